From an optimization exercise on the open Yosys and OpenROAD flow, aimed at small area and a short achievable clock period; shortcuts taken in it are not production practice. RTL that was checked went through simulation tests only; none was proved equivalent to the original. Runs are listed by start time; runs that overlapped did not see each other's results, and the first one shown may already differ from the original design. Not every run is shown, and edits may drop behaviour that the tests do not exercise. For runs 2 to 11, 14, 15, 20 and 23 to 26, only the layout was checked, not whether the RTL still works.

==> flow/design.v <==
`timescale 1ns / 1ps
module lowp5(signal_in,
                                signal_out,  
										  time_constant,
                                clock_in,
                                reset,
										  enable);
parameter N=3;
input enable;
input   signed  [27:0]  signal_in;
integer i;
input   signed  [4:0]  time_constant;
input   clock_in;
input   reset;           
reg signed  [27:0]  signal_out_1 [0:N-1];
reg signed  [27:0]  signal_in_1 [0:N-1];
output signed  [27:0]  signal_out;
assign signal_out=signal_out_1[0];
wire signed [31:0] a1=1073741824;
wire signed [31:0] a2=2148224448;
wire signed [31:0] a3=1073001490;
wire signed [31:0] b1=104;
wire signed [31:0] b2=208;
wire signed [31:0] b3=104;
wire    signed  [59:0]  multiply_out;
assign  multiply_out = (b1*signal_in+b2*signal_in_1[0]+b3*signal_in_1[1])-(a2*signal_out_1[0]+a3*signal_out_1[1]);
always @ (posedge clock_in)
begin
    if(reset)  
    begin
		  for (i = 0; i < N ; i = i + 1) begin
				signal_out_1[i] <= signal_in;
				signal_in_1[i] <= signal_in;
		  end
    end
    else if(enable)
    begin
	 signal_in_1[0]<=signal_in;
	 signal_out_1[0]<={multiply_out[59], multiply_out[56:30]};
		  for (i = 1; i < N ; i = i + 1) begin
				signal_out_1[i] <= signal_out_1[i-1];
				signal_in_1[i]  <= signal_in_1[i-1];
		  end
    end
end
endmodule
==> flow/run.sh <==
#!/bin/bash
# synth_recipe.tcl (not shown) runs the flow's synth.tcl, then flattens the netlist and writes it again
# the make line also repeats each setting of config.mk as NAME=value (left out here)
make -C /OpenROAD-flow-scripts/flow DESIGN_CONFIG=/design/flow/config.mk WORK_HOME=/design/flow/orfs CLKGATE_MAP_FILE= SYNTH_SCRIPT=/design/flow/synth_recipe.tcl finish
==> flow/config.mk <==
export PLATFORM = sky130hd
export DESIGN_NAME = lowp5
export DESIGN_NICKNAME = lowp5
export VERILOG_FILES = /design/flow/design.v
export SDC_FILE = /design/flow/constraint.sdc
export NUM_CORES = 4
export LEC_CHECK = 0
export CAP_MARGIN = 20
export CORE_MARGIN = 2
export CORE_UTILIZATION = 40
export SLEW_MARGIN = 20
==> flow/constraint.sdc <==
create_clock -name core_clock -period 15.0 [get_ports {clock_in}]
set_input_delay 3.0000 -clock core_clock [delete_from_list [all_inputs] [get_ports {clock_in}]]
set_output_delay 3.0000 -clock core_clock [all_outputs]
set_load 0.01 [all_outputs]
==> results of run 1 <==
==> state kept, by name, summed over array words and instances, names as in the netlist <==
| signal | count |
|---|---|
| signal_in_1 | 56 |
| signal_out_1 | 56 |
==> cells by family after synthesis <==
| kind of cell | count (synthesis) | share of synthesized area, % |
|---|---|---|
| flops | 112 | 7.74 |
| compound gates | 674 | 9.90 |
| simple gates | 464 | 5.21 |
| buf+inv | 1417 | 12.2 |
| xor+xnor | 224 | 4.53 |
| mux | 13 | 0.325 |
| fa+ha+maj | 1642 | 60.1 |
==> placed cells by master, fill, tap and decap left out, types with 7 or more instances in the layout <==
cell                n
and2_1             13
o21a_1             26
and3_1             26
a311oi_1            8
a21o_1            102
edfxtp_1          112
o2111ai_1           7
nand3_1            43
clkbuf_16           9
o31ai_1             7
mux2_2              9
and4_1              9
buf_4              11
xnor2_1           157
o211ai_1           10
o21ai_1            10
nand2b_1           31
nand4_1            21
ha_1              901
clkdlybuf4s50_1    57
inv_1            1393
xor2_1             66
fa_1              741
o21ai_0           188
a31oi_1            16
nand2_1           138
o21bai_1           21
a211o_1            13
a211oi_1           17
a21oi_1           176
nor2_1            109
nor2b_1            26
nor3_1             20
or3_1               8
a21boi_0            9
==> layer usage <==
layer	up-vias	track usage, %	share of wire (%)	wire, um
li1	14500	-	-	-
met1	14900	28.4	47	51200
met2	545	34.1	47	51600
met3	95	1.41	3.6	3970
met4	0	4.96	2.5	2690
met5	-	0	0	0
==> area by class of cell <==
| cell class | count | area [um2] |
|---|---|---|
| fillers | 10500 | 61200 |
| diodes | 1 | 2.50 |
| clock inverters | 7 | 104 |
| clock buffers | 9 | 225 |
| flip-flops and latches | 112 | 3360 |
| well taps | 1403 | 1760 |
| multi-input cells | 3017 | 34800 |
| inverters | 1393 | 5230 |
| repair buffers | 68 | 653 |
==> Yosys cell counts, drive strengths merged, types with 20 or more instances <==
cell type | n | area (um2)
nand2b | 31 | 194
xor2 | 66 | 578
inv | 1393 | 5230
nor2b | 26 | 163
nand3 | 43 | 215
o21bai | 21 | 158
fa | 741 | 14800
xnor2 | 158 | 1390
nand4 | 21 | 131
edfxtp | 112 | 3360
o21a | 26 | 195
ha | 901 | 11300
and3 | 27 | 170
o21ai | 200 | 1000
a21o | 104 | 783
clkbuf | 22 | 82.6
nand2 | 138 | 518
a21oi | 177 | 890
nor3 | 20 | 100
nor2 | 109 | 409
==> critical path: cells and delay by family <==
family	cells	cell delay [ps]
buffers and inverters	4	760
adder cells (fa/ha/maj)	8	3140
AO/OA/AOI/OAI	22	5610
AND/OR/NAND/NOR	1	140
XOR/XNOR	1	290
==> final timing paths <==
| path | from | end | slack [ps] | cells after the start |
|---|---|---|---|---|
| max | signal_in[3] | signal_out_1[0][27] | 2160 | 36 |
| min | signal_in_1[0][2] | signal_in_1[1][2] | 750 | 2 |
| max reg2reg | signal_out_1[1][2] | signal_out_1[0][26] | 2780 | 38 |
| min reg2reg | signal_in_1[0][2] | signal_in_1[1][2] | 750 | 2 |
==> per-stage QoR <==
| stage | hold slack, ps | worst slack (ps) | instances | utilization, % |
|---|---|---|---|---|
| finish | 745 | 2160 | 6010 | 43.0 |
| global route | 768 | 1620 | 6009 | 43.0 |
| global placement | 719 | 1970 | 5993 | 42.7 |
| CTS | 751 | 2290 | 6009 | 43.0 |
| detailed placement | 730 | 1900 | 5993 | 42.7 |
| floorplan | 631 | 3940 | 4546 | - |
==> notes.md, run 1 <==
* Status: no timing/DRC/antenna violations
* DIE HEIGHT at 334 um
* Mapped Cells at 4546
* # rows at 120
* Sequential area share after synthesis at 7.74%
* Async S/R FF share, synth at 0%
* Pin count of the biggest net entering global routing at 85
* Critical Path RT at 15120 ps
* Worst-Margin Slew at 1080 ps
* Die area at 111000 um2
* CP max-delay cell: clkdlybuf4s50_1
* First-pass GRT wire length at 175 mm
* Tcrit/Tclk final at 85.6%
* Final instance area at 46100 um2
* Fmax at 77.9 MHz
* Final nets at 6279
* Share of cells above drive strength 1 at 1.35%
* Post-Route WL at 109 mm
* Cts hold-fix bufs at 0
* Cts repair resizes at 0
* Total global-route track usage at 20.3%
* Yosys cell types at 81
* Slew Limit Headroom at 26.0%
* DP Area at 45800 um2
* Setup crit end kind: register
* Slew Viols, Final at 0
* Via/cell ratio at 4.99
* Routed len/inst at 18.2 um
* Routability congestion estimate at 0.899
* Starting DRT DRC Count at 1602
* CTS Buf Count at 9
* Crit path max fanout at 5
* # setup viols final at 0
* TritonCTS Sinks at 112
* Initial antenna violation count at 4
* CTS tree: built
* Pre-antenna DRT Iters at 8
* Synth warn at 3
* HPWL Detailed at 98.4 mm
* Mapped Avg Cell Area at 9.56 um2
* Clock latency (worst-skew pair) at 390 ps
* Antenna Nets Post-Route at 0
* Main synth FF type: edfxtp_1
* H-tree depth at 3
* Fin. Hold Viols at 0
* Max stage delay on crit path at 590 ps
* Hold WC Path Type: reg2reg
* Most used cell, CP: o21ai_0
* Total core area at 107000 um2
* Routed vias at 30000
* Total of max-cap violations at 0
* Post-synth EDFFs at 112
* Clock skew at 11.9 ps
* Synthesized flop and latch total at 112
* Post-CTS setup buffer count at 0
* Worst-path clk slew at 90 ps
* RSZ-0062 raised after global routing: false
* Residual DRC at 0
* Crit path time final at 12840 ps
* Die width at 334 um
* CP Class: in2reg
* Startpoint types: input pin
* Crit path DAT at 12960 ps
* Vias in the first global route at 31800
* Netlist Area Pre-Place at 43500 um2
* Longest Clk Path Bufs at 2
* I/O Pins at 64
* GR Overflow Total at 0
* Port bufs at 58
* CTS root buf: clkbuf_16
* Synth-to-Final Area Change at 6.11%
* Starting Density at 40.5%
* Setup TNS at 0 ps
Power of run 1 is not shown: default switching activity piles up to over one toggle a cycle in this logic, so the estimate is an artifact.
==> run 2: changes to the inputs <==
==> flow/design.v (replaced) <==
module lowp5(signal_in, signal_out, time_constant, clock_in, reset, enable);
input enable;
input signed [27:0] signal_in;
input signed [4:0] time_constant;
input clock_in;
input reset;
output signed [27:0] signal_out;
reg [27:0] x1, x2, y1, y2;
assign signal_out = y1;
wire [27:0] x = signal_in;
wire [27:0] xn = ~x, x1n = ~x1, x2n = ~x2, y1n = ~y1, y2n = ~y2;
wire s1, c2; bq_ha us1 (.a(y2n[2]), .b(x2[0]), .s(s1), .co(c2));
wire s3, c4; bq_fa us3 (.a(y2n[0]), .b(x2[1]), .c(x1[0]), .s(s3), .co(c4));
wire s5, c6; bq_fa us5 (.a(~y2n[3]), .b(c2), .c(s3), .s(s5), .co(c6));
wire s7, c8; bq_fa us7 (.a(y2n[4]), .b(y2n[1]), .c(x2[2]), .s(s7), .co(c8));
wire s9, c10; bq_fa us9 (.a(x2n[0]), .b(x1[1]), .c(y2n[3]), .s(s9), .co(c10));
wire s11, c12; bq_fa us11 (.a(c4), .b(s7), .c(s9), .s(s11), .co(c12));
wire s13, c14; bq_fa us13 (.a(c6), .b(s11), .c(x[2]), .s(s13), .co(c14));
wire s15, c16; bq_fa us15 (.a(y1[0]), .b(y2n[5]), .c(y2n[2]), .s(s15), .co(c16));
wire s17, c18; bq_fa us17 (.a(x2[3]), .b(x2n[1]), .c(x1[2]), .s(s17), .co(c18));
wire s19, c20; bq_fa us19 (.a(x1n[0]), .b(c8), .c(c10), .s(s19), .co(c20));
wire s21, c22; bq_fa us21 (.a(s15), .b(s17), .c(c12), .s(s21), .co(c22));
wire s23, c24; bq_fa us23 (.a(s19), .b(s21), .c(x[3]), .s(s23), .co(c24));
wire s25, c26; bq_ha us25 (.a(xn[1]), .b(c14), .s(s25), .co(c26));
wire s27, c28; bq_fa us27 (.a(y2n[6]), .b(y2n[3]), .c(x2[4]), .s(s27), .co(c28));
wire s29, c30; bq_fa us29 (.a(x2n[2]), .b(x2[0]), .c(x1[3]), .s(s29), .co(c30));
wire s31, c32; bq_fa us31 (.a(x1n[1]), .b(~y1[1]), .c(c16), .s(s31), .co(c32));
wire s33, c34; bq_fa us33 (.a(c18), .b(s27), .c(s29), .s(s33), .co(c34));
wire s35, c36; bq_fa us35 (.a(c20), .b(s31), .c(s33), .s(s35), .co(c36));
wire s37, c38; bq_fa us37 (.a(c22), .b(s35), .c(x[4]), .s(s37), .co(c38));
wire s39, c40; bq_fa us39 (.a(xn[2]), .b(x[0]), .c(c24), .s(s39), .co(c40));
wire s41, c42; bq_ha us41 (.a(s37), .b(c26), .s(s41), .co(c42));
wire s43, c44; bq_fa us43 (.a(y1[2]), .b(y2n[7]), .c(y2n[4]), .s(s43), .co(c44));
wire s45, c46; bq_fa us45 (.a(x2[5]), .b(x2n[3]), .c(x2[1]), .s(s45), .co(c46));
wire s47, c48; bq_fa us47 (.a(x1[4]), .b(x1n[2]), .c(x1[0]), .s(s47), .co(c48));
wire s49, c50; bq_fa us49 (.a(y1[1]), .b(c28), .c(c30), .s(s49), .co(c50));
wire s51, c52; bq_fa us51 (.a(s43), .b(s45), .c(s47), .s(s51), .co(c52));
wire s53, c54; bq_fa us53 (.a(c32), .b(c34), .c(s49), .s(s53), .co(c54));
wire s55, c56; bq_fa us55 (.a(s51), .b(c36), .c(s53), .s(s55), .co(c56));
wire s57, c58; bq_fa us57 (.a(s55), .b(x[5]), .c(xn[3]), .s(s57), .co(c58));
wire s59, c60; bq_fa us59 (.a(x[1]), .b(c38), .c(s57), .s(s59), .co(c60));
wire s61, c62; bq_ha us61 (.a(c40), .b(c42), .s(s61), .co(c62));
wire s63, c64; bq_fa us63 (.a(y1[3]), .b(y1[0]), .c(y2n[8]), .s(s63), .co(c64));
wire s65, c66; bq_fa us65 (.a(y2n[5]), .b(x2[6]), .c(x2n[4]), .s(s65), .co(c66));
wire s67, c68; bq_fa us67 (.a(x2[2]), .b(x1[5]), .c(x1n[3]), .s(s67), .co(c68));
wire s69, c70; bq_fa us69 (.a(x1[1]), .b(c44), .c(c46), .s(s69), .co(c70));
wire s71, c72; bq_fa us71 (.a(c48), .b(s63), .c(s65), .s(s71), .co(c72));
wire s73, c74; bq_fa us73 (.a(s67), .b(c50), .c(c52), .s(s73), .co(c74));
wire s75, c76; bq_fa us75 (.a(s69), .b(s71), .c(c54), .s(s75), .co(c76));
wire s77, c78; bq_fa us77 (.a(s73), .b(c56), .c(s75), .s(s77), .co(c78));
wire s79, c80; bq_fa us79 (.a(s77), .b(x[6]), .c(xn[4]), .s(s79), .co(c80));
wire s81, c82; bq_fa us81 (.a(x[2]), .b(c58), .c(s79), .s(s81), .co(c82));
wire s83, c84; bq_ha us83 (.a(c60), .b(s81), .s(s83), .co(c84));
wire s85, c86; bq_fa us85 (.a(y1[1]), .b(y2n[9]), .c(y2n[6]), .s(s85), .co(c86));
wire s87, c88; bq_fa us87 (.a(y2n[0]), .b(x2[7]), .c(x2n[5]), .s(s87), .co(c88));
wire s89, c90; bq_fa us89 (.a(x2[3]), .b(x1[6]), .c(x1n[4]), .s(s89), .co(c90));
wire s91, c92; bq_fa us91 (.a(x1[2]), .b(~y1[4]), .c(c64), .s(s91), .co(c92));
wire s93, c94; bq_fa us93 (.a(c66), .b(c68), .c(s85), .s(s93), .co(c94));
wire s95, c96; bq_fa us95 (.a(s87), .b(s89), .c(c70), .s(s95), .co(c96));
wire s97, c98; bq_fa us97 (.a(c72), .b(s91), .c(s93), .s(s97), .co(c98));
wire s99, c100; bq_fa us99 (.a(c74), .b(s95), .c(s97), .s(s99), .co(c100));
wire s101, c102; bq_fa us101 (.a(c76), .b(s99), .c(c78), .s(s101), .co(c102));
wire s103, c104; bq_fa us103 (.a(s101), .b(x[7]), .c(xn[5]), .s(s103), .co(c104));
wire s105, c106; bq_fa us105 (.a(x[3]), .b(c80), .c(s103), .s(s105), .co(c106));
wire s107, c108; bq_ha us107 (.a(c82), .b(s105), .s(s107), .co(c108));
wire s109, c110; bq_fa us109 (.a(y1[5]), .b(y1[2]), .c(y2n[10]), .s(s109), .co(c110));
wire s111, c112; bq_fa us111 (.a(y2n[7]), .b(y2n[1]), .c(x2[8]), .s(s111), .co(c112));
wire s113, c114; bq_fa us113 (.a(x2n[6]), .b(x2[4]), .c(x1[7]), .s(s113), .co(c114));
wire s115, c116; bq_fa us115 (.a(x1n[5]), .b(x1[3]), .c(y1[4]), .s(s115), .co(c116));
wire s117, c118; bq_fa us117 (.a(c86), .b(c88), .c(c90), .s(s117), .co(c118));
wire s119, c120; bq_fa us119 (.a(s109), .b(s111), .c(s113), .s(s119), .co(c120));
wire s121, c122; bq_fa us121 (.a(s115), .b(c92), .c(c94), .s(s121), .co(c122));
wire s123, c124; bq_fa us123 (.a(s117), .b(s119), .c(c96), .s(s123), .co(c124));
wire s125, c126; bq_fa us125 (.a(c98), .b(s121), .c(s123), .s(s125), .co(c126));
wire s127, c128; bq_fa us127 (.a(c100), .b(s125), .c(c102), .s(s127), .co(c128));
wire s129, c130; bq_fa us129 (.a(s127), .b(x[8]), .c(xn[6]), .s(s129), .co(c130));
wire s131, c132; bq_fa us131 (.a(x[4]), .b(c104), .c(s129), .s(s131), .co(c132));
wire s133, c134; bq_ha us133 (.a(c106), .b(s131), .s(s133), .co(c134));
wire s135, c136; bq_fa us135 (.a(y1[3]), .b(y1n[0]), .c(y2n[11]), .s(s135), .co(c136));
wire s137, c138; bq_fa us137 (.a(y2n[8]), .b(y2n[2]), .c(y2[0]), .s(s137), .co(c138));
wire s139, c140; bq_fa us139 (.a(x2[9]), .b(x2n[7]), .c(x2[5]), .s(s139), .co(c140));
wire s141, c142; bq_fa us141 (.a(x1[8]), .b(x1n[6]), .c(x1[4]), .s(s141), .co(c142));
wire s143, c144; bq_fa us143 (.a(~y1[6]), .b(c110), .c(c112), .s(s143), .co(c144));
wire s145, c146; bq_fa us145 (.a(c114), .b(c116), .c(s135), .s(s145), .co(c146));
wire s147, c148; bq_fa us147 (.a(s137), .b(s139), .c(s141), .s(s147), .co(c148));
wire s149, c150; bq_fa us149 (.a(c118), .b(c120), .c(s143), .s(s149), .co(c150));
wire s151, c152; bq_fa us151 (.a(s145), .b(s147), .c(c122), .s(s151), .co(c152));
wire s153, c154; bq_fa us153 (.a(s149), .b(c124), .c(s151), .s(s153), .co(c154));
wire s155, c156; bq_fa us155 (.a(c126), .b(s153), .c(c128), .s(s155), .co(c156));
wire s157, c158; bq_fa us157 (.a(x[9]), .b(xn[7]), .c(x[5]), .s(s157), .co(c158));
wire s159, c160; bq_fa us159 (.a(s155), .b(c130), .c(s157), .s(s159), .co(c160));
wire s161, c162; bq_ha us161 (.a(c132), .b(s159), .s(s161), .co(c162));
wire s163, c164; bq_fa us163 (.a(y1[7]), .b(y1[4]), .c(y1n[1]), .s(s163), .co(c164));
wire s165, c166; bq_fa us165 (.a(y2n[12]), .b(y2n[9]), .c(y2n[3]), .s(s165), .co(c166));
wire s167, c168; bq_fa us167 (.a(y2[1]), .b(x2[10]), .c(x2n[8]), .s(s167), .co(c168));
wire s169, c170; bq_fa us169 (.a(x2[6]), .b(x1[9]), .c(x1n[7]), .s(s169), .co(c170));
wire s171, c172; bq_fa us171 (.a(x1[5]), .b(y1[6]), .c(c136), .s(s171), .co(c172));
wire s173, c174; bq_fa us173 (.a(c138), .b(c140), .c(c142), .s(s173), .co(c174));
wire s175, c176; bq_fa us175 (.a(s163), .b(s165), .c(s167), .s(s175), .co(c176));
wire s177, c178; bq_fa us177 (.a(s169), .b(c144), .c(c146), .s(s177), .co(c178));
wire s179, c180; bq_fa us179 (.a(c148), .b(s171), .c(s173), .s(s179), .co(c180));
wire s181, c182; bq_fa us181 (.a(s175), .b(c150), .c(s177), .s(s181), .co(c182));
wire s183, c184; bq_fa us183 (.a(s179), .b(c152), .c(s181), .s(s183), .co(c184));
wire s185, c186; bq_fa us185 (.a(c154), .b(s183), .c(x[10]), .s(s185), .co(c186));
wire s187, c188; bq_fa us187 (.a(xn[8]), .b(x[6]), .c(c156), .s(s187), .co(c188));
wire s189, c190; bq_fa us189 (.a(c158), .b(s185), .c(s187), .s(s189), .co(c190));
wire s191, c192; bq_ha us191 (.a(c160), .b(s189), .s(s191), .co(c192));
wire s193, c194; bq_fa us193 (.a(y1[5]), .b(y1n[2]), .c(y1n[0]), .s(s193), .co(c194));
wire s195, c196; bq_fa us195 (.a(y2n[13]), .b(y2n[10]), .c(y2n[4]), .s(s195), .co(c196));
wire s197, c198; bq_fa us197 (.a(y2[2]), .b(y2[0]), .c(x2[11]), .s(s197), .co(c198));
wire s199, c200; bq_fa us199 (.a(x2n[9]), .b(x2[7]), .c(x1[10]), .s(s199), .co(c200));
wire s201, c202; bq_fa us201 (.a(x1n[8]), .b(x1[6]), .c(~y1[8]), .s(s201), .co(c202));
wire s203, c204; bq_fa us203 (.a(c164), .b(c166), .c(c168), .s(s203), .co(c204));
wire s205, c206; bq_fa us205 (.a(c170), .b(s193), .c(s195), .s(s205), .co(c206));
wire s207, c208; bq_fa us207 (.a(s197), .b(s199), .c(s201), .s(s207), .co(c208));
wire s209, c210; bq_fa us209 (.a(c172), .b(c174), .c(c176), .s(s209), .co(c210));
wire s211, c212; bq_fa us211 (.a(s203), .b(s205), .c(s207), .s(s211), .co(c212));
wire s213, c214; bq_fa us213 (.a(c178), .b(c180), .c(s209), .s(s213), .co(c214));
wire s215, c216; bq_fa us215 (.a(s211), .b(c182), .c(s213), .s(s215), .co(c216));
wire s217, c218; bq_fa us217 (.a(c184), .b(s215), .c(x[11]), .s(s217), .co(c218));
wire s219, c220; bq_fa us219 (.a(xn[9]), .b(x[7]), .c(c186), .s(s219), .co(c220));
wire s221, c222; bq_fa us221 (.a(s217), .b(c188), .c(s219), .s(s221), .co(c222));
wire s223, c224; bq_ha us223 (.a(c190), .b(c192), .s(s223), .co(c224));
wire s225, c226; bq_fa us225 (.a(y1[9]), .b(y1[6]), .c(y1n[3]), .s(s225), .co(c226));
wire s227, c228; bq_fa us227 (.a(y1n[1]), .b(y2n[14]), .c(y2n[11]), .s(s227), .co(c228));
wire s229, c230; bq_fa us229 (.a(y2n[5]), .b(y2[3]), .c(y2[1]), .s(s229), .co(c230));
wire s231, c232; bq_fa us231 (.a(x2[12]), .b(x2n[10]), .c(x2[8]), .s(s231), .co(c232));
wire s233, c234; bq_fa us233 (.a(x1[11]), .b(x1n[9]), .c(x1[7]), .s(s233), .co(c234));
wire s235, c236; bq_fa us235 (.a(y1[8]), .b(c194), .c(c196), .s(s235), .co(c236));
wire s237, c238; bq_fa us237 (.a(c198), .b(c200), .c(c202), .s(s237), .co(c238));
wire s239, c240; bq_fa us239 (.a(s225), .b(s227), .c(s229), .s(s239), .co(c240));
wire s241, c242; bq_fa us241 (.a(s231), .b(s233), .c(c204), .s(s241), .co(c242));
wire s243, c244; bq_fa us243 (.a(c206), .b(c208), .c(s235), .s(s243), .co(c244));
wire s245, c246; bq_fa us245 (.a(s237), .b(s239), .c(c210), .s(s245), .co(c246));
wire s247, c248; bq_fa us247 (.a(s241), .b(c212), .c(s243), .s(s247), .co(c248));
wire s249, c250; bq_fa us249 (.a(c214), .b(s245), .c(s247), .s(s249), .co(c250));
wire s251, c252; bq_fa us251 (.a(c216), .b(s249), .c(x[12]), .s(s251), .co(c252));
wire s253, c254; bq_fa us253 (.a(xn[10]), .b(x[8]), .c(c218), .s(s253), .co(c254));
wire s255, c256; bq_fa us255 (.a(s251), .b(c220), .c(s253), .s(s255), .co(c256));
wire s257, c258; bq_ha us257 (.a(c222), .b(s255), .s(s257), .co(c258));
wire s259, c260; bq_fa us259 (.a(y1[7]), .b(y1n[4]), .c(y1n[2]), .s(s259), .co(c260));
wire s261, c262; bq_fa us261 (.a(y1[0]), .b(y2n[15]), .c(y2n[12]), .s(s261), .co(c262));
wire s263, c264; bq_fa us263 (.a(y2n[6]), .b(y2[4]), .c(y2[2]), .s(s263), .co(c264));
wire s265, c266; bq_fa us265 (.a(y2n[0]), .b(x2[13]), .c(x2n[11]), .s(s265), .co(c266));
wire s267, c268; bq_fa us267 (.a(x2[9]), .b(x1[12]), .c(x1n[10]), .s(s267), .co(c268));
wire s269, c270; bq_fa us269 (.a(x1[8]), .b(~y1[10]), .c(c226), .s(s269), .co(c270));
wire s271, c272; bq_fa us271 (.a(c228), .b(c230), .c(c232), .s(s271), .co(c272));
wire s273, c274; bq_fa us273 (.a(c234), .b(s259), .c(s261), .s(s273), .co(c274));
wire s275, c276; bq_fa us275 (.a(s263), .b(s265), .c(s267), .s(s275), .co(c276));
wire s277, c278; bq_fa us277 (.a(c236), .b(c238), .c(c240), .s(s277), .co(c278));
wire s279, c280; bq_fa us279 (.a(s269), .b(s271), .c(s273), .s(s279), .co(c280));
wire s281, c282; bq_fa us281 (.a(s275), .b(c242), .c(c244), .s(s281), .co(c282));
wire s283, c284; bq_fa us283 (.a(s277), .b(s279), .c(c246), .s(s283), .co(c284));
wire s285, c286; bq_fa us285 (.a(c248), .b(s281), .c(s283), .s(s285), .co(c286));
wire s287, c288; bq_fa us287 (.a(c250), .b(s285), .c(x[13]), .s(s287), .co(c288));
wire s289, c290; bq_fa us289 (.a(xn[11]), .b(x[9]), .c(c252), .s(s289), .co(c290));
wire s291, c292; bq_fa us291 (.a(s287), .b(c254), .c(s289), .s(s291), .co(c292));
wire s293, c294; bq_ha us293 (.a(c256), .b(s291), .s(s293), .co(c294));
wire s295, c296; bq_fa us295 (.a(y1[11]), .b(y1[8]), .c(y1n[5]), .s(s295), .co(c296));
wire s297, c298; bq_fa us297 (.a(y1n[3]), .b(y1[1]), .c(y2n[16]), .s(s297), .co(c298));
wire s299, c300; bq_fa us299 (.a(y2n[13]), .b(y2n[7]), .c(y2[5]), .s(s299), .co(c300));
wire s301, c302; bq_fa us301 (.a(y2[3]), .b(y2n[1]), .c(x2[14]), .s(s301), .co(c302));
wire s303, c304; bq_fa us303 (.a(x2n[12]), .b(x2[10]), .c(x1[13]), .s(s303), .co(c304));
wire s305, c306; bq_fa us305 (.a(x1n[11]), .b(x1[9]), .c(y1[10]), .s(s305), .co(c306));
wire s307, c308; bq_fa us307 (.a(c260), .b(c262), .c(c264), .s(s307), .co(c308));
wire s309, c310; bq_fa us309 (.a(c266), .b(c268), .c(s295), .s(s309), .co(c310));
wire s311, c312; bq_fa us311 (.a(s297), .b(s299), .c(s301), .s(s311), .co(c312));
wire s313, c314; bq_fa us313 (.a(s303), .b(s305), .c(c270), .s(s313), .co(c314));
wire s315, c316; bq_fa us315 (.a(c272), .b(c274), .c(c276), .s(s315), .co(c316));
wire s317, c318; bq_fa us317 (.a(s307), .b(s309), .c(s311), .s(s317), .co(c318));
wire s319, c320; bq_fa us319 (.a(c278), .b(s313), .c(c280), .s(s319), .co(c320));
wire s321, c322; bq_fa us321 (.a(s315), .b(s317), .c(c282), .s(s321), .co(c322));
wire s323, c324; bq_fa us323 (.a(s319), .b(c284), .c(s321), .s(s323), .co(c324));
wire s325, c326; bq_fa us325 (.a(c286), .b(s323), .c(x[14]), .s(s325), .co(c326));
wire s327, c328; bq_fa us327 (.a(xn[12]), .b(x[10]), .c(c288), .s(s327), .co(c328));
wire s329, c330; bq_fa us329 (.a(s325), .b(c290), .c(s327), .s(s329), .co(c330));
wire s331, c332; bq_ha us331 (.a(c292), .b(s329), .s(s331), .co(c332));
wire s333, c334; bq_fa us333 (.a(y1[9]), .b(y1n[6]), .c(y1n[4]), .s(s333), .co(c334));
wire s335, c336; bq_fa us335 (.a(y1[2]), .b(y1[0]), .c(y2n[17]), .s(s335), .co(c336));
wire s337, c338; bq_fa us337 (.a(y2n[14]), .b(y2n[8]), .c(y2[6]), .s(s337), .co(c338));
wire s339, c340; bq_fa us339 (.a(y2[4]), .b(y2n[2]), .c(y2n[0]), .s(s339), .co(c340));
wire s341, c342; bq_fa us341 (.a(x2[15]), .b(x2n[13]), .c(x2[11]), .s(s341), .co(c342));
wire s343, c344; bq_fa us343 (.a(x1[14]), .b(x1n[12]), .c(x1[10]), .s(s343), .co(c344));
wire s345, c346; bq_fa us345 (.a(~y1[12]), .b(c296), .c(c298), .s(s345), .co(c346));
wire s347, c348; bq_fa us347 (.a(c300), .b(c302), .c(c304), .s(s347), .co(c348));
wire s349, c350; bq_fa us349 (.a(c306), .b(s333), .c(s335), .s(s349), .co(c350));
wire s351, c352; bq_fa us351 (.a(s337), .b(s339), .c(s341), .s(s351), .co(c352));
wire s353, c354; bq_fa us353 (.a(s343), .b(c308), .c(c310), .s(s353), .co(c354));
wire s355, c356; bq_fa us355 (.a(c312), .b(s345), .c(s347), .s(s355), .co(c356));
wire s357, c358; bq_fa us357 (.a(s349), .b(s351), .c(c314), .s(s357), .co(c358));
wire s359, c360; bq_fa us359 (.a(c316), .b(c318), .c(s353), .s(s359), .co(c360));
wire s361, c362; bq_fa us361 (.a(s355), .b(s357), .c(c320), .s(s361), .co(c362));
wire s363, c364; bq_fa us363 (.a(s359), .b(c322), .c(s361), .s(s363), .co(c364));
wire s365, c366; bq_fa us365 (.a(c324), .b(s363), .c(x[15]), .s(s365), .co(c366));
wire s367, c368; bq_fa us367 (.a(xn[13]), .b(x[11]), .c(c326), .s(s367), .co(c368));
wire s369, c370; bq_fa us369 (.a(s365), .b(c328), .c(s367), .s(s369), .co(c370));
wire s371, c372; bq_ha us371 (.a(c330), .b(s369), .s(s371), .co(c372));
wire s373, c374; bq_fa us373 (.a(y1[13]), .b(y1[10]), .c(y1n[7]), .s(s373), .co(c374));
wire s375, c376; bq_fa us375 (.a(y1n[5]), .b(y1[3]), .c(y1[1]), .s(s375), .co(c376));
wire s377, c378; bq_fa us377 (.a(y2n[18]), .b(y2n[15]), .c(y2n[9]), .s(s377), .co(c378));
wire s379, c380; bq_fa us379 (.a(y2[7]), .b(y2[5]), .c(y2n[3]), .s(s379), .co(c380));
wire s381, c382; bq_fa us381 (.a(y2n[1]), .b(x2[16]), .c(x2n[14]), .s(s381), .co(c382));
wire s383, c384; bq_fa us383 (.a(x2[12]), .b(x1[15]), .c(x1n[13]), .s(s383), .co(c384));
wire s385, c386; bq_fa us385 (.a(x1[11]), .b(y1[12]), .c(c334), .s(s385), .co(c386));
wire s387, c388; bq_fa us387 (.a(c336), .b(c338), .c(c340), .s(s387), .co(c388));
wire s389, c390; bq_fa us389 (.a(c342), .b(c344), .c(s373), .s(s389), .co(c390));
wire s391, c392; bq_fa us391 (.a(s375), .b(s377), .c(s379), .s(s391), .co(c392));
wire s393, c394; bq_fa us393 (.a(s381), .b(s383), .c(c346), .s(s393), .co(c394));
wire s395, c396; bq_fa us395 (.a(c348), .b(c350), .c(c352), .s(s395), .co(c396));
wire s397, c398; bq_fa us397 (.a(s385), .b(s387), .c(s389), .s(s397), .co(c398));
wire s399, c400; bq_fa us399 (.a(s391), .b(c354), .c(c356), .s(s399), .co(c400));
wire s401, c402; bq_fa us401 (.a(s393), .b(s395), .c(s397), .s(s401), .co(c402));
wire s403, c404; bq_fa us403 (.a(c358), .b(c360), .c(s399), .s(s403), .co(c404));
wire s405, c406; bq_fa us405 (.a(s401), .b(c362), .c(s403), .s(s405), .co(c406));
wire s407, c408; bq_fa us407 (.a(c364), .b(s405), .c(x[16]), .s(s407), .co(c408));
wire s409, c410; bq_fa us409 (.a(xn[14]), .b(x[12]), .c(c366), .s(s409), .co(c410));
wire s411, c412; bq_fa us411 (.a(s407), .b(c368), .c(s409), .s(s411), .co(c412));
wire s413, c414; bq_ha us413 (.a(c370), .b(s411), .s(s413), .co(c414));
wire s415, c416; bq_fa us415 (.a(y1[11]), .b(y1n[8]), .c(y1n[6]), .s(s415), .co(c416));
wire s417, c418; bq_fa us417 (.a(y1[4]), .b(y1[2]), .c(y1n[0]), .s(s417), .co(c418));
wire s419, c420; bq_fa us419 (.a(y2n[19]), .b(y2n[16]), .c(y2n[10]), .s(s419), .co(c420));
wire s421, c422; bq_fa us421 (.a(y2[8]), .b(y2[6]), .c(y2n[4]), .s(s421), .co(c422));
wire s423, c424; bq_fa us423 (.a(y2n[2]), .b(y2[0]), .c(x2[17]), .s(s423), .co(c424));
wire s425, c426; bq_fa us425 (.a(x2n[15]), .b(x2[13]), .c(x1[16]), .s(s425), .co(c426));
wire s427, c428; bq_fa us427 (.a(x1n[14]), .b(x1[12]), .c(~y1[14]), .s(s427), .co(c428));
wire s429, c430; bq_fa us429 (.a(c374), .b(c376), .c(c378), .s(s429), .co(c430));
wire s431, c432; bq_fa us431 (.a(c380), .b(c382), .c(c384), .s(s431), .co(c432));
wire s433, c434; bq_fa us433 (.a(s415), .b(s417), .c(s419), .s(s433), .co(c434));
wire s435, c436; bq_fa us435 (.a(s421), .b(s423), .c(s425), .s(s435), .co(c436));
wire s437, c438; bq_fa us437 (.a(s427), .b(c386), .c(c388), .s(s437), .co(c438));
wire s439, c440; bq_fa us439 (.a(c390), .b(c392), .c(s429), .s(s439), .co(c440));
wire s441, c442; bq_fa us441 (.a(s431), .b(s433), .c(s435), .s(s441), .co(c442));
wire s443, c444; bq_fa us443 (.a(c394), .b(c396), .c(s437), .s(s443), .co(c444));
wire s445, c446; bq_fa us445 (.a(c398), .b(s439), .c(s441), .s(s445), .co(c446));
wire s447, c448; bq_fa us447 (.a(c400), .b(s443), .c(c402), .s(s447), .co(c448));
wire s449, c450; bq_fa us449 (.a(s445), .b(c404), .c(s447), .s(s449), .co(c450));
wire s451, c452; bq_fa us451 (.a(c406), .b(s449), .c(x[17]), .s(s451), .co(c452));
wire s453, c454; bq_fa us453 (.a(xn[15]), .b(x[13]), .c(c408), .s(s453), .co(c454));
wire s455, c456; bq_fa us455 (.a(s451), .b(c410), .c(s453), .s(s455), .co(c456));
wire s457, c458; bq_ha us457 (.a(c412), .b(s455), .s(s457), .co(c458));
wire s459, c460; bq_fa us459 (.a(y1[15]), .b(y1[12]), .c(y1n[9]), .s(s459), .co(c460));
wire s461, c462; bq_fa us461 (.a(y1n[7]), .b(y1[5]), .c(y1[3]), .s(s461), .co(c462));
wire s463, c464; bq_fa us463 (.a(y1n[1]), .b(y2n[20]), .c(y2n[17]), .s(s463), .co(c464));
wire s465, c466; bq_fa us465 (.a(y2n[11]), .b(y2[9]), .c(y2[7]), .s(s465), .co(c466));
wire s467, c468; bq_fa us467 (.a(y2n[5]), .b(y2n[3]), .c(y2[1]), .s(s467), .co(c468));
wire s469, c470; bq_fa us469 (.a(x2[18]), .b(x2n[16]), .c(x2[14]), .s(s469), .co(c470));
wire s471, c472; bq_fa us471 (.a(x1[17]), .b(x1n[15]), .c(x1[13]), .s(s471), .co(c472));
wire s473, c474; bq_fa us473 (.a(y1[14]), .b(c416), .c(c418), .s(s473), .co(c474));
wire s475, c476; bq_fa us475 (.a(c420), .b(c422), .c(c424), .s(s475), .co(c476));
wire s477, c478; bq_fa us477 (.a(c426), .b(c428), .c(s459), .s(s477), .co(c478));
wire s479, c480; bq_fa us479 (.a(s461), .b(s463), .c(s465), .s(s479), .co(c480));
wire s481, c482; bq_fa us481 (.a(s467), .b(s469), .c(s471), .s(s481), .co(c482));
wire s483, c484; bq_fa us483 (.a(c430), .b(c432), .c(c434), .s(s483), .co(c484));
wire s485, c486; bq_fa us485 (.a(c436), .b(s473), .c(s475), .s(s485), .co(c486));
wire s487, c488; bq_fa us487 (.a(s477), .b(s479), .c(s481), .s(s487), .co(c488));
wire s489, c490; bq_fa us489 (.a(c438), .b(c440), .c(c442), .s(s489), .co(c490));
wire s491, c492; bq_fa us491 (.a(s483), .b(s485), .c(s487), .s(s491), .co(c492));
wire s493, c494; bq_fa us493 (.a(c444), .b(c446), .c(s489), .s(s493), .co(c494));
wire s495, c496; bq_fa us495 (.a(s491), .b(c448), .c(s493), .s(s495), .co(c496));
wire s497, c498; bq_fa us497 (.a(c450), .b(s495), .c(x[18]), .s(s497), .co(c498));
wire s499, c500; bq_fa us499 (.a(xn[16]), .b(x[14]), .c(c452), .s(s499), .co(c500));
wire s501, c502; bq_fa us501 (.a(s497), .b(c454), .c(s499), .s(s501), .co(c502));
wire s503, c504; bq_ha us503 (.a(c456), .b(s501), .s(s503), .co(c504));
wire s505, c506; bq_fa us505 (.a(y1[16]), .b(y1[13]), .c(y1n[10]), .s(s505), .co(c506));
wire s507, c508; bq_fa us507 (.a(y1n[8]), .b(y1[6]), .c(y1[4]), .s(s507), .co(c508));
wire s509, c510; bq_fa us509 (.a(y1n[2]), .b(y2n[21]), .c(y2n[18]), .s(s509), .co(c510));
wire s511, c512; bq_fa us511 (.a(y2n[12]), .b(y2[10]), .c(y2[8]), .s(s511), .co(c512));
wire s513, c514; bq_fa us513 (.a(y2n[6]), .b(y2n[4]), .c(y2[2]), .s(s513), .co(c514));
wire s515, c516; bq_fa us515 (.a(x2[19]), .b(x2n[17]), .c(x2[15]), .s(s515), .co(c516));
wire s517, c518; bq_fa us517 (.a(x1[18]), .b(x1n[16]), .c(x1[14]), .s(s517), .co(c518));
wire s519, c520; bq_fa us519 (.a(c460), .b(c462), .c(c464), .s(s519), .co(c520));
wire s521, c522; bq_fa us521 (.a(c466), .b(c468), .c(c470), .s(s521), .co(c522));
wire s523, c524; bq_fa us523 (.a(c472), .b(s505), .c(s507), .s(s523), .co(c524));
wire s525, c526; bq_fa us525 (.a(s509), .b(s511), .c(s513), .s(s525), .co(c526));
wire s527, c528; bq_fa us527 (.a(s515), .b(s517), .c(c474), .s(s527), .co(c528));
wire s529, c530; bq_fa us529 (.a(c476), .b(c478), .c(c480), .s(s529), .co(c530));
wire s531, c532; bq_fa us531 (.a(c482), .b(s519), .c(s521), .s(s531), .co(c532));
wire s533, c534; bq_fa us533 (.a(s523), .b(s525), .c(c484), .s(s533), .co(c534));
wire s535, c536; bq_fa us535 (.a(c486), .b(s527), .c(c488), .s(s535), .co(c536));
wire s537, c538; bq_fa us537 (.a(s529), .b(s531), .c(c490), .s(s537), .co(c538));
wire s539, c540; bq_fa us539 (.a(s533), .b(c492), .c(s535), .s(s539), .co(c540));
wire s541, c542; bq_fa us541 (.a(c494), .b(s537), .c(s539), .s(s541), .co(c542));
wire s543, c544; bq_fa us543 (.a(c496), .b(s541), .c(x[19]), .s(s543), .co(c544));
wire s545, c546; bq_fa us545 (.a(xn[17]), .b(x[15]), .c(c498), .s(s545), .co(c546));
wire s547, c548; bq_fa us547 (.a(s543), .b(c500), .c(s545), .s(s547), .co(c548));
wire s549, c550; bq_ha us549 (.a(c502), .b(s547), .s(s549), .co(c550));
wire s551, c552; bq_fa us551 (.a(y1[17]), .b(y1[14]), .c(y1n[11]), .s(s551), .co(c552));
wire s553, c554; bq_fa us553 (.a(y1n[9]), .b(y1[7]), .c(y1[5]), .s(s553), .co(c554));
wire s555, c556; bq_fa us555 (.a(y1n[3]), .b(y2n[22]), .c(y2n[19]), .s(s555), .co(c556));
wire s557, c558; bq_fa us557 (.a(y2n[13]), .b(y2[11]), .c(y2[9]), .s(s557), .co(c558));
wire s559, c560; bq_fa us559 (.a(y2n[7]), .b(y2n[5]), .c(y2[3]), .s(s559), .co(c560));
wire s561, c562; bq_fa us561 (.a(x2[20]), .b(x2n[18]), .c(x2[16]), .s(s561), .co(c562));
wire s563, c564; bq_fa us563 (.a(x1[19]), .b(x1n[17]), .c(x1[15]), .s(s563), .co(c564));
wire s565, c566; bq_fa us565 (.a(c506), .b(c508), .c(c510), .s(s565), .co(c566));
wire s567, c568; bq_fa us567 (.a(c512), .b(c514), .c(c516), .s(s567), .co(c568));
wire s569, c570; bq_fa us569 (.a(c518), .b(s551), .c(s553), .s(s569), .co(c570));
wire s571, c572; bq_fa us571 (.a(s555), .b(s557), .c(s559), .s(s571), .co(c572));
wire s573, c574; bq_fa us573 (.a(s561), .b(s563), .c(c520), .s(s573), .co(c574));
wire s575, c576; bq_fa us575 (.a(c522), .b(c524), .c(c526), .s(s575), .co(c576));
wire s577, c578; bq_fa us577 (.a(s565), .b(s567), .c(s569), .s(s577), .co(c578));
wire s579, c580; bq_fa us579 (.a(s571), .b(c528), .c(c530), .s(s579), .co(c580));
wire s581, c582; bq_fa us581 (.a(c532), .b(s573), .c(s575), .s(s581), .co(c582));
wire s583, c584; bq_fa us583 (.a(s577), .b(c534), .c(c536), .s(s583), .co(c584));
wire s585, c586; bq_fa us585 (.a(s579), .b(s581), .c(c538), .s(s585), .co(c586));
wire s587, c588; bq_fa us587 (.a(c540), .b(s583), .c(s585), .s(s587), .co(c588));
wire s589, c590; bq_fa us589 (.a(c542), .b(s587), .c(x[20]), .s(s589), .co(c590));
wire s591, c592; bq_fa us591 (.a(xn[18]), .b(x[16]), .c(c544), .s(s591), .co(c592));
wire s593, c594; bq_fa us593 (.a(s589), .b(c546), .c(s591), .s(s593), .co(c594));
wire s595, c596; bq_ha us595 (.a(c548), .b(s593), .s(s595), .co(c596));
wire s597, c598; bq_fa us597 (.a(y1[18]), .b(y1[15]), .c(y1n[12]), .s(s597), .co(c598));
wire s599, c600; bq_fa us599 (.a(y1n[10]), .b(y1[8]), .c(y1[6]), .s(s599), .co(c600));
wire s601, c602; bq_fa us601 (.a(y1n[4]), .b(y2n[23]), .c(y2n[20]), .s(s601), .co(c602));
wire s603, c604; bq_fa us603 (.a(y2n[14]), .b(y2[12]), .c(y2[10]), .s(s603), .co(c604));
wire s605, c606; bq_fa us605 (.a(y2n[8]), .b(y2n[6]), .c(y2[4]), .s(s605), .co(c606));
wire s607, c608; bq_fa us607 (.a(x2[21]), .b(x2n[19]), .c(x2[17]), .s(s607), .co(c608));
wire s609, c610; bq_fa us609 (.a(x1[20]), .b(x1n[18]), .c(x1[16]), .s(s609), .co(c610));
wire s611, c612; bq_fa us611 (.a(c552), .b(c554), .c(c556), .s(s611), .co(c612));
wire s613, c614; bq_fa us613 (.a(c558), .b(c560), .c(c562), .s(s613), .co(c614));
wire s615, c616; bq_fa us615 (.a(c564), .b(s597), .c(s599), .s(s615), .co(c616));
wire s617, c618; bq_fa us617 (.a(s601), .b(s603), .c(s605), .s(s617), .co(c618));
wire s619, c620; bq_fa us619 (.a(s607), .b(s609), .c(c566), .s(s619), .co(c620));
wire s621, c622; bq_fa us621 (.a(c568), .b(c570), .c(c572), .s(s621), .co(c622));
wire s623, c624; bq_fa us623 (.a(s611), .b(s613), .c(s615), .s(s623), .co(c624));
wire s625, c626; bq_fa us625 (.a(s617), .b(c574), .c(c576), .s(s625), .co(c626));
wire s627, c628; bq_fa us627 (.a(s619), .b(c578), .c(s621), .s(s627), .co(c628));
wire s629, c630; bq_fa us629 (.a(s623), .b(c580), .c(c582), .s(s629), .co(c630));
wire s631, c632; bq_fa us631 (.a(s625), .b(s627), .c(c584), .s(s631), .co(c632));
wire s633, c634; bq_fa us633 (.a(s629), .b(c586), .c(s631), .s(s633), .co(c634));
wire s635, c636; bq_fa us635 (.a(c588), .b(s633), .c(x[21]), .s(s635), .co(c636));
wire s637, c638; bq_fa us637 (.a(xn[19]), .b(x[17]), .c(c590), .s(s637), .co(c638));
wire s639, c640; bq_fa us639 (.a(s635), .b(c592), .c(s637), .s(s639), .co(c640));
wire s641, c642; bq_ha us641 (.a(c594), .b(s639), .s(s641), .co(c642));
wire s643, c644; bq_fa us643 (.a(y1[19]), .b(y1[16]), .c(y1n[13]), .s(s643), .co(c644));
wire s645, c646; bq_fa us645 (.a(y1n[11]), .b(y1[9]), .c(y1[7]), .s(s645), .co(c646));
wire s647, c648; bq_fa us647 (.a(y1n[5]), .b(y2n[24]), .c(y2n[21]), .s(s647), .co(c648));
wire s649, c650; bq_fa us649 (.a(y2n[15]), .b(y2[13]), .c(y2[11]), .s(s649), .co(c650));
wire s651, c652; bq_fa us651 (.a(y2n[9]), .b(y2n[7]), .c(y2[5]), .s(s651), .co(c652));
wire s653, c654; bq_fa us653 (.a(x2[22]), .b(x2n[20]), .c(x2[18]), .s(s653), .co(c654));
wire s655, c656; bq_fa us655 (.a(x1[21]), .b(x1n[19]), .c(x1[17]), .s(s655), .co(c656));
wire s657, c658; bq_fa us657 (.a(c598), .b(c600), .c(c602), .s(s657), .co(c658));
wire s659, c660; bq_fa us659 (.a(c604), .b(c606), .c(c608), .s(s659), .co(c660));
wire s661, c662; bq_fa us661 (.a(c610), .b(s643), .c(s645), .s(s661), .co(c662));
wire s663, c664; bq_fa us663 (.a(s647), .b(s649), .c(s651), .s(s663), .co(c664));
wire s665, c666; bq_fa us665 (.a(s653), .b(s655), .c(c612), .s(s665), .co(c666));
wire s667, c668; bq_fa us667 (.a(c614), .b(c616), .c(c618), .s(s667), .co(c668));
wire s669, c670; bq_fa us669 (.a(s657), .b(s659), .c(s661), .s(s669), .co(c670));
wire s671, c672; bq_fa us671 (.a(s663), .b(c620), .c(c622), .s(s671), .co(c672));
wire s673, c674; bq_fa us673 (.a(s665), .b(c624), .c(s667), .s(s673), .co(c674));
wire s675, c676; bq_fa us675 (.a(s669), .b(c626), .c(c628), .s(s675), .co(c676));
wire s677, c678; bq_fa us677 (.a(s671), .b(s673), .c(c630), .s(s677), .co(c678));
wire s679, c680; bq_fa us679 (.a(s675), .b(c632), .c(s677), .s(s679), .co(c680));
wire s681, c682; bq_fa us681 (.a(c634), .b(s679), .c(x[22]), .s(s681), .co(c682));
wire s683, c684; bq_fa us683 (.a(xn[20]), .b(x[18]), .c(c636), .s(s683), .co(c684));
wire s685, c686; bq_fa us685 (.a(s681), .b(c638), .c(s683), .s(s685), .co(c686));
wire s687, c688; bq_ha us687 (.a(c640), .b(s685), .s(s687), .co(c688));
wire s689, c690; bq_fa us689 (.a(y1[20]), .b(y1[17]), .c(y1n[14]), .s(s689), .co(c690));
wire s691, c692; bq_fa us691 (.a(y1n[12]), .b(y1[10]), .c(y1[8]), .s(s691), .co(c692));
wire s693, c694; bq_fa us693 (.a(y1n[6]), .b(y2n[25]), .c(y2n[22]), .s(s693), .co(c694));
wire s695, c696; bq_fa us695 (.a(y2n[16]), .b(y2[14]), .c(y2[12]), .s(s695), .co(c696));
wire s697, c698; bq_fa us697 (.a(y2n[10]), .b(y2n[8]), .c(y2[6]), .s(s697), .co(c698));
wire s699, c700; bq_fa us699 (.a(x2[23]), .b(x2n[21]), .c(x2[19]), .s(s699), .co(c700));
wire s701, c702; bq_fa us701 (.a(x1[22]), .b(x1n[20]), .c(x1[18]), .s(s701), .co(c702));
wire s703, c704; bq_fa us703 (.a(c644), .b(c646), .c(c648), .s(s703), .co(c704));
wire s705, c706; bq_fa us705 (.a(c650), .b(c652), .c(c654), .s(s705), .co(c706));
wire s707, c708; bq_fa us707 (.a(c656), .b(s689), .c(s691), .s(s707), .co(c708));
wire s709, c710; bq_fa us709 (.a(s693), .b(s695), .c(s697), .s(s709), .co(c710));
wire s711, c712; bq_fa us711 (.a(s699), .b(s701), .c(c658), .s(s711), .co(c712));
wire s713, c714; bq_fa us713 (.a(c660), .b(c662), .c(c664), .s(s713), .co(c714));
wire s715, c716; bq_fa us715 (.a(s703), .b(s705), .c(s707), .s(s715), .co(c716));
wire s717, c718; bq_fa us717 (.a(s709), .b(c666), .c(c668), .s(s717), .co(c718));
wire s719, c720; bq_fa us719 (.a(s711), .b(c670), .c(s713), .s(s719), .co(c720));
wire s721, c722; bq_fa us721 (.a(s715), .b(c672), .c(c674), .s(s721), .co(c722));
wire s723, c724; bq_fa us723 (.a(s717), .b(s719), .c(c676), .s(s723), .co(c724));
wire s725, c726; bq_fa us725 (.a(s721), .b(c678), .c(s723), .s(s725), .co(c726));
wire s727, c728; bq_fa us727 (.a(c680), .b(s725), .c(x[23]), .s(s727), .co(c728));
wire s729, c730; bq_fa us729 (.a(xn[21]), .b(x[19]), .c(c682), .s(s729), .co(c730));
wire s731, c732; bq_fa us731 (.a(s727), .b(c684), .c(s729), .s(s731), .co(c732));
wire s733, c734; bq_ha us733 (.a(c686), .b(s731), .s(s733), .co(c734));
wire s735, c736; bq_fa us735 (.a(y1[21]), .b(y1[18]), .c(y1n[15]), .s(s735), .co(c736));
wire s737, c738; bq_fa us737 (.a(y1n[13]), .b(y1[11]), .c(y1[9]), .s(s737), .co(c738));
wire s739, c740; bq_fa us739 (.a(y1n[7]), .b(y2n[26]), .c(y2n[23]), .s(s739), .co(c740));
wire s741, c742; bq_fa us741 (.a(y2n[17]), .b(y2[15]), .c(y2[13]), .s(s741), .co(c742));
wire s743, c744; bq_fa us743 (.a(y2n[11]), .b(y2n[9]), .c(y2[7]), .s(s743), .co(c744));
wire s745, c746; bq_fa us745 (.a(x2[24]), .b(x2n[22]), .c(x2[20]), .s(s745), .co(c746));
wire s747, c748; bq_fa us747 (.a(x1[23]), .b(x1n[21]), .c(x1[19]), .s(s747), .co(c748));
wire s749, c750; bq_fa us749 (.a(c690), .b(c692), .c(c694), .s(s749), .co(c750));
wire s751, c752; bq_fa us751 (.a(c696), .b(c698), .c(c700), .s(s751), .co(c752));
wire s753, c754; bq_fa us753 (.a(c702), .b(s735), .c(s737), .s(s753), .co(c754));
wire s755, c756; bq_fa us755 (.a(s739), .b(s741), .c(s743), .s(s755), .co(c756));
wire s757, c758; bq_fa us757 (.a(s745), .b(s747), .c(c704), .s(s757), .co(c758));
wire s759, c760; bq_fa us759 (.a(c706), .b(c708), .c(c710), .s(s759), .co(c760));
wire s761, c762; bq_fa us761 (.a(s749), .b(s751), .c(s753), .s(s761), .co(c762));
wire s763, c764; bq_fa us763 (.a(s755), .b(c712), .c(c714), .s(s763), .co(c764));
wire s765, c766; bq_fa us765 (.a(s757), .b(c716), .c(s759), .s(s765), .co(c766));
wire s767, c768; bq_fa us767 (.a(s761), .b(c718), .c(c720), .s(s767), .co(c768));
wire s769, c770; bq_fa us769 (.a(s763), .b(s765), .c(c722), .s(s769), .co(c770));
wire s771, c772; bq_fa us771 (.a(s767), .b(c724), .c(s769), .s(s771), .co(c772));
wire s773, c774; bq_fa us773 (.a(c726), .b(s771), .c(x[24]), .s(s773), .co(c774));
wire s775, c776; bq_fa us775 (.a(xn[22]), .b(x[20]), .c(c728), .s(s775), .co(c776));
wire s777, c778; bq_fa us777 (.a(s773), .b(c730), .c(s775), .s(s777), .co(c778));
wire s779, c780; bq_ha us779 (.a(c732), .b(s777), .s(s779), .co(c780));
wire s781, c782; bq_fa us781 (.a(y1[19]), .b(y1n[16]), .c(y1n[14]), .s(s781), .co(c782));
wire s783, c784; bq_fa us783 (.a(y1[12]), .b(y1[10]), .c(y1n[8]), .s(s783), .co(c784));
wire s785, c786; bq_fa us785 (.a(y2[27]), .b(y2n[24]), .c(y2n[18]), .s(s785), .co(c786));
wire s787, c788; bq_fa us787 (.a(y2[16]), .b(y2[14]), .c(y2n[12]), .s(s787), .co(c788));
wire s789, c790; bq_fa us789 (.a(y2n[10]), .b(y2[8]), .c(x2[25]), .s(s789), .co(c790));
wire s791, c792; bq_fa us791 (.a(x2n[23]), .b(x2[21]), .c(x1[24]), .s(s791), .co(c792));
wire s793, c794; bq_fa us793 (.a(x1n[22]), .b(x1[20]), .c(~y1[22]), .s(s793), .co(c794));
wire s795, c796; bq_fa us795 (.a(c736), .b(c738), .c(c740), .s(s795), .co(c796));
wire s797, c798; bq_fa us797 (.a(c742), .b(c744), .c(c746), .s(s797), .co(c798));
wire s799, c800; bq_fa us799 (.a(c748), .b(s781), .c(s783), .s(s799), .co(c800));
wire s801, c802; bq_fa us801 (.a(s785), .b(s787), .c(s789), .s(s801), .co(c802));
wire s803, c804; bq_fa us803 (.a(s791), .b(s793), .c(c750), .s(s803), .co(c804));
wire s805, c806; bq_fa us805 (.a(c752), .b(c754), .c(c756), .s(s805), .co(c806));
wire s807, c808; bq_fa us807 (.a(s795), .b(s797), .c(s799), .s(s807), .co(c808));
wire s809, c810; bq_fa us809 (.a(s801), .b(c758), .c(c760), .s(s809), .co(c810));
wire s811, c812; bq_fa us811 (.a(s803), .b(c762), .c(s805), .s(s811), .co(c812));
wire s813, c814; bq_fa us813 (.a(s807), .b(c764), .c(c766), .s(s813), .co(c814));
wire s815, c816; bq_fa us815 (.a(s809), .b(s811), .c(c768), .s(s815), .co(c816));
wire s817, c818; bq_fa us817 (.a(s813), .b(c770), .c(s815), .s(s817), .co(c818));
wire s819, c820; bq_fa us819 (.a(c772), .b(s817), .c(x[25]), .s(s819), .co(c820));
wire s821, c822; bq_fa us821 (.a(xn[23]), .b(x[21]), .c(c774), .s(s821), .co(c822));
wire s823, c824; bq_fa us823 (.a(s819), .b(c776), .c(s821), .s(s823), .co(c824));
wire s825, c826; bq_ha us825 (.a(c778), .b(s823), .s(s825), .co(c826));
wire s827, c828; bq_fa us827 (.a(y1[20]), .b(y1n[17]), .c(y1n[15]), .s(s827), .co(c828));
wire s829, c830; bq_fa us829 (.a(y1[13]), .b(y1[11]), .c(y1n[9]), .s(s829), .co(c830));
wire s831, c832; bq_fa us831 (.a(y2n[25]), .b(y2n[19]), .c(y2[17]), .s(s831), .co(c832));
wire s833, c834; bq_fa us833 (.a(y2[15]), .b(y2n[13]), .c(y2n[11]), .s(s833), .co(c834));
wire s835, c836; bq_fa us835 (.a(y2[9]), .b(x2[26]), .c(x2n[24]), .s(s835), .co(c836));
wire s837, c838; bq_fa us837 (.a(x2[22]), .b(x1[25]), .c(x1n[23]), .s(s837), .co(c838));
wire s839, c840; bq_fa us839 (.a(x1[21]), .b(y1[22]), .c(~y1[23]), .s(s839), .co(c840));
wire s841, c842; bq_fa us841 (.a(c782), .b(c784), .c(c786), .s(s841), .co(c842));
wire s843, c844; bq_fa us843 (.a(c788), .b(c790), .c(c792), .s(s843), .co(c844));
wire s845, c846; bq_fa us845 (.a(c794), .b(s827), .c(s829), .s(s845), .co(c846));
wire s847, c848; bq_fa us847 (.a(s831), .b(s833), .c(s835), .s(s847), .co(c848));
wire s849, c850; bq_fa us849 (.a(s837), .b(s839), .c(c796), .s(s849), .co(c850));
wire s851, c852; bq_fa us851 (.a(c798), .b(c800), .c(c802), .s(s851), .co(c852));
wire s853, c854; bq_fa us853 (.a(s841), .b(s843), .c(s845), .s(s853), .co(c854));
wire s855, c856; bq_fa us855 (.a(s847), .b(c804), .c(c806), .s(s855), .co(c856));
wire s857, c858; bq_fa us857 (.a(s849), .b(c808), .c(s851), .s(s857), .co(c858));
wire s859, c860; bq_fa us859 (.a(s853), .b(c810), .c(c812), .s(s859), .co(c860));
wire s861, c862; bq_fa us861 (.a(s855), .b(s857), .c(c814), .s(s861), .co(c862));
wire s863, c864; bq_fa us863 (.a(s859), .b(c816), .c(s861), .s(s863), .co(c864));
wire s865, c866; bq_fa us865 (.a(c818), .b(s863), .c(x[26]), .s(s865), .co(c866));
wire s867, c868; bq_fa us867 (.a(xn[24]), .b(x[22]), .c(c820), .s(s867), .co(c868));
wire s869, c870; bq_fa us869 (.a(s865), .b(c822), .c(s867), .s(s869), .co(c870));
wire s871, c872; bq_ha us871 (.a(c824), .b(s869), .s(s871), .co(c872));
wire s873, c874; bq_fa us873 (.a(y1[24]), .b(y1[21]), .c(y1n[18]), .s(s873), .co(c874));
wire s875, c876; bq_fa us875 (.a(y1n[16]), .b(y1[14]), .c(y1[12]), .s(s875), .co(c876));
wire s877, c878; bq_fa us877 (.a(y1n[10]), .b(y2n[26]), .c(y2n[20]), .s(s877), .co(c878));
wire s879, c880; bq_fa us879 (.a(y2[18]), .b(y2[16]), .c(y2n[14]), .s(s879), .co(c880));
wire s881, c882; bq_fa us881 (.a(y2n[12]), .b(y2[10]), .c(y2n[0]), .s(s881), .co(c882));
wire s883, c884; bq_fa us883 (.a(x2n[27]), .b(x2n[25]), .c(x2[23]), .s(s883), .co(c884));
wire s885, c886; bq_fa us885 (.a(x1[26]), .b(x1n[24]), .c(x1[22]), .s(s885), .co(c886));
wire s887, c888; bq_fa us887 (.a(y1[23]), .b(c828), .c(c830), .s(s887), .co(c888));
wire s889, c890; bq_fa us889 (.a(c832), .b(c834), .c(c836), .s(s889), .co(c890));
wire s891, c892; bq_fa us891 (.a(c838), .b(c840), .c(s873), .s(s891), .co(c892));
wire s893, c894; bq_fa us893 (.a(s875), .b(s877), .c(s879), .s(s893), .co(c894));
wire s895, c896; bq_fa us895 (.a(s881), .b(s883), .c(s885), .s(s895), .co(c896));
wire s897, c898; bq_fa us897 (.a(c842), .b(c844), .c(c846), .s(s897), .co(c898));
wire s899, c900; bq_fa us899 (.a(c848), .b(s887), .c(s889), .s(s899), .co(c900));
wire s901, c902; bq_fa us901 (.a(s891), .b(s893), .c(s895), .s(s901), .co(c902));
wire s903, c904; bq_fa us903 (.a(c850), .b(c852), .c(c854), .s(s903), .co(c904));
wire s905, c906; bq_fa us905 (.a(s897), .b(s899), .c(s901), .s(s905), .co(c906));
wire s907, c908; bq_fa us907 (.a(c856), .b(c858), .c(s903), .s(s907), .co(c908));
wire s909, c910; bq_fa us909 (.a(s905), .b(c860), .c(s907), .s(s909), .co(c910));
wire s911, c912; bq_fa us911 (.a(c862), .b(s909), .c(c864), .s(s911), .co(c912));
wire s913, c914; bq_fa us913 (.a(xn[27]), .b(xn[25]), .c(x[23]), .s(s913), .co(c914));
wire s915, c916; bq_fa us915 (.a(s911), .b(c866), .c(s913), .s(s915), .co(c916));
wire s917, c918; bq_fa us917 (.a(c868), .b(s915), .c(c870), .s(s917), .co(c918));
wire s919, c920; bq_fa us919 (.a(y1[22]), .b(y1n[19]), .c(y1n[17]), .s(s919), .co(c920));
wire s921, c922; bq_fa us921 (.a(y1[15]), .b(y1[13]), .c(y1n[11]), .s(s921), .co(c922));
wire s923, c924; bq_fa us923 (.a(y1[0]), .b(y2[27]), .c(y2n[21]), .s(s923), .co(c924));
wire s925, c926; bq_fa us925 (.a(y2[19]), .b(y2[17]), .c(y2n[15]), .s(s925), .co(c926));
wire s927, c928; bq_fa us927 (.a(y2n[13]), .b(y2[11]), .c(y2n[1]), .s(s927), .co(c928));
wire s929, c930; bq_fa us929 (.a(x2n[26]), .b(x2[24]), .c(x1n[27]), .s(s929), .co(c930));
wire s931, c932; bq_fa us931 (.a(x1n[25]), .b(x1[23]), .c(~y1[25]), .s(s931), .co(c932));
wire s933, c934; bq_fa us933 (.a(c874), .b(c876), .c(c878), .s(s933), .co(c934));
wire s935, c936; bq_fa us935 (.a(c880), .b(c882), .c(c884), .s(s935), .co(c936));
wire s937, c938; bq_fa us937 (.a(c886), .b(s919), .c(s921), .s(s937), .co(c938));
wire s939, c940; bq_fa us939 (.a(s923), .b(s925), .c(s927), .s(s939), .co(c940));
wire s941, c942; bq_fa us941 (.a(s929), .b(s931), .c(c888), .s(s941), .co(c942));
wire s943, c944; bq_fa us943 (.a(c890), .b(c892), .c(c894), .s(s943), .co(c944));
wire s945, c946; bq_fa us945 (.a(c896), .b(s933), .c(s935), .s(s945), .co(c946));
wire s947, c948; bq_fa us947 (.a(s937), .b(s939), .c(c898), .s(s947), .co(c948));
wire s949, c950; bq_fa us949 (.a(c900), .b(s941), .c(c902), .s(s949), .co(c950));
wire s951, c952; bq_fa us951 (.a(s943), .b(s945), .c(c904), .s(s951), .co(c952));
wire s953, c954; bq_fa us953 (.a(s947), .b(c906), .c(s949), .s(s953), .co(c954));
wire s955, c956; bq_fa us955 (.a(c908), .b(s951), .c(s953), .s(s955), .co(c956));
wire s957, c958; bq_fa us957 (.a(c910), .b(s955), .c(xn[26]), .s(s957), .co(c958));
wire s959, c960; bq_fa us959 (.a(x[24]), .b(c912), .c(c914), .s(s959), .co(c960));
wire s961, c962; bq_fa us961 (.a(s957), .b(c916), .c(s959), .s(s961), .co(c962));
wire s963, c964; bq_fa us963 (.a(y1[26]), .b(y1[23]), .c(y1n[20]), .s(s963), .co(c964));
wire s965, c966; bq_fa us965 (.a(y1n[18]), .b(y1[16]), .c(y1[14]), .s(s965), .co(c966));
wire s967, c968; bq_fa us967 (.a(y1n[12]), .b(y1[1]), .c(y2n[22]), .s(s967), .co(c968));
wire s969, c970; bq_fa us969 (.a(y2[20]), .b(y2[18]), .c(y2n[16]), .s(s969), .co(c970));
wire s971, c972; bq_fa us971 (.a(y2n[14]), .b(y2[12]), .c(y2n[2]), .s(s971), .co(c972));
wire s973, c974; bq_fa us973 (.a(x2[27]), .b(x2[25]), .c(x1n[26]), .s(s973), .co(c974));
wire s975, c976; bq_fa us975 (.a(x1[24]), .b(y1[25]), .c(c920), .s(s975), .co(c976));
wire s977, c978; bq_fa us977 (.a(c922), .b(c924), .c(c926), .s(s977), .co(c978));
wire s979, c980; bq_fa us979 (.a(c928), .b(c930), .c(c932), .s(s979), .co(c980));
wire s981, c982; bq_fa us981 (.a(s963), .b(s965), .c(s967), .s(s981), .co(c982));
wire s983, c984; bq_fa us983 (.a(s969), .b(s971), .c(s973), .s(s983), .co(c984));
wire s985, c986; bq_fa us985 (.a(c934), .b(c936), .c(c938), .s(s985), .co(c986));
wire s987, c988; bq_fa us987 (.a(c940), .b(s975), .c(s977), .s(s987), .co(c988));
wire s989, c990; bq_fa us989 (.a(s979), .b(s981), .c(s983), .s(s989), .co(c990));
wire s991, c992; bq_fa us991 (.a(c942), .b(c944), .c(c946), .s(s991), .co(c992));
wire s993, c994; bq_fa us993 (.a(s985), .b(s987), .c(s989), .s(s993), .co(c994));
wire s995, c996; bq_fa us995 (.a(c948), .b(c950), .c(s991), .s(s995), .co(c996));
wire s997, c998; bq_fa us997 (.a(s993), .b(c952), .c(c954), .s(s997), .co(c998));
wire s999, c1000; bq_fa us999 (.a(s995), .b(c956), .c(s997), .s(s999), .co(c1000));
wire s1001, c1002; bq_fa us1001 (.a(s999), .b(x[27]), .c(x[25]), .s(s1001), .co(c1002));
wire s1003, c1004; bq_fa us1003 (.a(c958), .b(s1001), .c(c960), .s(s1003), .co(c1004));
wire s1005, c1006; bq_fa us1005 (.a(y1n[27]), .b(y1[24]), .c(y1n[21]), .s(s1005), .co(c1006));
wire s1007, c1008; bq_fa us1007 (.a(y1n[19]), .b(y1[17]), .c(y1[15]), .s(s1007), .co(c1008));
wire s1009, c1010; bq_fa us1009 (.a(y1n[13]), .b(y1[2]), .c(y2n[23]), .s(s1009), .co(c1010));
wire s1011, c1012; bq_fa us1011 (.a(y2[21]), .b(y2[19]), .c(y2n[17]), .s(s1011), .co(c1012));
wire s1013, c1014; bq_fa us1013 (.a(y2n[15]), .b(y2[13]), .c(y2n[3]), .s(s1013), .co(c1014));
wire s1015, c1016; bq_fa us1015 (.a(x2[26]), .b(x1[27]), .c(x1[25]), .s(s1015), .co(c1016));
wire s1017, c1018; bq_fa us1017 (.a(c964), .b(c966), .c(c968), .s(s1017), .co(c1018));
wire s1019, c1020; bq_fa us1019 (.a(c970), .b(c972), .c(c974), .s(s1019), .co(c1020));
wire s1021, c1022; bq_fa us1021 (.a(s1005), .b(s1007), .c(s1009), .s(s1021), .co(c1022));
wire s1023, c1024; bq_fa us1023 (.a(s1011), .b(s1013), .c(s1015), .s(s1023), .co(c1024));
wire s1025, c1026; bq_fa us1025 (.a(c976), .b(c978), .c(c980), .s(s1025), .co(c1026));
wire s1027, c1028; bq_fa us1027 (.a(c982), .b(c984), .c(s1017), .s(s1027), .co(c1028));
wire s1029, c1030; bq_fa us1029 (.a(s1019), .b(s1021), .c(s1023), .s(s1029), .co(c1030));
wire s1031, c1032; bq_fa us1031 (.a(c986), .b(c988), .c(s1025), .s(s1031), .co(c1032));
wire s1033, c1034; bq_fa us1033 (.a(c990), .b(s1027), .c(s1029), .s(s1033), .co(c1034));
wire s1035, c1036; bq_fa us1035 (.a(c992), .b(s1031), .c(c994), .s(s1035), .co(c1036));
wire s1037, c1038; bq_fa us1037 (.a(s1033), .b(c996), .c(s1035), .s(s1037), .co(c1038));
wire s1039, c1040; bq_fa us1039 (.a(c998), .b(s1037), .c(c1000), .s(s1039), .co(c1040));
wire s1041, c1042; bq_fa us1041 (.a(x[26]), .b(s1039), .c(c1002), .s(s1041), .co(c1042));
wire s1043, c1044; bq_fa us1043 (.a(y1[25]), .b(y1n[22]), .c(y1n[20]), .s(s1043), .co(c1044));
wire s1045, c1046; bq_fa us1045 (.a(y1[18]), .b(y1[16]), .c(y1n[14]), .s(s1045), .co(c1046));
wire s1047, c1048; bq_fa us1047 (.a(y1[3]), .b(y2n[24]), .c(y2[22]), .s(s1047), .co(c1048));
wire s1049, c1050; bq_fa us1049 (.a(y2[20]), .b(y2n[18]), .c(y2n[16]), .s(s1049), .co(c1050));
wire s1051, c1052; bq_fa us1051 (.a(y2[14]), .b(y2n[4]), .c(x2n[27]), .s(s1051), .co(c1052));
wire s1053, c1054; bq_fa us1053 (.a(x1[26]), .b(c1006), .c(c1008), .s(s1053), .co(c1054));
wire s1055, c1056; bq_fa us1055 (.a(c1010), .b(c1012), .c(c1014), .s(s1055), .co(c1056));
wire s1057, c1058; bq_fa us1057 (.a(c1016), .b(s1043), .c(s1045), .s(s1057), .co(c1058));
wire s1059, c1060; bq_fa us1059 (.a(s1047), .b(s1049), .c(s1051), .s(s1059), .co(c1060));
wire s1061, c1062; bq_fa us1061 (.a(c1018), .b(c1020), .c(c1022), .s(s1061), .co(c1062));
wire s1063, c1064; bq_fa us1063 (.a(c1024), .b(s1053), .c(s1055), .s(s1063), .co(c1064));
wire s1065, c1066; bq_fa us1065 (.a(s1057), .b(s1059), .c(c1026), .s(s1065), .co(c1066));
wire s1067, c1068; bq_fa us1067 (.a(c1028), .b(c1030), .c(s1061), .s(s1067), .co(c1068));
wire s1069, c1070; bq_fa us1069 (.a(s1063), .b(c1032), .c(s1065), .s(s1069), .co(c1070));
wire s1071, c1072; bq_fa us1071 (.a(c1034), .b(s1067), .c(s1069), .s(s1071), .co(c1072));
wire s1073, c1074; bq_fa us1073 (.a(c1036), .b(s1071), .c(c1038), .s(s1073), .co(c1074));
wire s1075, c1076; bq_fa us1075 (.a(s1073), .b(xn[27]), .c(c1040), .s(s1075), .co(c1076));
wire s1077, c1078; bq_fa us1077 (.a(y1n[23]), .b(y1n[21]), .c(y1[19]), .s(s1077), .co(c1078));
wire s1079, c1080; bq_fa us1079 (.a(y1[17]), .b(y1n[15]), .c(y1[4]), .s(s1079), .co(c1080));
wire s1081, c1082; bq_fa us1081 (.a(y2n[25]), .b(y2[23]), .c(y2[21]), .s(s1081), .co(c1082));
wire s1083, c1084; bq_fa us1083 (.a(y2n[19]), .b(y2n[17]), .c(y2[15]), .s(s1083), .co(c1084));
wire s1085, c1086; bq_fa us1085 (.a(y2n[5]), .b(x1n[27]), .c(~y1[26]), .s(s1085), .co(c1086));
wire s1087, c1088; bq_fa us1087 (.a(c1044), .b(c1046), .c(c1048), .s(s1087), .co(c1088));
wire s1089, c1090; bq_fa us1089 (.a(c1050), .b(c1052), .c(s1077), .s(s1089), .co(c1090));
wire s1091, c1092; bq_fa us1091 (.a(s1079), .b(s1081), .c(s1083), .s(s1091), .co(c1092));
wire s1093, c1094; bq_fa us1093 (.a(s1085), .b(c1054), .c(c1056), .s(s1093), .co(c1094));
wire s1095, c1096; bq_fa us1095 (.a(c1058), .b(c1060), .c(s1087), .s(s1095), .co(c1096));
wire s1097, c1098; bq_fa us1097 (.a(s1089), .b(s1091), .c(c1062), .s(s1097), .co(c1098));
wire s1099, c1100; bq_fa us1099 (.a(c1064), .b(s1093), .c(s1095), .s(s1099), .co(c1100));
wire s1101, c1102; bq_fa us1101 (.a(c1066), .b(c1068), .c(s1097), .s(s1101), .co(c1102));
wire s1103, c1104; bq_fa us1103 (.a(s1099), .b(c1070), .c(s1101), .s(s1103), .co(c1104));
wire s1105, c1106; bq_fa us1105 (.a(c1072), .b(s1103), .c(c1074), .s(s1105), .co(c1106));
wire s1107, c1108; bq_fa us1107 (.a(y1n[24]), .b(y1n[22]), .c(y1[20]), .s(s1107), .co(c1108));
wire s1109, c1110; bq_fa us1109 (.a(y1[18]), .b(y1n[16]), .c(y1[5]), .s(s1109), .co(c1110));
wire s1111, c1112; bq_fa us1111 (.a(y2n[26]), .b(y2[24]), .c(y2[22]), .s(s1111), .co(c1112));
wire s1113, c1114; bq_fa us1113 (.a(y2n[20]), .b(y2n[18]), .c(y2[16]), .s(s1113), .co(c1114));
wire s1115, c1116; bq_fa us1115 (.a(y2n[6]), .b(y1[26]), .c(~y1n[27]), .s(s1115), .co(c1116));
wire s1117, c1118; bq_fa us1117 (.a(c1078), .b(c1080), .c(c1082), .s(s1117), .co(c1118));
wire s1119, c1120; bq_fa us1119 (.a(c1084), .b(c1086), .c(s1107), .s(s1119), .co(c1120));
wire s1121, c1122; bq_fa us1121 (.a(s1109), .b(s1111), .c(s1113), .s(s1121), .co(c1122));
wire s1123, c1124; bq_fa us1123 (.a(s1115), .b(c1088), .c(c1090), .s(s1123), .co(c1124));
wire s1125, c1126; bq_fa us1125 (.a(c1092), .b(s1117), .c(s1119), .s(s1125), .co(c1126));
wire s1127, c1128; bq_fa us1127 (.a(s1121), .b(c1094), .c(c1096), .s(s1127), .co(c1128));
wire s1129, c1130; bq_fa us1129 (.a(s1123), .b(s1125), .c(c1098), .s(s1129), .co(c1130));
wire s1131, c1132; bq_fa us1131 (.a(c1100), .b(s1127), .c(c1102), .s(s1131), .co(c1132));
wire s1133, c1134; bq_fa us1133 (.a(s1129), .b(c1104), .c(s1131), .s(s1133), .co(c1134));
wire s1135, c1136; bq_fa us1135 (.a(y1n[23]), .b(y1[21]), .c(y1[19]), .s(s1135), .co(c1136));
wire s1137, c1138; bq_fa us1137 (.a(y1n[17]), .b(y1[6]), .c(y2[27]), .s(s1137), .co(c1138));
wire s1139, c1140; bq_fa us1139 (.a(y2[25]), .b(y2[23]), .c(y2n[21]), .s(s1139), .co(c1140));
wire s1141, c1142; bq_fa us1141 (.a(y2n[19]), .b(y2[17]), .c(y2n[7]), .s(s1141), .co(c1142));
wire s1143, c1144; bq_fa us1143 (.a(y1n[27]), .b(~y1n[25]), .c(c1108), .s(s1143), .co(c1144));
wire s1145, c1146; bq_fa us1145 (.a(c1110), .b(c1112), .c(c1114), .s(s1145), .co(c1146));
wire s1147, c1148; bq_fa us1147 (.a(c1116), .b(s1135), .c(s1137), .s(s1147), .co(c1148));
wire s1149, c1150; bq_fa us1149 (.a(s1139), .b(s1141), .c(c1118), .s(s1149), .co(c1150));
wire s1151, c1152; bq_fa us1151 (.a(c1120), .b(c1122), .c(s1143), .s(s1151), .co(c1152));
wire s1153, c1154; bq_fa us1153 (.a(s1145), .b(s1147), .c(c1124), .s(s1153), .co(c1154));
wire s1155, c1156; bq_fa us1155 (.a(s1149), .b(c1126), .c(s1151), .s(s1155), .co(c1156));
wire s1157, c1158; bq_fa us1157 (.a(c1128), .b(s1153), .c(s1155), .s(s1157), .co(c1158));
wire s1159, c1160; bq_fa us1159 (.a(c1130), .b(s1157), .c(c1132), .s(s1159), .co(c1160));
wire s1161, c1162; bq_fa us1161 (.a(y1n[26]), .b(y1n[24]), .c(y1[22]), .s(s1161), .co(c1162));
wire s1163, c1164; bq_fa us1163 (.a(y1[20]), .b(y1n[18]), .c(y1[7]), .s(s1163), .co(c1164));
wire s1165, c1166; bq_fa us1165 (.a(y2[26]), .b(y2[24]), .c(y2n[22]), .s(s1165), .co(c1166));
wire s1167, c1168; bq_fa us1167 (.a(y2n[20]), .b(y2[18]), .c(y2n[8]), .s(s1167), .co(c1168));
wire s1169, c1170; bq_fa us1169 (.a(y1n[25]), .b(c1136), .c(c1138), .s(s1169), .co(c1170));
wire s1171, c1172; bq_fa us1171 (.a(c1140), .b(c1142), .c(s1161), .s(s1171), .co(c1172));
wire s1173, c1174; bq_fa us1173 (.a(s1163), .b(s1165), .c(s1167), .s(s1173), .co(c1174));
wire s1175, c1176; bq_fa us1175 (.a(c1144), .b(c1146), .c(c1148), .s(s1175), .co(c1176));
wire s1177, c1178; bq_fa us1177 (.a(s1169), .b(s1171), .c(s1173), .s(s1177), .co(c1178));
wire s1179, c1180; bq_fa us1179 (.a(c1150), .b(c1152), .c(s1175), .s(s1179), .co(c1180));
wire s1181, c1182; bq_fa us1181 (.a(s1177), .b(c1154), .c(c1156), .s(s1181), .co(c1182));
wire s1183, c1184; bq_fa us1183 (.a(s1179), .b(c1158), .c(s1181), .s(s1183), .co(c1184));
wire s1185, c1186; bq_fa us1185 (.a(y1n[25]), .b(y1[23]), .c(y1[21]), .s(s1185), .co(c1186));
wire s1187, c1188; bq_fa us1187 (.a(y1n[19]), .b(y1[8]), .c(y2n[27]), .s(s1187), .co(c1188));
wire s1189, c1190; bq_fa us1189 (.a(y2[25]), .b(y2n[23]), .c(y2n[21]), .s(s1189), .co(c1190));
wire s1191, c1192; bq_fa us1191 (.a(y2[19]), .b(y2n[9]), .c(~y1[27]), .s(s1191), .co(c1192));
wire s1193, c1194; bq_fa us1193 (.a(c1162), .b(c1164), .c(c1166), .s(s1193), .co(c1194));
wire s1195, c1196; bq_fa us1195 (.a(c1168), .b(s1185), .c(s1187), .s(s1195), .co(c1196));
wire s1197, c1198; bq_fa us1197 (.a(s1189), .b(s1191), .c(c1170), .s(s1197), .co(c1198));
wire s1199, c1200; bq_fa us1199 (.a(c1172), .b(c1174), .c(s1193), .s(s1199), .co(c1200));
wire s1201, c1202; bq_fa us1201 (.a(s1195), .b(c1176), .c(s1197), .s(s1201), .co(c1202));
wire s1203, c1204; bq_fa us1203 (.a(c1178), .b(s1199), .c(c1180), .s(s1203), .co(c1204));
wire s1205, c1206; bq_fa us1205 (.a(s1201), .b(c1182), .c(s1203), .s(s1205), .co(c1206));
wire s1207, c1208; bq_fa us1207 (.a(y1n[26]), .b(y1[24]), .c(y1[22]), .s(s1207), .co(c1208));
wire s1209, c1210; bq_fa us1209 (.a(y1n[20]), .b(y1[9]), .c(y2[26]), .s(s1209), .co(c1210));
wire s1211, c1212; bq_fa us1211 (.a(y2n[24]), .b(y2n[22]), .c(y2[20]), .s(s1211), .co(c1212));
wire s1213, c1214; bq_fa us1213 (.a(y2n[10]), .b(y1[27]), .c(c1186), .s(s1213), .co(c1214));
wire s1215, c1216; bq_fa us1215 (.a(c1188), .b(c1190), .c(c1192), .s(s1215), .co(c1216));
wire s1217, c1218; bq_fa us1217 (.a(s1207), .b(s1209), .c(s1211), .s(s1217), .co(c1218));
wire s1219, c1220; bq_fa us1219 (.a(c1194), .b(c1196), .c(s1213), .s(s1219), .co(c1220));
wire s1221, c1222; bq_fa us1221 (.a(s1215), .b(s1217), .c(c1198), .s(s1221), .co(c1222));
wire s1223, c1224; bq_fa us1223 (.a(c1200), .b(s1219), .c(c1202), .s(s1223), .co(c1224));
wire s1225, c1226; bq_fa us1225 (.a(s1221), .b(c1204), .c(s1223), .s(s1225), .co(c1226));
wire s1227, c1228; bq_fa us1227 (.a(y1[25]), .b(y1[23]), .c(y1n[21]), .s(s1227), .co(c1228));
wire s1229, c1230; bq_fa us1229 (.a(y1[10]), .b(y2n[27]), .c(y2n[25]), .s(s1229), .co(c1230));
wire s1231, c1232; bq_fa us1231 (.a(y2n[23]), .b(y2[21]), .c(y2n[11]), .s(s1231), .co(c1232));
wire s1233, c1234; bq_fa us1233 (.a(~y1[27]), .b(c1208), .c(c1210), .s(s1233), .co(c1234));
wire s1235, c1236; bq_fa us1235 (.a(c1212), .b(s1227), .c(s1229), .s(s1235), .co(c1236));
wire s1237, c1238; bq_fa us1237 (.a(s1231), .b(c1214), .c(c1216), .s(s1237), .co(c1238));
wire s1239, c1240; bq_fa us1239 (.a(c1218), .b(s1233), .c(s1235), .s(s1239), .co(c1240));
wire s1241, c1242; bq_fa us1241 (.a(c1220), .b(s1237), .c(s1239), .s(s1241), .co(c1242));
wire s1243, c1244; bq_fa us1243 (.a(c1222), .b(s1241), .c(c1224), .s(s1243), .co(c1244));
wire s1245, c1246; bq_fa us1245 (.a(y1[26]), .b(y1[24]), .c(y1n[22]), .s(s1245), .co(c1246));
wire s1247, c1248; bq_fa us1247 (.a(y1[11]), .b(y2n[26]), .c(y2n[24]), .s(s1247), .co(c1248));
wire s1249, c1250; bq_fa us1249 (.a(y2[22]), .b(y2n[12]), .c(y1[27]), .s(s1249), .co(c1250));
wire s1251, c1252; bq_fa us1251 (.a(c1228), .b(c1230), .c(c1232), .s(s1251), .co(c1252));
wire s1253, c1254; bq_fa us1253 (.a(s1245), .b(s1247), .c(s1249), .s(s1253), .co(c1254));
wire s1255, c1256; bq_fa us1255 (.a(c1234), .b(c1236), .c(s1251), .s(s1255), .co(c1256));
wire s1257, c1258; bq_fa us1257 (.a(s1253), .b(c1238), .c(c1240), .s(s1257), .co(c1258));
wire s1259, c1260; bq_fa us1259 (.a(s1255), .b(c1242), .c(s1257), .s(s1259), .co(c1260));
wire s1261, c1262; bq_fa us1261 (.a(y1[25]), .b(y1n[23]), .c(y1[12]), .s(s1261), .co(c1262));
wire s1263, c1264; bq_fa us1263 (.a(y2[27]), .b(y2n[25]), .c(y2[23]), .s(s1263), .co(c1264));
wire s1265, c1266; bq_fa us1265 (.a(y2n[13]), .b(~y1n[27]), .c(c1246), .s(s1265), .co(c1266));
wire s1267, c1268; bq_fa us1267 (.a(c1248), .b(c1250), .c(s1261), .s(s1267), .co(c1268));
wire s1269, c1270; bq_fa us1269 (.a(s1263), .b(c1252), .c(c1254), .s(s1269), .co(c1270));
wire s1271, c1272; bq_fa us1271 (.a(s1265), .b(s1267), .c(c1256), .s(s1271), .co(c1272));
wire s1273, c1274; bq_fa us1273 (.a(s1269), .b(c1258), .c(s1271), .s(s1273), .co(c1274));
wire s1275, c1276; bq_fa us1275 (.a(y1[26]), .b(y1n[24]), .c(y1[13]), .s(s1275), .co(c1276));
wire s1277, c1278; bq_fa us1277 (.a(y2n[26]), .b(y2[24]), .c(y2n[14]), .s(s1277), .co(c1278));
wire s1279, c1280; bq_fa us1279 (.a(y1n[27]), .b(c1262), .c(c1264), .s(s1279), .co(c1280));
wire s1281, c1282; bq_fa us1281 (.a(s1275), .b(s1277), .c(c1266), .s(s1281), .co(c1282));
wire s1283, c1284; bq_fa us1283 (.a(c1268), .b(s1279), .c(c1270), .s(s1283), .co(c1284));
wire s1285, c1286; bq_fa us1285 (.a(s1281), .b(c1272), .c(s1283), .s(s1285), .co(c1286));
wire s1287, c1288; bq_fa us1287 (.a(y1n[25]), .b(y1[14]), .c(y2[27]), .s(s1287), .co(c1288));
wire s1289, c1290; bq_fa us1289 (.a(y2[25]), .b(y2n[15]), .c(~y1n[27]), .s(s1289), .co(c1290));
wire s1291, c1292; bq_fa us1291 (.a(c1276), .b(c1278), .c(s1287), .s(s1291), .co(c1292));
wire s1293, c1294; bq_fa us1293 (.a(s1289), .b(c1280), .c(s1291), .s(s1293), .co(c1294));
wire s1295, c1296; bq_fa us1295 (.a(c1282), .b(s1293), .c(c1284), .s(s1295), .co(c1296));
wire s1297, c1298; bq_fa us1297 (.a(y1n[26]), .b(y1[15]), .c(y2[26]), .s(s1297), .co(c1298));
wire s1299, c1300; bq_fa us1299 (.a(y2n[16]), .b(y1n[27]), .c(c1288), .s(s1299), .co(c1300));
wire s1301, c1302; bq_fa us1301 (.a(c1290), .b(s1297), .c(c1292), .s(s1301), .co(c1302));
wire s1303, c1304; bq_fa us1303 (.a(s1299), .b(c1294), .c(s1301), .s(s1303), .co(c1304));
wire s1305, c1306; bq_fa us1305 (.a(y1[16]), .b(y2n[27]), .c(y2n[17]), .s(s1305), .co(c1306));
wire s1307, c1308; bq_fa us1307 (.a(~y1[27]), .b(c1298), .c(s1305), .s(s1307), .co(c1308));
wire s1309, c1310; bq_fa us1309 (.a(c1300), .b(s1307), .c(c1302), .s(s1309), .co(c1310));
wire s1311, c1312; bq_fa us1311 (.a(y1[17]), .b(y2n[18]), .c(y1[27]), .s(s1311), .co(c1312));
wire s1313, c1314; bq_fa us1313 (.a(c1306), .b(s1311), .c(c1308), .s(s1313), .co(c1314));
wire s1315, c1316; bq_fa us1315 (.a(y2n[19]), .b(~y1[18]), .c(c1312), .s(s1315), .co(c1316));
wire s1317, c1318; bq_fa us1317 (.a(y2n[20]), .b(y1[18]), .c(~y1[19]), .s(s1317), .co(c1318));
wire s1319, c1320; bq_fa us1319 (.a(y2n[21]), .b(y1[19]), .c(~y1[20]), .s(s1319), .co(c1320));
wire s1321, c1322; bq_fa us1321 (.a(y2n[22]), .b(y1[20]), .c(~y1[21]), .s(s1321), .co(c1322));
wire s1323, c1324; bq_fa us1323 (.a(y2n[23]), .b(y1[21]), .c(~y1[22]), .s(s1323), .co(c1324));
wire s1325, c1326; bq_fa us1325 (.a(y2n[24]), .b(y1[22]), .c(~y1[23]), .s(s1325), .co(c1326));
wire s1327, c1328; bq_fa us1327 (.a(y2n[25]), .b(y1[23]), .c(~y1[24]), .s(s1327), .co(c1328));
wire s1329, c1330; bq_fa us1329 (.a(y2n[26]), .b(y1[24]), .c(~y1[25]), .s(s1329), .co(c1330));
wire s1331, c1332; bq_fa us1331 (.a(y1[26]), .b(y2[27]), .c(y1[25]), .s(s1331), .co(c1332));
wire [59:0] ra = {1'b1, y1n[27], c1330, c1328, c1326, c1324, c1322, c1320, c1318, s1317, s1315, s1313, c1304, s1303, c1286, c1274, c1260, s1259, c1226, c1206, c1184, s1183, c1134, s1133, s1105, s1075, s1041, s1003, s961, c872, c826, c780, c734, c688, c642, c596, c550, c504, c458, c414, c372, c332, c294, c258, c224, s221, c162, c134, c108, c84, c62, s59, s39, s23, xn[0], s5, s1, y2n[1], 1'b1, 1'b0};
wire [59:0] rb = {1'b0, c1332, s1331, s1329, s1327, s1325, s1323, s1321, s1319, c1316, c1314, c1310, s1309, c1296, s1295, s1285, s1273, c1244, s1243, s1225, s1205, c1160, s1159, c1106, c1076, c1042, c1004, c962, c918, s917, s871, s825, s779, s733, s687, s641, s595, s549, s503, s457, s413, s371, s331, s293, s257, s223, s191, s161, s133, s107, s83, s61, s41, s25, s13, x[1], x[0], 1'b0, y2n[0], 1'b0};
wire [59:0] m = ra + rb;
wire [27:0] ynew = {m[59], m[56:30]};
always @(posedge clock_in) begin
  if (reset) begin
    x1 <= signal_in; x2 <= signal_in; y1 <= signal_in; y2 <= signal_in;
  end else if (enable) begin
    x1 <= x; x2 <= x1; y1 <= ynew; y2 <= y1;
  end
end
endmodule
module bq_fa(input a, input b, input c, output s, output co);
assign s = a ^ b ^ c;
assign co = (a & b) | (a & c) | (b & c);
endmodule
module bq_ha(input a, input b, output s, output co);
assign s = a ^ b;
assign co = a & b;
endmodule
--- a/flow/config.mk
+++ b/flow/config.mk
@@ -9,3 +9,4 @@
 export CORE_MARGIN = 2
 export CORE_UTILIZATION = 40
 export SLEW_MARGIN = 20
+export SYNTH_HIERARCHICAL = 1
==> run 2 against run 1 <==
Compared with the run above:
- maximum frequency is 33% higher
- cell count is 64% lower
- count of clock-buffer cells in the layout is 1 higher
==> notes.md, run 2 <==
* Clock skew at 19.8 ps
* Tcrit/Tclk final at 64.5%
* # setup viols final at 0
* Worst R2R Setup Slack at 5330 ps
* Area leader, netlist: fa_1
* Critical Path RT at 15120 ps
* I/O Pins at 64
* CP Class: reg2reg
* Starting DRT DRC Count at 1047
* Mapped Avg Cell Area at 14.4 um2
* Mapped Cells at 1402
* RSZ-0062 raised after global routing: false
* Worst r2r path cells at 21
* Startpoint types: register
* Synth top area share at 63.4%
* Initial antenna violation count at 2
* HP Start: x1[0]
* GR Overflow Total at 0
* Commonest cells after routing, fill and taps aside: fa_1 (641), inv_1 (149), edfxtp_1 (112)
* Worst-Margin Slew at 961 ps
* DIE HEIGHT at 229 um
* Cts repair resizes at 0
* CTS root buf: clkbuf_16
* Die area at 52400 um2
* TritonCTS Sinks at 112
* H-tree depth at 3
* Slew Limit Headroom at 35.9%
* Crit path DAT at 9790 ps
* Status: no timing/DRC/antenna violations
* Post-CTS setup buffer count at 0
* Netlist Area Pre-Place at 20200 um2
* Slew Viols, Final at 0
* Routability congestion estimate at 0.982
* Final nets at 2216
* Worst r2r dst: y1[22]
* Cts hold-fix bufs at 0
* Fmax at 103 MHz
* Setup TNS at 0 ps
* Total of max-cap violations at 0
* Sequential area share after synthesis at 16.6%
* Routed len/inst at 30.3 um
* Fin. Hold Viols at 0
* Combinational family with the most area after synthesis: adder cells
* Hold EP: x2[0]
* Residual DRC at 0
* Post-synth EDFFs at 112
* HPWL Detailed at 54.7 mm
* Synth top area cells: fa_1 (63%), edfxtp_1 (17%), ha_1 (5.0%)
* CTS Buf Count at 9
* Crit path time final at 9670 ps
* Crit path max fanout at 8
* Share of cells above drive strength 1 at 3.01%
* Routed vias at 12200
* Cells on Worst Hold Path at 2
* Cell with the most instances after synthesis: fa_1
* Port bufs at 58
* Setup crit end kind: register
* Post-synthesis mux area share at 0%
* Die width at 229 um
* CTS tree: built
* Synth Area in Adders at 68.5%
* Most common cell after layout, fill and taps aside: fa_1
* Vias in the first global route at 14300
* Pin count of the biggest net entering global routing at 69
* Synth warn at 7
* Synth-to-Final Area Change at 8.57%
* Hold WC Path Type: reg2reg
* Yosys cell types at 71
* Async S/R FF share, synth at 0%
* Post-synthesis xor/xnor area fraction at 0.606%
* RR Startpoint: y1[12]
* Pre-antenna DRT Iters at 8
* Post-Route WL at 64.7 mm
* Antenna Nets Post-Route at 0
* Total global-route track usage at 26.2%
* Worst-path clk slew at 80 ps
* Longest Clk Path Bufs at 2
* First-pass GRT wire length at 97.0 mm
* Synthesized flop and latch total at 112
* Main synth FF type: edfxtp_1
* Via/cell ratio at 5.72
* Top cells by count, synth: fa_1 (641), inv_1 (149), edfxtp_1 (112)
* Total core area at 50100 um2
* Clock latency (worst-skew pair) at 400 ps
* Starting Density at 40.4%
* Post-Synth Simple-Gate Area at 3.82%
* # rows at 82
* Compound-Gate Fraction of Synth Area at 7.29%
[run 2: cell types whose count changed after synthesis, sizes merged, moves of 74 or more]
cell	change
inv	-1244
ha	-820
xnor2	-149
a21oi	-133
o21ai	-106
fa	-100
nand2	-83
nor2	-80
a21o	-74
[run 2: modules after synthesis, one instance, submodules excluded]
module	cell area [um2]	flops+latches
bq_fa	20.0	0
bq_ha	12.5	0
lowp5	7080	112
[run 2: routing by layer]
metal | GRT usage, % | up-vias | part of all wire, %
li1 | - | 4748 | -
met3 | 8.15 | 117 | 10
met4 | 9.19 | 2 | 3.9
met1 | 34.0 | 6721 | 38
met5 | 0 | - | 0.017
met2 | 41.9 | 640 | 48
[run 2: area by class of cell]
| type | count | area [um2] |
|---|---|---|
| Clock buffer | 10 | 229 |
| Fill cell | 4708 | 28100 |
| Sequential cell | 112 | 3360 |
| Antenna cell | 2 | 5.00 |
| Timing Repair Buffer | 67 | 646 |
| Inverter | 149 | 559 |
| Tap cell | 672 | 841 |
| Clock inverter | 6 | 97.6 |
| Multi-Input combinational cell | 1119 | 16200 |
[run 2: through the flow]
| step | hold slack, ps | setup WS (ps) | cells | area (um2) | utilization, % |
|---|---|---|---|---|---|
| after detailed placement | 767 | 5450 | 2119 | 21600 | 43.2 |
| final | 798 | 5330 | 2137 | 22000 | 43.9 |
| after floorplan | 667 | 7100 | 1402 | 20200 | - |
| after global routing | 848 | 5060 | 2135 | 22000 | 43.8 |
| after CTS | 775 | 5430 | 2135 | 22000 | 43.8 |
| after global placement | 742 | 5470 | 2119 | 21600 | 43.2 |
[run 2: critical path, stage by stage (launching register included)]
cell	delay (ps)
edfxtp_1	920
inv_1	570
fa_1	700
fa_1	470
fa_1	420
fa_1	420
fa_1	400
fa_1	510
fa_1	460
fa_1	420
fa_1	420
fa_1	420
fa_1	480
ha_1	510
and4_2	380
nand4_1	180
a21oi_2	290
o21ai_2	190
o31ai_2	690
a41oi_1	230
xor2_1	220
o21ai_1	80
[run 2: how the worst max path moves through the flow]
stage / from / end / cells past startpoint
4_1_cts: y1[12] / y1[26] / 22
3_5_place_dp: y1[12] / y1[26] / 22
3_3_place_gp: y1[12] / y1[26] / 22
6_report: y1[12] / y1[22] / 21
5_1_grt: y1[12] / y1[22] / 21
2_1_floorplan: y1[10] / y1[26] / 22
[run 2: logic make-up after synthesis]
kind of cell	Yosys count
simple gates	155
xor+xnor	14
buf+inv	171
compound gates	228
flops	112
fa+ha+maj	722
Power of run 2 is left out for the same reason.
## Run 3: large edit since run 2, in outline
flow/design.v: 697 -> 557 lines; modules unchanged: 2
  lowp5: edited, 689 -> 549 lines, shown in part
==> module lowp5 as of run 3, first 17 of 549 lines <==
module lowp5(signal_in, signal_out, time_constant, clock_in, reset, enable);
input enable;
input signed [27:0] signal_in;
input signed [4:0] time_constant;
input clock_in;
input reset;
output signed [27:0] signal_out;
reg [27:0] x1, x2, y1, y2;
assign signal_out = y1;
wire [27:0] x = signal_in;
wire [27:0] xn = ~x, x1n = ~x1, x2n = ~x2, y1n = ~y1, y2n = ~y2;
wire [28:0] d = {y1[27], y1} - {y2[27], y2};
wire [28:0] dn = ~d;
wire s1, c2; bq_ha us1 (.a(y2n[2]), .b(x2[0]), .s(s1), .co(c2));
wire s3, c4; bq_fa us3 (.a(y2n[0]), .b(x2[1]), .c(x1[0]), .s(s3), .co(c4));
wire s5, c6; bq_fa us5 (.a(~y2n[3]), .b(c2), .c(s3), .s(s5), .co(c6));
wire s7, c8; bq_fa us7 (.a(y2n[4]), .b(y2n[1]), .c(x2[2]), .s(s7), .co(c8));
==> run 3 against run 2 <==
Compared with the run above:
- sequential cell count is the same
- critical path type unchanged
- cell count up 1.8%
- register-to-register slack got worse by 130 ps
- via count rose by 1.2%
- synthesized area shrank 4.9%
- first-iteration DRC count down 9.7%
- sequential share of layout area is 0.92 points higher
- count of clock-buffer cells in the layout down 1
- largest cell class unchanged
- routed wire length fell by 12%
- synthesized cell count rose by 8.2%
==> notes.md, run 3 <==
* Combinational family with the most area after synthesis: adder cells
* Synth-to-Final Area Change at 7.68%
* DIE HEIGHT at 223 um
* Most used cell, CP: fa_1
* Post-CTS setup buffer count at 0
* # setup viols final at 0
* Critical Path RT at 15130 ps
* Hold WC Path Type: reg2reg
* Synth warn at 7
* Netlist Area Pre-Place at 19200 um2
* Total global-route track usage at 23.8%
* Crit-path leading delay family: adder cells
* Port bufs at 58
* Share of cells above drive strength 1 at 3.20%
* Starting DRT DRC Count at 945
* Fin. Hold Viols at 0
* Initial antenna violation count at 0
* Synth Area in Adders at 59.3%
* Final nets at 2201
* Vias in the first global route at 13600
* Top cells by count, synth: fa_1 (505), inv_1 (179), edfxtp_1 (112)
* Worst-path clk slew at 80 ps
* Mapped Avg Cell Area at 12.7 um2
* Max stage delay on crit path at 620 ps
* Routability congestion estimate at 0.929
* Async S/R FF share, synth at 0%
* Cell with the most instances after synthesis: fa_1
* Final Non-Filler Cells at 2176
* Pin count of the biggest net entering global routing at 91
* Worst r2r path cells at 28
* TritonCTS Sinks at 112
* CTS Buf Count at 9
* Commonest cells after routing, fill and taps aside: fa_1 (505), inv_1 (179), edfxtp_1 (112)
* Die area at 49900 um2
* # rows at 80
* Compound-Gate Fraction of Synth Area at 10.8%
* Startpoint types: register
* Worst r2r dst: y1[20]
* Worst path buffer plus inverter count at 2
* Synth top area cells: fa_1 (53%), edfxtp_1 (17%), ha_1 (6.8%)
* Fmax at 102 MHz
* Cts repair resizes at 0
* HP Start: x1[3]
* Synthesized flop and latch total at 112
* CP max-delay cell: edfxtp_1
* Post-Route WL at 56.6 mm
* Post-synthesis mux area share at 0.111%
* Routed len/inst at 26.0 um
* Post-synthesis xor/xnor area fraction at 1.96%
* Worst R2R Setup Slack at 5200 ps
* RR Startpoint: y1[0]
* Slew Viols, Final at 0
* Synth top area share at 52.6%
* Setup TNS at 0 ps
* Mapped Cells at 1517
* Crit path max fanout at 11
* CP Class: reg2reg
* Placed cell count at 2160
* H-tree depth at 3
* Die width at 223 um
* Worst-Margin Slew at 1020 ps
* Tcrit/Tclk final at 65.3%
* Crit path DAT at 9930 ps
* Crit path time final at 9800 ps
* Hold EP: x2[3]
* GR Overflow Total at 0
* Sequential area share after synthesis at 17.5%
* Clock skew at 13.1 ps
* Status: no timing/DRC/antenna violations
* Longest Clk Path Bufs at 2
* Starting Density at 40.4%
* RSZ-0062 raised after global routing: false
* Routed vias at 12400
* Post-synth EDFFs at 112
* Cts hold-fix bufs at 0
* I/O Pins at 64
* Main synth FF type: edfxtp_1
* Slew Limit Headroom at 32.1%
* First-pass GRT wire length at 85.3 mm
* Residual DRC at 0
* Clock latency (worst-skew pair) at 370 ps
* ANT cells at 0
* HPWL Detailed at 48.4 mm
* Via/cell ratio at 5.69
* Yosys cell types at 78
* Area leader, netlist: fa_1
* Total of max-cap violations at 0
* Setup crit end kind: register
* # fillers at 4405
* Cells on Worst Hold Path at 2
* Total core area at 47600 um2
* Post-Synth Simple-Gate Area at 5.91%
* Most common cell after layout, fill and taps aside: fa_1
* Pre-antenna DRT Iters at 5
* CTS tree: built
* Antenna Nets Post-Route at 0
* CTS root buf: clkbuf_16
## run 3: changes by cell type in the layout (fill, tap and decap cells not counted), moves of 13 or more
| cell | delta |
|---|---|
| xnor2_1 | +15 |
| nor2_1 | +15 |
| nor3_1 | +17 |
| a21oi_1 | +21 |
| fa_1 | -136 |
| xor2_1 | +14 |
| ha_1 | +23 |
| nand2_1 | +13 |
| inv_1 | +30 |
## run 3: worst register-to-register path: cells and delay by family, from the launching register on
family	cells	cell delay, ps
buffers and inverters	2	220
flip-flops	1	620
AO/OA/AOI/OAI	10	2820
multiplexers	1	140
AND/OR/NAND/NOR	5	1180
adder cells (fa/ha/maj)	10	4580
## run 3: layout make-up
type | instances | area [um2] | area share (%)
clock buffer | 9 | 225 | 1.09
inverter | 179 | 672 | 3.24
clock inverter | 7 | 53.8 | 0.260
timing repair buffer | 60 | 593 | 2.86
multi-input combinational | 1194 | 15000 | 72.6
tap | 615 | 769 | 3.71
sequential | 112 | 3360 | 16.2
## run 3: worst max path at each step
stage,from,to,slack [ps],cells after the start
after global routing,y1[0],y1[20],4750,28
after global placement,y1[0],y1[20],5330,28
after detailed placement,y1[0],y1[20],5280,28
after floorplan,y1[0],y1[19],7040,28
after CTS,y1[0],y1[20],5200,28
final,y1[0],y1[20],5200,28
## run 3: per-layer routing
metal  GRT usage [%]  wire length, um  share of wire (%)
met5               0                0                  0
met4            8.30             2260                4.0
met3            4.79             3920                6.9
met2            39.2            27200                 48
met1            31.5            23200                 41
## run 3: cell families after synthesis
group | after synthesis
adder cells (fa/ha/maj) | 609
AO/OA/AOI/OAI | 314
AND/OR/NAND/NOR | 226
buffers and inverters | 211
flip-flops | 112
XOR/XNOR | 43
multiplexers | 2
## run 3: metrics by stage
step / util, % / hold slack [ps] / instance area (um2) / setup slack, ps
5_1_grt: 43.5 / 819 / 20700 / 4750
3_5_place_dp: 42.9 / 765 / 20400 / 5280
6_report: 43.5 / 781 / 20700 / 5200
4_1_cts: 43.5 / 778 / 20700 / 5200
2_1_floorplan: - / 680 / 19200 / 7040
3_3_place_gp: 42.9 / 763 / 20400 / 5330
## run 3: per-module statistics from Yosys (local to each module, per instance)
module	area, um2	times used
bq_fa	20.0	504
bq_ha	12.5	20
lowp5	8900	1
Power of run 3 is left out for the same reason.
==> run 4: changes to the inputs <==
--- a/flow/config.mk
+++ b/flow/config.mk
@@ -8,5 +8,6 @@
 export CAP_MARGIN = 20
 export CORE_MARGIN = 2
 export CORE_UTILIZATION = 40
+export SETUP_SLACK_MARGIN = 5
 export SLEW_MARGIN = 20
 export SYNTH_HIERARCHICAL = 1
==> run 4 against run 3 <==
Compared with the run above:
- largest cell class unchanged
- still clean
- hold slack better by 3.2 ps
- global-route usage stayed put
- worst setup slack better by 300 ps
- die area stayed put
- register-to-register slack better by 300 ps
- clock skew is 0.56 ps higher
- critical path type unchanged
- sequential cell count stayed put
==> notes.md, run 4 <==
* Reg area at 3360 um2
* Worst r2r path cells at 28
* RSZ-0062 raised after global routing: false
* Cells on Worst Hold Path at 2
* First-pass GRT wire length at 85.3 mm
* Crit-path leading delay family: adder cells
* Share of cells above drive strength 1 at 3.40%
* Post-synth EDFFs at 112
* Routed len/inst at 26.1 um
* Startpoint types: register
* Port bufs at 58
* Worst r2r dst: y1[20]
* Longest Clk Path Bufs at 2
* Worst R2R Setup Slack at 5500 ps
* Fin. Hold Viols at 0
* Routed vias at 12300
* Most common cell after layout, fill and taps aside: fa_1
* Post-CTS setup buffer count at 0
* Final nets at 2201
* Residual DRC at 0
* Cell with the most instances after synthesis: fa_1
* Main synth FF type: edfxtp_1
* RR Startpoint: y1[0]
* Sequential area share after synthesis at 17.5%
* DIE HEIGHT at 223 um
* Critical Path RT at 15130 ps
* Total core area at 47600 um2
* Multi-input gate area at 15100 um2
* Async S/R FF share, synth at 0%
* Final Util at 43.5%
* Clock skew at 13.7 ps
* Pre-antenna DRT Iters at 5
* # setup viols final at 0
* Most used cell, CP: fa_1
* Netlist Area Pre-Place at 19200 um2
* Total global-route track usage at 23.8%
* Synthesized flop and latch total at 112
* TritonCTS Sinks at 112
* Routability congestion estimate at 0.929
* Cts hold-fix bufs at 0
* # fillers at 4405
* Crit path time final at 9500 ps
* Die width at 223 um
* Tcrit/Tclk final at 63.4%
* Mapped Avg Cell Area at 12.7 um2
* Top cells by count, synth: fa_1 (505), inv_1 (179), edfxtp_1 (112)
* Worst path buffer plus inverter count at 3
* Initial antenna violation count at 0
* Fmax at 105 MHz
* Hold WC Path Type: reg2reg
* Max stage delay on crit path at 630 ps
* Setup TNS at 0 ps
* Hold EP: x2[3]
* Starting DRT DRC Count at 985
* Clock latency (worst-skew pair) at 380 ps
* Setup crit end kind: register
* Mapped Cells at 1517
* ANT cells at 0
* CP Class: reg2reg
* CTS root buf: clkbuf_16
* Slew Viols, Final at 0
* CTS Buf Count at 9
* CTS tree: built
* Antenna Nets Post-Route at 0
* Synth top area share at 52.6%
* Commonest cells after routing, fill and taps aside: fa_1 (505), inv_1 (179), edfxtp_1 (112)
* Synth top area cells: fa_1 (53%), edfxtp_1 (17%), ha_1 (6.8%)
* Starting Density at 40.4%
* Yosys cell types at 78
* Slew Limit Headroom at 32.4%
* Post-Route WL at 56.7 mm
* Synth warn at 7
* Pin count of the biggest net entering global routing at 91
* CP max-delay cell: edfxtp_1
* Vias in the first global route at 13600
* Crit path max fanout at 11
* H-tree depth at 3
* Via/cell ratio at 5.67
* HPWL Detailed at 48.4 mm
* Synth-to-Final Area Change at 7.78%
* Total of max-cap violations at 0
* HP Start: x1[3]
* Die area at 49900 um2
* Crit path DAT at 9630 ps
* GR Overflow Total at 0
* Status: no timing/DRC/antenna violations
* Area leader, netlist: fa_1
* I/O Pins at 64
* Worst-path clk slew at 80 ps
* Worst-Margin Slew at 1010 ps
* # rows at 80
-- run 4: area by class of cell --
type | count | area share, %
Clock buffer | 9 | 1.09
Clock inverter | 7 | 0.259
Inverter | 179 | 3.24
Multi-Input combinational cell | 1194 | 72.6
Sequential cell | 112 | 16.2
Tap cell | 615 | 3.71
Timing Repair Buffer | 60 | 2.86
-- run 4: kinds of logic (layout without fill, tap and decap cells) --
group	after synthesis	count (layout)	share of synthesized area (%)
adder cells (fa/ha/maj)	609	609	59.3
AO/OA/AOI/OAI	314	314	10.8
AND/OR/NAND/NOR	226	226	5.91
buffers and inverters	211	255	4.40
flip-flops	112	112	17.5
XOR/XNOR	43	43	1.96
multiplexers	2	2	0.111
-- run 4: timing repair --
item                                   CTS  global route
setup endpoints to repair                0             9
endpoints found under the hold margin    0             0
resized for setup                        0             4
-- run 4: tightest hold or removal path: cells and delay by family, from the launching register on --
family                 cells  cell delay, ps
AOI/OAI and AO/OA          1             140
buffers and inverters      1             100
DFF                        1             430
-- run 4: how the worst max path moves through the flow --
stage,to,startpoint,cells after the start
finish,y1[20],y1[0],28
global route,y1[21],y1[0],28
CTS,y1[20],y1[0],28
detailed placement,y1[20],y1[0],28
global placement,y1[20],y1[0],28
floorplan,y1[19],y1[0],28
-- run 4: modules after synthesis (local to each module, per instance) --
module | flops+latches | cells
lowp5 | 112 | 993
bq_ha | 0 | 1
bq_fa | 0 | 1
-- run 4: layer usage --
layer  global-route usage (%)  up-vias  part of all wire (%)
met5                        0        -                     0
met4                     8.30        0                   3.9
met3                     4.79       86                   6.7
met2                     39.2      445                    48
met1                     31.5     6576                    41
li1                         -     5221                     -
-- run 4: stage by stage --
step	worst slack (ps)	hold slack (ps)	instance area [um2]	std cells
2_1_floorplan	7040	680	19200	1517
3_3_place_gp	5330	763	20400	2160
6_report	5500	784	20700	2176
4_1_cts	5200	778	20700	2176
5_1_grt	5010	819	20700	2176
3_5_place_dp	5280	765	20400	2160
Power of run 4 is left out for the same reason.
==> run 5: changes to the inputs <==
--- a/flow/config.mk
+++ b/flow/config.mk
@@ -5,9 +5,9 @@
 export SDC_FILE = /design/flow/constraint.sdc
 export NUM_CORES = 4
 export LEC_CHECK = 0
+export ABC_CLOCK_PERIOD_IN_PS = 3000
 export CAP_MARGIN = 20
 export CORE_MARGIN = 2
 export CORE_UTILIZATION = 40
-export SETUP_SLACK_MARGIN = 5
 export SLEW_MARGIN = 20
 export SYNTH_HIERARCHICAL = 1
==> run 5 against run 4 <==
Compared with the run above:
- highest routed layer unchanged
- core utilization is essentially flat
- worst setup slack worse by 300 ps
- via count up 0.41%
- synthesized cell count unchanged
- critical path depth unchanged
- synthesized area unchanged
- maximum frequency shrank 3.0%
- routed wire length shrank 0.28%
==> notes.md, run 5 <==
* Antenna Nets Post-Route at 0
* Synth top area share at 52.6%
* Residual DRC at 0
* Slew Viols, Final at 0
* Setup ws final at 5200 ps
* Vias in the first global route at 13600
* Fin. Hold Viols at 0
* Die area at 49900 um2
* Combinational family with the most area after synthesis: adder cells
* Final nets at 2201
* Most common cell after layout, fill and taps aside: fa_1
* Post-Route WL at 56.6 mm
* Routability congestion estimate at 0.929
* Worst-path clk slew at 80 ps
* # setup viols final at 0
* Via/cell ratio at 5.69
* Status: no timing/DRC/antenna violations
* Setup TNS at 0 ps
* Sequential area share after synthesis at 17.5%
* Crit path time final at 9800 ps
* Netlist Area Pre-Place at 19200 um2
* Post-Synth Simple-Gate Area at 5.91%
* Post-synthesis mux area share at 0.111%
* ANT cells at 0
* Total core area at 47600 um2
* CTS Buf Count at 9
* CTS tree: built
* First-pass GRT wire length at 85.3 mm
* CP max-delay cell: edfxtp_1
* Clock latency (worst-skew pair) at 370 ps
* I/O Pins at 64
* Yosys cell types at 78
* Critical Path RT at 15130 ps
* Cell with the most instances after synthesis: fa_1
* Total of max-cap violations at 0
* Compound-Gate Fraction of Synth Area at 10.8%
* Synth-to-Final Area Change at 7.68%
* Hold WC Path Type: reg2reg
* GR Overflow Total at 0
* Post-synthesis xor/xnor area fraction at 1.96%
* Post-synth EDFFs at 112
* Pin count of the biggest net entering global routing at 91
* Initial antenna violation count at 0
* Cts hold-fix bufs at 0
* Synth warn at 7
* Final Util at 43.5%
* Worst-Margin Slew at 1020 ps
* HPWL Detailed at 48.4 mm
* # rows at 80
* Synth top area cells: fa_1 (53%), edfxtp_1 (17%), ha_1 (6.8%)
* Main synth FF type: edfxtp_1
* RSZ-0062 raised after global routing: false
* Most used cell, CP: fa_1
* Mapped Cells at 1517
* Mapped Avg Cell Area at 12.7 um2
* Starting DRT DRC Count at 945
* Slew Limit Headroom at 32.1%
* Cts repair resizes at 0
* Starting Density at 40.4%
* Async S/R FF share, synth at 0%
* Crit path max fanout at 11
* Area leader, netlist: fa_1
* CP Class: reg2reg
* Share of cells above drive strength 1 at 3.20%
* Longest Clk Path Bufs at 2
* Startpoint types: register
* H-tree depth at 3
* Crit path DAT at 9930 ps
* Synthesized flop and latch total at 112
* Post-CTS setup buffer count at 0
* Setup crit end kind: register
* Pre-antenna DRT Iters at 5
* DIE HEIGHT at 223 um
* Routed len/inst at 26.0 um
* Total global-route track usage at 23.8%
* Port bufs at 58
* CTS root buf: clkbuf_16
* Routed vias at 12400
* Die width at 223 um
* TritonCTS Sinks at 112
* Tcrit/Tclk final at 65.3%
* Synth Area in Adders at 59.3%
* Dpl ws at 5280 ps
* Clock skew at 13.1 ps
* Max stage delay on crit path at 620 ps
* Commonest cells after routing, fill and taps aside: fa_1 (505), inv_1 (179), edfxtp_1 (112)
* Fmax at 102 MHz
* Top cells by count, synth: fa_1 (505), inv_1 (179), edfxtp_1 (112)
-- run 5: kinds of logic (layout without fill, tap and decap cells) --
logic type | Yosys count | count (layout)
AOI/OAI and AO/OA | 314 | 314
and+or+nand+nor | 226 | 226
DFF | 112 | 112
muxes | 2 | 2
buffers and inverters | 211 | 255
xor gates and xnor gates | 43 | 43
adders and majority gates | 609 | 609
-- run 5: cell type report --
| cell class | instances | area [um2] |
|---|---|---|
| Fill cell | 4405 | 26900 |
| Multi-Input combinational cell | 1194 | 15000 |
| Sequential cell | 112 | 3360 |
| Tap cell | 615 | 769 |
| Inverter | 179 | 672 |
| Timing Repair Buffer | 60 | 593 |
| Clock buffer | 9 | 225 |
| Clock inverter | 7 | 53.8 |
-- run 5: per-layer routing --
layer	up-vias	track usage, %	part of all wire (%)
met5	-	0	0
met2	480	39.2	48
met3	90	4.79	6.9
met1	6585	31.5	41
met4	0	8.30	4.0
li1	5223	-	-
-- run 5: final timing paths --
kind                            depth (start not counted)  slack (ps)  startpoint      to
worst min register to register                          2         780       x1[3]   x2[3]
worst min-delay path                                    2         780       x1[3]   x2[3]
worst max-delay path                                   28        5200       y1[0]  y1[20]
worst max register to register                         28        5200       y1[0]  y1[20]
-- run 5: metrics by stage --
step	hold WS [ps]	area (um2)	cells
2_1_floorplan	680	19200	1517
3_3_place_gp	763	20400	2160
3_5_place_dp	765	20400	2160
4_1_cts	778	20700	2176
5_1_grt	819	20700	2176
6_report	781	20700	2176
-- run 5: critical path, delay by kind of cell (launching register included) --
family,cells,cell delay (ps)
adders and majority gates,10,4570
AOI/OAI and AO/OA,10,2820
and+or+nand+nor,5,1160
DFF,1,620
buffers and inverters,2,220
muxes,1,140
-- run 5: per-module statistics from Yosys (local to each module, per instance) --
module	flip-flops and latches	cells	cell area, um2
bq_fa	0	1	20.0
lowp5	112	993	8900
bq_ha	0	1	12.5
Power of run 5 is left out for the same reason.
==> run 6: too many edits to list; what changed since run 5 <==
flow/design.v: 557 -> 486 lines; modules unchanged: 2
  lowp5: edited, 549 -> 478 lines, not shown
--- a/flow/config.mk
+++ b/flow/config.mk
@@ -5,9 +5,9 @@
 export SDC_FILE = /design/flow/constraint.sdc
 export NUM_CORES = 4
 export LEC_CHECK = 0
-export ABC_CLOCK_PERIOD_IN_PS = 3000
 export CAP_MARGIN = 20
 export CORE_MARGIN = 2
 export CORE_UTILIZATION = 40
+export SETUP_SLACK_MARGIN = 5
 export SLEW_MARGIN = 20
 export SYNTH_HIERARCHICAL = 1
==> run 6 against run 5 <==
Compared with the run above:
- first-iteration DRC count is 0.21% higher
- critical path depth is 1 higher
- die area is 3.2% lower
- count of clock-buffer cells in the layout is 9 higher
- cell count is 2.0% higher
- clock skew is 5.8 ps higher
- synthesized cell count is 2.1% higher
- non-clock buffer count is 1 higher
- register-to-register slack better by 330 ps
- hold slack worse by 190 ps
- sequential share of layout area is 0.53 points higher
- critical endpoint is now y1[11]
==> notes.md, run 6 <==
* Final nets at 2198
* Tcrit/Tclk final at 63.2%
* Worst-Margin Slew at 870 ps
* Most flops, register: r
* Routability congestion estimate at 0.911
* Longest Clk Path Bufs at 2
* Synth top area share at 46.2%
* Combinational family with the most area after synthesis: adder cells
* Post-Synth Simple-Gate Area at 6.92%
* Pre-antenna DRT Iters at 5
* Synth warn at 7
* CTS tree: built
* Worst R2R Setup Slack at 5530 ps
* Top cells by count, synth: fa_1 (429), inv_1 (137), ha_1 (133)
* # fillers at 4391
* GR Overflow Total at 0
* Async S/R FF share, synth at 0%
* CP Class: reg2reg
* Via/cell ratio at 5.60
* Crit path launch: y1[0]
* Post-synth EDFFs at 114
* Clock skew at 18.9 ps
* Commonest cells after routing, fill and taps aside: fa_1 (429), inv_1 (137), ha_1 (133)
* Starting Density at 40.2%
* CP max-delay cell: edfxtp_1
* Initial antenna violation count at 0
* Mapped Avg Cell Area at 12.0 um2
* Worst r2r dst: y1[11]
* Post-synthesis mux area share at 0.0605%
* Startpoint types: register
* First-pass GRT wire length at 84.5 mm
* Most common cell after layout, fill and taps aside: fa_1
* Starting DRT DRC Count at 947
* Yosys cell types at 68
* RR Startpoint: y1[0]
* Mapped Cells at 1549
* Total of max-cap violations at 0
* Synth Area in Adders at 55.1%
* Vias in the first global route at 13400
* CTS root buf: clkbuf_16
* Slew Viols, Final at 0
* Synth-to-Final Area Change at 9.73%
* Clock latency (worst-skew pair) at 490 ps
* CP Capture Point: y1[11]
* Fmax at 106 MHz
* Multi-input gate area at 14600 um2
* CTS Buf Count at 17
* RSZ-0062 raised after global routing: false
* Cts hold-fix bufs at 0
* Routed len/inst at 25.2 um
* Residual DRC at 0
* HPWL Detailed at 47.4 mm
* Port bufs at 58
* Synthesized flop and latch total at 114
* Setup crit end kind: register
* Post-synthesis xor/xnor area fraction at 3.30%
* Die area at 48300 um2
* Worst-path clk slew at 60 ps
* Most used cell, CP: fa_1
* Compound-Gate Fraction of Synth Area at 12.9%
* Hold WC Path Type: reg2reg
* Antenna Nets Post-Route at 0
* H-tree depth at 4
* Max stage delay on crit path at 660 ps
* Netlist Area Pre-Place at 18600 um2
* Cell with the most instances after synthesis: fa_1
* Sequential area share after synthesis at 18.4%
* Main synth FF type: edfxtp_1
* Post-Route WL at 55.9 mm
* Post-CTS setup buffer count at 0
* TritonCTS Sinks at 114
* Crit path max fanout at 6
* Reg area at 3420 um2
* Cts repair resizes at 0
* Die width at 220 um
* Crit path DAT at 9690 ps
* Setup ws final at 5530 ps
* I/O Pins at 64
* # rows at 79
* DIE HEIGHT at 220 um
* Number of flip-flops in the largest register at 30
* Status: no timing/DRC/antenna violations
* # setup viols final at 0
* Dpl ws at 5320 ps
* Pin count of the biggest net entering global routing at 62
* Total global-route track usage at 24.7%
* Fin. Hold Viols at 0
* Crit path time final at 9470 ps
* ANT cells at 0
* Worst r2r path cells at 29
* Setup TNS at 0 ps
* Critical Path RT at 15210 ps
* Share of cells above drive strength 1 at 3.53%
* Total core area at 46300 um2
* HP Start: x1[0]
* Slew Limit Headroom at 42.0%
* Area leader, netlist: fa_1
* Routed vias at 12400
* Synth top area cells: fa_1 (46%), edfxtp_1 (18%), ha_1 (8.9%)
run 6: cell type report:
| type | count | area share (%) |
|---|---|---|
| Clock buffer | 18 | 2.10 |
| Clock inverter | 14 | 0.631 |
| Inverter | 137 | 2.52 |
| Multi-Input combinational cell | 1269 | 71.3 |
| Sequential cell | 114 | 16.8 |
| Tap cell | 607 | 3.72 |
| Timing Repair Buffer | 61 | 2.94 |
run 6: Yosys stat by module, one instance, submodules excluded:
module / cell area, um2 / times used / cells
bq_fa: 20.0 / 427 / 1
lowp5: 9790 / 1 / 1101
bq_ha: 12.5 / 21 / 1
run 6: logic make-up (layout without fill, tap and decap cells):
| group | Yosys count | in the layout |
|---|---|---|
| AOI/OAI and AO/OA | 377 | 377 |
| xor gates and xnor gates | 70 | 70 |
| adders and majority gates | 562 | 562 |
| buffers and inverters | 166 | 230 |
| DFF | 114 | 114 |
| muxes | 1 | 1 |
| and+or+nand+nor | 259 | 259 |
run 6: how the worst min path moves through the flow:
| stage | to | slack (ps) | cells past startpoint |
|---|---|---|---|
| after floorplan | r[0] | 550 | 2 |
| after global placement | r[0] | 570 | 2 |
| after detailed placement | r[0] | 580 | 2 |
| after CTS | r[0] | 590 | 2 |
| after global routing | r[0] | 630 | 2 |
| final | r[0] | 590 | 2 |
run 6: layer usage:
layer / vias to the layer above / track usage, % / wire length [um]
met5: - / 0 / 0
met4: 0 / 9.37 / 1990
met3: 78 / 5.16 / 3450
met2: 396 / 39.8 / 26500
met1: 6473 / 32.9 / 24000
li1: 5487 / - / -
run 6: worst max-delay path: cells and delay by family (launching register included):
| family | cells | cell delay, ps |
|---|---|---|
| compound gates | 14 | 3480 |
| fa+ha+maj | 8 | 3280 |
| simple gates | 2 | 390 |
| buf+inv | 3 | 570 |
| flops | 1 | 660 |
| xor+xnor | 2 | 820 |
run 6: stage by stage:
step | area (um2) | std cells | utilization, % | hold slack, ps
finish | 20400 | 2220 | 44.1 | 587
detailed placement | 19900 | 2188 | 42.9 | 580
floorplan | 18600 | 1549 | - | 549
CTS | 20400 | 2220 | 44.1 | 591
global route | 20400 | 2220 | 44.1 | 630
global placement | 19900 | 2188 | 42.9 | 573
Power of run 6 is left out for the same reason.
## Run 7: large edit since run 6, in outline
flow/design.v: 486 -> 555 lines; modules unchanged: 2
  lowp5: edited, 478 -> 547 lines, shown in part
==> module lowp5 as of run 7, first 18 of 547 lines <==
module lowp5(signal_in, signal_out, time_constant, clock_in, reset, enable);
input enable;
input signed [27:0] signal_in;
input signed [4:0] time_constant;
input clock_in;
input reset;
output signed [27:0] signal_out;
reg [27:0] x1, x2, y1, y2;
wire [27:0] x2n = ~x2;
assign signal_out = y1;
wire [27:0] x = signal_in;
wire [27:0] xn = ~x, x1n = ~x1, y1n = ~y1, y2n = ~y2;
wire [28:0] d = {y1[27], y1} - {y2[27], y2};
wire [28:0] dn = ~d;
wire s1, c2; bq_ha us1 (.a(x2[0]), .b(y2n[2]), .s(s1), .co(c2));
wire s3, c4; bq_fa us3 (.a(x1[0]), .b(~x2[1]), .c(y2n[3]), .s(s3), .co(c4));
wire s5, c6; bq_fa us5 (.a(y2n[0]), .b(c2), .c(s3), .s(s5), .co(c6));
wire s7, c8; bq_fa us7 (.a(x2[2]), .b(x2[0]), .c(x1[1]), .s(s7), .co(c8));
==> run 7 against run 6 <==
Compared with the run above:
- global-route usage down 0.086 points
- still clean
- sequential share of layout area down 0.43 points
- worst setup slack better by 440 ps
- die area up 2.0%
- via count up 0.36%
- synthesized cell count down 4.3%
- sequential cell count down 2
- core utilization about the same
==> notes.md, run 7 <==
* Post-Route WL at 58.3 mm
* Most common cell after layout, fill and taps aside: fa_1
* # setup viols final at 0
* Starting DRT DRC Count at 1071
* Antenna Nets Post-Route at 0
* Share of cells above drive strength 1 at 2.35%
* CTS root buf: clkbuf_16
* Fin. Hold Viols at 0
* Slew Limit Headroom at 31.6%
* Synth-to-Final Area Change at 8.50%
* Slew Viols, Final at 0
* Mapped Avg Cell Area at 12.8 um2
* Post-Synth Simple-Gate Area at 6.32%
* Cts hold-fix bufs at 0
* Crit path time final at 9030 ps
* # fillers at 4332
* Hold WC Path Type: reg2reg
* Final nets at 2172
* Synth Area in Adders at 59.8%
* Worst-Margin Slew at 1020 ps
* Pin count of the biggest net entering global routing at 77
* Cts repair resizes at 0
* Area leader, netlist: fa_1
* Async S/R FF share, synth at 0%
* Via/cell ratio at 5.83
* Post-synthesis mux area share at 0.224%
* Yosys cell types at 68
* DP Area at 20300 um2
* Starting Density at 40.7%
* Port bufs at 58
* H-tree depth at 3
* GR Overflow Total at 0
* Routability congestion estimate at 0.946
* Top cells by count, synth: fa_1 (502), inv_1 (134), edfxtp_1 (112)
* Routed len/inst at 27.2 um
* Main synth FF type: edfxtp_1
* Hold EP: x2[27]
* Die area at 49200 um2
* Synth top area share at 53.0%
* Netlist Area Pre-Place at 19000 um2
* Vias in the first global route at 13700
* Final instance area at 20600 um2
* Synthesized flop and latch total at 112
* Crit path DAT at 9170 ps
* Post-synthesis xor/xnor area fraction at 1.66%
* Worst R2R Setup Slack at 6040 ps
* HPWL Detailed at 49.7 mm
* Total of max-cap violations at 0
* Setup TNS at 0 ps
* Worst r2r dst: y1[27]
* CP Class: in2reg
* Clock latency (worst-skew pair) at 390 ps
* Total core area at 46700 um2
* Compound-Gate Fraction of Synth Area at 11.1%
* First-pass GRT wire length at 87.8 mm
* RR Startpoint: y1[0]
* Combinational family with the most area after synthesis: adder cells
* CTS Buf Count at 9
* Commonest cells after routing, fill and taps aside: fa_1 (502), inv_1 (134), edfxtp_1 (112)
* Post-CTS setup buffer count at 0
* CTS tree: built
* DIE HEIGHT at 222 um
* Mapped Cells at 1483
* Fmax at 111 MHz
* Longest Clk Path Bufs at 2
* Tcrit/Tclk final at 60.2%
* Cells on Worst Hold Path at 2
* Total global-route track usage at 24.6%
* RSZ-0062 raised after global routing: false
* Die width at 222 um
* Synth warn at 7
* Worst r2r path cells at 25
* Startpoint types: input pin
* Synth top area cells: fa_1 (53%), edfxtp_1 (18%), ha_1 (6.9%)
* Residual DRC at 0
* Clock skew at 11.9 ps
* Critical Path RT at 15140 ps
* Status: no timing/DRC/antenna violations
* ANT cells at 0
* Min Hold Slack at 727 ps
* Setup crit end kind: register
* TritonCTS Sinks at 112
* Worst-path clk slew at 90 ps
* Initial antenna violation count at 0
* Post-synth EDFFs at 112
* # rows at 79
* Routed vias at 12500
* Sequential area share after synthesis at 17.7%
* I/O Pins at 64
* Pre-antenna DRT Iters at 18
* HP Start: x1[27]
* Cell with the most instances after synthesis: fa_1
* Crit path max fanout at 9
[run 7: changes by cell type after synthesis, moves of 7 or more]
| cell | previous run | this run |
|---|---|---|
| a211oi_1 | 4 | 11 |
| a21o_1 | 61 | 35 |
| a21oi_1 | 87 | 76 |
| a31oi_1 | 17 | 10 |
| fa_1 | 429 | 502 |
| ha_1 | 133 | 104 |
| nor2_1 | 50 | 39 |
| nor3_1 | 10 | 17 |
| o21ai_0 | 116 | 109 |
| xnor2_1 | 40 | 24 |
| xor2_1 | 30 | 12 |
[run 7: Yosys stat by module (local to each module, per instance)]
module	cells	area, um2	copies in the design
lowp5	962	8700	1
bq_fa	1	20.0	501
bq_ha	1	12.5	20
[run 7: per-layer routing]
| layer | GRT usage, % | vias up | wire, um |
|---|---|---|---|
| met5 | 0 | - | 0 |
| met4 | 7.30 | 0 | 1770 |
| met3 | 6.73 | 86 | 4810 |
| met2 | 40.5 | 480 | 28300 |
| met1 | 31.9 | 6704 | 23400 |
| li1 | - | 5209 | - |
[run 7: worst max path at each step]
stage / cells after the start / to / slack (ps) / from
2_1_floorplan: 15 / y1[23] / 7140 / signal_in[25]
3_3_place_gp: 16 / y1[23] / 5550 / signal_in[25]
3_5_place_dp: 16 / y1[23] / 5500 / signal_in[25]
4_1_cts: 16 / y1[23] / 5910 / signal_in[25]
5_1_grt: 26 / y1[23] / 5640 / y1[0]
6_report: 16 / y1[23] / 5970 / signal_in[25]
[run 7: cells by family (layout without fill, tap and decap cells)]
logic type	count (synthesis)	after routing
simple gates	239	239
fa+ha+maj	606	606
mux	4	4
buf+inv	161	213
flops	112	112
xor+xnor	36	36
compound gates	325	325
[run 7: cell type report]
class                   count  area [um2]  share of cell area (%)
repair buffers             63         616                    2.99
well taps                 607         759                    3.69
flip-flops and latches    112        3360                    16.3
clock inverters             7         111                   0.541
clock buffers               9         225                    1.09
inverters                 134         503                    2.44
multi-input cells        1210       15000                    72.9
[run 7: critical path: stages]
cell and delay, ps:
clkdlybuf4s50_1 800, fa_1 560, fa_1 470, fa_1 410
fa_1 480, fa_1 390, fa_1 430, ha_1 450
inv_1 200, nor3_1 400, o21ai_0 140, o21ai_0 300
a31oi_4 180, a2111oi_4 530, nor2_1 80, a311o_1 330
[run 7: stage by stage]
step | setup WS, ps | utilization [%] | std cells
2_1_floorplan | 7140 | - | 1483
3_3_place_gp | 5550 | 43.4 | 2126
3_5_place_dp | 5500 | 43.4 | 2126
4_1_cts | 5910 | 44.1 | 2142
5_1_grt | 5640 | 44.1 | 2142
6_report | 5970 | 44.1 | 2142
Power of run 7 is left out for the same reason.
--- run 8: outline of the changes from run 7 ---
flow/design.v: 555 -> 909 lines; modules unchanged: 2
  lowp5: edited, 547 -> 901 lines, not shown
removed: flow/run.sh
==> flow/flow/run.sh (new file) <==
#!/bin/bash
set -euo pipefail
MARGIN=$(cat flow/margin.txt 2>/dev/null || echo 5)
bash standard.sh \
  "BUFFER_PORTS_ARGS=-buffer_cell sky130_fd_sc_hd__buf_2" \
  "SETUP_SLACK_MARGIN=$MARGIN" \
  finish > flow_make.log 2>&1
==> flow/flow/margin.txt (new file) <==
7
==> flow/standard.sh (new file) <==
#!/bin/bash
# synth_recipe.tcl (not shown) runs the flow's synth.tcl, then flattens the netlist and writes it again
# the make line also repeats each setting of config.mk as NAME=value (left out here)
make -C /OpenROAD-flow-scripts/flow DESIGN_CONFIG=/design/flow/config.mk WORK_HOME=/design/flow/orfs CLKGATE_MAP_FILE= SYNTH_SCRIPT=/design/flow/synth_recipe.tcl "${@:-finish}"
--- a/flow/config.mk
+++ b/flow/config.mk
@@ -8,6 +8,5 @@
 export CAP_MARGIN = 20
 export CORE_MARGIN = 2
 export CORE_UTILIZATION = 40
-export SETUP_SLACK_MARGIN = 5
 export SLEW_MARGIN = 20
 export SYNTH_HIERARCHICAL = 1
==> run 8 against run 7 <==
Compared with the run above:
- still clean
- clock skew rose by 5.7 ps
- sequential share of layout area increased by 0.087 points
- worst setup slack gained 1200 ps
- die area is 3.1% lower
==> notes.md, run 8 <==
* Residual DRC at 0
* Pre-antenna DRT Iters at 5
* Tcrit/Tclk final at 51.9%
* RSZ-0062 raised after global routing: false
* HPWL Detailed at 46.1 mm
* Total global-route track usage at 24.3%
* DIE HEIGHT at 218 um
* Setup crit end kind: register
* Synth top area cells: fa_1 (46%), edfxtp_1 (19%), ha_1 (8.5%)
* Routed vias at 12800
* CTS tree: built
* Sequential area share after synthesis at 18.6%
* Starting DRT DRC Count at 953
* Min Hold Slack at 597 ps
* Mapped Avg Cell Area at 12.2 um2
* Pin count of the biggest net entering global routing at 66
* CP Class: reg2reg
* Synthesized flop and latch total at 114
* Post-Route WL at 55.2 mm
* Status: no timing/DRC/antenna violations
* Routed len/inst at 24.5 um
* CTS Buf Count at 17
* Die width at 218 um
* Clock latency (worst-skew pair) at 460 ps
* Post-synth EDFFs at 114
* Crit path DAT at 7980 ps
* I/O Pins at 64
* Initial antenna violation count at 1
* Starting Density at 40.5%
* Share of cells above drive strength 1 at 13.8%
* Via/cell ratio at 5.70
* Total of max-cap violations at 0
* Crit path time final at 7790 ps
* Most common cell after layout, fill and taps aside: fa_1
* Number of flip-flops in the largest register at 30
* Fmax at 128 MHz
* Longest Clk Path Bufs at 2
* Cts hold-fix bufs at 0
* Vias in the first global route at 13600
* Total core area at 45400 um2
* Most flops, register: r
* Clock skew at 17.7 ps
* Slew Viols, Final at 0
* Netlist Area Pre-Place at 18400 um2
* Critical Path RT at 15190 ps
* GR Overflow Total at 0
* Die area at 47700 um2
* Setup TNS at 0 ps
* Hold WC Path Type: reg2reg
* H-tree depth at 4
* TritonCTS Sinks at 114
* Top cells by count, synth: fa_1 (426), ha_1 (125), edfxtp_1 (114)
* Worst-Margin Slew at 1090 ps
* Crit path max fanout at 6
* Main synth FF type: edfxtp_1
* First-pass GRT wire length at 83.4 mm
* Synth-to-Final Area Change at 13.4%
* CTS root buf: clkbuf_16
* Port bufs at 58
* # setup viols final at 0
* Fin. Hold Viols at 0
* Async S/R FF share, synth at 0%
* Final nets at 2224
* Synth top area share at 46.4%
* Mapped Cells at 1507
* Antenna Nets Post-Route at 0
* Worst-path clk slew at 60 ps
* Startpoint types: register
* Commonest cells after routing, fill and taps aside: fa_1 (426), ha_1 (122), edfxtp_1 (114)
* Slew Limit Headroom at 27.1%
* Cell with the most instances after synthesis: fa_1
* # rows at 78
* Synth warn at 7
* Routability congestion estimate at 0.962
* Area leader, netlist: fa_1
* Yosys cell types at 64
-- run 8: logic make-up (layout without fill, tap and decap cells) --
family | count (synthesis) | after routing | share of synthesized area, %
mux | 7 | 7 | 0.408
other cells | 0 | 1 | 0
flops | 114 | 114 | 18.6
xor+xnor | 65 | 65 | 3.10
buf+inv | 134 | 277 | 2.75
fa+ha+maj | 551 | 551 | 54.9
simple gates | 255 | 255 | 6.96
compound gates | 381 | 381 | 13.3
-- run 8: modules after synthesis (local to each module, per instance) --
module | times used | cell area (um2) | cells inside | flip-flops and latches
lowp5 | 1 | 9740 | 1070 | 114
bq_fa | 424 | 20.0 | 1 | 0
bq_ha | 13 | 12.5 | 1 | 0
-- run 8: cell type report --
class,count,area (um2)
Fill cell,4166,24500
Multi-Input combinational cell,1259,14800
Sequential cell,114,3420
Timing Repair Buffer,136,891
Tap cell,600,751
Clock buffer,17,425
Inverter,109,409
Clock inverter,15,144
Antenna cell,1,2.50
-- run 8: worst paths after layout --
path | start | to | slack [ps] | depth (start not counted)
setup / recovery | y1[18] | y1[26] | 7210 | 19
hold / removal | x1[0] | r[0] | 600 | 2
setup reg to reg | y1[18] | y1[26] | 7210 | 19
hold reg to reg | x1[0] | r[0] | 600 | 2
-- run 8: what timing repair did --
action | CTS | global route
gates resized for setup | 27 | 30
setup endpoints to repair | 28 | 25
setup buffers | 14 | 55
pin swaps | 3 | 9
-- run 8: routing by layer --
metal / part of all wire [%] / vias up / track usage (%) / wire length, um
li1: - / 5552 / - / -
met5: 0 / - / 0 / 0
met1: 42 / 6708 / 32.5 / 23400
met4: 3.5 / 0 / 8.78 / 1920
met3: 6.6 / 87 / 4.89 / 3620
met2: 48 / 482 / 39.1 / 26200
-- run 8: worst max-delay path, stage by stage (launching register included) --
cell and delay, ps:
edfxtp_1 480, fa_1 580, fa_1 450, fa_1 430
fa_1 440, fa_1 560, fa_1 450, fa_1 400
fa_1 530, fa_1 440, fa_1 510, ha_1 440
and2_1 350, o211ai_1 170, and3b_1 220, o21ai_2 310
o21a_2 290, o211ai_1 140, a21boi_0 250, o31ai_1 80
-- run 8: through the flow --
| step | worst slack [ps] | cell area (um2) | util (%) | instances |
|---|---|---|---|---|
| floorplan | 7760 | 18400 | - | 1507 |
| global placement | 5800 | 19400 | 42.7 | 2148 |
| detailed placement | 5710 | 19400 | 42.7 | 2148 |
| CTS | 7000 | 20300 | 44.7 | 2194 |
| global route | 7000 | 20800 | 45.9 | 2250 |
| finish | 7210 | 20800 | 45.9 | 2251 |
Power of run 8 is left out for the same reason.
--- run 9: outline of the changes from run 8 ---
flow/design.v: 909 -> 1051 lines; modules unchanged: 2
  lowp5: edited, 901 -> 1043 lines, not shown
removed: flow/flow/run.sh
removed: flow/flow/margin.txt
removed: flow/standard.sh
==> flow/run.sh (new file) <==
#!/bin/bash
# synth_recipe.tcl (not shown) runs the flow's synth.tcl, then flattens the netlist and writes it again
# the make line also repeats each setting of config.mk as NAME=value (left out here)
make -C /OpenROAD-flow-scripts/flow DESIGN_CONFIG=/design/flow/config.mk WORK_HOME=/design/flow/orfs CLKGATE_MAP_FILE= SYNTH_SCRIPT=/design/flow/synth_recipe.tcl finish
--- a/flow/config.mk
+++ b/flow/config.mk
@@ -8,5 +8,6 @@
 export CAP_MARGIN = 20
 export CORE_MARGIN = 2
 export CORE_UTILIZATION = 40
+export SETUP_SLACK_MARGIN = 5
 export SLEW_MARGIN = 20
 export SYNTH_HIERARCHICAL = 1
==> run 9 against run 8 <==
Compared with the run above:
- still clean on timing, DRC and antenna
- maximum frequency down 15%
- core utilization fell by 1.7 points
- routed wire length fell by 5.7%
- synthesized cell count down 7.4%
- critical path type unchanged
- largest cell class unchanged
- highest routed layer is now met5
==> notes.md, run 9 <==
* Synth-to-Final Area Change at 8.77%
* Fin. Hold Viols at 0
* Slew Viols, Final at 0
* Final nets at 2078
* Starting DRT DRC Count at 829
* Total of max-cap violations at 0
* Cts repair resizes at 0
* Worst r2r path cells at 25
* Crit path time final at 9220 ps
* # fillers at 4160
* Vias in the first global route at 13000
* Total core area at 45600 um2
* Crit path max fanout at 6
* # setup viols final at 0
* Routed vias at 11700
* I/O Pins at 64
* ANT cells at 0
* Hold WC Path Type: reg2reg
* Sequential area share after synthesis at 18.1%
* Share of cells above drive strength 1 at 3.37%
* Startpoint types: register
* Setup crit end kind: register
* First-pass GRT wire length at 79.6 mm
* Synth warn at 7
* # rows at 78
* Via/cell ratio at 5.68
* Main synth FF type: edfxtp_1
* Die width at 219 um
* Initial antenna violation count at 1
* Worst-Margin Slew at 1120 ps
* Crit path launch: y1[0]
* Pin count of the biggest net entering global routing at 76
* Synth top area share at 53.9%
* CTS Buf Count at 9
* Port bufs at 58
* Area leader, netlist: fa_1
* Longest Clk Path Bufs at 2
* CP Class: reg2reg
* Status: no timing/DRC/antenna violations
* DIE HEIGHT at 219 um
* Synth top area cells: fa_1 (54%), edfxtp_1 (18%), ha_1 (6.5%)
* Yosys cell types at 73
* GR Overflow Total at 0
* Crit path DAT at 9410 ps
* Crit-path leading delay family: compound AO/OA/AOI/OAI gates
* H-tree depth at 3
* Die area at 48100 um2
* Critical Path Stages at 25
* HP Start: x1[27]
* Total global-route track usage at 23.0%
* Min Hold Slack at 738 ps
* Cells on Worst Hold Path at 2
* Top cells by count, synth: fa_1 (499), edfxtp_1 (112), ha_1 (96)
* Clock skew at 21.7 ps
* Critical Path RT at 15200 ps
* Starting Density at 40.7%
* Post-Route WL at 52.1 mm
* Residual DRC at 0
* CP max-delay cell: edfxtp_1
* Commonest cells after routing, fill and taps aside: fa_1 (499), edfxtp_1 (112), ha_1 (96)
* Post-synth EDFFs at 112
* Mapped Cells at 1396
* TritonCTS Sinks at 112
* Clock latency (worst-skew pair) at 390 ps
* RR Startpoint: y1[0]
* Post-CTS setup buffer count at 0
* CTS root buf: clkbuf_16
* Max stage delay on crit path at 700 ps
* Netlist Area Pre-Place at 18500 um2
* HPWL Detailed at 44.3 mm
* Antenna Nets Post-Route at 0
* Fmax at 109 MHz
* Tcrit/Tclk final at 61.4%
* Final Non-Filler Cells at 2052
* Most common cell after layout, fill and taps aside: fa_1
* Cell with the most instances after synthesis: fa_1
* Routed len/inst at 25.4 um
* Pre-antenna DRT Iters at 5
* Async S/R FF share, synth at 0%
* Synthesized flop and latch total at 112
* RSZ-0062 raised after global routing: false
* Mapped Avg Cell Area at 13.3 um2
* Worst-path clk slew at 100 ps
* Placed cell count at 2036
* Routability congestion estimate at 0.920
* CTS tree: built
* Setup TNS at 0 ps
* Slew Limit Headroom at 24.5%
* Most used cell, CP: fa_1
* Cts hold-fix bufs at 0
* Worst path buffer plus inverter count at 1
[run 9: cell count changes in the layout (fill, tap and decap cells not counted), moves of 11 or more]
| cell | before | now |
|---|---|---|
| a21oi_1 | 83 | 62 |
| buf_2 | 57 | 0 |
| buf_4 | 77 | 11 |
| clkdlybuf4s50_1 | 0 | 57 |
| fa_1 | 426 | 499 |
| ha_1 | 122 | 96 |
| inv_1 | 109 | 94 |
| nand2_1 | 77 | 62 |
| o211ai_1 | 19 | 6 |
| o21ai_1 | 20 | 9 |
| xnor2_1 | 36 | 22 |
[run 9: worst reg2reg max path, stage by stage (launching register included)]
cell       delay [ps]
edfxtp_1          700
ha_1              280
inv_1              60
fa_1              410
a211oi_1          230
nor2_1            120
o221a_2           280
a21bo_2           230
o21ai_1           420
o21ai_0           150
a21oi_1           350
xnor2_1           460
fa_1              560
fa_1              480
fa_1              430
fa_1              510
fa_1              440
ha_1              360
a21oi_1           230
a2bb2oi_1         250
a21oi_1           140
o311ai_0          430
o211ai_1          150
a21oi_1           650
o21ai_1           330
o311ai_1          390
[run 9: worst paths after layout]
path,endpoint,slack [ps]
setup / recovery,y1[25],5780
hold / removal,x2[27],740
setup reg to reg,y1[25],5780
hold reg to reg,x2[27],740
[run 9: logic make-up after synthesis]
kind of cell | count (synthesis) | synth area share, %
AOI/OAI and AO/OA | 310 | 11.0
xor gates and xnor gates | 44 | 2.08
DFF | 112 | 18.1
buffers and inverters | 122 | 2.48
muxes | 11 | 0.621
adders and majority gates | 595 | 60.4
and+or+nand+nor | 202 | 5.33
[run 9: metrics by stage]
step	cell area (um2)	util, %	setup slack, ps
detailed placement	19800	43.5	5910
CTS	20100	44.2	5880
global placement	19800	43.5	5890
floorplan	18500	-	7720
finish	20200	44.2	5780
global route	20200	44.2	5290
[run 9: cell type report]
type	count	area, um2	share of cell area, %
timing repair buffer	68	653	3.24
sequential	112	3360	16.7
inverter	94	353	1.75
clock buffer	9	225	1.12
clock inverter	7	78.8	0.391
multi-input combinational	1162	14700	73.1
tap	600	751	3.72
[run 9: modules after synthesis (local to each module, per instance)]
module / cell area (um2) / cells inside
lowp5: 8420 / 886
bq_fa: 20.0 / 1
bq_ha: 12.5 / 1
[run 9: routing by layer]
| metal | global-route usage [%] | wire (um) | part of all wire (%) |
|---|---|---|---|
| met3 | 4.24 | 3300 | 6.3 |
| met5 | 0 | 10 | 0.019 |
| met2 | 38.1 | 25600 | 49 |
| met1 | 30.5 | 21600 | 41 |
| met4 | 7.61 | 1610 | 3.1 |
Power of run 9 is left out for the same reason.
==> run 10: changes to the inputs <==
==> flow/design.v: back to that of run 8 <==
==> flow/flow/run.sh (new file) <==
#!/bin/bash
set -euo pipefail
MARGIN=$(cat flow/margin.txt 2>/dev/null || echo 5)
bash standard.sh \
  "BUFFER_PORTS_ARGS=-buffer_cell sky130_fd_sc_hd__buf_2" \
  "SETUP_SLACK_MARGIN=$MARGIN" \
  finish > flow_make.log 2>&1
==> flow/flow/margin.txt (new file) <==
9
==> flow/standard.sh (new file) <==
#!/bin/bash
# synth_recipe.tcl (not shown) runs the flow's synth.tcl, then flattens the netlist and writes it again
# the make line also repeats each setting of config.mk as NAME=value (left out here)
make -C /OpenROAD-flow-scripts/flow DESIGN_CONFIG=/design/flow/config.mk WORK_HOME=/design/flow/orfs CLKGATE_MAP_FILE= SYNTH_SCRIPT=/design/flow/synth_recipe.tcl "${@:-finish}"
--- a/flow/config.mk
+++ b/flow/config.mk
@@ -8,6 +8,5 @@
 export CAP_MARGIN = 20
 export CORE_MARGIN = 2
 export CORE_UTILIZATION = 40
-export SETUP_SLACK_MARGIN = 5
 export SLEW_MARGIN = 20
 export SYNTH_HIERARCHICAL = 1
removed: flow/run.sh
==> run 10 against run 9 <==
Compared with the run above:
- worst setup slack better by 1800 ps
- core utilization up 5.8 points
- sequential cell count up 2
- synthesized area down 0.81%
- critical endpoint is now y1[23]
- sequential share of layout area down 1.6 points
- critical path depth down 2
- first-iteration DRC count up 23%
- cell count up 14%
- global-route usage up 2.4 points
- die area down 0.80%
==> notes.md, run 10 <==
* Die width at 218 um
* Fin. Hold Viols at 0
* Final nets at 2318
* Starting Density at 40.5%
* Routed vias at 13300
* Starting DRT DRC Count at 1022
* Fmax at 134 MHz
* CTS Buf Count at 17
* Longest Clk Path Bufs at 2
* Synth warn at 7
* Combinational family with the most area after synthesis: adder cells
* Synth top area share at 46.4%
* Residual DRC at 0
* Post-Synth Simple-Gate Area at 6.96%
* First-pass GRT wire length at 87.5 mm
* Setup crit end kind: register
* Initial antenna violation count at 0
* Compound-Gate Fraction of Synth Area at 13.3%
* Slew Viols, Final at 0
* # setup viols final at 0
* Critical Path RT at 15200 ps
* CTS root buf: clkbuf_16
* Clock latency (worst-skew pair) at 460 ps
* Main synth FF type: edfxtp_1
* Post-synth EDFFs at 114
* Worst R2R Setup Slack at 7550 ps
* RSZ-0062 raised after global routing: true
* Die area at 47700 um2
* Netlist Area Pre-Place at 18400 um2
* Final Non-Filler Cells at 2344
* Synth top area cells: fa_1 (46%), edfxtp_1 (19%), ha_1 (8.5%)
* Routability congestion estimate at 0.948
* Tcrit/Tclk final at 49.7%
* Share of cells above drive strength 1 at 28.5%
* Sequential area share after synthesis at 18.6%
* Crit path time final at 7450 ps
* CP Class: reg2reg
* Worst-Margin Slew at 1080 ps
* Startpoint types: register
* Clock skew at 13.4 ps
* CTS tree: built
* Post-synthesis mux area share at 0.408%
* Worst r2r dst: y1[23]
* Mapped Cells at 1507
* Pre-antenna DRT Iters at 5
* Commonest cells after routing, fill and taps aside: fa_1 (353), buf_4 (145), edfxtp_1 (114)
* Port bufs at 58
* Crit path max fanout at 4
* Final instance area at 22700 um2
* DIE HEIGHT at 218 um
* Worst r2r path cells at 23
* Via/cell ratio at 5.67
* Total of max-cap violations at 0
* TritonCTS Sinks at 114
* HP Start: x1[0]
* Hold EP: r[0]
* RR Startpoint: r[25]
* Async S/R FF share, synth at 0%
* Final Util at 50.0%
* Cell with the most instances after synthesis: fa_1
* Yosys cell types at 64
* Mapped Avg Cell Area at 12.2 um2
* Synthesized flop and latch total at 114
* Area leader, netlist: fa_1
* Post-synthesis xor/xnor area fraction at 3.10%
* Routed len/inst at 24.7 um
* GR Overflow Total at 0
* HPWL Detailed at 47.0 mm
* DP Area at 19700 um2
* # rows at 78
* Setup TNS at 0 ps
* Slew Limit Headroom at 27.8%
* H-tree depth at 4
* Vias in the first global route at 14300
* Placed cell count at 2147
* Synth-to-Final Area Change at 23.5%
* Hold WC Path Type: reg2reg
* Cells on Worst Hold Path at 2
* Top cells by count, synth: fa_1 (426), ha_1 (125), edfxtp_1 (114)
* Most common cell after layout, fill and taps aside: fa_1
* Synth Area in Adders at 54.9%
* Worst-path clk slew at 60 ps
* Total core area at 45400 um2
* Crit path DAT at 7660 ps
* Number of flip-flops in the largest register at 30
* Pin count of the biggest net entering global routing at 56
* ANT cells at 0
* Status: no timing/DRC/antenna violations
* I/O Pins at 64
* Post-Route WL at 57.8 mm
* Total global-route track usage at 25.3%
* Antenna Nets Post-Route at 0
* Most flops, register: r
-- run 10: cell types whose count changed in the layout (fill, tap and decap cells not counted), sizes merged, moves of 10 or more --
| cell | change |
|---|---|
| a211oi | +10 |
| a21oi | +27 |
| buf | +219 |
| clkdlybuf4s50 | -57 |
| fa | -73 |
| ha | +29 |
| inv | +12 |
| nand2 | +15 |
| o211ai | +13 |
| o21ai | +15 |
| xnor2 | +20 |
-- run 10: kinds of logic (layout without fill, tap and decap cells) --
group / Yosys count / count (layout)
fa+ha+maj: 551 / 551
compound gates: 381 / 381
simple gates: 255 / 255
buf+inv: 134 / 371
flops: 114 / 114
xor+xnor: 65 / 65
mux: 7 / 7
-- run 10: timing repair --
item,in CTS,in global routing
pin swaps,73,67
buffers inserted,121,44
gates resized for setup,173,66
hold buffers,0,0
endpoints found under the setup margin,31,33
-- run 10: layout make-up --
class | count | area [um2]
clock inverter | 14 | 133
sequential | 114 | 3420
multi-input combinational | 1259 | 15800
inverter | 109 | 409
clock buffer | 18 | 429
timing repair buffer | 230 | 1720
fill | 3970 | 22700
tap | 600 | 751
-- run 10: metal layers --
layer,vias up,track usage (%),part of all wire [%]
li1,5732,-,-
met1,6967,33.6,42
met2,487,41.3,48
met3,116,4.93,6.0
met4,0,9.25,3.9
met5,-,0,0
-- run 10: worst max path at each step --
stage / to / start / depth (start not counted)
finish: y1[23] / r[25] / 23
detailed placement: y1[20] / y2n[1] / 25
global placement: y1[26] / y1[1] / 25
floorplan: y1[27] / y1[19] / 21
CTS: y1[19] / y2n[18] / 22
global route: y1[19] / y2n[18] / 22
-- run 10: through the flow --
stage	hold slack (ps)	worst slack [ps]
final	654	7550
after global routing	689	7360
after CTS	613	7630
after detailed placement	601	6420
after global placement	578	6470
after floorplan	549	7990
-- run 10: worst max-delay path: stages, from the launching register on --
cell	delay, ps
edfxtp_1	420
buf_4	160
fa_1	500
fa_2	350
fa_1	490
fa_2	380
fa_1	550
fa_1	450
fa_2	540
fa_1	440
fa_2	580
ha_4	210
ha_4	280
nand4_1	160
nor2_1	170
o31ai_2	100
a211oi_2	320
a21oi_2	60
buf_6	140
o31ai_4	310
buf_6	170
a31oi_4	100
xor2_2	230
o21ai_1	70
-- run 10: Yosys stat by module (local to each module, per instance) --
module / area [um2] / cells / flops+latches / copies in the design
bq_fa: 20.0 / 1 / 0 / 424
bq_ha: 12.5 / 1 / 0 / 13
lowp5: 9740 / 1070 / 114 / 1
Power of run 10 is left out for the same reason.
==> run 11: changes to the inputs <==
==> flow/flow/margin.txt (replaced) <==
7
--- a/flow/config.mk
+++ b/flow/config.mk
@@ -8,5 +8,6 @@
 export CAP_MARGIN = 20
 export CORE_MARGIN = 2
 export CORE_UTILIZATION = 40
+export CTS_BUF_LIST = sky130_fd_sc_hd__clkbuf_4 sky130_fd_sc_hd__clkbuf_8
 export SLEW_MARGIN = 20
 export SYNTH_HIERARCHICAL = 1
==> run 11 against run 10 <==
Compared with the run above:
- still clean on timing, DRC and antenna
- core utilization shrank 4.6 points
- count of clock-buffer cells in the layout shrank 1
- synthesized area is the same
- hold slack lost 62 ps
- die area is the same
- highest routed layer unchanged
==> notes.md, run 11 <==
* Status: no timing/DRC/antenna violations
* Share of cells above drive strength 1 at 13.7%
* Port bufs at 58
* GR Overflow Total at 0
* Clock skew at 22.9 ps
* Via/cell ratio at 5.70
* Most flops, register: r
* Main synth FF type: edfxtp_1
* Worst-Margin Slew at 1100 ps
* Clock latency (worst-skew pair) at 510 ps
* Antenna Nets Post-Route at 0
* Routed vias at 12800
* Hold WC Path Type: reg2reg
* TritonCTS Sinks at 114
* Synthesized flop and latch total at 114
* Pin count of the biggest net entering global routing at 66
* Fin. Hold Viols at 0
* CTS tree: built
* # setup viols final at 0
* Routability congestion estimate at 0.962
* Setup TNS at 0 ps
* Crit path max fanout at 6
* CTS root buf: clkbuf_8
* Post-Route WL at 54.9 mm
* Slew Limit Headroom at 26.2%
* Residual DRC at 0
* RSZ-0062 raised after global routing: false
* Pre-antenna DRT Iters at 5
* Netlist Area Pre-Place at 18400 um2
* Cell with the most instances after synthesis: fa_1
* Final nets at 2222
* Yosys cell types at 64
* Worst-path clk slew at 90 ps
* Tcrit/Tclk final at 51.7%
* Top cells by count, synth: fa_1 (426), ha_1 (125), edfxtp_1 (114)
* CP Class: reg2reg
* Post-synth EDFFs at 114
* HPWL Detailed at 46.1 mm
* H-tree depth at 4
* Total core area at 45400 um2
* CTS Buf Count at 17
* Setup crit end kind: register
* Most common cell after layout, fill and taps aside: fa_1
* Cts hold-fix bufs at 0
* # rows at 78
* Number of flip-flops in the largest register at 30
* Initial antenna violation count at 0
* Mapped Avg Cell Area at 12.2 um2
* Fmax at 129 MHz
* Area leader, netlist: fa_1
* Routed len/inst at 24.4 um
* First-pass GRT wire length at 83.3 mm
* Async S/R FF share, synth at 0%
* Critical Path RT at 15240 ps
* Crit path DAT at 8000 ps
* DIE HEIGHT at 218 um
* Longest Clk Path Bufs at 2
* Mapped Cells at 1507
* Die area at 47700 um2
* Vias in the first global route at 13600
* Commonest cells after routing, fill and taps aside: fa_1 (426), ha_1 (122), edfxtp_1 (114)
* Synth-to-Final Area Change at 12.2%
* Die width at 218 um
* Total global-route track usage at 24.2%
* Startpoint types: register
* Starting DRT DRC Count at 919
* I/O Pins at 64
* Starting Density at 40.5%
* Synth top area share at 46.4%
* Synth top area cells: fa_1 (46%), edfxtp_1 (19%), ha_1 (8.5%)
* Sequential area share after synthesis at 18.6%
* Synth warn at 7
* Crit path time final at 7760 ps
* Total of max-cap violations at 0
* Slew Viols, Final at 0
## run 11: cell counts after synthesis
Identical to the previous run, type by type.
## run 11: worst paths after layout
check                 to  depth (start not counted)    start  slack (ps)
setup / recovery  y1[27]                         20  y2n[15]        7240
hold / removal      r[0]                          2    x1[0]         590
setup reg to reg  y1[27]                         20  y2n[15]        7240
hold reg to reg     r[0]                          2    x1[0]         590
## run 11: cell families after synthesis
family | Yosys count | synth area share (%)
flip-flops | 114 | 18.6
AND/OR/NAND/NOR | 255 | 6.96
adder cells (fa/ha/maj) | 551 | 54.9
multiplexers | 7 | 0.408
AO/OA/AOI/OAI | 381 | 13.3
buffers and inverters | 134 | 2.75
XOR/XNOR | 65 | 3.10
## run 11: Yosys stat by module (local to each module, per instance)
module | flops+latches | cell area [um2] | cells inside | times used
bq_fa | 0 | 20.0 | 1 | 424
bq_ha | 0 | 12.5 | 1 | 13
lowp5 | 114 | 9740 | 1070 | 1
## run 11: critical path, stage by stage, from the launching register on
cell,delay (ps)
edfxtp_1,600
fa_1,560
fa_1,410
fa_1,540
fa_1,460
fa_1,430
fa_1,430
fa_1,490
fa_1,540
fa_1,440
ha_1,420
nand2_1,150
nor4_2,380
nand4_1,210
nor4b_2,420
nor3_4,120
o31ai_4,220
buf_4,190
a31o_2,210
nor2b_1,180
o41ai_2,90
## run 11: per-stage QoR
stage	util (%)	instances	hold WS [ps]	setup WS, ps	area, um2
after floorplan	-	1507	549	7760	18400
after global placement	42.7	2148	569	5800	19400
after detailed placement	42.7	2148	600	5710	19400
after CTS	44.2	2194	604	7000	20100
after global routing	45.5	2248	679	6990	20600
final	45.5	2249	592	7240	20600
## run 11: area by class of cell
cell class              count  area, um2
repair buffers            134        876
clock buffers              17        234
fillers                  4193      24700
well taps                 600        751
multi-input cells        1259      14800
flip-flops and latches    114       3420
diodes                      1       2.50
clock inverters            15        144
inverters                 109        409
## run 11: repair_timing
action | in CTS | in global routing
gates resized for setup | 26 | 30
cloned | 0 | 0
endpoints found under the setup margin | 28 | 25
pin swaps | 3 | 7
setup buffers | 14 | 53
## run 11: routing by layer
metal | wire [um] | vias to the layer above | share of wire (%) | global-route usage, %
li1 | - | 5547 | - | -
met3 | 3580 | 87 | 6.5 | 4.90
met4 | 1970 | 0 | 3.6 | 9.16
met5 | 0 | - | 0 | 0
met1 | 23200 | 6703 | 42 | 32.5
met2 | 26100 | 482 | 48 | 38.7
Power of run 11 is left out for the same reason.
==> run 12: changes to the inputs <==
--- a/flow/design.v
+++ b/flow/design.v
@@ -9,7 +9,8 @@
 reg [29:0] r;
 assign signal_out = y1;
 wire [27:0] x = signal_in;
-wire [28:0] e = {~y2n[27], ~y2n} - {y1[27], y1};
+wire [27:0] xm = reset ? x : x1;
+wire [28:0] e = {e_s[27], e_s[26], e_s[25], e_s[24], e_s[23], e_s[22], e_s[21], e_s[20], e_s[19], e_s[18], e_s[17], e_s[16], e_s[15], e_s[14], e_s[13], e_s[12], e_s[11], e_s[10], e_s[9], e_s[8], e_s[7], e_s[6], e_s[5], e_s[4], e_s[3], e_s[2], e_s[1], e_s[0], ~e_p[0]};
 wire t1s, t1c;
 bq_ha ut1 (.a(y2n[2]), .b(r[0]), .s(t1s), .co(t1c));
 wire t2s, t2c;
@@ -884,12 +885,35 @@
 bq_fa ut436 (.a(y2n[26]), .b(y1[24]), .c(~y1[25]), .s(t436s), .co(t436c));
 wire t437s, t437c;
 bq_fa ut437 (.a(y1[26]), .b(y1[25]), .c(~y2n[27]), .s(t437s), .co(t437c));
-wire [59:0] ra = {1'b1, ~y1[27], t436c, t435c, t434c, t433c, t432c, t431c, t430c, t429c, t428c, t427c, t425c, t423c, t420c, t416c, t412c, t407c, t402c, t396c, t390c, t383c, t375c, t366c, t356c, t345c, t332c, t318c, t303c, t288c, t274c, t260c, t246c, t232c, t218c, t204c, t190c, t176c, t162c, t148c, t134c, t121c, t108c, t107s, t85c, t74c, t64c, t54c, t44c, t35c, t27c, t26s, t19s, t12s, x[0], x[1], x[0], y2n[1], ~y2n[0], 1'b0};
-wire [59:0] rb = {1'b0, t437c, t437s, t436s, t435s, t434s, t433s, t432s, t431s, t430s, t429s, t428s, t427s, t425s, t423s, t420s, t416s, t412s, t407s, t402s, t396s, t390s, t383s, t375s, t366s, t356s, t345s, t332s, t318s, t303s, t288s, t274s, t260s, t246s, t232s, t218s, t204s, t190s, t176s, t162s, t148s, t134s, t121s, t108s, t96s, t85s, t74s, t64s, t54s, t44s, t35s, t27s, t20s, t13s, t7s, t3s, t1s, y2n[0], 1'b0, 1'b0};
-wire [59:0] m = ra + rb;
-wire [27:0] ynew = {m[59], m[56:30]};
-wire [27:0] xm = reset ? x : x1;
-wire [29:0] rnext = {x[27], x, 1'b0} + {{2{xm[27]}}, xm};
+wire [56:0] m_pa, m_pb, m_p, m_g;
+assign m_pa = {~y1[27], t436c, t435c, t434c, t433c, t432c, t431c, t430c, t429c, t428c, t427c, t425c, t423c, t420c, t416c, t412c, t407c, t402c, t396c, t390c, t383c, t375c, t366c, t356c, t345c, t332c, t318c, t303c, t288c, t274c, t260c, t246c, t232c, t218c, t204c, t190c, t176c, t162c, t148c, t134c, t121c, t108c, t107s, t85c, t74c, t64c, t54c, t44c, t35c, t27c, t26s, t19s, t12s, x[0], x[1], x[0], y2n[1]};
+assign m_pb = {t437c, t437s, t436s, t435s, t434s, t433s, t432s, t431s, t430s, t429s, t428s, t427s, t425s, t423s, t420s, t416s, t412s, t407s, t402s, t396s, t390s, t383s, t375s, t366s, t356s, t345s, t332s, t318s, t303s, t288s, t274s, t260s, t246s, t232s, t218s, t204s, t190s, t176s, t162s, t148s, t134s, t121s, t108s, t96s, t85s, t74s, t64s, t54s, t44s, t35s, t27s, t20s, t13s, t7s, t3s, t1s, y2n[0]};
+bq_m_x um_x (.a(m_pa), .b(m_pb), .y(m_p));
+bq_m_a um_a (.a(m_pa), .b(m_pb), .y(m_g));
+wire [27:0] m_c;
+bq_m_c um_c (.i({1'b1, m_p[56], m_p[55], m_p[54], m_p[53], m_p[52], m_p[51], m_p[50], m_p[49], m_p[48], m_p[47], m_p[46], m_p[45], m_p[44], m_p[43], m_p[42], m_p[41], m_p[40], m_p[39], m_p[38], m_p[37], m_p[36], m_p[35], m_p[34], m_p[33], m_p[32], m_p[31], m_p[30], m_p[29], m_p[28], m_p[27], m_p[26], m_p[25], m_p[24], m_p[23], m_p[22], m_p[21], m_p[20], m_p[19], m_p[18], m_p[17], m_p[16], m_p[15], m_p[14], m_p[13], m_p[12], m_p[11], m_p[10], m_p[9], m_p[8], m_p[7], m_p[6], m_p[5], m_p[4], m_p[3], m_p[2], m_p[1], m_p[0], ~y2n[0], m_g[56], m_g[55], m_g[54], m_g[53], m_g[52], m_g[51], m_g[50], m_g[49], m_g[48], m_g[47], m_g[46], m_g[45], m_g[44], m_g[43], m_g[42], m_g[41], m_g[40], m_g[39], m_g[38], m_g[37], m_g[36], m_g[35], m_g[34], m_g[33], m_g[32], m_g[31], m_g[30], m_g[29], m_g[28], m_g[27], m_g[26], m_g[25], m_g[24], m_g[23], m_g[22], m_g[21], m_g[20], m_g[19], m_g[18], m_g[17], m_g[16], m_g[15], m_g[14], m_g[13], m_g[12], m_g[11], m_g[10], m_g[9], m_g[8], m_g[7], m_g[6], m_g[5], m_g[4], m_g[3], m_g[2], m_g[1], m_g[0]}), .c(m_c));
+wire [27:0] m_s;
+bq_m_s um_s (.a({1'b1, m_p[54], m_p[53], m_p[52], m_p[51], m_p[50], m_p[49], m_p[48], m_p[47], m_p[46], m_p[45], m_p[44], m_p[43], m_p[42], m_p[41], m_p[40], m_p[39], m_p[38], m_p[37], m_p[36], m_p[35], m_p[34], m_p[33], m_p[32], m_p[31], m_p[30], m_p[29], m_p[28]}), .b({m_c[27], m_c[26], m_c[25], m_c[24], m_c[23], m_c[22], m_c[21], m_c[20], m_c[19], m_c[18], m_c[17], m_c[16], m_c[15], m_c[14], m_c[13], m_c[12], m_c[11], m_c[10], m_c[9], m_c[8], m_c[7], m_c[6], m_c[5], m_c[4], m_c[3], m_c[2], m_c[1], m_c[0]}), .y(m_s));
+wire [28:0] e_pa, e_pb, e_p, e_g;
+assign e_pa = {y1[27], y1[27], y1[26], y1[25], y1[24], y1[23], y1[22], y1[21], y1[20], y1[19], y1[18], y1[17], y1[16], y1[15], y1[14], y1[13], y1[12], y1[11], y1[10], y1[9], y1[8], y1[7], y1[6], y1[5], y1[4], y1[3], y1[2], y1[1], y1[0]};
+assign e_pb = {y2n[27], y2n[27], y2n[26], y2n[25], y2n[24], y2n[23], y2n[22], y2n[21], y2n[20], y2n[19], y2n[18], y2n[17], y2n[16], y2n[15], y2n[14], y2n[13], y2n[12], y2n[11], y2n[10], y2n[9], y2n[8], y2n[7], y2n[6], y2n[5], y2n[4], y2n[3], y2n[2], y2n[1], y2n[0]};
+bq_e_x ue_x (.a(e_pa), .b(e_pb), .y(e_p));
+bq_e_a ue_a (.a(e_pa), .b(e_pb), .y(e_g));
+wire [26:0] e_c;
+bq_e_c ue_c (.i({e_p[28], e_p[27], e_p[26], e_p[25], e_p[24], e_p[23], e_p[22], e_p[21], e_p[20], e_p[19], e_p[18], e_p[17], e_p[16], e_p[15], e_p[14], e_p[13], e_p[12], e_p[11], e_p[10], e_p[9], e_p[8], e_p[7], e_p[6], e_p[5], e_p[4], e_p[3], e_p[2], e_p[1], e_p[0], e_g[28], e_g[27], e_g[26], e_g[25], e_g[24], e_g[23], e_g[22], e_g[21], e_g[20], e_g[19], e_g[18], e_g[17], e_g[16], e_g[15], e_g[14], e_g[13], e_g[12], e_g[11], e_g[10], e_g[9], e_g[8], e_g[7], e_g[6], e_g[5], e_g[4], e_g[3], e_g[2], e_g[1], e_g[0]}), .c(e_c));
+wire [27:0] e_s;
+bq_e_s ue_s (.a({e_p[28], e_p[27], e_p[26], e_p[25], e_p[24], e_p[23], e_p[22], e_p[21], e_p[20], e_p[19], e_p[18], e_p[17], e_p[16], e_p[15], e_p[14], e_p[13], e_p[12], e_p[11], e_p[10], e_p[9], e_p[8], e_p[7], e_p[6], e_p[5], e_p[4], e_p[3], e_p[2], e_p[1]}), .b({e_c[26], e_c[25], e_c[24], e_c[23], e_c[22], e_c[21], e_c[20], e_c[19], e_c[18], e_c[17], e_c[16], e_c[15], e_c[14], e_c[13], e_c[12], e_c[11], e_c[10], e_c[9], e_c[8], e_c[7], e_c[6], e_c[5], e_c[4], e_c[3], e_c[2], e_c[1], e_c[0], e_g[0]}), .y(e_s));
+wire [28:0] r_pa, r_pb, r_p, r_g;
+assign r_pa = {x[27], x[27], x[26], x[25], x[24], x[23], x[22], x[21], x[20], x[19], x[18], x[17], x[16], x[15], x[14], x[13], x[12], x[11], x[10], x[9], x[8], x[7], x[6], x[5], x[4], x[3], x[2], x[1], x[0]};
+assign r_pb = {xm[27], xm[27], xm[27], xm[26], xm[25], xm[24], xm[23], xm[22], xm[21], xm[20], xm[19], xm[18], xm[17], xm[16], xm[15], xm[14], xm[13], xm[12], xm[11], xm[10], xm[9], xm[8], xm[7], xm[6], xm[5], xm[4], xm[3], xm[2], xm[1]};
+bq_r_x ur_x (.a(r_pa), .b(r_pb), .y(r_p));
+bq_r_a ur_a (.a(r_pa), .b(r_pb), .y(r_g));
+wire [26:0] r_c;
+bq_r_c ur_c (.i({r_p[28], r_p[27], r_p[26], r_p[25], r_p[24], r_p[23], r_p[22], r_p[21], r_p[20], r_p[19], r_p[18], r_p[17], r_p[16], r_p[15], r_p[14], r_p[13], r_p[12], r_p[11], r_p[10], r_p[9], r_p[8], r_p[7], r_p[6], r_p[5], r_p[4], r_p[3], r_p[2], r_p[1], r_p[0], xm[0], r_g[28], r_g[27], r_g[26], r_g[25], r_g[24], r_g[23], r_g[22], r_g[21], r_g[20], r_g[19], r_g[18], r_g[17], r_g[16], r_g[15], r_g[14], r_g[13], r_g[12], r_g[11], r_g[10], r_g[9], r_g[8], r_g[7], r_g[6], r_g[5], r_g[4], r_g[3], r_g[2], r_g[1], r_g[0]}), .c(r_c));
+wire [27:0] r_s;
+bq_r_s ur_s (.a({r_p[28], r_p[27], r_p[26], r_p[25], r_p[24], r_p[23], r_p[22], r_p[21], r_p[20], r_p[19], r_p[18], r_p[17], r_p[16], r_p[15], r_p[14], r_p[13], r_p[12], r_p[11], r_p[10], r_p[9], r_p[8], r_p[7], r_p[6], r_p[5], r_p[4], r_p[3], r_p[2], r_p[1]}), .b({r_c[26], r_c[25], r_c[24], r_c[23], r_c[22], r_c[21], r_c[20], r_c[19], r_c[18], r_c[17], r_c[16], r_c[15], r_c[14], r_c[13], r_c[12], r_c[11], r_c[10], r_c[9], r_c[8], r_c[7], r_c[6], r_c[5], r_c[4], r_c[3], r_c[2], r_c[1], r_c[0], r_g[0]}), .y(r_s));
+wire [27:0] ynew = {m_s[27], m_s[26], m_s[25], m_s[24], m_s[23], m_s[22], m_s[21], m_s[20], m_s[19], m_s[18], m_s[17], m_s[16], m_s[15], m_s[14], m_s[13], m_s[12], m_s[11], m_s[10], m_s[9], m_s[8], m_s[7], m_s[6], m_s[5], m_s[4], m_s[3], m_s[2], m_s[1], m_s[0]};
+wire [29:0] rnext = {r_s[27], r_s[26], r_s[25], r_s[24], r_s[23], r_s[22], r_s[21], r_s[20], r_s[19], r_s[18], r_s[17], r_s[16], r_s[15], r_s[14], r_s[13], r_s[12], r_s[11], r_s[10], r_s[9], r_s[8], r_s[7], r_s[6], r_s[5], r_s[4], r_s[3], r_s[2], r_s[1], r_s[0], r_p[0], xm[0]};
 always @(posedge clock_in) begin
   if (reset | enable) r <= rnext;
   if (reset) begin
@@ -907,3 +931,901 @@
 assign s = a ^ b;
 assign co = a & b;
 endmodule
+module bq_m_x(input [56:0] a, input [56:0] b, output [56:0] y);
+assign y = a ^ b;
+endmodule
+module bq_m_a(input [56:0] a, input [56:0] b, output [56:0] y);
+assign y = a & b;
+endmodule
+module bq_m_c(input [115:0] i, output [27:0] c);
+wire w1 = i[59] & i[0];
+wire w2 = i[1] | w1;
+wire w3 = i[59] & i[58];
+wire w4 = i[61] & i[2];
+wire w5 = i[3] | w4;
+wire w6 = i[61] & i[60];
+wire w7 = i[63] & i[4];
+wire w8 = i[5] | w7;
+wire w9 = i[63] & i[62];
+wire w10 = i[62] & w5;
+wire w11 = i[4] | w10;
+wire w12 = i[62] & w6;
+wire w13 = w9 & w5;
+wire w14 = w8 | w13;
+wire w15 = w9 & w6;
+wire w16 = i[60] & w2;
+wire w17 = i[2] | w16;
+wire w18 = w6 & w2;
+wire w19 = w5 | w18;
+wire w20 = w12 & w2;
+wire w21 = w11 | w20;
+wire w22 = w15 & w2;
+wire w23 = w14 | w22;
+wire w24 = i[65] & i[6];
+wire w25 = i[7] | w24;
+wire w26 = i[65] & i[64];
+wire w27 = i[67] & i[8];
+wire w28 = i[9] | w27;
+wire w29 = i[67] & i[66];
+wire w30 = i[66] & w25;
+wire w31 = i[8] | w30;
+wire w32 = i[66] & w26;
+wire w33 = w29 & w25;
+wire w34 = w28 | w33;
+wire w35 = w29 & w26;
+wire w36 = i[69] & i[10];
+wire w37 = i[11] | w36;
+wire w38 = i[69] & i[68];
+wire w39 = i[70] & w37;
+wire w40 = i[12] | w39;
+wire w41 = i[70] & w38;
+wire w42 = i[68] & w34;
+wire w43 = i[10] | w42;
+wire w44 = i[68] & w35;
+wire w45 = w38 & w34;
+wire w46 = w37 | w45;
+wire w47 = w38 & w35;
+wire w48 = w41 & w34;
+wire w49 = w40 | w48;
+wire w50 = w41 & w35;
+wire w51 = i[64] & w23;
+wire w52 = i[6] | w51;
+wire w53 = w26 & w23;
+wire w54 = w25 | w53;
+wire w55 = w32 & w23;
+wire w56 = w31 | w55;
+wire w57 = w35 & w23;
+wire w58 = w34 | w57;
+wire w59 = w44 & w23;
+wire w60 = w43 | w59;
+wire w61 = w47 & w23;
+wire w62 = w46 | w61;
+wire w63 = w50 & w23;
+wire w64 = w49 | w63;
+wire w65 = i[72] & i[13];
+wire w66 = i[14] | w65;
+wire w67 = i[72] & i[71];
+wire w68 = i[74] & i[15];
+wire w69 = i[16] | w68;
+wire w70 = i[74] & i[73];
+wire w71 = i[73] & w66;
+wire w72 = i[15] | w71;
+wire w73 = i[73] & w67;
+wire w74 = w70 & w66;
+wire w75 = w69 | w74;
+wire w76 = w70 & w67;
+wire w77 = i[76] & i[17];
+wire w78 = i[18] | w77;
+wire w79 = i[76] & i[75];
+wire w80 = i[78] & i[19];
+wire w81 = i[20] | w80;
+wire w82 = i[78] & i[77];
+wire w83 = i[77] & w78;
+wire w84 = i[19] | w83;
+wire w85 = i[77] & w79;
+wire w86 = w82 & w78;
+wire w87 = w81 | w86;
+wire w88 = w82 & w79;
+wire w89 = i[75] & w75;
+wire w90 = i[17] | w89;
+wire w91 = i[75] & w76;
+wire w92 = w79 & w75;
+wire w93 = w78 | w92;
+wire w94 = w79 & w76;
+wire w95 = w85 & w75;
+wire w96 = w84 | w95;
+wire w97 = w85 & w76;
+wire w98 = w88 & w75;
+wire w99 = w87 | w98;
+wire w100 = w88 & w76;
+wire w101 = i[80] & i[21];
+wire w102 = i[22] | w101;
+wire w103 = i[80] & i[79];
+wire w104 = i[82] & i[23];
+wire w105 = i[24] | w104;
+wire w106 = i[82] & i[81];
+wire w107 = i[81] & w102;
+wire w108 = i[23] | w107;
+wire w109 = i[81] & w103;
+wire w110 = w106 & w102;
+wire w111 = w105 | w110;
+wire w112 = w106 & w103;
+wire w113 = i[84] & i[25];
+wire w114 = i[26] | w113;
+wire w115 = i[84] & i[83];
+wire w116 = i[85] & w114;
+wire w117 = i[27] | w116;
+wire w118 = i[85] & w115;
+wire w119 = i[83] & w111;
+wire w120 = i[25] | w119;
+wire w121 = i[83] & w112;
+wire w122 = w115 & w111;
+wire w123 = w114 | w122;
+wire w124 = w115 & w112;
+wire w125 = w118 & w111;
+wire w126 = w117 | w125;
+wire w127 = w118 & w112;
+wire w128 = i[79] & w99;
+wire w129 = i[21] | w128;
+wire w130 = i[79] & w100;
+wire w131 = w103 & w99;
+wire w132 = w102 | w131;
+wire w133 = w103 & w100;
+wire w134 = w109 & w99;
+wire w135 = w108 | w134;
+wire w136 = w109 & w100;
+wire w137 = w112 & w99;
+wire w138 = w111 | w137;
+wire w139 = w112 & w100;
+wire w140 = w121 & w99;
+wire w141 = w120 | w140;
+wire w142 = w121 & w100;
+wire w143 = w124 & w99;
+wire w144 = w123 | w143;
+wire w145 = w124 & w100;
+wire w146 = w127 & w99;
+wire w147 = w126 | w146;
+wire w148 = w127 & w100;
+wire w149 = i[71] & w64;
+wire w150 = i[13] | w149;
+wire w151 = w67 & w64;
+wire w152 = w66 | w151;
+wire w153 = w73 & w64;
+wire w154 = w72 | w153;
+wire w155 = w76 & w64;
+wire w156 = w75 | w155;
+wire w157 = w91 & w64;
+wire w158 = w90 | w157;
+wire w159 = w94 & w64;
+wire w160 = w93 | w159;
+wire w161 = w97 & w64;
+wire w162 = w96 | w161;
+wire w163 = w100 & w64;
+wire w164 = w99 | w163;
+wire w165 = w130 & w64;
+wire w166 = w129 | w165;
+wire w167 = w133 & w64;
+wire w168 = w132 | w167;
+wire w169 = w136 & w64;
+wire w170 = w135 | w169;
+wire w171 = w139 & w64;
+wire w172 = w138 | w171;
+wire w173 = w142 & w64;
+wire w174 = w141 | w173;
+wire w175 = w145 & w64;
+wire w176 = w144 | w175;
+wire w177 = w148 & w64;
+wire w178 = w147 | w177;
+wire w179 = i[87] & i[28];
+wire w180 = i[29] | w179;
+wire w181 = i[87] & i[86];
+wire w182 = i[89] & i[30];
+wire w183 = i[31] | w182;
+wire w184 = i[89] & i[88];
+wire w185 = i[88] & w180;
+wire w186 = i[30] | w185;
+wire w187 = i[88] & w181;
+wire w188 = w184 & w180;
+wire w189 = w183 | w188;
+wire w190 = w184 & w181;
+wire w191 = i[91] & i[32];
+wire w192 = i[33] | w191;
+wire w193 = i[91] & i[90];
+wire w194 = i[93] & i[34];
+wire w195 = i[35] | w194;
+wire w196 = i[93] & i[92];
+wire w197 = i[92] & w192;
+wire w198 = i[34] | w197;
+wire w199 = i[92] & w193;
+wire w200 = w196 & w192;
+wire w201 = w195 | w200;
+wire w202 = w196 & w193;
+wire w203 = i[90] & w189;
+wire w204 = i[32] | w203;
+wire w205 = i[90] & w190;
+wire w206 = w193 & w189;
+wire w207 = w192 | w206;
+wire w208 = w193 & w190;
+wire w209 = w199 & w189;
+wire w210 = w198 | w209;
+wire w211 = w199 & w190;
+wire w212 = w202 & w189;
+wire w213 = w201 | w212;
+wire w214 = w202 & w190;
+wire w215 = i[95] & i[36];
+wire w216 = i[37] | w215;
+wire w217 = i[95] & i[94];
+wire w218 = i[97] & i[38];
+wire w219 = i[39] | w218;
+wire w220 = i[97] & i[96];
+wire w221 = i[96] & w216;
+wire w222 = i[38] | w221;
+wire w223 = i[96] & w217;
+wire w224 = w220 & w216;
+wire w225 = w219 | w224;
+wire w226 = w220 & w217;
+wire w227 = i[99] & i[40];
+wire w228 = i[41] | w227;
+wire w229 = i[99] & i[98];
+wire w230 = i[100] & w228;
+wire w231 = i[42] | w230;
+wire w232 = i[100] & w229;
+wire w233 = i[98] & w225;
+wire w234 = i[40] | w233;
+wire w235 = i[98] & w226;
+wire w236 = w229 & w225;
+wire w237 = w228 | w236;
+wire w238 = w229 & w226;
+wire w239 = w232 & w225;
+wire w240 = w231 | w239;
+wire w241 = w232 & w226;
+wire w242 = i[94] & w213;
+wire w243 = i[36] | w242;
+wire w244 = i[94] & w214;
+wire w245 = w217 & w213;
+wire w246 = w216 | w245;
+wire w247 = w217 & w214;
+wire w248 = w223 & w213;
+wire w249 = w222 | w248;
+wire w250 = w223 & w214;
+wire w251 = w226 & w213;
+wire w252 = w225 | w251;
+wire w253 = w226 & w214;
+wire w254 = w235 & w213;
+wire w255 = w234 | w254;
+wire w256 = w235 & w214;
+wire w257 = w238 & w213;
+wire w258 = w237 | w257;
+wire w259 = w238 & w214;
+wire w260 = w241 & w213;
+wire w261 = w240 | w260;
+wire w262 = w241 & w214;
+wire w263 = i[102] & i[43];
+wire w264 = i[44] | w263;
+wire w265 = i[102] & i[101];
+wire w266 = i[104] & i[45];
+wire w267 = i[46] | w266;
+wire w268 = i[104] & i[103];
+wire w269 = i[103] & w264;
+wire w270 = i[45] | w269;
+wire w271 = i[103] & w265;
+wire w272 = w268 & w264;
+wire w273 = w267 | w272;
+wire w274 = w268 & w265;
+wire w275 = i[106] & i[47];
+wire w276 = i[48] | w275;
+wire w277 = i[106] & i[105];
+wire w278 = i[108] & i[49];
+wire w279 = i[50] | w278;
+wire w280 = i[108] & i[107];
+wire w281 = i[107] & w276;
+wire w282 = i[49] | w281;
+wire w283 = i[107] & w277;
+wire w284 = w280 & w276;
+wire w285 = w279 | w284;
+wire w286 = w280 & w277;
+wire w287 = i[105] & w273;
+wire w288 = i[47] | w287;
+wire w289 = i[105] & w274;
+wire w290 = w277 & w273;
+wire w291 = w276 | w290;
+wire w292 = w277 & w274;
+wire w293 = w283 & w273;
+wire w294 = w282 | w293;
+wire w295 = w283 & w274;
+wire w296 = w286 & w273;
+wire w297 = w285 | w296;
+wire w298 = w286 & w274;
+wire w299 = i[110] & i[51];
+wire w300 = i[52] | w299;
+wire w301 = i[110] & i[109];
+wire w302 = i[112] & i[53];
+wire w303 = i[54] | w302;
+wire w304 = i[112] & i[111];
+wire w305 = i[111] & w300;
+wire w306 = i[53] | w305;
+wire w307 = i[111] & w301;
+wire w308 = w304 & w300;
+wire w309 = w303 | w308;
+wire w310 = w304 & w301;
+wire w311 = i[114] & i[55];
+wire w312 = i[56] | w311;
+wire w313 = i[114] & i[113];
+wire w314 = i[115] & w312;
+wire w315 = i[115] & w313;
+wire w316 = i[113] & w309;
+wire w317 = i[55] | w316;
+wire w318 = i[113] & w310;
+wire w319 = w313 & w309;
+wire w320 = w312 | w319;
+wire w321 = w313 & w310;
+wire w322 = w315 & w309;
+wire w323 = w314 | w322;
+wire w324 = w315 & w310;
+wire w325 = i[109] & w297;
+wire w326 = i[51] | w325;
+wire w327 = i[109] & w298;
+wire w328 = w301 & w297;
+wire w329 = w300 | w328;
+wire w330 = w301 & w298;
+wire w331 = w307 & w297;
+wire w332 = w306 | w331;
+wire w333 = w307 & w298;
+wire w334 = w310 & w297;
+wire w335 = w309 | w334;
+wire w336 = w310 & w298;
+wire w337 = w318 & w297;
+wire w338 = w317 | w337;
+wire w339 = w318 & w298;
+wire w340 = w321 & w297;
+wire w341 = w320 | w340;
+wire w342 = w321 & w298;
+wire w343 = w324 & w297;
+wire w344 = w323 | w343;
+wire w345 = w324 & w298;
+wire w346 = i[101] & w261;
+wire w347 = i[43] | w346;
+wire w348 = i[101] & w262;
+wire w349 = w265 & w261;
+wire w350 = w264 | w349;
+wire w351 = w265 & w262;
+wire w352 = w271 & w261;
+wire w353 = w270 | w352;
+wire w354 = w271 & w262;
+wire w355 = w274 & w261;
+wire w356 = w273 | w355;
+wire w357 = w274 & w262;
+wire w358 = w289 & w261;
+wire w359 = w288 | w358;
+wire w360 = w289 & w262;
+wire w361 = w292 & w261;
+wire w362 = w291 | w361;
+wire w363 = w292 & w262;
+wire w364 = w295 & w261;
+wire w365 = w294 | w364;
+wire w366 = w295 & w262;
+wire w367 = w298 & w261;
+wire w368 = w297 | w367;
+wire w369 = w298 & w262;
+wire w370 = w327 & w261;
+wire w371 = w326 | w370;
+wire w372 = w327 & w262;
+wire w373 = w330 & w261;
+wire w374 = w329 | w373;
+wire w375 = w330 & w262;
+wire w376 = w333 & w261;
+wire w377 = w332 | w376;
+wire w378 = w333 & w262;
+wire w379 = w336 & w261;
+wire w380 = w335 | w379;
+wire w381 = w336 & w262;
+wire w382 = w339 & w261;
+wire w383 = w338 | w382;
+wire w384 = w339 & w262;
+wire w385 = w342 & w261;
+wire w386 = w341 | w385;
+wire w387 = w342 & w262;
+wire w388 = w345 & w261;
+wire w389 = w344 | w388;
+wire w390 = w345 & w262;
+wire w391 = i[86] & w178;
+wire w392 = i[28] | w391;
+wire w393 = w181 & w178;
+wire w394 = w180 | w393;
+wire w395 = w187 & w178;
+wire w396 = w186 | w395;
+wire w397 = w190 & w178;
+wire w398 = w189 | w397;
+wire w399 = w205 & w178;
+wire w400 = w204 | w399;
+wire w401 = w208 & w178;
+wire w402 = w207 | w401;
+wire w403 = w211 & w178;
+wire w404 = w210 | w403;
+wire w405 = w214 & w178;
+wire w406 = w213 | w405;
+wire w407 = w244 & w178;
+wire w408 = w243 | w407;
+wire w409 = w247 & w178;
+wire w410 = w246 | w409;
+wire w411 = w250 & w178;
+wire w412 = w249 | w411;
+wire w413 = w253 & w178;
+wire w414 = w252 | w413;
+wire w415 = w256 & w178;
+wire w416 = w255 | w415;
+wire w417 = w259 & w178;
+wire w418 = w258 | w417;
+wire w419 = w262 & w178;
+wire w420 = w261 | w419;
+wire w421 = w348 & w178;
+wire w422 = w347 | w421;
+wire w423 = w351 & w178;
+wire w424 = w350 | w423;
+wire w425 = w354 & w178;
+wire w426 = w353 | w425;
+wire w427 = w357 & w178;
+wire w428 = w356 | w427;
+wire w429 = w360 & w178;
+wire w430 = w359 | w429;
+wire w431 = w363 & w178;
+wire w432 = w362 | w431;
+wire w433 = w366 & w178;
+wire w434 = w365 | w433;
+wire w435 = w369 & w178;
+wire w436 = w368 | w435;
+wire w437 = w372 & w178;
+wire w438 = w371 | w437;
+wire w439 = w375 & w178;
+wire w440 = w374 | w439;
+wire w441 = w378 & w178;
+wire w442 = w377 | w441;
+wire w443 = w381 & w178;
+wire w444 = w380 | w443;
+wire w445 = w384 & w178;
+wire w446 = w383 | w445;
+wire w447 = w387 & w178;
+wire w448 = w386 | w447;
+wire w449 = w390 & w178;
+wire w450 = w389 | w449;
+assign c = {w448, w442, w440, w438, w436, w434, w432, w430, w428, w426, w424, w422, w420, w418, w416, w414, w412, w410, w408, w406, w404, w402, w400, w398, w396, w394, w392, w178};
+endmodule
+module bq_m_s(input [27:0] a, input [27:0] b, output [27:0] y);
+assign y = (a ^ b);
+endmodule
+module bq_e_x(input [28:0] a, input [28:0] b, output [28:0] y);
+assign y = a ^ b;
+endmodule
+module bq_e_a(input [28:0] a, input [28:0] b, output [28:0] y);
+assign y = a & b;
+endmodule
+module bq_e_c(input [57:0] i, output [26:0] c);
+wire w1 = i[30] & i[0];
+wire w2 = i[1] | w1;
+wire w3 = i[30] & i[29];
+wire w4 = i[32] & i[2];
+wire w5 = i[3] | w4;
+wire w6 = i[32] & i[31];
+wire w7 = i[31] & w2;
+wire w8 = i[2] | w7;
+wire w9 = i[31] & w3;
+wire w10 = w6 & w2;
+wire w11 = w5 | w10;
+wire w12 = w6 & w3;
+wire w13 = i[34] & i[4];
+wire w14 = i[5] | w13;
+wire w15 = i[34] & i[33];
+wire w16 = i[36] & i[6];
+wire w17 = i[7] | w16;
+wire w18 = i[36] & i[35];
+wire w19 = i[35] & w14;
+wire w20 = i[6] | w19;
+wire w21 = i[35] & w15;
+wire w22 = w18 & w14;
+wire w23 = w17 | w22;
+wire w24 = w18 & w15;
+wire w25 = i[33] & w11;
+wire w26 = i[4] | w25;
+wire w27 = i[33] & w12;
+wire w28 = w15 & w11;
+wire w29 = w14 | w28;
+wire w30 = w15 & w12;
+wire w31 = w21 & w11;
+wire w32 = w20 | w31;
+wire w33 = w21 & w12;
+wire w34 = w24 & w11;
+wire w35 = w23 | w34;
+wire w36 = w24 & w12;
+wire w37 = i[38] & i[8];
+wire w38 = i[9] | w37;
+wire w39 = i[38] & i[37];
+wire w40 = i[40] & i[10];
+wire w41 = i[11] | w40;
+wire w42 = i[40] & i[39];
+wire w43 = i[39] & w38;
+wire w44 = i[10] | w43;
+wire w45 = i[39] & w39;
+wire w46 = w42 & w38;
+wire w47 = w41 | w46;
+wire w48 = w42 & w39;
+wire w49 = i[42] & i[12];
+wire w50 = i[13] | w49;
+wire w51 = i[42] & i[41];
+wire w52 = i[43] & w50;
+wire w53 = i[14] | w52;
+wire w54 = i[43] & w51;
+wire w55 = i[41] & w47;
+wire w56 = i[12] | w55;
+wire w57 = i[41] & w48;
+wire w58 = w51 & w47;
+wire w59 = w50 | w58;
+wire w60 = w51 & w48;
+wire w61 = w54 & w47;
+wire w62 = w53 | w61;
+wire w63 = w54 & w48;
+wire w64 = i[37] & w35;
+wire w65 = i[8] | w64;
+wire w66 = i[37] & w36;
+wire w67 = w39 & w35;
+wire w68 = w38 | w67;
+wire w69 = w39 & w36;
+wire w70 = w45 & w35;
+wire w71 = w44 | w70;
+wire w72 = w45 & w36;
+wire w73 = w48 & w35;
+wire w74 = w47 | w73;
+wire w75 = w48 & w36;
+wire w76 = w57 & w35;
+wire w77 = w56 | w76;
+wire w78 = w57 & w36;
+wire w79 = w60 & w35;
+wire w80 = w59 | w79;
+wire w81 = w60 & w36;
+wire w82 = w63 & w35;
+wire w83 = w62 | w82;
+wire w84 = w63 & w36;
+wire w85 = i[45] & i[15];
+wire w86 = i[16] | w85;
+wire w87 = i[45] & i[44];
+wire w88 = i[47] & i[17];
+wire w89 = i[18] | w88;
+wire w90 = i[47] & i[46];
+wire w91 = i[46] & w86;
+wire w92 = i[17] | w91;
+wire w93 = i[46] & w87;
+wire w94 = w90 & w86;
+wire w95 = w89 | w94;
+wire w96 = w90 & w87;
+wire w97 = i[49] & i[19];
+wire w98 = i[20] | w97;
+wire w99 = i[49] & i[48];
+wire w100 = i[50] & w98;
+wire w101 = i[21] | w100;
+wire w102 = i[50] & w99;
+wire w103 = i[48] & w95;
+wire w104 = i[19] | w103;
+wire w105 = i[48] & w96;
+wire w106 = w99 & w95;
+wire w107 = w98 | w106;
+wire w108 = w99 & w96;
+wire w109 = w102 & w95;
+wire w110 = w101 | w109;
+wire w111 = w102 & w96;
+wire w112 = i[52] & i[22];
+wire w113 = i[23] | w112;
+wire w114 = i[52] & i[51];
+wire w115 = i[54] & i[24];
+wire w116 = i[25] | w115;
+wire w117 = i[54] & i[53];
+wire w118 = i[53] & w113;
+wire w119 = i[24] | w118;
+wire w120 = i[53] & w114;
+wire w121 = w117 & w113;
+wire w122 = w116 | w121;
+wire w123 = w117 & w114;
+wire w124 = i[56] & i[26];
+wire w125 = i[27] | w124;
+wire w126 = i[56] & i[55];
+wire w127 = i[57] & w125;
+wire w128 = i[28] | w127;
+wire w129 = i[57] & w126;
+wire w130 = i[55] & w122;
+wire w131 = i[26] | w130;
+wire w132 = i[55] & w123;
+wire w133 = w126 & w122;
+wire w134 = w125 | w133;
+wire w135 = w126 & w123;
+wire w136 = w129 & w122;
+wire w137 = w128 | w136;
+wire w138 = w129 & w123;
+wire w139 = i[51] & w110;
+wire w140 = i[22] | w139;
+wire w141 = i[51] & w111;
+wire w142 = w114 & w110;
+wire w143 = w113 | w142;
+wire w144 = w114 & w111;
+wire w145 = w120 & w110;
+wire w146 = w119 | w145;
+wire w147 = w120 & w111;
+wire w148 = w123 & w110;
+wire w149 = w122 | w148;
+wire w150 = w123 & w111;
+wire w151 = w132 & w110;
+wire w152 = w131 | w151;
+wire w153 = w132 & w111;
+wire w154 = w135 & w110;
+wire w155 = w134 | w154;
+wire w156 = w135 & w111;
+wire w157 = w138 & w110;
+wire w158 = w137 | w157;
+wire w159 = w138 & w111;
+wire w160 = i[44] & w83;
+wire w161 = i[15] | w160;
+wire w162 = i[44] & w84;
+wire w163 = w87 & w83;
+wire w164 = w86 | w163;
+wire w165 = w87 & w84;
+wire w166 = w93 & w83;
+wire w167 = w92 | w166;
+wire w168 = w93 & w84;
+wire w169 = w96 & w83;
+wire w170 = w95 | w169;
+wire w171 = w96 & w84;
+wire w172 = w105 & w83;
+wire w173 = w104 | w172;
+wire w174 = w105 & w84;
+wire w175 = w108 & w83;
+wire w176 = w107 | w175;
+wire w177 = w108 & w84;
+wire w178 = w111 & w83;
+wire w179 = w110 | w178;
+wire w180 = w111 & w84;
+wire w181 = w141 & w83;
+wire w182 = w140 | w181;
+wire w183 = w141 & w84;
+wire w184 = w144 & w83;
+wire w185 = w143 | w184;
+wire w186 = w144 & w84;
+wire w187 = w147 & w83;
+wire w188 = w146 | w187;
+wire w189 = w147 & w84;
+wire w190 = w150 & w83;
+wire w191 = w149 | w190;
+wire w192 = w150 & w84;
+wire w193 = w153 & w83;
+wire w194 = w152 | w193;
+wire w195 = w153 & w84;
+wire w196 = w156 & w83;
+wire w197 = w155 | w196;
+wire w198 = w156 & w84;
+wire w199 = w159 & w83;
+wire w200 = w158 | w199;
+wire w201 = w159 & w84;
+assign c = {w197, w194, w191, w188, w185, w182, w179, w176, w173, w170, w167, w164, w161, w83, w80, w77, w74, w71, w68, w65, w35, w32, w29, w26, w11, w8, w2};
+endmodule
+module bq_e_s(input [27:0] a, input [27:0] b, output [27:0] y);
+assign y = ~(a ^ b);
+endmodule
+module bq_r_x(input [28:0] a, input [28:0] b, output [28:0] y);
+assign y = a ^ b;
+endmodule
+module bq_r_a(input [28:0] a, input [28:0] b, output [28:0] y);
+assign y = a & b;
+endmodule
+module bq_r_c(input [58:0] i, output [26:0] c);
+wire w1 = i[30] & i[29];
+wire w2 = i[32] & i[1];
+wire w3 = i[2] | w2;
+wire w4 = i[32] & i[31];
+wire w5 = i[31] & i[0];
+wire w6 = i[1] | w5;
+wire w7 = i[31] & w1;
+wire w8 = w4 & i[0];
+wire w9 = w3 | w8;
+wire w10 = w4 & w1;
+wire w11 = i[34] & i[3];
+wire w12 = i[4] | w11;
+wire w13 = i[34] & i[33];
+wire w14 = i[36] & i[5];
+wire w15 = i[6] | w14;
+wire w16 = i[36] & i[35];
+wire w17 = i[35] & w12;
+wire w18 = i[5] | w17;
+wire w19 = i[35] & w13;
+wire w20 = w16 & w12;
+wire w21 = w15 | w20;
+wire w22 = w16 & w13;
+wire w23 = i[33] & w9;
+wire w24 = i[3] | w23;
+wire w25 = i[33] & w10;
+wire w26 = w13 & w9;
+wire w27 = w12 | w26;
+wire w28 = w13 & w10;
+wire w29 = w19 & w9;
+wire w30 = w18 | w29;
+wire w31 = w19 & w10;
+wire w32 = w22 & w9;
+wire w33 = w21 | w32;
+wire w34 = w22 & w10;
+wire w35 = i[38] & i[7];
+wire w36 = i[8] | w35;
+wire w37 = i[38] & i[37];
+wire w38 = i[40] & i[9];
+wire w39 = i[10] | w38;
+wire w40 = i[40] & i[39];
+wire w41 = i[39] & w36;
+wire w42 = i[9] | w41;
+wire w43 = i[39] & w37;
+wire w44 = w40 & w36;
+wire w45 = w39 | w44;
+wire w46 = w40 & w37;
+wire w47 = i[42] & i[11];
+wire w48 = i[12] | w47;
+wire w49 = i[42] & i[41];
+wire w50 = i[43] & w48;
+wire w51 = i[13] | w50;
+wire w52 = i[43] & w49;
+wire w53 = i[41] & w45;
+wire w54 = i[11] | w53;
+wire w55 = i[41] & w46;
+wire w56 = w49 & w45;
+wire w57 = w48 | w56;
+wire w58 = w49 & w46;
+wire w59 = w52 & w45;
+wire w60 = w51 | w59;
+wire w61 = w52 & w46;
+wire w62 = i[37] & w33;
+wire w63 = i[7] | w62;
+wire w64 = i[37] & w34;
+wire w65 = w37 & w33;
+wire w66 = w36 | w65;
+wire w67 = w37 & w34;
+wire w68 = w43 & w33;
+wire w69 = w42 | w68;
+wire w70 = w43 & w34;
+wire w71 = w46 & w33;
+wire w72 = w45 | w71;
+wire w73 = w46 & w34;
+wire w74 = w55 & w33;
+wire w75 = w54 | w74;
+wire w76 = w55 & w34;
+wire w77 = w58 & w33;
+wire w78 = w57 | w77;
+wire w79 = w58 & w34;
+wire w80 = w61 & w33;
+wire w81 = w60 | w80;
+wire w82 = w61 & w34;
+wire w83 = i[45] & i[14];
+wire w84 = i[15] | w83;
+wire w85 = i[45] & i[44];
+wire w86 = i[47] & i[16];
+wire w87 = i[17] | w86;
+wire w88 = i[47] & i[46];
+wire w89 = i[46] & w84;
+wire w90 = i[16] | w89;
+wire w91 = i[46] & w85;
+wire w92 = w88 & w84;
+wire w93 = w87 | w92;
+wire w94 = w88 & w85;
+wire w95 = i[49] & i[18];
+wire w96 = i[19] | w95;
+wire w97 = i[49] & i[48];
+wire w98 = i[51] & i[20];
+wire w99 = i[21] | w98;
+wire w100 = i[51] & i[50];
+wire w101 = i[50] & w96;
+wire w102 = i[20] | w101;
+wire w103 = i[50] & w97;
+wire w104 = w100 & w96;
+wire w105 = w99 | w104;
+wire w106 = w100 & w97;
+wire w107 = i[48] & w93;
+wire w108 = i[18] | w107;
+wire w109 = i[48] & w94;
+wire w110 = w97 & w93;
+wire w111 = w96 | w110;
+wire w112 = w97 & w94;
+wire w113 = w103 & w93;
+wire w114 = w102 | w113;
+wire w115 = w103 & w94;
+wire w116 = w106 & w93;
+wire w117 = w105 | w116;
+wire w118 = w106 & w94;
+wire w119 = i[53] & i[22];
+wire w120 = i[23] | w119;
+wire w121 = i[53] & i[52];
+wire w122 = i[55] & i[24];
+wire w123 = i[25] | w122;
+wire w124 = i[55] & i[54];
+wire w125 = i[54] & w120;
+wire w126 = i[24] | w125;
+wire w127 = i[54] & w121;
+wire w128 = w124 & w120;
+wire w129 = w123 | w128;
+wire w130 = w124 & w121;
+wire w131 = i[57] & i[26];
+wire w132 = i[27] | w131;
+wire w133 = i[57] & i[56];
+wire w134 = i[58] & w132;
+wire w135 = i[28] | w134;
+wire w136 = i[58] & w133;
+wire w137 = i[56] & w129;
+wire w138 = i[26] | w137;
+wire w139 = i[56] & w130;
+wire w140 = w133 & w129;
+wire w141 = w132 | w140;
+wire w142 = w133 & w130;
+wire w143 = w136 & w129;
+wire w144 = w135 | w143;
+wire w145 = w136 & w130;
+wire w146 = i[52] & w117;
+wire w147 = i[22] | w146;
+wire w148 = i[52] & w118;
+wire w149 = w121 & w117;
+wire w150 = w120 | w149;
+wire w151 = w121 & w118;
+wire w152 = w127 & w117;
+wire w153 = w126 | w152;
+wire w154 = w127 & w118;
+wire w155 = w130 & w117;
+wire w156 = w129 | w155;
+wire w157 = w130 & w118;
+wire w158 = w139 & w117;
+wire w159 = w138 | w158;
+wire w160 = w139 & w118;
+wire w161 = w142 & w117;
+wire w162 = w141 | w161;
+wire w163 = w142 & w118;
+wire w164 = w145 & w117;
+wire w165 = w144 | w164;
+wire w166 = w145 & w118;
+wire w167 = i[44] & w81;
+wire w168 = i[14] | w167;
+wire w169 = i[44] & w82;
+wire w170 = w85 & w81;
+wire w171 = w84 | w170;
+wire w172 = w85 & w82;
+wire w173 = w91 & w81;
+wire w174 = w90 | w173;
+wire w175 = w91 & w82;
+wire w176 = w94 & w81;
+wire w177 = w93 | w176;
+wire w178 = w94 & w82;
+wire w179 = w109 & w81;
+wire w180 = w108 | w179;
+wire w181 = w109 & w82;
+wire w182 = w112 & w81;
+wire w183 = w111 | w182;
+wire w184 = w112 & w82;
+wire w185 = w115 & w81;
+wire w186 = w114 | w185;
+wire w187 = w115 & w82;
+wire w188 = w118 & w81;
+wire w189 = w117 | w188;
+wire w190 = w118 & w82;
+wire w191 = w148 & w81;
+wire w192 = w147 | w191;
+wire w193 = w148 & w82;
+wire w194 = w151 & w81;
+wire w195 = w150 | w194;
+wire w196 = w151 & w82;
+wire w197 = w154 & w81;
+wire w198 = w153 | w197;
+wire w199 = w154 & w82;
+wire w200 = w157 & w81;
+wire w201 = w156 | w200;
+wire w202 = w157 & w82;
+wire w203 = w160 & w81;
+wire w204 = w159 | w203;
+wire w205 = w160 & w82;
+wire w206 = w163 & w81;
+wire w207 = w162 | w206;
+wire w208 = w163 & w82;
+wire w209 = w166 & w81;
+wire w210 = w165 | w209;
+wire w211 = w166 & w82;
+assign c = {w207, w204, w201, w198, w195, w192, w189, w186, w183, w180, w177, w174, w171, w168, w81, w78, w75, w72, w69, w66, w63, w33, w30, w27, w24, w9, w6};
+endmodule
+module bq_r_s(input [27:0] a, input [27:0] b, output [27:0] y);
+assign y = (a ^ b);
+endmodule
--- a/flow/config.mk
+++ b/flow/config.mk
@@ -8,6 +8,5 @@
 export CAP_MARGIN = 20
 export CORE_MARGIN = 2
 export CORE_UTILIZATION = 40
-export CTS_BUF_LIST = sky130_fd_sc_hd__clkbuf_4 sky130_fd_sc_hd__clkbuf_8
 export SLEW_MARGIN = 20
 export SYNTH_HIERARCHICAL = 1
==> run 12 against run 11 <==
Compared with the run above:
- still clean on timing, DRC and antenna
- global-route usage shrank 3.8 points
- synthesized area fell by 1.1%
- sequential cell count unchanged
- die area decreased by 1.1%
- non-clock buffer count rose by 41
- final area down 1.3%
- count of clock-buffer cells in the layout increased by 2
- largest cell class unchanged
- sequential share of layout area grew 0.22 points
- maximum frequency increased by 0.41%
==> notes.md, run 12 <==
* Worst r2r path cells at 21
* Commonest cells after routing, fill and taps aside: fa_1 (423), xor2_1 (163), buf_4 (114), edfxtp_1 (114), and2_1 (113)
* HP Start: x1[0]
* CP Cell Sequence: buf_4 -> fa_1 -> fa_1 -> fa_1 -> fa_1 -> fa_1 -> fa_1 -> fa_1 -> fa_1 -> fa_1 -> xor2_1 -> a21oi_1 -> o21ai_1 -> a221oi_2 -> a31oi_1 -> a2111o_1 -> a21bo_1 -> a21o_1 -> a31o_1 -> xor2_1 -> mux2_2
* I/O Pins at 64
* CP max-delay cell: fa_1
* Clock latency (worst-skew pair) at 460 ps
* Total core area at 45100 um2
* Total of max-cap violations at 0
* Mapped Cells at 1363
* Setup crit end kind: register
* Slew Limit Headroom at 27.4%
* Max stage delay on crit path at 530 ps
* RR Startpoint: y2n[16]
* Netlist Area Pre-Place at 18200 um2
* HPWL Detailed at 36.1 mm
* Crit path time final at 7730 ps
* Pin count of the biggest net entering global routing at 66
* Crit path max fanout at 5
* First-pass GRT wire length at 70.3 mm
* Routed len/inst at 22.0 um
* Crit path launch: y2n[16]
* ANT cells at 0
* H-tree depth at 4
* Hold WC Path Type: reg2reg
* Post-Route WL at 45.6 mm
* Routability congestion estimate at 0.874
* Residual DRC at 0
* Longest Clk Path Bufs at 2
* GR Overflow Total at 0
* Mapped Avg Cell Area at 13.3 um2
* CTS Buf Count at 17
* Status: no timing/DRC/antenna violations
* Worst R2R Setup Slack at 7270 ps
* DIE HEIGHT at 217 um
* Via/cell ratio at 5.22
* Worst-path clk slew at 60 ps
* Die area at 47200 um2
* RSZ-0062 raised after global routing: false
* Crit path DAT at 7940 ps
* Startpoint types: register
* Cts hold-fix bufs at 0
* Synth warn at 7
* Final nets at 1938
* CTS tree: built
* Die width at 217 um
* Number of flip-flops in the largest register at 30
* Antenna Nets Post-Route at 0
* Worst-Margin Slew at 1080 ps
* Total global-route track usage at 20.4%
* Initial antenna violation count at 0
* # setup viols final at 0
* Hold EP: r[0]
* Cells on Worst Hold Path at 1
* Synth-to-Final Area Change at 12.0%
* Fmax at 129 MHz
* TritonCTS Sinks at 114
* Port bufs at 58
* Critical Path RT at 15210 ps
* Fin. Hold Viols at 0
* Routed vias at 10800
* Setup TNS at 0 ps
* Worst r2r dst: y1[7]
* CP Class: reg2reg
* Tcrit/Tclk final at 51.5%
* Most common cell after layout, fill and taps aside: fa_1
* CTS root buf: clkbuf_16
* Pre-antenna DRT Iters at 5
* Starting DRT DRC Count at 590
* Slew Viols, Final at 0
* Share of cells above drive strength 1 at 21.3%
* Most used cell, CP: fa_1
* # rows at 78
* Most flops, register: r
* Clock skew at 11.3 ps
* Vias in the first global route at 11600
* Starting Density at 40.3%
## run 12: layout make-up
cell class | instances | area (um2)
Fill cell | 4134 | 24700
Clock inverter | 12 | 213
Multi-Input combinational cell | 1119 | 14200
Tap cell | 600 | 751
Clock buffer | 19 | 433
Timing Repair Buffer | 175 | 1220
Sequential cell | 114 | 3420
Inverter | 38 | 143
## run 12: routing by layer
layer	vias to the layer above	track usage, %	routed length [um]
met4	0	6.23	881
met3	42	3.49	2120
li1	4711	-	-
met2	246	33.3	22500
met5	-	0	0
met1	5847	27.9	20100
## run 12: critical path, delay by kind of cell (launching register included)
family,cells,cell delay [ps]
compound gates,8,1960
xor+xnor,2,370
fa+ha+maj,9,4180
buf+inv,1,220
flops,1,460
mux,1,280
## run 12: repair_timing
action,CTS,global route
gates cloned,0,0
setup buffers,27,81
resized for setup,8,22
pin swaps,0,4
endpoints found under the setup margin,14,21
## run 12: stage by stage
step / instances / utilization (%) / worst slack [ps] / cell area [um2] / hold slack (ps)
6_report: 2077 / 45.2 / 7270 / 20400 / 556
4_1_cts: 1996 / 43.3 / 7000 / 19500 / 554
3_5_place_dp: 1938 / 41.3 / 6600 / 18600 / 538
2_1_floorplan: 1363 / - / 7490 / 18200 / 525
5_1_grt: 2077 / 45.2 / 6960 / 20400 / 559
3_3_place_gp: 1937 / 41.2 / 6670 / 18600 / 538
## run 12: how the worst max path moves through the flow
stage	slack, ps	to	cells after the start
4_1_cts	7000	y1[27]	20
2_1_floorplan	7490	y1[27]	22
3_5_place_dp	6600	y1[27]	23
6_report	7270	y1[7]	21
3_3_place_gp	6670	y1[25]	23
5_1_grt	6960	y1[27]	22
Power of run 12 is left out for the same reason.
==> run 13: changes to the inputs <==
--- a/flow/config.mk
+++ b/flow/config.mk
@@ -7,6 +7,7 @@
 export LEC_CHECK = 0
 export CAP_MARGIN = 20
 export CORE_MARGIN = 2
-export CORE_UTILIZATION = 40
+export CORE_UTILIZATION = 60
+export CTS_BUF_LIST = sky130_fd_sc_hd__clkbuf_4 sky130_fd_sc_hd__clkbuf_8
 export SLEW_MARGIN = 20
 export SYNTH_HIERARCHICAL = 1
==> run 13 against run 12 <==
Compared with the run above:
- critical path depth increased by 1
- first-iteration DRC count grew 0.17%
- die area down 33%
- critical path type unchanged
==> notes.md, run 13 <==
* Critical Path RT at 15260 ps
* Total global-route track usage at 29.9%
* WL met1 at 18.4 mm
* Synth warn at 7
* Die area at 31700 um2
* Synth-to-Final Area Change at 7.30%
* Status: no timing/DRC/antenna violations
* CTS tree: built
* Crit-path leading delay family: adder cells
* ANT cells at 0
* DP Area at 18300 um2
* Share of cells above drive strength 1 at 19.3%
* Fmax at 128 MHz
* Starting Density at 61.2%
* TritonCTS Sinks at 114
* Mapped Cells at 1363
* Antenna Nets Post-Route at 0
* Final nets at 1898
* Netlist Area Pre-Place at 18200 um2
* Startpoint types: register
* Total core area at 29700 um2
* Routability congestion estimate at 0.881
* Setup crit end kind: register
* Crit path time final at 7780 ps
* First-pass GRT wire length at 67.1 mm
* Port bufs at 58
* Post-Route WL at 43.6 mm
* DR WL met2 at 21.4 mm
* CP max-delay cell: fa_1
* Commonest cells after routing, fill and taps aside: fa_1 (423), xor2_1 (165), edfxtp_1 (114)
* Worst-Margin Slew at 1080 ps
* Crit path max fanout at 3
* Hold EP: r[0]
* Total of max-cap violations at 0
* # setup viols final at 0
* # rows at 63
* I/O Pins at 64
* CP Cell Sequence: buf_4 -> fa_1 -> fa_1 -> fa_1 -> fa_1 -> fa_1 -> fa_1 -> fa_1 -> fa_1 -> fa_1 -> xor2_1 -> nand4_1 -> buf_4 -> nor4_4 -> a21boi_2 -> o21ai_2 -> a2bb2oi_4 -> buf_4 -> o31ai_2 -> a21o_1 -> xor2_1 -> mux2_2
* Reg area at 3420 um2
* Clock latency (worst-skew pair) at 520 ps
* HP Start: x1[0]
* Clock skew at 17.7 ps
* Most used cell, CP: fa_1
* RSZ-0062 raised after global routing: true
* Worst R2R Setup Slack at 7220 ps
* Routed vias at 10600
* Most flops, register: r
* GR Overflow Total at 0
* Residual DRC at 0
* Crit path DAT at 8040 ps
* Die width at 178 um
* Fin. Hold Viols at 0
* CTS Buf Count at 17
* Hold WC Path Type: reg2reg
* Starting DRT DRC Count at 591
* Slew Viols, Final at 0
* # fillers at 2255
* Met3 WL at 2.58 mm
* CP Class: reg2reg
* Max stage delay on crit path at 570 ps
* HPWL Detailed at 34.4 mm
* CTS root buf: clkbuf_8
* Via/cell ratio at 5.81
* Mapped Avg Cell Area at 13.3 um2
* RR Startpoint: y2n[18]
* Worst path buffer plus inverter count at 3
* DIE HEIGHT at 178 um
* Worst-path clk slew at 70 ps
* Top Metal Used: met4
* Setup TNS at 0 ps
* Final instance area at 19500 um2
* Multi-input gate area at 14200 um2
* Pre-antenna DRT Iters at 5
* Pin count of the biggest net entering global routing at 61
* Number of flip-flops in the largest register at 30
* Initial antenna violation count at 0
* Tcrit/Tclk final at 51.9%
* Most common cell after layout, fill and taps aside: fa_1
* Vias in the first global route at 11500
* Worst r2r dst: y1[22]
* Longest Clk Path Bufs at 2
* Routed len/inst at 23.8 um
* Cells on Worst Hold Path at 1
* Worst r2r path cells at 22
* Slew Limit Headroom at 27.3%
* H-tree depth at 4
run 13: worst max-delay path by stage:
| stage | start | to | cells past startpoint |
|---|---|---|---|
| after global routing | y1[8] | y1[22] | 24 |
| after global placement | y2n[9] | y1[25] | 23 |
| final | y2n[18] | y1[22] | 22 |
| after detailed placement | y2n[3] | y1[26] | 23 |
| after floorplan | y1[19] | y1[27] | 22 |
| after CTS | y2n[18] | y1[27] | 21 |
run 13: repair_timing:
item | 4_1_cts | 5_1_grt
setup endpoints to repair | 15 | 19
hold buffers | 0 | 0
hold endpoints to repair | 0 | 0
setup buffers | 32 | 41
pin swaps | 0 | 4
gates resized for setup | 13 | 15
run 13: stage by stage:
stage | utilization (%) | setup slack (ps) | hold WS, ps | cells
after global placement | 61.6 | 6690 | 531 | 1723
after CTS | 64.2 | 7030 | 555 | 1787
after detailed placement | 61.6 | 6600 | 538 | 1723
after floorplan | - | 7490 | 525 | 1363
final | 65.6 | 7220 | 551 | 1828
after global routing | 65.6 | 6960 | 569 | 1828
run 13: layout make-up:
| cell class | count | share of cell area, % |
|---|---|---|
| Clock buffer | 17 | 1.20 |
| Clock inverter | 15 | 0.949 |
| Inverter | 38 | 0.731 |
| Multi-Input combinational cell | 1119 | 72.5 |
| Sequential cell | 114 | 17.5 |
| Tap cell | 390 | 2.50 |
| Timing Repair Buffer | 135 | 4.53 |
run 13: per-layer routing:
layer,GRT usage (%),vias up
met5,0,-
met4,10.1,0
met3,7.20,73
met2,48.3,279
met1,40.2,5638
li1,-,4632
Power of run 13 is left out for the same reason.
## Run 14: large edit since run 13, in outline
flow/design.v: 1831 -> 1972 lines; modules unchanged: 8
  lowp5: edited, 925 -> 925 lines, not shown
  bq_m_a: edited, 3 -> 3 lines
  bq_m_c: edited, 453 -> 453 lines, not shown
  bq_e_a: edited, 3 -> 3 lines
  bq_e_c: edited, 204 -> 345 lines, not shown
  bq_r_a: edited, 3 -> 3 lines, not shown
  bq_r_c: edited, 214 -> 214 lines, not shown
==> module bq_m_a as of run 14 <==
module bq_m_a(input [56:0] a, input [56:0] b, output [56:0] y);
assign y = ~(a & b);
endmodule
==> module bq_e_a as of run 14 <==
module bq_e_a(input [28:0] a, input [28:0] b, output [28:0] y);
assign y = ~(a & b);
endmodule
==> run 14 against run 13 <==
Compared with the run above:
- final area up 2.4%
- count of clock-buffer cells in the layout rose by 1
- non-clock buffer count grew 23
==> notes.md, run 14 <==
* Status: no timing/DRC/antenna violations
* Total global-route track usage at 30.9%
* Worst-path clk slew at 80 ps
* Routability congestion estimate at 0.931
* Cts hold-fix bufs at 0
* Startpoint types: register
* DP Area at 18300 um2
* # rows at 63
* Netlist Area Pre-Place at 18100 um2
* Tcrit/Tclk final at 52.2%
* ANT cells at 0
* Longest Clk Path Bufs at 2
* Clock latency (worst-skew pair) at 490 ps
* Final nets at 2002
* Worst-Margin Slew at 1100 ps
* Most common cell after layout, fill and taps aside: fa_1
* Mapped Avg Cell Area at 12.6 um2
* Post-Route WL at 45.6 mm
* Synth warn at 7
* CTS Buf Count at 17
* Share of cells above drive strength 1 at 21.9%
* Die width at 178 um
* Final Non-Filler Cells at 1932
* Setup TNS at 0 ps
* Most flops, register: r
* HPWL Detailed at 34.5 mm
* Crit path max fanout at 4
* Slew Viols, Final at 0
* Clock skew at 8.72 ps
* Fin. Hold Viols at 0
* CP Class: reg2reg
* Critical Path RT at 15250 ps
* Total core area at 29700 um2
* TritonCTS Sinks at 114
* CTS root buf: clkbuf_8
* Vias in the first global route at 11800
* Fmax at 128 MHz
* Crit path time final at 7840 ps
* Pre-antenna DRT Iters at 5
* First-pass GRT wire length at 69.6 mm
* RSZ-0062 raised after global routing: true
* Starting DRT DRC Count at 742
* CTS tree: built
* Cells on Worst Hold Path at 1
* Via/cell ratio at 5.76
* I/O Pins at 64
* Mapped Cells at 1444
* Commonest cells after routing, fill and taps aside: fa_1 (417), nand2_1 (185), xor2_1 (153)
* Starting Density at 61.0%
* Number of flip-flops in the largest register at 30
* Synth-to-Final Area Change at 10.2%
* Worst r2r path cells at 27
* Initial antenna violation count at 0
* # setup viols final at 0
* Slew Limit Headroom at 25.9%
* Final instance area at 20000 um2
* # fillers at 2254
* Hold WC Path Type: reg2reg
* Port bufs at 58
* Antenna Nets Post-Route at 0
* Crit path DAT at 8080 ps
* Routed vias at 11100
* Pin count of the biggest net entering global routing at 63
* Routed len/inst at 23.6 um
* Total of max-cap violations at 0
* H-tree depth at 4
* Residual DRC at 0
* Placed cell count at 1808
* GR Overflow Total at 0
* Setup crit end kind: register
* DIE HEIGHT at 178 um
* Die area at 31600 um2
==> run 14: final cells by class <==
cell class / count / area, um2 / area share (%)
multi-input cells: 1144 / 14200 / 71.1
flip-flops and latches: 114 / 3420 / 17.1
clock buffers: 18 / 241 / 1.21
well taps: 390 / 488 / 2.44
clock inverters: 14 / 204 / 1.02
inverters: 94 / 353 / 1.77
repair buffers: 158 / 1060 / 5.29
==> run 14: path summary, 6_finish.rpt <==
check        startpoint      to  slack [ps]
min               x1[0]    r[0]         560
min reg2reg       x1[0]    r[0]         560
max               y1[2]  y1[14]        7160
max reg2reg       y1[2]  y1[14]        7160
==> run 14: timing repair <==
action,in CTS,in global routing
pin swaps,9,28
buffers inserted,40,52
setup endpoints to repair,28,23
resized for setup,34,45
==> run 14: metal layers <==
layer | track usage, % | wire (um) | vias to the layer above
met2 | 52.6 | 23100 | 327
met4 | 10.1 | 1460 | 0
met5 | 0 | 0 | -
met1 | 41.0 | 18700 | 5907
met3 | 4.52 | 2280 | 68
li1 | - | - | 4835
==> run 14: metrics by stage <==
step                worst slack [ps]  util (%)  hold WS, ps
floorplan                       7390         -          525
global placement                5770      61.5          536
detailed placement              5740      61.5          535
CTS                             6950      64.8          566
global route                    6950      67.2          573
finish                          7160      67.2          562
==> run 14: worst max-delay path, stage by stage (launching register included) <==
cell and delay, ps:
edfxtp_1 530, xor2_2 250, nand4_1 180, a21oi_4 60, nor3_4 220, o21ai_2 90
a31o_4 250, a31oi_4 240, inv_2 110, xnor2_4 250, fa_1 470, fa_1 400
fa_1 480, fa_1 450, fa_1 470, fa_1 600, xor2_2 230, nand4_2 170
nor4_4 240, buf_4 180, nand2_2 80, a41oi_4 310, o21ai_4 120, o2111ai_2 250
a31oi_2 140, o31ai_2 340, xor2_2 170, mux2_2 290
Power of run 14 is left out for the same reason.
==> run 15: changes to the inputs <==
--- a/flow/design.v
+++ b/flow/design.v
@@ -938,457 +938,814 @@
 assign y = ~(a & b);
 endmodule
 module bq_m_c(input [115:0] i, output [27:0] c);
-wire w1 = i[59] & ~i[0];
-wire w2 = ~i[1] | w1;
-wire w3 = i[59] & i[58];
-wire w4 = i[61] & ~i[2];
-wire w5 = ~i[3] | w4;
-wire w6 = i[61] & i[60];
-wire w7 = i[63] & ~i[4];
-wire w8 = ~i[5] | w7;
-wire w9 = i[63] & i[62];
-wire w10 = i[62] & w5;
-wire w11 = ~i[4] | w10;
-wire w12 = i[62] & w6;
-wire w13 = w9 & w5;
-wire w14 = w8 | w13;
-wire w15 = w9 & w6;
-wire w16 = i[60] & w2;
-wire w17 = ~i[2] | w16;
-wire w18 = w6 & w2;
-wire w19 = w5 | w18;
-wire w20 = w12 & w2;
-wire w21 = w11 | w20;
-wire w22 = w15 & w2;
-wire w23 = w14 | w22;
-wire w24 = i[65] & ~i[6];
-wire w25 = ~i[7] | w24;
-wire w26 = i[65] & i[64];
-wire w27 = i[67] & ~i[8];
-wire w28 = ~i[9] | w27;
-wire w29 = i[67] & i[66];
-wire w30 = i[66] & w25;
-wire w31 = ~i[8] | w30;
-wire w32 = i[66] & w26;
-wire w33 = w29 & w25;
-wire w34 = w28 | w33;
-wire w35 = w29 & w26;
-wire w36 = i[69] & ~i[10];
-wire w37 = ~i[11] | w36;
-wire w38 = i[69] & i[68];
-wire w39 = i[70] & w37;
-wire w40 = ~i[12] | w39;
-wire w41 = i[70] & w38;
-wire w42 = i[68] & w34;
-wire w43 = ~i[10] | w42;
-wire w44 = i[68] & w35;
-wire w45 = w38 & w34;
-wire w46 = w37 | w45;
-wire w47 = w38 & w35;
-wire w48 = w41 & w34;
-wire w49 = w40 | w48;
-wire w50 = w41 & w35;
-wire w51 = i[64] & w23;
-wire w52 = ~i[6] | w51;
-wire w53 = w26 & w23;
-wire w54 = w25 | w53;
-wire w55 = w32 & w23;
-wire w56 = w31 | w55;
-wire w57 = w35 & w23;
-wire w58 = w34 | w57;
-wire w59 = w44 & w23;
-wire w60 = w43 | w59;
-wire w61 = w47 & w23;
-wire w62 = w46 | w61;
-wire w63 = w50 & w23;
-wire w64 = w49 | w63;
-wire w65 = i[72] & ~i[13];
-wire w66 = ~i[14] | w65;
-wire w67 = i[72] & i[71];
-wire w68 = i[74] & ~i[15];
-wire w69 = ~i[16] | w68;
-wire w70 = i[74] & i[73];
-wire w71 = i[73] & w66;
-wire w72 = ~i[15] | w71;
-wire w73 = i[73] & w67;
-wire w74 = w70 & w66;
-wire w75 = w69 | w74;
-wire w76 = w70 & w67;
-wire w77 = i[76] & ~i[17];
-wire w78 = ~i[18] | w77;
-wire w79 = i[76] & i[75];
-wire w80 = i[78] & ~i[19];
-wire w81 = ~i[20] | w80;
-wire w82 = i[78] & i[77];
-wire w83 = i[77] & w78;
-wire w84 = ~i[19] | w83;
-wire w85 = i[77] & w79;
-wire w86 = w82 & w78;
-wire w87 = w81 | w86;
-wire w88 = w82 & w79;
-wire w89 = i[75] & w75;
-wire w90 = ~i[17] | w89;
-wire w91 = i[75] & w76;
-wire w92 = w79 & w75;
-wire w93 = w78 | w92;
-wire w94 = w79 & w76;
-wire w95 = w85 & w75;
-wire w96 = w84 | w95;
-wire w97 = w85 & w76;
-wire w98 = w88 & w75;
-wire w99 = w87 | w98;
-wire w100 = w88 & w76;
-wire w101 = i[80] & ~i[21];
-wire w102 = ~i[22] | w101;
-wire w103 = i[80] & i[79];
-wire w104 = i[82] & ~i[23];
-wire w105 = ~i[24] | w104;
-wire w106 = i[82] & i[81];
-wire w107 = i[81] & w102;
-wire w108 = ~i[23] | w107;
-wire w109 = i[81] & w103;
-wire w110 = w106 & w102;
-wire w111 = w105 | w110;
-wire w112 = w106 & w103;
-wire w113 = i[84] & ~i[25];
-wire w114 = ~i[26] | w113;
-wire w115 = i[84] & i[83];
-wire w116 = i[85] & w114;
-wire w117 = ~i[27] | w116;
-wire w118 = i[85] & w115;
-wire w119 = i[83] & w111;
-wire w120 = ~i[25] | w119;
-wire w121 = i[83] & w112;
-wire w122 = w115 & w111;
-wire w123 = w114 | w122;
-wire w124 = w115 & w112;
-wire w125 = w118 & w111;
-wire w126 = w117 | w125;
-wire w127 = w118 & w112;
-wire w128 = i[79] & w99;
-wire w129 = ~i[21] | w128;
-wire w130 = i[79] & w100;
-wire w131 = w103 & w99;
-wire w132 = w102 | w131;
-wire w133 = w103 & w100;
-wire w134 = w109 & w99;
-wire w135 = w108 | w134;
-wire w136 = w109 & w100;
-wire w137 = w112 & w99;
-wire w138 = w111 | w137;
-wire w139 = w112 & w100;
-wire w140 = w121 & w99;
-wire w141 = w120 | w140;
-wire w142 = w121 & w100;
-wire w143 = w124 & w99;
-wire w144 = w123 | w143;
-wire w145 = w124 & w100;
-wire w146 = w127 & w99;
-wire w147 = w126 | w146;
-wire w148 = w127 & w100;
-wire w149 = i[71] & w64;
-wire w150 = ~i[13] | w149;
-wire w151 = w67 & w64;
-wire w152 = w66 | w151;
-wire w153 = w73 & w64;
-wire w154 = w72 | w153;
-wire w155 = w76 & w64;
-wire w156 = w75 | w155;
-wire w157 = w91 & w64;
-wire w158 = w90 | w157;
-wire w159 = w94 & w64;
-wire w160 = w93 | w159;
-wire w161 = w97 & w64;
-wire w162 = w96 | w161;
-wire w163 = w100 & w64;
-wire w164 = w99 | w163;
-wire w165 = w130 & w64;
-wire w166 = w129 | w165;
-wire w167 = w133 & w64;
-wire w168 = w132 | w167;
-wire w169 = w136 & w64;
-wire w170 = w135 | w169;
-wire w171 = w139 & w64;
-wire w172 = w138 | w171;
-wire w173 = w142 & w64;
-wire w174 = w141 | w173;
-wire w175 = w145 & w64;
-wire w176 = w144 | w175;
-wire w177 = w148 & w64;
-wire w178 = w147 | w177;
-wire w179 = i[87] & ~i[28];
-wire w180 = ~i[29] | w179;
-wire w181 = i[87] & i[86];
-wire w182 = i[89] & ~i[30];
-wire w183 = ~i[31] | w182;
-wire w184 = i[89] & i[88];
-wire w185 = i[88] & w180;
-wire w186 = ~i[30] | w185;
-wire w187 = i[88] & w181;
-wire w188 = w184 & w180;
-wire w189 = w183 | w188;
-wire w190 = w184 & w181;
-wire w191 = i[91] & ~i[32];
-wire w192 = ~i[33] | w191;
-wire w193 = i[91] & i[90];
-wire w194 = i[93] & ~i[34];
-wire w195 = ~i[35] | w194;
-wire w196 = i[93] & i[92];
-wire w197 = i[92] & w192;
-wire w198 = ~i[34] | w197;
-wire w199 = i[92] & w193;
-wire w200 = w196 & w192;
-wire w201 = w195 | w200;
-wire w202 = w196 & w193;
-wire w203 = i[90] & w189;
-wire w204 = ~i[32] | w203;
-wire w205 = i[90] & w190;
-wire w206 = w193 & w189;
-wire w207 = w192 | w206;
-wire w208 = w193 & w190;
-wire w209 = w199 & w189;
-wire w210 = w198 | w209;
-wire w211 = w199 & w190;
-wire w212 = w202 & w189;
-wire w213 = w201 | w212;
-wire w214 = w202 & w190;
-wire w215 = i[95] & ~i[36];
-wire w216 = ~i[37] | w215;
-wire w217 = i[95] & i[94];
-wire w218 = i[97] & ~i[38];
-wire w219 = ~i[39] | w218;
-wire w220 = i[97] & i[96];
-wire w221 = i[96] & w216;
-wire w222 = ~i[38] | w221;
-wire w223 = i[96] & w217;
-wire w224 = w220 & w216;
-wire w225 = w219 | w224;
-wire w226 = w220 & w217;
-wire w227 = i[99] & ~i[40];
-wire w228 = ~i[41] | w227;
-wire w229 = i[99] & i[98];
-wire w230 = i[100] & w228;
-wire w231 = ~i[42] | w230;
-wire w232 = i[100] & w229;
-wire w233 = i[98] & w225;
-wire w234 = ~i[40] | w233;
-wire w235 = i[98] & w226;
-wire w236 = w229 & w225;
-wire w237 = w228 | w236;
-wire w238 = w229 & w226;
-wire w239 = w232 & w225;
-wire w240 = w231 | w239;
-wire w241 = w232 & w226;
-wire w242 = i[94] & w213;
-wire w243 = ~i[36] | w242;
-wire w244 = i[94] & w214;
-wire w245 = w217 & w213;
-wire w246 = w216 | w245;
-wire w247 = w217 & w214;
-wire w248 = w223 & w213;
-wire w249 = w222 | w248;
-wire w250 = w223 & w214;
-wire w251 = w226 & w213;
-wire w252 = w225 | w251;
-wire w253 = w226 & w214;
-wire w254 = w235 & w213;
-wire w255 = w234 | w254;
-wire w256 = w235 & w214;
-wire w257 = w238 & w213;
-wire w258 = w237 | w257;
-wire w259 = w238 & w214;
-wire w260 = w241 & w213;
-wire w261 = w240 | w260;
-wire w262 = w241 & w214;
-wire w263 = i[102] & ~i[43];
-wire w264 = ~i[44] | w263;
-wire w265 = i[102] & i[101];
-wire w266 = i[104] & ~i[45];
-wire w267 = ~i[46] | w266;
-wire w268 = i[104] & i[103];
-wire w269 = i[103] & w264;
-wire w270 = ~i[45] | w269;
-wire w271 = i[103] & w265;
-wire w272 = w268 & w264;
-wire w273 = w267 | w272;
-wire w274 = w268 & w265;
-wire w275 = i[106] & ~i[47];
-wire w276 = ~i[48] | w275;
-wire w277 = i[106] & i[105];
-wire w278 = i[108] & ~i[49];
-wire w279 = ~i[50] | w278;
-wire w280 = i[108] & i[107];
-wire w281 = i[107] & w276;
-wire w282 = ~i[49] | w281;
-wire w283 = i[107] & w277;
-wire w284 = w280 & w276;
-wire w285 = w279 | w284;
-wire w286 = w280 & w277;
-wire w287 = i[105] & w273;
-wire w288 = ~i[47] | w287;
-wire w289 = i[105] & w274;
-wire w290 = w277 & w273;
-wire w291 = w276 | w290;
-wire w292 = w277 & w274;
-wire w293 = w283 & w273;
-wire w294 = w282 | w293;
-wire w295 = w283 & w274;
-wire w296 = w286 & w273;
-wire w297 = w285 | w296;
-wire w298 = w286 & w274;
-wire w299 = i[110] & ~i[51];
-wire w300 = ~i[52] | w299;
-wire w301 = i[110] & i[109];
-wire w302 = i[112] & ~i[53];
-wire w303 = ~i[54] | w302;
-wire w304 = i[112] & i[111];
-wire w305 = i[111] & w300;
-wire w306 = ~i[53] | w305;
-wire w307 = i[111] & w301;
-wire w308 = w304 & w300;
-wire w309 = w303 | w308;
-wire w310 = w304 & w301;
-wire w311 = i[114] & ~i[55];
-wire w312 = ~i[56] | w311;
-wire w313 = i[114] & i[113];
-wire w314 = i[115] & w312;
-wire w315 = i[115] & w313;
-wire w316 = i[113] & w309;
-wire w317 = ~i[55] | w316;
-wire w318 = i[113] & w310;
-wire w319 = w313 & w309;
-wire w320 = w312 | w319;
-wire w321 = w313 & w310;
-wire w322 = w315 & w309;
-wire w323 = w314 | w322;
-wire w324 = w315 & w310;
-wire w325 = i[109] & w297;
-wire w326 = ~i[51] | w325;
-wire w327 = i[109] & w298;
-wire w328 = w301 & w297;
-wire w329 = w300 | w328;
-wire w330 = w301 & w298;
-wire w331 = w307 & w297;
-wire w332 = w306 | w331;
-wire w333 = w307 & w298;
-wire w334 = w310 & w297;
-wire w335 = w309 | w334;
-wire w336 = w310 & w298;
-wire w337 = w318 & w297;
-wire w338 = w317 | w337;
-wire w339 = w318 & w298;
-wire w340 = w321 & w297;
-wire w341 = w320 | w340;
-wire w342 = w321 & w298;
-wire w343 = w324 & w297;
-wire w344 = w323 | w343;
-wire w345 = w324 & w298;
-wire w346 = i[101] & w261;
-wire w347 = ~i[43] | w346;
-wire w348 = i[101] & w262;
-wire w349 = w265 & w261;
-wire w350 = w264 | w349;
-wire w351 = w265 & w262;
-wire w352 = w271 & w261;
-wire w353 = w270 | w352;
-wire w354 = w271 & w262;
-wire w355 = w274 & w261;
-wire w356 = w273 | w355;
-wire w357 = w274 & w262;
-wire w358 = w289 & w261;
-wire w359 = w288 | w358;
-wire w360 = w289 & w262;
-wire w361 = w292 & w261;
-wire w362 = w291 | w361;
-wire w363 = w292 & w262;
-wire w364 = w295 & w261;
-wire w365 = w294 | w364;
-wire w366 = w295 & w262;
-wire w367 = w298 & w261;
-wire w368 = w297 | w367;
-wire w369 = w298 & w262;
-wire w370 = w327 & w261;
-wire w371 = w326 | w370;
-wire w372 = w327 & w262;
-wire w373 = w330 & w261;
-wire w374 = w329 | w373;
-wire w375 = w330 & w262;
-wire w376 = w333 & w261;
-wire w377 = w332 | w376;
-wire w378 = w333 & w262;
-wire w379 = w336 & w261;
-wire w380 = w335 | w379;
-wire w381 = w336 & w262;
-wire w382 = w339 & w261;
-wire w383 = w338 | w382;
-wire w384 = w339 & w262;
-wire w385 = w342 & w261;
-wire w386 = w341 | w385;
-wire w387 = w342 & w262;
-wire w388 = w345 & w261;
-wire w389 = w344 | w388;
-wire w390 = w345 & w262;
-wire w391 = i[86] & w178;
-wire w392 = ~i[28] | w391;
-wire w393 = w181 & w178;
-wire w394 = w180 | w393;
-wire w395 = w187 & w178;
-wire w396 = w186 | w395;
-wire w397 = w190 & w178;
-wire w398 = w189 | w397;
-wire w399 = w205 & w178;
-wire w400 = w204 | w399;
-wire w401 = w208 & w178;
-wire w402 = w207 | w401;
-wire w403 = w211 & w178;
-wire w404 = w210 | w403;
-wire w405 = w214 & w178;
-wire w406 = w213 | w405;
-wire w407 = w244 & w178;
-wire w408 = w243 | w407;
-wire w409 = w247 & w178;
-wire w410 = w246 | w409;
-wire w411 = w250 & w178;
-wire w412 = w249 | w411;
-wire w413 = w253 & w178;
-wire w414 = w252 | w413;
-wire w415 = w256 & w178;
-wire w416 = w255 | w415;
-wire w417 = w259 & w178;
-wire w418 = w258 | w417;
-wire w419 = w262 & w178;
-wire w420 = w261 | w419;
-wire w421 = w348 & w178;
-wire w422 = w347 | w421;
-wire w423 = w351 & w178;
-wire w424 = w350 | w423;
-wire w425 = w354 & w178;
-wire w426 = w353 | w425;
-wire w427 = w357 & w178;
-wire w428 = w356 | w427;
-wire w429 = w360 & w178;
-wire w430 = w359 | w429;
-wire w431 = w363 & w178;
-wire w432 = w362 | w431;
-wire w433 = w366 & w178;
-wire w434 = w365 | w433;
-wire w435 = w369 & w178;
-wire w436 = w368 | w435;
-wire w437 = w372 & w178;
-wire w438 = w371 | w437;
-wire w439 = w375 & w178;
-wire w440 = w374 | w439;
-wire w441 = w378 & w178;
-wire w442 = w377 | w441;
-wire w443 = w381 & w178;
-wire w444 = w380 | w443;
-wire w445 = w384 & w178;
-wire w446 = w383 | w445;
-wire w447 = w387 & w178;
-wire w448 = w386 | w447;
-wire w449 = w390 & w178;
-wire w450 = w389 | w449;
-assign c = {w448, w442, w440, w438, w436, w434, w432, w430, w428, w426, w424, w422, w420, w418, w416, w414, w412, w410, w408, w406, w404, w402, w400, w398, w396, w394, w392, w178};
+wire w1 = i[58] & i[57];
+wire w2 = i[59] & ~i[0];
+wire w3 = ~i[1] | w2;
+wire w4 = i[59] & i[58];
+wire w5 = i[60] & ~i[1];
+wire w6 = ~i[2] | w5;
+wire w7 = i[60] & i[59];
+wire w8 = i[61] & ~i[2];
+wire w9 = ~i[3] | w8;
+wire w10 = i[61] & i[60];
+wire w11 = i[62] & ~i[3];
+wire w12 = ~i[4] | w11;
+wire w13 = i[62] & i[61];
+wire w14 = i[63] & ~i[4];
+wire w15 = ~i[5] | w14;
+wire w16 = i[63] & i[62];
+wire w17 = i[64] & ~i[5];
+wire w18 = ~i[6] | w17;
+wire w19 = i[64] & i[63];
+wire w20 = i[65] & ~i[6];
+wire w21 = ~i[7] | w20;
+wire w22 = i[65] & i[64];
+wire w23 = i[66] & ~i[7];
+wire w24 = ~i[8] | w23;
+wire w25 = i[66] & i[65];
+wire w26 = i[67] & ~i[8];
+wire w27 = ~i[9] | w26;
+wire w28 = i[67] & i[66];
+wire w29 = i[68] & ~i[9];
+wire w30 = ~i[10] | w29;
+wire w31 = i[68] & i[67];
+wire w32 = i[69] & ~i[10];
+wire w33 = ~i[11] | w32;
+wire w34 = i[69] & i[68];
+wire w35 = i[70] & ~i[11];
+wire w36 = ~i[12] | w35;
+wire w37 = i[70] & i[69];
+wire w38 = i[71] & ~i[12];
+wire w39 = ~i[13] | w38;
+wire w40 = i[71] & i[70];
+wire w41 = i[72] & ~i[13];
+wire w42 = ~i[14] | w41;
+wire w43 = i[72] & i[71];
+wire w44 = i[73] & ~i[14];
+wire w45 = ~i[15] | w44;
+wire w46 = i[73] & i[72];
+wire w47 = i[74] & ~i[15];
+wire w48 = ~i[16] | w47;
+wire w49 = i[74] & i[73];
+wire w50 = i[75] & ~i[16];
+wire w51 = ~i[17] | w50;
+wire w52 = i[75] & i[74];
+wire w53 = i[76] & ~i[17];
+wire w54 = ~i[18] | w53;
+wire w55 = i[76] & i[75];
+wire w56 = i[77] & ~i[18];
+wire w57 = ~i[19] | w56;
+wire w58 = i[77] & i[76];
+wire w59 = i[78] & ~i[19];
+wire w60 = ~i[20] | w59;
+wire w61 = i[78] & i[77];
+wire w62 = i[79] & ~i[20];
+wire w63 = ~i[21] | w62;
+wire w64 = i[79] & i[78];
+wire w65 = i[80] & ~i[21];
+wire w66 = ~i[22] | w65;
+wire w67 = i[80] & i[79];
+wire w68 = i[81] & ~i[22];
+wire w69 = ~i[23] | w68;
+wire w70 = i[81] & i[80];
+wire w71 = i[82] & ~i[23];
+wire w72 = ~i[24] | w71;
+wire w73 = i[82] & i[81];
+wire w74 = i[83] & ~i[24];
+wire w75 = ~i[25] | w74;
+wire w76 = i[83] & i[82];
+wire w77 = i[84] & ~i[25];
+wire w78 = ~i[26] | w77;
+wire w79 = i[84] & i[83];
+wire w80 = i[85] & ~i[26];
+wire w81 = ~i[27] | w80;
+wire w82 = i[85] & i[84];
+wire w83 = i[86] & ~i[27];
+wire w84 = ~i[28] | w83;
+wire w85 = i[86] & i[85];
+wire w86 = i[87] & ~i[28];
+wire w87 = ~i[29] | w86;
+wire w88 = i[87] & i[86];
+wire w89 = i[88] & ~i[29];
+wire w90 = ~i[30] | w89;
+wire w91 = i[88] & i[87];
+wire w92 = i[89] & ~i[30];
+wire w93 = ~i[31] | w92;
+wire w94 = i[89] & i[88];
+wire w95 = i[90] & ~i[31];
+wire w96 = ~i[32] | w95;
+wire w97 = i[90] & i[89];
+wire w98 = i[91] & ~i[32];
+wire w99 = ~i[33] | w98;
+wire w100 = i[91] & i[90];
+wire w101 = i[92] & ~i[33];
+wire w102 = ~i[34] | w101;
+wire w103 = i[92] & i[91];
+wire w104 = i[93] & ~i[34];
+wire w105 = ~i[35] | w104;
+wire w106 = i[93] & i[92];
+wire w107 = i[94] & ~i[35];
+wire w108 = ~i[36] | w107;
+wire w109 = i[94] & i[93];
+wire w110 = i[95] & ~i[36];
+wire w111 = ~i[37] | w110;
+wire w112 = i[95] & i[94];
+wire w113 = i[96] & ~i[37];
+wire w114 = ~i[38] | w113;
+wire w115 = i[96] & i[95];
+wire w116 = i[97] & ~i[38];
+wire w117 = ~i[39] | w116;
+wire w118 = i[97] & i[96];
+wire w119 = i[98] & ~i[39];
+wire w120 = ~i[40] | w119;
+wire w121 = i[98] & i[97];
+wire w122 = i[99] & ~i[40];
+wire w123 = ~i[41] | w122;
+wire w124 = i[99] & i[98];
+wire w125 = i[100] & ~i[41];
+wire w126 = ~i[42] | w125;
+wire w127 = i[100] & i[99];
+wire w128 = i[101] & ~i[42];
+wire w129 = ~i[43] | w128;
+wire w130 = i[101] & i[100];
+wire w131 = i[102] & ~i[43];
+wire w132 = ~i[44] | w131;
+wire w133 = i[102] & i[101];
+wire w134 = i[103] & ~i[44];
+wire w135 = ~i[45] | w134;
+wire w136 = i[103] & i[102];
+wire w137 = i[104] & ~i[45];
+wire w138 = ~i[46] | w137;
+wire w139 = i[104] & i[103];
+wire w140 = i[105] & ~i[46];
+wire w141 = ~i[47] | w140;
+wire w142 = i[105] & i[104];
+wire w143 = i[106] & ~i[47];
+wire w144 = ~i[48] | w143;
+wire w145 = i[106] & i[105];
+wire w146 = i[107] & ~i[48];
+wire w147 = ~i[49] | w146;
+wire w148 = i[107] & i[106];
+wire w149 = i[108] & ~i[49];
+wire w150 = ~i[50] | w149;
+wire w151 = i[108] & i[107];
+wire w152 = i[109] & ~i[50];
+wire w153 = ~i[51] | w152;
+wire w154 = i[109] & i[108];
+wire w155 = i[110] & ~i[51];
+wire w156 = ~i[52] | w155;
+wire w157 = i[110] & i[109];
+wire w158 = i[111] & ~i[52];
+wire w159 = ~i[53] | w158;
+wire w160 = i[111] & i[110];
+wire w161 = i[112] & ~i[53];
+wire w162 = ~i[54] | w161;
+wire w163 = i[112] & i[111];
+wire w164 = i[113] & ~i[54];
+wire w165 = ~i[55] | w164;
+wire w166 = i[113] & i[112];
+wire w167 = i[114] & ~i[55];
+wire w168 = ~i[56] | w167;
+wire w169 = i[114] & i[113];
+wire w170 = i[115] & ~i[56];
+wire w171 = i[115] & i[114];
+wire w172 = w7 & ~i[0];
+wire w173 = w6 | w172;
+wire w174 = w7 & w1;
+wire w175 = w10 & w3;
+wire w176 = w9 | w175;
+wire w177 = w10 & w4;
+wire w178 = w13 & w6;
+wire w179 = w12 | w178;
+wire w180 = w13 & w7;
+wire w181 = w16 & w9;
+wire w182 = w15 | w181;
+wire w183 = w16 & w10;
+wire w184 = w19 & w12;
+wire w185 = w18 | w184;
+wire w186 = w19 & w13;
+wire w187 = w22 & w15;
+wire w188 = w21 | w187;
+wire w189 = w22 & w16;
+wire w190 = w25 & w18;
+wire w191 = w24 | w190;
+wire w192 = w25 & w19;
+wire w193 = w28 & w21;
+wire w194 = w27 | w193;
+wire w195 = w28 & w22;
+wire w196 = w31 & w24;
+wire w197 = w30 | w196;
+wire w198 = w31 & w25;
+wire w199 = w34 & w27;
+wire w200 = w33 | w199;
+wire w201 = w34 & w28;
+wire w202 = w37 & w30;
+wire w203 = w36 | w202;
+wire w204 = w37 & w31;
+wire w205 = w40 & w33;
+wire w206 = w39 | w205;
+wire w207 = w40 & w34;
+wire w208 = w43 & w36;
+wire w209 = w42 | w208;
+wire w210 = w43 & w37;
+wire w211 = w46 & w39;
+wire w212 = w45 | w211;
+wire w213 = w46 & w40;
+wire w214 = w49 & w42;
+wire w215 = w48 | w214;
+wire w216 = w49 & w43;
+wire w217 = w52 & w45;
+wire w218 = w51 | w217;
+wire w219 = w52 & w46;
+wire w220 = w55 & w48;
+wire w221 = w54 | w220;
+wire w222 = w55 & w49;
+wire w223 = w58 & w51;
+wire w224 = w57 | w223;
+wire w225 = w58 & w52;
+wire w226 = w61 & w54;
+wire w227 = w60 | w226;
+wire w228 = w61 & w55;
+wire w229 = w64 & w57;
+wire w230 = w63 | w229;
+wire w231 = w64 & w58;
+wire w232 = w67 & w60;
+wire w233 = w66 | w232;
+wire w234 = w67 & w61;
+wire w235 = w70 & w63;
+wire w236 = w69 | w235;
+wire w237 = w70 & w64;
+wire w238 = w73 & w66;
+wire w239 = w72 | w238;
+wire w240 = w73 & w67;
+wire w241 = w76 & w69;
+wire w242 = w75 | w241;
+wire w243 = w76 & w70;
+wire w244 = w79 & w72;
+wire w245 = w78 | w244;
+wire w246 = w79 & w73;
+wire w247 = w82 & w75;
+wire w248 = w81 | w247;
+wire w249 = w82 & w76;
+wire w250 = w85 & w78;
+wire w251 = w84 | w250;
+wire w252 = w85 & w79;
+wire w253 = w88 & w81;
+wire w254 = w87 | w253;
+wire w255 = w88 & w82;
+wire w256 = w91 & w84;
+wire w257 = w90 | w256;
+wire w258 = w91 & w85;
+wire w259 = w94 & w87;
+wire w260 = w93 | w259;
+wire w261 = w94 & w88;
+wire w262 = w97 & w90;
+wire w263 = w96 | w262;
+wire w264 = w97 & w91;
+wire w265 = w100 & w93;
+wire w266 = w99 | w265;
+wire w267 = w100 & w94;
+wire w268 = w103 & w96;
+wire w269 = w102 | w268;
+wire w270 = w103 & w97;
+wire w271 = w106 & w99;
+wire w272 = w105 | w271;
+wire w273 = w106 & w100;
+wire w274 = w109 & w102;
+wire w275 = w108 | w274;
+wire w276 = w109 & w103;
+wire w277 = w112 & w105;
+wire w278 = w111 | w277;
+wire w279 = w112 & w106;
+wire w280 = w115 & w108;
+wire w281 = w114 | w280;
+wire w282 = w115 & w109;
+wire w283 = w118 & w111;
+wire w284 = w117 | w283;
+wire w285 = w118 & w112;
+wire w286 = w121 & w114;
+wire w287 = w120 | w286;
+wire w288 = w121 & w115;
+wire w289 = w124 & w117;
+wire w290 = w123 | w289;
+wire w291 = w124 & w118;
+wire w292 = w127 & w120;
+wire w293 = w126 | w292;
+wire w294 = w127 & w121;
+wire w295 = w130 & w123;
+wire w296 = w129 | w295;
+wire w297 = w130 & w124;
+wire w298 = w133 & w126;
+wire w299 = w132 | w298;
+wire w300 = w133 & w127;
+wire w301 = w136 & w129;
+wire w302 = w135 | w301;
+wire w303 = w136 & w130;
+wire w304 = w139 & w132;
+wire w305 = w138 | w304;
+wire w306 = w139 & w133;
+wire w307 = w142 & w135;
+wire w308 = w141 | w307;
+wire w309 = w142 & w136;
+wire w310 = w145 & w138;
+wire w311 = w144 | w310;
+wire w312 = w145 & w139;
+wire w313 = w148 & w141;
+wire w314 = w147 | w313;
+wire w315 = w148 & w142;
+wire w316 = w151 & w144;
+wire w317 = w150 | w316;
+wire w318 = w151 & w145;
+wire w319 = w154 & w147;
+wire w320 = w153 | w319;
+wire w321 = w154 & w148;
+wire w322 = w157 & w150;
+wire w323 = w156 | w322;
+wire w324 = w157 & w151;
+wire w325 = w160 & w153;
+wire w326 = w159 | w325;
+wire w327 = w160 & w154;
+wire w328 = w163 & w156;
+wire w329 = w162 | w328;
+wire w330 = w163 & w157;
+wire w331 = w166 & w159;
+wire w332 = w165 | w331;
+wire w333 = w166 & w160;
+wire w334 = w169 & w162;
+wire w335 = w168 | w334;
+wire w336 = w169 & w163;
+wire w337 = w171 & w165;
+wire w338 = w170 | w337;
+wire w339 = w171 & w166;
+wire w340 = w180 & ~i[0];
+wire w341 = w179 | w340;
+wire w342 = w183 & w3;
+wire w343 = w182 | w342;
+wire w344 = w186 & w173;
+wire w345 = w185 | w344;
+wire w346 = w186 & w174;
+wire w347 = w189 & w176;
+wire w348 = w188 | w347;
+wire w349 = w189 & w177;
+wire w350 = w192 & w179;
+wire w351 = w191 | w350;
+wire w352 = w192 & w180;
+wire w353 = w195 & w182;
+wire w354 = w194 | w353;
+wire w355 = w195 & w183;
+wire w356 = w198 & w185;
+wire w357 = w197 | w356;
+wire w358 = w198 & w186;
+wire w359 = w201 & w188;
+wire w360 = w200 | w359;
+wire w361 = w201 & w189;
+wire w362 = w204 & w191;
+wire w363 = w203 | w362;
+wire w364 = w204 & w192;
+wire w365 = w207 & w194;
+wire w366 = w206 | w365;
+wire w367 = w207 & w195;
+wire w368 = w210 & w197;
+wire w369 = w209 | w368;
+wire w370 = w210 & w198;
+wire w371 = w213 & w200;
+wire w372 = w212 | w371;
+wire w373 = w213 & w201;
+wire w374 = w216 & w203;
+wire w375 = w215 | w374;
+wire w376 = w216 & w204;
+wire w377 = w219 & w206;
+wire w378 = w218 | w377;
+wire w379 = w219 & w207;
+wire w380 = w222 & w209;
+wire w381 = w221 | w380;
+wire w382 = w222 & w210;
+wire w383 = w225 & w212;
+wire w384 = w224 | w383;
+wire w385 = w225 & w213;
+wire w386 = w228 & w215;
+wire w387 = w227 | w386;
+wire w388 = w228 & w216;
+wire w389 = w231 & w218;
+wire w390 = w230 | w389;
+wire w391 = w231 & w219;
+wire w392 = w234 & w221;
+wire w393 = w233 | w392;
+wire w394 = w234 & w222;
+wire w395 = w237 & w224;
+wire w396 = w236 | w395;
+wire w397 = w237 & w225;
+wire w398 = w240 & w227;
+wire w399 = w239 | w398;
+wire w400 = w240 & w228;
+wire w401 = w243 & w230;
+wire w402 = w242 | w401;
+wire w403 = w243 & w231;
+wire w404 = w246 & w233;
+wire w405 = w245 | w404;
+wire w406 = w246 & w234;
+wire w407 = w249 & w236;
+wire w408 = w248 | w407;
+wire w409 = w249 & w237;
+wire w410 = w252 & w239;
+wire w411 = w251 | w410;
+wire w412 = w252 & w240;
+wire w413 = w255 & w242;
+wire w414 = w254 | w413;
+wire w415 = w255 & w243;
+wire w416 = w258 & w245;
+wire w417 = w257 | w416;
+wire w418 = w258 & w246;
+wire w419 = w261 & w248;
+wire w420 = w260 | w419;
+wire w421 = w261 & w249;
+wire w422 = w264 & w251;
+wire w423 = w263 | w422;
+wire w424 = w264 & w252;
+wire w425 = w267 & w254;
+wire w426 = w266 | w425;
+wire w427 = w267 & w255;
+wire w428 = w270 & w257;
+wire w429 = w269 | w428;
+wire w430 = w270 & w258;
+wire w431 = w273 & w260;
+wire w432 = w272 | w431;
+wire w433 = w273 & w261;
+wire w434 = w276 & w263;
+wire w435 = w275 | w434;
+wire w436 = w276 & w264;
+wire w437 = w279 & w266;
+wire w438 = w278 | w437;
+wire w439 = w279 & w267;
+wire w440 = w282 & w269;
+wire w441 = w281 | w440;
+wire w442 = w282 & w270;
+wire w443 = w285 & w272;
+wire w444 = w284 | w443;
+wire w445 = w285 & w273;
+wire w446 = w288 & w275;
+wire w447 = w287 | w446;
+wire w448 = w288 & w276;
+wire w449 = w291 & w278;
+wire w450 = w290 | w449;
+wire w451 = w291 & w279;
+wire w452 = w294 & w281;
+wire w453 = w293 | w452;
+wire w454 = w294 & w282;
+wire w455 = w297 & w284;
+wire w456 = w296 | w455;
+wire w457 = w297 & w285;
+wire w458 = w300 & w287;
+wire w459 = w299 | w458;
+wire w460 = w300 & w288;
+wire w461 = w303 & w290;
+wire w462 = w302 | w461;
+wire w463 = w303 & w291;
+wire w464 = w306 & w293;
+wire w465 = w305 | w464;
+wire w466 = w306 & w294;
+wire w467 = w309 & w296;
+wire w468 = w308 | w467;
+wire w469 = w309 & w297;
+wire w470 = w312 & w299;
+wire w471 = w311 | w470;
+wire w472 = w312 & w300;
+wire w473 = w315 & w302;
+wire w474 = w314 | w473;
+wire w475 = w315 & w303;
+wire w476 = w318 & w305;
+wire w477 = w317 | w476;
+wire w478 = w318 & w306;
+wire w479 = w321 & w308;
+wire w480 = w320 | w479;
+wire w481 = w321 & w309;
+wire w482 = w324 & w311;
+wire w483 = w323 | w482;
+wire w484 = w324 & w312;
+wire w485 = w327 & w314;
+wire w486 = w326 | w485;
+wire w487 = w327 & w315;
+wire w488 = w330 & w317;
+wire w489 = w329 | w488;
+wire w490 = w330 & w318;
+wire w491 = w333 & w320;
+wire w492 = w332 | w491;
+wire w493 = w333 & w321;
+wire w494 = w336 & w323;
+wire w495 = w335 | w494;
+wire w496 = w336 & w324;
+wire w497 = w339 & w326;
+wire w498 = w338 | w497;
+wire w499 = w339 & w327;
+wire w500 = w352 & ~i[0];
+wire w501 = w351 | w500;
+wire w502 = w355 & w3;
+wire w503 = w354 | w502;
+wire w504 = w358 & w173;
+wire w505 = w357 | w504;
+wire w506 = w361 & w176;
+wire w507 = w360 | w506;
+wire w508 = w364 & w341;
+wire w509 = w363 | w508;
+wire w510 = w367 & w343;
+wire w511 = w366 | w510;
+wire w512 = w370 & w345;
+wire w513 = w369 | w512;
+wire w514 = w370 & w346;
+wire w515 = w373 & w348;
+wire w516 = w372 | w515;
+wire w517 = w373 & w349;
+wire w518 = w376 & w351;
+wire w519 = w375 | w518;
+wire w520 = w376 & w352;
+wire w521 = w379 & w354;
+wire w522 = w378 | w521;
+wire w523 = w379 & w355;
+wire w524 = w382 & w357;
+wire w525 = w381 | w524;
+wire w526 = w382 & w358;
+wire w527 = w385 & w360;
+wire w528 = w384 | w527;
+wire w529 = w385 & w361;
+wire w530 = w388 & w363;
+wire w531 = w387 | w530;
+wire w532 = w388 & w364;
+wire w533 = w391 & w366;
+wire w534 = w390 | w533;
+wire w535 = w391 & w367;
+wire w536 = w394 & w369;
+wire w537 = w393 | w536;
+wire w538 = w394 & w370;
+wire w539 = w397 & w372;
+wire w540 = w396 | w539;
+wire w541 = w397 & w373;
+wire w542 = w400 & w375;
+wire w543 = w399 | w542;
+wire w544 = w400 & w376;
+wire w545 = w403 & w378;
+wire w546 = w402 | w545;
+wire w547 = w403 & w379;
+wire w548 = w406 & w381;
+wire w549 = w405 | w548;
+wire w550 = w406 & w382;
+wire w551 = w409 & w384;
+wire w552 = w408 | w551;
+wire w553 = w409 & w385;
+wire w554 = w412 & w387;
+wire w555 = w411 | w554;
+wire w556 = w412 & w388;
+wire w557 = w415 & w390;
+wire w558 = w414 | w557;
+wire w559 = w415 & w391;
+wire w560 = w418 & w393;
+wire w561 = w417 | w560;
+wire w562 = w418 & w394;
+wire w563 = w421 & w396;
+wire w564 = w420 | w563;
+wire w565 = w421 & w397;
+wire w566 = w424 & w399;
+wire w567 = w423 | w566;
+wire w568 = w424 & w400;
+wire w569 = w427 & w402;
+wire w570 = w426 | w569;
+wire w571 = w427 & w403;
+wire w572 = w430 & w405;
+wire w573 = w429 | w572;
+wire w574 = w430 & w406;
+wire w575 = w433 & w408;
+wire w576 = w432 | w575;
+wire w577 = w433 & w409;
+wire w578 = w436 & w411;
+wire w579 = w435 | w578;
+wire w580 = w436 & w412;
+wire w581 = w439 & w414;
+wire w582 = w438 | w581;
+wire w583 = w439 & w415;
+wire w584 = w442 & w417;
+wire w585 = w441 | w584;
+wire w586 = w442 & w418;
+wire w587 = w445 & w420;
+wire w588 = w444 | w587;
+wire w589 = w445 & w421;
+wire w590 = w448 & w423;
+wire w591 = w447 | w590;
+wire w592 = w448 & w424;
+wire w593 = w451 & w426;
+wire w594 = w450 | w593;
+wire w595 = w451 & w427;
+wire w596 = w454 & w429;
+wire w597 = w453 | w596;
+wire w598 = w454 & w430;
+wire w599 = w457 & w432;
+wire w600 = w456 | w599;
+wire w601 = w457 & w433;
+wire w602 = w460 & w435;
+wire w603 = w459 | w602;
+wire w604 = w460 & w436;
+wire w605 = w463 & w438;
+wire w606 = w462 | w605;
+wire w607 = w463 & w439;
+wire w608 = w466 & w441;
+wire w609 = w465 | w608;
+wire w610 = w466 & w442;
+wire w611 = w469 & w444;
+wire w612 = w468 | w611;
+wire w613 = w469 & w445;
+wire w614 = w472 & w447;
+wire w615 = w471 | w614;
+wire w616 = w472 & w448;
+wire w617 = w475 & w450;
+wire w618 = w474 | w617;
+wire w619 = w475 & w451;
+wire w620 = w478 & w453;
+wire w621 = w477 | w620;
+wire w622 = w478 & w454;
+wire w623 = w481 & w456;
+wire w624 = w480 | w623;
+wire w625 = w481 & w457;
+wire w626 = w484 & w459;
+wire w627 = w483 | w626;
+wire w628 = w484 & w460;
+wire w629 = w487 & w462;
+wire w630 = w486 | w629;
+wire w631 = w487 & w463;
+wire w632 = w490 & w465;
+wire w633 = w489 | w632;
+wire w634 = w490 & w466;
+wire w635 = w493 & w468;
+wire w636 = w492 | w635;
+wire w637 = w493 & w469;
+wire w638 = w496 & w471;
+wire w639 = w495 | w638;
+wire w640 = w496 & w472;
+wire w641 = w499 & w474;
+wire w642 = w498 | w641;
+wire w643 = w499 & w475;
+wire w644 = w520 & ~i[0];
+wire w645 = w519 | w644;
+wire w646 = w523 & w3;
+wire w647 = w522 | w646;
+wire w648 = w526 & w173;
+wire w649 = w525 | w648;
+wire w650 = w529 & w176;
+wire w651 = w528 | w650;
+wire w652 = w532 & w341;
+wire w653 = w531 | w652;
+wire w654 = w535 & w343;
+wire w655 = w534 | w654;
+wire w656 = w538 & w345;
+wire w657 = w537 | w656;
+wire w658 = w541 & w348;
+wire w659 = w540 | w658;
+wire w660 = w544 & w501;
+wire w661 = w543 | w660;
+wire w662 = w547 & w503;
+wire w663 = w546 | w662;
+wire w664 = w550 & w505;
+wire w665 = w549 | w664;
+wire w666 = w553 & w507;
+wire w667 = w552 | w666;
+wire w668 = w556 & w509;
+wire w669 = w555 | w668;
+wire w670 = w559 & w511;
+wire w671 = w558 | w670;
+wire w672 = w562 & w513;
+wire w673 = w561 | w672;
+wire w674 = w562 & w514;
+wire w675 = w565 & w516;
+wire w676 = w564 | w675;
+wire w677 = w565 & w517;
+wire w678 = w568 & w519;
+wire w679 = w567 | w678;
+wire w680 = w568 & w520;
+wire w681 = w571 & w522;
+wire w682 = w570 | w681;
+wire w683 = w571 & w523;
+wire w684 = w574 & w525;
+wire w685 = w573 | w684;
+wire w686 = w574 & w526;
+wire w687 = w577 & w528;
+wire w688 = w576 | w687;
+wire w689 = w577 & w529;
+wire w690 = w580 & w531;
+wire w691 = w579 | w690;
+wire w692 = w580 & w532;
+wire w693 = w583 & w534;
+wire w694 = w582 | w693;
+wire w695 = w583 & w535;
+wire w696 = w586 & w537;
+wire w697 = w585 | w696;
+wire w698 = w586 & w538;
+wire w699 = w589 & w540;
+wire w700 = w588 | w699;
+wire w701 = w589 & w541;
+wire w702 = w592 & w543;
+wire w703 = w591 | w702;
+wire w704 = w592 & w544;
+wire w705 = w595 & w546;
+wire w706 = w594 | w705;
+wire w707 = w595 & w547;
+wire w708 = w598 & w549;
+wire w709 = w597 | w708;
+wire w710 = w598 & w550;
+wire w711 = w601 & w552;
+wire w712 = w600 | w711;
+wire w713 = w601 & w553;
+wire w714 = w604 & w555;
+wire w715 = w603 | w714;
+wire w716 = w604 & w556;
+wire w717 = w607 & w558;
+wire w718 = w606 | w717;
+wire w719 = w607 & w559;
+wire w720 = w610 & w561;
+wire w721 = w609 | w720;
+wire w722 = w610 & w562;
+wire w723 = w613 & w564;
+wire w724 = w612 | w723;
+wire w725 = w613 & w565;
+wire w726 = w616 & w567;
+wire w727 = w615 | w726;
+wire w728 = w616 & w568;
+wire w729 = w619 & w570;
+wire w730 = w618 | w729;
+wire w731 = w619 & w571;
+wire w732 = w622 & w573;
+wire w733 = w621 | w732;
+wire w734 = w622 & w574;
+wire w735 = w625 & w576;
+wire w736 = w624 | w735;
+wire w737 = w625 & w577;
+wire w738 = w628 & w579;
+wire w739 = w627 | w738;
+wire w740 = w628 & w580;
+wire w741 = w631 & w582;
+wire w742 = w630 | w741;
+wire w743 = w631 & w583;
+wire w744 = w634 & w585;
+wire w745 = w633 | w744;
+wire w746 = w634 & w586;
+wire w747 = w637 & w588;
+wire w748 = w636 | w747;
+wire w749 = w637 & w589;
+wire w750 = w640 & w591;
+wire w751 = w639 | w750;
+wire w752 = w640 & w592;
+wire w753 = w643 & w594;
+wire w754 = w642 | w753;
+wire w755 = w643 & w595;
+wire w756 = w680 & ~i[0];
+wire w757 = w679 | w756;
+wire w758 = w683 & w3;
+wire w759 = w682 | w758;
+wire w760 = w686 & w173;
+wire w761 = w685 | w760;
+wire w762 = w689 & w176;
+wire w763 = w688 | w762;
+wire w764 = w692 & w341;
+wire w765 = w691 | w764;
+wire w766 = w695 & w343;
+wire w767 = w694 | w766;
+wire w768 = w698 & w345;
+wire w769 = w697 | w768;
+wire w770 = w701 & w348;
+wire w771 = w700 | w770;
+wire w772 = w704 & w501;
+wire w773 = w703 | w772;
+wire w774 = w707 & w503;
+wire w775 = w706 | w774;
+wire w776 = w710 & w505;
+wire w777 = w709 | w776;
+wire w778 = w713 & w507;
+wire w779 = w712 | w778;
+wire w780 = w716 & w509;
+wire w781 = w715 | w780;
+wire w782 = w719 & w511;
+wire w783 = w718 | w782;
+wire w784 = w722 & w513;
+wire w785 = w721 | w784;
+wire w786 = w725 & w516;
+wire w787 = w724 | w786;
+wire w788 = w728 & w645;
+wire w789 = w727 | w788;
+wire w790 = w731 & w647;
+wire w791 = w730 | w790;
+wire w792 = w734 & w649;
+wire w793 = w733 | w792;
+wire w794 = w737 & w651;
+wire w795 = w736 | w794;
+wire w796 = w740 & w653;
+wire w797 = w739 | w796;
+wire w798 = w743 & w655;
+wire w799 = w742 | w798;
+wire w800 = w746 & w657;
+wire w801 = w745 | w800;
+wire w802 = w749 & w659;
+wire w803 = w748 | w802;
+wire w804 = w752 & w661;
+wire w805 = w751 | w804;
+wire w806 = w755 & w663;
+wire w807 = w754 | w806;
+assign c = {w805, w799, w797, w795, w793, w791, w789, w787, w785, w783, w781, w779, w777, w775, w773, w771, w769, w767, w765, w763, w761, w759, w757, w676, w673, w671, w669, w667};
 endmodule
 module bq_m_s(input [27:0] a, input [27:0] b, output [27:0] y);
 assign y = (a ^ b);
==> run 15 against run 14 <==
Compared with the run above:
- still clean
- worst setup slack worse by 25 ps
- register-to-register slack got worse by 20 ps
- maximum frequency shrank 0.31%
- critical endpoint is now y1[20]
- largest cell class unchanged
==> notes.md, run 15 <==
* Status: no timing/DRC/antenna violations
* HPWL Detailed at 40.5 mm
* Tcrit/Tclk final at 52.4%
* First-pass GRT wire length at 81.3 mm
* Routed len/inst at 25.5 um
* RSZ-0062 raised after global routing: true
* RR Startpoint: y2n[8]
* Cells on Worst Hold Path at 1
* Total global-route track usage at 34.4%
* H-tree depth at 4
* Crit path time final at 7860 ps
* Fin. Hold Viols at 0
* Clock latency (worst-skew pair) at 520 ps
* Longest Clk Path Bufs at 2
* Total of max-cap violations at 0
* Residual DRC at 0
* Netlist Area Pre-Place at 18900 um2
* Routed vias at 12700
* Commonest cells after routing, fill and taps aside: fa_1 (395), nand2_1 (203), xor2_1 (140)
* Final nets at 2159
* # setup viols final at 0
* Critical Path RT at 15260 ps
* Total core area at 30700 um2
* Slew Viols, Final at 0
* Worst-Margin Slew at 891 ps
* Setup crit end kind: register
* Most common cell after layout, fill and taps aside: fa_1
* Worst r2r dst: y1[20]
* DIE HEIGHT at 181 um
* Slew Limit Headroom at 40.6%
* # rows at 64
* I/O Pins at 64
* CP Class: reg2reg
* Startpoint types: register
* Setup TNS at 0 ps
* Port bufs at 58
* ANT cells at 0
* Hold WC Path Type: reg2reg
* Initial antenna violation count at 0
* Vias in the first global route at 13600
* Starting Density at 61.3%
* TritonCTS Sinks at 114
* Hold EP: r[0]
* Die width at 181 um
* Placed cell count at 1952
* HP Start: x1[0]
* Post-Route WL at 53.4 mm
* CTS Buf Count at 17
* Starting DRT DRC Count at 955
* Most flops, register: r
* Final Non-Filler Cells at 2095
* Cts hold-fix bufs at 0
* Clock skew at 30.7 ps
* Synth-to-Final Area Change at 12.3%
* Crit path max fanout at 4
* Mapped Avg Cell Area at 11.9 um2
* GR Overflow Total at 0
* Pin count of the biggest net entering global routing at 60
* Worst-path clk slew at 80 ps
* Number of flip-flops in the largest register at 30
* Fmax at 127 MHz
* Die area at 32900 um2
* Mapped Cells at 1579
* Worst R2R Setup Slack at 7140 ps
* Final Util at 68.9%
* Antenna Nets Post-Route at 0
* Synth warn at 7
* CTS tree: built
* Crit path DAT at 8120 ps
* Pre-antenna DRT Iters at 5
* Via/cell ratio at 6.06
* Worst r2r path cells at 22
* Routability congestion estimate at 0.929
* Share of cells above drive strength 1 at 23.6%
* CTS root buf: clkbuf_8
[run 15: cell type report]
type | count | area, um2
clock inverters | 14 | 115
repair buffers | 181 | 1270
well taps | 396 | 495
multi-input cells | 1258 | 15200
clock buffers | 18 | 241
inverters | 114 | 428
fillers | 2292 | 9570
flip-flops and latches | 114 | 3420
[run 15: critical path, stage by stage (launching register included)]
cell	delay, ps
edfxtp_1	410
buf_6	180
fa_1	510
fa_1	420
fa_1	490
fa_1	540
fa_1	440
fa_2	550
fa_1	450
fa_2	390
fa_2	580
xor2_2	180
nand4_1	190
nor4_4	330
nand4_1	180
nor3_2	210
o21ai_1	110
nand4_2	150
a31oi_4	130
o41a_1	510
o311ai_2	270
xor2_1	120
mux2_4	280
[run 15: metal layers]
layer	GRT usage [%]	vias to the layer above	wire length, um
met5	0	-	72
met4	13.9	2	2450
met3	6.41	112	3660
met2	56.8	499	26300
met1	45.6	6673	20900
li1	-	5407	-
[run 15: worst max path at each step]
| stage | from | to | depth (start not counted) |
|---|---|---|---|
| 3_5_place_dp | y1[4] | y1[18] | 27 |
| 2_1_floorplan | y1[5] | y1[18] | 29 |
| 3_3_place_gp | y2n[5] | y1[18] | 27 |
| 5_1_grt | y1[9] | y1[20] | 25 |
| 4_1_cts | y1[11] | y1[18] | 24 |
| 6_report | y2n[8] | y1[20] | 22 |
[run 15: through the flow]
stage,worst slack [ps],instance area [um2],hold slack [ps]
after global routing,6810,21200,598
after CTS,6970,20100,560
after global placement,5490,19000,528
final,7140,21200,575
after detailed placement,5470,19000,542
after floorplan,7120,18900,525
[run 15: repair_timing]
item / CTS / global route
pin swaps: 10 / 53
setup endpoints to repair: 28 / 18
cloned: 0 / 0
buffers inserted: 39 / 72
gates resized for setup: 57 / 96
Power of run 15 is left out for the same reason.
==> run 16: changes to the inputs <==
==> flow/design.v: back to that of run 12 <==
--- a/flow/config.mk
+++ b/flow/config.mk
@@ -7,7 +7,7 @@
 export LEC_CHECK = 0
 export CAP_MARGIN = 20
 export CORE_MARGIN = 2
-export CORE_UTILIZATION = 60
+export CORE_UTILIZATION = 70
 export CTS_BUF_LIST = sky130_fd_sc_hd__clkbuf_4 sky130_fd_sc_hd__clkbuf_8
 export SLEW_MARGIN = 20
 export SYNTH_HIERARCHICAL = 1
==> run 16 against run 15 <==
Compared with the run above:
- core utilization increased by 7.0 points
- final area down 9.3%
- highest routed layer is now met4
- critical path type unchanged
- worst setup slack better by 31 ps
- die area fell by 17%
==> notes.md, run 16 <==
* RSZ-0062 raised after global routing: true
* Share of cells above drive strength 1 at 17.9%
* CTS root buf: clkbuf_8
* Startpoint types: register
* Synth warn at 7
* Status: no timing/DRC/antenna violations
* I/O Pins at 64
* Most flops, register: r
* Setup TNS at 0 ps
* Final nets at 1876
* Tcrit/Tclk final at 52.2%
* Routability congestion estimate at 0.887
* Longest Clk Path Bufs at 2
* Post-Route WL at 42.8 mm
* Most common cell after layout, fill and taps aside: fa_1
* Commonest cells after routing, fill and taps aside: fa_1 (423), xor2_1 (166), edfxtp_1 (114)
* Initial antenna violation count at 0
* Hold WC Path Type: reg2reg
* Vias in the first global route at 11600
* Total global-route track usage at 34.0%
* # setup viols final at 0
* Worst path buffer plus inverter count at 0
* Critical Path Stages at 21
* Synth-to-Final Area Change at 5.68%
* Cells on Worst Hold Path at 1
* Port bufs at 58
* Die area at 27300 um2
* Pin count of the biggest net entering global routing at 62
* Slew Limit Headroom at 19.4%
* Fmax at 128 MHz
* Crit-path leading delay family: adder cells
* Fin. Hold Viols at 0
* TritonCTS Sinks at 114
* CTS tree: built
* Number of flip-flops in the largest register at 30
* Die width at 165 um
* Antenna Nets Post-Route at 0
* Residual DRC at 0
* Worst-path clk slew at 80 ps
* Worst r2r path cells at 21
* Routed vias at 10800
* Routed len/inst at 24.5 um
* Starting Density at 71.8%
* Worst-Margin Slew at 1200 ps
* # rows at 58
* CP max-delay cell: fa_2
* Mapped Avg Cell Area at 13.3 um2
* Slew Viols, Final at 0
* Crit path max fanout at 7
* Total core area at 25300 um2
* Netlist Area Pre-Place at 18200 um2
* Mapped Cells at 1363
* Clock latency (worst-skew pair) at 460 ps
* Setup crit end kind: register
* Cts hold-fix bufs at 0
* HPWL Detailed at 33.8 mm
* Most used cell, CP: fa_1
* H-tree depth at 4
* Total of max-cap violations at 0
* CTS Buf Count at 17
* Crit path DAT at 8030 ps
* Clock skew at 27.6 ps
* GR Overflow Total at 0
* Crit path time final at 7830 ps
* CP Class: reg2reg
* Pre-antenna DRT Iters at 5
* Max stage delay on crit path at 640 ps
* Critical Path RT at 15200 ps
* Via/cell ratio at 6.16
* ANT cells at 0
* First-pass GRT wire length at 65.7 mm
* Starting DRT DRC Count at 792
* DIE HEIGHT at 165 um
* CP Cell Sequence: fa_1 -> fa_1 -> fa_1 -> fa_1 -> fa_1 -> fa_1 -> fa_1 -> fa_1 -> fa_1 -> fa_2 -> xor2_4 -> a21oi_1 -> o21ai_1 -> a221oi_2 -> o21a_1 -> o21ai_2 -> a2bb2oi_4 -> o21ba_2 -> o31ai_2 -> xor2_1 -> mux2_2
==> run 16: through the flow <==
step / instances / hold WS (ps) / cell area, um2 / util, % / setup WS (ps)
3_5_place_dp: 1662 / 547 / 18200 / 71.9 / 6710
6_report: 1746 / 566 / 19200 / 75.9 / 7170
3_3_place_gp: 1662 / 531 / 18200 / 71.9 / 6790
5_1_grt: 1746 / 596 / 19200 / 75.9 / 6870
4_1_cts: 1708 / 566 / 18800 / 74.1 / 7000
2_1_floorplan: 1363 / 525 / 18200 / - / 7490
==> run 16: layout make-up <==
type | instances | area [um2]
fillers | 1710 | 6110
flip-flops and latches | 114 | 3420
clock inverters | 14 | 164
inverters | 38 | 143
well taps | 330 | 413
clock buffers | 18 | 241
multi-input cells | 1119 | 14100
repair buffers | 113 | 706
==> run 16: per-layer routing <==
metal  global-route usage, %  vias to the layer above  part of all wire [%]
li1                        -                     4593                     -
met1                    46.0                     5685                    40
met2                    55.9                      402                    50
met3                    7.09                       70                   6.8
met4                    11.1                        0                   3.0
met5                       0                        -                     0
==> run 16: final timing paths <==
| path | startpoint | endpoint | slack, ps |
|---|---|---|---|
| hold / removal | x1[0] | r[0] | 570 |
| hold reg to reg | x1[0] | r[0] | 570 |
| setup reg to reg | y2n[24] | y1[27] | 7170 |
| setup / recovery | y2n[24] | y1[27] | 7170 |
==> run 16: what timing repair did <==
| action | in CTS | in global routing |
|---|---|---|
| resized for setup | 6 | 20 |
| endpoints found under the setup margin | 12 | 20 |
| buffers inserted | 14 | 38 |
| pin swaps | 0 | 4 |
| cloned | 0 | 0 |
Power of run 16 is left out for the same reason.
==> run 17: changes to the inputs <==
==> flow/flow/margin.txt (replaced) <==
7.5
--- a/flow/config.mk
+++ b/flow/config.mk
@@ -7,7 +7,7 @@
 export LEC_CHECK = 0
 export CAP_MARGIN = 20
 export CORE_MARGIN = 2
-export CORE_UTILIZATION = 70
+export CORE_UTILIZATION = 60
 export CTS_BUF_LIST = sky130_fd_sc_hd__clkbuf_4 sky130_fd_sc_hd__clkbuf_8
 export SLEW_MARGIN = 20
 export SYNTH_HIERARCHICAL = 1
==> run 17 against run 16 <==
Compared with the run above:
- synthesized area did not move
- critical path depth up 2
- non-clock buffer count grew 112
- sequential share of layout area decreased by 1.4 points
- via count up 3.9%
- hold slack lost 12 ps
- count of clock-buffer cells in the layout grew 1
- sequential cell count stayed put
- synthesized cell count is the same
- maximum frequency rose by 4.4%
- largest cell class unchanged
==> notes.md, run 17 <==
* CTS Buf Count at 17
* Synth warn at 7
* Via/cell ratio at 5.83
* Hold WC Path Type: reg2reg
* Number of flip-flops in the largest register at 30
* Netlist Area Pre-Place at 18200 um2
* Tcrit/Tclk final at 50.0%
* Placed cell count at 1723
* Status: no timing/DRC/antenna violations
* CTS tree: built
* Die width at 178 um
* Slew Viols, Final at 0
* Final Non-Filler Cells at 1917
* Most used cell, CP: fa_2
* Initial antenna violation count at 0
* Worst-path clk slew at 100 ps
* RSZ-0062 raised after global routing: true
* Total core area at 29700 um2
* Pre-antenna DRT Iters at 6
* GR Overflow Total at 0
* Most common cell after layout, fill and taps aside: fa_1
* Routed len/inst at 24.2 um
* CP Class: reg2reg
* Slew Limit Headroom at 27.9%
* Total of max-cap violations at 0
* Total global-route track usage at 30.9%
* Met3 WL at 2.35 mm
* ANT cells at 0
* Post-Route WL at 46.3 mm
* Critical Path RT at 15270 ps
* Worst-Margin Slew at 1070 ps
* Clock latency (worst-skew pair) at 510 ps
* HPWL Detailed at 34.7 mm
* I/O Pins at 64
* Starting DRT DRC Count at 712
* # rows at 63
* Cells on Worst Hold Path at 1
* Vias in the first global route at 12100
* Starting Density at 61.2%
* Crit path time final at 7500 ps
* TritonCTS Sinks at 114
* Setup crit end kind: register
* Share of cells above drive strength 1 at 31.8%
* Most flops, register: r
* Crit path max fanout at 4
* CP Cell Sequence: buf_12 -> fa_2 -> fa_2 -> fa_1 -> fa_1 -> fa_2 -> fa_2 -> fa_1 -> fa_1 -> fa_2 -> xor2_4 -> nand4_1 -> buf_6 -> buf_4 -> nor3_2 -> nand2_1 -> nand3_2 -> o21ai_4 -> o31a_1 -> o31ai_4 -> a21o_1 -> xor2_1 -> mux2_2
* # setup viols final at 0
* Worst r2r dst: y1[14]
* Pin count of the biggest net entering global routing at 61
* Port bufs at 58
* Fin. Hold Viols at 0
* CP max-delay cell: fa_2
* HP Start: x1[0]
* First-pass GRT wire length at 69.5 mm
* Cts hold-fix bufs at 0
* Longest Clk Path Bufs at 2
* Final nets at 1988
* # fillers at 2114
* RR Startpoint: y1[14]
* WL met1 at 19.1 mm
* Routability congestion estimate at 0.877
* Setup TNS at 0 ps
* DIE HEIGHT at 178 um
* Routed vias at 11200
* Antenna Nets Post-Route at 0
* Max stage delay on crit path at 620 ps
* Worst R2R Setup Slack at 7500 ps
* Crit path DAT at 7780 ps
* Reg area at 3420 um2
* H-tree depth at 4
* Top Metal Used: met4
* Startpoint types: register
* Hold EP: r[0]
* Multi-input gate area at 14800 um2
* CTS root buf: clkbuf_8
* Clock skew at 30.2 ps
* Mapped Avg Cell Area at 13.3 um2
* Commonest cells after routing, fill and taps aside: fa_1 (340), buf_4 (154), xor2_1 (148)
* Fmax at 133 MHz
* Synth-to-Final Area Change at 14.6%
* Mapped Cells at 1363
* DR WL met2 at 23.6 mm
* Worst r2r path cells at 23
* Die area at 31700 um2
* Residual DRC at 0
[run 17: cell types whose count changed in the layout (fill, tap and decap cells not counted), sizes merged]
cell and delta:
clkinvlp +1, inv -1, bufinv -2, clkbuf +1
buf +112
[run 17: worst max-delay path by stage]
| stage | slack (ps) | depth (start not counted) | endpoint | startpoint |
|---|---|---|---|---|
| floorplan | 7560 | 22 | y1[25] | y1[19] |
| global placement | 6730 | 23 | y1[25] | y2n[9] |
| detailed placement | 6670 | 23 | y1[26] | y2n[9] |
| CTS | 7440 | 21 | y1[14] | y1[14] |
| global route | 7290 | 23 | y1[14] | y1[14] |
| finish | 7500 | 23 | y1[14] | y1[14] |
[run 17: critical path: cells and delay by family (launching register included)]
| family | cells | cell delay (ps) |
|---|---|---|
| DFF | 1 | 420 |
| xor gates and xnor gates | 2 | 300 |
| muxes | 1 | 290 |
| and+or+nand+nor | 4 | 550 |
| adders and majority gates | 9 | 4300 |
| buffers and inverters | 3 | 440 |
| AOI/OAI and AO/OA | 4 | 930 |
[run 17: per-stage QoR]
stage | instance area (um2) | utilization (%) | setup WS (ps) | hold WS (ps)
3_3_place_gp | 18300 | 61.6 | 6730 | 532
3_5_place_dp | 18300 | 61.6 | 6670 | 539
6_report | 20800 | 70.1 | 7500 | 554
5_1_grt | 20800 | 70.1 | 7290 | 567
2_1_floorplan | 18200 | - | 7560 | 525
4_1_cts | 19700 | 66.4 | 7440 | 560
[run 17: layout make-up]
type / instances / share of cell area (%)
clock buffers: 19 / 1.20
well taps: 390 / 2.34
inverters: 38 / 0.685
repair buffers: 225 / 7.85
flip-flops and latches: 114 / 16.4
multi-input cells: 1119 / 71.0
clock inverters: 12 / 0.451
[run 17: what timing repair did]
| item | CTS | global route |
|---|---|---|
| setup buffers | 96 | 67 |
| resized for setup | 55 | 126 |
| cloned | 0 | 0 |
| endpoints found under the setup margin | 25 | 23 |
| pin swaps | 35 | 69 |
[run 17: layer usage]
layer | vias to the layer above | track usage (%)
li1 | 4796 | -
met1 | 6026 | 41.1
met2 | 284 | 50.5
met4 | 0 | 12.7
met3 | 65 | 6.05
met5 | - | 0
Power of run 17 is left out for the same reason.
==> run 18: changes to the inputs <==
==> flow/flow/margin.txt (replaced) <==
7
--- a/flow/config.mk
+++ b/flow/config.mk
@@ -5,6 +5,7 @@
 export SDC_FILE = /design/flow/constraint.sdc
 export NUM_CORES = 4
 export LEC_CHECK = 0
+export ABC_AREA = 1
 export CAP_MARGIN = 20
 export CORE_MARGIN = 2
 export CORE_UTILIZATION = 60
==> run 18 against run 17 <==
Compared with the run above:
- critical path type unchanged
- routed wire length rose by 16%
- die area rose by 18%
- first-iteration DRC count rose by 47%
- sequential share of layout area fell by 0.97 points
- largest cell class unchanged
- register-to-register slack got worse by 60 ps
==> notes.md, run 18 <==
* Crit-path leading delay family: adder cells
* # rows at 69
* GR Overflow Total at 0
* CTS root buf: clkbuf_8
* Commonest cells after routing, fill and taps aside: nand2_1 (1196), inv_1 (693), fa_1 (424)
* Post-Route WL at 53.6 mm
* Synth warn at 7
* Crit path max fanout at 13
* Routed len/inst at 16.3 um
* Pin count of the biggest net entering global routing at 68
* Antenna Nets Post-Route at 0
* Starting Density at 60.9%
* Startpoint types: register
* Die area at 37500 um2
* Netlist Area Pre-Place at 21600 um2
* Mapped Cells at 2823
* Die width at 194 um
* Worst-Margin Slew at 1010 ps
* Pre-antenna DRT Iters at 7
* Hold WC Path Type: reg2reg
* Setup crit end kind: register
* # fillers at 3244
* Most flops, register: r
* CTS tree: built
* H-tree depth at 4
* Total of max-cap violations at 0
* Most used cell, CP: nand2_1
* Total core area at 35500 um2
* # setup viols final at 0
* Starting DRT DRC Count at 1050
* CTS Buf Count at 17
* Initial antenna violation count at 1
* ANT cells at 0
* First-pass GRT wire length at 87.9 mm
* Clock latency (worst-skew pair) at 470 ps
* Slew Viols, Final at 0
* Fin. Hold Viols at 0
* Clock skew at 22.0 ps
* Slew Limit Headroom at 32.9%
* I/O Pins at 64
* DIE HEIGHT at 194 um
* Vias in the first global route at 16600
* Share of cells above drive strength 1 at 7.14%
* Worst-path clk slew at 80 ps
* Total global-route track usage at 30.5%
* Worst path buffer plus inverter count at 1
* CP Class: reg2reg
* Synth-to-Final Area Change at 2.53%
* Mapped Avg Cell Area at 7.65 um2
* Tcrit/Tclk final at 50.4%
* Longest Clk Path Bufs at 2
* Fmax at 132 MHz
* Setup TNS at 0 ps
* CP max-delay cell: edfxtp_1
* Routability congestion estimate at 0.958
* Crit path time final at 7560 ps
* Max stage delay on crit path at 700 ps
* Cts hold-fix bufs at 0
* Crit path DAT at 7770 ps
* Residual DRC at 0
* Final nets at 3277
* TritonCTS Sinks at 114
* RSZ-0062 raised after global routing: false
* Most common cell after layout, fill and taps aside: nand2_1
* Critical Path RT at 15220 ps
* Port bufs at 58
* Number of flip-flops in the largest register at 30
* Routed vias at 16100
* Status: no timing/DRC/antenna violations
* HPWL Detailed at 44.0 mm
* Via/cell ratio at 4.91
[run 18: tightest hold or removal path: stages (launching register included)]
cell	delay, ps
edfxtp_1	340
nand2_1	60
nand2_1	60
[run 18: metrics by stage]
step                      hold WS (ps)  worst slack (ps)  instance area, um2  util (%)  std cells
after detailed placement           532              7170               21700      61.2       3243
after global placement             503              7240               21700      61.2       3243
after global routing               603              7040               22100      62.4       3278
final                              563              7440               22100      62.4       3278
after floorplan                    487              8240               21600         -       2824
after CTS                          554              7170               22100      62.3       3275
[run 18: cell type report]
type | instances | area (um2) | area share (%)
clock buffer | 18 | 241 | 1.09
clock inverter | 14 | 153 | 0.690
inverter | 707 | 2650 | 12.0
multi-input combinational | 1900 | 14800 | 66.6
sequential | 114 | 3420 | 15.5
tap | 461 | 577 | 2.61
timing repair buffer | 64 | 335 | 1.51
[run 18: layer usage]
| layer | part of all wire (%) | vias up | track usage [%] |
|---|---|---|---|
| met5 | 0 | - | 0 |
| li1 | - | 7924 | - |
| met3 | 4.5 | 87 | 3.67 |
| met4 | 3.3 | 0 | 10.7 |
| met1 | 42 | 7720 | 39.7 |
| met2 | 50 | 356 | 53.2 |
[run 18: path summary, 6_finish.rpt]
kind	start	slack, ps	end	cells after the start
max reg2reg	y2n[18]	7440	y1[18]	27
max	y2n[18]	7440	y1[18]	27
min reg2reg	x1[0]	560	r[0]	2
min	x1[0]	560	r[0]	2
[run 18: what timing repair did]
item	in CTS	in global routing
setup buffers	0	3
setup endpoints to repair	0	12
resized for setup	0	1
Power of run 18 is left out for the same reason.
==> run 19: changes to the inputs <==
==> flow/flow/margin.txt (replaced) <==
6.5
--- a/flow/config.mk
+++ b/flow/config.mk
@@ -5,10 +5,9 @@
 export SDC_FILE = /design/flow/constraint.sdc
 export NUM_CORES = 4
 export LEC_CHECK = 0
-export ABC_AREA = 1
 export CAP_MARGIN = 20
 export CORE_MARGIN = 2
-export CORE_UTILIZATION = 60
+export CORE_UTILIZATION = 65
 export CTS_BUF_LIST = sky130_fd_sc_hd__clkbuf_4 sky130_fd_sc_hd__clkbuf_8
 export SLEW_MARGIN = 20
 export SYNTH_HIERARCHICAL = 1
==> run 19 against run 18 <==
Compared with the run above:
- non-clock buffer count down 2
- critical path depth is 6 lower
- hold slack lost 5.8 ps
- still clean on timing, DRC and antenna
- core utilization is 5.5 points higher
- maximum frequency down 7.6%
- routed wire length decreased by 22%
==> notes.md, run 19 <==
* Status: no timing/DRC/antenna violations
* Top Metal Used: met4
* Routability congestion estimate at 0.882
* Fmax at 122 MHz
* Crit path max fanout at 7
* Setup TNS at 0 ps
* Total of max-cap violations at 0
* RSZ-0062 raised after global routing: false
* Setup crit end kind: register
* Routed vias at 10300
* DIE HEIGHT at 171 um
* ANT cells at 0
* Final nets at 1825
* Synth warn at 7
* WL met1 at 17.4 mm
* Vias in the first global route at 11300
* H-tree depth at 4
* Die area at 29300 um2
* Synth-to-Final Area Change at 3.10%
* Worst r2r path cells at 21
* Total global-route track usage at 31.4%
* Post-Route WL at 41.8 mm
* Crit path time final at 8180 ps
* Via/cell ratio at 5.90
* # setup viols final at 0
* HP Start: x1[0]
* Netlist Area Pre-Place at 18200 um2
* CTS tree: built
* Slew Viols, Final at 0
* Routed len/inst at 24.0 um
* Starting DRT DRC Count at 597
* Slew Limit Headroom at 26.9%
* Worst-path clk slew at 80 ps
* Critical Path RT at 15250 ps
* Port bufs at 58
* HPWL Detailed at 34.2 mm
* GR Overflow Total at 0
* Total core area at 27600 um2
* Crit path DAT at 8430 ps
* Tcrit/Tclk final at 54.5%
* Starting Density at 65.8%
* TritonCTS Sinks at 114
* Met3 WL at 2.53 mm
* Cts repair resizes at 0
* RR Startpoint: y2n[24]
* Most flops, register: r
* Cells on Worst Hold Path at 1
* CP Class: reg2reg
* Clock skew at 17.5 ps
* Antenna Nets Post-Route at 0
* Worst r2r dst: y1[25]
* CTS Buf Count at 17
* Number of flip-flops in the largest register at 30
* # rows at 61
* Cts hold-fix bufs at 0
* CTS root buf: clkbuf_8
* Residual DRC at 0
* Longest Clk Path Bufs at 2
* Mapped Cells at 1363
* Worst-Margin Slew at 1090 ps
* Most common cell after layout, fill and taps aside: fa_1
* Commonest cells after routing, fill and taps aside: fa_1 (424), xor2_1 (169), edfxtp_1 (114)
* Pre-antenna DRT Iters at 6
* Pin count of the biggest net entering global routing at 62
* Share of cells above drive strength 1 at 13.4%
* Startpoint types: register
* I/O Pins at 64
* Initial antenna violation count at 0
* Hold EP: r[0]
* Post-CTS setup buffer count at 0
* First-pass GRT wire length at 65.2 mm
* Fin. Hold Viols at 0
* Worst R2R Setup Slack at 6820 ps
* Mapped Avg Cell Area at 13.3 um2
* Clock latency (worst-skew pair) at 500 ps
* Die width at 171 um
* DR WL met2 at 21.2 mm
* Hold WC Path Type: reg2reg
==> run 19: final cells by class <==
type | count | area, um2
multi-input combinational | 1119 | 14000
tap | 378 | 473
inverter | 38 | 143
timing repair buffer | 62 | 323
fill | 2070 | 8880
sequential | 114 | 3420
clock buffer | 18 | 241
clock inverter | 14 | 164
==> run 19: worst max path at each step <==
stage | startpoint | to | slack (ps) | cells after the start
2_1_floorplan | y1[19] | y1[27] | 7490 | 22
3_3_place_gp | y2n[9] | y1[25] | 6720 | 23
3_5_place_dp | y2n[9] | y1[26] | 6690 | 23
4_1_cts | y2n[9] | y1[26] | 6650 | 23
5_1_grt | y1[19] | y1[25] | 6540 | 21
6_report | y2n[24] | y1[25] | 6820 | 21
==> run 19: worst max-delay path, cell delays in order (launching register included) <==
cell and delay (ps):
edfxtp_1 630, fa_1 540, fa_1 420, fa_1 530
fa_1 440, fa_1 550, fa_1 430, fa_1 400
fa_1 540, fa_1 440, fa_1 560, xor2_2 250
a21oi_1 190, o21ai_1 80, a221oi_1 460, o21a_1 190
o21ai_1 120, a2bb2oi_4 310, o21ba_2 290, o21ai_1 100
xor2_1 160, mux2_2 270
==> run 19: metal layers <==
layer	vias to the layer above	global-route usage (%)
li1	4478	-
met5	-	0
met2	247	52.3
met3	30	7.46
met4	0	7.89
met1	5525	42.3
==> run 19: stage by stage <==
step                setup slack (ps)  cells  util, %  cell area, um2  hold slack (ps)
floorplan                       7490   1363        -           18200              525
global placement                6720   1710     66.1           18300              533
detailed placement              6690   1710     66.1           18300              535
CTS                             6650   1742     67.6           18700              556
global route                    6540   1743     67.8           18700              587
finish                          6820   1743     67.8           18700              557
Power of run 19 is left out for the same reason.
==> run 20: changes to the inputs <==
--- a/flow/design.v
+++ b/flow/design.v
@@ -74,7 +74,7 @@
 wire t31s, t31c;
 bq_fa ut31 (.a(t28s), .b(t29s), .c(t23c), .s(t31s), .co(t31c));
 wire t32s, t32c;
-bq_fa ut32 (.a(t30s), .b(t31s), .c(t24c), .s(t32s), .co(t32c));
+bq_fa ut32 (.a(t30s), .b(t24c), .c(t31s), .s(t32s), .co(t32c));
 wire t33s, t33c;
 bq_fa ut33 (.a(t32s), .b(x[6]), .c(x[4]), .s(t33s), .co(t33c));
 wire t34s, t34c;
@@ -134,9 +134,9 @@
 wire t61s, t61c;
 bq_fa ut61 (.a(t50c), .b(t60s), .c(e[0]), .s(t61s), .co(t61c));
 wire t62s, t62c;
-bq_fa ut62 (.a(t51c), .b(x[9]), .c(x[7]), .s(t62s), .co(t62c));
+bq_fa ut62 (.a(x[9]), .b(x[7]), .c(x[6]), .s(t62s), .co(t62c));
 wire t63s, t63c;
-bq_fa ut63 (.a(x[6]), .b(t61s), .c(t52c), .s(t63s), .co(t63c));
+bq_fa ut63 (.a(t61s), .b(t51c), .c(t52c), .s(t63s), .co(t63c));
 wire t64s, t64c;
 bq_fa ut64 (.a(t62s), .b(t53c), .c(t63s), .s(t64s), .co(t64c));
 wire t65s, t65c;
@@ -598,9 +598,9 @@
 wire t293s, t293c;
 bq_fa ut293 (.a(t290s), .b(t291s), .c(t277c), .s(t293s), .co(t293c));
 wire t294s, t294c;
-bq_fa ut294 (.a(t278c), .b(t292s), .c(t293s), .s(t294s), .co(t294c));
+bq_fa ut294 (.a(t278c), .b(t292s), .c(t279c), .s(t294s), .co(t294c));
 wire t295s, t295c;
-bq_fa ut295 (.a(t279c), .b(t294s), .c(t280c), .s(t295s), .co(t295c));
+bq_fa ut295 (.a(t293s), .b(t280c), .c(t294s), .s(t295s), .co(t295c));
 wire t296s, t296c;
 bq_fa ut296 (.a(e[18]), .b(e[16]), .c(e[14]), .s(t296s), .co(t296c));
 wire t297s, t297c;
@@ -608,9 +608,9 @@
 wire t298s, t298c;
 bq_fa ut298 (.a(t281c), .b(t282c), .c(x[25]), .s(t298s), .co(t298c));
 wire t299s, t299c;
-bq_fa ut299 (.a(x[24]), .b(t296s), .c(t297s), .s(t299s), .co(t299c));
+bq_fa ut299 (.a(x[24]), .b(t296s), .c(~x[27]), .s(t299s), .co(t299c));
 wire t300s, t300c;
-bq_fa ut300 (.a(~x[27]), .b(t283c), .c(t284c), .s(t300s), .co(t300c));
+bq_fa ut300 (.a(t283c), .b(t297s), .c(t284c), .s(t300s), .co(t300c));
 wire t301s, t301c;
 bq_fa ut301 (.a(t298s), .b(t299s), .c(t285c), .s(t301s), .co(t301c));
 wire t302s, t302c;
@@ -642,7 +642,7 @@
 wire t315s, t315c;
 bq_fa ut315 (.a(t312s), .b(t297c), .c(t298c), .s(t315s), .co(t315c));
 wire t316s, t316c;
-bq_fa ut316 (.a(t313s), .b(t299c), .c(t314s), .s(t316s), .co(t316c));
+bq_fa ut316 (.a(t313s), .b(t314s), .c(t299c), .s(t316s), .co(t316c));
 wire t317s, t317c;
 bq_fa ut317 (.a(t300c), .b(t315s), .c(t316s), .s(t317s), .co(t317c));
 wire t318s, t318c;
@@ -668,11 +668,11 @@
 wire t328s, t328c;
 bq_fa ut328 (.a(t311c), .b(t312c), .c(x[26]), .s(t328s), .co(t328c));
 wire t329s, t329c;
-bq_fa ut329 (.a(t326s), .b(t327s), .c(~x[27]), .s(t329s), .co(t329c));
+bq_fa ut329 (.a(t326s), .b(~x[27]), .c(t313c), .s(t329s), .co(t329c));
 wire t330s, t330c;
-bq_fa ut330 (.a(t313c), .b(t314c), .c(t328s), .s(t330s), .co(t330c));
+bq_fa ut330 (.a(t327s), .b(t314c), .c(t328s), .s(t330s), .co(t330c));
 wire t331s, t331c;
-bq_fa ut331 (.a(t329s), .b(t315c), .c(t316c), .s(t331s), .co(t331c));
+bq_fa ut331 (.a(t315c), .b(t329s), .c(t316c), .s(t331s), .co(t331c));
 wire t332s, t332c;
 bq_fa ut332 (.a(t330s), .b(t317c), .c(t331s), .s(t332s), .co(t332c));
 wire t333s, t333c;
@@ -694,9 +694,9 @@
 wire t341s, t341c;
 bq_fa ut341 (.a(e[14]), .b(t325c), .c(t326c), .s(t341s), .co(t341c));
 wire t342s, t342c;
-bq_fa ut342 (.a(t339s), .b(t340s), .c(t327c), .s(t342s), .co(t342c));
+bq_fa ut342 (.a(t339s), .b(t340s), .c(~x[27]), .s(t342s), .co(t342c));
 wire t343s, t343c;
-bq_fa ut343 (.a(~x[27]), .b(t328c), .c(t341s), .s(t343s), .co(t343c));
+bq_fa ut343 (.a(t327c), .b(t328c), .c(t341s), .s(t343s), .co(t343c));
 wire t344s, t344c;
 bq_fa ut344 (.a(t342s), .b(t329c), .c(t330c), .s(t344s), .co(t344c));
 wire t345s, t345c;
@@ -740,7 +740,7 @@
 wire t364s, t364c;
 bq_fa ut364 (.a(t351c), .b(t352c), .c(t362s), .s(t364s), .co(t364c));
 wire t365s, t365c;
-bq_fa ut365 (.a(t363s), .b(t353c), .c(t364s), .s(t365s), .co(t365c));
+bq_fa ut365 (.a(t353c), .b(t363s), .c(t364s), .s(t365s), .co(t365c));
 wire t366s, t366c;
 bq_fa ut366 (.a(t354c), .b(t365s), .c(t355c), .s(t366s), .co(t366c));
 wire t367s, t367c;
@@ -752,13 +752,13 @@
 wire t370s, t370c;
 bq_fa ut370 (.a(t359c), .b(t369s), .c(t360c), .s(t370s), .co(t370c));
 wire t371s, t371c;
-bq_fa ut371 (.a(t370s), .b(e[24]), .c(e[22]), .s(t371s), .co(t371c));
+bq_fa ut371 (.a(e[24]), .b(e[22]), .c(e[20]), .s(t371s), .co(t371c));
 wire t372s, t372c;
-bq_fa ut372 (.a(e[20]), .b(e[19]), .c(e[17]), .s(t372s), .co(t372c));
+bq_fa ut372 (.a(e[19]), .b(e[17]), .c(t370s), .s(t372s), .co(t372c));
 wire t373s, t373c;
-bq_fa ut373 (.a(t361c), .b(t362c), .c(t363c), .s(t373s), .co(t373c));
+bq_fa ut373 (.a(t361c), .b(t362c), .c(t371s), .s(t373s), .co(t373c));
 wire t374s, t374c;
-bq_fa ut374 (.a(t371s), .b(t372s), .c(t364c), .s(t374s), .co(t374c));
+bq_fa ut374 (.a(t372s), .b(t363c), .c(t364c), .s(t374s), .co(t374c));
 wire t375s, t375c;
 bq_fa ut375 (.a(t373s), .b(t365c), .c(t374s), .s(t375s), .co(t375c));
 wire t376s, t376c;
@@ -935,7 +935,7 @@
 assign y = a ^ b;
 endmodule
 module bq_m_a(input [56:0] a, input [56:0] b, output [56:0] y);
-assign y = a & b;
+assign y = (a & b);
 endmodule
 module bq_m_c(input [115:0] i, output [27:0] c);
 wire w1 = i[59] & i[0];
@@ -1397,7 +1397,7 @@
 assign y = a ^ b;
 endmodule
 module bq_e_a(input [28:0] a, input [28:0] b, output [28:0] y);
-assign y = a & b;
+assign y = (a & b);
 endmodule
 module bq_e_c(input [57:0] i, output [26:0] c);
 wire w1 = i[30] & i[0];
@@ -1610,7 +1610,7 @@
 assign y = a ^ b;
 endmodule
 module bq_r_a(input [28:0] a, input [28:0] b, output [28:0] y);
-assign y = a & b;
+assign y = (a & b);
 endmodule
 module bq_r_c(input [58:0] i, output [26:0] c);
 wire w1 = i[30] & i[29];
==> flow/flow/margin.txt (replaced) <==
7
--- a/flow/config.mk
+++ b/flow/config.mk
@@ -7,7 +7,7 @@
 export LEC_CHECK = 0
 export CAP_MARGIN = 20
 export CORE_MARGIN = 2
-export CORE_UTILIZATION = 65
+export CORE_UTILIZATION = 60
 export CTS_BUF_LIST = sky130_fd_sc_hd__clkbuf_4 sky130_fd_sc_hd__clkbuf_8
 export SLEW_MARGIN = 20
 export SYNTH_HIERARCHICAL = 1
==> run 20 against run 19 <==
Compared with the run above:
- still clean on timing, DRC and antenna
- hold slack worse by 1.6 ps
- global-route usage down 1.2 points
- core utilization fell by 1.6 points
- final area grew 5.1%
==> notes.md, run 20 <==
* Initial antenna violation count at 1
* Most flops, register: r
* Netlist Area Pre-Place at 18200 um2
* Starting Density at 61.2%
* Routability congestion estimate at 0.876
* Clock skew at 18.2 ps
* Critical Path RT at 15210 ps
* Number of flip-flops in the largest register at 30
* Total of max-cap violations at 0
* Status: no timing/DRC/antenna violations
* Crit-path leading delay family: adder cells
* Cts hold-fix bufs at 0
* Worst-Margin Slew at 1030 ps
* Final Non-Filler Cells at 1857
* Final nets at 1927
* Worst path buffer plus inverter count at 0
* Pre-antenna DRT Iters at 5
* CP Class: reg2reg
* Fmax at 129 MHz
* I/O Pins at 64
* Vias in the first global route at 11900
* Die width at 178 um
* Total core area at 29700 um2
* Crit path DAT at 7980 ps
* Clock latency (worst-skew pair) at 470 ps
* Final instance area at 19700 um2
* Most common cell after layout, fill and taps aside: fa_1
* DR WL met2 at 22.4 mm
* Top Metal Used: met4
* Routed len/inst at 23.9 um
* Placed cell count at 1725
* Tcrit/Tclk final at 51.8%
* Hold WC Path Type: reg2reg
* DP Area at 18300 um2
* GR Overflow Total at 0
* RSZ-0062 raised after global routing: true
* Slew Viols, Final at 0
* Commonest cells after routing, fill and taps aside: fa_1 (423), xor2_1 (165), edfxtp_1 (114)
* Total global-route track usage at 30.2%
* CP max-delay cell: fa_1
* Mapped Cells at 1363
* CTS Buf Count at 17
* Most used cell, CP: fa_1
* Die area at 31700 um2
* Mapped Avg Cell Area at 13.3 um2
* Max stage delay on crit path at 580 ps
* Crit path time final at 7770 ps
* HPWL Detailed at 35.3 mm
* CTS tree: built
* First-pass GRT wire length at 68.4 mm
* DIE HEIGHT at 178 um
* Residual DRC at 0
* Pin count of the biggest net entering global routing at 60
* Fin. Hold Viols at 0
* # rows at 63
* Starting DRT DRC Count at 728
* WL met1 at 18.3 mm
* ANT cells at 0
* Post-Route WL at 44.3 mm
* Crit path max fanout at 6
* Share of cells above drive strength 1 at 20.7%
* Routed vias at 10800
* Synth warn at 7
* Synth-to-Final Area Change at 8.31%
* Startpoint types: register
* H-tree depth at 4
* CTS root buf: clkbuf_8
* Met3 WL at 2.55 mm
* Worst-path clk slew at 70 ps
* Setup crit end kind: register
* Via/cell ratio at 5.83
* Antenna Nets Post-Route at 0
* # setup viols final at 0
* CP Cell Sequence: fa_1 -> fa_1 -> fa_1 -> fa_1 -> fa_1 -> fa_1 -> fa_1 -> fa_1 -> fa_1 -> xor2_1 -> nand3_2 -> nor4_4 -> a21boi_2 -> o21ai_2 -> a2bb2oi_4 -> o21ba_2 -> o31ai_1 -> xor2_1 -> mux2_2
* Longest Clk Path Bufs at 2
* TritonCTS Sinks at 114
* Slew Limit Headroom at 30.8%
* Port bufs at 58
* Setup TNS at 0 ps
## run 20: final timing paths
kind / from / endpoint / slack [ps] / cells after the start
setup / recovery: y2n[20] / y1[27] / 7230 / 19
hold / removal: x1[0] / r[0] / 560 / 1
setup reg to reg: y2n[20] / y1[27] / 7230 / 19
hold reg to reg: x1[0] / r[0] / 560 / 1
## run 20: worst reg2reg max path: stages, from the launching register on
cell	delay, ps
edfxtp_1	500
fa_1	510
fa_1	470
fa_1	530
fa_1	450
fa_1	450
fa_1	460
fa_1	490
fa_1	470
fa_1	580
xor2_1	270
nand3_2	260
nor4_4	430
a21boi_2	250
o21ai_2	120
a2bb2oi_4	240
o21ba_2	320
o31ai_1	340
xor2_1	110
mux2_2	270
## run 20: through the flow
step,setup WS [ps],hold WS [ps],utilization (%)
final,7230,556,66.3
after global placement,6770,528,61.6
after floorplan,7640,525,-
after detailed placement,6660,541,61.6
after global routing,6960,566,66.3
after CTS,7000,558,63.9
## run 20: what timing repair did
| item | in CTS | in global routing |
|---|---|---|
| buffers inserted | 22 | 78 |
| endpoints found under the setup margin | 14 | 18 |
| pin swaps | 0 | 6 |
| gates resized for setup | 12 | 14 |
## run 20: cell type report
type / instances / area [um2]
multi-input combinational: 1119 / 14100
fill: 2299 / 10000
sequential: 114 / 3420
timing repair buffer: 164 / 1090
tap: 390 / 488
clock buffer: 21 / 264
clock inverter: 11 / 161
inverter: 38 / 143
## run 20: metal layers
metal  track usage [%]  vias up
li1                  -     4690
met1              40.5     5806
met2              50.9      286
met3              5.71       53
met4              8.61        0
met5                 0        -
Power of run 20 is left out for the same reason.
==> run 21: changes to the inputs <==
--- a/flow/design.v
+++ b/flow/design.v
@@ -74,7 +74,7 @@
 wire t31s, t31c;
 bq_fa ut31 (.a(t28s), .b(t29s), .c(t23c), .s(t31s), .co(t31c));
 wire t32s, t32c;
-bq_fa ut32 (.a(t30s), .b(t24c), .c(t31s), .s(t32s), .co(t32c));
+bq_fa ut32 (.a(t30s), .b(t31s), .c(t24c), .s(t32s), .co(t32c));
 wire t33s, t33c;
 bq_fa ut33 (.a(t32s), .b(x[6]), .c(x[4]), .s(t33s), .co(t33c));
 wire t34s, t34c;
@@ -134,9 +134,9 @@
 wire t61s, t61c;
 bq_fa ut61 (.a(t50c), .b(t60s), .c(e[0]), .s(t61s), .co(t61c));
 wire t62s, t62c;
-bq_fa ut62 (.a(x[9]), .b(x[7]), .c(x[6]), .s(t62s), .co(t62c));
+bq_fa ut62 (.a(t51c), .b(x[9]), .c(x[7]), .s(t62s), .co(t62c));
 wire t63s, t63c;
-bq_fa ut63 (.a(t61s), .b(t51c), .c(t52c), .s(t63s), .co(t63c));
+bq_fa ut63 (.a(x[6]), .b(t61s), .c(t52c), .s(t63s), .co(t63c));
 wire t64s, t64c;
 bq_fa ut64 (.a(t62s), .b(t53c), .c(t63s), .s(t64s), .co(t64c));
 wire t65s, t65c;
@@ -598,9 +598,9 @@
 wire t293s, t293c;
 bq_fa ut293 (.a(t290s), .b(t291s), .c(t277c), .s(t293s), .co(t293c));
 wire t294s, t294c;
-bq_fa ut294 (.a(t278c), .b(t292s), .c(t279c), .s(t294s), .co(t294c));
+bq_fa ut294 (.a(t278c), .b(t292s), .c(t293s), .s(t294s), .co(t294c));
 wire t295s, t295c;
-bq_fa ut295 (.a(t293s), .b(t280c), .c(t294s), .s(t295s), .co(t295c));
+bq_fa ut295 (.a(t279c), .b(t294s), .c(t280c), .s(t295s), .co(t295c));
 wire t296s, t296c;
 bq_fa ut296 (.a(e[18]), .b(e[16]), .c(e[14]), .s(t296s), .co(t296c));
 wire t297s, t297c;
@@ -608,9 +608,9 @@
 wire t298s, t298c;
 bq_fa ut298 (.a(t281c), .b(t282c), .c(x[25]), .s(t298s), .co(t298c));
 wire t299s, t299c;
-bq_fa ut299 (.a(x[24]), .b(t296s), .c(~x[27]), .s(t299s), .co(t299c));
+bq_fa ut299 (.a(x[24]), .b(t296s), .c(t297s), .s(t299s), .co(t299c));
 wire t300s, t300c;
-bq_fa ut300 (.a(t283c), .b(t297s), .c(t284c), .s(t300s), .co(t300c));
+bq_fa ut300 (.a(~x[27]), .b(t283c), .c(t284c), .s(t300s), .co(t300c));
 wire t301s, t301c;
 bq_fa ut301 (.a(t298s), .b(t299s), .c(t285c), .s(t301s), .co(t301c));
 wire t302s, t302c;
@@ -642,7 +642,7 @@
 wire t315s, t315c;
 bq_fa ut315 (.a(t312s), .b(t297c), .c(t298c), .s(t315s), .co(t315c));
 wire t316s, t316c;
-bq_fa ut316 (.a(t313s), .b(t314s), .c(t299c), .s(t316s), .co(t316c));
+bq_fa ut316 (.a(t313s), .b(t299c), .c(t314s), .s(t316s), .co(t316c));
 wire t317s, t317c;
 bq_fa ut317 (.a(t300c), .b(t315s), .c(t316s), .s(t317s), .co(t317c));
 wire t318s, t318c;
@@ -668,11 +668,11 @@
 wire t328s, t328c;
 bq_fa ut328 (.a(t311c), .b(t312c), .c(x[26]), .s(t328s), .co(t328c));
 wire t329s, t329c;
-bq_fa ut329 (.a(t326s), .b(~x[27]), .c(t313c), .s(t329s), .co(t329c));
+bq_fa ut329 (.a(t326s), .b(t327s), .c(~x[27]), .s(t329s), .co(t329c));
 wire t330s, t330c;
-bq_fa ut330 (.a(t327s), .b(t314c), .c(t328s), .s(t330s), .co(t330c));
+bq_fa ut330 (.a(t313c), .b(t314c), .c(t328s), .s(t330s), .co(t330c));
 wire t331s, t331c;
-bq_fa ut331 (.a(t315c), .b(t329s), .c(t316c), .s(t331s), .co(t331c));
+bq_fa ut331 (.a(t329s), .b(t315c), .c(t316c), .s(t331s), .co(t331c));
 wire t332s, t332c;
 bq_fa ut332 (.a(t330s), .b(t317c), .c(t331s), .s(t332s), .co(t332c));
 wire t333s, t333c;
@@ -694,9 +694,9 @@
 wire t341s, t341c;
 bq_fa ut341 (.a(e[14]), .b(t325c), .c(t326c), .s(t341s), .co(t341c));
 wire t342s, t342c;
-bq_fa ut342 (.a(t339s), .b(t340s), .c(~x[27]), .s(t342s), .co(t342c));
+bq_fa ut342 (.a(t339s), .b(t340s), .c(t327c), .s(t342s), .co(t342c));
 wire t343s, t343c;
-bq_fa ut343 (.a(t327c), .b(t328c), .c(t341s), .s(t343s), .co(t343c));
+bq_fa ut343 (.a(~x[27]), .b(t328c), .c(t341s), .s(t343s), .co(t343c));
 wire t344s, t344c;
 bq_fa ut344 (.a(t342s), .b(t329c), .c(t330c), .s(t344s), .co(t344c));
 wire t345s, t345c;
@@ -740,7 +740,7 @@
 wire t364s, t364c;
 bq_fa ut364 (.a(t351c), .b(t352c), .c(t362s), .s(t364s), .co(t364c));
 wire t365s, t365c;
-bq_fa ut365 (.a(t353c), .b(t363s), .c(t364s), .s(t365s), .co(t365c));
+bq_fa ut365 (.a(t363s), .b(t353c), .c(t364s), .s(t365s), .co(t365c));
 wire t366s, t366c;
 bq_fa ut366 (.a(t354c), .b(t365s), .c(t355c), .s(t366s), .co(t366c));
 wire t367s, t367c;
@@ -752,13 +752,13 @@
 wire t370s, t370c;
 bq_fa ut370 (.a(t359c), .b(t369s), .c(t360c), .s(t370s), .co(t370c));
 wire t371s, t371c;
-bq_fa ut371 (.a(e[24]), .b(e[22]), .c(e[20]), .s(t371s), .co(t371c));
+bq_fa ut371 (.a(t370s), .b(e[24]), .c(e[22]), .s(t371s), .co(t371c));
 wire t372s, t372c;
-bq_fa ut372 (.a(e[19]), .b(e[17]), .c(t370s), .s(t372s), .co(t372c));
+bq_fa ut372 (.a(e[20]), .b(e[19]), .c(e[17]), .s(t372s), .co(t372c));
 wire t373s, t373c;
-bq_fa ut373 (.a(t361c), .b(t362c), .c(t371s), .s(t373s), .co(t373c));
+bq_fa ut373 (.a(t361c), .b(t362c), .c(t363c), .s(t373s), .co(t373c));
 wire t374s, t374c;
-bq_fa ut374 (.a(t372s), .b(t363c), .c(t364c), .s(t374s), .co(t374c));
+bq_fa ut374 (.a(t371s), .b(t372s), .c(t364c), .s(t374s), .co(t374c));
 wire t375s, t375c;
 bq_fa ut375 (.a(t373s), .b(t365c), .c(t374s), .s(t375s), .co(t375c));
 wire t376s, t376c;
==> run 21 against run 20 <==
Compared with the run above:
- global-route usage fell by 0.32 points
- non-clock buffer count decreased by 29
- synthesized cell count did not move
- die area did not move
- via count is 2.0% lower
- synthesized area stayed put
- critical path type unchanged
- sequential cell count did not move
- cell count down 1.6%
- clock skew down 0.53 ps
- worst setup slack lost 10 ps
- hold slack got worse by 4.3 ps
- highest routed layer unchanged
- maximum frequency decreased by 0.13%
==> notes.md, run 21 <==
* GR Overflow Total at 0
* H-tree depth at 4
* # rows at 63
* Most common cell after layout, fill and taps aside: fa_1
* Longest Clk Path Bufs at 2
* Vias in the first global route at 11500
* First-pass GRT wire length at 67.1 mm
* Via/cell ratio at 5.81
* Max stage delay on crit path at 570 ps
* Die width at 178 um
* DP Area at 18300 um2
* Pin count of the biggest net entering global routing at 61
* Die area at 31700 um2
* Crit path max fanout at 3
* Total core area at 29700 um2
* RR Startpoint: y2n[18]
* CP Class: reg2reg
* Mapped Cells at 1363
* Synth-to-Final Area Change at 7.30%
* Fmax at 128 MHz
* Crit path launch: y2n[18]
* Starting Density at 61.2%
* Status: no timing/DRC/antenna violations
* # setup viols final at 0
* CTS Buf Count at 17
* HPWL Detailed at 34.4 mm
* Crit path time final at 7780 ps
* Share of cells above drive strength 1 at 19.3%
* Total global-route track usage at 29.9%
* # fillers at 2255
* CP max-delay cell: fa_1
* Residual DRC at 0
* Tcrit/Tclk final at 51.9%
* Worst-Margin Slew at 1080 ps
* Port bufs at 58
* Setup ws final at 7220 ps
* Dpl ws at 6600 ps
* Final nets at 1898
* Worst-path clk slew at 70 ps
* Most flops, register: r
* DIE HEIGHT at 178 um
* Pre-antenna DRT Iters at 5
* Netlist Area Pre-Place at 18200 um2
* Hold WC Path Type: reg2reg
* Total of max-cap violations at 0
* HP Start: x1[0]
* Starting DRT DRC Count at 591
* Mapped Avg Cell Area at 13.3 um2
* Number of flip-flops in the largest register at 30
* Most used cell, CP: fa_1
* Clock latency (worst-skew pair) at 520 ps
* Routability congestion estimate at 0.881
* Slew Limit Headroom at 27.3%
* RSZ-0062 raised after global routing: true
* Slew Viols, Final at 0
* Multi-input gate area at 14200 um2
* CTS root buf: clkbuf_8
* Crit path DAT at 8040 ps
* ANT cells at 0
* CP Cell Sequence: buf_4 -> fa_1 -> fa_1 -> fa_1 -> fa_1 -> fa_1 -> fa_1 -> fa_1 -> fa_1 -> fa_1 -> xor2_1 -> nand4_1 -> buf_4 -> nor4_4 -> a21boi_2 -> o21ai_2 -> a2bb2oi_4 -> buf_4 -> o31ai_2 -> a21o_1 -> xor2_1 -> mux2_2
* Initial antenna violation count at 0
* I/O Pins at 64
* Final instance area at 19500 um2
* Critical Path RT at 15260 ps
* Worst path buffer plus inverter count at 3
* Startpoint types: register
* Routed vias at 10600
* Post-Route WL at 43.6 mm
* Synth warn at 7
* Setup TNS at 0 ps
* Cts hold-fix bufs at 0
* Setup crit end kind: register
* Antenna Nets Post-Route at 0
* Routed len/inst at 23.8 um
* Reg area at 3420 um2
* Commonest cells after routing, fill and taps aside: fa_1 (423), xor2_1 (165), edfxtp_1 (114)
* Crit-path leading delay family: adder cells
* TritonCTS Sinks at 114
* Clock skew at 17.7 ps
* CTS tree: built
* Fin. Hold Viols at 0
run 21: per-layer routing:
metal  vias up  track usage (%)  wire [um]
met3        73             7.20       2580
met1      5638             40.2      18400
met4         0             10.1       1260
met2       279             48.3      21400
met5         -                0          0
li1       4632                -          -
run 21: worst paths after layout:
| kind | end | slack, ps | depth (start not counted) |
|---|---|---|---|
| setup / recovery | y1[22] | 7220 | 22 |
| hold / removal | r[0] | 550 | 1 |
| setup reg to reg | y1[22] | 7220 | 22 |
| hold reg to reg | r[0] | 550 | 1 |
run 21: cell type report:
type,count,area share (%)
repair buffers,135,4.53
flip-flops and latches,114,17.5
clock buffers,17,1.20
clock inverters,15,0.949
well taps,390,2.50
inverters,38,0.731
multi-input cells,1119,72.5
run 21: stage by stage:
step	util [%]	cells	hold slack (ps)
after floorplan	-	1363	525
after global placement	61.6	1723	531
after detailed placement	61.6	1723	538
after CTS	64.2	1787	555
after global routing	65.6	1828	569
final	65.6	1828	551
run 21: timing repair:
action | CTS | global route
gates resized for setup | 13 | 15
pin swaps | 0 | 4
endpoints found under the setup margin | 15 | 19
buffers inserted | 32 | 41
Power of run 21 is left out for the same reason.
==> run 22: changes to the inputs <==
--- a/flow/config.mk
+++ b/flow/config.mk
@@ -11,3 +11,4 @@
 export CTS_BUF_LIST = sky130_fd_sc_hd__clkbuf_4 sky130_fd_sc_hd__clkbuf_8
 export SLEW_MARGIN = 20
 export SYNTH_HIERARCHICAL = 1
+export TNS_END_PERCENT = 20
==> run 22 against run 21 <==
Compared with the run above:
- synthesized cell count unchanged
- count of clock-buffer cells in the layout unchanged
- global-route usage about the same
==> notes.md, run 22 <==
* Initial antenna violation count at 0
* Pin count of the biggest net entering global routing at 61
* Longest Clk Path Bufs at 2
* Final nets at 1896
* # fillers at 2267
* Routability congestion estimate at 0.881
* Starting DRT DRC Count at 602
* Number of flip-flops in the largest register at 30
* Mapped Cells at 1363
* Pre-antenna DRT Iters at 5
* Residual DRC at 0
* CTS root buf: clkbuf_8
* Antenna Nets Post-Route at 0
* Min Hold Slack at 551 ps
* ANT cells at 0
* Post-Route WL at 43.5 mm
* Crit path DAT at 8040 ps
* RSZ-0062 raised after global routing: true
* Setup crit end kind: register
* Clock skew at 18.4 ps
* Total of max-cap violations at 0
* Most used cell, CP: fa_1
* Worst R2R Setup Slack at 7210 ps
* Status: no timing/DRC/antenna violations
* Hold WC Path Type: reg2reg
* Commonest cells after routing, fill and taps aside: fa_1 (424), xor2_1 (165), edfxtp_1 (114)
* Total global-route track usage at 29.9%
* Crit path time final at 7790 ps
* Routed len/inst at 23.8 um
* I/O Pins at 64
* H-tree depth at 4
* Starting Density at 61.2%
* Die area at 31700 um2
* DIE HEIGHT at 178 um
* Via/cell ratio at 5.81
* Worst-Margin Slew at 1040 ps
* CP Capture Point: y1[26]
* Port bufs at 58
* Clock latency (worst-skew pair) at 510 ps
* TritonCTS Sinks at 114
* Total core area at 29700 um2
* CP Class: reg2reg
* Most common cell after layout, fill and taps aside: fa_1
* HPWL Detailed at 34.4 mm
* Worst-path clk slew at 70 ps
* RR Startpoint: y1[19]
* Setup TNS at 0 ps
* Tcrit/Tclk final at 51.9%
* CP max-delay cell: fa_1
* Share of cells above drive strength 1 at 19.1%
* Netlist Area Pre-Place at 18200 um2
* Vias in the first global route at 11500
* GR Overflow Total at 0
* Worst r2r path cells at 21
* Die width at 178 um
* First-pass GRT wire length at 67.0 mm
* Crit path launch: y1[19]
* Critical Path RT at 15250 ps
* Mapped Avg Cell Area at 13.3 um2
* CTS tree: built
* Startpoint types: register
* # setup viols final at 0
* Routed vias at 10600
* CP Cell Sequence: fa_1 -> fa_1 -> fa_1 -> fa_1 -> fa_1 -> fa_1 -> fa_1 -> fa_1 -> fa_1 -> fa_1 -> xor2_2 -> a21oi_1 -> o21ai_1 -> a221oi_2 -> o21a_1 -> o21ai_2 -> a2bb2oi_4 -> o21ba_2 -> o21ai_1 -> xor2_1 -> mux2_2
* Slew Limit Headroom at 30.4%
* Fmax at 128 MHz
* CTS Buf Count at 17
* Most flops, register: r
* Synth warn at 7
* Crit path max fanout at 6
* Slew Viols, Final at 0
* # rows at 63
* Synth-to-Final Area Change at 7.12%
* Fin. Hold Viols at 0
* Max stage delay on crit path at 560 ps
* Worst r2r dst: y1[26]
## run 22: cell types whose count changed in the layout (fill, tap and decap cells not counted)
cell,change
buf_4,-2
xor2_2,+1
fa_2,-1
fa_1,+1
o31ai_1,+1
xor2_4,-1
o31ai_2,-1
## run 22: worst min path at each step
stage | start | cells after the start | slack [ps] | to
floorplan | x1[0] | 1 | 520 | r[0]
global placement | x1[0] | 1 | 530 | r[0]
detailed placement | x1[0] | 1 | 540 | r[0]
CTS | x1[0] | 1 | 560 | r[0]
global route | x1[0] | 1 | 570 | r[0]
finish | x1[0] | 1 | 550 | r[0]
## run 22: critical path, delay by kind of cell (launching register included)
family                     cells  cell delay, ps
xor gates and xnor gates       2             370
DFF                            1             480
AOI/OAI and AO/OA              8            1610
adders and majority gates     10            4800
muxes                          1             270
## run 22: area by class of cell
class	instances	area [um2]	area share, %
inverter	38	143	0.732
clock buffer	17	234	1.20
tap	390	488	2.51
multi-input combinational	1119	14100	72.6
timing repair buffer	133	868	4.46
sequential	114	3420	17.6
clock inverter	15	185	0.951
## run 22: what timing repair did
action                                  4_1_cts  5_1_grt
endpoints found under the setup margin       15       19
buffers inserted                             29       42
gates resized for setup                      12       13
hold buffers                                  0        0
pin swaps                                     0        4
## run 22: routing by layer
layer  wire length, um  global-route usage [%]  vias up
li1                  -                       -     4623
met1             18600                    40.2     5654
met2             21300                    48.4      261
met3              2320                    7.18       69
met4              1220                    9.73        0
met5                 0                       0        -
## run 22: metrics by stage
stage               util, %  std cells  instance area (um2)  worst slack (ps)
floorplan                 -       1363                18200              7490
global placement       61.6       1723                18300              6690
detailed placement     61.6       1723                18300              6600
CTS                    64.1       1784                19000              6990
global route           65.5       1826                19500              6890
finish                 65.5       1826                19500              7210
Power of run 22 is left out for the same reason.
==> run 23: changes to the inputs <==
--- a/flow/design.v
+++ b/flow/design.v
@@ -893,7 +893,7 @@
 wire [27:0] m_c;
 bq_m_c um_c (.i({1'b1, m_p[56], m_p[55], m_p[54], m_p[53], m_p[52], m_p[51], m_p[50], m_p[49], m_p[48], m_p[47], m_p[46], m_p[45], m_p[44], m_p[43], m_p[42], m_p[41], m_p[40], m_p[39], m_p[38], m_p[37], m_p[36], m_p[35], m_p[34], m_p[33], m_p[32], m_p[31], m_p[30], m_p[29], m_p[28], m_p[27], m_p[26], m_p[25], m_p[24], m_p[23], m_p[22], m_p[21], m_p[20], m_p[19], m_p[18], m_p[17], m_p[16], m_p[15], m_p[14], m_p[13], m_p[12], m_p[11], m_p[10], m_p[9], m_p[8], m_p[7], m_p[6], m_p[5], m_p[4], m_p[3], m_p[2], m_p[1], m_p[0], ~y2n[0], m_g[56], m_g[55], m_g[54], m_g[53], m_g[52], m_g[51], m_g[50], m_g[49], m_g[48], m_g[47], m_g[46], m_g[45], m_g[44], m_g[43], m_g[42], m_g[41], m_g[40], m_g[39], m_g[38], m_g[37], m_g[36], m_g[35], m_g[34], m_g[33], m_g[32], m_g[31], m_g[30], m_g[29], m_g[28], m_g[27], m_g[26], m_g[25], m_g[24], m_g[23], m_g[22], m_g[21], m_g[20], m_g[19], m_g[18], m_g[17], m_g[16], m_g[15], m_g[14], m_g[13], m_g[12], m_g[11], m_g[10], m_g[9], m_g[8], m_g[7], m_g[6], m_g[5], m_g[4], m_g[3], m_g[2], m_g[1], m_g[0]}), .c(m_c));
 wire [27:0] m_s;
-bq_m_s um_s (.a({1'b1, m_p[54], m_p[53], m_p[52], m_p[51], m_p[50], m_p[49], m_p[48], m_p[47], m_p[46], m_p[45], m_p[44], m_p[43], m_p[42], m_p[41], m_p[40], m_p[39], m_p[38], m_p[37], m_p[36], m_p[35], m_p[34], m_p[33], m_p[32], m_p[31], m_p[30], m_p[29], m_p[28]}), .b({m_c[27], m_c[26], m_c[25], m_c[24], m_c[23], m_c[22], m_c[21], m_c[20], m_c[19], m_c[18], m_c[17], m_c[16], m_c[15], m_c[14], m_c[13], m_c[12], m_c[11], m_c[10], m_c[9], m_c[8], m_c[7], m_c[6], m_c[5], m_c[4], m_c[3], m_c[2], m_c[1], m_c[0]}), .y(m_s));
+bq_m_s um_s (.a({1'b1, m_p[54], m_p[53], m_p[52], m_p[51], m_p[50], m_p[49], m_p[48], m_p[47], m_p[46], m_p[45], m_p[44], m_p[43], m_p[42], m_p[41], m_p[40], m_p[39], m_p[38], m_p[37], m_p[36], m_p[35], m_p[34], m_p[33], m_p[32], m_p[31], m_p[30], m_p[29], m_p[28]}), .b({m_c[27], m_c[26], m_c[25], m_c[24], m_c[23], m_c[22], m_c[21], m_c[20], m_c[19], m_c[18], m_c[17], m_c[16], m_c[15], m_c[14], m_c[13], m_c[12], m_c[11], m_c[10], m_c[9], m_c[8], m_c[7], m_c[6], m_c[5], m_c[4], m_c[3], m_c[2], m_c[1], m_c[0]}), .v({signal_in[27], signal_in[26], signal_in[25], signal_in[24], signal_in[23], signal_in[22], signal_in[21], signal_in[20], signal_in[19], signal_in[18], signal_in[17], signal_in[16], signal_in[15], signal_in[14], signal_in[13], signal_in[12], signal_in[11], signal_in[10], signal_in[9], signal_in[8], signal_in[7], signal_in[6], signal_in[5], signal_in[4], signal_in[3], signal_in[2], signal_in[1], signal_in[0]}), .r(reset), .y(m_s));
 wire [28:0] e_pa, e_pb, e_p, e_g;
 assign e_pa = {y1[27], y1[27], y1[26], y1[25], y1[24], y1[23], y1[22], y1[21], y1[20], y1[19], y1[18], y1[17], y1[16], y1[15], y1[14], y1[13], y1[12], y1[11], y1[10], y1[9], y1[8], y1[7], y1[6], y1[5], y1[4], y1[3], y1[2], y1[1], y1[0]};
 assign e_pb = {y2n[27], y2n[27], y2n[26], y2n[25], y2n[24], y2n[23], y2n[22], y2n[21], y2n[20], y2n[19], y2n[18], y2n[17], y2n[16], y2n[15], y2n[14], y2n[13], y2n[12], y2n[11], y2n[10], y2n[9], y2n[8], y2n[7], y2n[6], y2n[5], y2n[4], y2n[3], y2n[2], y2n[1], y2n[0]};
@@ -912,15 +912,14 @@
 bq_r_c ur_c (.i({r_p[28], r_p[27], r_p[26], r_p[25], r_p[24], r_p[23], r_p[22], r_p[21], r_p[20], r_p[19], r_p[18], r_p[17], r_p[16], r_p[15], r_p[14], r_p[13], r_p[12], r_p[11], r_p[10], r_p[9], r_p[8], r_p[7], r_p[6], r_p[5], r_p[4], r_p[3], r_p[2], r_p[1], r_p[0], xm[0], r_g[28], r_g[27], r_g[26], r_g[25], r_g[24], r_g[23], r_g[22], r_g[21], r_g[20], r_g[19], r_g[18], r_g[17], r_g[16], r_g[15], r_g[14], r_g[13], r_g[12], r_g[11], r_g[10], r_g[9], r_g[8], r_g[7], r_g[6], r_g[5], r_g[4], r_g[3], r_g[2], r_g[1], r_g[0]}), .c(r_c));
 wire [27:0] r_s;
 bq_r_s ur_s (.a({r_p[28], r_p[27], r_p[26], r_p[25], r_p[24], r_p[23], r_p[22], r_p[21], r_p[20], r_p[19], r_p[18], r_p[17], r_p[16], r_p[15], r_p[14], r_p[13], r_p[12], r_p[11], r_p[10], r_p[9], r_p[8], r_p[7], r_p[6], r_p[5], r_p[4], r_p[3], r_p[2], r_p[1]}), .b({r_c[26], r_c[25], r_c[24], r_c[23], r_c[22], r_c[21], r_c[20], r_c[19], r_c[18], r_c[17], r_c[16], r_c[15], r_c[14], r_c[13], r_c[12], r_c[11], r_c[10], r_c[9], r_c[8], r_c[7], r_c[6], r_c[5], r_c[4], r_c[3], r_c[2], r_c[1], r_c[0], r_g[0]}), .y(r_s));
-wire [27:0] ynew = {m_s[27], m_s[26], m_s[25], m_s[24], m_s[23], m_s[22], m_s[21], m_s[20], m_s[19], m_s[18], m_s[17], m_s[16], m_s[15], m_s[14], m_s[13], m_s[12], m_s[11], m_s[10], m_s[9], m_s[8], m_s[7], m_s[6], m_s[5], m_s[4], m_s[3], m_s[2], m_s[1], m_s[0]};
+wire [27:0] y1d = {m_s[27], m_s[26], m_s[25], m_s[24], m_s[23], m_s[22], m_s[21], m_s[20], m_s[19], m_s[18], m_s[17], m_s[16], m_s[15], m_s[14], m_s[13], m_s[12], m_s[11], m_s[10], m_s[9], m_s[8], m_s[7], m_s[6], m_s[5], m_s[4], m_s[3], m_s[2], m_s[1], m_s[0]};
 wire [29:0] rnext = {r_s[27], r_s[26], r_s[25], r_s[24], r_s[23], r_s[22], r_s[21], r_s[20], r_s[19], r_s[18], r_s[17], r_s[16], r_s[15], r_s[14], r_s[13], r_s[12], r_s[11], r_s[10], r_s[9], r_s[8], r_s[7], r_s[6], r_s[5], r_s[4], r_s[3], r_s[2], r_s[1], r_s[0], r_p[0], xm[0]};
 always @(posedge clock_in) begin
-  if (reset | enable) r <= rnext;
-  if (reset) begin
-    x1 <= signal_in; y1 <= signal_in; y2n <= ~signal_in;
-  end else if (enable) begin
-    x1 <= x; y1 <= ynew; y2n <= ~y1;
+  if (reset | enable) begin
+    r <= rnext; x1 <= x; y1 <= y1d;
   end
+  if (reset) y2n <= ~signal_in;
+  else if (enable) y2n <= ~y1;
 end
 endmodule
 module bq_fa(input a, input b, input c, output s, output co);
@@ -1390,8 +1389,8 @@
 wire w450 = w389 | w449;
 assign c = {w448, w442, w440, w438, w436, w434, w432, w430, w428, w426, w424, w422, w420, w418, w416, w414, w412, w410, w408, w406, w404, w402, w400, w398, w396, w394, w392, w178};
 endmodule
-module bq_m_s(input [27:0] a, input [27:0] b, output [27:0] y);
-assign y = (a ^ b);
+module bq_m_s(input [27:0] a, input [27:0] b, input [27:0] v, input r, output [27:0] y);
+assign y = (r ? v : a) ^ (b & {28{~r}});
 endmodule
 module bq_e_x(input [28:0] a, input [28:0] b, output [28:0] y);
 assign y = a ^ b;
--- a/flow/config.mk
+++ b/flow/config.mk
@@ -7,8 +7,7 @@
 export LEC_CHECK = 0
 export CAP_MARGIN = 20
 export CORE_MARGIN = 2
-export CORE_UTILIZATION = 60
+export CORE_UTILIZATION = 70
 export CTS_BUF_LIST = sky130_fd_sc_hd__clkbuf_4 sky130_fd_sc_hd__clkbuf_8
 export SLEW_MARGIN = 20
 export SYNTH_HIERARCHICAL = 1
-export TNS_END_PERCENT = 20
==> run 23 against run 22 <==
Compared with the run above:
- the flow now stops in Yosys front end
==> notes.md, run 23 <==
* Synth warn at 0
* Run Error: ERROR: Assert `arg->is_signed == sig.as_wire()->is_signed' failed in frontends/ast/genrtlil.cc:2140.
* Status: did not finish
* Halt Stage: Yosys front end
==> run 24: changes to the inputs <==
--- a/flow/config.mk
+++ b/flow/config.mk
@@ -7,7 +7,7 @@
 export LEC_CHECK = 0
 export CAP_MARGIN = 20
 export CORE_MARGIN = 2
-export CORE_UTILIZATION = 70
+export CORE_UTILIZATION = 60
 export CTS_BUF_LIST = sky130_fd_sc_hd__clkbuf_4 sky130_fd_sc_hd__clkbuf_8
 export SLEW_MARGIN = 20
 export SYNTH_HIERARCHICAL = 1
==> run 24 against run 23 <==
Compared with the run above:
- the flow again stops in Yosys front end
==> notes.md, run 24 <==
* Synth warn at 0
* Status: did not finish
* Halt Stage: Yosys front end
* Run Error: ERROR: Assert `arg->is_signed == sig.as_wire()->is_signed' failed in frontends/ast/genrtlil.cc:2140.
==> run 25: changes to the inputs <==
--- a/flow/design.v
+++ b/flow/design.v
@@ -74,7 +74,7 @@
 wire t31s, t31c;
 bq_fa ut31 (.a(t28s), .b(t29s), .c(t23c), .s(t31s), .co(t31c));
 wire t32s, t32c;
-bq_fa ut32 (.a(t30s), .b(t31s), .c(t24c), .s(t32s), .co(t32c));
+bq_fa ut32 (.a(t30s), .b(t24c), .c(t31s), .s(t32s), .co(t32c));
 wire t33s, t33c;
 bq_fa ut33 (.a(t32s), .b(x[6]), .c(x[4]), .s(t33s), .co(t33c));
 wire t34s, t34c;
@@ -128,15 +128,15 @@
 wire t58s, t58c;
 bq_fa ut58 (.a(t46c), .b(t47c), .c(t55s), .s(t58s), .co(t58c));
 wire t59s, t59c;
-bq_fa ut59 (.a(t56s), .b(t48c), .c(t57s), .s(t59s), .co(t59c));
+bq_fa ut59 (.a(t56s), .b(e[0]), .c(t48c), .s(t59s), .co(t59c));
 wire t60s, t60c;
-bq_fa ut60 (.a(t58s), .b(t49c), .c(t59s), .s(t60s), .co(t60c));
+bq_fa ut60 (.a(t57s), .b(t58s), .c(t49c), .s(t60s), .co(t60c));
 wire t61s, t61c;
-bq_fa ut61 (.a(t50c), .b(t60s), .c(e[0]), .s(t61s), .co(t61c));
+bq_fa ut61 (.a(t59s), .b(t60s), .c(t50c), .s(t61s), .co(t61c));
 wire t62s, t62c;
-bq_fa ut62 (.a(t51c), .b(x[9]), .c(x[7]), .s(t62s), .co(t62c));
+bq_fa ut62 (.a(t61s), .b(x[9]), .c(x[7]), .s(t62s), .co(t62c));
 wire t63s, t63c;
-bq_fa ut63 (.a(x[6]), .b(t61s), .c(t52c), .s(t63s), .co(t63c));
+bq_fa ut63 (.a(x[6]), .b(t51c), .c(t52c), .s(t63s), .co(t63c));
 wire t64s, t64c;
 bq_fa ut64 (.a(t62s), .b(t53c), .c(t63s), .s(t64s), .co(t64c));
 wire t65s, t65c;
@@ -148,15 +148,15 @@
 wire t68s, t68c;
 bq_fa ut68 (.a(t56c), .b(t65s), .c(t66s), .s(t68s), .co(t68c));
 wire t69s, t69c;
-bq_fa ut69 (.a(t57c), .b(t58c), .c(t67s), .s(t69s), .co(t69c));
+bq_fa ut69 (.a(t57c), .b(e[1]), .c(t58c), .s(t69s), .co(t69c));
 wire t70s, t70c;
-bq_fa ut70 (.a(t68s), .b(t59c), .c(t69s), .s(t70s), .co(t70c));
+bq_fa ut70 (.a(t67s), .b(t68s), .c(t59c), .s(t70s), .co(t70c));
 wire t71s, t71c;
-bq_fa ut71 (.a(t60c), .b(t70s), .c(e[1]), .s(t71s), .co(t71c));
+bq_fa ut71 (.a(t69s), .b(t60c), .c(t70s), .s(t71s), .co(t71c));
 wire t72s, t72c;
-bq_fa ut72 (.a(t61c), .b(x[10]), .c(x[8]), .s(t72s), .co(t72c));
+bq_fa ut72 (.a(t61c), .b(t71s), .c(x[10]), .s(t72s), .co(t72c));
 wire t73s, t73c;
-bq_fa ut73 (.a(x[7]), .b(t71s), .c(t62c), .s(t73s), .co(t73c));
+bq_fa ut73 (.a(x[8]), .b(x[7]), .c(t62c), .s(t73s), .co(t73c));
 wire t74s, t74c;
 bq_fa ut74 (.a(t72s), .b(t63c), .c(t73s), .s(t74s), .co(t74c));
 wire t75s, t75c;
@@ -168,17 +168,17 @@
 wire t78s, t78c;
 bq_fa ut78 (.a(t66c), .b(t75s), .c(t76s), .s(t78s), .co(t78c));
 wire t79s, t79c;
-bq_fa ut79 (.a(t67c), .b(t68c), .c(t77s), .s(t79s), .co(t79c));
+bq_fa ut79 (.a(e[0]), .b(t67c), .c(t68c), .s(t79s), .co(t79c));
 wire t80s, t80c;
-bq_fa ut80 (.a(t78s), .b(t69c), .c(t79s), .s(t80s), .co(t80c));
+bq_fa ut80 (.a(t77s), .b(t78s), .c(e[2]), .s(t80s), .co(t80c));
 wire t81s, t81c;
-bq_fa ut81 (.a(t70c), .b(t80s), .c(e[2]), .s(t81s), .co(t81c));
+bq_fa ut81 (.a(t69c), .b(t79s), .c(t80s), .s(t81s), .co(t81c));
 wire t82s, t82c;
-bq_fa ut82 (.a(e[0]), .b(t71c), .c(x[11]), .s(t82s), .co(t82c));
+bq_fa ut82 (.a(t70c), .b(t81s), .c(t71c), .s(t82s), .co(t82c));
 wire t83s, t83c;
-bq_fa ut83 (.a(x[9]), .b(x[8]), .c(t81s), .s(t83s), .co(t83c));
+bq_fa ut83 (.a(x[11]), .b(x[9]), .c(x[8]), .s(t83s), .co(t83c));
 wire t84s, t84c;
-bq_fa ut84 (.a(t72c), .b(t82s), .c(t83s), .s(t84s), .co(t84c));
+bq_fa ut84 (.a(t82s), .b(t72c), .c(t83s), .s(t84s), .co(t84c));
 wire t85s, t85c;
 bq_ha ut85 (.a(t73c), .b(t84s), .s(t85s), .co(t85c));
 wire t86s, t86c;
@@ -190,17 +190,17 @@
 wire t89s, t89c;
 bq_fa ut89 (.a(t76c), .b(t86s), .c(t87s), .s(t89s), .co(t89c));
 wire t90s, t90c;
-bq_fa ut90 (.a(t77c), .b(t78c), .c(t88s), .s(t90s), .co(t90c));
+bq_fa ut90 (.a(t77c), .b(e[1]), .c(t78c), .s(t90s), .co(t90c));
 wire t91s, t91c;
-bq_fa ut91 (.a(t89s), .b(t79c), .c(t90s), .s(t91s), .co(t91c));
+bq_fa ut91 (.a(t88s), .b(t89s), .c(e[3]), .s(t91s), .co(t91c));
 wire t92s, t92c;
-bq_fa ut92 (.a(t80c), .b(t91s), .c(e[3]), .s(t92s), .co(t92c));
+bq_fa ut92 (.a(t79c), .b(t90s), .c(t80c), .s(t92s), .co(t92c));
 wire t93s, t93c;
-bq_fa ut93 (.a(e[1]), .b(t81c), .c(x[12]), .s(t93s), .co(t93c));
+bq_fa ut93 (.a(t91s), .b(t81c), .c(t92s), .s(t93s), .co(t93c));
 wire t94s, t94c;
-bq_fa ut94 (.a(x[10]), .b(x[9]), .c(t92s), .s(t94s), .co(t94c));
+bq_fa ut94 (.a(x[12]), .b(x[10]), .c(x[9]), .s(t94s), .co(t94c));
 wire t95s, t95c;
-bq_fa ut95 (.a(t82c), .b(t83c), .c(t93s), .s(t95s), .co(t95c));
+bq_fa ut95 (.a(t93s), .b(t82c), .c(t83c), .s(t95s), .co(t95c));
 wire t96s, t96c;
 bq_fa ut96 (.a(t94s), .b(t84c), .c(t95s), .s(t96s), .co(t96c));
 wire t97s, t97c;
@@ -212,21 +212,21 @@
 wire t100s, t100c;
 bq_fa ut100 (.a(t87c), .b(t97s), .c(t98s), .s(t100s), .co(t100c));
 wire t101s, t101c;
-bq_fa ut101 (.a(t88c), .b(t89c), .c(t99s), .s(t101s), .co(t101c));
+bq_fa ut101 (.a(e[0]), .b(t88c), .c(t89c), .s(t101s), .co(t101c));
 wire t102s, t102c;
-bq_fa ut102 (.a(t100s), .b(t90c), .c(t101s), .s(t102s), .co(t102c));
+bq_fa ut102 (.a(t99s), .b(t100s), .c(e[2]), .s(t102s), .co(t102c));
 wire t103s, t103c;
-bq_fa ut103 (.a(t91c), .b(t102s), .c(e[4]), .s(t103s), .co(t103c));
+bq_fa ut103 (.a(e[4]), .b(t90c), .c(t101s), .s(t103s), .co(t103c));
 wire t104s, t104c;
-bq_fa ut104 (.a(e[2]), .b(e[0]), .c(t92c), .s(t104s), .co(t104c));
+bq_fa ut104 (.a(t91c), .b(t102s), .c(t103s), .s(t104s), .co(t104c));
 wire t105s, t105c;
-bq_fa ut105 (.a(x[13]), .b(x[11]), .c(x[10]), .s(t105s), .co(t105c));
+bq_fa ut105 (.a(t92c), .b(t104s), .c(x[13]), .s(t105s), .co(t105c));
 wire t106s, t106c;
-bq_fa ut106 (.a(t103s), .b(t93c), .c(t94c), .s(t106s), .co(t106c));
+bq_fa ut106 (.a(x[11]), .b(x[10]), .c(t93c), .s(t106s), .co(t106c));
 wire t107s, t107c;
-bq_fa ut107 (.a(t104s), .b(t105s), .c(t95c), .s(t107s), .co(t107c));
+bq_fa ut107 (.a(t94c), .b(t105s), .c(t106s), .s(t107s), .co(t107c));
 wire t108s, t108c;
-bq_ha ut108 (.a(t106s), .b(t96c), .s(t108s), .co(t108c));
+bq_ha ut108 (.a(t95c), .b(t107s), .s(t108s), .co(t108c));
 wire t109s, t109c;
 bq_fa ut109 (.a(y1[11]), .b(y1[8]), .c(y2n[16]), .s(t109s), .co(t109c));
 wire t110s, t110c;
@@ -236,23 +236,23 @@
 wire t112s, t112c;
 bq_fa ut112 (.a(t98c), .b(t109s), .c(t110s), .s(t112s), .co(t112c));
 wire t113s, t113c;
-bq_fa ut113 (.a(t99c), .b(t100c), .c(t111s), .s(t113s), .co(t113c));
+bq_fa ut113 (.a(e[0]), .b(t99c), .c(e[1]), .s(t113s), .co(t113c));
 wire t114s, t114c;
-bq_fa ut114 (.a(t112s), .b(t101c), .c(t113s), .s(t114s), .co(t114c));
+bq_fa ut114 (.a(t100c), .b(t111s), .c(t112s), .s(t114s), .co(t114c));
 wire t115s, t115c;
-bq_fa ut115 (.a(t102c), .b(t114s), .c(e[5]), .s(t115s), .co(t115c));
+bq_fa ut115 (.a(e[3]), .b(e[5]), .c(t101c), .s(t115s), .co(t115c));
 wire t116s, t116c;
-bq_fa ut116 (.a(e[3]), .b(e[1]), .c(e[0]), .s(t116s), .co(t116c));
+bq_fa ut116 (.a(t113s), .b(t114s), .c(t102c), .s(t116s), .co(t116c));
 wire t117s, t117c;
-bq_fa ut117 (.a(t103c), .b(x[14]), .c(x[12]), .s(t117s), .co(t117c));
+bq_fa ut117 (.a(t103c), .b(t115s), .c(t116s), .s(t117s), .co(t117c));
 wire t118s, t118c;
-bq_fa ut118 (.a(x[11]), .b(t115s), .c(t116s), .s(t118s), .co(t118c));
+bq_fa ut118 (.a(t104c), .b(x[14]), .c(x[12]), .s(t118s), .co(t118c));
 wire t119s, t119c;
-bq_fa ut119 (.a(t104c), .b(t105c), .c(t117s), .s(t119s), .co(t119c));
+bq_fa ut119 (.a(x[11]), .b(t117s), .c(t105c), .s(t119s), .co(t119c));
 wire t120s, t120c;
 bq_fa ut120 (.a(t118s), .b(t106c), .c(t119s), .s(t120s), .co(t120c));
 wire t121s, t121c;
-bq_ha ut121 (.a(t107c), .b(t120s), .s(t121s), .co(t121c));
+bq_ha ut121 (.a(t107c), .b(t108c), .s(t121s), .co(t121c));
 wire t122s, t122c;
 bq_fa ut122 (.a(y1[12]), .b(y1[9]), .c(y2n[17]), .s(t122s), .co(t122c));
 wire t123s, t123c;
@@ -262,23 +262,23 @@
 wire t125s, t125c;
 bq_fa ut125 (.a(t110c), .b(t122s), .c(t123s), .s(t125s), .co(t125c));
 wire t126s, t126c;
-bq_fa ut126 (.a(t111c), .b(t112c), .c(t124s), .s(t126s), .co(t126c));
+bq_fa ut126 (.a(t111c), .b(e[1]), .c(t112c), .s(t126s), .co(t126c));
 wire t127s, t127c;
-bq_fa ut127 (.a(t125s), .b(t113c), .c(t126s), .s(t127s), .co(t127c));
+bq_fa ut127 (.a(t124s), .b(t125s), .c(e[2]), .s(t127s), .co(t127c));
 wire t128s, t128c;
-bq_fa ut128 (.a(t114c), .b(t127s), .c(e[6]), .s(t128s), .co(t128c));
+bq_fa ut128 (.a(t113c), .b(e[6]), .c(e[4]), .s(t128s), .co(t128c));
 wire t129s, t129c;
-bq_fa ut129 (.a(e[4]), .b(e[2]), .c(e[1]), .s(t129s), .co(t129c));
+bq_fa ut129 (.a(t114c), .b(t126s), .c(t127s), .s(t129s), .co(t129c));
 wire t130s, t130c;
-bq_fa ut130 (.a(t115c), .b(t116c), .c(x[15]), .s(t130s), .co(t130c));
+bq_fa ut130 (.a(t115c), .b(t128s), .c(t116c), .s(t130s), .co(t130c));
 wire t131s, t131c;
-bq_fa ut131 (.a(x[13]), .b(x[12]), .c(t128s), .s(t131s), .co(t131c));
+bq_fa ut131 (.a(t129s), .b(x[15]), .c(x[13]), .s(t131s), .co(t131c));
 wire t132s, t132c;
-bq_fa ut132 (.a(t129s), .b(t117c), .c(t118c), .s(t132s), .co(t132c));
+bq_fa ut132 (.a(x[12]), .b(t117c), .c(t130s), .s(t132s), .co(t132c));
 wire t133s, t133c;
-bq_fa ut133 (.a(t130s), .b(t131s), .c(t119c), .s(t133s), .co(t133c));
+bq_fa ut133 (.a(t118c), .b(t131s), .c(t132s), .s(t133s), .co(t133c));
 wire t134s, t134c;
-bq_fa ut134 (.a(t132s), .b(t120c), .c(t133s), .s(t134s), .co(t134c));
+bq_fa ut134 (.a(t119c), .b(t133s), .c(t120c), .s(t134s), .co(t134c));
 wire t135s, t135c;
 bq_fa ut135 (.a(y1[13]), .b(y1[10]), .c(y2n[18]), .s(t135s), .co(t135c));
 wire t136s, t136c;
@@ -288,23 +288,23 @@
 wire t138s, t138c;
 bq_fa ut138 (.a(t123c), .b(t135s), .c(t136s), .s(t138s), .co(t138c));
 wire t139s, t139c;
-bq_fa ut139 (.a(t124c), .b(t125c), .c(t137s), .s(t139s), .co(t139c));
+bq_fa ut139 (.a(e[0]), .b(t124c), .c(t125c), .s(t139s), .co(t139c));
 wire t140s, t140c;
-bq_fa ut140 (.a(t138s), .b(t126c), .c(t139s), .s(t140s), .co(t140c));
+bq_fa ut140 (.a(t137s), .b(t138s), .c(e[3]), .s(t140s), .co(t140c));
 wire t141s, t141c;
-bq_fa ut141 (.a(t127c), .b(t140s), .c(e[7]), .s(t141s), .co(t141c));
+bq_fa ut141 (.a(e[2]), .b(e[7]), .c(e[5]), .s(t141s), .co(t141c));
 wire t142s, t142c;
-bq_fa ut142 (.a(e[5]), .b(e[3]), .c(e[2]), .s(t142s), .co(t142c));
+bq_fa ut142 (.a(t126c), .b(t139s), .c(t127c), .s(t142s), .co(t142c));
 wire t143s, t143c;
-bq_fa ut143 (.a(e[0]), .b(t128c), .c(t129c), .s(t143s), .co(t143c));
+bq_fa ut143 (.a(t140s), .b(t128c), .c(t141s), .s(t143s), .co(t143c));
 wire t144s, t144c;
-bq_fa ut144 (.a(x[16]), .b(x[14]), .c(x[13]), .s(t144s), .co(t144c));
+bq_fa ut144 (.a(t129c), .b(t142s), .c(t143s), .s(t144s), .co(t144c));
 wire t145s, t145c;
-bq_fa ut145 (.a(t141s), .b(t142s), .c(t130c), .s(t145s), .co(t145c));
+bq_fa ut145 (.a(x[16]), .b(x[14]), .c(x[13]), .s(t145s), .co(t145c));
 wire t146s, t146c;
-bq_fa ut146 (.a(t131c), .b(t143s), .c(t144s), .s(t146s), .co(t146c));
+bq_fa ut146 (.a(t130c), .b(t144s), .c(t131c), .s(t146s), .co(t146c));
 wire t147s, t147c;
-bq_fa ut147 (.a(t132c), .b(t145s), .c(t146s), .s(t147s), .co(t147c));
+bq_fa ut147 (.a(t145s), .b(t132c), .c(t146s), .s(t147s), .co(t147c));
 wire t148s, t148c;
 bq_ha ut148 (.a(t133c), .b(t147s), .s(t148s), .co(t148c));
 wire t149s, t149c;
@@ -316,25 +316,25 @@
 wire t152s, t152c;
 bq_fa ut152 (.a(t136c), .b(t149s), .c(t150s), .s(t152s), .co(t152c));
 wire t153s, t153c;
-bq_fa ut153 (.a(t137c), .b(t138c), .c(t151s), .s(t153s), .co(t153c));
+bq_fa ut153 (.a(t137c), .b(e[1]), .c(t138c), .s(t153s), .co(t153c));
 wire t154s, t154c;
-bq_fa ut154 (.a(t152s), .b(t139c), .c(t153s), .s(t154s), .co(t154c));
+bq_fa ut154 (.a(t151s), .b(t152s), .c(e[3]), .s(t154s), .co(t154c));
 wire t155s, t155c;
-bq_fa ut155 (.a(t140c), .b(t154s), .c(e[8]), .s(t155s), .co(t155c));
+bq_fa ut155 (.a(e[6]), .b(e[4]), .c(t139c), .s(t155s), .co(t155c));
 wire t156s, t156c;
-bq_fa ut156 (.a(e[6]), .b(e[4]), .c(e[3]), .s(t156s), .co(t156c));
+bq_fa ut156 (.a(t153s), .b(t140c), .c(e[8]), .s(t156s), .co(t156c));
 wire t157s, t157c;
-bq_fa ut157 (.a(e[1]), .b(t141c), .c(t142c), .s(t157s), .co(t157c));
+bq_fa ut157 (.a(t154s), .b(t141c), .c(t155s), .s(t157s), .co(t157c));
 wire t158s, t158c;
-bq_fa ut158 (.a(x[17]), .b(x[15]), .c(x[14]), .s(t158s), .co(t158c));
+bq_fa ut158 (.a(t142c), .b(t156s), .c(t143c), .s(t158s), .co(t158c));
 wire t159s, t159c;
-bq_fa ut159 (.a(t155s), .b(t156s), .c(t143c), .s(t159s), .co(t159c));
+bq_fa ut159 (.a(t157s), .b(x[17]), .c(x[15]), .s(t159s), .co(t159c));
 wire t160s, t160c;
-bq_fa ut160 (.a(t144c), .b(t157s), .c(t158s), .s(t160s), .co(t160c));
+bq_fa ut160 (.a(x[14]), .b(t144c), .c(t158s), .s(t160s), .co(t160c));
 wire t161s, t161c;
-bq_fa ut161 (.a(t145c), .b(t159s), .c(t146c), .s(t161s), .co(t161c));
+bq_fa ut161 (.a(t145c), .b(t159s), .c(t160s), .s(t161s), .co(t161c));
 wire t162s, t162c;
-bq_fa ut162 (.a(t160s), .b(t147c), .c(t161s), .s(t162s), .co(t162c));
+bq_fa ut162 (.a(t146c), .b(t161s), .c(t147c), .s(t162s), .co(t162c));
 wire t163s, t163c;
 bq_fa ut163 (.a(y1[15]), .b(y1[12]), .c(y2n[20]), .s(t163s), .co(t163c));
 wire t164s, t164c;
@@ -346,19 +346,19 @@
 wire t167s, t167c;
 bq_fa ut167 (.a(t151c), .b(t152c), .c(t165s), .s(t167s), .co(t167c));
 wire t168s, t168c;
-bq_fa ut168 (.a(t166s), .b(t153c), .c(t167s), .s(t168s), .co(t168c));
+bq_fa ut168 (.a(t166s), .b(e[2]), .c(e[7]), .s(t168s), .co(t168c));
 wire t169s, t169c;
-bq_fa ut169 (.a(t154c), .b(t168s), .c(e[9]), .s(t169s), .co(t169c));
+bq_fa ut169 (.a(e[5]), .b(e[4]), .c(t153c), .s(t169s), .co(t169c));
 wire t170s, t170c;
-bq_fa ut170 (.a(e[7]), .b(e[5]), .c(e[4]), .s(t170s), .co(t170c));
+bq_fa ut170 (.a(t167s), .b(t154c), .c(e[9]), .s(t170s), .co(t170c));
 wire t171s, t171c;
-bq_fa ut171 (.a(e[2]), .b(t155c), .c(t156c), .s(t171s), .co(t171c));
+bq_fa ut171 (.a(t155c), .b(t168s), .c(t169s), .s(t171s), .co(t171c));
 wire t172s, t172c;
-bq_fa ut172 (.a(x[18]), .b(x[16]), .c(x[15]), .s(t172s), .co(t172c));
+bq_fa ut172 (.a(t156c), .b(t170s), .c(t157c), .s(t172s), .co(t172c));
 wire t173s, t173c;
-bq_fa ut173 (.a(t169s), .b(t170s), .c(t157c), .s(t173s), .co(t173c));
+bq_fa ut173 (.a(t171s), .b(x[18]), .c(x[16]), .s(t173s), .co(t173c));
 wire t174s, t174c;
-bq_fa ut174 (.a(t158c), .b(t171s), .c(t172s), .s(t174s), .co(t174c));
+bq_fa ut174 (.a(x[15]), .b(t158c), .c(t172s), .s(t174s), .co(t174c));
 wire t175s, t175c;
 bq_fa ut175 (.a(t159c), .b(t173s), .c(t160c), .s(t175s), .co(t175c));
 wire t176s, t176c;
@@ -374,19 +374,19 @@
 wire t181s, t181c;
 bq_fa ut181 (.a(t165c), .b(t166c), .c(t179s), .s(t181s), .co(t181c));
 wire t182s, t182c;
-bq_fa ut182 (.a(t180s), .b(t167c), .c(t181s), .s(t182s), .co(t182c));
+bq_fa ut182 (.a(t180s), .b(e[3]), .c(e[6]), .s(t182s), .co(t182c));
 wire t183s, t183c;
-bq_fa ut183 (.a(t168c), .b(t182s), .c(e[10]), .s(t183s), .co(t183c));
+bq_fa ut183 (.a(e[5]), .b(t167c), .c(t181s), .s(t183s), .co(t183c));
 wire t184s, t184c;
-bq_fa ut184 (.a(e[8]), .b(e[6]), .c(e[5]), .s(t184s), .co(t184c));
+bq_fa ut184 (.a(e[10]), .b(e[8]), .c(t168c), .s(t184s), .co(t184c));
 wire t185s, t185c;
-bq_fa ut185 (.a(e[3]), .b(t169c), .c(t170c), .s(t185s), .co(t185c));
+bq_fa ut185 (.a(t169c), .b(t182s), .c(t183s), .s(t185s), .co(t185c));
 wire t186s, t186c;
-bq_fa ut186 (.a(x[19]), .b(x[17]), .c(x[16]), .s(t186s), .co(t186c));
+bq_fa ut186 (.a(t170c), .b(t171c), .c(t184s), .s(t186s), .co(t186c));
 wire t187s, t187c;
-bq_fa ut187 (.a(t183s), .b(t184s), .c(t171c), .s(t187s), .co(t187c));
+bq_fa ut187 (.a(t185s), .b(x[19]), .c(x[17]), .s(t187s), .co(t187c));
 wire t188s, t188c;
-bq_fa ut188 (.a(t172c), .b(t185s), .c(t186s), .s(t188s), .co(t188c));
+bq_fa ut188 (.a(x[16]), .b(t172c), .c(t186s), .s(t188s), .co(t188c));
 wire t189s, t189c;
 bq_fa ut189 (.a(t173c), .b(t187s), .c(t174c), .s(t189s), .co(t189c));
 wire t190s, t190c;
@@ -402,19 +402,19 @@
 wire t195s, t195c;
 bq_fa ut195 (.a(t179c), .b(t180c), .c(t193s), .s(t195s), .co(t195c));
 wire t196s, t196c;
-bq_fa ut196 (.a(t194s), .b(t181c), .c(t195s), .s(t196s), .co(t196c));
+bq_fa ut196 (.a(t194s), .b(e[7]), .c(e[6]), .s(t196s), .co(t196c));
 wire t197s, t197c;
-bq_fa ut197 (.a(t182c), .b(t196s), .c(e[11]), .s(t197s), .co(t197c));
+bq_fa ut197 (.a(e[4]), .b(t181c), .c(t195s), .s(t197s), .co(t197c));
 wire t198s, t198c;
-bq_fa ut198 (.a(e[9]), .b(e[7]), .c(e[6]), .s(t198s), .co(t198c));
+bq_fa ut198 (.a(e[11]), .b(e[9]), .c(t182c), .s(t198s), .co(t198c));
 wire t199s, t199c;
-bq_fa ut199 (.a(e[4]), .b(t183c), .c(t184c), .s(t199s), .co(t199c));
+bq_fa ut199 (.a(t183c), .b(t196s), .c(t197s), .s(t199s), .co(t199c));
 wire t200s, t200c;
-bq_fa ut200 (.a(x[20]), .b(x[18]), .c(x[17]), .s(t200s), .co(t200c));
+bq_fa ut200 (.a(t184c), .b(t198s), .c(t185c), .s(t200s), .co(t200c));
 wire t201s, t201c;
-bq_fa ut201 (.a(t197s), .b(t198s), .c(t185c), .s(t201s), .co(t201c));
+bq_fa ut201 (.a(t199s), .b(x[20]), .c(x[18]), .s(t201s), .co(t201c));
 wire t202s, t202c;
-bq_fa ut202 (.a(t186c), .b(t199s), .c(t200s), .s(t202s), .co(t202c));
+bq_fa ut202 (.a(x[17]), .b(t186c), .c(t200s), .s(t202s), .co(t202c));
 wire t203s, t203c;
 bq_fa ut203 (.a(t187c), .b(t201s), .c(t188c), .s(t203s), .co(t203c));
 wire t204s, t204c;
@@ -430,19 +430,19 @@
 wire t209s, t209c;
 bq_fa ut209 (.a(t193c), .b(t194c), .c(t207s), .s(t209s), .co(t209c));
 wire t210s, t210c;
-bq_fa ut210 (.a(t208s), .b(t195c), .c(t209s), .s(t210s), .co(t210c));
+bq_fa ut210 (.a(t208s), .b(e[7]), .c(e[5]), .s(t210s), .co(t210c));
 wire t211s, t211c;
-bq_fa ut211 (.a(t196c), .b(t210s), .c(e[12]), .s(t211s), .co(t211c));
+bq_fa ut211 (.a(t195c), .b(t209s), .c(e[12]), .s(t211s), .co(t211c));
 wire t212s, t212c;
-bq_fa ut212 (.a(e[10]), .b(e[8]), .c(e[7]), .s(t212s), .co(t212c));
+bq_fa ut212 (.a(e[10]), .b(e[8]), .c(t196c), .s(t212s), .co(t212c));
 wire t213s, t213c;
-bq_fa ut213 (.a(e[5]), .b(t197c), .c(t198c), .s(t213s), .co(t213c));
+bq_fa ut213 (.a(t197c), .b(t210s), .c(t211s), .s(t213s), .co(t213c));
 wire t214s, t214c;
-bq_fa ut214 (.a(x[21]), .b(x[19]), .c(x[18]), .s(t214s), .co(t214c));
+bq_fa ut214 (.a(t198c), .b(t212s), .c(t199c), .s(t214s), .co(t214c));
 wire t215s, t215c;
-bq_fa ut215 (.a(t211s), .b(t212s), .c(t199c), .s(t215s), .co(t215c));
+bq_fa ut215 (.a(x[21]), .b(x[19]), .c(x[18]), .s(t215s), .co(t215c));
 wire t216s, t216c;
-bq_fa ut216 (.a(t200c), .b(t213s), .c(t214s), .s(t216s), .co(t216c));
+bq_fa ut216 (.a(t213s), .b(t200c), .c(t214s), .s(t216s), .co(t216c));
 wire t217s, t217c;
 bq_fa ut217 (.a(t201c), .b(t215s), .c(t202c), .s(t217s), .co(t217c));
 wire t218s, t218c;
@@ -458,21 +458,21 @@
 wire t223s, t223c;
 bq_fa ut223 (.a(t207c), .b(t208c), .c(t221s), .s(t223s), .co(t223c));
 wire t224s, t224c;
-bq_fa ut224 (.a(t222s), .b(t209c), .c(t223s), .s(t224s), .co(t224c));
+bq_fa ut224 (.a(t222s), .b(e[6]), .c(t209c), .s(t224s), .co(t224c));
 wire t225s, t225c;
-bq_fa ut225 (.a(t210c), .b(t224s), .c(e[13]), .s(t225s), .co(t225c));
+bq_fa ut225 (.a(t223s), .b(e[13]), .c(e[11]), .s(t225s), .co(t225c));
 wire t226s, t226c;
-bq_fa ut226 (.a(e[11]), .b(e[9]), .c(e[8]), .s(t226s), .co(t226c));
+bq_fa ut226 (.a(e[9]), .b(e[8]), .c(t210c), .s(t226s), .co(t226c));
 wire t227s, t227c;
-bq_fa ut227 (.a(e[6]), .b(t211c), .c(t212c), .s(t227s), .co(t227c));
+bq_fa ut227 (.a(t224s), .b(t211c), .c(t225s), .s(t227s), .co(t227c));
 wire t228s, t228c;
-bq_fa ut228 (.a(x[22]), .b(x[20]), .c(x[19]), .s(t228s), .co(t228c));
+bq_fa ut228 (.a(t212c), .b(t226s), .c(x[22]), .s(t228s), .co(t228c));
 wire t229s, t229c;
-bq_fa ut229 (.a(t225s), .b(t226s), .c(t213c), .s(t229s), .co(t229c));
+bq_fa ut229 (.a(x[20]), .b(x[19]), .c(t213c), .s(t229s), .co(t229c));
 wire t230s, t230c;
-bq_fa ut230 (.a(t214c), .b(t227s), .c(t228s), .s(t230s), .co(t230c));
+bq_fa ut230 (.a(t227s), .b(t214c), .c(t215c), .s(t230s), .co(t230c));
 wire t231s, t231c;
-bq_fa ut231 (.a(t215c), .b(t229s), .c(t216c), .s(t231s), .co(t231c));
+bq_fa ut231 (.a(t228s), .b(t229s), .c(t216c), .s(t231s), .co(t231c));
 wire t232s, t232c;
 bq_fa ut232 (.a(t230s), .b(t217c), .c(t231s), .s(t232s), .co(t232c));
 wire t233s, t233c;
@@ -486,19 +486,19 @@
 wire t237s, t237c;
 bq_fa ut237 (.a(t221c), .b(t222c), .c(t235s), .s(t237s), .co(t237c));
 wire t238s, t238c;
-bq_fa ut238 (.a(t236s), .b(t223c), .c(t237s), .s(t238s), .co(t238c));
+bq_fa ut238 (.a(t236s), .b(e[7]), .c(t223c), .s(t238s), .co(t238c));
 wire t239s, t239c;
-bq_fa ut239 (.a(t224c), .b(t238s), .c(e[14]), .s(t239s), .co(t239c));
+bq_fa ut239 (.a(t237s), .b(e[14]), .c(e[12]), .s(t239s), .co(t239c));
 wire t240s, t240c;
-bq_fa ut240 (.a(e[12]), .b(e[10]), .c(e[9]), .s(t240s), .co(t240c));
+bq_fa ut240 (.a(e[10]), .b(e[9]), .c(t224c), .s(t240s), .co(t240c));
 wire t241s, t241c;
-bq_fa ut241 (.a(e[7]), .b(t225c), .c(t226c), .s(t241s), .co(t241c));
+bq_fa ut241 (.a(t238s), .b(t225c), .c(t239s), .s(t241s), .co(t241c));
 wire t242s, t242c;
-bq_fa ut242 (.a(x[23]), .b(x[21]), .c(x[20]), .s(t242s), .co(t242c));
+bq_fa ut242 (.a(t226c), .b(t240s), .c(x[23]), .s(t242s), .co(t242c));
 wire t243s, t243c;
-bq_fa ut243 (.a(t239s), .b(t240s), .c(t227c), .s(t243s), .co(t243c));
+bq_fa ut243 (.a(x[21]), .b(x[20]), .c(t227c), .s(t243s), .co(t243c));
 wire t244s, t244c;
-bq_fa ut244 (.a(t228c), .b(t241s), .c(t242s), .s(t244s), .co(t244c));
+bq_fa ut244 (.a(t241s), .b(t228c), .c(t242s), .s(t244s), .co(t244c));
 wire t245s, t245c;
 bq_fa ut245 (.a(t229c), .b(t243s), .c(t230c), .s(t245s), .co(t245c));
 wire t246s, t246c;
@@ -516,17 +516,17 @@
 wire t252s, t252c;
 bq_fa ut252 (.a(t250s), .b(t237c), .c(t251s), .s(t252s), .co(t252c));
 wire t253s, t253c;
-bq_fa ut253 (.a(t238c), .b(t252s), .c(e[15]), .s(t253s), .co(t253c));
+bq_fa ut253 (.a(e[15]), .b(e[13]), .c(e[11]), .s(t253s), .co(t253c));
 wire t254s, t254c;
-bq_fa ut254 (.a(e[13]), .b(e[11]), .c(e[10]), .s(t254s), .co(t254c));
+bq_fa ut254 (.a(e[10]), .b(e[8]), .c(t238c), .s(t254s), .co(t254c));
 wire t255s, t255c;
-bq_fa ut255 (.a(e[8]), .b(t239c), .c(t240c), .s(t255s), .co(t255c));
+bq_fa ut255 (.a(t252s), .b(t239c), .c(t253s), .s(t255s), .co(t255c));
 wire t256s, t256c;
-bq_fa ut256 (.a(x[24]), .b(x[22]), .c(x[21]), .s(t256s), .co(t256c));
+bq_fa ut256 (.a(t240c), .b(t254s), .c(x[24]), .s(t256s), .co(t256c));
 wire t257s, t257c;
-bq_fa ut257 (.a(t253s), .b(t254s), .c(t241c), .s(t257s), .co(t257c));
+bq_fa ut257 (.a(x[22]), .b(x[21]), .c(t241c), .s(t257s), .co(t257c));
 wire t258s, t258c;
-bq_fa ut258 (.a(t242c), .b(t255s), .c(t256s), .s(t258s), .co(t258c));
+bq_fa ut258 (.a(t255s), .b(t242c), .c(t256s), .s(t258s), .co(t258c));
 wire t259s, t259c;
 bq_fa ut259 (.a(t243c), .b(t257s), .c(t244c), .s(t259s), .co(t259c));
 wire t260s, t260c;
@@ -544,17 +544,17 @@
 wire t266s, t266c;
 bq_fa ut266 (.a(t264s), .b(t251c), .c(t265s), .s(t266s), .co(t266c));
 wire t267s, t267c;
-bq_fa ut267 (.a(t252c), .b(t266s), .c(e[16]), .s(t267s), .co(t267c));
+bq_fa ut267 (.a(e[14]), .b(e[12]), .c(e[11]), .s(t267s), .co(t267c));
 wire t268s, t268c;
-bq_fa ut268 (.a(e[14]), .b(e[12]), .c(e[11]), .s(t268s), .co(t268c));
+bq_fa ut268 (.a(e[9]), .b(e[16]), .c(t252c), .s(t268s), .co(t268c));
 wire t269s, t269c;
-bq_fa ut269 (.a(e[9]), .b(t253c), .c(t254c), .s(t269s), .co(t269c));
+bq_fa ut269 (.a(t266s), .b(t253c), .c(t267s), .s(t269s), .co(t269c));
 wire t270s, t270c;
-bq_fa ut270 (.a(x[25]), .b(x[23]), .c(x[22]), .s(t270s), .co(t270c));
+bq_fa ut270 (.a(t254c), .b(t268s), .c(x[25]), .s(t270s), .co(t270c));
 wire t271s, t271c;
-bq_fa ut271 (.a(t267s), .b(t268s), .c(t255c), .s(t271s), .co(t271c));
+bq_fa ut271 (.a(x[23]), .b(x[22]), .c(t255c), .s(t271s), .co(t271c));
 wire t272s, t272c;
-bq_fa ut272 (.a(t256c), .b(t269s), .c(t270s), .s(t272s), .co(t272c));
+bq_fa ut272 (.a(t269s), .b(t256c), .c(t270s), .s(t272s), .co(t272c));
 wire t273s, t273c;
 bq_fa ut273 (.a(t257c), .b(t271s), .c(t258c), .s(t273s), .co(t273c));
 wire t274s, t274c;
@@ -572,17 +572,17 @@
 wire t280s, t280c;
 bq_fa ut280 (.a(t278s), .b(t265c), .c(t279s), .s(t280s), .co(t280c));
 wire t281s, t281c;
-bq_fa ut281 (.a(t266c), .b(t280s), .c(e[17]), .s(t281s), .co(t281c));
+bq_fa ut281 (.a(e[15]), .b(e[13]), .c(e[12]), .s(t281s), .co(t281c));
 wire t282s, t282c;
-bq_fa ut282 (.a(e[15]), .b(e[13]), .c(e[12]), .s(t282s), .co(t282c));
+bq_fa ut282 (.a(e[10]), .b(e[17]), .c(t266c), .s(t282s), .co(t282c));
 wire t283s, t283c;
-bq_fa ut283 (.a(e[10]), .b(t267c), .c(t268c), .s(t283s), .co(t283c));
+bq_fa ut283 (.a(t280s), .b(t267c), .c(t281s), .s(t283s), .co(t283c));
 wire t284s, t284c;
-bq_fa ut284 (.a(x[26]), .b(x[24]), .c(x[23]), .s(t284s), .co(t284c));
+bq_fa ut284 (.a(t268c), .b(t282s), .c(x[26]), .s(t284s), .co(t284c));
 wire t285s, t285c;
-bq_fa ut285 (.a(t281s), .b(t282s), .c(t269c), .s(t285s), .co(t285c));
+bq_fa ut285 (.a(x[24]), .b(x[23]), .c(t269c), .s(t285s), .co(t285c));
 wire t286s, t286c;
-bq_fa ut286 (.a(t270c), .b(t283s), .c(t284s), .s(t286s), .co(t286c));
+bq_fa ut286 (.a(t283s), .b(t270c), .c(t284s), .s(t286s), .co(t286c));
 wire t287s, t287c;
 bq_fa ut287 (.a(t271c), .b(t285s), .c(t272c), .s(t287s), .co(t287c));
 wire t288s, t288c;
@@ -598,23 +598,23 @@
 wire t293s, t293c;
 bq_fa ut293 (.a(t290s), .b(t291s), .c(t277c), .s(t293s), .co(t293c));
 wire t294s, t294c;
-bq_fa ut294 (.a(t278c), .b(t292s), .c(t293s), .s(t294s), .co(t294c));
+bq_fa ut294 (.a(t278c), .b(t292s), .c(t279c), .s(t294s), .co(t294c));
 wire t295s, t295c;
-bq_fa ut295 (.a(t279c), .b(t294s), .c(t280c), .s(t295s), .co(t295c));
+bq_fa ut295 (.a(t293s), .b(e[14]), .c(e[13]), .s(t295s), .co(t295c));
 wire t296s, t296c;
-bq_fa ut296 (.a(e[18]), .b(e[16]), .c(e[14]), .s(t296s), .co(t296c));
+bq_fa ut296 (.a(e[11]), .b(e[18]), .c(e[16]), .s(t296s), .co(t296c));
 wire t297s, t297c;
-bq_fa ut297 (.a(e[13]), .b(e[11]), .c(t295s), .s(t297s), .co(t297c));
+bq_fa ut297 (.a(t280c), .b(t294s), .c(t281c), .s(t297s), .co(t297c));
 wire t298s, t298c;
-bq_fa ut298 (.a(t281c), .b(t282c), .c(x[25]), .s(t298s), .co(t298c));
+bq_fa ut298 (.a(t295s), .b(t282c), .c(t296s), .s(t298s), .co(t298c));
 wire t299s, t299c;
-bq_fa ut299 (.a(x[24]), .b(t296s), .c(t297s), .s(t299s), .co(t299c));
+bq_fa ut299 (.a(x[25]), .b(x[24]), .c(~x[27]), .s(t299s), .co(t299c));
 wire t300s, t300c;
-bq_fa ut300 (.a(~x[27]), .b(t283c), .c(t284c), .s(t300s), .co(t300c));
+bq_fa ut300 (.a(t283c), .b(t297s), .c(t298s), .s(t300s), .co(t300c));
 wire t301s, t301c;
-bq_fa ut301 (.a(t298s), .b(t299s), .c(t285c), .s(t301s), .co(t301c));
+bq_fa ut301 (.a(t284c), .b(t285c), .c(t299s), .s(t301s), .co(t301c));
 wire t302s, t302c;
-bq_fa ut302 (.a(t286c), .b(t300s), .c(t301s), .s(t302s), .co(t302c));
+bq_fa ut302 (.a(t300s), .b(t286c), .c(t301s), .s(t302s), .co(t302c));
 wire t303s, t303c;
 bq_ha ut303 (.a(t287c), .b(t302s), .s(t303s), .co(t303c));
 wire t304s, t304c;
@@ -632,21 +632,21 @@
 wire t310s, t310c;
 bq_fa ut310 (.a(t308s), .b(t293c), .c(t309s), .s(t310s), .co(t310c));
 wire t311s, t311c;
-bq_fa ut311 (.a(t294c), .b(t310s), .c(e[19]), .s(t311s), .co(t311c));
+bq_fa ut311 (.a(e[15]), .b(e[14]), .c(e[12]), .s(t311s), .co(t311c));
 wire t312s, t312c;
-bq_fa ut312 (.a(e[17]), .b(e[15]), .c(e[14]), .s(t312s), .co(t312c));
+bq_fa ut312 (.a(t294c), .b(e[19]), .c(e[17]), .s(t312s), .co(t312c));
 wire t313s, t313c;
-bq_fa ut313 (.a(e[12]), .b(t295c), .c(t296c), .s(t313s), .co(t313c));
+bq_fa ut313 (.a(t310s), .b(t295c), .c(t311s), .s(t313s), .co(t313c));
 wire t314s, t314c;
-bq_fa ut314 (.a(x[26]), .b(x[25]), .c(t311s), .s(t314s), .co(t314c));
+bq_fa ut314 (.a(t296c), .b(t312s), .c(x[26]), .s(t314s), .co(t314c));
 wire t315s, t315c;
-bq_fa ut315 (.a(t312s), .b(t297c), .c(t298c), .s(t315s), .co(t315c));
+bq_fa ut315 (.a(x[25]), .b(t297c), .c(t313s), .s(t315s), .co(t315c));
 wire t316s, t316c;
-bq_fa ut316 (.a(t313s), .b(t299c), .c(t314s), .s(t316s), .co(t316c));
+bq_fa ut316 (.a(t298c), .b(t314s), .c(t299c), .s(t316s), .co(t316c));
 wire t317s, t317c;
-bq_fa ut317 (.a(t300c), .b(t315s), .c(t316s), .s(t317s), .co(t317c));
+bq_fa ut317 (.a(t315s), .b(t300c), .c(t301c), .s(t317s), .co(t317c));
 wire t318s, t318c;
-bq_fa ut318 (.a(t301c), .b(t317s), .c(t302c), .s(t318s), .co(t318c));
+bq_fa ut318 (.a(t316s), .b(t317s), .c(t302c), .s(t318s), .co(t318c));
 wire t319s, t319c;
 bq_fa ut319 (.a(y1[23]), .b(y1[1]), .c(y2n[22]), .s(t319s), .co(t319c));
 wire t320s, t320c;
@@ -660,21 +660,21 @@
 wire t324s, t324c;
 bq_fa ut324 (.a(t321s), .b(t322s), .c(t309c), .s(t324s), .co(t324c));
 wire t325s, t325c;
-bq_fa ut325 (.a(t323s), .b(t310c), .c(t324s), .s(t325s), .co(t325c));
+bq_fa ut325 (.a(t323s), .b(e[15]), .c(e[13]), .s(t325s), .co(t325c));
 wire t326s, t326c;
 bq_fa ut326 (.a(e[20]), .b(e[18]), .c(e[16]), .s(t326s), .co(t326c));
 wire t327s, t327c;
-bq_fa ut327 (.a(e[15]), .b(e[13]), .c(t325s), .s(t327s), .co(t327c));
+bq_fa ut327 (.a(t310c), .b(t324s), .c(t311c), .s(t327s), .co(t327c));
 wire t328s, t328c;
-bq_fa ut328 (.a(t311c), .b(t312c), .c(x[26]), .s(t328s), .co(t328c));
+bq_fa ut328 (.a(t325s), .b(t312c), .c(t326s), .s(t328s), .co(t328c));
 wire t329s, t329c;
-bq_fa ut329 (.a(t326s), .b(t327s), .c(~x[27]), .s(t329s), .co(t329c));
+bq_fa ut329 (.a(x[26]), .b(~x[27]), .c(t313c), .s(t329s), .co(t329c));
 wire t330s, t330c;
-bq_fa ut330 (.a(t313c), .b(t314c), .c(t328s), .s(t330s), .co(t330c));
+bq_fa ut330 (.a(t327s), .b(t328s), .c(t314c), .s(t330s), .co(t330c));
 wire t331s, t331c;
-bq_fa ut331 (.a(t329s), .b(t315c), .c(t316c), .s(t331s), .co(t331c));
+bq_fa ut331 (.a(t315c), .b(t329s), .c(t330s), .s(t331s), .co(t331c));
 wire t332s, t332c;
-bq_fa ut332 (.a(t330s), .b(t317c), .c(t331s), .s(t332s), .co(t332c));
+bq_fa ut332 (.a(t316c), .b(t331s), .c(t317c), .s(t332s), .co(t332c));
 wire t333s, t333c;
 bq_fa ut333 (.a(y1[24]), .b(y1[2]), .c(y2n[23]), .s(t333s), .co(t333c));
 wire t334s, t334c;
@@ -688,19 +688,19 @@
 wire t338s, t338c;
 bq_fa ut338 (.a(t336s), .b(t323c), .c(t337s), .s(t338s), .co(t338c));
 wire t339s, t339c;
-bq_fa ut339 (.a(t324c), .b(t338s), .c(e[21]), .s(t339s), .co(t339c));
+bq_fa ut339 (.a(e[14]), .b(t324c), .c(e[21]), .s(t339s), .co(t339c));
 wire t340s, t340c;
 bq_fa ut340 (.a(e[19]), .b(e[17]), .c(e[16]), .s(t340s), .co(t340c));
 wire t341s, t341c;
-bq_fa ut341 (.a(e[14]), .b(t325c), .c(t326c), .s(t341s), .co(t341c));
+bq_fa ut341 (.a(t338s), .b(t325c), .c(t326c), .s(t341s), .co(t341c));
 wire t342s, t342c;
 bq_fa ut342 (.a(t339s), .b(t340s), .c(t327c), .s(t342s), .co(t342c));
 wire t343s, t343c;
 bq_fa ut343 (.a(~x[27]), .b(t328c), .c(t341s), .s(t343s), .co(t343c));
 wire t344s, t344c;
-bq_fa ut344 (.a(t342s), .b(t329c), .c(t330c), .s(t344s), .co(t344c));
+bq_fa ut344 (.a(t329c), .b(t342s), .c(t343s), .s(t344s), .co(t344c));
 wire t345s, t345c;
-bq_fa ut345 (.a(t343s), .b(t331c), .c(t344s), .s(t345s), .co(t345c));
+bq_fa ut345 (.a(t330c), .b(t344s), .c(t331c), .s(t345s), .co(t345c));
 wire t346s, t346c;
 bq_fa ut346 (.a(y1[3]), .b(y2n[24]), .c(y2n[4]), .s(t346s), .co(t346c));
 wire t347s, t347c;
@@ -712,11 +712,11 @@
 wire t350s, t350c;
 bq_fa ut350 (.a(t348s), .b(t337c), .c(t349s), .s(t350s), .co(t350c));
 wire t351s, t351c;
-bq_fa ut351 (.a(t338c), .b(t350s), .c(e[22]), .s(t351s), .co(t351c));
+bq_fa ut351 (.a(e[15]), .b(e[22]), .c(e[20]), .s(t351s), .co(t351c));
 wire t352s, t352c;
-bq_fa ut352 (.a(e[20]), .b(e[18]), .c(e[17]), .s(t352s), .co(t352c));
+bq_fa ut352 (.a(e[18]), .b(e[17]), .c(t338c), .s(t352s), .co(t352c));
 wire t353s, t353c;
-bq_fa ut353 (.a(e[15]), .b(t339c), .c(t340c), .s(t353s), .co(t353c));
+bq_fa ut353 (.a(t350s), .b(t339c), .c(t340c), .s(t353s), .co(t353c));
 wire t354s, t354c;
 bq_fa ut354 (.a(t351s), .b(t352s), .c(t341c), .s(t354s), .co(t354c));
 wire t355s, t355c;
@@ -732,15 +732,15 @@
 wire t360s, t360c;
 bq_fa ut360 (.a(t358s), .b(t348c), .c(t359s), .s(t360s), .co(t360c));
 wire t361s, t361c;
-bq_fa ut361 (.a(t349c), .b(t360s), .c(t350c), .s(t361s), .co(t361c));
+bq_fa ut361 (.a(t349c), .b(t360s), .c(e[23]), .s(t361s), .co(t361c));
 wire t362s, t362c;
-bq_fa ut362 (.a(e[23]), .b(e[21]), .c(e[19]), .s(t362s), .co(t362c));
+bq_fa ut362 (.a(e[21]), .b(e[19]), .c(e[18]), .s(t362s), .co(t362c));
 wire t363s, t363c;
-bq_fa ut363 (.a(e[18]), .b(e[16]), .c(t361s), .s(t363s), .co(t363c));
+bq_fa ut363 (.a(e[16]), .b(t350c), .c(t351c), .s(t363s), .co(t363c));
 wire t364s, t364c;
-bq_fa ut364 (.a(t351c), .b(t352c), .c(t362s), .s(t364s), .co(t364c));
+bq_fa ut364 (.a(t352c), .b(t361s), .c(t362s), .s(t364s), .co(t364c));
 wire t365s, t365c;
-bq_fa ut365 (.a(t363s), .b(t353c), .c(t364s), .s(t365s), .co(t365c));
+bq_fa ut365 (.a(t353c), .b(t363s), .c(t364s), .s(t365s), .co(t365c));
 wire t366s, t366c;
 bq_fa ut366 (.a(t354c), .b(t365s), .c(t355c), .s(t366s), .co(t366c));
 wire t367s, t367c;
@@ -752,13 +752,13 @@
 wire t370s, t370c;
 bq_fa ut370 (.a(t359c), .b(t369s), .c(t360c), .s(t370s), .co(t370c));
 wire t371s, t371c;
-bq_fa ut371 (.a(t370s), .b(e[24]), .c(e[22]), .s(t371s), .co(t371c));
+bq_fa ut371 (.a(e[24]), .b(e[22]), .c(e[20]), .s(t371s), .co(t371c));
 wire t372s, t372c;
-bq_fa ut372 (.a(e[20]), .b(e[19]), .c(e[17]), .s(t372s), .co(t372c));
+bq_fa ut372 (.a(e[19]), .b(e[17]), .c(t370s), .s(t372s), .co(t372c));
 wire t373s, t373c;
-bq_fa ut373 (.a(t361c), .b(t362c), .c(t363c), .s(t373s), .co(t373c));
+bq_fa ut373 (.a(t361c), .b(t362c), .c(t371s), .s(t373s), .co(t373c));
 wire t374s, t374c;
-bq_fa ut374 (.a(t371s), .b(t372s), .c(t364c), .s(t374s), .co(t374c));
+bq_fa ut374 (.a(t372s), .b(t363c), .c(t364c), .s(t374s), .co(t374c));
 wire t375s, t375c;
 bq_fa ut375 (.a(t373s), .b(t365c), .c(t374s), .s(t375s), .co(t375c));
 wire t376s, t376c;
@@ -768,13 +768,13 @@
 wire t378s, t378c;
 bq_fa ut378 (.a(t368c), .b(t377s), .c(t369c), .s(t378s), .co(t378c));
 wire t379s, t379c;
-bq_fa ut379 (.a(t378s), .b(t370c), .c(e[25]), .s(t379s), .co(t379c));
+bq_fa ut379 (.a(e[25]), .b(e[23]), .c(e[21]), .s(t379s), .co(t379c));
 wire t380s, t380c;
-bq_fa ut380 (.a(e[23]), .b(e[21]), .c(e[20]), .s(t380s), .co(t380c));
+bq_fa ut380 (.a(e[20]), .b(e[18]), .c(t378s), .s(t380s), .co(t380c));
 wire t381s, t381c;
-bq_fa ut381 (.a(e[18]), .b(t371c), .c(t372c), .s(t381s), .co(t381c));
+bq_fa ut381 (.a(t370c), .b(t371c), .c(t379s), .s(t381s), .co(t381c));
 wire t382s, t382c;
-bq_fa ut382 (.a(t379s), .b(t380s), .c(t373c), .s(t382s), .co(t382c));
+bq_fa ut382 (.a(t380s), .b(t372c), .c(t373c), .s(t382s), .co(t382c));
 wire t383s, t383c;
 bq_fa ut383 (.a(t381s), .b(t374c), .c(t382s), .s(t383s), .co(t383c));
 wire t384s, t384c;
@@ -886,7 +886,7 @@
 wire t437s, t437c;
 bq_fa ut437 (.a(y1[26]), .b(y1[25]), .c(~y2n[27]), .s(t437s), .co(t437c));
 wire [56:0] m_pa, m_pb, m_p, m_g;
-assign m_pa = {~y1[27], t436c, t435c, t434c, t433c, t432c, t431c, t430c, t429c, t428c, t427c, t425c, t423c, t420c, t416c, t412c, t407c, t402c, t396c, t390c, t383c, t375c, t366c, t356c, t345c, t332c, t318c, t303c, t288c, t274c, t260c, t246c, t232c, t218c, t204c, t190c, t176c, t162c, t148c, t134c, t121c, t108c, t107s, t85c, t74c, t64c, t54c, t44c, t35c, t27c, t26s, t19s, t12s, x[0], x[1], x[0], y2n[1]};
+assign m_pa = {~y1[27], t436c, t435c, t434c, t433c, t432c, t431c, t430c, t429c, t428c, t427c, t425c, t423c, t420c, t416c, t412c, t407c, t402c, t396c, t390c, t383c, t375c, t366c, t356c, t345c, t332c, t318c, t303c, t288c, t274c, t260c, t246c, t232c, t218c, t204c, t190c, t176c, t162c, t148c, t134c, t121c, t120s, t96c, t85c, t74c, t64c, t54c, t44c, t35c, t27c, t26s, t19s, t12s, x[0], x[1], x[0], y2n[1]};
 assign m_pb = {t437c, t437s, t436s, t435s, t434s, t433s, t432s, t431s, t430s, t429s, t428s, t427s, t425s, t423s, t420s, t416s, t412s, t407s, t402s, t396s, t390s, t383s, t375s, t366s, t356s, t345s, t332s, t318s, t303s, t288s, t274s, t260s, t246s, t232s, t218s, t204s, t190s, t176s, t162s, t148s, t134s, t121s, t108s, t96s, t85s, t74s, t64s, t54s, t44s, t35s, t27s, t20s, t13s, t7s, t3s, t1s, y2n[0]};
 bq_m_x um_x (.a(m_pa), .b(m_pb), .y(m_p));
 bq_m_a um_a (.a(m_pa), .b(m_pb), .y(m_g));
==> run 25 against run 24 <==
Compared with the run above:
- the flow again stops in Yosys front end
==> notes.md, run 25 <==
* Status: did not finish
* Halt Stage: Yosys front end
* Synth warn at 0
* Run Error: ERROR: Assert `arg->is_signed == sig.as_wire()->is_signed' failed in frontends/ast/genrtlil.cc:2140.
==> run 26: too many edits to list; what changed since run 25 <==
flow/design.v: 1830 -> 1830 lines; modules unchanged: 14
  lowp5: edited, 924 -> 924 lines, not shown
==> run 26 against run 25 <==
Compared with the run above:
- now clean on timing, DRC and antenna
==> notes.md, run 26 <==
* CP Capture Point: y1[27]
* Pre-antenna DRT Iters at 5
* Most common cell after layout, fill and taps aside: fa_1
* HP Start: x1[0]
* Commonest cells after routing, fill and taps aside: fa_1 (423), xor2_1 (138), edfxtp_1 (114)
* I/O Pins at 64
* HPWL Detailed at 35.2 mm
* Longest Clk Path Bufs at 2
* Residual DRC at 0
* Post-Route WL at 43.6 mm
* Routed vias at 10800
* CP Class: reg2reg
* Fin. Hold Viols at 0
* Crit path max fanout at 7
* Fmax at 129 MHz
* TritonCTS Sinks at 114
* Share of cells above drive strength 1 at 17.4%
* Crit path DAT at 7960 ps
* Pin count of the biggest net entering global routing at 63
* Starting Density at 61.1%
* RSZ-0062 raised after global routing: false
* Antenna Nets Post-Route at 0
* Number of flip-flops in the largest register at 30
* Mapped Cells at 1393
* Clock skew at 26.5 ps
* Tcrit/Tclk final at 51.7%
* H-tree depth at 4
* DIE HEIGHT at 178 um
* CTS root buf: clkbuf_8
* Port bufs at 58
* Worst r2r dst: y1[27]
* CTS tree: built
* Crit path launch: y1[19]
* # rows at 63
* Startpoint types: register
* Vias in the first global route at 11600
* Cells on Worst Hold Path at 1
* Most flops, register: r
* Worst r2r path cells at 21
* Routability congestion estimate at 0.895
* Routed len/inst at 23.5 um
* Setup TNS at 0 ps
* Crit path time final at 7750 ps
* Worst R2R Setup Slack at 7250 ps
* ANT cells at 0
* Synth warn at 7
* Final nets at 1926
* Worst-Margin Slew at 1050 ps
* Worst-path clk slew at 80 ps
* Via/cell ratio at 5.79
* RR Startpoint: y1[19]
* Slew Viols, Final at 0
* Die width at 178 um
* Initial antenna violation count at 0
* Synth-to-Final Area Change at 6.68%
* Status: no timing/DRC/antenna violations
* Setup crit end kind: register
* Netlist Area Pre-Place at 18100 um2
* Mapped Avg Cell Area at 13.0 um2
* Starting DRT DRC Count at 551
* Hold WC Path Type: reg2reg
* Total core area at 29600 um2
* # setup viols final at 0
* Clock latency (worst-skew pair) at 490 ps
* Total global-route track usage at 29.8%
* CTS Buf Count at 17
* Slew Limit Headroom at 29.6%
* Critical Path RT at 15210 ps
* Die area at 31600 um2
* Total of max-cap violations at 0
* First-pass GRT wire length at 67.3 mm
* GR Overflow Total at 0
-- run 26: through the flow --
step	worst slack, ps	hold slack (ps)	cells	utilization (%)	area (um2)
after floorplan	7620	525	1393	-	18100
after global placement	6770	530	1754	61.5	18200
after detailed placement	6700	536	1754	61.5	18200
after CTS	6920	559	1788	62.9	18700
after global routing	6960	569	1856	65.2	19300
final	7250	557	1856	65.2	19300
-- run 26: repair_timing --
item | CTS | global route
endpoints found under the hold margin | 0 | 0
resized for setup | 3 | 18
buffers inserted | 2 | 67
pin swaps | 0 | 3
setup endpoints to repair | 9 | 20
hold buffers | 0 | 0
-- run 26: per-layer routing --
metal | global-route usage (%) | vias up | part of all wire, %
met5 | 0 | - | 0
met4 | 8.33 | 0 | 1.7
met3 | 6.21 | 50 | 4.9
met2 | 49.8 | 251 | 51
met1 | 39.9 | 5746 | 42
li1 | - | 4707 | -
-- run 26: final cells by class --
type | instances | area (um2)
multi-input cells | 1147 | 14000
fillers | 2333 | 10300
flip-flops and latches | 114 | 3420
repair buffers | 135 | 871
well taps | 390 | 488
clock buffers | 20 | 256
inverters | 38 | 143
clock inverters | 12 | 140
-- run 26: worst min-delay path by stage --
stage,end,slack [ps]
global route,r[0],570
global placement,r[0],530
floorplan,r[0],520
detailed placement,r[0],540
CTS,r[0],560
finish,r[0],560
-- run 26: critical path, cell delays in order, from the launching register on --
cell and delay, ps:
edfxtp_1 530, fa_1 490, fa_1 440, fa_1 540, fa_1 460, fa_1 550
fa_1 430, fa_1 410, fa_1 540, fa_1 450, fa_2 620, xor2_4 220
a21oi_1 100, o21ai_1 170, a221oi_2 100, o21a_1 220, o21ai_2 220, a2bb2oi_4 140
o21ba_2 340, o31ai_2 280, xnor2_1 140, o21ai_0 80
Power of run 26 is left out for the same reason.
==> run 27: changes to the inputs <==
--- a/flow/design.v
+++ b/flow/design.v
@@ -74,7 +74,7 @@
 wire t31s, t31c;
 bq_fa ut31 (.a(t28s), .b(t29s), .c(t23c), .s(t31s), .co(t31c));
 wire t32s, t32c;
-bq_fa ut32 (.a(t30s), .b(t31s), .c(t24c), .s(t32s), .co(t32c));
+bq_fa ut32 (.a(t30s), .b(t24c), .c(t31s), .s(t32s), .co(t32c));
 wire t33s, t33c;
 bq_fa ut33 (.a(t32s), .b(x[6]), .c(x[4]), .s(t33s), .co(t33c));
 wire t34s, t34c;
@@ -128,15 +128,15 @@
 wire t58s, t58c;
 bq_fa ut58 (.a(t46c), .b(t47c), .c(t55s), .s(t58s), .co(t58c));
 wire t59s, t59c;
-bq_fa ut59 (.a(t56s), .b(t48c), .c(t57s), .s(t59s), .co(t59c));
+bq_fa ut59 (.a(t56s), .b(e[0]), .c(t48c), .s(t59s), .co(t59c));
 wire t60s, t60c;
-bq_fa ut60 (.a(t58s), .b(t49c), .c(t59s), .s(t60s), .co(t60c));
+bq_fa ut60 (.a(t57s), .b(t58s), .c(t49c), .s(t60s), .co(t60c));
 wire t61s, t61c;
-bq_fa ut61 (.a(t50c), .b(t60s), .c(e[0]), .s(t61s), .co(t61c));
+bq_fa ut61 (.a(t59s), .b(t60s), .c(t50c), .s(t61s), .co(t61c));
 wire t62s, t62c;
-bq_fa ut62 (.a(t51c), .b(x[9]), .c(x[7]), .s(t62s), .co(t62c));
+bq_fa ut62 (.a(t61s), .b(x[9]), .c(x[7]), .s(t62s), .co(t62c));
 wire t63s, t63c;
-bq_fa ut63 (.a(x[6]), .b(t61s), .c(t52c), .s(t63s), .co(t63c));
+bq_fa ut63 (.a(x[6]), .b(t51c), .c(t52c), .s(t63s), .co(t63c));
 wire t64s, t64c;
 bq_fa ut64 (.a(t62s), .b(t53c), .c(t63s), .s(t64s), .co(t64c));
 wire t65s, t65c;
@@ -148,15 +148,15 @@
 wire t68s, t68c;
 bq_fa ut68 (.a(t56c), .b(t65s), .c(t66s), .s(t68s), .co(t68c));
 wire t69s, t69c;
-bq_fa ut69 (.a(t57c), .b(t58c), .c(t67s), .s(t69s), .co(t69c));
+bq_fa ut69 (.a(t57c), .b(e[1]), .c(t58c), .s(t69s), .co(t69c));
 wire t70s, t70c;
-bq_fa ut70 (.a(t68s), .b(t59c), .c(t69s), .s(t70s), .co(t70c));
+bq_fa ut70 (.a(t67s), .b(t68s), .c(t59c), .s(t70s), .co(t70c));
 wire t71s, t71c;
-bq_fa ut71 (.a(t60c), .b(t70s), .c(e[1]), .s(t71s), .co(t71c));
+bq_fa ut71 (.a(t69s), .b(t60c), .c(t70s), .s(t71s), .co(t71c));
 wire t72s, t72c;
-bq_fa ut72 (.a(t61c), .b(x[10]), .c(x[8]), .s(t72s), .co(t72c));
+bq_fa ut72 (.a(t61c), .b(t71s), .c(x[10]), .s(t72s), .co(t72c));
 wire t73s, t73c;
-bq_fa ut73 (.a(x[7]), .b(t71s), .c(t62c), .s(t73s), .co(t73c));
+bq_fa ut73 (.a(x[8]), .b(x[7]), .c(t62c), .s(t73s), .co(t73c));
 wire t74s, t74c;
 bq_fa ut74 (.a(t72s), .b(t63c), .c(t73s), .s(t74s), .co(t74c));
 wire t75s, t75c;
@@ -168,17 +168,17 @@
 wire t78s, t78c;
 bq_fa ut78 (.a(t66c), .b(t75s), .c(t76s), .s(t78s), .co(t78c));
 wire t79s, t79c;
-bq_fa ut79 (.a(t67c), .b(t68c), .c(t77s), .s(t79s), .co(t79c));
+bq_fa ut79 (.a(e[0]), .b(t67c), .c(t68c), .s(t79s), .co(t79c));
 wire t80s, t80c;
-bq_fa ut80 (.a(t78s), .b(t69c), .c(t79s), .s(t80s), .co(t80c));
+bq_fa ut80 (.a(t77s), .b(t78s), .c(e[2]), .s(t80s), .co(t80c));
 wire t81s, t81c;
-bq_fa ut81 (.a(t70c), .b(t80s), .c(e[2]), .s(t81s), .co(t81c));
+bq_fa ut81 (.a(t69c), .b(t79s), .c(t80s), .s(t81s), .co(t81c));
 wire t82s, t82c;
-bq_fa ut82 (.a(e[0]), .b(t71c), .c(x[11]), .s(t82s), .co(t82c));
+bq_fa ut82 (.a(t70c), .b(t81s), .c(t71c), .s(t82s), .co(t82c));
 wire t83s, t83c;
-bq_fa ut83 (.a(x[9]), .b(x[8]), .c(t81s), .s(t83s), .co(t83c));
+bq_fa ut83 (.a(x[11]), .b(x[9]), .c(x[8]), .s(t83s), .co(t83c));
 wire t84s, t84c;
-bq_fa ut84 (.a(t72c), .b(t82s), .c(t83s), .s(t84s), .co(t84c));
+bq_fa ut84 (.a(t82s), .b(t72c), .c(t83s), .s(t84s), .co(t84c));
 wire t85s, t85c;
 bq_ha ut85 (.a(t73c), .b(t84s), .s(t85s), .co(t85c));
 wire t86s, t86c;
@@ -190,17 +190,17 @@
 wire t89s, t89c;
 bq_fa ut89 (.a(t76c), .b(t86s), .c(t87s), .s(t89s), .co(t89c));
 wire t90s, t90c;
-bq_fa ut90 (.a(t77c), .b(t78c), .c(t88s), .s(t90s), .co(t90c));
+bq_fa ut90 (.a(t77c), .b(e[1]), .c(t78c), .s(t90s), .co(t90c));
 wire t91s, t91c;
-bq_fa ut91 (.a(t89s), .b(t79c), .c(t90s), .s(t91s), .co(t91c));
+bq_fa ut91 (.a(t88s), .b(t89s), .c(e[3]), .s(t91s), .co(t91c));
 wire t92s, t92c;
-bq_fa ut92 (.a(t80c), .b(t91s), .c(e[3]), .s(t92s), .co(t92c));
+bq_fa ut92 (.a(t79c), .b(t90s), .c(t80c), .s(t92s), .co(t92c));
 wire t93s, t93c;
-bq_fa ut93 (.a(e[1]), .b(t81c), .c(x[12]), .s(t93s), .co(t93c));
+bq_fa ut93 (.a(t91s), .b(t81c), .c(t92s), .s(t93s), .co(t93c));
 wire t94s, t94c;
-bq_fa ut94 (.a(x[10]), .b(x[9]), .c(t92s), .s(t94s), .co(t94c));
+bq_fa ut94 (.a(x[12]), .b(x[10]), .c(x[9]), .s(t94s), .co(t94c));
 wire t95s, t95c;
-bq_fa ut95 (.a(t82c), .b(t83c), .c(t93s), .s(t95s), .co(t95c));
+bq_fa ut95 (.a(t93s), .b(t82c), .c(t83c), .s(t95s), .co(t95c));
 wire t96s, t96c;
 bq_fa ut96 (.a(t94s), .b(t84c), .c(t95s), .s(t96s), .co(t96c));
 wire t97s, t97c;
@@ -212,21 +212,21 @@
 wire t100s, t100c;
 bq_fa ut100 (.a(t87c), .b(t97s), .c(t98s), .s(t100s), .co(t100c));
 wire t101s, t101c;
-bq_fa ut101 (.a(t88c), .b(t89c), .c(t99s), .s(t101s), .co(t101c));
+bq_fa ut101 (.a(e[0]), .b(t88c), .c(t89c), .s(t101s), .co(t101c));
 wire t102s, t102c;
-bq_fa ut102 (.a(t100s), .b(t90c), .c(t101s), .s(t102s), .co(t102c));
+bq_fa ut102 (.a(t99s), .b(t100s), .c(e[2]), .s(t102s), .co(t102c));
 wire t103s, t103c;
-bq_fa ut103 (.a(t91c), .b(t102s), .c(e[4]), .s(t103s), .co(t103c));
+bq_fa ut103 (.a(e[4]), .b(t90c), .c(t101s), .s(t103s), .co(t103c));
 wire t104s, t104c;
-bq_fa ut104 (.a(e[2]), .b(e[0]), .c(t92c), .s(t104s), .co(t104c));
+bq_fa ut104 (.a(t91c), .b(t102s), .c(t103s), .s(t104s), .co(t104c));
 wire t105s, t105c;
-bq_fa ut105 (.a(x[13]), .b(x[11]), .c(x[10]), .s(t105s), .co(t105c));
+bq_fa ut105 (.a(t92c), .b(t104s), .c(x[13]), .s(t105s), .co(t105c));
 wire t106s, t106c;
-bq_fa ut106 (.a(t103s), .b(t93c), .c(t94c), .s(t106s), .co(t106c));
+bq_fa ut106 (.a(x[11]), .b(x[10]), .c(t93c), .s(t106s), .co(t106c));
 wire t107s, t107c;
-bq_fa ut107 (.a(t104s), .b(t105s), .c(t95c), .s(t107s), .co(t107c));
+bq_fa ut107 (.a(t94c), .b(t105s), .c(t106s), .s(t107s), .co(t107c));
 wire t108s, t108c;
-bq_ha ut108 (.a(t106s), .b(t96c), .s(t108s), .co(t108c));
+bq_ha ut108 (.a(t95c), .b(t107s), .s(t108s), .co(t108c));
 wire t109s, t109c;
 bq_fa ut109 (.a(y1[11]), .b(y1[8]), .c(y2n[16]), .s(t109s), .co(t109c));
 wire t110s, t110c;
@@ -236,23 +236,23 @@
 wire t112s, t112c;
 bq_fa ut112 (.a(t98c), .b(t109s), .c(t110s), .s(t112s), .co(t112c));
 wire t113s, t113c;
-bq_fa ut113 (.a(t99c), .b(t100c), .c(t111s), .s(t113s), .co(t113c));
+bq_fa ut113 (.a(e[0]), .b(t99c), .c(e[1]), .s(t113s), .co(t113c));
 wire t114s, t114c;
-bq_fa ut114 (.a(t112s), .b(t101c), .c(t113s), .s(t114s), .co(t114c));
+bq_fa ut114 (.a(t100c), .b(t111s), .c(t112s), .s(t114s), .co(t114c));
 wire t115s, t115c;
-bq_fa ut115 (.a(t102c), .b(t114s), .c(e[5]), .s(t115s), .co(t115c));
+bq_fa ut115 (.a(e[3]), .b(e[5]), .c(t101c), .s(t115s), .co(t115c));
 wire t116s, t116c;
-bq_fa ut116 (.a(e[3]), .b(e[1]), .c(e[0]), .s(t116s), .co(t116c));
+bq_fa ut116 (.a(t113s), .b(t114s), .c(t102c), .s(t116s), .co(t116c));
 wire t117s, t117c;
-bq_fa ut117 (.a(t103c), .b(x[14]), .c(x[12]), .s(t117s), .co(t117c));
+bq_fa ut117 (.a(t103c), .b(t115s), .c(t116s), .s(t117s), .co(t117c));
 wire t118s, t118c;
-bq_fa ut118 (.a(x[11]), .b(t115s), .c(t116s), .s(t118s), .co(t118c));
+bq_fa ut118 (.a(t104c), .b(x[14]), .c(x[12]), .s(t118s), .co(t118c));
 wire t119s, t119c;
-bq_fa ut119 (.a(t104c), .b(t105c), .c(t117s), .s(t119s), .co(t119c));
+bq_fa ut119 (.a(x[11]), .b(t117s), .c(t105c), .s(t119s), .co(t119c));
 wire t120s, t120c;
 bq_fa ut120 (.a(t118s), .b(t106c), .c(t119s), .s(t120s), .co(t120c));
 wire t121s, t121c;
-bq_ha ut121 (.a(t107c), .b(t120s), .s(t121s), .co(t121c));
+bq_ha ut121 (.a(t107c), .b(t108c), .s(t121s), .co(t121c));
 wire t122s, t122c;
 bq_fa ut122 (.a(y1[12]), .b(y1[9]), .c(y2n[17]), .s(t122s), .co(t122c));
 wire t123s, t123c;
@@ -262,23 +262,23 @@
 wire t125s, t125c;
 bq_fa ut125 (.a(t110c), .b(t122s), .c(t123s), .s(t125s), .co(t125c));
 wire t126s, t126c;
-bq_fa ut126 (.a(t111c), .b(t112c), .c(t124s), .s(t126s), .co(t126c));
+bq_fa ut126 (.a(t111c), .b(e[1]), .c(t112c), .s(t126s), .co(t126c));
 wire t127s, t127c;
-bq_fa ut127 (.a(t125s), .b(t113c), .c(t126s), .s(t127s), .co(t127c));
+bq_fa ut127 (.a(t124s), .b(t125s), .c(e[2]), .s(t127s), .co(t127c));
 wire t128s, t128c;
-bq_fa ut128 (.a(t114c), .b(t127s), .c(e[6]), .s(t128s), .co(t128c));
+bq_fa ut128 (.a(t113c), .b(e[6]), .c(e[4]), .s(t128s), .co(t128c));
 wire t129s, t129c;
-bq_fa ut129 (.a(e[4]), .b(e[2]), .c(e[1]), .s(t129s), .co(t129c));
+bq_fa ut129 (.a(t114c), .b(t126s), .c(t127s), .s(t129s), .co(t129c));
 wire t130s, t130c;
-bq_fa ut130 (.a(t115c), .b(t116c), .c(x[15]), .s(t130s), .co(t130c));
+bq_fa ut130 (.a(t115c), .b(t128s), .c(t116c), .s(t130s), .co(t130c));
 wire t131s, t131c;
-bq_fa ut131 (.a(x[13]), .b(x[12]), .c(t128s), .s(t131s), .co(t131c));
+bq_fa ut131 (.a(t129s), .b(x[15]), .c(x[13]), .s(t131s), .co(t131c));
 wire t132s, t132c;
-bq_fa ut132 (.a(t129s), .b(t117c), .c(t118c), .s(t132s), .co(t132c));
+bq_fa ut132 (.a(x[12]), .b(t117c), .c(t130s), .s(t132s), .co(t132c));
 wire t133s, t133c;
-bq_fa ut133 (.a(t130s), .b(t131s), .c(t119c), .s(t133s), .co(t133c));
+bq_fa ut133 (.a(t118c), .b(t131s), .c(t132s), .s(t133s), .co(t133c));
 wire t134s, t134c;
-bq_fa ut134 (.a(t132s), .b(t120c), .c(t133s), .s(t134s), .co(t134c));
+bq_fa ut134 (.a(t119c), .b(t133s), .c(t120c), .s(t134s), .co(t134c));
 wire t135s, t135c;
 bq_fa ut135 (.a(y1[13]), .b(y1[10]), .c(y2n[18]), .s(t135s), .co(t135c));
 wire t136s, t136c;
@@ -288,23 +288,23 @@
 wire t138s, t138c;
 bq_fa ut138 (.a(t123c), .b(t135s), .c(t136s), .s(t138s), .co(t138c));
 wire t139s, t139c;
-bq_fa ut139 (.a(t124c), .b(t125c), .c(t137s), .s(t139s), .co(t139c));
+bq_fa ut139 (.a(e[0]), .b(t124c), .c(t125c), .s(t139s), .co(t139c));
 wire t140s, t140c;
-bq_fa ut140 (.a(t138s), .b(t126c), .c(t139s), .s(t140s), .co(t140c));
+bq_fa ut140 (.a(t137s), .b(t138s), .c(e[3]), .s(t140s), .co(t140c));
 wire t141s, t141c;
-bq_fa ut141 (.a(t127c), .b(t140s), .c(e[7]), .s(t141s), .co(t141c));
+bq_fa ut141 (.a(e[2]), .b(e[7]), .c(e[5]), .s(t141s), .co(t141c));
 wire t142s, t142c;
-bq_fa ut142 (.a(e[5]), .b(e[3]), .c(e[2]), .s(t142s), .co(t142c));
+bq_fa ut142 (.a(t126c), .b(t139s), .c(t127c), .s(t142s), .co(t142c));
 wire t143s, t143c;
-bq_fa ut143 (.a(e[0]), .b(t128c), .c(t129c), .s(t143s), .co(t143c));
+bq_fa ut143 (.a(t140s), .b(t128c), .c(t141s), .s(t143s), .co(t143c));
 wire t144s, t144c;
-bq_fa ut144 (.a(x[16]), .b(x[14]), .c(x[13]), .s(t144s), .co(t144c));
+bq_fa ut144 (.a(t129c), .b(t142s), .c(t143s), .s(t144s), .co(t144c));
 wire t145s, t145c;
-bq_fa ut145 (.a(t141s), .b(t142s), .c(t130c), .s(t145s), .co(t145c));
+bq_fa ut145 (.a(x[16]), .b(x[14]), .c(x[13]), .s(t145s), .co(t145c));
 wire t146s, t146c;
-bq_fa ut146 (.a(t131c), .b(t143s), .c(t144s), .s(t146s), .co(t146c));
+bq_fa ut146 (.a(t130c), .b(t144s), .c(t131c), .s(t146s), .co(t146c));
 wire t147s, t147c;
-bq_fa ut147 (.a(t132c), .b(t145s), .c(t146s), .s(t147s), .co(t147c));
+bq_fa ut147 (.a(t145s), .b(t132c), .c(t146s), .s(t147s), .co(t147c));
 wire t148s, t148c;
 bq_ha ut148 (.a(t133c), .b(t147s), .s(t148s), .co(t148c));
 wire t149s, t149c;
@@ -316,25 +316,25 @@
 wire t152s, t152c;
 bq_fa ut152 (.a(t136c), .b(t149s), .c(t150s), .s(t152s), .co(t152c));
 wire t153s, t153c;
-bq_fa ut153 (.a(t137c), .b(t138c), .c(t151s), .s(t153s), .co(t153c));
+bq_fa ut153 (.a(t137c), .b(e[1]), .c(t138c), .s(t153s), .co(t153c));
 wire t154s, t154c;
-bq_fa ut154 (.a(t152s), .b(t139c), .c(t153s), .s(t154s), .co(t154c));
+bq_fa ut154 (.a(t151s), .b(t152s), .c(e[3]), .s(t154s), .co(t154c));
 wire t155s, t155c;
-bq_fa ut155 (.a(t140c), .b(t154s), .c(e[8]), .s(t155s), .co(t155c));
+bq_fa ut155 (.a(e[6]), .b(e[4]), .c(t139c), .s(t155s), .co(t155c));
 wire t156s, t156c;
-bq_fa ut156 (.a(e[6]), .b(e[4]), .c(e[3]), .s(t156s), .co(t156c));
+bq_fa ut156 (.a(t153s), .b(t140c), .c(e[8]), .s(t156s), .co(t156c));
 wire t157s, t157c;
-bq_fa ut157 (.a(e[1]), .b(t141c), .c(t142c), .s(t157s), .co(t157c));
+bq_fa ut157 (.a(t154s), .b(t141c), .c(t155s), .s(t157s), .co(t157c));
 wire t158s, t158c;
-bq_fa ut158 (.a(x[17]), .b(x[15]), .c(x[14]), .s(t158s), .co(t158c));
+bq_fa ut158 (.a(t142c), .b(t156s), .c(t143c), .s(t158s), .co(t158c));
 wire t159s, t159c;
-bq_fa ut159 (.a(t155s), .b(t156s), .c(t143c), .s(t159s), .co(t159c));
+bq_fa ut159 (.a(t157s), .b(x[17]), .c(x[15]), .s(t159s), .co(t159c));
 wire t160s, t160c;
-bq_fa ut160 (.a(t144c), .b(t157s), .c(t158s), .s(t160s), .co(t160c));
+bq_fa ut160 (.a(x[14]), .b(t144c), .c(t158s), .s(t160s), .co(t160c));
 wire t161s, t161c;
-bq_fa ut161 (.a(t145c), .b(t159s), .c(t146c), .s(t161s), .co(t161c));
+bq_fa ut161 (.a(t145c), .b(t159s), .c(t160s), .s(t161s), .co(t161c));
 wire t162s, t162c;
-bq_fa ut162 (.a(t160s), .b(t147c), .c(t161s), .s(t162s), .co(t162c));
+bq_fa ut162 (.a(t146c), .b(t161s), .c(t147c), .s(t162s), .co(t162c));
 wire t163s, t163c;
 bq_fa ut163 (.a(y1[15]), .b(y1[12]), .c(y2n[20]), .s(t163s), .co(t163c));
 wire t164s, t164c;
@@ -346,19 +346,19 @@
 wire t167s, t167c;
 bq_fa ut167 (.a(t151c), .b(t152c), .c(t165s), .s(t167s), .co(t167c));
 wire t168s, t168c;
-bq_fa ut168 (.a(t166s), .b(t153c), .c(t167s), .s(t168s), .co(t168c));
+bq_fa ut168 (.a(t166s), .b(e[2]), .c(e[7]), .s(t168s), .co(t168c));
 wire t169s, t169c;
-bq_fa ut169 (.a(t154c), .b(t168s), .c(e[9]), .s(t169s), .co(t169c));
+bq_fa ut169 (.a(e[5]), .b(e[4]), .c(t153c), .s(t169s), .co(t169c));
 wire t170s, t170c;
-bq_fa ut170 (.a(e[7]), .b(e[5]), .c(e[4]), .s(t170s), .co(t170c));
+bq_fa ut170 (.a(t167s), .b(t154c), .c(e[9]), .s(t170s), .co(t170c));
 wire t171s, t171c;
-bq_fa ut171 (.a(e[2]), .b(t155c), .c(t156c), .s(t171s), .co(t171c));
+bq_fa ut171 (.a(t155c), .b(t168s), .c(t169s), .s(t171s), .co(t171c));
 wire t172s, t172c;
-bq_fa ut172 (.a(x[18]), .b(x[16]), .c(x[15]), .s(t172s), .co(t172c));
+bq_fa ut172 (.a(t156c), .b(t170s), .c(t157c), .s(t172s), .co(t172c));
 wire t173s, t173c;
-bq_fa ut173 (.a(t169s), .b(t170s), .c(t157c), .s(t173s), .co(t173c));
+bq_fa ut173 (.a(t171s), .b(x[18]), .c(x[16]), .s(t173s), .co(t173c));
 wire t174s, t174c;
-bq_fa ut174 (.a(t158c), .b(t171s), .c(t172s), .s(t174s), .co(t174c));
+bq_fa ut174 (.a(x[15]), .b(t158c), .c(t172s), .s(t174s), .co(t174c));
 wire t175s, t175c;
 bq_fa ut175 (.a(t159c), .b(t173s), .c(t160c), .s(t175s), .co(t175c));
 wire t176s, t176c;
@@ -374,19 +374,19 @@
 wire t181s, t181c;
 bq_fa ut181 (.a(t165c), .b(t166c), .c(t179s), .s(t181s), .co(t181c));
 wire t182s, t182c;
-bq_fa ut182 (.a(t180s), .b(t167c), .c(t181s), .s(t182s), .co(t182c));
+bq_fa ut182 (.a(t180s), .b(e[3]), .c(e[6]), .s(t182s), .co(t182c));
 wire t183s, t183c;
-bq_fa ut183 (.a(t168c), .b(t182s), .c(e[10]), .s(t183s), .co(t183c));
+bq_fa ut183 (.a(e[5]), .b(t167c), .c(t181s), .s(t183s), .co(t183c));
 wire t184s, t184c;
-bq_fa ut184 (.a(e[8]), .b(e[6]), .c(e[5]), .s(t184s), .co(t184c));
+bq_fa ut184 (.a(e[10]), .b(e[8]), .c(t168c), .s(t184s), .co(t184c));
 wire t185s, t185c;
-bq_fa ut185 (.a(e[3]), .b(t169c), .c(t170c), .s(t185s), .co(t185c));
+bq_fa ut185 (.a(t169c), .b(t182s), .c(t183s), .s(t185s), .co(t185c));
 wire t186s, t186c;
-bq_fa ut186 (.a(x[19]), .b(x[17]), .c(x[16]), .s(t186s), .co(t186c));
+bq_fa ut186 (.a(t170c), .b(t171c), .c(t184s), .s(t186s), .co(t186c));
 wire t187s, t187c;
-bq_fa ut187 (.a(t183s), .b(t184s), .c(t171c), .s(t187s), .co(t187c));
+bq_fa ut187 (.a(t185s), .b(x[19]), .c(x[17]), .s(t187s), .co(t187c));
 wire t188s, t188c;
-bq_fa ut188 (.a(t172c), .b(t185s), .c(t186s), .s(t188s), .co(t188c));
+bq_fa ut188 (.a(x[16]), .b(t172c), .c(t186s), .s(t188s), .co(t188c));
 wire t189s, t189c;
 bq_fa ut189 (.a(t173c), .b(t187s), .c(t174c), .s(t189s), .co(t189c));
 wire t190s, t190c;
@@ -402,19 +402,19 @@
 wire t195s, t195c;
 bq_fa ut195 (.a(t179c), .b(t180c), .c(t193s), .s(t195s), .co(t195c));
 wire t196s, t196c;
-bq_fa ut196 (.a(t194s), .b(t181c), .c(t195s), .s(t196s), .co(t196c));
+bq_fa ut196 (.a(t194s), .b(e[7]), .c(e[6]), .s(t196s), .co(t196c));
 wire t197s, t197c;
-bq_fa ut197 (.a(t182c), .b(t196s), .c(e[11]), .s(t197s), .co(t197c));
+bq_fa ut197 (.a(e[4]), .b(t181c), .c(t195s), .s(t197s), .co(t197c));
 wire t198s, t198c;
-bq_fa ut198 (.a(e[9]), .b(e[7]), .c(e[6]), .s(t198s), .co(t198c));
+bq_fa ut198 (.a(e[11]), .b(e[9]), .c(t182c), .s(t198s), .co(t198c));
 wire t199s, t199c;
-bq_fa ut199 (.a(e[4]), .b(t183c), .c(t184c), .s(t199s), .co(t199c));
+bq_fa ut199 (.a(t183c), .b(t196s), .c(t197s), .s(t199s), .co(t199c));
 wire t200s, t200c;
-bq_fa ut200 (.a(x[20]), .b(x[18]), .c(x[17]), .s(t200s), .co(t200c));
+bq_fa ut200 (.a(t184c), .b(t198s), .c(t185c), .s(t200s), .co(t200c));
 wire t201s, t201c;
-bq_fa ut201 (.a(t197s), .b(t198s), .c(t185c), .s(t201s), .co(t201c));
+bq_fa ut201 (.a(t199s), .b(x[20]), .c(x[18]), .s(t201s), .co(t201c));
 wire t202s, t202c;
-bq_fa ut202 (.a(t186c), .b(t199s), .c(t200s), .s(t202s), .co(t202c));
+bq_fa ut202 (.a(x[17]), .b(t186c), .c(t200s), .s(t202s), .co(t202c));
 wire t203s, t203c;
 bq_fa ut203 (.a(t187c), .b(t201s), .c(t188c), .s(t203s), .co(t203c));
 wire t204s, t204c;
@@ -430,19 +430,19 @@
 wire t209s, t209c;
 bq_fa ut209 (.a(t193c), .b(t194c), .c(t207s), .s(t209s), .co(t209c));
 wire t210s, t210c;
-bq_fa ut210 (.a(t208s), .b(t195c), .c(t209s), .s(t210s), .co(t210c));
+bq_fa ut210 (.a(t208s), .b(e[7]), .c(e[5]), .s(t210s), .co(t210c));
 wire t211s, t211c;
-bq_fa ut211 (.a(t196c), .b(t210s), .c(e[12]), .s(t211s), .co(t211c));
+bq_fa ut211 (.a(t195c), .b(t209s), .c(e[12]), .s(t211s), .co(t211c));
 wire t212s, t212c;
-bq_fa ut212 (.a(e[10]), .b(e[8]), .c(e[7]), .s(t212s), .co(t212c));
+bq_fa ut212 (.a(e[10]), .b(e[8]), .c(t196c), .s(t212s), .co(t212c));
 wire t213s, t213c;
-bq_fa ut213 (.a(e[5]), .b(t197c), .c(t198c), .s(t213s), .co(t213c));
+bq_fa ut213 (.a(t197c), .b(t210s), .c(t211s), .s(t213s), .co(t213c));
 wire t214s, t214c;
-bq_fa ut214 (.a(x[21]), .b(x[19]), .c(x[18]), .s(t214s), .co(t214c));
+bq_fa ut214 (.a(t198c), .b(t212s), .c(t199c), .s(t214s), .co(t214c));
 wire t215s, t215c;
-bq_fa ut215 (.a(t211s), .b(t212s), .c(t199c), .s(t215s), .co(t215c));
+bq_fa ut215 (.a(x[21]), .b(x[19]), .c(x[18]), .s(t215s), .co(t215c));
 wire t216s, t216c;
-bq_fa ut216 (.a(t200c), .b(t213s), .c(t214s), .s(t216s), .co(t216c));
+bq_fa ut216 (.a(t213s), .b(t200c), .c(t214s), .s(t216s), .co(t216c));
 wire t217s, t217c;
 bq_fa ut217 (.a(t201c), .b(t215s), .c(t202c), .s(t217s), .co(t217c));
 wire t218s, t218c;
@@ -458,21 +458,21 @@
 wire t223s, t223c;
 bq_fa ut223 (.a(t207c), .b(t208c), .c(t221s), .s(t223s), .co(t223c));
 wire t224s, t224c;
-bq_fa ut224 (.a(t222s), .b(t209c), .c(t223s), .s(t224s), .co(t224c));
+bq_fa ut224 (.a(t222s), .b(e[6]), .c(t209c), .s(t224s), .co(t224c));
 wire t225s, t225c;
-bq_fa ut225 (.a(t210c), .b(t224s), .c(e[13]), .s(t225s), .co(t225c));
+bq_fa ut225 (.a(t223s), .b(e[13]), .c(e[11]), .s(t225s), .co(t225c));
 wire t226s, t226c;
-bq_fa ut226 (.a(e[11]), .b(e[9]), .c(e[8]), .s(t226s), .co(t226c));
+bq_fa ut226 (.a(e[9]), .b(e[8]), .c(t210c), .s(t226s), .co(t226c));
 wire t227s, t227c;
-bq_fa ut227 (.a(e[6]), .b(t211c), .c(t212c), .s(t227s), .co(t227c));
+bq_fa ut227 (.a(t224s), .b(t211c), .c(t225s), .s(t227s), .co(t227c));
 wire t228s, t228c;
-bq_fa ut228 (.a(x[22]), .b(x[20]), .c(x[19]), .s(t228s), .co(t228c));
+bq_fa ut228 (.a(t212c), .b(t226s), .c(x[22]), .s(t228s), .co(t228c));
 wire t229s, t229c;
-bq_fa ut229 (.a(t225s), .b(t226s), .c(t213c), .s(t229s), .co(t229c));
+bq_fa ut229 (.a(x[20]), .b(x[19]), .c(t213c), .s(t229s), .co(t229c));
 wire t230s, t230c;
-bq_fa ut230 (.a(t214c), .b(t227s), .c(t228s), .s(t230s), .co(t230c));
+bq_fa ut230 (.a(t227s), .b(t214c), .c(t215c), .s(t230s), .co(t230c));
 wire t231s, t231c;
-bq_fa ut231 (.a(t215c), .b(t229s), .c(t216c), .s(t231s), .co(t231c));
+bq_fa ut231 (.a(t228s), .b(t229s), .c(t216c), .s(t231s), .co(t231c));
 wire t232s, t232c;
 bq_fa ut232 (.a(t230s), .b(t217c), .c(t231s), .s(t232s), .co(t232c));
 wire t233s, t233c;
@@ -486,19 +486,19 @@
 wire t237s, t237c;
 bq_fa ut237 (.a(t221c), .b(t222c), .c(t235s), .s(t237s), .co(t237c));
 wire t238s, t238c;
-bq_fa ut238 (.a(t236s), .b(t223c), .c(t237s), .s(t238s), .co(t238c));
+bq_fa ut238 (.a(t236s), .b(e[7]), .c(t223c), .s(t238s), .co(t238c));
 wire t239s, t239c;
-bq_fa ut239 (.a(t224c), .b(t238s), .c(e[14]), .s(t239s), .co(t239c));
+bq_fa ut239 (.a(t237s), .b(e[14]), .c(e[12]), .s(t239s), .co(t239c));
 wire t240s, t240c;
-bq_fa ut240 (.a(e[12]), .b(e[10]), .c(e[9]), .s(t240s), .co(t240c));
+bq_fa ut240 (.a(e[10]), .b(e[9]), .c(t224c), .s(t240s), .co(t240c));
 wire t241s, t241c;
-bq_fa ut241 (.a(e[7]), .b(t225c), .c(t226c), .s(t241s), .co(t241c));
+bq_fa ut241 (.a(t238s), .b(t225c), .c(t239s), .s(t241s), .co(t241c));
 wire t242s, t242c;
-bq_fa ut242 (.a(x[23]), .b(x[21]), .c(x[20]), .s(t242s), .co(t242c));
+bq_fa ut242 (.a(t226c), .b(t240s), .c(x[23]), .s(t242s), .co(t242c));
 wire t243s, t243c;
-bq_fa ut243 (.a(t239s), .b(t240s), .c(t227c), .s(t243s), .co(t243c));
+bq_fa ut243 (.a(x[21]), .b(x[20]), .c(t227c), .s(t243s), .co(t243c));
 wire t244s, t244c;
-bq_fa ut244 (.a(t228c), .b(t241s), .c(t242s), .s(t244s), .co(t244c));
+bq_fa ut244 (.a(t241s), .b(t228c), .c(t242s), .s(t244s), .co(t244c));
 wire t245s, t245c;
 bq_fa ut245 (.a(t229c), .b(t243s), .c(t230c), .s(t245s), .co(t245c));
 wire t246s, t246c;
@@ -516,17 +516,17 @@
 wire t252s, t252c;
 bq_fa ut252 (.a(t250s), .b(t237c), .c(t251s), .s(t252s), .co(t252c));
 wire t253s, t253c;
-bq_fa ut253 (.a(t238c), .b(t252s), .c(e[15]), .s(t253s), .co(t253c));
+bq_fa ut253 (.a(e[15]), .b(e[13]), .c(e[11]), .s(t253s), .co(t253c));
 wire t254s, t254c;
-bq_fa ut254 (.a(e[13]), .b(e[11]), .c(e[10]), .s(t254s), .co(t254c));
+bq_fa ut254 (.a(e[10]), .b(e[8]), .c(t238c), .s(t254s), .co(t254c));
 wire t255s, t255c;
-bq_fa ut255 (.a(e[8]), .b(t239c), .c(t240c), .s(t255s), .co(t255c));
+bq_fa ut255 (.a(t252s), .b(t239c), .c(t253s), .s(t255s), .co(t255c));
 wire t256s, t256c;
-bq_fa ut256 (.a(x[24]), .b(x[22]), .c(x[21]), .s(t256s), .co(t256c));
+bq_fa ut256 (.a(t240c), .b(t254s), .c(x[24]), .s(t256s), .co(t256c));
 wire t257s, t257c;
-bq_fa ut257 (.a(t253s), .b(t254s), .c(t241c), .s(t257s), .co(t257c));
+bq_fa ut257 (.a(x[22]), .b(x[21]), .c(t241c), .s(t257s), .co(t257c));
 wire t258s, t258c;
-bq_fa ut258 (.a(t242c), .b(t255s), .c(t256s), .s(t258s), .co(t258c));
+bq_fa ut258 (.a(t255s), .b(t242c), .c(t256s), .s(t258s), .co(t258c));
 wire t259s, t259c;
 bq_fa ut259 (.a(t243c), .b(t257s), .c(t244c), .s(t259s), .co(t259c));
 wire t260s, t260c;
@@ -544,17 +544,17 @@
 wire t266s, t266c;
 bq_fa ut266 (.a(t264s), .b(t251c), .c(t265s), .s(t266s), .co(t266c));
 wire t267s, t267c;
-bq_fa ut267 (.a(t252c), .b(t266s), .c(e[16]), .s(t267s), .co(t267c));
+bq_fa ut267 (.a(e[14]), .b(e[12]), .c(e[11]), .s(t267s), .co(t267c));
 wire t268s, t268c;
-bq_fa ut268 (.a(e[14]), .b(e[12]), .c(e[11]), .s(t268s), .co(t268c));
+bq_fa ut268 (.a(e[9]), .b(e[16]), .c(t252c), .s(t268s), .co(t268c));
 wire t269s, t269c;
-bq_fa ut269 (.a(e[9]), .b(t253c), .c(t254c), .s(t269s), .co(t269c));
+bq_fa ut269 (.a(t266s), .b(t253c), .c(t267s), .s(t269s), .co(t269c));
 wire t270s, t270c;
-bq_fa ut270 (.a(x[25]), .b(x[23]), .c(x[22]), .s(t270s), .co(t270c));
+bq_fa ut270 (.a(t254c), .b(t268s), .c(x[25]), .s(t270s), .co(t270c));
 wire t271s, t271c;
-bq_fa ut271 (.a(t267s), .b(t268s), .c(t255c), .s(t271s), .co(t271c));
+bq_fa ut271 (.a(x[23]), .b(x[22]), .c(t255c), .s(t271s), .co(t271c));
 wire t272s, t272c;
-bq_fa ut272 (.a(t256c), .b(t269s), .c(t270s), .s(t272s), .co(t272c));
+bq_fa ut272 (.a(t269s), .b(t256c), .c(t270s), .s(t272s), .co(t272c));
 wire t273s, t273c;
 bq_fa ut273 (.a(t257c), .b(t271s), .c(t258c), .s(t273s), .co(t273c));
 wire t274s, t274c;
@@ -572,17 +572,17 @@
 wire t280s, t280c;
 bq_fa ut280 (.a(t278s), .b(t265c), .c(t279s), .s(t280s), .co(t280c));
 wire t281s, t281c;
-bq_fa ut281 (.a(t266c), .b(t280s), .c(e[17]), .s(t281s), .co(t281c));
+bq_fa ut281 (.a(e[15]), .b(e[13]), .c(e[12]), .s(t281s), .co(t281c));
 wire t282s, t282c;
-bq_fa ut282 (.a(e[15]), .b(e[13]), .c(e[12]), .s(t282s), .co(t282c));
+bq_fa ut282 (.a(e[10]), .b(e[17]), .c(t266c), .s(t282s), .co(t282c));
 wire t283s, t283c;
-bq_fa ut283 (.a(e[10]), .b(t267c), .c(t268c), .s(t283s), .co(t283c));
+bq_fa ut283 (.a(t280s), .b(t267c), .c(t281s), .s(t283s), .co(t283c));
 wire t284s, t284c;
-bq_fa ut284 (.a(x[26]), .b(x[24]), .c(x[23]), .s(t284s), .co(t284c));
+bq_fa ut284 (.a(t268c), .b(t282s), .c(x[26]), .s(t284s), .co(t284c));
 wire t285s, t285c;
-bq_fa ut285 (.a(t281s), .b(t282s), .c(t269c), .s(t285s), .co(t285c));
+bq_fa ut285 (.a(x[24]), .b(x[23]), .c(t269c), .s(t285s), .co(t285c));
 wire t286s, t286c;
-bq_fa ut286 (.a(t270c), .b(t283s), .c(t284s), .s(t286s), .co(t286c));
+bq_fa ut286 (.a(t283s), .b(t270c), .c(t284s), .s(t286s), .co(t286c));
 wire t287s, t287c;
 bq_fa ut287 (.a(t271c), .b(t285s), .c(t272c), .s(t287s), .co(t287c));
 wire t288s, t288c;
@@ -598,23 +598,23 @@
 wire t293s, t293c;
 bq_fa ut293 (.a(t290s), .b(t291s), .c(t277c), .s(t293s), .co(t293c));
 wire t294s, t294c;
-bq_fa ut294 (.a(t278c), .b(t292s), .c(t293s), .s(t294s), .co(t294c));
+bq_fa ut294 (.a(t278c), .b(t292s), .c(t279c), .s(t294s), .co(t294c));
 wire t295s, t295c;
-bq_fa ut295 (.a(t279c), .b(t294s), .c(t280c), .s(t295s), .co(t295c));
+bq_fa ut295 (.a(t293s), .b(e[14]), .c(e[13]), .s(t295s), .co(t295c));
 wire t296s, t296c;
-bq_fa ut296 (.a(e[18]), .b(e[16]), .c(e[14]), .s(t296s), .co(t296c));
+bq_fa ut296 (.a(e[11]), .b(e[18]), .c(e[16]), .s(t296s), .co(t296c));
 wire t297s, t297c;
-bq_fa ut297 (.a(e[13]), .b(e[11]), .c(t295s), .s(t297s), .co(t297c));
+bq_fa ut297 (.a(t280c), .b(t294s), .c(t281c), .s(t297s), .co(t297c));
 wire t298s, t298c;
-bq_fa ut298 (.a(t281c), .b(t282c), .c(x[25]), .s(t298s), .co(t298c));
+bq_fa ut298 (.a(t295s), .b(t282c), .c(t296s), .s(t298s), .co(t298c));
 wire t299s, t299c;
-bq_fa ut299 (.a(x[24]), .b(t296s), .c(t297s), .s(t299s), .co(t299c));
+bq_fa ut299 (.a(x[25]), .b(x[24]), .c(~x[27]), .s(t299s), .co(t299c));
 wire t300s, t300c;
-bq_fa ut300 (.a(~x[27]), .b(t283c), .c(t284c), .s(t300s), .co(t300c));
+bq_fa ut300 (.a(t283c), .b(t297s), .c(t298s), .s(t300s), .co(t300c));
 wire t301s, t301c;
-bq_fa ut301 (.a(t298s), .b(t299s), .c(t285c), .s(t301s), .co(t301c));
+bq_fa ut301 (.a(t284c), .b(t285c), .c(t299s), .s(t301s), .co(t301c));
 wire t302s, t302c;
-bq_fa ut302 (.a(t286c), .b(t300s), .c(t301s), .s(t302s), .co(t302c));
+bq_fa ut302 (.a(t300s), .b(t286c), .c(t301s), .s(t302s), .co(t302c));
 wire t303s, t303c;
 bq_ha ut303 (.a(t287c), .b(t302s), .s(t303s), .co(t303c));
 wire t304s, t304c;
@@ -632,21 +632,21 @@
 wire t310s, t310c;
 bq_fa ut310 (.a(t308s), .b(t293c), .c(t309s), .s(t310s), .co(t310c));
 wire t311s, t311c;
-bq_fa ut311 (.a(t294c), .b(t310s), .c(e[19]), .s(t311s), .co(t311c));
+bq_fa ut311 (.a(e[15]), .b(e[14]), .c(e[12]), .s(t311s), .co(t311c));
 wire t312s, t312c;
-bq_fa ut312 (.a(e[17]), .b(e[15]), .c(e[14]), .s(t312s), .co(t312c));
+bq_fa ut312 (.a(t294c), .b(e[19]), .c(e[17]), .s(t312s), .co(t312c));
 wire t313s, t313c;
-bq_fa ut313 (.a(e[12]), .b(t295c), .c(t296c), .s(t313s), .co(t313c));
+bq_fa ut313 (.a(t310s), .b(t295c), .c(t311s), .s(t313s), .co(t313c));
 wire t314s, t314c;
-bq_fa ut314 (.a(x[26]), .b(x[25]), .c(t311s), .s(t314s), .co(t314c));
+bq_fa ut314 (.a(t296c), .b(t312s), .c(x[26]), .s(t314s), .co(t314c));
 wire t315s, t315c;
-bq_fa ut315 (.a(t312s), .b(t297c), .c(t298c), .s(t315s), .co(t315c));
+bq_fa ut315 (.a(x[25]), .b(t297c), .c(t313s), .s(t315s), .co(t315c));
 wire t316s, t316c;
-bq_fa ut316 (.a(t313s), .b(t299c), .c(t314s), .s(t316s), .co(t316c));
+bq_fa ut316 (.a(t298c), .b(t314s), .c(t299c), .s(t316s), .co(t316c));
 wire t317s, t317c;
-bq_fa ut317 (.a(t300c), .b(t315s), .c(t316s), .s(t317s), .co(t317c));
+bq_fa ut317 (.a(t315s), .b(t300c), .c(t301c), .s(t317s), .co(t317c));
 wire t318s, t318c;
-bq_fa ut318 (.a(t301c), .b(t317s), .c(t302c), .s(t318s), .co(t318c));
+bq_fa ut318 (.a(t316s), .b(t317s), .c(t302c), .s(t318s), .co(t318c));
 wire t319s, t319c;
 bq_fa ut319 (.a(y1[23]), .b(y1[1]), .c(y2n[22]), .s(t319s), .co(t319c));
 wire t320s, t320c;
@@ -660,21 +660,21 @@
 wire t324s, t324c;
 bq_fa ut324 (.a(t321s), .b(t322s), .c(t309c), .s(t324s), .co(t324c));
 wire t325s, t325c;
-bq_fa ut325 (.a(t323s), .b(t310c), .c(t324s), .s(t325s), .co(t325c));
+bq_fa ut325 (.a(t323s), .b(e[15]), .c(e[13]), .s(t325s), .co(t325c));
 wire t326s, t326c;
 bq_fa ut326 (.a(e[20]), .b(e[18]), .c(e[16]), .s(t326s), .co(t326c));
 wire t327s, t327c;
-bq_fa ut327 (.a(e[15]), .b(e[13]), .c(t325s), .s(t327s), .co(t327c));
+bq_fa ut327 (.a(t310c), .b(t324s), .c(t311c), .s(t327s), .co(t327c));
 wire t328s, t328c;
-bq_fa ut328 (.a(t311c), .b(t312c), .c(x[26]), .s(t328s), .co(t328c));
+bq_fa ut328 (.a(t325s), .b(t312c), .c(t326s), .s(t328s), .co(t328c));
 wire t329s, t329c;
-bq_fa ut329 (.a(t326s), .b(t327s), .c(~x[27]), .s(t329s), .co(t329c));
+bq_fa ut329 (.a(x[26]), .b(~x[27]), .c(t313c), .s(t329s), .co(t329c));
 wire t330s, t330c;
-bq_fa ut330 (.a(t313c), .b(t314c), .c(t328s), .s(t330s), .co(t330c));
+bq_fa ut330 (.a(t327s), .b(t328s), .c(t314c), .s(t330s), .co(t330c));
 wire t331s, t331c;
-bq_fa ut331 (.a(t329s), .b(t315c), .c(t316c), .s(t331s), .co(t331c));
+bq_fa ut331 (.a(t315c), .b(t329s), .c(t330s), .s(t331s), .co(t331c));
 wire t332s, t332c;
-bq_fa ut332 (.a(t330s), .b(t317c), .c(t331s), .s(t332s), .co(t332c));
+bq_fa ut332 (.a(t316c), .b(t331s), .c(t317c), .s(t332s), .co(t332c));
 wire t333s, t333c;
 bq_fa ut333 (.a(y1[24]), .b(y1[2]), .c(y2n[23]), .s(t333s), .co(t333c));
 wire t334s, t334c;
@@ -688,19 +688,19 @@
 wire t338s, t338c;
 bq_fa ut338 (.a(t336s), .b(t323c), .c(t337s), .s(t338s), .co(t338c));
 wire t339s, t339c;
-bq_fa ut339 (.a(t324c), .b(t338s), .c(e[21]), .s(t339s), .co(t339c));
+bq_fa ut339 (.a(e[14]), .b(t324c), .c(e[21]), .s(t339s), .co(t339c));
 wire t340s, t340c;
 bq_fa ut340 (.a(e[19]), .b(e[17]), .c(e[16]), .s(t340s), .co(t340c));
 wire t341s, t341c;
-bq_fa ut341 (.a(e[14]), .b(t325c), .c(t326c), .s(t341s), .co(t341c));
+bq_fa ut341 (.a(t338s), .b(t325c), .c(t326c), .s(t341s), .co(t341c));
 wire t342s, t342c;
 bq_fa ut342 (.a(t339s), .b(t340s), .c(t327c), .s(t342s), .co(t342c));
 wire t343s, t343c;
 bq_fa ut343 (.a(~x[27]), .b(t328c), .c(t341s), .s(t343s), .co(t343c));
 wire t344s, t344c;
-bq_fa ut344 (.a(t342s), .b(t329c), .c(t330c), .s(t344s), .co(t344c));
+bq_fa ut344 (.a(t329c), .b(t342s), .c(t343s), .s(t344s), .co(t344c));
 wire t345s, t345c;
-bq_fa ut345 (.a(t343s), .b(t331c), .c(t344s), .s(t345s), .co(t345c));
+bq_fa ut345 (.a(t330c), .b(t344s), .c(t331c), .s(t345s), .co(t345c));
 wire t346s, t346c;
 bq_fa ut346 (.a(y1[3]), .b(y2n[24]), .c(y2n[4]), .s(t346s), .co(t346c));
 wire t347s, t347c;
@@ -712,11 +712,11 @@
 wire t350s, t350c;
 bq_fa ut350 (.a(t348s), .b(t337c), .c(t349s), .s(t350s), .co(t350c));
 wire t351s, t351c;
-bq_fa ut351 (.a(t338c), .b(t350s), .c(e[22]), .s(t351s), .co(t351c));
+bq_fa ut351 (.a(e[15]), .b(e[22]), .c(e[20]), .s(t351s), .co(t351c));
 wire t352s, t352c;
-bq_fa ut352 (.a(e[20]), .b(e[18]), .c(e[17]), .s(t352s), .co(t352c));
+bq_fa ut352 (.a(e[18]), .b(e[17]), .c(t338c), .s(t352s), .co(t352c));
 wire t353s, t353c;
-bq_fa ut353 (.a(e[15]), .b(t339c), .c(t340c), .s(t353s), .co(t353c));
+bq_fa ut353 (.a(t350s), .b(t339c), .c(t340c), .s(t353s), .co(t353c));
 wire t354s, t354c;
 bq_fa ut354 (.a(t351s), .b(t352s), .c(t341c), .s(t354s), .co(t354c));
 wire t355s, t355c;
@@ -732,15 +732,15 @@
 wire t360s, t360c;
 bq_fa ut360 (.a(t358s), .b(t348c), .c(t359s), .s(t360s), .co(t360c));
 wire t361s, t361c;
-bq_fa ut361 (.a(t349c), .b(t360s), .c(t350c), .s(t361s), .co(t361c));
+bq_fa ut361 (.a(t349c), .b(t360s), .c(e[23]), .s(t361s), .co(t361c));
 wire t362s, t362c;
-bq_fa ut362 (.a(e[23]), .b(e[21]), .c(e[19]), .s(t362s), .co(t362c));
+bq_fa ut362 (.a(e[21]), .b(e[19]), .c(e[18]), .s(t362s), .co(t362c));
 wire t363s, t363c;
-bq_fa ut363 (.a(e[18]), .b(e[16]), .c(t361s), .s(t363s), .co(t363c));
+bq_fa ut363 (.a(e[16]), .b(t350c), .c(t351c), .s(t363s), .co(t363c));
 wire t364s, t364c;
-bq_fa ut364 (.a(t351c), .b(t352c), .c(t362s), .s(t364s), .co(t364c));
+bq_fa ut364 (.a(t352c), .b(t361s), .c(t362s), .s(t364s), .co(t364c));
 wire t365s, t365c;
-bq_fa ut365 (.a(t363s), .b(t353c), .c(t364s), .s(t365s), .co(t365c));
+bq_fa ut365 (.a(t353c), .b(t363s), .c(t364s), .s(t365s), .co(t365c));
 wire t366s, t366c;
 bq_fa ut366 (.a(t354c), .b(t365s), .c(t355c), .s(t366s), .co(t366c));
 wire t367s, t367c;
@@ -752,13 +752,13 @@
 wire t370s, t370c;
 bq_fa ut370 (.a(t359c), .b(t369s), .c(t360c), .s(t370s), .co(t370c));
 wire t371s, t371c;
-bq_fa ut371 (.a(t370s), .b(e[24]), .c(e[22]), .s(t371s), .co(t371c));
+bq_fa ut371 (.a(e[24]), .b(e[22]), .c(e[20]), .s(t371s), .co(t371c));
 wire t372s, t372c;
-bq_fa ut372 (.a(e[20]), .b(e[19]), .c(e[17]), .s(t372s), .co(t372c));
+bq_fa ut372 (.a(e[19]), .b(e[17]), .c(t370s), .s(t372s), .co(t372c));
 wire t373s, t373c;
-bq_fa ut373 (.a(t361c), .b(t362c), .c(t363c), .s(t373s), .co(t373c));
+bq_fa ut373 (.a(t361c), .b(t362c), .c(t371s), .s(t373s), .co(t373c));
 wire t374s, t374c;
-bq_fa ut374 (.a(t371s), .b(t372s), .c(t364c), .s(t374s), .co(t374c));
+bq_fa ut374 (.a(t372s), .b(t363c), .c(t364c), .s(t374s), .co(t374c));
 wire t375s, t375c;
 bq_fa ut375 (.a(t373s), .b(t365c), .c(t374s), .s(t375s), .co(t375c));
 wire t376s, t376c;
@@ -768,13 +768,13 @@
 wire t378s, t378c;
 bq_fa ut378 (.a(t368c), .b(t377s), .c(t369c), .s(t378s), .co(t378c));
 wire t379s, t379c;
-bq_fa ut379 (.a(t378s), .b(t370c), .c(e[25]), .s(t379s), .co(t379c));
+bq_fa ut379 (.a(e[25]), .b(e[23]), .c(e[21]), .s(t379s), .co(t379c));
 wire t380s, t380c;
-bq_fa ut380 (.a(e[23]), .b(e[21]), .c(e[20]), .s(t380s), .co(t380c));
+bq_fa ut380 (.a(e[20]), .b(e[18]), .c(t378s), .s(t380s), .co(t380c));
 wire t381s, t381c;
-bq_fa ut381 (.a(e[18]), .b(t371c), .c(t372c), .s(t381s), .co(t381c));
+bq_fa ut381 (.a(t370c), .b(t371c), .c(t379s), .s(t381s), .co(t381c));
 wire t382s, t382c;
-bq_fa ut382 (.a(t379s), .b(t380s), .c(t373c), .s(t382s), .co(t382c));
+bq_fa ut382 (.a(t380s), .b(t372c), .c(t373c), .s(t382s), .co(t382c));
 wire t383s, t383c;
 bq_fa ut383 (.a(t381s), .b(t374c), .c(t382s), .s(t383s), .co(t383c));
 wire t384s, t384c;
@@ -886,7 +886,7 @@
 wire t437s, t437c;
 bq_fa ut437 (.a(y1[26]), .b(y1[25]), .c(~y2n[27]), .s(t437s), .co(t437c));
 wire [56:0] m_pa, m_pb, m_p, m_g;
-assign m_pa = {~y1[27], t436c, t435c, t434c, t433c, t432c, t431c, t430c, t429c, t428c, t427c, t425c, t423c, t420c, t416c, t412c, t407c, t402c, t396c, t390c, t383c, t375c, t366c, t356c, t345c, t332c, t318c, t303c, t288c, t274c, t260c, t246c, t232c, t218c, t204c, t190c, t176c, t162c, t148c, t134c, t121c, t108c, t107s, t85c, t74c, t64c, t54c, t44c, t35c, t27c, t26s, t19s, t12s, x[0], x[1], x[0], y2n[1]};
+assign m_pa = {~y1[27], t436c, t435c, t434c, t433c, t432c, t431c, t430c, t429c, t428c, t427c, t425c, t423c, t420c, t416c, t412c, t407c, t402c, t396c, t390c, t383c, t375c, t366c, t356c, t345c, t332c, t318c, t303c, t288c, t274c, t260c, t246c, t232c, t218c, t204c, t190c, t176c, t162c, t148c, t134c, t121c, t120s, t96c, t85c, t74c, t64c, t54c, t44c, t35c, t27c, t26s, t19s, t12s, x[0], x[1], x[0], y2n[1]};
 assign m_pb = {t437c, t437s, t436s, t435s, t434s, t433s, t432s, t431s, t430s, t429s, t428s, t427s, t425s, t423s, t420s, t416s, t412s, t407s, t402s, t396s, t390s, t383s, t375s, t366s, t356s, t345s, t332s, t318s, t303s, t288s, t274s, t260s, t246s, t232s, t218s, t204s, t190s, t176s, t162s, t148s, t134s, t121s, t108s, t96s, t85s, t74s, t64s, t54s, t44s, t35s, t27s, t20s, t13s, t7s, t3s, t1s, y2n[0]};
 bq_m_x um_x (.a(m_pa), .b(m_pb), .y(m_p));
 bq_m_a um_a (.a(m_pa), .b(m_pb), .y(m_g));
==> run 27 against run 26 <==
Compared with the run above:
- final area is 0.38% higher
- count of clock-buffer cells in the layout is 3 lower
- die area stayed put
- first-iteration DRC count is 31% higher
- critical path depth is 3 higher
- synthesized area stayed put
- clock skew is 15 ps lower
- register-to-register slack better by 20 ps
- global-route usage is 0.67 points higher
- critical endpoint is now y1[7]
==> notes.md, run 27 <==
* Status: no timing/DRC/antenna violations
* Vias in the first global route at 11700
* # rows at 63
* Cts hold-fix bufs at 0
* Share of cells above drive strength 1 at 17.3%
* Critical Path RT at 15210 ps
* Tcrit/Tclk final at 51.5%
* CP Class: reg2reg
* Setup TNS at 0 ps
* CTS root buf: clkbuf_8
* Crit path DAT at 7940 ps
* Hold WC Path Type: reg2reg
* Mapped Cells at 1393
* Port bufs at 58
* Total of max-cap violations at 0
* Die width at 178 um
* Pre-antenna DRT Iters at 5
* Pin count of the biggest net entering global routing at 61
* TritonCTS Sinks at 114
* Longest Clk Path Bufs at 2
* Most used cell, CP: fa_1
* Total core area at 29600 um2
* Number of flip-flops in the largest register at 30
* Max stage delay on crit path at 530 ps
* Netlist Area Pre-Place at 18100 um2
* Via/cell ratio at 5.83
* Synth-to-Final Area Change at 7.08%
* DIE HEIGHT at 178 um
* Worst r2r path cells at 24
* Starting DRT DRC Count at 722
* CTS tree: built
* HP Start: x1[0]
* CP max-delay cell: edfxtp_1
* First-pass GRT wire length at 68.4 mm
* Final instance area at 19400 um2
* # fillers at 2335
* RSZ-0062 raised after global routing: false
* Post-Route WL at 44.5 mm
* Commonest cells after routing, fill and taps aside: fa_1 (424), xor2_1 (136), edfxtp_1 (114)
* Startpoint types: register
* Crit path max fanout at 5
* Crit path time final at 7730 ps
* Fin. Hold Viols at 0
* CP Cell Sequence: xor2_1 -> a21o_1 -> a22oi_4 -> nand2b_1 -> a21o_1 -> a21o_1 -> xnor2_4 -> fa_1 -> fa_1 -> fa_1 -> fa_1 -> fa_1 -> fa_1 -> xor2_2 -> a21oi_1 -> o21ai_1 -> a221oi_2 -> a31oi_1 -> a2111o_1 -> a21bo_1 -> a21o_1 -> a31o_1 -> xnor2_1 -> o21ai_0
* HPWL Detailed at 35.2 mm
* Clock latency (worst-skew pair) at 470 ps
* Die area at 31600 um2
* Crit path launch: y1[3]
* Final nets at 1927
* Mapped Avg Cell Area at 13.0 um2
* Clock skew at 11.7 ps
* # setup viols final at 0
* Starting Density at 61.1%
* Cells on Worst Hold Path at 1
* RR Startpoint: y1[3]
* GR Overflow Total at 0
* Slew Limit Headroom at 30.2%
* H-tree depth at 4
* Antenna Nets Post-Route at 0
* Final Util at 65.4%
* Most common cell after layout, fill and taps aside: fa_1
* Routed len/inst at 24.0 um
* Slew Viols, Final at 0
* Routed vias at 10800
* Total global-route track usage at 30.5%
* Fmax at 129 MHz
* Initial antenna violation count at 0
* Worst-Margin Slew at 1040 ps
* Most flops, register: r
* Routability congestion estimate at 0.901
* DP Area at 18300 um2
* CTS Buf Count at 17
* Residual DRC at 0
* Synth warn at 7
* I/O Pins at 64
* Setup crit end kind: register
* Worst-path clk slew at 80 ps
-- run 27: path summary, 6_finish.rpt --
check        slack, ps    end
max               7270  y1[7]
min                550   r[0]
min reg2reg        550   r[0]
max reg2reg       7270  y1[7]
-- run 27: area by class of cell --
| type | instances | area, um2 | share of cell area (%) |
|---|---|---|---|
| Multi-Input combinational cell | 1147 | 14000 | 72.3 |
| Sequential cell | 114 | 3420 | 17.7 |
| Timing Repair Buffer | 136 | 878 | 4.53 |
| Tap cell | 390 | 488 | 2.52 |
| Clock buffer | 17 | 234 | 1.21 |
| Clock inverter | 15 | 191 | 0.988 |
| Inverter | 38 | 143 | 0.736 |
| Antenna cell | 1 | 2.50 | 0.0129 |
-- run 27: critical path, delay by kind of cell (launching register included) --
| family | cells | cell delay, ps |
|---|---|---|
| flip-flops | 1 | 530 |
| AO/OA/AOI/OAI | 13 | 3060 |
| XOR/XNOR | 4 | 930 |
| adder cells (fa/ha/maj) | 6 | 2780 |
| AND/OR/NAND/NOR | 1 | 150 |
-- run 27: per-stage QoR --
stage | setup WS (ps) | hold WS [ps] | instances
4_1_cts | 7030 | 556 | 1800
2_1_floorplan | 7690 | 525 | 1393
6_report | 7270 | 552 | 1858
5_1_grt | 6990 | 579 | 1857
3_3_place_gp | 6500 | 531 | 1758
3_5_place_dp | 6410 | 536 | 1758
-- run 27: routing by layer --
layer | vias to the layer above | GRT usage [%] | wire length, um
met5 | - | 0 | 0
met4 | 0 | 9.80 | 1200
met3 | 63 | 6.66 | 2570
met2 | 273 | 50.4 | 22600
met1 | 5774 | 40.4 | 18100
li1 | 4716 | - | -
-- run 27: timing repair --
action / CTS / global route
buffers inserted: 10 / 57
pin swaps: 0 / 6
setup endpoints to repair: 23 / 20
gates resized for setup: 9 / 14
Power of run 27 is left out for the same reason.
==> run 28: changes to the inputs <==
--- a/flow/config.mk
+++ b/flow/config.mk
@@ -7,7 +7,7 @@
 export LEC_CHECK = 0
 export CAP_MARGIN = 20
 export CORE_MARGIN = 2
-export CORE_UTILIZATION = 60
+export CORE_UTILIZATION = 70
 export CTS_BUF_LIST = sky130_fd_sc_hd__clkbuf_4 sky130_fd_sc_hd__clkbuf_8
 export SLEW_MARGIN = 20
 export SYNTH_HIERARCHICAL = 1
==> run 28 against run 27 <==
Compared with the run above:
- still clean
- critical path depth is 1 higher
- non-clock buffer count is 9 higher
- maximum frequency is 1.7% lower
- routed wire length is 1.6% lower
- sequential share of layout area hardly changed
- worst setup slack worse by 140 ps
- synthesized cell count stayed put
- count of clock-buffer cells in the layout stayed put
- highest routed layer unchanged
==> notes.md, run 28 <==
* Synth-to-Final Area Change at 7.16%
* Final nets at 1936
* Starting Density at 71.7%
* Antenna Nets Post-Route at 0
* Clock latency (worst-skew pair) at 470 ps
* Pin count of the biggest net entering global routing at 61
* Initial antenna violation count at 0
* Share of cells above drive strength 1 at 17.8%
* H-tree depth at 4
* Cts hold-fix bufs at 0
* TritonCTS Sinks at 114
* Clock skew at 22.7 ps
* Hold WC Path Type: reg2reg
* Port bufs at 58
* Pre-antenna DRT Iters at 5
* Starting DRT DRC Count at 698
* Routability congestion estimate at 0.890
* Longest Clk Path Bufs at 2
* Total global-route track usage at 34.2%
* First-pass GRT wire length at 66.4 mm
* # rows at 58
* Commonest cells after routing, fill and taps aside: fa_1 (424), xor2_1 (135), edfxtp_1 (114)
* Residual DRC at 0
* Final Util at 76.8%
* Tcrit/Tclk final at 52.5%
* CP max-delay cell: edfxtp_1
* GR Overflow Total at 0
* Post-Route WL at 43.8 mm
* Crit path DAT at 8040 ps
* # setup viols final at 0
* CTS Buf Count at 17
* CTS tree: built
* Number of flip-flops in the largest register at 30
* Slew Viols, Final at 0
* Most flops, register: r
* Routed len/inst at 24.3 um
* Startpoint types: register
* Worst-path clk slew at 70 ps
* I/O Pins at 64
* Slew Limit Headroom at 25.4%
* Die width at 165 um
* Placed cell count at 1695
* Die area at 27200 um2
* DIE HEIGHT at 165 um
* CP Class: reg2reg
* Crit path max fanout at 6
* Synth warn at 7
* Netlist Area Pre-Place at 18100 um2
* Setup crit end kind: register
* Most used cell, CP: fa_1
* RSZ-0062 raised after global routing: false
* ANT cells at 0
* Worst-Margin Slew at 1110 ps
* Total of max-cap violations at 0
* Mapped Cells at 1393
* Fin. Hold Viols at 0
* Crit path time final at 7870 ps
* Via/cell ratio at 6.18
* Setup TNS at 0 ps
* Fmax at 127 MHz
* Max stage delay on crit path at 560 ps
* Vias in the first global route at 11900
* Routed vias at 11200
* CTS root buf: clkbuf_8
* # fillers at 1623
* Total core area at 25300 um2
* Critical Path RT at 15170 ps
* Final Non-Filler Cells at 1806
* Status: no timing/DRC/antenna violations
* Mapped Avg Cell Area at 13.0 um2
* HPWL Detailed at 34.2 mm
* Most common cell after layout, fill and taps aside: fa_1
* Min Hold Slack at 553 ps
## run 28: final timing paths
| kind | start | end | slack (ps) | depth (start not counted) |
|---|---|---|---|---|
| max reg2reg | y1[3] | y1[7] | 7130 | 25 |
| min | x1[0] | r[0] | 550 | 1 |
| min reg2reg | x1[0] | r[0] | 550 | 1 |
| max | y1[3] | y1[7] | 7130 | 25 |
## run 28: critical path, delay by kind of cell (launching register included)
family          cells  cell delay [ps]
compound gates     11             2830
fa+ha+maj           6             2790
xor+xnor            4              840
flops               1              560
simple gates        2              320
buf+inv             2              260
## run 28: metal layers
layer | track usage [%] | part of all wire [%] | routed length, um | vias up
met2 | 57.9 | 51 | 22300 | 424
met1 | 45.6 | 40 | 17500 | 5916
met3 | 6.23 | 6.1 | 2690 | 92
li1 | - | - | - | 4723
met5 | 0 | 0 | 0 | -
met4 | 11.1 | 2.9 | 1290 | 0
## run 28: per-stage QoR
stage | instance area (um2) | setup slack, ps
floorplan | 18100 | 7690
global placement | 18100 | 6620
detailed placement | 18100 | 6500
CTS | 18600 | 7020
global route | 19400 | 6950
finish | 19400 | 7130
## run 28: cell type report
class                      instances  area, um2  share of cell area (%)
sequential                       114       3420                    17.6
multi-input combinational       1147      14000                    72.4
tap                              330        413                    2.13
inverter                          38        143                   0.735
clock inverter                    15        190                   0.980
timing repair buffer             145        946                    4.88
clock buffer                      17        234                    1.21
## run 28: repair_timing
action / 4_1_cts / 5_1_grt
endpoints found under the setup margin: 24 / 21
resized for setup: 8 / 19
buffers inserted: 1 / 78
pin swaps: 0 / 5
Power of run 28 is left out for the same reason.

-- what the ideal ports hide --
The results above use ideal ports. As a check the final layouts listed here were re-extracted and re-timed, cells and wires unchanged. Step 1: set_driving_cell puts a clkbuf_16 on clock_in and a buf_2 on each other input, an assumption about the parent block. Step 2 also shifts input and output timing later by t, the mid clock arrival at the registers, as if the neighbouring blocks saw the same clock. a / b / c = no drivers / after step 1 / after step 2; a / b = the first two.
run | t, ns | setup slack, ns | worst register clock-pin slew, ns
run 1 | 0.438 | 2.159 / 2.187 / 1.749 | 0.09 / 0.09
run 2 | 0.442 | 5.328 / 5.328 / 5.328 | 0.09 / 0.09
run 3 | 0.419 | 5.200 / 5.200 / 5.200 | 0.09 / 0.09
run 4 | 0.419 | 5.496 / 5.496 / 5.496 | 0.09 / 0.09
run 5 | 0.419 | 5.200 / 5.200 / 5.200 | 0.09 / 0.09
run 6 | 0.538 | 5.526 / 5.526 / 5.158 | 0.07 / 0.07
run 7 | 0.431 | 5.968 / 5.993 / 5.562 | 0.09 / 0.09
run 8 | 0.505 | 7.209 / 7.209 / 7.114 | 0.07 / 0.07
run 9 | 0.430 | 5.784 / 5.784 / 5.784 | 0.10 / 0.10
run 10 | 0.516 | 7.549 / 7.549 / 7.411 | 0.07 / 0.07
run 11 | 0.551 | 7.239 / 7.239 / 7.074 | 0.10 / 0.10
run 12 | 0.511 | 7.271 / 7.271 / 6.956 | 0.06 / 0.06
run 13 | 0.555 | 7.215 / 7.215 / 6.972 | 0.09 / 0.09
run 14 | 0.532 | 7.164 / 7.164 / 7.164 | 0.08 / 0.08
run 15 | 0.559 | 7.140 / 7.140 / 7.001 | 0.10 / 0.10
run 16 | 0.496 | 7.171 / 7.171 / 7.060 | 0.10 / 0.10
run 17 | 0.544 | 7.498 / 7.498 / 6.996 | 0.10 / 0.10
run 18 | 0.515 | 7.443 / 7.443 / 7.443 | 0.10 / 0.10
run 19 | 0.544 | 6.823 / 6.823 / 6.823 | 0.09 / 0.09
run 20 | 0.510 | 7.226 / 7.226 / 6.872 | 0.09 / 0.09
run 21 | 0.555 | 7.215 / 7.215 / 6.972 | 0.09 / 0.09
run 22 | 0.548 | 7.210 / 7.210 / 7.012 | 0.09 / 0.09
run 26 | 0.528 | 7.245 / 7.245 / 7.090 | 0.09 / 0.09
run 27 | 0.519 | 7.268 / 7.268 / 7.200 | 0.08 / 0.08
run 28 | 0.507 | 7.132 / 7.132 / 7.111 | 0.09 / 0.09
After both steps every run listed still meets setup and hold. For run 17, which loses most, drivers alone change the setup slack by 0.000 ns; drivers and shift together by -0.502 ns.
